What follows belongs to an exercise in optimizing a design on an open flow for small area and a short achievable clock period; a production flow would make more cautious choices.
Where RTL was checked, it was by simulation tests only, not by an equivalence proof against the original.
Runs are listed by start time; runs that overlapped did not see each other's results, and the first one shown may already differ from the original design.
The series may have gaps, and a smaller design here may also do less where the tests do not look.
Only the layout flow was run in runs 1, 2, 13, 15, 18 to 21, 23, 24 and 28; the RTL was not checked for function there.
Power is estimated from default activity; no workload was simulated.

File: design.v
module cmul(input clk, input [22:0] x, input [4:0] xe, input xs, input [22:0] wm, input [7:0] we, input ws,
            output reg [31:0] p);
  wire one0 = wm[0] ^ 1'b0;
  wire two0 = (wm[1] & ~wm[0] & ~1'b0) | (~wm[1] & wm[0] & 1'b0);
  wire neg0 = wm[1] & ~(wm[0] & 1'b0);
  wire pp0_0 = neg0 ^ ((one0 & x[0]));
  wire pp0_1 = neg0 ^ ((one0 & x[1]) | (two0 & x[0]));
  wire pp0_2 = neg0 ^ ((one0 & x[2]) | (two0 & x[1]));
  wire pp0_3 = neg0 ^ ((one0 & x[3]) | (two0 & x[2]));
  wire pp0_4 = neg0 ^ ((one0 & x[4]) | (two0 & x[3]));
  wire pp0_5 = neg0 ^ ((one0 & x[5]) | (two0 & x[4]));
  wire pp0_6 = neg0 ^ ((one0 & x[6]) | (two0 & x[5]));
  wire pp0_7 = neg0 ^ ((one0 & x[7]) | (two0 & x[6]));
  wire pp0_8 = neg0 ^ ((one0 & x[8]) | (two0 & x[7]));
  wire pp0_9 = neg0 ^ ((one0 & x[9]) | (two0 & x[8]));
  wire pp0_10 = neg0 ^ ((one0 & x[10]) | (two0 & x[9]));
  wire pp0_11 = neg0 ^ ((one0 & x[11]) | (two0 & x[10]));
  wire pp0_12 = neg0 ^ ((one0 & x[12]) | (two0 & x[11]));
  wire pp0_13 = neg0 ^ ((one0 & x[13]) | (two0 & x[12]));
  wire pp0_14 = neg0 ^ ((one0 & x[14]) | (two0 & x[13]));
  wire pp0_15 = neg0 ^ ((one0 & x[15]) | (two0 & x[14]));
  wire pp0_16 = neg0 ^ ((one0 & x[16]) | (two0 & x[15]));
  wire pp0_17 = neg0 ^ ((one0 & x[17]) | (two0 & x[16]));
  wire pp0_18 = neg0 ^ ((one0 & x[18]) | (two0 & x[17]));
  wire pp0_19 = neg0 ^ ((one0 & x[19]) | (two0 & x[18]));
  wire pp0_20 = neg0 ^ ((one0 & x[20]) | (two0 & x[19]));
  wire pp0_21 = neg0 ^ ((one0 & x[21]) | (two0 & x[20]));
  wire pp0_22 = neg0 ^ ((one0 & x[22]) | (two0 & x[21]));
  wire pp0_23 = neg0 ^ ((one0 & 1'b1) | (two0 & x[22]));
  wire pp0_24 = neg0 ^ ((two0 & 1'b1));
  wire one1 = wm[2] ^ wm[1];
  wire two1 = (wm[3] & ~wm[2] & ~wm[1]) | (~wm[3] & wm[2] & wm[1]);
  wire neg1 = wm[3] & ~(wm[2] & wm[1]);
  wire pp1_0 = neg1 ^ ((one1 & x[0]));
  wire pp1_1 = neg1 ^ ((one1 & x[1]) | (two1 & x[0]));
  wire pp1_2 = neg1 ^ ((one1 & x[2]) | (two1 & x[1]));
  wire pp1_3 = neg1 ^ ((one1 & x[3]) | (two1 & x[2]));
  wire pp1_4 = neg1 ^ ((one1 & x[4]) | (two1 & x[3]));
  wire pp1_5 = neg1 ^ ((one1 & x[5]) | (two1 & x[4]));
  wire pp1_6 = neg1 ^ ((one1 & x[6]) | (two1 & x[5]));
  wire pp1_7 = neg1 ^ ((one1 & x[7]) | (two1 & x[6]));
  wire pp1_8 = neg1 ^ ((one1 & x[8]) | (two1 & x[7]));
  wire pp1_9 = neg1 ^ ((one1 & x[9]) | (two1 & x[8]));
  wire pp1_10 = neg1 ^ ((one1 & x[10]) | (two1 & x[9]));
  wire pp1_11 = neg1 ^ ((one1 & x[11]) | (two1 & x[10]));
  wire pp1_12 = neg1 ^ ((one1 & x[12]) | (two1 & x[11]));
  wire pp1_13 = neg1 ^ ((one1 & x[13]) | (two1 & x[12]));
  wire pp1_14 = neg1 ^ ((one1 & x[14]) | (two1 & x[13]));
  wire pp1_15 = neg1 ^ ((one1 & x[15]) | (two1 & x[14]));
  wire pp1_16 = neg1 ^ ((one1 & x[16]) | (two1 & x[15]));
  wire pp1_17 = neg1 ^ ((one1 & x[17]) | (two1 & x[16]));
  wire pp1_18 = neg1 ^ ((one1 & x[18]) | (two1 & x[17]));
  wire pp1_19 = neg1 ^ ((one1 & x[19]) | (two1 & x[18]));
  wire pp1_20 = neg1 ^ ((one1 & x[20]) | (two1 & x[19]));
  wire pp1_21 = neg1 ^ ((one1 & x[21]) | (two1 & x[20]));
  wire pp1_22 = neg1 ^ ((one1 & x[22]) | (two1 & x[21]));
  wire pp1_23 = neg1 ^ ((one1 & 1'b1) | (two1 & x[22]));
  wire pp1_24 = neg1 ^ ((two1 & 1'b1));
  wire one2 = wm[4] ^ wm[3];
  wire two2 = (wm[5] & ~wm[4] & ~wm[3]) | (~wm[5] & wm[4] & wm[3]);
  wire neg2 = wm[5] & ~(wm[4] & wm[3]);
  wire pp2_0 = neg2 ^ ((one2 & x[0]));
  wire pp2_1 = neg2 ^ ((one2 & x[1]) | (two2 & x[0]));
  wire pp2_2 = neg2 ^ ((one2 & x[2]) | (two2 & x[1]));
  wire pp2_3 = neg2 ^ ((one2 & x[3]) | (two2 & x[2]));
  wire pp2_4 = neg2 ^ ((one2 & x[4]) | (two2 & x[3]));
  wire pp2_5 = neg2 ^ ((one2 & x[5]) | (two2 & x[4]));
  wire pp2_6 = neg2 ^ ((one2 & x[6]) | (two2 & x[5]));
  wire pp2_7 = neg2 ^ ((one2 & x[7]) | (two2 & x[6]));
  wire pp2_8 = neg2 ^ ((one2 & x[8]) | (two2 & x[7]));
  wire pp2_9 = neg2 ^ ((one2 & x[9]) | (two2 & x[8]));
  wire pp2_10 = neg2 ^ ((one2 & x[10]) | (two2 & x[9]));
  wire pp2_11 = neg2 ^ ((one2 & x[11]) | (two2 & x[10]));
  wire pp2_12 = neg2 ^ ((one2 & x[12]) | (two2 & x[11]));
  wire pp2_13 = neg2 ^ ((one2 & x[13]) | (two2 & x[12]));
  wire pp2_14 = neg2 ^ ((one2 & x[14]) | (two2 & x[13]));
  wire pp2_15 = neg2 ^ ((one2 & x[15]) | (two2 & x[14]));
  wire pp2_16 = neg2 ^ ((one2 & x[16]) | (two2 & x[15]));
  wire pp2_17 = neg2 ^ ((one2 & x[17]) | (two2 & x[16]));
  wire pp2_18 = neg2 ^ ((one2 & x[18]) | (two2 & x[17]));
  wire pp2_19 = neg2 ^ ((one2 & x[19]) | (two2 & x[18]));
  wire pp2_20 = neg2 ^ ((one2 & x[20]) | (two2 & x[19]));
  wire pp2_21 = neg2 ^ ((one2 & x[21]) | (two2 & x[20]));
  wire pp2_22 = neg2 ^ ((one2 & x[22]) | (two2 & x[21]));
  wire pp2_23 = neg2 ^ ((one2 & 1'b1) | (two2 & x[22]));
  wire pp2_24 = neg2 ^ ((two2 & 1'b1));
  wire one3 = wm[6] ^ wm[5];
  wire two3 = (wm[7] & ~wm[6] & ~wm[5]) | (~wm[7] & wm[6] & wm[5]);
  wire neg3 = wm[7] & ~(wm[6] & wm[5]);
  wire pp3_0 = neg3 ^ ((one3 & x[0]));
  wire pp3_1 = neg3 ^ ((one3 & x[1]) | (two3 & x[0]));
  wire pp3_2 = neg3 ^ ((one3 & x[2]) | (two3 & x[1]));
  wire pp3_3 = neg3 ^ ((one3 & x[3]) | (two3 & x[2]));
  wire pp3_4 = neg3 ^ ((one3 & x[4]) | (two3 & x[3]));
  wire pp3_5 = neg3 ^ ((one3 & x[5]) | (two3 & x[4]));
  wire pp3_6 = neg3 ^ ((one3 & x[6]) | (two3 & x[5]));
  wire pp3_7 = neg3 ^ ((one3 & x[7]) | (two3 & x[6]));
  wire pp3_8 = neg3 ^ ((one3 & x[8]) | (two3 & x[7]));
  wire pp3_9 = neg3 ^ ((one3 & x[9]) | (two3 & x[8]));
  wire pp3_10 = neg3 ^ ((one3 & x[10]) | (two3 & x[9]));
  wire pp3_11 = neg3 ^ ((one3 & x[11]) | (two3 & x[10]));
  wire pp3_12 = neg3 ^ ((one3 & x[12]) | (two3 & x[11]));
  wire pp3_13 = neg3 ^ ((one3 & x[13]) | (two3 & x[12]));
  wire pp3_14 = neg3 ^ ((one3 & x[14]) | (two3 & x[13]));
  wire pp3_15 = neg3 ^ ((one3 & x[15]) | (two3 & x[14]));
  wire pp3_16 = neg3 ^ ((one3 & x[16]) | (two3 & x[15]));
  wire pp3_17 = neg3 ^ ((one3 & x[17]) | (two3 & x[16]));
  wire pp3_18 = neg3 ^ ((one3 & x[18]) | (two3 & x[17]));
  wire pp3_19 = neg3 ^ ((one3 & x[19]) | (two3 & x[18]));
  wire pp3_20 = neg3 ^ ((one3 & x[20]) | (two3 & x[19]));
  wire pp3_21 = neg3 ^ ((one3 & x[21]) | (two3 & x[20]));
  wire pp3_22 = neg3 ^ ((one3 & x[22]) | (two3 & x[21]));
  wire pp3_23 = neg3 ^ ((one3 & 1'b1) | (two3 & x[22]));
  wire pp3_24 = neg3 ^ ((two3 & 1'b1));
  wire one4 = wm[8] ^ wm[7];
  wire two4 = (wm[9] & ~wm[8] & ~wm[7]) | (~wm[9] & wm[8] & wm[7]);
  wire neg4 = wm[9] & ~(wm[8] & wm[7]);
  wire pp4_0 = neg4 ^ ((one4 & x[0]));
  wire pp4_1 = neg4 ^ ((one4 & x[1]) | (two4 & x[0]));
  wire pp4_2 = neg4 ^ ((one4 & x[2]) | (two4 & x[1]));
  wire pp4_3 = neg4 ^ ((one4 & x[3]) | (two4 & x[2]));
  wire pp4_4 = neg4 ^ ((one4 & x[4]) | (two4 & x[3]));
  wire pp4_5 = neg4 ^ ((one4 & x[5]) | (two4 & x[4]));
  wire pp4_6 = neg4 ^ ((one4 & x[6]) | (two4 & x[5]));
  wire pp4_7 = neg4 ^ ((one4 & x[7]) | (two4 & x[6]));
  wire pp4_8 = neg4 ^ ((one4 & x[8]) | (two4 & x[7]));
  wire pp4_9 = neg4 ^ ((one4 & x[9]) | (two4 & x[8]));
  wire pp4_10 = neg4 ^ ((one4 & x[10]) | (two4 & x[9]));
  wire pp4_11 = neg4 ^ ((one4 & x[11]) | (two4 & x[10]));
  wire pp4_12 = neg4 ^ ((one4 & x[12]) | (two4 & x[11]));
  wire pp4_13 = neg4 ^ ((one4 & x[13]) | (two4 & x[12]));
  wire pp4_14 = neg4 ^ ((one4 & x[14]) | (two4 & x[13]));
  wire pp4_15 = neg4 ^ ((one4 & x[15]) | (two4 & x[14]));
  wire pp4_16 = neg4 ^ ((one4 & x[16]) | (two4 & x[15]));
  wire pp4_17 = neg4 ^ ((one4 & x[17]) | (two4 & x[16]));
  wire pp4_18 = neg4 ^ ((one4 & x[18]) | (two4 & x[17]));
  wire pp4_19 = neg4 ^ ((one4 & x[19]) | (two4 & x[18]));
  wire pp4_20 = neg4 ^ ((one4 & x[20]) | (two4 & x[19]));
  wire pp4_21 = neg4 ^ ((one4 & x[21]) | (two4 & x[20]));
  wire pp4_22 = neg4 ^ ((one4 & x[22]) | (two4 & x[21]));
  wire pp4_23 = neg4 ^ ((one4 & 1'b1) | (two4 & x[22]));
  wire pp4_24 = neg4 ^ ((two4 & 1'b1));
  wire one5 = wm[10] ^ wm[9];
  wire two5 = (wm[11] & ~wm[10] & ~wm[9]) | (~wm[11] & wm[10] & wm[9]);
  wire neg5 = wm[11] & ~(wm[10] & wm[9]);
  wire pp5_0 = neg5 ^ ((one5 & x[0]));
  wire pp5_1 = neg5 ^ ((one5 & x[1]) | (two5 & x[0]));
  wire pp5_2 = neg5 ^ ((one5 & x[2]) | (two5 & x[1]));
  wire pp5_3 = neg5 ^ ((one5 & x[3]) | (two5 & x[2]));
  wire pp5_4 = neg5 ^ ((one5 & x[4]) | (two5 & x[3]));
  wire pp5_5 = neg5 ^ ((one5 & x[5]) | (two5 & x[4]));
  wire pp5_6 = neg5 ^ ((one5 & x[6]) | (two5 & x[5]));
  wire pp5_7 = neg5 ^ ((one5 & x[7]) | (two5 & x[6]));
  wire pp5_8 = neg5 ^ ((one5 & x[8]) | (two5 & x[7]));
  wire pp5_9 = neg5 ^ ((one5 & x[9]) | (two5 & x[8]));
  wire pp5_10 = neg5 ^ ((one5 & x[10]) | (two5 & x[9]));
  wire pp5_11 = neg5 ^ ((one5 & x[11]) | (two5 & x[10]));
  wire pp5_12 = neg5 ^ ((one5 & x[12]) | (two5 & x[11]));
  wire pp5_13 = neg5 ^ ((one5 & x[13]) | (two5 & x[12]));
  wire pp5_14 = neg5 ^ ((one5 & x[14]) | (two5 & x[13]));
  wire pp5_15 = neg5 ^ ((one5 & x[15]) | (two5 & x[14]));
  wire pp5_16 = neg5 ^ ((one5 & x[16]) | (two5 & x[15]));
  wire pp5_17 = neg5 ^ ((one5 & x[17]) | (two5 & x[16]));
  wire pp5_18 = neg5 ^ ((one5 & x[18]) | (two5 & x[17]));
  wire pp5_19 = neg5 ^ ((one5 & x[19]) | (two5 & x[18]));
  wire pp5_20 = neg5 ^ ((one5 & x[20]) | (two5 & x[19]));
  wire pp5_21 = neg5 ^ ((one5 & x[21]) | (two5 & x[20]));
  wire pp5_22 = neg5 ^ ((one5 & x[22]) | (two5 & x[21]));
  wire pp5_23 = neg5 ^ ((one5 & 1'b1) | (two5 & x[22]));
  wire pp5_24 = neg5 ^ ((two5 & 1'b1));
  wire one6 = wm[12] ^ wm[11];
  wire two6 = (wm[13] & ~wm[12] & ~wm[11]) | (~wm[13] & wm[12] & wm[11]);
  wire neg6 = wm[13] & ~(wm[12] & wm[11]);
  wire pp6_0 = neg6 ^ ((one6 & x[0]));
  wire pp6_1 = neg6 ^ ((one6 & x[1]) | (two6 & x[0]));
  wire pp6_2 = neg6 ^ ((one6 & x[2]) | (two6 & x[1]));
  wire pp6_3 = neg6 ^ ((one6 & x[3]) | (two6 & x[2]));
  wire pp6_4 = neg6 ^ ((one6 & x[4]) | (two6 & x[3]));
  wire pp6_5 = neg6 ^ ((one6 & x[5]) | (two6 & x[4]));
  wire pp6_6 = neg6 ^ ((one6 & x[6]) | (two6 & x[5]));
  wire pp6_7 = neg6 ^ ((one6 & x[7]) | (two6 & x[6]));
  wire pp6_8 = neg6 ^ ((one6 & x[8]) | (two6 & x[7]));
  wire pp6_9 = neg6 ^ ((one6 & x[9]) | (two6 & x[8]));
  wire pp6_10 = neg6 ^ ((one6 & x[10]) | (two6 & x[9]));
  wire pp6_11 = neg6 ^ ((one6 & x[11]) | (two6 & x[10]));
  wire pp6_12 = neg6 ^ ((one6 & x[12]) | (two6 & x[11]));
  wire pp6_13 = neg6 ^ ((one6 & x[13]) | (two6 & x[12]));
  wire pp6_14 = neg6 ^ ((one6 & x[14]) | (two6 & x[13]));
  wire pp6_15 = neg6 ^ ((one6 & x[15]) | (two6 & x[14]));
  wire pp6_16 = neg6 ^ ((one6 & x[16]) | (two6 & x[15]));
  wire pp6_17 = neg6 ^ ((one6 & x[17]) | (two6 & x[16]));
  wire pp6_18 = neg6 ^ ((one6 & x[18]) | (two6 & x[17]));
  wire pp6_19 = neg6 ^ ((one6 & x[19]) | (two6 & x[18]));
  wire pp6_20 = neg6 ^ ((one6 & x[20]) | (two6 & x[19]));
  wire pp6_21 = neg6 ^ ((one6 & x[21]) | (two6 & x[20]));
  wire pp6_22 = neg6 ^ ((one6 & x[22]) | (two6 & x[21]));
  wire pp6_23 = neg6 ^ ((one6 & 1'b1) | (two6 & x[22]));
  wire pp6_24 = neg6 ^ ((two6 & 1'b1));
  wire one7 = wm[14] ^ wm[13];
  wire two7 = (wm[15] & ~wm[14] & ~wm[13]) | (~wm[15] & wm[14] & wm[13]);
  wire neg7 = wm[15] & ~(wm[14] & wm[13]);
  wire pp7_0 = neg7 ^ ((one7 & x[0]));
  wire pp7_1 = neg7 ^ ((one7 & x[1]) | (two7 & x[0]));
  wire pp7_2 = neg7 ^ ((one7 & x[2]) | (two7 & x[1]));
  wire pp7_3 = neg7 ^ ((one7 & x[3]) | (two7 & x[2]));
  wire pp7_4 = neg7 ^ ((one7 & x[4]) | (two7 & x[3]));
  wire pp7_5 = neg7 ^ ((one7 & x[5]) | (two7 & x[4]));
  wire pp7_6 = neg7 ^ ((one7 & x[6]) | (two7 & x[5]));
  wire pp7_7 = neg7 ^ ((one7 & x[7]) | (two7 & x[6]));
  wire pp7_8 = neg7 ^ ((one7 & x[8]) | (two7 & x[7]));
  wire pp7_9 = neg7 ^ ((one7 & x[9]) | (two7 & x[8]));
  wire pp7_10 = neg7 ^ ((one7 & x[10]) | (two7 & x[9]));
  wire pp7_11 = neg7 ^ ((one7 & x[11]) | (two7 & x[10]));
  wire pp7_12 = neg7 ^ ((one7 & x[12]) | (two7 & x[11]));
  wire pp7_13 = neg7 ^ ((one7 & x[13]) | (two7 & x[12]));
  wire pp7_14 = neg7 ^ ((one7 & x[14]) | (two7 & x[13]));
  wire pp7_15 = neg7 ^ ((one7 & x[15]) | (two7 & x[14]));
  wire pp7_16 = neg7 ^ ((one7 & x[16]) | (two7 & x[15]));
  wire pp7_17 = neg7 ^ ((one7 & x[17]) | (two7 & x[16]));
  wire pp7_18 = neg7 ^ ((one7 & x[18]) | (two7 & x[17]));
  wire pp7_19 = neg7 ^ ((one7 & x[19]) | (two7 & x[18]));
  wire pp7_20 = neg7 ^ ((one7 & x[20]) | (two7 & x[19]));
  wire pp7_21 = neg7 ^ ((one7 & x[21]) | (two7 & x[20]));
  wire pp7_22 = neg7 ^ ((one7 & x[22]) | (two7 & x[21]));
  wire pp7_23 = neg7 ^ ((one7 & 1'b1) | (two7 & x[22]));
  wire pp7_24 = neg7 ^ ((two7 & 1'b1));
  wire one8 = wm[16] ^ wm[15];
  wire two8 = (wm[17] & ~wm[16] & ~wm[15]) | (~wm[17] & wm[16] & wm[15]);
  wire neg8 = wm[17] & ~(wm[16] & wm[15]);
  wire pp8_0 = neg8 ^ ((one8 & x[0]));
  wire pp8_1 = neg8 ^ ((one8 & x[1]) | (two8 & x[0]));
  wire pp8_2 = neg8 ^ ((one8 & x[2]) | (two8 & x[1]));
  wire pp8_3 = neg8 ^ ((one8 & x[3]) | (two8 & x[2]));
  wire pp8_4 = neg8 ^ ((one8 & x[4]) | (two8 & x[3]));
  wire pp8_5 = neg8 ^ ((one8 & x[5]) | (two8 & x[4]));
  wire pp8_6 = neg8 ^ ((one8 & x[6]) | (two8 & x[5]));
  wire pp8_7 = neg8 ^ ((one8 & x[7]) | (two8 & x[6]));
  wire pp8_8 = neg8 ^ ((one8 & x[8]) | (two8 & x[7]));
  wire pp8_9 = neg8 ^ ((one8 & x[9]) | (two8 & x[8]));
  wire pp8_10 = neg8 ^ ((one8 & x[10]) | (two8 & x[9]));
  wire pp8_11 = neg8 ^ ((one8 & x[11]) | (two8 & x[10]));
  wire pp8_12 = neg8 ^ ((one8 & x[12]) | (two8 & x[11]));
  wire pp8_13 = neg8 ^ ((one8 & x[13]) | (two8 & x[12]));
  wire pp8_14 = neg8 ^ ((one8 & x[14]) | (two8 & x[13]));
  wire pp8_15 = neg8 ^ ((one8 & x[15]) | (two8 & x[14]));
  wire pp8_16 = neg8 ^ ((one8 & x[16]) | (two8 & x[15]));
  wire pp8_17 = neg8 ^ ((one8 & x[17]) | (two8 & x[16]));
  wire pp8_18 = neg8 ^ ((one8 & x[18]) | (two8 & x[17]));
  wire pp8_19 = neg8 ^ ((one8 & x[19]) | (two8 & x[18]));
  wire pp8_20 = neg8 ^ ((one8 & x[20]) | (two8 & x[19]));
  wire pp8_21 = neg8 ^ ((one8 & x[21]) | (two8 & x[20]));
  wire pp8_22 = neg8 ^ ((one8 & x[22]) | (two8 & x[21]));
  wire pp8_23 = neg8 ^ ((one8 & 1'b1) | (two8 & x[22]));
  wire pp8_24 = neg8 ^ ((two8 & 1'b1));
  wire one9 = wm[18] ^ wm[17];
  wire two9 = (wm[19] & ~wm[18] & ~wm[17]) | (~wm[19] & wm[18] & wm[17]);
  wire neg9 = wm[19] & ~(wm[18] & wm[17]);
  wire pp9_0 = neg9 ^ ((one9 & x[0]));
  wire pp9_1 = neg9 ^ ((one9 & x[1]) | (two9 & x[0]));
  wire pp9_2 = neg9 ^ ((one9 & x[2]) | (two9 & x[1]));
  wire pp9_3 = neg9 ^ ((one9 & x[3]) | (two9 & x[2]));
  wire pp9_4 = neg9 ^ ((one9 & x[4]) | (two9 & x[3]));
  wire pp9_5 = neg9 ^ ((one9 & x[5]) | (two9 & x[4]));
  wire pp9_6 = neg9 ^ ((one9 & x[6]) | (two9 & x[5]));
  wire pp9_7 = neg9 ^ ((one9 & x[7]) | (two9 & x[6]));
  wire pp9_8 = neg9 ^ ((one9 & x[8]) | (two9 & x[7]));
  wire pp9_9 = neg9 ^ ((one9 & x[9]) | (two9 & x[8]));
  wire pp9_10 = neg9 ^ ((one9 & x[10]) | (two9 & x[9]));
  wire pp9_11 = neg9 ^ ((one9 & x[11]) | (two9 & x[10]));
  wire pp9_12 = neg9 ^ ((one9 & x[12]) | (two9 & x[11]));
  wire pp9_13 = neg9 ^ ((one9 & x[13]) | (two9 & x[12]));
  wire pp9_14 = neg9 ^ ((one9 & x[14]) | (two9 & x[13]));
  wire pp9_15 = neg9 ^ ((one9 & x[15]) | (two9 & x[14]));
  wire pp9_16 = neg9 ^ ((one9 & x[16]) | (two9 & x[15]));
  wire pp9_17 = neg9 ^ ((one9 & x[17]) | (two9 & x[16]));
  wire pp9_18 = neg9 ^ ((one9 & x[18]) | (two9 & x[17]));
  wire pp9_19 = neg9 ^ ((one9 & x[19]) | (two9 & x[18]));
  wire pp9_20 = neg9 ^ ((one9 & x[20]) | (two9 & x[19]));
  wire pp9_21 = neg9 ^ ((one9 & x[21]) | (two9 & x[20]));
  wire pp9_22 = neg9 ^ ((one9 & x[22]) | (two9 & x[21]));
  wire pp9_23 = neg9 ^ ((one9 & 1'b1) | (two9 & x[22]));
  wire pp9_24 = neg9 ^ ((two9 & 1'b1));
  wire one10 = wm[20] ^ wm[19];
  wire two10 = (wm[21] & ~wm[20] & ~wm[19]) | (~wm[21] & wm[20] & wm[19]);
  wire neg10 = wm[21] & ~(wm[20] & wm[19]);
  wire pp10_0 = neg10 ^ ((one10 & x[0]));
  wire pp10_1 = neg10 ^ ((one10 & x[1]) | (two10 & x[0]));
  wire pp10_2 = neg10 ^ ((one10 & x[2]) | (two10 & x[1]));
  wire pp10_3 = neg10 ^ ((one10 & x[3]) | (two10 & x[2]));
  wire pp10_4 = neg10 ^ ((one10 & x[4]) | (two10 & x[3]));
  wire pp10_5 = neg10 ^ ((one10 & x[5]) | (two10 & x[4]));
  wire pp10_6 = neg10 ^ ((one10 & x[6]) | (two10 & x[5]));
  wire pp10_7 = neg10 ^ ((one10 & x[7]) | (two10 & x[6]));
  wire pp10_8 = neg10 ^ ((one10 & x[8]) | (two10 & x[7]));
  wire pp10_9 = neg10 ^ ((one10 & x[9]) | (two10 & x[8]));
  wire pp10_10 = neg10 ^ ((one10 & x[10]) | (two10 & x[9]));
  wire pp10_11 = neg10 ^ ((one10 & x[11]) | (two10 & x[10]));
  wire pp10_12 = neg10 ^ ((one10 & x[12]) | (two10 & x[11]));
  wire pp10_13 = neg10 ^ ((one10 & x[13]) | (two10 & x[12]));
  wire pp10_14 = neg10 ^ ((one10 & x[14]) | (two10 & x[13]));
  wire pp10_15 = neg10 ^ ((one10 & x[15]) | (two10 & x[14]));
  wire pp10_16 = neg10 ^ ((one10 & x[16]) | (two10 & x[15]));
  wire pp10_17 = neg10 ^ ((one10 & x[17]) | (two10 & x[16]));
  wire pp10_18 = neg10 ^ ((one10 & x[18]) | (two10 & x[17]));
  wire pp10_19 = neg10 ^ ((one10 & x[19]) | (two10 & x[18]));
  wire pp10_20 = neg10 ^ ((one10 & x[20]) | (two10 & x[19]));
  wire pp10_21 = neg10 ^ ((one10 & x[21]) | (two10 & x[20]));
  wire pp10_22 = neg10 ^ ((one10 & x[22]) | (two10 & x[21]));
  wire pp10_23 = neg10 ^ ((one10 & 1'b1) | (two10 & x[22]));
  wire pp10_24 = neg10 ^ ((two10 & 1'b1));
  wire one11 = wm[22] ^ wm[21];
  wire two11 = (1'b1 & ~wm[22] & ~wm[21]) | (~1'b1 & wm[22] & wm[21]);
  wire neg11 = 1'b1 & ~(wm[22] & wm[21]);
  wire pp11_0 = neg11 ^ ((one11 & x[0]));
  wire pp11_1 = neg11 ^ ((one11 & x[1]) | (two11 & x[0]));
  wire pp11_2 = neg11 ^ ((one11 & x[2]) | (two11 & x[1]));
  wire pp11_3 = neg11 ^ ((one11 & x[3]) | (two11 & x[2]));
  wire pp11_4 = neg11 ^ ((one11 & x[4]) | (two11 & x[3]));
  wire pp11_5 = neg11 ^ ((one11 & x[5]) | (two11 & x[4]));
  wire pp11_6 = neg11 ^ ((one11 & x[6]) | (two11 & x[5]));
  wire pp11_7 = neg11 ^ ((one11 & x[7]) | (two11 & x[6]));
  wire pp11_8 = neg11 ^ ((one11 & x[8]) | (two11 & x[7]));
  wire pp11_9 = neg11 ^ ((one11 & x[9]) | (two11 & x[8]));
  wire pp11_10 = neg11 ^ ((one11 & x[10]) | (two11 & x[9]));
  wire pp11_11 = neg11 ^ ((one11 & x[11]) | (two11 & x[10]));
  wire pp11_12 = neg11 ^ ((one11 & x[12]) | (two11 & x[11]));
  wire pp11_13 = neg11 ^ ((one11 & x[13]) | (two11 & x[12]));
  wire pp11_14 = neg11 ^ ((one11 & x[14]) | (two11 & x[13]));
  wire pp11_15 = neg11 ^ ((one11 & x[15]) | (two11 & x[14]));
  wire pp11_16 = neg11 ^ ((one11 & x[16]) | (two11 & x[15]));
  wire pp11_17 = neg11 ^ ((one11 & x[17]) | (two11 & x[16]));
  wire pp11_18 = neg11 ^ ((one11 & x[18]) | (two11 & x[17]));
  wire pp11_19 = neg11 ^ ((one11 & x[19]) | (two11 & x[18]));
  wire pp11_20 = neg11 ^ ((one11 & x[20]) | (two11 & x[19]));
  wire pp11_21 = neg11 ^ ((one11 & x[21]) | (two11 & x[20]));
  wire pp11_22 = neg11 ^ ((one11 & x[22]) | (two11 & x[21]));
  wire pp11_23 = neg11 ^ ((one11 & 1'b1) | (two11 & x[22]));
  wire pp11_24 = neg11 ^ ((two11 & 1'b1));
  wire s1 = pp0_16 ^ pp1_14;
  wire c2 = pp0_16 & pp1_14;
  wire s3 = pp0_17 ^ pp1_15;
  wire c4 = pp0_17 & pp1_15;
  wire s5 = pp0_18 ^ pp1_16 ^ pp2_14;
  wire c6 = (pp0_18 & pp1_16) | (pp0_18 & pp2_14) | (pp1_16 & pp2_14);
  wire s7 = pp3_12 ^ pp4_10;
  wire c8 = pp3_12 & pp4_10;
  wire s9 = pp0_19 ^ pp1_17 ^ pp2_15;
  wire c10 = (pp0_19 & pp1_17) | (pp0_19 & pp2_15) | (pp1_17 & pp2_15);
  wire s11 = pp3_13 ^ pp4_11;
  wire c12 = pp3_13 & pp4_11;
  wire s13 = pp0_20 ^ pp1_18 ^ pp2_16;
  wire c14 = (pp0_20 & pp1_18) | (pp0_20 & pp2_16) | (pp1_18 & pp2_16);
  wire s15 = pp3_14 ^ pp4_12 ^ pp5_10;
  wire c16 = (pp3_14 & pp4_12) | (pp3_14 & pp5_10) | (pp4_12 & pp5_10);
  wire s17 = pp6_8 ^ pp7_6;
  wire c18 = pp6_8 & pp7_6;
  wire s19 = pp0_21 ^ pp1_19 ^ pp2_17;
  wire c20 = (pp0_21 & pp1_19) | (pp0_21 & pp2_17) | (pp1_19 & pp2_17);
  wire s21 = pp3_15 ^ pp4_13 ^ pp5_11;
  wire c22 = (pp3_15 & pp4_13) | (pp3_15 & pp5_11) | (pp4_13 & pp5_11);
  wire s23 = pp6_9 ^ pp7_7;
  wire c24 = pp6_9 & pp7_7;
  wire s25 = pp0_22 ^ pp1_20 ^ pp2_18;
  wire c26 = (pp0_22 & pp1_20) | (pp0_22 & pp2_18) | (pp1_20 & pp2_18);
  wire s27 = pp3_16 ^ pp4_14 ^ pp5_12;
  wire c28 = (pp3_16 & pp4_14) | (pp3_16 & pp5_12) | (pp4_14 & pp5_12);
  wire s29 = pp6_10 ^ pp7_8 ^ pp8_6;
  wire c30 = (pp6_10 & pp7_8) | (pp6_10 & pp8_6) | (pp7_8 & pp8_6);
  wire s31 = pp9_4 ^ pp10_2;
  wire c32 = pp9_4 & pp10_2;
  wire s33 = pp0_23 ^ pp1_21 ^ pp2_19;
  wire c34 = (pp0_23 & pp1_21) | (pp0_23 & pp2_19) | (pp1_21 & pp2_19);
  wire s35 = pp3_17 ^ pp4_15 ^ pp5_13;
  wire c36 = (pp3_17 & pp4_15) | (pp3_17 & pp5_13) | (pp4_15 & pp5_13);
  wire s37 = pp6_11 ^ pp7_9 ^ pp8_7;
  wire c38 = (pp6_11 & pp7_9) | (pp6_11 & pp8_7) | (pp7_9 & pp8_7);
  wire s39 = pp9_5 ^ pp10_3;
  wire c40 = pp9_5 & pp10_3;
  wire s41 = pp0_24 ^ pp1_22 ^ pp2_20;
  wire c42 = (pp0_24 & pp1_22) | (pp0_24 & pp2_20) | (pp1_22 & pp2_20);
  wire s43 = pp3_18 ^ pp4_16 ^ pp5_14;
  wire c44 = (pp3_18 & pp4_16) | (pp3_18 & pp5_14) | (pp4_16 & pp5_14);
  wire s45 = pp6_12 ^ pp7_10 ^ pp8_8;
  wire c46 = (pp6_12 & pp7_10) | (pp6_12 & pp8_8) | (pp7_10 & pp8_8);
  wire s47 = pp9_6 ^ pp10_4 ^ pp11_2;
  wire c48 = (pp9_6 & pp10_4) | (pp9_6 & pp11_2) | (pp10_4 & pp11_2);
  wire s49 = pp1_23 ^ pp2_21 ^ pp3_19;
  wire c50 = (pp1_23 & pp2_21) | (pp1_23 & pp3_19) | (pp2_21 & pp3_19);
  wire s51 = pp4_17 ^ pp5_15 ^ pp6_13;
  wire c52 = (pp4_17 & pp5_15) | (pp4_17 & pp6_13) | (pp5_15 & pp6_13);
  wire s53 = pp7_11 ^ pp8_9 ^ pp9_7;
  wire c54 = (pp7_11 & pp8_9) | (pp7_11 & pp9_7) | (pp8_9 & pp9_7);
  wire s55 = pp10_5 ^ pp11_3 ^ neg0;
  wire c56 = (pp10_5 & pp11_3) | (pp10_5 & neg0) | (pp11_3 & neg0);
  wire s57 = pp1_24 ^ pp2_22 ^ pp3_20;
  wire c58 = (pp1_24 & pp2_22) | (pp1_24 & pp3_20) | (pp2_22 & pp3_20);
  wire s59 = pp4_18 ^ pp5_16 ^ pp6_14;
  wire c60 = (pp4_18 & pp5_16) | (pp4_18 & pp6_14) | (pp5_16 & pp6_14);
  wire s61 = pp7_12 ^ pp8_10 ^ pp9_8;
  wire c62 = (pp7_12 & pp8_10) | (pp7_12 & pp9_8) | (pp8_10 & pp9_8);
  wire s63 = pp10_6 ^ pp11_4 ^ neg0;
  wire c64 = (pp10_6 & pp11_4) | (pp10_6 & neg0) | (pp11_4 & neg0);
  wire s65 = pp2_23 ^ pp3_21 ^ pp4_19;
  wire c66 = (pp2_23 & pp3_21) | (pp2_23 & pp4_19) | (pp3_21 & pp4_19);
  wire s67 = pp5_17 ^ pp6_15 ^ pp7_13;
  wire c68 = (pp5_17 & pp6_15) | (pp5_17 & pp7_13) | (pp6_15 & pp7_13);
  wire s69 = pp8_11 ^ pp9_9 ^ pp10_7;
  wire c70 = (pp8_11 & pp9_9) | (pp8_11 & pp10_7) | (pp9_9 & pp10_7);
  wire s71 = pp11_5 ^ ~neg0 ^ ~neg1;
  wire c72 = (pp11_5 & ~neg0) | (pp11_5 & ~neg1) | (~neg0 & ~neg1);
  wire s73 = pp2_24 ^ pp3_22 ^ pp4_20;
  wire c74 = (pp2_24 & pp3_22) | (pp2_24 & pp4_20) | (pp3_22 & pp4_20);
  wire s75 = pp5_18 ^ pp6_16 ^ pp7_14;
  wire c76 = (pp5_18 & pp6_16) | (pp5_18 & pp7_14) | (pp6_16 & pp7_14);
  wire s77 = pp8_12 ^ pp9_10 ^ pp10_8;
  wire c78 = (pp8_12 & pp9_10) | (pp8_12 & pp10_8) | (pp9_10 & pp10_8);
  wire s79 = pp11_6 ^ 1'b1;
  wire c80 = pp11_6 & 1'b1;
  wire s81 = pp3_23 ^ pp4_21 ^ pp5_19;
  wire c82 = (pp3_23 & pp4_21) | (pp3_23 & pp5_19) | (pp4_21 & pp5_19);
  wire s83 = pp6_17 ^ pp7_15 ^ pp8_13;
  wire c84 = (pp6_17 & pp7_15) | (pp6_17 & pp8_13) | (pp7_15 & pp8_13);
  wire s85 = pp9_11 ^ pp10_9 ^ pp11_7;
  wire c86 = (pp9_11 & pp10_9) | (pp9_11 & pp11_7) | (pp10_9 & pp11_7);
  wire s87 = pp3_24 ^ pp4_22 ^ pp5_20;
  wire c88 = (pp3_24 & pp4_22) | (pp3_24 & pp5_20) | (pp4_22 & pp5_20);
  wire s89 = pp6_18 ^ pp7_16 ^ pp8_14;
  wire c90 = (pp6_18 & pp7_16) | (pp6_18 & pp8_14) | (pp7_16 & pp8_14);
  wire s91 = pp9_12 ^ pp10_10;
  wire c92 = pp9_12 & pp10_10;
  wire s93 = pp4_23 ^ pp5_21 ^ pp6_19;
  wire c94 = (pp4_23 & pp5_21) | (pp4_23 & pp6_19) | (pp5_21 & pp6_19);
  wire s95 = pp7_17 ^ pp8_15 ^ pp9_13;
  wire c96 = (pp7_17 & pp8_15) | (pp7_17 & pp9_13) | (pp8_15 & pp9_13);
  wire s97 = pp4_24 ^ pp5_22 ^ pp6_20;
  wire c98 = (pp4_24 & pp5_22) | (pp4_24 & pp6_20) | (pp5_22 & pp6_20);
  wire s99 = pp7_18 ^ pp8_16;
  wire c100 = pp7_18 & pp8_16;
  wire s101 = pp5_23 ^ pp6_21 ^ pp7_19;
  wire c102 = (pp5_23 & pp6_21) | (pp5_23 & pp7_19) | (pp6_21 & pp7_19);
  wire s103 = pp5_24 ^ pp6_22;
  wire c104 = pp5_24 & pp6_22;
  wire s105 = pp0_10 ^ pp1_8;
  wire c106 = pp0_10 & pp1_8;
  wire s107 = pp0_11 ^ pp1_9;
  wire c108 = pp0_11 & pp1_9;
  wire s109 = pp0_12 ^ pp1_10 ^ pp2_8;
  wire c110 = (pp0_12 & pp1_10) | (pp0_12 & pp2_8) | (pp1_10 & pp2_8);
  wire s111 = pp3_6 ^ pp4_4;
  wire c112 = pp3_6 & pp4_4;
  wire s113 = pp0_13 ^ pp1_11 ^ pp2_9;
  wire c114 = (pp0_13 & pp1_11) | (pp0_13 & pp2_9) | (pp1_11 & pp2_9);
  wire s115 = pp3_7 ^ pp4_5;
  wire c116 = pp3_7 & pp4_5;
  wire s117 = pp0_14 ^ pp1_12 ^ pp2_10;
  wire c118 = (pp0_14 & pp1_12) | (pp0_14 & pp2_10) | (pp1_12 & pp2_10);
  wire s119 = pp3_8 ^ pp4_6 ^ pp5_4;
  wire c120 = (pp3_8 & pp4_6) | (pp3_8 & pp5_4) | (pp4_6 & pp5_4);
  wire s121 = pp6_2 ^ pp7_0;
  wire c122 = pp6_2 & pp7_0;
  wire s123 = pp0_15 ^ pp1_13 ^ pp2_11;
  wire c124 = (pp0_15 & pp1_13) | (pp0_15 & pp2_11) | (pp1_13 & pp2_11);
  wire s125 = pp3_9 ^ pp4_7 ^ pp5_5;
  wire c126 = (pp3_9 & pp4_7) | (pp3_9 & pp5_5) | (pp4_7 & pp5_5);
  wire s127 = pp6_3 ^ pp7_1;
  wire c128 = pp6_3 & pp7_1;
  wire s129 = pp2_12 ^ pp3_10 ^ pp4_8;
  wire c130 = (pp2_12 & pp3_10) | (pp2_12 & pp4_8) | (pp3_10 & pp4_8);
  wire s131 = pp5_6 ^ pp6_4 ^ pp7_2;
  wire c132 = (pp5_6 & pp6_4) | (pp5_6 & pp7_2) | (pp6_4 & pp7_2);
  wire s133 = pp8_0 ^ neg8 ^ s1;
  wire c134 = (pp8_0 & neg8) | (pp8_0 & s1) | (neg8 & s1);
  wire s135 = pp2_13 ^ pp3_11 ^ pp4_9;
  wire c136 = (pp2_13 & pp3_11) | (pp2_13 & pp4_9) | (pp3_11 & pp4_9);
  wire s137 = pp5_7 ^ pp6_5 ^ pp7_3;
  wire c138 = (pp5_7 & pp6_5) | (pp5_7 & pp7_3) | (pp6_5 & pp7_3);
  wire s139 = pp8_1 ^ c2 ^ s3;
  wire c140 = (pp8_1 & c2) | (pp8_1 & s3) | (c2 & s3);
  wire s141 = pp5_8 ^ pp6_6 ^ pp7_4;
  wire c142 = (pp5_8 & pp6_6) | (pp5_8 & pp7_4) | (pp6_6 & pp7_4);
  wire s143 = pp8_2 ^ pp9_0 ^ neg9;
  wire c144 = (pp8_2 & pp9_0) | (pp8_2 & neg9) | (pp9_0 & neg9);
  wire s145 = c4 ^ s5 ^ s7;
  wire c146 = (c4 & s5) | (c4 & s7) | (s5 & s7);
  wire s147 = pp5_9 ^ pp6_7 ^ pp7_5;
  wire c148 = (pp5_9 & pp6_7) | (pp5_9 & pp7_5) | (pp6_7 & pp7_5);
  wire s149 = pp8_3 ^ pp9_1 ^ c6;
  wire c150 = (pp8_3 & pp9_1) | (pp8_3 & c6) | (pp9_1 & c6);
  wire s151 = c8 ^ s9 ^ s11;
  wire c152 = (c8 & s9) | (c8 & s11) | (s9 & s11);
  wire s153 = pp8_4 ^ pp9_2 ^ pp10_0;
  wire c154 = (pp8_4 & pp9_2) | (pp8_4 & pp10_0) | (pp9_2 & pp10_0);
  wire s155 = neg10 ^ c10 ^ c12;
  wire c156 = (neg10 & c10) | (neg10 & c12) | (c10 & c12);
  wire s157 = s13 ^ s15 ^ s17;
  wire c158 = (s13 & s15) | (s13 & s17) | (s15 & s17);
  wire s159 = pp8_5 ^ pp9_3 ^ pp10_1;
  wire c160 = (pp8_5 & pp9_3) | (pp8_5 & pp10_1) | (pp9_3 & pp10_1);
  wire s161 = c14 ^ c16 ^ c18;
  wire c162 = (c14 & c16) | (c14 & c18) | (c16 & c18);
  wire s163 = s19 ^ s21 ^ s23;
  wire c164 = (s19 & s21) | (s19 & s23) | (s21 & s23);
  wire s165 = pp11_0 ^ neg11 ^ c20;
  wire c166 = (pp11_0 & neg11) | (pp11_0 & c20) | (neg11 & c20);
  wire s167 = c22 ^ c24 ^ s25;
  wire c168 = (c22 & c24) | (c22 & s25) | (c24 & s25);
  wire s169 = s27 ^ s29 ^ s31;
  wire c170 = (s27 & s29) | (s27 & s31) | (s29 & s31);
  wire s171 = pp11_1 ^ c26 ^ c28;
  wire c172 = (pp11_1 & c26) | (pp11_1 & c28) | (c26 & c28);
  wire s173 = c30 ^ c32 ^ s33;
  wire c174 = (c30 & c32) | (c30 & s33) | (c32 & s33);
  wire s175 = s35 ^ s37 ^ s39;
  wire c176 = (s35 & s37) | (s35 & s39) | (s37 & s39);
  wire s177 = x[0] ^ c34 ^ c36;
  wire c178 = (x[0] & c34) | (x[0] & c36) | (c34 & c36);
  wire s179 = c38 ^ c40 ^ s41;
  wire c180 = (c38 & c40) | (c38 & s41) | (c40 & s41);
  wire s181 = s43 ^ s45 ^ s47;
  wire c182 = (s43 & s45) | (s43 & s47) | (s45 & s47);
  wire s183 = x[1] ^ c42 ^ c44;
  wire c184 = (x[1] & c42) | (x[1] & c44) | (c42 & c44);
  wire s185 = c46 ^ c48 ^ s49;
  wire c186 = (c46 & c48) | (c46 & s49) | (c48 & s49);
  wire s187 = s51 ^ s53 ^ s55;
  wire c188 = (s51 & s53) | (s51 & s55) | (s53 & s55);
  wire s189 = x[2] ^ c50 ^ c52;
  wire c190 = (x[2] & c50) | (x[2] & c52) | (c50 & c52);
  wire s191 = c54 ^ c56 ^ s57;
  wire c192 = (c54 & c56) | (c54 & s57) | (c56 & s57);
  wire s193 = s59 ^ s61 ^ s63;
  wire c194 = (s59 & s61) | (s59 & s63) | (s61 & s63);
  wire s195 = x[3] ^ c58 ^ c60;
  wire c196 = (x[3] & c58) | (x[3] & c60) | (c58 & c60);
  wire s197 = c62 ^ c64 ^ s65;
  wire c198 = (c62 & c64) | (c62 & s65) | (c64 & s65);
  wire s199 = s67 ^ s69 ^ s71;
  wire c200 = (s67 & s69) | (s67 & s71) | (s69 & s71);
  wire s201 = x[4] ^ c66 ^ c68;
  wire c202 = (x[4] & c66) | (x[4] & c68) | (c66 & c68);
  wire s203 = c70 ^ c72 ^ s73;
  wire c204 = (c70 & c72) | (c70 & s73) | (c72 & s73);
  wire s205 = s75 ^ s77 ^ s79;
  wire c206 = (s75 & s77) | (s75 & s79) | (s77 & s79);
  wire s207 = ~neg2 ^ x[5] ^ c74;
  wire c208 = (~neg2 & x[5]) | (~neg2 & c74) | (x[5] & c74);
  wire s209 = c76 ^ c78 ^ c80;
  wire c210 = (c76 & c78) | (c76 & c80) | (c78 & c80);
  wire s211 = s81 ^ s83 ^ s85;
  wire c212 = (s81 & s83) | (s81 & s85) | (s83 & s85);
  wire s213 = pp11_8 ^ 1'b1 ^ x[6];
  wire c214 = (pp11_8 & 1'b1) | (pp11_8 & x[6]) | (1'b1 & x[6]);
  wire s215 = c82 ^ c84 ^ c86;
  wire c216 = (c82 & c84) | (c82 & c86) | (c84 & c86);
  wire s217 = s87 ^ s89 ^ s91;
  wire c218 = (s87 & s89) | (s87 & s91) | (s89 & s91);
  wire s219 = pp10_11 ^ pp11_9 ^ ~neg3;
  wire c220 = (pp10_11 & pp11_9) | (pp10_11 & ~neg3) | (pp11_9 & ~neg3);
  wire s221 = x[7] ^ c88 ^ c90;
  wire c222 = (x[7] & c88) | (x[7] & c90) | (c88 & c90);
  wire s223 = c92 ^ s93 ^ s95;
  wire c224 = (c92 & s93) | (c92 & s95) | (s93 & s95);
  wire s225 = pp9_14 ^ pp10_12 ^ pp11_10;
  wire c226 = (pp9_14 & pp10_12) | (pp9_14 & pp11_10) | (pp10_12 & pp11_10);
  wire s227 = 1'b1 ^ x[8] ^ c94;
  wire c228 = (1'b1 & x[8]) | (1'b1 & c94) | (x[8] & c94);
  wire s229 = c96 ^ s97 ^ s99;
  wire c230 = (c96 & s97) | (c96 & s99) | (s97 & s99);
  wire s231 = pp8_17 ^ pp9_15 ^ pp10_13;
  wire c232 = (pp8_17 & pp9_15) | (pp8_17 & pp10_13) | (pp9_15 & pp10_13);
  wire s233 = pp11_11 ^ ~neg4 ^ x[9];
  wire c234 = (pp11_11 & ~neg4) | (pp11_11 & x[9]) | (~neg4 & x[9]);
  wire s235 = c98 ^ c100 ^ s101;
  wire c236 = (c98 & c100) | (c98 & s101) | (c100 & s101);
  wire s237 = pp7_20 ^ pp8_18 ^ pp9_16;
  wire c238 = (pp7_20 & pp8_18) | (pp7_20 & pp9_16) | (pp8_18 & pp9_16);
  wire s239 = pp10_14 ^ pp11_12 ^ 1'b1;
  wire c240 = (pp10_14 & pp11_12) | (pp10_14 & 1'b1) | (pp11_12 & 1'b1);
  wire s241 = x[10] ^ c102 ^ s103;
  wire c242 = (x[10] & c102) | (x[10] & s103) | (c102 & s103);
  wire s243 = pp6_23 ^ pp7_21 ^ pp8_19;
  wire c244 = (pp6_23 & pp7_21) | (pp6_23 & pp8_19) | (pp7_21 & pp8_19);
  wire s245 = pp9_17 ^ pp10_15 ^ pp11_13;
  wire c246 = (pp9_17 & pp10_15) | (pp9_17 & pp11_13) | (pp10_15 & pp11_13);
  wire s247 = ~neg5 ^ x[11] ^ c104;
  wire c248 = (~neg5 & x[11]) | (~neg5 & c104) | (x[11] & c104);
  wire s249 = pp6_24 ^ pp7_22 ^ pp8_20;
  wire c250 = (pp6_24 & pp7_22) | (pp6_24 & pp8_20) | (pp7_22 & pp8_20);
  wire s251 = pp9_18 ^ pp10_16 ^ pp11_14;
  wire c252 = (pp9_18 & pp10_16) | (pp9_18 & pp11_14) | (pp10_16 & pp11_14);
  wire s253 = 1'b1 ^ x[12];
  wire c254 = 1'b1 & x[12];
  wire s255 = pp7_23 ^ pp8_21 ^ pp9_19;
  wire c256 = (pp7_23 & pp8_21) | (pp7_23 & pp9_19) | (pp8_21 & pp9_19);
  wire s257 = pp10_17 ^ pp11_15 ^ ~neg6;
  wire c258 = (pp10_17 & pp11_15) | (pp10_17 & ~neg6) | (pp11_15 & ~neg6);
  wire s259 = pp7_24 ^ pp8_22 ^ pp9_20;
  wire c260 = (pp7_24 & pp8_22) | (pp7_24 & pp9_20) | (pp8_22 & pp9_20);
  wire s261 = pp10_18 ^ pp11_16;
  wire c262 = pp10_18 & pp11_16;
  wire s263 = pp8_23 ^ pp9_21 ^ pp10_19;
  wire c264 = (pp8_23 & pp9_21) | (pp8_23 & pp10_19) | (pp9_21 & pp10_19);
  wire s265 = pp8_24 ^ pp9_22;
  wire c266 = pp8_24 & pp9_22;
  wire s509 = t1_282 ^ t1_283;
  wire c510 = t1_282 & t1_283;
  wire s511 = t1_287 ^ t1_288;
  wire c512 = t1_287 & t1_288;
  wire s513 = t1_291 ^ t1_292 ^ t1_293;
  wire c514 = (t1_291 & t1_292) | (t1_291 & t1_293) | (t1_292 & t1_293);
  wire s515 = t1_294 ^ t1_295;
  wire c516 = t1_294 & t1_295;
  wire s517 = t1_297 ^ t1_298 ^ t1_299;
  wire c518 = (t1_297 & t1_298) | (t1_297 & t1_299) | (t1_298 & t1_299);
  wire s519 = t1_300 ^ t1_301;
  wire c520 = t1_300 & t1_301;
  wire s521 = t1_302 ^ t1_303 ^ t1_304;
  wire c522 = (t1_302 & t1_303) | (t1_302 & t1_304) | (t1_303 & t1_304);
  wire s523 = t1_305 ^ t1_306 ^ t1_307;
  wire c524 = (t1_305 & t1_306) | (t1_305 & t1_307) | (t1_306 & t1_307);
  wire s525 = t1_308 ^ t1_309 ^ t1_310;
  wire c526 = (t1_308 & t1_309) | (t1_308 & t1_310) | (t1_309 & t1_310);
  wire s527 = t1_311 ^ t1_312 ^ t1_313;
  wire c528 = (t1_311 & t1_312) | (t1_311 & t1_313) | (t1_312 & t1_313);
  wire s529 = t1_314 ^ t1_315 ^ t1_316;
  wire c530 = (t1_314 & t1_315) | (t1_314 & t1_316) | (t1_315 & t1_316);
  wire s531 = t1_317 ^ t1_318 ^ t1_319;
  wire c532 = (t1_317 & t1_318) | (t1_317 & t1_319) | (t1_318 & t1_319);
  wire s533 = t1_320 ^ t1_321 ^ t1_322;
  wire c534 = (t1_320 & t1_321) | (t1_320 & t1_322) | (t1_321 & t1_322);
  wire s535 = t1_323 ^ t1_324 ^ t1_325;
  wire c536 = (t1_323 & t1_324) | (t1_323 & t1_325) | (t1_324 & t1_325);
  wire s537 = t1_326 ^ t1_327 ^ t1_328;
  wire c538 = (t1_326 & t1_327) | (t1_326 & t1_328) | (t1_327 & t1_328);
  wire s539 = t1_329 ^ t1_330 ^ t1_331;
  wire c540 = (t1_329 & t1_330) | (t1_329 & t1_331) | (t1_330 & t1_331);
  wire s541 = t1_332 ^ t1_333 ^ t1_334;
  wire c542 = (t1_332 & t1_333) | (t1_332 & t1_334) | (t1_333 & t1_334);
  wire s543 = t1_335 ^ t1_336 ^ t1_337;
  wire c544 = (t1_335 & t1_336) | (t1_335 & t1_337) | (t1_336 & t1_337);
  wire s545 = t1_338 ^ t1_339 ^ t1_340;
  wire c546 = (t1_338 & t1_339) | (t1_338 & t1_340) | (t1_339 & t1_340);
  wire s547 = t1_341 ^ t1_342 ^ t1_343;
  wire c548 = (t1_341 & t1_342) | (t1_341 & t1_343) | (t1_342 & t1_343);
  wire s549 = t1_344 ^ t1_345 ^ t1_346;
  wire c550 = (t1_344 & t1_345) | (t1_344 & t1_346) | (t1_345 & t1_346);
  wire s551 = t1_347 ^ t1_348 ^ t1_349;
  wire c552 = (t1_347 & t1_348) | (t1_347 & t1_349) | (t1_348 & t1_349);
  wire s553 = t1_350 ^ t1_351 ^ t1_352;
  wire c554 = (t1_350 & t1_351) | (t1_350 & t1_352) | (t1_351 & t1_352);
  wire s555 = t1_353 ^ t1_354 ^ t1_355;
  wire c556 = (t1_353 & t1_354) | (t1_353 & t1_355) | (t1_354 & t1_355);
  wire s557 = t1_356 ^ t1_357 ^ t1_358;
  wire c558 = (t1_356 & t1_357) | (t1_356 & t1_358) | (t1_357 & t1_358);
  wire s559 = t1_359 ^ t1_360 ^ t1_361;
  wire c560 = (t1_359 & t1_360) | (t1_359 & t1_361) | (t1_360 & t1_361);
  wire s561 = t1_362 ^ t1_363 ^ t1_364;
  wire c562 = (t1_362 & t1_363) | (t1_362 & t1_364) | (t1_363 & t1_364);
  wire s563 = t1_365 ^ t1_366 ^ t1_367;
  wire c564 = (t1_365 & t1_366) | (t1_365 & t1_367) | (t1_366 & t1_367);
  wire s565 = t1_368 ^ t1_369 ^ t1_370;
  wire c566 = (t1_368 & t1_369) | (t1_368 & t1_370) | (t1_369 & t1_370);
  wire s567 = t1_371 ^ t1_372 ^ t1_373;
  wire c568 = (t1_371 & t1_372) | (t1_371 & t1_373) | (t1_372 & t1_373);
  wire s569 = t1_374 ^ t1_375 ^ t1_376;
  wire c570 = (t1_374 & t1_375) | (t1_374 & t1_376) | (t1_375 & t1_376);
  wire s571 = t1_377 ^ t1_378 ^ t1_379;
  wire c572 = (t1_377 & t1_378) | (t1_377 & t1_379) | (t1_378 & t1_379);
  wire s573 = t1_380 ^ t1_381 ^ t1_382;
  wire c574 = (t1_380 & t1_381) | (t1_380 & t1_382) | (t1_381 & t1_382);
  wire s575 = t1_383 ^ t1_384 ^ t1_385;
  wire c576 = (t1_383 & t1_384) | (t1_383 & t1_385) | (t1_384 & t1_385);
  wire s577 = t1_386 ^ t1_387 ^ t1_388;
  wire c578 = (t1_386 & t1_387) | (t1_386 & t1_388) | (t1_387 & t1_388);
  wire s579 = t1_389 ^ t1_390 ^ t1_391;
  wire c580 = (t1_389 & t1_390) | (t1_389 & t1_391) | (t1_390 & t1_391);
  wire s581 = t1_392 ^ t1_393 ^ t1_394;
  wire c582 = (t1_392 & t1_393) | (t1_392 & t1_394) | (t1_393 & t1_394);
  wire s583 = t1_395 ^ t1_396 ^ t1_397;
  wire c584 = (t1_395 & t1_396) | (t1_395 & t1_397) | (t1_396 & t1_397);
  wire s585 = t1_398 ^ t1_399 ^ t1_400;
  wire c586 = (t1_398 & t1_399) | (t1_398 & t1_400) | (t1_399 & t1_400);
  wire s587 = t1_401 ^ t1_402 ^ t1_403;
  wire c588 = (t1_401 & t1_402) | (t1_401 & t1_403) | (t1_402 & t1_403);
  wire s589 = t1_404 ^ t1_405 ^ t1_406;
  wire c590 = (t1_404 & t1_405) | (t1_404 & t1_406) | (t1_405 & t1_406);
  wire s591 = t1_407 ^ t1_408 ^ t1_409;
  wire c592 = (t1_407 & t1_408) | (t1_407 & t1_409) | (t1_408 & t1_409);
  wire s593 = t1_410 ^ t1_411 ^ t1_412;
  wire c594 = (t1_410 & t1_411) | (t1_410 & t1_412) | (t1_411 & t1_412);
  wire s595 = t1_413 ^ t1_414 ^ t1_415;
  wire c596 = (t1_413 & t1_414) | (t1_413 & t1_415) | (t1_414 & t1_415);
  wire s597 = t1_416 ^ t1_417 ^ t1_418;
  wire c598 = (t1_416 & t1_417) | (t1_416 & t1_418) | (t1_417 & t1_418);
  wire s599 = t1_419 ^ t1_420 ^ t1_421;
  wire c600 = (t1_419 & t1_420) | (t1_419 & t1_421) | (t1_420 & t1_421);
  wire s601 = t1_422 ^ t1_423 ^ t1_424;
  wire c602 = (t1_422 & t1_423) | (t1_422 & t1_424) | (t1_423 & t1_424);
  wire s603 = t1_425 ^ t1_426 ^ t1_427;
  wire c604 = (t1_425 & t1_426) | (t1_425 & t1_427) | (t1_426 & t1_427);
  wire s605 = t1_428 ^ t1_429 ^ t1_430;
  wire c606 = (t1_428 & t1_429) | (t1_428 & t1_430) | (t1_429 & t1_430);
  wire s607 = t1_431 ^ t1_432 ^ t1_433;
  wire c608 = (t1_431 & t1_432) | (t1_431 & t1_433) | (t1_432 & t1_433);
  wire s609 = t1_434 ^ t1_435 ^ t1_436;
  wire c610 = (t1_434 & t1_435) | (t1_434 & t1_436) | (t1_435 & t1_436);
  wire s611 = t1_437 ^ t1_438 ^ t1_439;
  wire c612 = (t1_437 & t1_438) | (t1_437 & t1_439) | (t1_438 & t1_439);
  wire s613 = t1_440 ^ t1_441 ^ t1_442;
  wire c614 = (t1_440 & t1_441) | (t1_440 & t1_442) | (t1_441 & t1_442);
  wire s615 = t1_443 ^ t1_444 ^ t1_445;
  wire c616 = (t1_443 & t1_444) | (t1_443 & t1_445) | (t1_444 & t1_445);
  wire s617 = t1_446 ^ t1_447 ^ t1_448;
  wire c618 = (t1_446 & t1_447) | (t1_446 & t1_448) | (t1_447 & t1_448);
  wire s619 = t1_449 ^ t1_450 ^ t1_451;
  wire c620 = (t1_449 & t1_450) | (t1_449 & t1_451) | (t1_450 & t1_451);
  wire s621 = t1_452 ^ t1_453 ^ t1_454;
  wire c622 = (t1_452 & t1_453) | (t1_452 & t1_454) | (t1_453 & t1_454);
  wire s623 = t1_455 ^ t1_456 ^ t1_457;
  wire c624 = (t1_455 & t1_456) | (t1_455 & t1_457) | (t1_456 & t1_457);
  wire s625 = t1_458 ^ t1_459 ^ t1_460;
  wire c626 = (t1_458 & t1_459) | (t1_458 & t1_460) | (t1_459 & t1_460);
  wire s627 = t1_461 ^ t1_462 ^ t1_463;
  wire c628 = (t1_461 & t1_462) | (t1_461 & t1_463) | (t1_462 & t1_463);
  wire s629 = t1_464 ^ t1_465 ^ t1_466;
  wire c630 = (t1_464 & t1_465) | (t1_464 & t1_466) | (t1_465 & t1_466);
  wire s631 = t1_467 ^ t1_468 ^ t1_469;
  wire c632 = (t1_467 & t1_468) | (t1_467 & t1_469) | (t1_468 & t1_469);
  wire s633 = 1'b1 ^ t1_470 ^ t1_471;
  wire c634 = (1'b1 & t1_470) | (1'b1 & t1_471) | (t1_470 & t1_471);
  wire s635 = t1_472 ^ t1_473 ^ t1_474;
  wire c636 = (t1_472 & t1_473) | (t1_472 & t1_474) | (t1_473 & t1_474);
  wire s637 = t1_475 ^ t1_476 ^ t1_477;
  wire c638 = (t1_475 & t1_476) | (t1_475 & t1_477) | (t1_476 & t1_477);
  wire s639 = t1_478 ^ t1_479 ^ t1_480;
  wire c640 = (t1_478 & t1_479) | (t1_478 & t1_480) | (t1_479 & t1_480);
  wire s641 = t1_481 ^ t1_482 ^ 1'b1;
  wire c642 = (t1_481 & t1_482) | (t1_481 & 1'b1) | (t1_482 & 1'b1);
  wire s643 = t1_483 ^ t1_484 ^ t1_485;
  wire c644 = (t1_483 & t1_484) | (t1_483 & t1_485) | (t1_484 & t1_485);
  wire s645 = t1_486 ^ t1_487 ^ t1_488;
  wire c646 = (t1_486 & t1_487) | (t1_486 & t1_488) | (t1_487 & t1_488);
  wire s647 = t1_489 ^ t1_490 ^ t1_491;
  wire c648 = (t1_489 & t1_490) | (t1_489 & t1_491) | (t1_490 & t1_491);
  wire s649 = t1_492 ^ t1_493 ^ t1_494;
  wire c650 = (t1_492 & t1_493) | (t1_492 & t1_494) | (t1_493 & t1_494);
  wire s651 = 1'b1 ^ t1_495;
  wire c652 = 1'b1 & t1_495;
  wire s653 = t1_496 ^ t1_497 ^ t1_498;
  wire c654 = (t1_496 & t1_497) | (t1_496 & t1_498) | (t1_497 & t1_498);
  wire s655 = t1_500 ^ t1_501;
  wire c656 = t1_500 & t1_501;
  wire s657 = t1_275 ^ t1_276;
  wire c658 = t1_275 & t1_276;
  wire s659 = t1_279 ^ t1_280;
  wire c660 = t1_279 & t1_280;
  wire s661 = t1_284 ^ t1_285 ^ t1_286;
  wire c662 = (t1_284 & t1_285) | (t1_284 & t1_286) | (t1_285 & t1_286);
  wire s663 = t1_289 ^ t1_290 ^ c510;
  wire c664 = (t1_289 & t1_290) | (t1_289 & c510) | (t1_290 & c510);
  wire s665 = t1_296 ^ c512 ^ s513;
  wire c666 = (t1_296 & c512) | (t1_296 & s513) | (c512 & s513);
  wire s667 = c514 ^ c516 ^ s517;
  wire c668 = (c514 & c516) | (c514 & s517) | (c516 & s517);
  wire s669 = c518 ^ c520 ^ s521;
  wire c670 = (c518 & c520) | (c518 & s521) | (c520 & s521);
  wire s671 = c522 ^ c524 ^ s525;
  wire c672 = (c522 & c524) | (c522 & s525) | (c524 & s525);
  wire s673 = c526 ^ c528 ^ s529;
  wire c674 = (c526 & c528) | (c526 & s529) | (c528 & s529);
  wire s675 = c530 ^ c532 ^ s533;
  wire c676 = (c530 & c532) | (c530 & s533) | (c532 & s533);
  wire s677 = c534 ^ c536 ^ s537;
  wire c678 = (c534 & c536) | (c534 & s537) | (c536 & s537);
  wire s679 = c538 ^ c540 ^ s541;
  wire c680 = (c538 & c540) | (c538 & s541) | (c540 & s541);
  wire s681 = c542 ^ c544 ^ s545;
  wire c682 = (c542 & c544) | (c542 & s545) | (c544 & s545);
  wire s683 = c546 ^ c548 ^ s549;
  wire c684 = (c546 & c548) | (c546 & s549) | (c548 & s549);
  wire s685 = c550 ^ c552 ^ s553;
  wire c686 = (c550 & c552) | (c550 & s553) | (c552 & s553);
  wire s687 = c554 ^ c556 ^ s557;
  wire c688 = (c554 & c556) | (c554 & s557) | (c556 & s557);
  wire s689 = c558 ^ c560 ^ s561;
  wire c690 = (c558 & c560) | (c558 & s561) | (c560 & s561);
  wire s691 = c562 ^ c564 ^ s565;
  wire c692 = (c562 & c564) | (c562 & s565) | (c564 & s565);
  wire s693 = c566 ^ c568 ^ s569;
  wire c694 = (c566 & c568) | (c566 & s569) | (c568 & s569);
  wire s695 = c570 ^ c572 ^ s573;
  wire c696 = (c570 & c572) | (c570 & s573) | (c572 & s573);
  wire s697 = c574 ^ c576 ^ s577;
  wire c698 = (c574 & c576) | (c574 & s577) | (c576 & s577);
  wire s699 = c578 ^ c580 ^ s581;
  wire c700 = (c578 & c580) | (c578 & s581) | (c580 & s581);
  wire s701 = c582 ^ c584 ^ s585;
  wire c702 = (c582 & c584) | (c582 & s585) | (c584 & s585);
  wire s703 = c586 ^ c588 ^ s589;
  wire c704 = (c586 & c588) | (c586 & s589) | (c588 & s589);
  wire s705 = c590 ^ c592 ^ s593;
  wire c706 = (c590 & c592) | (c590 & s593) | (c592 & s593);
  wire s707 = c594 ^ c596 ^ s597;
  wire c708 = (c594 & c596) | (c594 & s597) | (c596 & s597);
  wire s709 = c598 ^ c600 ^ s601;
  wire c710 = (c598 & c600) | (c598 & s601) | (c600 & s601);
  wire s711 = c602 ^ c604 ^ s605;
  wire c712 = (c602 & c604) | (c602 & s605) | (c604 & s605);
  wire s713 = c606 ^ c608 ^ s609;
  wire c714 = (c606 & c608) | (c606 & s609) | (c608 & s609);
  wire s715 = c610 ^ c612 ^ s613;
  wire c716 = (c610 & c612) | (c610 & s613) | (c612 & s613);
  wire s717 = c614 ^ c616 ^ s617;
  wire c718 = (c614 & c616) | (c614 & s617) | (c616 & s617);
  wire s719 = c618 ^ c620 ^ s621;
  wire c720 = (c618 & c620) | (c618 & s621) | (c620 & s621);
  wire s721 = c622 ^ c624 ^ s625;
  wire c722 = (c622 & c624) | (c622 & s625) | (c624 & s625);
  wire s723 = c626 ^ c628 ^ s629;
  wire c724 = (c626 & c628) | (c626 & s629) | (c628 & s629);
  wire s725 = c630 ^ c632 ^ s633;
  wire c726 = (c630 & c632) | (c630 & s633) | (c632 & s633);
  wire s727 = c634 ^ c636 ^ s637;
  wire c728 = (c634 & c636) | (c634 & s637) | (c636 & s637);
  wire s729 = c638 ^ c640 ^ s641;
  wire c730 = (c638 & c640) | (c638 & s641) | (c640 & s641);
  wire s731 = c642 ^ c644 ^ s645;
  wire c732 = (c642 & c644) | (c642 & s645) | (c644 & s645);
  wire s733 = c646 ^ c648 ^ s649;
  wire c734 = (c646 & c648) | (c646 & s649) | (c648 & s649);
  wire s735 = t1_499 ^ c650 ^ c652;
  wire c736 = (t1_499 & c650) | (t1_499 & c652) | (c650 & c652);
  wire s737 = 1'b1 ^ t1_502 ^ c654;
  wire c738 = (1'b1 & t1_502) | (1'b1 & c654) | (t1_502 & c654);
  wire s739 = t1_503 ^ t1_504 ^ t1_505;
  wire c740 = (t1_503 & t1_504) | (t1_503 & t1_505) | (t1_504 & t1_505);
  wire s741 = t1_506 ^ 1'b1;
  wire c742 = t1_506 & 1'b1;
  wire s882 = t2_746 ^ t2_747;
  wire c883 = t2_746 & t2_747;
  wire s884 = t2_749 ^ t2_750;
  wire c885 = t2_749 & t2_750;
  wire s886 = t2_751 ^ t2_752 ^ t2_753;
  wire c887 = (t2_751 & t2_752) | (t2_751 & t2_753) | (t2_752 & t2_753);
  wire s888 = t2_754 ^ t2_755 ^ t2_756;
  wire c889 = (t2_754 & t2_755) | (t2_754 & t2_756) | (t2_755 & t2_756);
  wire s890 = t2_757 ^ t2_758 ^ t2_759;
  wire c891 = (t2_757 & t2_758) | (t2_757 & t2_759) | (t2_758 & t2_759);
  wire s892 = t2_760 ^ t2_761 ^ t2_762;
  wire c893 = (t2_760 & t2_761) | (t2_760 & t2_762) | (t2_761 & t2_762);
  wire s894 = t2_763 ^ t2_764 ^ t2_765;
  wire c895 = (t2_763 & t2_764) | (t2_763 & t2_765) | (t2_764 & t2_765);
  wire s896 = t2_766 ^ t2_767 ^ t2_768;
  wire c897 = (t2_766 & t2_767) | (t2_766 & t2_768) | (t2_767 & t2_768);
  wire s898 = t2_769 ^ t2_770 ^ t2_771;
  wire c899 = (t2_769 & t2_770) | (t2_769 & t2_771) | (t2_770 & t2_771);
  wire s900 = t2_772 ^ t2_773 ^ t2_774;
  wire c901 = (t2_772 & t2_773) | (t2_772 & t2_774) | (t2_773 & t2_774);
  wire s902 = t2_775 ^ t2_776 ^ t2_777;
  wire c903 = (t2_775 & t2_776) | (t2_775 & t2_777) | (t2_776 & t2_777);
  wire s904 = t2_778 ^ t2_779 ^ t2_780;
  wire c905 = (t2_778 & t2_779) | (t2_778 & t2_780) | (t2_779 & t2_780);
  wire s906 = t2_781 ^ t2_782 ^ t2_783;
  wire c907 = (t2_781 & t2_782) | (t2_781 & t2_783) | (t2_782 & t2_783);
  wire s908 = t2_784 ^ t2_785 ^ t2_786;
  wire c909 = (t2_784 & t2_785) | (t2_784 & t2_786) | (t2_785 & t2_786);
  wire s910 = t2_787 ^ t2_788 ^ t2_789;
  wire c911 = (t2_787 & t2_788) | (t2_787 & t2_789) | (t2_788 & t2_789);
  wire s912 = t2_790 ^ t2_791 ^ t2_792;
  wire c913 = (t2_790 & t2_791) | (t2_790 & t2_792) | (t2_791 & t2_792);
  wire s914 = t2_793 ^ t2_794 ^ t2_795;
  wire c915 = (t2_793 & t2_794) | (t2_793 & t2_795) | (t2_794 & t2_795);
  wire s916 = t2_796 ^ t2_797 ^ t2_798;
  wire c917 = (t2_796 & t2_797) | (t2_796 & t2_798) | (t2_797 & t2_798);
  wire s918 = t2_799 ^ t2_800 ^ t2_801;
  wire c919 = (t2_799 & t2_800) | (t2_799 & t2_801) | (t2_800 & t2_801);
  wire s920 = t2_802 ^ t2_803 ^ t2_804;
  wire c921 = (t2_802 & t2_803) | (t2_802 & t2_804) | (t2_803 & t2_804);
  wire s922 = t2_805 ^ t2_806 ^ t2_807;
  wire c923 = (t2_805 & t2_806) | (t2_805 & t2_807) | (t2_806 & t2_807);
  wire s924 = t2_808 ^ t2_809 ^ t2_810;
  wire c925 = (t2_808 & t2_809) | (t2_808 & t2_810) | (t2_809 & t2_810);
  wire s926 = t2_811 ^ t2_812 ^ t2_813;
  wire c927 = (t2_811 & t2_812) | (t2_811 & t2_813) | (t2_812 & t2_813);
  wire s928 = t2_814 ^ t2_815 ^ t2_816;
  wire c929 = (t2_814 & t2_815) | (t2_814 & t2_816) | (t2_815 & t2_816);
  wire s930 = t2_817 ^ t2_818 ^ t2_819;
  wire c931 = (t2_817 & t2_818) | (t2_817 & t2_819) | (t2_818 & t2_819);
  wire s932 = t2_820 ^ t2_821 ^ t2_822;
  wire c933 = (t2_820 & t2_821) | (t2_820 & t2_822) | (t2_821 & t2_822);
  wire s934 = t2_823 ^ t2_824 ^ t2_825;
  wire c935 = (t2_823 & t2_824) | (t2_823 & t2_825) | (t2_824 & t2_825);
  wire s936 = t2_826 ^ t2_827 ^ t2_828;
  wire c937 = (t2_826 & t2_827) | (t2_826 & t2_828) | (t2_827 & t2_828);
  wire s938 = t2_829 ^ t2_830 ^ t2_831;
  wire c939 = (t2_829 & t2_830) | (t2_829 & t2_831) | (t2_830 & t2_831);
  wire s940 = t2_832 ^ t2_833 ^ t2_834;
  wire c941 = (t2_832 & t2_833) | (t2_832 & t2_834) | (t2_833 & t2_834);
  wire s942 = t2_835 ^ t2_836 ^ t2_837;
  wire c943 = (t2_835 & t2_836) | (t2_835 & t2_837) | (t2_836 & t2_837);
  wire s944 = t2_838 ^ t2_839 ^ t2_840;
  wire c945 = (t2_838 & t2_839) | (t2_838 & t2_840) | (t2_839 & t2_840);
  wire s946 = t2_841 ^ t2_842 ^ t2_843;
  wire c947 = (t2_841 & t2_842) | (t2_841 & t2_843) | (t2_842 & t2_843);
  wire s948 = t2_844 ^ t2_845 ^ t2_846;
  wire c949 = (t2_844 & t2_845) | (t2_844 & t2_846) | (t2_845 & t2_846);
  wire s950 = t2_847 ^ t2_848 ^ t2_849;
  wire c951 = (t2_847 & t2_848) | (t2_847 & t2_849) | (t2_848 & t2_849);
  wire s952 = t2_850 ^ t2_851 ^ t2_852;
  wire c953 = (t2_850 & t2_851) | (t2_850 & t2_852) | (t2_851 & t2_852);
  wire s954 = t2_853 ^ t2_854 ^ t2_855;
  wire c955 = (t2_853 & t2_854) | (t2_853 & t2_855) | (t2_854 & t2_855);
  wire s956 = t2_856 ^ t2_857 ^ t2_858;
  wire c957 = (t2_856 & t2_857) | (t2_856 & t2_858) | (t2_857 & t2_858);
  wire s958 = t2_859 ^ t2_860 ^ t2_861;
  wire c959 = (t2_859 & t2_860) | (t2_859 & t2_861) | (t2_860 & t2_861);
  wire s960 = t2_862 ^ t2_863 ^ t2_864;
  wire c961 = (t2_862 & t2_863) | (t2_862 & t2_864) | (t2_863 & t2_864);
  wire s962 = t2_865 ^ t2_866 ^ t2_867;
  wire c963 = (t2_865 & t2_866) | (t2_865 & t2_867) | (t2_866 & t2_867);
  wire s964 = t2_868 ^ t2_869 ^ t2_870;
  wire c965 = (t2_868 & t2_869) | (t2_868 & t2_870) | (t2_869 & t2_870);
  wire s966 = t2_871 ^ t2_872 ^ t2_873;
  wire c967 = (t2_871 & t2_872) | (t2_871 & t2_873) | (t2_872 & t2_873);
  wire s968 = t2_874 ^ t2_875 ^ t2_876;
  wire c969 = (t2_874 & t2_875) | (t2_874 & t2_876) | (t2_875 & t2_876);
  wire s970 = t2_877 ^ t2_878 ^ t2_879;
  wire c971 = (t2_877 & t2_878) | (t2_877 & t2_879) | (t2_878 & t2_879);
  wire s972 = t2_880 ^ 1'b1 ^ t2_881;
  wire c973 = (t2_880 & 1'b1) | (t2_880 & t2_881) | (1'b1 & t2_881);
  reg t1_267;
  reg t1_268;
  reg t1_269;
  reg t1_270;
  reg t1_271;
  reg t1_272;
  reg t1_273;
  reg t1_274;
  reg t1_275;
  reg t1_276;
  reg t1_277;
  reg t1_278;
  reg t1_279;
  reg t1_280;
  reg t1_281;
  reg t1_282;
  reg t1_283;
  reg t1_284;
  reg t1_285;
  reg t1_286;
  reg t1_287;
  reg t1_288;
  reg t1_289;
  reg t1_290;
  reg t1_291;
  reg t1_292;
  reg t1_293;
  reg t1_294;
  reg t1_295;
  reg t1_296;
  reg t1_297;
  reg t1_298;
  reg t1_299;
  reg t1_300;
  reg t1_301;
  reg t1_302;
  reg t1_303;
  reg t1_304;
  reg t1_305;
  reg t1_306;
  reg t1_307;
  reg t1_308;
  reg t1_309;
  reg t1_310;
  reg t1_311;
  reg t1_312;
  reg t1_313;
  reg t1_314;
  reg t1_315;
  reg t1_316;
  reg t1_317;
  reg t1_318;
  reg t1_319;
  reg t1_320;
  reg t1_321;
  reg t1_322;
  reg t1_323;
  reg t1_324;
  reg t1_325;
  reg t1_326;
  reg t1_327;
  reg t1_328;
  reg t1_329;
  reg t1_330;
  reg t1_331;
  reg t1_332;
  reg t1_333;
  reg t1_334;
  reg t1_335;
  reg t1_336;
  reg t1_337;
  reg t1_338;
  reg t1_339;
  reg t1_340;
  reg t1_341;
  reg t1_342;
  reg t1_343;
  reg t1_344;
  reg t1_345;
  reg t1_346;
  reg t1_347;
  reg t1_348;
  reg t1_349;
  reg t1_350;
  reg t1_351;
  reg t1_352;
  reg t1_353;
  reg t1_354;
  reg t1_355;
  reg t1_356;
  reg t1_357;
  reg t1_358;
  reg t1_359;
  reg t1_360;
  reg t1_361;
  reg t1_362;
  reg t1_363;
  reg t1_364;
  reg t1_365;
  reg t1_366;
  reg t1_367;
  reg t1_368;
  reg t1_369;
  reg t1_370;
  reg t1_371;
  reg t1_372;
  reg t1_373;
  reg t1_374;
  reg t1_375;
  reg t1_376;
  reg t1_377;
  reg t1_378;
  reg t1_379;
  reg t1_380;
  reg t1_381;
  reg t1_382;
  reg t1_383;
  reg t1_384;
  reg t1_385;
  reg t1_386;
  reg t1_387;
  reg t1_388;
  reg t1_389;
  reg t1_390;
  reg t1_391;
  reg t1_392;
  reg t1_393;
  reg t1_394;
  reg t1_395;
  reg t1_396;
  reg t1_397;
  reg t1_398;
  reg t1_399;
  reg t1_400;
  reg t1_401;
  reg t1_402;
  reg t1_403;
  reg t1_404;
  reg t1_405;
  reg t1_406;
  reg t1_407;
  reg t1_408;
  reg t1_409;
  reg t1_410;
  reg t1_411;
  reg t1_412;
  reg t1_413;
  reg t1_414;
  reg t1_415;
  reg t1_416;
  reg t1_417;
  reg t1_418;
  reg t1_419;
  reg t1_420;
  reg t1_421;
  reg t1_422;
  reg t1_423;
  reg t1_424;
  reg t1_425;
  reg t1_426;
  reg t1_427;
  reg t1_428;
  reg t1_429;
  reg t1_430;
  reg t1_431;
  reg t1_432;
  reg t1_433;
  reg t1_434;
  reg t1_435;
  reg t1_436;
  reg t1_437;
  reg t1_438;
  reg t1_439;
  reg t1_440;
  reg t1_441;
  reg t1_442;
  reg t1_443;
  reg t1_444;
  reg t1_445;
  reg t1_446;
  reg t1_447;
  reg t1_448;
  reg t1_449;
  reg t1_450;
  reg t1_451;
  reg t1_452;
  reg t1_453;
  reg t1_454;
  reg t1_455;
  reg t1_456;
  reg t1_457;
  reg t1_458;
  reg t1_459;
  reg t1_460;
  reg t1_461;
  reg t1_462;
  reg t1_463;
  reg t1_464;
  reg t1_465;
  reg t1_466;
  reg t1_467;
  reg t1_468;
  reg t1_469;
  reg t1_470;
  reg t1_471;
  reg t1_472;
  reg t1_473;
  reg t1_474;
  reg t1_475;
  reg t1_476;
  reg t1_477;
  reg t1_478;
  reg t1_479;
  reg t1_480;
  reg t1_481;
  reg t1_482;
  reg t1_483;
  reg t1_484;
  reg t1_485;
  reg t1_486;
  reg t1_487;
  reg t1_488;
  reg t1_489;
  reg t1_490;
  reg t1_491;
  reg t1_492;
  reg t1_493;
  reg t1_494;
  reg t1_495;
  reg t1_496;
  reg t1_497;
  reg t1_498;
  reg t1_499;
  reg t1_500;
  reg t1_501;
  reg t1_502;
  reg t1_503;
  reg t1_504;
  reg t1_505;
  reg t1_506;
  reg t1_507;
  reg t1_508;
  reg t2_743;
  reg t2_744;
  reg t2_745;
  reg t2_746;
  reg t2_747;
  reg t2_748;
  reg t2_749;
  reg t2_750;
  reg t2_751;
  reg t2_752;
  reg t2_753;
  reg t2_754;
  reg t2_755;
  reg t2_756;
  reg t2_757;
  reg t2_758;
  reg t2_759;
  reg t2_760;
  reg t2_761;
  reg t2_762;
  reg t2_763;
  reg t2_764;
  reg t2_765;
  reg t2_766;
  reg t2_767;
  reg t2_768;
  reg t2_769;
  reg t2_770;
  reg t2_771;
  reg t2_772;
  reg t2_773;
  reg t2_774;
  reg t2_775;
  reg t2_776;
  reg t2_777;
  reg t2_778;
  reg t2_779;
  reg t2_780;
  reg t2_781;
  reg t2_782;
  reg t2_783;
  reg t2_784;
  reg t2_785;
  reg t2_786;
  reg t2_787;
  reg t2_788;
  reg t2_789;
  reg t2_790;
  reg t2_791;
  reg t2_792;
  reg t2_793;
  reg t2_794;
  reg t2_795;
  reg t2_796;
  reg t2_797;
  reg t2_798;
  reg t2_799;
  reg t2_800;
  reg t2_801;
  reg t2_802;
  reg t2_803;
  reg t2_804;
  reg t2_805;
  reg t2_806;
  reg t2_807;
  reg t2_808;
  reg t2_809;
  reg t2_810;
  reg t2_811;
  reg t2_812;
  reg t2_813;
  reg t2_814;
  reg t2_815;
  reg t2_816;
  reg t2_817;
  reg t2_818;
  reg t2_819;
  reg t2_820;
  reg t2_821;
  reg t2_822;
  reg t2_823;
  reg t2_824;
  reg t2_825;
  reg t2_826;
  reg t2_827;
  reg t2_828;
  reg t2_829;
  reg t2_830;
  reg t2_831;
  reg t2_832;
  reg t2_833;
  reg t2_834;
  reg t2_835;
  reg t2_836;
  reg t2_837;
  reg t2_838;
  reg t2_839;
  reg t2_840;
  reg t2_841;
  reg t2_842;
  reg t2_843;
  reg t2_844;
  reg t2_845;
  reg t2_846;
  reg t2_847;
  reg t2_848;
  reg t2_849;
  reg t2_850;
  reg t2_851;
  reg t2_852;
  reg t2_853;
  reg t2_854;
  reg t2_855;
  reg t2_856;
  reg t2_857;
  reg t2_858;
  reg t2_859;
  reg t2_860;
  reg t2_861;
  reg t2_862;
  reg t2_863;
  reg t2_864;
  reg t2_865;
  reg t2_866;
  reg t2_867;
  reg t2_868;
  reg t2_869;
  reg t2_870;
  reg t2_871;
  reg t2_872;
  reg t2_873;
  reg t2_874;
  reg t2_875;
  reg t2_876;
  reg t2_877;
  reg t2_878;
  reg t2_879;
  reg t2_880;
  reg t2_881;
  wire pz0 = (xe == 5'd0) | (we == 8'd0);
  wire ps0 = xs ^ ws;
  wire [4:0] pe0 = xe;
  reg pz1, ps1; reg [4:0] pe1;
  reg pz2, ps2; reg [4:0] pe2;
  always @(posedge clk) begin
    t1_267 <= pp0_0;
    t1_268 <= neg0;
    t1_269 <= pp0_1;
    t1_270 <= pp0_2;
    t1_271 <= pp1_0;
    t1_272 <= neg1;
    t1_273 <= pp0_3;
    t1_274 <= pp1_1;
    t1_275 <= pp0_4;
    t1_276 <= pp1_2;
    t1_277 <= pp2_0;
    t1_278 <= neg2;
    t1_279 <= pp0_5;
    t1_280 <= pp1_3;
    t1_281 <= pp2_1;
    t1_282 <= pp0_6;
    t1_283 <= pp1_4;
    t1_284 <= pp2_2;
    t1_285 <= pp3_0;
    t1_286 <= neg3;
    t1_287 <= pp0_7;
    t1_288 <= pp1_5;
    t1_289 <= pp2_3;
    t1_290 <= pp3_1;
    t1_291 <= pp0_8;
    t1_292 <= pp1_6;
    t1_293 <= pp2_4;
    t1_294 <= pp3_2;
    t1_295 <= pp4_0;
    t1_296 <= neg4;
    t1_297 <= pp0_9;
    t1_298 <= pp1_7;
    t1_299 <= pp2_5;
    t1_300 <= pp3_3;
    t1_301 <= pp4_1;
    t1_302 <= pp2_6;
    t1_303 <= pp3_4;
    t1_304 <= pp4_2;
    t1_305 <= pp5_0;
    t1_306 <= neg5;
    t1_307 <= s105;
    t1_308 <= pp2_7;
    t1_309 <= pp3_5;
    t1_310 <= pp4_3;
    t1_311 <= pp5_1;
    t1_312 <= c106;
    t1_313 <= s107;
    t1_314 <= pp5_2;
    t1_315 <= pp6_0;
    t1_316 <= neg6;
    t1_317 <= c108;
    t1_318 <= s109;
    t1_319 <= s111;
    t1_320 <= pp5_3;
    t1_321 <= pp6_1;
    t1_322 <= c110;
    t1_323 <= c112;
    t1_324 <= s113;
    t1_325 <= s115;
    t1_326 <= neg7;
    t1_327 <= c114;
    t1_328 <= c116;
    t1_329 <= s117;
    t1_330 <= s119;
    t1_331 <= s121;
    t1_332 <= c118;
    t1_333 <= c120;
    t1_334 <= c122;
    t1_335 <= s123;
    t1_336 <= s125;
    t1_337 <= s127;
    t1_338 <= c124;
    t1_339 <= c126;
    t1_340 <= c128;
    t1_341 <= s129;
    t1_342 <= s131;
    t1_343 <= s133;
    t1_344 <= c130;
    t1_345 <= c132;
    t1_346 <= c134;
    t1_347 <= s135;
    t1_348 <= s137;
    t1_349 <= s139;
    t1_350 <= c136;
    t1_351 <= c138;
    t1_352 <= c140;
    t1_353 <= s141;
    t1_354 <= s143;
    t1_355 <= s145;
    t1_356 <= c142;
    t1_357 <= c144;
    t1_358 <= c146;
    t1_359 <= s147;
    t1_360 <= s149;
    t1_361 <= s151;
    t1_362 <= c148;
    t1_363 <= c150;
    t1_364 <= c152;
    t1_365 <= s153;
    t1_366 <= s155;
    t1_367 <= s157;
    t1_368 <= c154;
    t1_369 <= c156;
    t1_370 <= c158;
    t1_371 <= s159;
    t1_372 <= s161;
    t1_373 <= s163;
    t1_374 <= c160;
    t1_375 <= c162;
    t1_376 <= c164;
    t1_377 <= s165;
    t1_378 <= s167;
    t1_379 <= s169;
    t1_380 <= c166;
    t1_381 <= c168;
    t1_382 <= c170;
    t1_383 <= s171;
    t1_384 <= s173;
    t1_385 <= s175;
    t1_386 <= c172;
    t1_387 <= c174;
    t1_388 <= c176;
    t1_389 <= s177;
    t1_390 <= s179;
    t1_391 <= s181;
    t1_392 <= c178;
    t1_393 <= c180;
    t1_394 <= c182;
    t1_395 <= s183;
    t1_396 <= s185;
    t1_397 <= s187;
    t1_398 <= c184;
    t1_399 <= c186;
    t1_400 <= c188;
    t1_401 <= s189;
    t1_402 <= s191;
    t1_403 <= s193;
    t1_404 <= c190;
    t1_405 <= c192;
    t1_406 <= c194;
    t1_407 <= s195;
    t1_408 <= s197;
    t1_409 <= s199;
    t1_410 <= c196;
    t1_411 <= c198;
    t1_412 <= c200;
    t1_413 <= s201;
    t1_414 <= s203;
    t1_415 <= s205;
    t1_416 <= c202;
    t1_417 <= c204;
    t1_418 <= c206;
    t1_419 <= s207;
    t1_420 <= s209;
    t1_421 <= s211;
    t1_422 <= c208;
    t1_423 <= c210;
    t1_424 <= c212;
    t1_425 <= s213;
    t1_426 <= s215;
    t1_427 <= s217;
    t1_428 <= c214;
    t1_429 <= c216;
    t1_430 <= c218;
    t1_431 <= s219;
    t1_432 <= s221;
    t1_433 <= s223;
    t1_434 <= c220;
    t1_435 <= c222;
    t1_436 <= c224;
    t1_437 <= s225;
    t1_438 <= s227;
    t1_439 <= s229;
    t1_440 <= c226;
    t1_441 <= c228;
    t1_442 <= c230;
    t1_443 <= s231;
    t1_444 <= s233;
    t1_445 <= s235;
    t1_446 <= c232;
    t1_447 <= c234;
    t1_448 <= c236;
    t1_449 <= s237;
    t1_450 <= s239;
    t1_451 <= s241;
    t1_452 <= c238;
    t1_453 <= c240;
    t1_454 <= c242;
    t1_455 <= s243;
    t1_456 <= s245;
    t1_457 <= s247;
    t1_458 <= c244;
    t1_459 <= c246;
    t1_460 <= c248;
    t1_461 <= s249;
    t1_462 <= s251;
    t1_463 <= s253;
    t1_464 <= x[13];
    t1_465 <= c250;
    t1_466 <= c252;
    t1_467 <= c254;
    t1_468 <= s255;
    t1_469 <= s257;
    t1_470 <= x[14];
    t1_471 <= c256;
    t1_472 <= c258;
    t1_473 <= s259;
    t1_474 <= s261;
    t1_475 <= pp11_17;
    t1_476 <= ~neg7;
    t1_477 <= x[15];
    t1_478 <= c260;
    t1_479 <= c262;
    t1_480 <= s263;
    t1_481 <= pp10_20;
    t1_482 <= pp11_18;
    t1_483 <= x[16];
    t1_484 <= c264;
    t1_485 <= s265;
    t1_486 <= pp9_23;
    t1_487 <= pp10_21;
    t1_488 <= pp11_19;
    t1_489 <= ~neg8;
    t1_490 <= x[17];
    t1_491 <= c266;
    t1_492 <= pp9_24;
    t1_493 <= pp10_22;
    t1_494 <= pp11_20;
    t1_495 <= x[18];
    t1_496 <= pp10_23;
    t1_497 <= pp11_21;
    t1_498 <= ~neg9;
    t1_499 <= x[19];
    t1_500 <= pp10_24;
    t1_501 <= pp11_22;
    t1_502 <= x[20];
    t1_503 <= pp11_23;
    t1_504 <= ~neg10;
    t1_505 <= x[21];
    t1_506 <= pp11_24;
    t1_507 <= x[22];
    t1_508 <= ~neg11;
    t2_743 <= t1_267;
    t2_744 <= t1_268;
    t2_745 <= t1_269;
    t2_746 <= t1_270;
    t2_747 <= t1_271;
    t2_748 <= t1_272;
    t2_749 <= t1_273;
    t2_750 <= t1_274;
    t2_751 <= t1_277;
    t2_752 <= t1_278;
    t2_753 <= s657;
    t2_754 <= t1_281;
    t2_755 <= c658;
    t2_756 <= s659;
    t2_757 <= s509;
    t2_758 <= c660;
    t2_759 <= s661;
    t2_760 <= s511;
    t2_761 <= c662;
    t2_762 <= s663;
    t2_763 <= s515;
    t2_764 <= c664;
    t2_765 <= s665;
    t2_766 <= s519;
    t2_767 <= c666;
    t2_768 <= s667;
    t2_769 <= s523;
    t2_770 <= c668;
    t2_771 <= s669;
    t2_772 <= s527;
    t2_773 <= c670;
    t2_774 <= s671;
    t2_775 <= s531;
    t2_776 <= c672;
    t2_777 <= s673;
    t2_778 <= s535;
    t2_779 <= c674;
    t2_780 <= s675;
    t2_781 <= s539;
    t2_782 <= c676;
    t2_783 <= s677;
    t2_784 <= s543;
    t2_785 <= c678;
    t2_786 <= s679;
    t2_787 <= s547;
    t2_788 <= c680;
    t2_789 <= s681;
    t2_790 <= s551;
    t2_791 <= c682;
    t2_792 <= s683;
    t2_793 <= s555;
    t2_794 <= c684;
    t2_795 <= s685;
    t2_796 <= s559;
    t2_797 <= c686;
    t2_798 <= s687;
    t2_799 <= s563;
    t2_800 <= c688;
    t2_801 <= s689;
    t2_802 <= s567;
    t2_803 <= c690;
    t2_804 <= s691;
    t2_805 <= s571;
    t2_806 <= c692;
    t2_807 <= s693;
    t2_808 <= s575;
    t2_809 <= c694;
    t2_810 <= s695;
    t2_811 <= s579;
    t2_812 <= c696;
    t2_813 <= s697;
    t2_814 <= s583;
    t2_815 <= c698;
    t2_816 <= s699;
    t2_817 <= s587;
    t2_818 <= c700;
    t2_819 <= s701;
    t2_820 <= s591;
    t2_821 <= c702;
    t2_822 <= s703;
    t2_823 <= s595;
    t2_824 <= c704;
    t2_825 <= s705;
    t2_826 <= s599;
    t2_827 <= c706;
    t2_828 <= s707;
    t2_829 <= s603;
    t2_830 <= c708;
    t2_831 <= s709;
    t2_832 <= s607;
    t2_833 <= c710;
    t2_834 <= s711;
    t2_835 <= s611;
    t2_836 <= c712;
    t2_837 <= s713;
    t2_838 <= s615;
    t2_839 <= c714;
    t2_840 <= s715;
    t2_841 <= s619;
    t2_842 <= c716;
    t2_843 <= s717;
    t2_844 <= s623;
    t2_845 <= c718;
    t2_846 <= s719;
    t2_847 <= s627;
    t2_848 <= c720;
    t2_849 <= s721;
    t2_850 <= s631;
    t2_851 <= c722;
    t2_852 <= s723;
    t2_853 <= s635;
    t2_854 <= c724;
    t2_855 <= s725;
    t2_856 <= s639;
    t2_857 <= c726;
    t2_858 <= s727;
    t2_859 <= s643;
    t2_860 <= c728;
    t2_861 <= s729;
    t2_862 <= s647;
    t2_863 <= c730;
    t2_864 <= s731;
    t2_865 <= s651;
    t2_866 <= c732;
    t2_867 <= s733;
    t2_868 <= s653;
    t2_869 <= c734;
    t2_870 <= s735;
    t2_871 <= s655;
    t2_872 <= c736;
    t2_873 <= s737;
    t2_874 <= c656;
    t2_875 <= c738;
    t2_876 <= s739;
    t2_877 <= t1_507;
    t2_878 <= c740;
    t2_879 <= s741;
    t2_880 <= t1_508;
    t2_881 <= c742;
    pz1 <= pz0; ps1 <= ps0; pe1 <= pe0;
    pz2 <= pz1; ps2 <= ps1; pe2 <= pe1;
  end
  wire [47:0] ca = {c971, c969, c967, c965, c963, c961, c959, c957, c955, c953, c951, c949, c947, c945, c943, c941, c939, c937, c935, c933, c931, c929, c927, c925, c923, c921, c919, c917, c915, c913, c911, c909, c907, c905, c903, c901, c899, c897, c895, c893, c891, c889, c887, c885, c883, t2_748, t2_745, t2_743};
  wire [47:0] cb = {s972, s970, s968, s966, s964, s962, s960, s958, s956, s954, s952, s950, s948, s946, s944, s942, s940, s938, s936, s934, s932, s930, s928, s926, s924, s922, s920, s918, s916, s914, s912, s910, s908, s906, s904, s902, s900, s898, s896, s894, s892, s890, s888, s886, s884, s882, 1'b0, t2_744};
  wire [47:0] sm = ca + cb;
  wire [7:0] eb = {3'b0, pe2} + we - 8'd16;
  wire [31:0] pn = pz2 ? 32'd0 : sm[47] ? {ps2, eb + 8'd1, sm[46:24]} : {ps2, eb, sm[45:23]};
  always @(posedge clk) p <= pn;
endmodule
module fadd(input clk, input [31:0] a, input [31:0] b, output reg [31:0] y);
  wire [7:0] ea = a[30:23], eb = b[30:23];
  wire agb = a[30:0] >= b[30:0];
  wire [7:0] dab = ea - eb, dba = eb - ea;
  wire [7:0] d0 = agb ? dab : dba;
  wire [30:0] big0 = agb ? a[30:0] : b[30:0];
  wire [22:0] sm0 = agb ? b[22:0] : a[22:0];
  wire [7:0] es0 = agb ? eb : ea;
  wire kill0 = (d0 > 8'd23) | (es0 == 8'd0);
  wire sgn0 = agb ? a[31] : b[31];
  wire sub0 = a[31] ^ b[31];
  wire [22:0] mb1;
  wire [7:0] eb1;
  wire [22:0] ms1;
  wire [4:0] d1;
  wire kill1;
  wire sub1;
  wire sgn1;
  reg [22:0] mb1_q;
  reg [7:0] eb1_q;
  reg [22:0] ms1_q;
  reg [4:0] d1_q;
  reg kill1_q;
  reg sub1_q;
  reg sgn1_q;
  always @(posedge clk) begin
    mb1_q <= big0[22:0];
    eb1_q <= big0[30:23];
    ms1_q <= sm0;
    d1_q <= d0[4:0];
    kill1_q <= kill0;
    sub1_q <= sub0;
    sgn1_q <= sgn0;
  end
  assign mb1 = mb1_q;
  assign eb1 = eb1_q;
  assign ms1 = ms1_q;
  assign d1 = d1_q;
  assign kill1 = kill1_q;
  assign sub1 = sub1_q;
  assign sgn1 = sgn1_q;
  wire [23:0] sh1 = kill1 ? 24'd0 : ({1'b1, ms1} >> d1);
  wire [23:0] mbh1 = {eb1 != 8'd0, mb1};
  wire [23:0] mb2;
  wire [23:0] sh2;
  wire [7:0] eb2;
  wire sub2;
  wire sgn2;
  reg [23:0] mb2_q;
  reg [23:0] sh2_q;
  reg [7:0] eb2_q;
  reg sub2_q;
  reg sgn2_q;
  always @(posedge clk) begin
    mb2_q <= mbh1;
    sh2_q <= sh1;
    eb2_q <= eb1;
    sub2_q <= sub1;
    sgn2_q <= sgn1;
  end
  assign mb2 = mb2_q;
  assign sh2 = sh2_q;
  assign eb2 = eb2_q;
  assign sub2 = sub2_q;
  assign sgn2 = sgn2_q;
  wire [24:0] r2 = {1'b0, mb2} + ({1'b0, sh2} ^ {25{sub2}}) + {24'd0, sub2};
  wire [24:0] r3;
  wire [7:0] eb3;
  wire sgn3;
  reg [24:0] r3_q;
  reg [7:0] eb3_q;
  reg sgn3_q;
  always @(posedge clk) begin
    r3_q <= r2;
    eb3_q <= eb2;
    sgn3_q <= sgn2;
  end
  assign r3 = r3_q;
  assign eb3 = eb3_q;
  assign sgn3 = sgn3_q;
  reg [4:0] lz3; integer i;
  always @* begin lz3 = 5'd0; for (i = 0; i < 24; i = i + 1) if (r3[i]) lz3 = 5'd23 - i[4:0]; end
  wire z3 = (r3 == 25'd0);
  wire [24:0] r4;
  wire [7:0] eb4;
  wire sgn4;
  wire [4:0] lz4;
  wire z4;
  reg [24:0] r4_q;
  reg [7:0] eb4_q;
  reg sgn4_q;
  reg [4:0] lz4_q;
  reg z4_q;
  always @(posedge clk) begin
    r4_q <= r3;
    eb4_q <= eb3;
    sgn4_q <= sgn3;
    lz4_q <= lz3;
    z4_q <= z3;
  end
  assign r4 = r4_q;
  assign eb4 = eb4_q;
  assign sgn4 = sgn4_q;
  assign lz4 = lz4_q;
  assign z4 = z4_q;
  wire [23:0] nl = r4[23:0] << lz4;
  wire [31:0] yn = r4[24] ? {sgn4, eb4 + 8'd1, r4[23:1]} : z4 ? 32'd0 : {sgn4, eb4 - {3'b0, lz4}, nl[22:0]};
  always @(posedge clk) y <= yn;
endmodule
module conv3x3_fp32(
    input         clk,
    input         resetn,
    input         valid_in,
    input  [31:0] data,
    input  [31:0] w1, w2, w3, w4, w5, w6, w7, w8, w9,
    output        valid_out,
    output [31:0] data_out
);
  reg [3:0] col, row;
  always @(posedge clk or negedge resetn) begin
    if (!resetn) begin col <= 4'd0; row <= 4'd0; end
    else if (valid_in) begin
      if (col == 4'd13) begin col <= 4'd0; row <= (row == 4'd13) ? 4'd0 : row + 4'd1; end
      else col <= col + 4'd1;
    end
  end
  wire win = valid_in & (row >= 4'd2) & (col >= 4'd2);
  reg [23:0] vp;
  always @(posedge clk or negedge resetn) begin
    if (!resetn) vp <= 24'd0;
    else vp <= {vp[22:0], win};
  end
  assign valid_out = vp[23];
  wire [4:0] de = (data[30:23] == 8'd0) ? 5'd0 : data[27:23] + 5'd17;
  wire [28:0] din = {data[31], de, data[22:0]};
  reg [28:0] lb [1:31];
  integer k;
  always @(posedge clk) if (valid_in) begin
    lb[1] <= din;
    for (k = 2; k <= 31; k = k + 1) lb[k] <= lb[k-1];
  end
  reg [22:0] wm1; always @(posedge clk) wm1 <= w1[22:0];
  reg [22:0] wm2; always @(posedge clk) wm2 <= w2[22:0];
  reg [22:0] wm3; always @(posedge clk) wm3 <= w3[22:0];
  reg [22:0] wm4; always @(posedge clk) wm4 <= w4[22:0];
  reg [22:0] wm5; always @(posedge clk) wm5 <= w5[22:0];
  reg [22:0] wm6; always @(posedge clk) wm6 <= w6[22:0];
  reg [22:0] wm7; always @(posedge clk) wm7 <= w7[22:0];
  reg [22:0] wm8; always @(posedge clk) wm8 <= w8[22:0];
  reg [22:0] wm9; always @(posedge clk) wm9 <= w9[22:0];
  wire [31:0] P1;
  cmul u_m1(.clk(clk), .x(lb[31][22:0]), .xe(lb[31][27:23]), .xs(lb[31][28]), .wm(wm1), .we(w1[30:23]), .ws(w1[31]), .p(P1));
  wire [31:0] P2;
  cmul u_m2(.clk(clk), .x(lb[30][22:0]), .xe(lb[30][27:23]), .xs(lb[30][28]), .wm(wm2), .we(w2[30:23]), .ws(w2[31]), .p(P2));
  wire [31:0] P3;
  cmul u_m3(.clk(clk), .x(lb[29][22:0]), .xe(lb[29][27:23]), .xs(lb[29][28]), .wm(wm3), .we(w3[30:23]), .ws(w3[31]), .p(P3));
  wire [31:0] P4;
  cmul u_m4(.clk(clk), .x(lb[17][22:0]), .xe(lb[17][27:23]), .xs(lb[17][28]), .wm(wm4), .we(w4[30:23]), .ws(w4[31]), .p(P4));
  wire [31:0] P5;
  cmul u_m5(.clk(clk), .x(lb[16][22:0]), .xe(lb[16][27:23]), .xs(lb[16][28]), .wm(wm5), .we(w5[30:23]), .ws(w5[31]), .p(P5));
  wire [31:0] P6;
  cmul u_m6(.clk(clk), .x(lb[15][22:0]), .xe(lb[15][27:23]), .xs(lb[15][28]), .wm(wm6), .we(w6[30:23]), .ws(w6[31]), .p(P6));
  wire [31:0] P7;
  cmul u_m7(.clk(clk), .x(lb[3][22:0]), .xe(lb[3][27:23]), .xs(lb[3][28]), .wm(wm7), .we(w7[30:23]), .ws(w7[31]), .p(P7));
  wire [31:0] P8;
  cmul u_m8(.clk(clk), .x(lb[2][22:0]), .xe(lb[2][27:23]), .xs(lb[2][28]), .wm(wm8), .we(w8[30:23]), .ws(w8[31]), .p(P8));
  wire [31:0] P9;
  cmul u_m9(.clk(clk), .x(lb[1][22:0]), .xe(lb[1][27:23]), .xs(lb[1][28]), .wm(wm9), .we(w9[30:23]), .ws(w9[31]), .p(P9));
  wire [31:0] s98, s76, s54, s32, s9876, s5432, s8, y;
  fadd a0(.clk(clk), .a(P9), .b(P8), .y(s98));
  fadd a1(.clk(clk), .a(P7), .b(P6), .y(s76));
  fadd a2(.clk(clk), .a(P5), .b(P4), .y(s54));
  fadd a3(.clk(clk), .a(P3), .b(P2), .y(s32));
  fadd a4(.clk(clk), .a(s98), .b(s76), .y(s9876));
  fadd a5(.clk(clk), .a(s54), .b(s32), .y(s5432));
  fadd a6(.clk(clk), .a(s5432), .b(s9876), .y(s8));
  reg [31:0] p1d [1:15];
  always @(posedge clk) begin
    p1d[1] <= P1;
    for (k = 2; k <= 15; k = k + 1) p1d[k] <= p1d[k-1];
  end
  fadd a7(.clk(clk), .a(s8), .b(p1d[15]), .y(y));
  assign data_out = y;
endmodule
File: run.sh
#!/bin/bash
# synth_recipe.tcl (not shown) runs the flow's synth.tcl, then flattens the netlist and writes it again
# the make line also repeats each setting of config.mk as NAME=value (left out here)
make -C /OpenROAD-flow-scripts/flow DESIGN_CONFIG=/design/flow/config.mk WORK_HOME=/design/flow/orfs CLKGATE_MAP_FILE= SYNTH_SCRIPT=/design/flow/synth_recipe.tcl finish
File: config.mk
export PLATFORM = sky130hd
export DESIGN_NAME = conv3x3_fp32
export DESIGN_NICKNAME = conv3x3_fp32
export VERILOG_FILES = /design/flow/design.v
export SDC_FILE = /design/flow/constraint.sdc
export NUM_CORES = 8
export LEC_CHECK = 0
export CAP_MARGIN = 30
export CORE_MARGIN = 2
export CORE_UTILIZATION = 45
export SLEW_MARGIN = 20
File: constraint.sdc
create_clock -name core_clock -period 8.0 [get_ports {clk}]
set_input_delay 1.6000 -clock core_clock [delete_from_list [all_inputs] [get_ports {clk}]]
set_output_delay 1.6000 -clock core_clock [all_outputs]
set_load 0.01 [all_outputs]
==> summary.txt, run 1 <==
Yosys Warn Count=7; final core occ=50.7%; CTS Buffer Depth=4; Die X=873 um; Sw Pwr=72.6 mW; Slowest-stage cell, CP=a311oi_2; Top FF cell, synth=dfxtp_1; H-Tree Depth=6; Peak VDD IR=0.392 mV; mapped cell area=0.340 sq mm; min Tclk post-route=5.47 ns; RSZ-0062 raised after global routing=no; count of unique library cells instantiated by Yosys=95; wire per inst=21.9 um; area share of the largest cell type after synthesis=37.4%; area delta synth->final=12.6%; Slew headroom=27.6%; syn_area_per_cell=10.9 sq um; placed cells=40400; Comb pwr share=47.1%; MaxCap Viol Count=0; post-DP HPWL=617000 um; slowest cell delay on critical path=0.50 ns; CP Cell Sequence=fa_1 > ha_1 > nand3_1 > or3_1 > or3_1 > a311oi_2 > o311ai_1 > a211oi_2 > nor2_1 > o31ai_4 > mux2i_1 > buf_4 > nor2_4 > buf_4 > nand2_1 > xor2_1 > nor2b_1; Setup-failing EPs final=0; Final GP Congestion=0.875; Vias/cell=5.31; cts hold-fix bufs=0; Mapped Nets=35200; setup_tns=0 ns; Buffers & Inverters on Critical Path=2; postcts setup bufs=0; P_leak=167 nW; pre-CTS WS=2.60 ns; antenna viol nets, final=0; Post-CTS Resized=0; CTS buffer count=766; leading cell types by total area after synthesis=dfxtp_1, fa_1, edfxtp_1, xnor2_1, ha_1; area leader, netlist=dfxtp_1; Setup crit end kind=flip-flop; Max Clock Skew=0.0836 ns; Slew @ Worst Pin=1.08 ns; final count of hold timing violations=0; Post-synth EDFFs=899; largest registers=lb (899), p1d (480); pin count of the biggest net entering global routing=154; initial antenna violation count=38; vias in the first global route=231000; Crit path required time=9.00 ns; share of post-route cells with drive strength above 1=8.15%; most common cell after layout, fill and taps aside=dfxtp_1; PwrDens=473 mW/mm^2; Clk network pwr share=20.5%; first-pass GRT wire length=1390000 um; Reg power frac=32.5%; crit share post-route=68.4%; GR Overflow Total=0; overall routing resource usage=23.5%; status=complete, no violations; core area=0.754 sq mm; Post-Syn Instances=31100; NumNets Final=35300; Setup Crit Path Kind=reg2reg; Post-Layout Cell Count=41900; most frequent cells in the layout=dfxtp_1, inv_1, fa_1, xnor2_1, a22oi_1; Int Power=108 mW; DR vias=222000; startpoint types=flip-flop; Clk Latency, worst-skew pair=1.17 ns; f_max=183 MHz; # rows=319; Largest register FFs=899; switch share=40.1%; FF+latch count, synth=7269; Post-Route WL=916000 um; Seq. cell area=0.155 sq mm; Power Total=181 mW; sequential fraction of the synthesis area=45.5%; CP top delay family=simple AND/OR/NAND/NOR gates; first drt pass iteration count=19; Most flops, register=lb; starting density of the core=45.1%; TritonCTS clock tree=yes; Sink Count=7269; worst min-delay path category=reg2reg; I/O pin total=356; Async S/R FF share, synth=0.440%; Port Buffer Count=355; number of DRC markers in iteration 0=17700; pins over their slew limit=0; fill count=66700; Worst EP arrival=6.48 ns; Reg clk slew, reported paths=0.06 ns; Vert. Die Dim=873 um; # DRC=0; worst-path fanout max=36; final worst setup slack=2.53 ns; full die area=0.762 sq mm; Root Driver=clkbuf_16; Multi-input gate area=0.163 sq mm
-- final cells by class --
| type | instances | area share, % |
|---|---|---|
| tap | 9951 | 3.26 |
| multi-input combinational | 17800 | 42.6 |
| clock inverter | 400 | 1.33 |
| clock buffer | 1032 | 5.68 |
| sequential | 7269 | 40.5 |
| antenna | 31 | 0.0203 |
| inverter | 4412 | 4.33 |
| timing repair buffer | 969 | 2.30 |
-- logic make-up after synthesis --
family	after synthesis	synth area share (%)
buffers and inverters	6044	6.69
AOI/OAI and AO/OA	5686	11.2
muxes	950	3.27
adders and majority gates	3809	19.2
xor gates and xnor gates	3352	8.64
DFF	7269	45.5
and+or+nand+nor	3993	5.45
-- stage by stage --
stage | hold WS (ns) | area, sq um
floorplan | 0.310 | 340000
CTS | 0.298 | 382000
finish | 0.298 | 382000
global placement | 0.310 | 355000
detailed placement | 0.312 | 355000
global route | 0.309 | 382000
-- Yosys cell counts, drive strengths merged (290+ instances only) --
library cell	instances
nor2	1115
xnor2	2294
mux2	398
nand2b	290
inv	4405
fa	2327
a21oi	1085
nand2	1338
edfxtp	899
a22oi	2189
xor2	1058
clkbuf	1387
dfxtp	6338
mux2i	465
ha	1482
o21ai	887
a21o	318
-- per-layer routing --
layer | vias to the layer above | part of all wire (%) | GRT usage (%)
met5 | - | 0.0039 | 0
met3 | 2263 | 7.4 | 4.05
met1 | 109000 | 42 | 30.4
met4 | 6 | 4.8 | 10.1
met2 | 8492 | 46 | 38.7
li1 | 103000 | - | -
-- worst paths after layout --
path | from | end | slack (ns) | cells after the start
setup / recovery | u_m4.t2_822$_DFF_P_ | u_m4.p[25]$_SDFF_PP0_ | 2.53 | 17
hold / removal | p1d[2][26]$_DFF_P_ | p1d[3][26]$_DFF_P_ | 0.30 | 0
setup reg to reg | u_m4.t2_822$_DFF_P_ | u_m4.p[25]$_SDFF_PP0_ | 2.53 | 17
hold reg to reg | p1d[2][26]$_DFF_P_ | p1d[3][26]$_DFF_P_ | 0.30 | 0
max in group asynchronous | resetn | row[2]$_DFFE_PN0P_ | 6.85 | 2
min in group asynchronous | resetn | vp[23]$_DFF_PN0_ | 0.82 | 2
-- power groups by stage --
stage	clock network [mW]	logic (mW)	registers (mW)
after floorplan	0	62.1	55.9
after global placement	0	82.8	59.6
after detailed placement	0	84.2	59.7
after CTS	37.8	84.9	59.0
after global routing	39.3	96.2	60.1
final	37.0	85.2	58.8
==> run 2, diff against run 1 <==
--- a/config.mk
+++ b/config.mk
@@ -9,3 +9,4 @@
 export CORE_MARGIN = 2
 export CORE_UTILIZATION = 45
+export SETUP_SLACK_MARGIN = 4.5
 export SLEW_MARGIN = 20
==> run 2 against run 1 <==
Synthesized area stayed put. Highest routed layer unchanged. Still clean. Synthesized cell count stayed put. Maximum frequency is 23% higher. Sequential share of layout area is 1.3 points lower. Register-to-register slack better by 1.0 ns. Clock power is 2% higher.
==> summary.txt, run 2 <==
status=complete, no violations; Post-Route WL=948000 um; CTS Buffer Depth=4; Mapped Nets=35200; setup_tns=0 ns; Clk Latency, worst-skew pair=1.17 ns; synth cell count leaders=dfxtp_1, inv_1, fa_1; first-pass GRT wire length=1430000 um; GR Overflow Total=0; Async S/R FF share, synth=0.440%; NumNets Final=35900; Most flops, register=lb; Post-Syn Instances=31100; initial antenna violation count=47; post-DP HPWL=621000 um; area delta synth->final=16.3%; mapped cell area=0.340 sq mm; number of DRC markers in iteration 0=18500; Top FF cell, synth=dfxtp_1; antenna viol nets, final=0; # rows=319; cts hold-fix bufs=0; syn_area_per_cell=10.9 sq um; DP Area=0.356 sq mm; H-Tree Depth=6; pin count of the biggest net entering global routing=176; I/O pin total=356; largest registers=lb (899), p1d (480); Root Driver=clkbuf_16; Yosys Warn Count=7; wire per inst=22.3 um; Largest register FFs=899; MaxCap Viol Count=0; Port Buffer Count=355; Clk network pwr share=18.7%; Slew @ Worst Pin=1.03 ns; area share of the largest cell type after synthesis=37.4%; startpoint types=flip-flop; CTS buffer count=764; first drt pass iteration count=17; most common cell after layout, fill and taps aside=dfxtp_1; vias in the first global route=235000; count of unique library cells instantiated by Yosys=95; Setup crit end kind=flip-flop; f_max=225 MHz; switch share=40.2%; Reg power frac=29.2%; hold slack=0.291 ns; Reg clk slew, reported paths=0.06 ns; # DRC=0; sequential fraction of the synthesis area=45.5%; most frequent cell after synthesis=dfxtp_1; worst-path fanout max=5; Vert. Die Dim=873 um; Vias/cell=5.34; crit share post-route=55.6%; Crit path required time=9.07 ns; Comb pwr share=52.0%; leading cell types by total area after synthesis=dfxtp_1, fa_1, edfxtp_1, xnor2_1, ha_1; overall routing resource usage=24.1%; min Tclk post-route=4.45 ns; full die area=0.762 sq mm; Sw Pwr=81.0 mW; Final GP Congestion=0.873; core area=0.754 sq mm; Int Power=120 mW; Worst EP arrival=5.51 ns; starting density of the core=45.1%; Setup-failing EPs final=0; DR vias=227000; Max Clock Skew=0.0580 ns; FF+latch count, synth=7269; Die X=873 um; share of post-route cells with drive strength above 1=12.6%; P_leak=172 nW; PwrDens=510 mW/mm^2; Peak VDD IR=0.377 mV; Setup Crit Path Kind=reg2reg; most frequent cells in the layout=dfxtp_1, inv_1, fa_1, xnor2_1, a22oi_1; RSZ-0062 raised after global routing=yes; area leader, netlist=dfxtp_1; Slew headroom=31.3%; TritonCTS clock tree=yes; pins over their slew limit=0; final count of hold timing violations=0; Sink Count=7269; design area=0.395 sq mm; worst min-delay path category=reg2reg; Post-synth EDFFs=899
-- run 2: changes by cell type in the layout (fill, tap and decap cells not counted), moves of 61 or more --
cell | previous run | this run
dfxtp_1 | 6324 | 6211
buf_6 | 0 | 143
buf_4 | 566 | 887
ha_1 | 1480 | 1408
ha_4 | 0 | 61
a21oi_1 | 1082 | 922
dfxtp_2 | 14 | 94
a21oi_2 | 0 | 150
nand2_1 | 1338 | 1260
o21ai_0 | 794 | 702
-- run 2: area by class of cell --
type | instances | area [sq um]
fillers | 65300 | 358000
multi-input cells | 17800 | 169000
flip-flops and latches | 7269 | 155000
clock buffers | 1078 | 22000
inverters | 4412 | 16600
repair buffers | 1548 | 15300
well taps | 9951 | 12500
clock inverters | 357 | 5200
diodes | 25 | 62.6
-- run 2: critical path, cell delays in order, from the launching register on --
cell and delay [ns]:
dfxtp_1 0.33, fa_1 0.53, ha_4 0.31, nand3_4 0.06
or3_4 0.35, or3_4 0.39, a311oi_4 0.39, o311ai_4 0.16
a211oi_2 0.29, nor2_2 0.11, o31ai_4 0.30, mux2i_4 0.34
nor2_4 0.10, buf_12 0.14, buf_16 0.13, a22o_1 0.20
a211oi_1 0.21
-- run 2: kinds of logic after synthesis --
group                      Yosys count  synth area share, %
buffers and inverters             6044                 6.69
adders and majority gates         3809                 19.2
DFF                               7269                 45.5
AOI/OAI and AO/OA                 5686                 11.2
muxes                              950                 3.27
and+or+nand+nor                   3993                 5.45
xor gates and xnor gates          3352                 8.64
-- run 2: worst paths after layout --
path                                startpoint                    to  slack (ns)  cells past startpoint
max                        u_m4.t2_819$_DFF_P_  u_m4.p[5]$_SDFF_PP0_        3.55                     16
min                        a5.mb1_q[1]$_DFF_P_   a5.mb2_q[1]$_DFF_P_        0.29                      0
max reg2reg                u_m4.t2_819$_DFF_P_  u_m4.p[5]$_SDFF_PP0_        3.55                     16
min reg2reg                a5.mb1_q[1]$_DFF_P_   a5.mb2_q[1]$_DFF_P_        0.29                      0
max in group asynchronous               resetn    col[3]$_DFFE_PN0P_        6.85                      2
min in group asynchronous               resetn      vp[20]$_DFF_PN0_        0.85                      2
-- run 2: metal layers --
layer | routed length (um) | share of wire, % | track usage (%)
met4 | 42800 | 4.5 | 9.81
met1 | 396000 | 42 | 31.4
met3 | 70300 | 7.4 | 4.47
met2 | 440000 | 46 | 39.9
met5 | 238 | 0.025 | 0
-- run 2: power groups by stage --
stage,sequential [mW],combinational (mW),clock [mW]
2_1_floorplan,55.9,63.7,0
3_3_place_gp,59.6,84.4,0
3_5_place_dp,59.7,85.9,0
4_1_cts,59.1,97.8,38.5
5_1_grt,60.3,116,39.9
6_report,58.9,105,37.7
-- run 2: timing repair --
action                     CTS  global route
cloned                      59             8
pin swaps                  360           450
resized for setup          833           618
buffers inserted           383           154
setup endpoints to repair  818           428
-- run 2: through the flow --
stage / power [mW] / cells / utilization, % / worst slack [ns]
finish: 201 / 42400 / 52.4 / 3.55
global route: 216 / 42400 / 52.4 / 3.40
CTS: 195 / 42200 / 51.8 / 3.42
detailed placement: 146 / 40400 / 47.2 / 2.68
global placement: 144 / 40300 / 47.1 / 2.68
floorplan: 120 / 31100 / - / 3.82
## Run 3: large edit since run 2, in outline
design.v: 1892 -> 2081 lines; modules unchanged: 0
  cmul: edited, 1708 -> 1581 lines, shown in part
  fadd: edited, 109 -> 425 lines, not shown
  conv3x3_fp32: edited, 75 -> 75 lines, not shown
==> module cmul as of run 3, first 63 of 1581 lines <==
module cmul(input clk, input [22:0] xm, input [4:0] xe, input xs, input [22:0] wm, input [7:0] we, input ws,
            output reg [31:0] p);
  reg t1_213;
  reg t1_214;
  reg t1_215;
  reg t1_216;
  reg t1_217;
  reg t1_218;
  reg t1_219;
  reg t1_220;
  reg t1_221;
  reg t1_222;
  reg t1_223;
  reg t1_224;
  reg t1_225;
  reg t1_226;
  reg t1_227;
  reg t1_228;
  reg t1_229;
  reg t1_230;
  reg t1_231;
  reg t1_232;
  reg t1_233;
  reg t1_234;
  reg t1_235;
  reg t1_236;
  reg t1_237;
  reg t1_238;
  reg t1_239;
  reg t1_240;
  reg t1_241;
  reg t1_242;
  reg t1_243;
  reg t1_244;
  reg t1_245;
  reg t1_246;
  reg t1_247;
  reg t1_248;
  reg t1_249;
  reg t1_250;
  reg t1_251;
  reg t1_252;
  reg t1_253;
  reg t1_254;
  reg t1_255;
  reg t1_256;
  reg t1_257;
  reg t1_258;
  reg t1_259;
  reg t1_260;
  reg t1_261;
  reg t1_262;
  reg t1_263;
  reg t1_264;
  reg t1_265;
  reg t1_266;
  reg t1_267;
  reg t1_268;
  reg t1_269;
  reg t1_270;
  reg t1_271;
  reg t1_272;
  reg t1_273;
--- a/config.mk
+++ b/config.mk
@@ -8,5 +8,5 @@
 export CAP_MARGIN = 30
 export CORE_MARGIN = 2
-export CORE_UTILIZATION = 45
+export CORE_UTILIZATION = 55
 export SETUP_SLACK_MARGIN = 4.5
 export SLEW_MARGIN = 20
==> run 3 against run 2 <==
Synthesized area is 17% lower. Flip-flop and latch count decreased by 2586. Combinational power fell by 7%. Synthesized cell count down 14%. Cell count shrank 19%. Maximum frequency is 0.59% higher. Core utilization rose by 12 points. Die area is 32% lower. Largest cell class unchanged. Largest power group unchanged.
==> summary.txt, run 3 <==
area delta synth->final=16.7%; worst min-delay path category=reg2reg; met2 wire length=384000 um; full die area=0.520 sq mm; worst-path fanout max=6; startpoint types=flip-flop; Vert. Die Dim=721 um; Post-Layout Cell Count=34600; hold path cells=0; Yosys Warn Count=7; setup_tns=0 ns; Clk Latency, worst-skew pair=1.10 ns; area share of the largest cell type after synthesis=26.6%; number of DRC markers in iteration 0=16600; syn_area_per_cell=10.5 sq um; post-DP HPWL=552000 um; area leader, netlist=dfxtp_1; Setup crit start=a0.d1[0]$_DFF_P_; CP Cell Sequence=buf_8 > buf_12 > mux2i_1 > mux2i_1 > nand2_1 > nand2_2 > nor2_1 > o32a_1 > nor2_2 > xor2_1 > ha_1 > nor2b_4 > o31a_1 > o41a_1 > a21o_1 > buf_4 > buf_6 > a21o_1 > a21oi_2 > o21ai_2 > fa_2 > xor2_1; Mapped Nets=31100; Die X=721 um; Peak VDD IR=0.375 mV; slowest cell delay on critical path=0.38 ns; Worst EP arrival=5.36 ns; most frequent cell after synthesis=dfxtp_1; fill count=40900; wl on met1=340000 um; Max Clock Skew=0.0637 ns; PwrDens=494 mW/mm^2; Sink Count=4683; # DRC=0; worst hold start=u_m5.pe1[4]$_DFF_P_; crit share post-route=55.2%; min Tclk post-route=4.42 ns; first drt pass iteration count=6; Crit path required time=8.94 ns; wire per inst=23.8 um; first-pass GRT wire length=1250000 um; R2R setup slack=3.58 ns; hold slack=0.297 ns; # rows=263; Post-Syn Instances=26800; highest metal used=met5; Buffers & Inverters on Critical Path=4; H-Tree Depth=6; pins over their slew limit=0; placed cells=32800; largest registers=lb (899), p1d (261); share of post-route cells with drive strength above 1=15.8%; Post-synth EDFFs=899; wire length on met3=61300 um; Crit path depth=22; most common cell after layout, fill and taps aside=dfxtp_1; leading cell types by total area after synthesis=dfxtp_1, fa_1, edfxtp_1, ha_1, xnor2_1; antenna viol nets, final=0; Slowest-stage cell, CP=dfxtp_4; Most flops, register=lb; Largest register FFs=899; final count of hold timing violations=0; DR vias=201000; Slew headroom=29.5%; most frequent cells in the layout=dfxtp_1, inv_1, fa_1, a22oi_1, xnor2_1; TritonCTS clock tree=yes; Vias/cell=5.82; CP top delay family=compound AO/OA/AOI/OAI gates; core area=0.512 sq mm; CTS buffer count=531; starting density of the core=55.2%; synth cell count leaders=dfxtp_1, inv_1, fa_1; I/O pin total=356; mapped cell area=0.283 sq mm; pin count of the biggest net entering global routing=182; RSZ-0062 raised after global routing=yes; Slew @ Worst Pin=1.06 ns; overall routing resource usage=30.8%; FF+latch count, synth=4683; Port Buffer Count=355; DP Area=0.295 sq mm; vias in the first global route=207000; NumNets Final=31600; count of unique library cells instantiated by Yosys=112; Setup crit end kind=flip-flop; design area=0.330 sq mm; CTS Buffer Depth=4; Reg clk slew, reported paths=0.06 ns; status=complete, no violations; Setup Crit Path Kind=reg2reg; Setup-failing EPs final=0; Post-Route WL=823000 um; sequential fraction of the synthesis area=36.4%; P_leak=139 nW; f_max=226 MHz; final core occ=64.4%; MaxCap Viol Count=0; initial antenna violation count=17; Final GP Congestion=0.905; Top FF cell, synth=dfxtp_1; worst r2r src=a0.d1[0]$_DFF_P_; R2R depth=22; Async S/R FF share, synth=0.512%; GR Overflow Total=0; Root Driver=clkbuf_16
[run 3: cell count changes in the layout (fill, tap and decap cells not counted), sizes merged, moves of 130 or more]
| cell | previous run | this run |
|---|---|---|
| buf | 1171 | 1301 |
| clkbuf | 1088 | 751 |
| a21oi | 1087 | 911 |
| dfxtp | 6338 | 3760 |
| xor2 | 1059 | 1223 |
| inv | 4441 | 2881 |
[run 3: metal layers]
metal	track usage (%)	vias up
met5	0	-
met4	12.9	2
met3	5.20	1855
met2	50.4	7943
met1	40.6	99900
li1	-	91700
[run 3: kinds of logic (layout without fill, tap and decap cells)]
family	Yosys count	count (layout)	synth area share [%]
other	0	7	0
adder cells (fa/ha/maj)	3941	3941	23.8
AND/OR/NAND/NOR	3823	3829	6.25
multiplexers	899	899	3.63
buffers and inverters	4574	5582	6.15
AO/OA/AOI/OAI	5469	5472	13.2
XOR/XNOR	3404	3404	10.6
flip-flops	4683	4683	36.4
[run 3: report_power, final]
part	switching (mW)	internal (mW)	total, mW	leakage (nW)
Clock	10.4	14.9	25.3	8.90
Combinational	53.6	44.3	97.9	89.7
Sequential	6.45	33.2	39.7	40.8
Total	70.5	92.4	163	139
[run 3: path summary, 6_finish.rpt]
| path | endpoint |
|---|---|
| max | a0.r2[17]$_DFF_P_ |
| min | u_m5.pe2[4]$_DFF_P_ |
| max reg2reg | a0.r2[17]$_DFF_P_ |
| min reg2reg | u_m5.pe2[4]$_DFF_P_ |
| max in group asynchronous | vp[3]$_DFF_PN0_ |
| min in group asynchronous | vp[15]$_DFF_PN0_ |
[run 3: repair_timing]
item,4_1_cts,5_1_grt
cloned,68,34
hold buffers,0,0
pin swaps,430,718
setup endpoints to repair,1449,838
resized for setup,1030,1367
setup buffers,397,270
[run 3: area by class of cell]
class / count / area [sq um] / area share, %
Clock buffer: 719 / 14900 / 4.51
Sequential cell: 4683 / 103000 / 31.3
Tap cell: 6757 / 8450 / 2.56
Inverter: 2900 / 11200 / 3.39
Clock inverter: 251 / 3450 / 1.05
Timing Repair inverter: 7 / 61.3 / 0.0186
Timing Repair Buffer: 1705 / 18100 / 5.50
Antenna cell: 7 / 17.5 / 0.00531
Multi-Input combinational cell: 17500 / 170000 / 51.7
[run 3: per-stage QoR]
stage / total power, mW / worst slack [ns]
2_1_floorplan: 98.5 / 3.82
3_3_place_gp: 123 / 2.78
3_5_place_dp: 125 / 2.74
4_1_cts: 157 / 3.55
5_1_grt: 177 / 3.37
6_report: 163 / 3.58
==> run 4, diff against run 3 <==
--- a/config.mk
+++ b/config.mk
@@ -8,5 +8,4 @@
 export CAP_MARGIN = 30
 export CORE_MARGIN = 2
-export CORE_UTILIZATION = 55
-export SETUP_SLACK_MARGIN = 4.5
+export CORE_UTILIZATION = 45
 export SLEW_MARGIN = 20
==> run 4 against run 3 <==
Maximum frequency shrank 25%. Clock power grew 2%. Synthesized area is the same. Still clean. Critical path type unchanged. Highest routed layer unchanged.
==> summary.txt, run 4 <==
postcts setup bufs=0; Port Buffer Count=355; post-synthesis simple-gate area fraction=6.25%; CP Cell Sequence=clkinv_1 > a211oi_1 > a21oi_1 > mux2i_1 > nor2_1 > a21oi_1 > o22a_1 > nor2_1 > mux2i_1 > fa_1 > nand2b_1 > a21oi_1 > o221ai_1 > a21oi_1 > o21ai_0 > a311oi_1 > o21ai_0 > a21oi_1 > o41ai_1 > o21bai_1 > xor2_1; Sink Count=4683; Clk Latency, worst-skew pair=1.14 ns; met1 Usage GRT=32.9%; worst min-delay path category=reg2reg; post-DP HPWL=559000 um; syn_area_per_cell=10.5 sq um; largest registers=lb (899), p1d (261); placed cells=34400; H-Tree Depth=6; most common cell after layout, fill and taps aside=dfxtp_1; Max Clock Skew=0.114 ns; Peak VDD IR=0.319 mV; first-pass GRT wire length=1230000 um; Post-synth EDFFs=899; Power Total=149 mW; PwrDens=475 mW/mm^2; Top FF cell, synth=dfxtp_1; CTS buffer count=539; area leader, netlist=dfxtp_1; pins over their slew limit=0; Post-Syn Instances=26800; Post-CTS Resized=0; f_max=170 MHz; Slew headroom=29.3%; mapped cell area=0.283 sq mm; most frequent cell after synthesis=dfxtp_1; P_leak=133 nW; Setup Crit Path Kind=reg2reg; I/O pin total=356; largest family of logic cells by synthesized area=adder cells; Slowest-stage cell, CP=dfxtp_1; slowest cell delay on critical path=0.91 ns; Die X=796 um; synth cell count leaders=dfxtp_1, inv_1, fa_1; cts hold-fix bufs=0; MaxCap Viol Count=0; Vert. Die Dim=796 um; wire per inst=22.4 um; met2 Usage GRT=40.2%; core area=0.627 sq mm; Vias/cell=5.53; min Tclk post-route=5.87 ns; Most flops, register=lb; startpoint types=flip-flop; Reg clk slew, reported paths=0.06 ns; RSZ-0062 raised after global routing=no; CTS Buffer Depth=4; first drt pass iteration count=8; Crit path required time=8.98 ns; count of unique library cells instantiated by Yosys=112; sequential fraction of the synthesis area=36.4%; TritonCTS clock tree=yes; Yosys Warn Count=7; mux share of post-synthesis cell area=3.63%; Root Driver=clkbuf_16; Post-Route WL=795000 um; Async S/R FF share, synth=0.512%; pin count of the biggest net entering global routing=184; most frequent cells in the layout=dfxtp_1, inv_1, fa_1, a22oi_1, xnor2_1; antenna viol nets, final=0; met3 Usage GRT=3.89%; # DRC=0; Final GP Congestion=0.892; initial antenna violation count=35; Worst EP arrival=6.85 ns; setup_tns=0 ns; share of post-route cells with drive strength above 1=7.75%; leading cell types by total area after synthesis=dfxtp_1, fa_1, edfxtp_1, ha_1, xnor2_1; Post-Synth Adder-Cell Area=23.8%; status=complete, no violations; vias in the first global route=203000; number of DRC markers in iteration 0=16400; most used cell, CP=a21oi_1; Setup crit end kind=flip-flop; Synth Area in XOR/XNOR=10.6%; hold slack=0.266 ns; Post-Layout Cell Count=35500; GR peak layer=met2; worst-path fanout max=27; # rows=291; overall routing resource usage=24.6%; area delta synth->final=11.4%; GR Overflow Total=0; area share of the largest cell type after synthesis=26.6%; final core occ=50.2%; starting density of the core=45.1%; Largest register FFs=899; NumNets Final=30900; final count of hold timing violations=0; Slew @ Worst Pin=1.06 ns; Setup-failing EPs final=0; FF+latch count, synth=4683; Mapped Nets=31100; full die area=0.634 sq mm; DR vias=196000; Synth Area in Compound Gates=13.2%; crit share post-route=73.3%
[run 4: per-stage QoR]
step | area [sq um] | setup slack [ns]
CTS | 314000 | 2.13
detailed placement | 296000 | 2.20
floorplan | 283000 | 3.19
global placement | 295000 | 2.16
global route | 315000 | 1.46
finish | 315000 | 2.13
[run 4: cells by family after synthesis]
| family | Yosys count |
|---|---|
| adder cells (fa/ha/maj) | 3941 |
| buffers and inverters | 4574 |
| AO/OA/AOI/OAI | 5469 |
| flip-flops | 4683 |
| XOR/XNOR | 3404 |
| AND/OR/NAND/NOR | 3823 |
| multiplexers | 899 |
[run 4: power breakdown]
part	internal (mW)	switching, mW
Combinational	36.0	48.3
Sequential	33.2	6.24
Clock	14.9	10.8
Total	84.1	65.3
[run 4: per-layer routing]
metal / routed length [um] / vias up
met2: 367000 / 7170
met1: 342000 / 97100
met5: 114 / -
met4: 31300 / 16
li1: - / 90100
met3: 54500 / 1615
[run 4: worst max-delay path, delay by kind of cell, from the launching register on]
family,cells,cell delay (ns)
compound gates,13,2.82
simple gates,3,0.32
buf+inv,1,0.71
fa+ha+maj,1,0.46
mux,2,0.37
xor+xnor,1,0.15
flops,1,0.91
[run 4: final timing paths]
path                                    startpoint  depth (start not counted)  slack, ns            endpoint
max in group asynchronous                   resetn                          2       6.81  col[3]$_DFFE_PN0P_
worst min-delay path            p1d[6][22]$_DFF_P_                          0       0.27  p1d[7][22]$_DFF_P_
worst max-delay path              a5.d1[1]$_DFF_P_                         21       2.13   a5.r2[24]$_DFF_P_
min in group asynchronous                   resetn                          2       0.90    vp[15]$_DFF_PN0_
worst max register to register    a5.d1[1]$_DFF_P_                         21       2.13   a5.r2[24]$_DFF_P_
worst min register to register  p1d[6][22]$_DFF_P_                          0       0.27  p1d[7][22]$_DFF_P_
[run 4: final cells by class]
type / instances / area (sq um)
diodes: 28 / 70.1
repair buffers: 971 / 8920
well taps: 8350 / 10400
inverters: 2900 / 10900
flip-flops and latches: 4683 / 103000
clock inverters: 261 / 3750
multi-input cells: 17500 / 163000
fillers: 56400 / 312000
clock buffers: 721 / 15000
--- run 5: outline of the changes from run 4 ---
design.v: 2081 -> 2085 lines; modules unchanged: 0
  cmul: edited, 1581 -> 1582 lines, shown in part
  fadd: edited, 425 -> 428 lines, not shown
  conv3x3_fp32: edited, 75 -> 75 lines, not shown
==> module cmul as of run 5, first 63 of 1582 lines <==
module cmul(input clk, input [22:0] xm, input [4:0] xe, input xs, input [22:0] wm, input [7:0] we, input ws,
            output reg [31:0] p);
  reg t1_213;
  reg t1_214;
  reg t1_215;
  reg t1_216;
  reg t1_217;
  reg t1_218;
  reg t1_219;
  reg t1_220;
  reg t1_221;
  reg t1_222;
  reg t1_223;
  reg t1_224;
  reg t1_225;
  reg t1_226;
  reg t1_227;
  reg t1_228;
  reg t1_229;
  reg t1_230;
  reg t1_231;
  reg t1_232;
  reg t1_233;
  reg t1_234;
  reg t1_235;
  reg t1_236;
  reg t1_237;
  reg t1_238;
  reg t1_239;
  reg t1_240;
  reg t1_241;
  reg t1_242;
  reg t1_243;
  reg t1_244;
  reg t1_245;
  reg t1_246;
  reg t1_247;
  reg t1_248;
  reg t1_249;
  reg t1_250;
  reg t1_251;
  reg t1_252;
  reg t1_253;
  reg t1_254;
  reg t1_255;
  reg t1_256;
  reg t1_257;
  reg t1_258;
  reg t1_259;
  reg t1_260;
  reg t1_261;
  reg t1_262;
  reg t1_263;
  reg t1_264;
  reg t1_265;
  reg t1_266;
  reg t1_267;
  reg t1_268;
  reg t1_269;
  reg t1_270;
  reg t1_271;
  reg t1_272;
  reg t1_273;
--- a/config.mk
+++ b/config.mk
@@ -8,4 +8,5 @@
 export CAP_MARGIN = 30
 export CORE_MARGIN = 2
-export CORE_UTILIZATION = 45
+export CORE_UTILIZATION = 55
+export SETUP_SLACK_MARGIN = 4.8
 export SLEW_MARGIN = 20
==> run 5 against run 4 <==
Routed wire length is 9.5% higher. Combinational power is 18% higher. Register-to-register slack better by 1.9 ns. Worst setup slack better by 1.9 ns. Largest power group unchanged. Total power is 19% higher. First-iteration DRC count is 6.7% higher. Synthesized area is 8.3% higher. Highest routed layer unchanged.
==> summary.txt, run 5 <==
count of unique library cells instantiated by Yosys=104; Crit path required time=8.95 ns; first-pass GRT wire length=1320000 um; starting density of the core=55.1%; Yosys Warn Count=7; synth cell count leaders=dfxtp_1, inv_1, fa_1; worst min-delay path category=reg2reg; crit share post-route=49.2%; Sink Count=5769; Worst EP arrival=4.89 ns; # rows=274; R2R depth=16; f_max=254 MHz; startpoint types=flip-flop; Most flops, register=lb; R2R setup slack=4.06 ns; RSZ-0062 raised after global routing=yes; Setup crit end kind=flip-flop; core area=0.556 sq mm; Die X=750 um; wire per inst=23.5 um; Vert. Die Dim=750 um; overall routing resource usage=30.1%; Port Buffer Count=355; P_leak=156 nW; worst r2r src=u_m6.t2_lb[13]$_DFF_P_; status=complete, no violations; Async S/R FF share, synth=0.485%; largest registers=lb (899), p1d (348); CTS Buffer Depth=4; H-Tree Depth=6; NumNets Final=33300; FF-to-FF End=u_m6.p[21]$_SDFF_PP0_; # DRC=0; Vias/cell=5.71; most common cell after layout, fill and taps aside=dfxtp_1; Setup Crit Path Kind=reg2reg; Final GP Congestion=0.899; Peak VDD IR=0.331 mV; pins over their slew limit=0; post-DP HPWL=571000 um; I/O pin total=356; number of DRC markers in iteration 0=17500; Root Driver=clkbuf_16; most frequent cells in the layout=dfxtp_1, inv_1, xnor2_1, a22oi_1, fa_1; vias in the first global route=218000; mapped cell area=0.306 sq mm; Post-Syn Instances=28100; final count of hold timing violations=0; Mapped Nets=32400; Post-synth EDFFs=899; antenna viol nets, final=0; PwrDens=479 mW/mm^2; Clk Latency, worst-skew pair=1.13 ns; worst hold start=u_m8.ps1$_DFF_P_; Hold EP=u_m8.ps2$_DFF_P_; setup_tns=0 ns; area delta synth->final=21.7%; most frequent cell after synthesis=dfxtp_1; hold path cells=0; Largest register FFs=899; Slew @ Worst Pin=1.12 ns; Top FF cell, synth=dfxtp_1; MaxCap Viol Count=0; initial antenna violation count=38; syn_area_per_cell=10.9 sq um; GR Overflow Total=0; pin count of the biggest net entering global routing=198; cts hold-fix bufs=0; Slew headroom=25.5%; Post-Route WL=871000 um; TritonCTS clock tree=yes; area share of the largest cell type after synthesis=31.7%; Power Total=178 mW; sequential fraction of the synthesis area=40.7%; FF+latch count, synth=5769; worst-path fanout max=7; CTS buffer count=622; share of post-route cells with drive strength above 1=24.5%; area leader, netlist=dfxtp_1; leading cell types by total area after synthesis=dfxtp_1, fa_1, edfxtp_1, ha_1, xnor2_1; Setup-failing EPs final=0; first drt pass iteration count=7; full die area=0.563 sq mm; Max Clock Skew=0.0725 ns; Reg clk slew, reported paths=0.06 ns; min Tclk post-route=3.94 ns; DR vias=212000
## run 5: final cells by class
class	instances	area (sq um)
diodes	14	35.0
clock inverters	330	4240
well taps	7452	9320
inverters	3037	11900
flip-flops and latches	5769	125000
repair inverters	15	145
fillers	41800	183000
repair buffers	2143	24300
multi-input cells	17500	180000
clock buffers	822	17600
## run 5: worst max path at each step
stage	from	to	cells past startpoint
6_report	u_m6.t2_lb[13]$_DFF_P_	u_m6.p[21]$_SDFF_PP0_	16
5_1_grt	u_m6.t2_la[9]$_DFF_P_	u_m6.p[21]$_SDFF_PP0_	16
4_1_cts	u_m6.t2_lb[13]$_DFF_P_	u_m6.p[18]$_SDFF_PP0_	15
3_5_place_dp	u_m6.t2_la[13]$_DFF_P_	u_m6.p[21]$_SDFF_PP0_	14
3_3_place_gp	u_m6.t2_la[13]$_DFF_P_	u_m6.p[21]$_SDFF_PP0_	14
2_1_floorplan	u_m3.t2_la[9]$_DFF_P_	u_m3.p[10]$_SDFF_PP0_	14
## run 5: cell families after synthesis
group	count (synthesis)	share of synthesized area, %
XOR/XNOR	3408	9.76
AND/OR/NAND/NOR	3738	5.68
buffers and inverters	4918	6.13
multiplexers	979	3.79
adder cells (fa/ha/maj)	3922	21.8
AO/OA/AOI/OAI	5403	12.1
flip-flops	5769	40.7
## run 5: report_power, final
| part | switching [mW] | internal, mW | total, mW | leakage [nW] |
|---|---|---|---|---|
| logic | 52.9 | 46.5 | 99.4 | 94.9 |
| registers | 7.71 | 40.9 | 48.6 | 50.0 |
| clock network | 12.5 | 17.7 | 30.2 | 10.6 |
## run 5: worst max-delay path, cell delays in order, from the launching register on
cell and delay, ns:
dfxtp_2 0.33, ha_4 0.24, nand4_1 0.24, nor3_2 0.09, a221oi_2 0.26, nand3_2 0.22
o311ai_4 0.40, o211ai_1 0.22, a211oi_2 0.24, buf_4 0.16, a211oi_4 0.07, o211ai_1 0.29
and3_4 0.28, buf_12 0.15, buf_6 0.16, nand2_1 0.10, a21oi_4 0.32
## run 5: routing by layer
| layer | vias up | GRT usage (%) | part of all wire [%] |
|---|---|---|---|
| met1 | 105000 | 40.9 | 42 |
| met3 | 1826 | 4.55 | 7.0 |
| met5 | - | 0 | 0.0030 |
| met4 | 4 | 10.9 | 3.9 |
| li1 | 96400 | - | - |
| met2 | 8211 | 49.0 | 47 |
## run 5: repair_timing
item	in CTS	in global routing
gates cloned	149	19
setup buffers	769	379
resized for setup	3217	1941
endpoints found under the setup margin	1843	1217
pin swaps	1504	1344
## run 5: metrics by stage
step,util [%],cells,setup WS (ns),cell area (sq um),hold slack (ns)
5_1_grt,67.0,37000,4.01,372000,0.304
3_5_place_dp,57.2,34500,3.21,318000,0.312
6_report,67.0,37100,4.06,372000,0.290
3_3_place_gp,57.0,34500,3.26,317000,0.310
2_1_floorplan,-,28100,4.59,309000,0.310
4_1_cts,64.9,36600,4.14,361000,0.302
==> run 6, diff against run 5 <==
--- a/config.mk
+++ b/config.mk
@@ -9,4 +9,4 @@
 export CORE_MARGIN = 2
 export CORE_UTILIZATION = 55
-export SETUP_SLACK_MARGIN = 4.8
+export SETUP_SLACK_MARGIN = 4.0
 export SLEW_MARGIN = 20
==> run 6 against run 5 <==
Still clean on timing, DRC and antenna. Critical path depth fell by 5. Count of clock-buffer cells in the layout rose by 36. Core utilization down 5.5 points. Via count down 4.2%. Largest cell class unchanged. Highest routed layer unchanged.
==> summary.txt, run 6 <==
status=complete, no violations; area share of the largest cell type after synthesis=31.7%; sequential fraction of the synthesis area=40.7%; DR vias=203000; Setup-failing EPs final=0; Root Driver=clkbuf_16; Yosys Warn Count=7; overall routing resource usage=28.2%; post-DP HPWL=569000 um; pins over their slew limit=0; RSZ-0062 raised after global routing=yes; Post-Route WL=808000 um; MaxCap Viol Count=0; Port Buffer Count=355; Largest register FFs=899; hold slack=0.320 ns; CP top delay family=compound AO/OA/AOI/OAI gates; CTS buffer count=622; R2R setup slack=4.11 ns; worst r2r src=u_m1.p[13]$_SDFF_PP0_; Sink Count=5769; Post-synth EDFFs=899; first drt pass iteration count=6; largest registers=lb (899), p1d (348); Top FF cell, synth=dfxtp_1; Peak VDD IR=0.287 mV; hold path cells=0; initial antenna violation count=32; crit share post-route=48.7%; CTS Buffer Depth=4; Worst EP arrival=4.85 ns; f_max=257 MHz; full die area=0.563 sq mm; final count of hold timing violations=0; Max Clock Skew=0.0703 ns; Setup Crit Path Kind=reg2reg; Die X=750 um; Vert. Die Dim=750 um; synth cell count leaders=dfxtp_1, inv_1, fa_1; # rows=274; FF-to-FF End=a7.kill1$_DFF_P_; most frequent cell after synthesis=dfxtp_1; Vias/cell=5.65; leading cell types by total area after synthesis=dfxtp_1, fa_1, edfxtp_1, ha_1, xnor2_1; count of unique library cells instantiated by Yosys=104; TritonCTS clock tree=yes; design area=0.342 sq mm; I/O pin total=356; first-pass GRT wire length=1240000 um; min Tclk post-route=3.89 ns; Slew headroom=22.6%; Crit path depth=11; worst-path fanout max=41; Crit path required time=8.96 ns; Slew @ Worst Pin=1.15 ns; Hold EP=p1d[3][9]$_DFF_P_; starting density of the core=55.1%; most common cell after layout, fill and taps aside=dfxtp_1; mapped cell area=0.306 sq mm; GR Overflow Total=0; PwrDens=458 mW/mm^2; # DRC=0; H-Tree Depth=6; CP Cell Sequence=inv_1 > ha_1 > nand4_1 > nor4_1 > a31o_4 > buf_16 > mux2i_1 > a221o_1 > a21oi_1 > xnor2_1 > a2111o_1; P_leak=146 nW; Clk Latency, worst-skew pair=1.12 ns; area leader, netlist=dfxtp_1; Setup crit start=u_m1.p[13]$_SDFF_PP0_; area delta synth->final=11.7%; DP Area=0.317 sq mm; NumNets Final=32200; core area=0.556 sq mm; Final GP Congestion=0.892; setup_tns=0 ns; FF+latch count, synth=5769; R2R depth=11; pin count of the biggest net entering global routing=199; placed cells=34600; Mapped Nets=32400; Slowest-stage cell, CP=nor4_1; Buffers & Inverters on Critical Path=2; share of post-route cells with drive strength above 1=9.07%; most frequent cells in the layout=dfxtp_1, inv_1, fa_1, a22oi_1, xnor2_1; syn_area_per_cell=10.9 sq um; number of DRC markers in iteration 0=17000; Most flops, register=lb; Post-Layout Cell Count=35900; Post-Syn Instances=28100; worst hold start=p1d[2][9]$_DFF_P_; Power Total=157 mW; Setup crit end kind=flip-flop; slowest cell delay on critical path=1.00 ns; wire per inst=22.5 um; startpoint types=flip-flop; antenna viol nets, final=0; Reg clk slew, reported paths=0.06 ns; Async S/R FF share, synth=0.485%; worst min-delay path category=reg2reg; vias in the first global route=209000
run 6: cell counts after synthesis:
Identical to the previous run, type by type.
run 6: through the flow:
step	util, %	worst slack [ns]
2_1_floorplan	-	4.18
3_3_place_gp	56.8	2.58
3_5_place_dp	57.0	3.00
4_1_cts	61.1	4.00
5_1_grt	61.5	3.79
6_report	61.5	4.11
run 6: cell type report:
class / instances / area (sq um)
antenna: 12 / 30.0
clock buffer: 858 / 17900
clock inverter: 295 / 3690
fill: 45400 / 214000
inverter: 3037 / 11500
multi-input combinational: 17500 / 165000
sequential: 5769 / 125000
tap: 7452 / 9320
timing repair buffer: 1028 / 10200
timing repair inverter: 1 / 5.00
run 6: logic make-up after synthesis:
| logic type | count (synthesis) | share of synthesized area [%] |
|---|---|---|
| AND/OR/NAND/NOR | 3738 | 5.68 |
| XOR/XNOR | 3408 | 9.76 |
| flip-flops | 5769 | 40.7 |
| AO/OA/AOI/OAI | 5403 | 12.1 |
| buffers and inverters | 4918 | 6.13 |
| multiplexers | 979 | 3.79 |
| adder cells (fa/ha/maj) | 3922 | 21.8 |
run 6: what timing repair did:
| action | 4_1_cts | 5_1_grt |
|---|---|---|
| cloned | 9 | 15 |
| endpoints found under the setup margin | 786 | 400 |
| gates resized for setup | 130 | 209 |
| pin swaps | 38 | 74 |
| hold buffers | 0 | 0 |
| setup buffers | 44 | 69 |
run 6: routing by layer:
metal	track usage, %	up-vias	part of all wire (%)
li1	-	94000	-
met1	38.7	100000	43
met2	45.7	7327	46
met3	4.91	1458	7.3
met4	8.87	16	3.1
met5	0	-	0.019
run 6: power by group:
part           internal, mW  leakage, nW  total (mW)  switching (mW)
Sequential             40.7         50.0        48.0            7.31
Combinational          34.4         85.5        78.9            44.4
Clock                  17.5         10.5        29.8            12.3
Total                  92.6          146         157            64.0
run 6: worst max path at each step:
stage                                  endpoint  slack (ns)
after floorplan                a2.y[29]$_DFF_P_        4.18
after global placement    u_m2.p[30]$_SDFF_PP0_        2.58
after detailed placement  u_m3.p[22]$_SDFF_PP0_        3.00
after CTS                 u_m1.p[29]$_SDFF_PP0_        4.00
after global routing           a2.y[30]$_DFF_P_        3.79
final                          a7.kill1$_DFF_P_        4.11
run 6: worst reg2reg max path: cells and delay by family, from the launching register on:
family / cells / cell delay (ns)
fa+ha+maj: 1 / 0.30
mux: 1 / 0.15
buf+inv: 2 / 0.32
simple gates: 2 / 1.13
xor+xnor: 1 / 0.13
flops: 1 / 0.37
compound gates: 4 / 1.38
==> run 7, diff against run 6 <==
--- a/config.mk
+++ b/config.mk
@@ -8,5 +8,5 @@
 export CAP_MARGIN = 30
 export CORE_MARGIN = 2
-export CORE_UTILIZATION = 55
+export CORE_UTILIZATION = 65
 export SETUP_SLACK_MARGIN = 4.0
 export SLEW_MARGIN = 20
==> run 7 against run 6 <==
Routed wire length down 3.3%. Critical endpoint is now u_m2.p[18]$_SDFF_PP0_. Core utilization up 10 points. Clock skew is 0.025 ns lower. Hold slack got worse by 0.012 ns. Sequential share of layout area rose by 0.38 points. Non-clock buffer count is 63 lower. Largest cell class unchanged.
==> summary.txt, run 7 <==
Slew @ Worst Pin=1.22 ns; Reg clk slew, reported paths=0.06 ns; share of post-route cells with drive strength above 1=8.69%; hold slack=0.308 ns; crit share post-route=49.5%; Crit path required time=8.95 ns; Slowest-stage cell, CP=a2111oi_4; most frequent cells in the layout=dfxtp_1, inv_1, fa_1, a22oi_1, xnor2_1; starting density of the core=65.1%; worst-path fanout max=7; TritonCTS clock tree=yes; Sink Count=5769; final worst setup slack=4.04 ns; design area=0.338 sq mm; mapped cell area=0.306 sq mm; pre-CTS WS=3.14 ns; Final GP Congestion=0.914; cts hold-fix bufs=0; area leader, netlist=dfxtp_1; Largest register FFs=899; worst min-delay path category=reg2reg; core area=0.470 sq mm; antenna viol nets, final=0; Root Driver=clkbuf_16; Comb pwr share=50.7%; Port Buffer Count=355; first drt pass iteration count=6; post-DP HPWL=547000 um; synth cell count leaders=dfxtp_1, inv_1, fa_1; PwrDens=460 mW/mm^2; Mapped Nets=32400; CTS buffer count=601; Vias/cell=5.95; Post-Layout Cell Count=34600; Yosys Warn Count=7; count of unique library cells instantiated by Yosys=104; MaxCap Viol Count=0; H-Tree Depth=6; pin count of the biggest net entering global routing=139; Most flops, register=lb; Slew headroom=17.6%; sequential fraction of the synthesis area=40.7%; GR Overflow Total=0; area share of the largest cell type after synthesis=31.7%; Top FF cell, synth=dfxtp_1; highest metal used=met5; Clk Latency, worst-skew pair=1.08 ns; Post-Route WL=781000 um; Vert. Die Dim=690 um; RSZ-0062 raised after global routing=yes; Die X=690 um; placed cells=33300; Post-synth EDFFs=899; Max Clock Skew=0.0456 ns; overall routing resource usage=32.1%; DR vias=206000; Int Power=91.8 mW; syn_area_per_cell=10.9 sq um; final count of hold timing violations=0; Setup crit end kind=flip-flop; most used cell, CP=buf_4; met2 wire length=363000 um; full die area=0.476 sq mm; wire per inst=22.6 um; Reg power frac=30.8%; largest registers=lb (899), p1d (348); area delta synth->final=10.6%; switch share=41.0%; Power Total=156 mW; most frequent cell after synthesis=dfxtp_1; Async S/R FF share, synth=0.485%; slowest cell delay on critical path=0.34 ns; P_leak=145 nW; first-pass GRT wire length=1210000 um; NumNets Final=32100; wl on met1=325000 um; Clk network pwr share=18.5%; Worst EP arrival=4.91 ns; initial antenna violation count=36; FF+latch count, synth=5769; status=complete, no violations; Sw Pwr=63.8 mW; vias in the first global route=211000; startpoint types=flip-flop; DP Area=0.314 sq mm; setup_tns=0 ns; Peak VDD IR=0.294 mV; f_max=253 MHz; # DRC=0; leading cell types by total area after synthesis=dfxtp_1, fa_1, edfxtp_1, ha_1, xnor2_1; I/O pin total=356; min Tclk post-route=3.96 ns; pins over their slew limit=0; # rows=252; Setup-failing EPs final=0; CP Cell Sequence=ha_4 > nand4_1 > a211oi_2 > o21ai_4 > a2111oi_4 > buf_4 > o211ai_1 > buf_4 > a211oi_4 > o211ai_1 > nand2_1 > o21ai_2 > mux2i_2 > buf_6 > or2_4 > buf_4 > clkbuf_16 > o21a_1 > nor4_4; number of DRC markers in iteration 0=19600; most common cell after layout, fill and taps aside=dfxtp_1; Post-Syn Instances=28100; final core occ=72.0%; CTS Buffer Depth=4; Setup Crit Path Kind=reg2reg; wire length on met3=61400 um
==> run 7: cell counts after synthesis <==
Identical to the previous run, type by type.
==> run 7: power by group through the flow <==
| stage | Sequential (mW) | Combinational (mW) | Clock (mW) |
|---|---|---|---|
| CTS | 48.0 | 77.0 | 29.2 |
| global route | 48.9 | 89.1 | 30.3 |
| floorplan | 44.9 | 55.8 | 0 |
| detailed placement | 48.6 | 75.5 | 0 |
| finish | 48.0 | 78.9 | 28.7 |
| global placement | 48.5 | 73.4 | 0 |
==> run 7: area by class of cell <==
class / instances / area [sq um]
clock inverters: 268 / 3350
repair inverters: 2 / 10.0
repair buffers: 965 / 9450
multi-input cells: 17500 / 165000
clock buffers: 837 / 17200
inverters: 3037 / 11500
fillers: 33700 / 132000
diodes: 15 / 37.5
flip-flops and latches: 5769 / 125000
well taps: 6223 / 7790
==> run 7: cells by family after synthesis <==
kind of cell,after synthesis,synth area share [%]
AOI/OAI and AO/OA,5403,12.1
xor gates and xnor gates,3408,9.76
adders and majority gates,3922,21.8
buffers and inverters,4918,6.13
DFF,5769,40.7
muxes,979,3.79
and+or+nand+nor,3738,5.68
==> run 7: final timing paths <==
check,start,endpoint,slack [ns],cells past startpoint
worst max-delay path,u_m2.t2_la[10]$_DFF_P_,u_m2.p[18]$_SDFF_PP0_,4.04,19
worst min-delay path,a2.mb1[22]$_DFF_P_,a2.mhq[22]$_DFF_P_,0.31,0
worst max register to register,u_m2.t2_la[10]$_DFF_P_,u_m2.p[18]$_SDFF_PP0_,4.04,19
worst min register to register,a2.mb1[22]$_DFF_P_,a2.mhq[22]$_DFF_P_,0.31,0
max in group asynchronous,resetn,col[3]$_DFFE_PN0P_,6.89,1
min in group asynchronous,resetn,vp[19]$_DFF_PN0_,0.59,1
==> run 7: timing repair <==
| action | in CTS | in global routing |
|---|---|---|
| endpoints found under the setup margin | 663 | 459 |
| setup buffers | 37 | 74 |
| gates cloned | 9 | 11 |
| pin swaps | 29 | 77 |
| resized for setup | 97 | 251 |
==> run 7: worst max-delay path, delay by kind of cell, from the launching register on <==
kind,cells,cell delay [ns]
flip-flops,1,0.33
buffers and inverters,5,0.83
AND/OR/NAND/NOR,4,0.74
AO/OA/AOI/OAI,8,1.49
multiplexers,1,0.16
adder cells (fa/ha/maj),1,0.26
==> run 7: layer usage <==
metal | vias to the layer above | track usage [%]
li1 | 93800 | -
met1 | 101000 | 43.4
met2 | 8964 | 52.1
met3 | 1921 | 5.23
met4 | 6 | 12.8
met5 | - | 0
==> run 8, diff against run 7 <==
--- a/config.mk
+++ b/config.mk
@@ -8,5 +8,5 @@
 export CAP_MARGIN = 30
 export CORE_MARGIN = 2
-export CORE_UTILIZATION = 65
-export SETUP_SLACK_MARGIN = 4.0
+export CORE_UTILIZATION = 55
+export SETUP_SLACK_MARGIN = 3.6
 export SLEW_MARGIN = 20
==> run 8 against run 7 <==
First-iteration DRC count down 15%. Via count down 1.7%. Clock skew up 0.029 ns. Synthesized area unchanged. Count of clock-buffer cells in the layout up 21. Cell count up 3.6%. Global-route usage down 4.0 points. Combinational power down 2.8%.
==> summary.txt, run 8 <==
share of post-route cells with drive strength above 1=8.32%; synth cell count leaders=dfxtp_1, inv_1, fa_1; design area=0.340 sq mm; Root Driver=clkbuf_16; first-pass GRT wire length=1240000 um; overall routing resource usage=28.2%; Vias/cell=5.65; Sw Pwr=63.1 mW; leading cell types by total area after synthesis=dfxtp_1, fa_1, edfxtp_1, ha_1, xnor2_1; H-Tree Depth=6; starting density of the core=55.1%; post-DP HPWL=569000 um; GR Overflow Total=0; Port Buffer Count=355; Post-Syn Instances=28100; FF+latch count, synth=5769; startpoint types=flip-flop; Largest register FFs=899; wire per inst=22.4 um; PwrDens=454 mW/mm^2; Reg power frac=31.1%; pin count of the biggest net entering global routing=199; core area=0.556 sq mm; min Tclk post-route=4.23 ns; Comb pwr share=49.7%; Top FF cell, synth=dfxtp_1; Crit path required time=8.95 ns; TritonCTS clock tree=yes; Post-Route WL=803000 um; Sink Count=5769; wl on met1=350000 um; Reg clk slew, reported paths=0.06 ns; Slew headroom=22.2%; count of unique library cells instantiated by Yosys=104; Vert. Die Dim=750 um; full die area=0.563 sq mm; Die X=750 um; antenna viol nets, final=0; Max Clock Skew=0.0746 ns; highest metal used=met5; # rows=274; Slowest-stage cell, CP=nand2b_1; RSZ-0062 raised after global routing=no; vias in the first global route=208000; f_max=236 MHz; mapped cell area=0.306 sq mm; first drt pass iteration count=9; Setup-failing EPs final=0; met2 wire length=369000 um; Setup Crit Path Kind=reg2reg; Post-synth EDFFs=899; sequential fraction of the synthesis area=40.7%; most common cell after layout, fill and taps aside=dfxtp_1; worst min-delay path category=reg2reg; most frequent cell after synthesis=dfxtp_1; area delta synth->final=11.1%; hold slack=0.317 ns; Setup crit end kind=flip-flop; Buffers & Inverters on Critical Path=3; DR vias=202000; pins over their slew limit=0; NumNets Final=32100; status=complete, no violations; wire length on met3=57600 um; slowest cell delay on critical path=0.61 ns; most frequent cells in the layout=dfxtp_1, inv_1, fa_1, a22oi_1, xnor2_1; Slew @ Worst Pin=1.16 ns; Worst EP arrival=5.18 ns; CTS buffer count=622; Peak VDD IR=0.286 mV; area share of the largest cell type after synthesis=31.7%; crit share post-route=52.9%; I/O pin total=356; Final GP Congestion=0.892; Mapped Nets=32400; most used cell, CP=fa_1; Most flops, register=lb; initial antenna violation count=30; syn_area_per_cell=10.9 sq um; # DRC=0; number of DRC markers in iteration 0=16700; cts hold-fix bufs=0; CTS Buffer Depth=4; DP Area=0.317 sq mm; setup_tns=0 ns; P_leak=145 nW; CP Cell Sequence=ha_1 > nand2b_1 > inv_2 > xnor2_1 > fa_1 > fa_1 > inv_1 > fa_1 > inv_1 > fa_1; area leader, netlist=dfxtp_1; worst-path fanout max=19; MaxCap Viol Count=0; Clk network pwr share=19.3%; Async S/R FF share, synth=0.485%; Yosys Warn Count=7; Int Power=91.4 mW; CP top delay family=adder cells; final count of hold timing violations=0; Clk Latency, worst-skew pair=1.12 ns; largest registers=lb (899), p1d (348); switch share=40.8%
run 8: cell count changes in the layout (fill, tap and decap cells not counted), sizes merged, moves of 2 or more:
cell	before	now
a221oi	48	46
clkbuf	845	859
clkinv	184	209
buf	604	584
inv	3035	3033
diode	15	13
run 8: logic make-up after synthesis:
logic type | Yosys count | synth area share (%)
multiplexers | 979 | 3.79
AND/OR/NAND/NOR | 3738 | 5.68
AO/OA/AOI/OAI | 5403 | 12.1
adder cells (fa/ha/maj) | 3922 | 21.8
XOR/XNOR | 3408 | 9.76
buffers and inverters | 4918 | 6.13
flip-flops | 5769 | 40.7
run 8: per-stage QoR:
stage / power, mW / setup slack, ns / cells / util [%]
finish: 154 / 3.77 / 35800 / 61.2
global route: 168 / 3.58 / 35800 / 61.2
CTS: 155 / 3.56 / 35700 / 60.9
detailed placement: 124 / 3.00 / 34600 / 57.0
global placement: 123 / 2.58 / 34500 / 56.8
floorplan: 101 / 4.18 / 28100 / -
run 8: timing repair:
| item | CTS | global route |
|---|---|---|
| pin swaps | 11 | 15 |
| endpoints found under the hold margin | 0 | 0 |
| gates resized for setup | 20 | 51 |
| buffers inserted | 11 | 21 |
| cloned | 4 | 3 |
| setup endpoints to repair | 183 | 229 |
run 8: worst paths after layout:
path	from	to	slack, ns	cells past startpoint
max	wm9[17]$_DFF_P_	u_m9.t2_hb[4]$_DFF_P_	3.77	10
min reg2reg	a5.mb1[6]$_DFF_P_	a5.mhq[6]$_DFF_P_	0.32	0
max reg2reg	wm9[17]$_DFF_P_	u_m9.t2_hb[4]$_DFF_P_	3.77	10
min in group asynchronous	resetn	vp[19]$_DFF_PN0_	0.57	1
min	a5.mb1[6]$_DFF_P_	a5.mhq[6]$_DFF_P_	0.32	0
max in group asynchronous	resetn	row[3]$_DFFE_PN0P_	6.91	1
run 8: cell type report:
cell class,count,area [sq um]
Sequential cell,5769,125000
Tap cell,7452,9320
Clock buffer,858,17900
Timing Repair Buffer,938,9260
Fill cell,45600,216000
Antenna cell,13,32.5
Inverter,3037,11400
Clock inverter,295,3690
Multi-Input combinational cell,17500,164000
run 8: power groups by stage:
stage	Combinational (mW)	Clock, mW	Sequential, mW
3_5_place_dp	75.8	0	48.7
5_1_grt	87.7	31.6	49.0
4_1_cts	76.6	30.4	48.1
2_1_floorplan	55.8	0	44.9
6_report	76.7	29.8	48.0
3_3_place_gp	74.6	0	48.7
run 8: routing by layer:
layer,GRT usage [%],vias up
met5,0,-
met4,8.86,20
met3,4.87,1470
met2,45.5,7228
met1,38.7,99800
li1,-,93700
--- run 9: outline of the changes from run 8 ---
design.v: 2085 -> 2039 lines; modules unchanged: 0
  cmul: edited, 1582 -> 1584 lines, not shown
  fadd: edited, 428 -> 380 lines, not shown
  conv3x3_fp32: edited, 75 -> 75 lines, not shown
--- a/config.mk
+++ b/config.mk
@@ -9,4 +9,4 @@
 export CORE_MARGIN = 2
 export CORE_UTILIZATION = 55
-export SETUP_SLACK_MARGIN = 3.6
+export SETUP_SLACK_MARGIN = 4.6
 export SLEW_MARGIN = 20
==> run 9 against run 8 <==
Design area rose by 8.1%. Via count rose by 2.5%. Worst setup slack improved by 0.49 ns. Die area rose by 0.12%. Non-clock buffer count rose by 725. Largest power group unchanged. Routed wire length rose by 9.7%. Synthesized area rose by 0.12%. Global-route usage rose by 2.4 points.
==> summary.txt, run 9 <==
status=complete, no violations; worst min-delay path category=reg2reg; area delta synth->final=19.9%; wire per inst=24.2 um; setup_tns=0 ns; area share of the largest cell type after synthesis=32.3%; Port Buffer Count=355; Vert. Die Dim=750 um; Async S/R FF share, synth=0.493%; H-Tree Depth=6; starting density of the core=55.1%; TritonCTS clock tree=yes; first drt pass iteration count=6; Clk Latency, worst-skew pair=1.10 ns; P_leak=154 nW; area leader, netlist=dfxtp_1; Hold EP=p1d[9][16]$_DFF_P_; Post-Syn Instances=27900; number of DRC markers in iteration 0=16100; Setup-failing EPs final=0; cts hold-fix bufs=0; Yosys Warn Count=7; # DRC=0; RSZ-0062 raised after global routing=yes; first-pass GRT wire length=1330000 um; Max Clock Skew=0.0386 ns; count of unique library cells instantiated by Yosys=97; Setup Crit Path Kind=in2reg; Root Driver=clkbuf_16; startpoint types=input port; core area=0.556 sq mm; Slew headroom=24.4%; initial antenna violation count=41; leading cell types by total area after synthesis=dfxtp_1, fa_1, edfxtp_1, ha_1, xnor2_1; Setup crit start=w5[21]; most used cell, CP=fa_1; worst hold start=p1d[8][16]$_DFF_P_; R2R depth=15; Setup crit end kind=flip-flop; FF+latch count, synth=5878; hold path cells=0; share of post-route cells with drive strength above 1=23.0%; f_max=267 MHz; syn_area_per_cell=11.0 sq um; Vias/cell=5.69; Worst EP arrival=4.70 ns; Slew @ Worst Pin=1.13 ns; mapped cell area=0.306 sq mm; Crit path required time=8.96 ns; synth cell count leaders=dfxtp_1, inv_1, fa_1; sequential fraction of the synthesis area=41.4%; most common cell after layout, fill and taps aside=dfxtp_1; vias in the first global route=215000; post-DP HPWL=587000 um; GR Overflow Total=0; Buffers & Inverters on Critical Path=7; Final GP Congestion=0.889; # rows=274; Peak VDD IR=0.294 mV; I/O pin total=356; R2R setup slack=4.59 ns; MaxCap Viol Count=0; Largest register FFs=899; Power Total=159 mW; worst r2r src=a6.r2[1]$_DFF_P_; most frequent cells in the layout=dfxtp_1, inv_1, xnor2_1, ha_1, a22oi_1; Reg clk slew, reported paths=0.06 ns; PwrDens=432 mW/mm^2; CTS buffer count=633; overall routing resource usage=30.6%; pins over their slew limit=0; Most flops, register=lb; FF-to-FF End=a6.y[21]$_DFF_P_; Sink Count=5878; Post-synth EDFFs=899; Mapped Nets=32200; CP top delay family=adder cells; final count of hold timing violations=0; antenna viol nets, final=0; CTS Buffer Depth=4; Top FF cell, synth=dfxtp_1; Post-Route WL=881000 um; min Tclk post-route=3.74 ns; largest registers=lb (899), p1d (348); Slowest-stage cell, CP=fa_1; CP Cell Sequence=buf_12 > inv_8 > or3_4 > o21ai_4 > buf_12 > buf_16 > a22oi_2 > xnor2_2 > fa_1 > inv_1 > fa_1 > inv_1 > fa_1 > inv_2 > fa_1; NumNets Final=32700; crit share post-route=46.8%; worst-path fanout max=6; most frequent cell after synthesis=dfxtp_1; slowest cell delay on critical path=0.43 ns; pin count of the biggest net entering global routing=197; Die X=750 um; full die area=0.563 sq mm; DR vias=207000
## run 9: changes by cell type in the layout (fill, tap and decap cells not counted), moves of 240 or more
cell,delta
buf_4,+293
xnor2_2,+252
inv_1,-678
fa_1,-1012
fa_2,+964
buf_12,+240
a22oi_2,+812
inv_2,+560
a22oi_1,-814
xnor2_1,-274
## run 9: what timing repair did
item / in CTS / in global routing
buffers inserted: 593 / 259
endpoints found under the setup margin: 1846 / 902
pin swaps: 890 / 974
gates cloned: 113 / 15
resized for setup: 1693 / 1028
## run 9: layout make-up
| type | count | area, sq um |
|---|---|---|
| Antenna cell | 21 | 52.6 |
| Sequential cell | 5878 | 127000 |
| Tap cell | 7452 | 9320 |
| Clock inverter | 308 | 3890 |
| Timing Repair inverter | 16 | 150 |
| Clock buffer | 850 | 17700 |
| Inverter | 2979 | 12000 |
| Timing Repair Buffer | 1663 | 19400 |
| Multi-Input combinational cell | 17300 | 178000 |
| Fill cell | 42300 | 189000 |
## run 9: worst max-delay path by stage
stage	to	slack (ns)	cells after the start
3_3_place_gp	u_m3.t2_hb[15]$_DFF_P_	2.15	11
6_report	u_m5.t2_hb[14]$_DFF_P_	4.26	15
4_1_cts	u_m9.t2_hb[5]$_DFF_P_	4.39	14
2_1_floorplan	u_m5.t2_hb[5]$_DFF_P_	3.51	10
3_5_place_dp	u_m1.t2_hb[17]$_DFF_P_	2.14	11
5_1_grt	u_m5.t2_hb[14]$_DFF_P_	4.29	15
## run 9: through the flow
stage / instances / hold slack [ns] / instance area (sq um) / utilization (%) / setup WS (ns)
floorplan: 27900 / 0.310 / 322000 / - / 3.51
global placement: 34200 / 0.310 / 325000 / 58.4 / 2.15
detailed placement: 34300 / 0.312 / 326000 / 58.7 / 2.14
CTS: 36100 / 0.297 / 361000 / 64.8 / 4.39
global route: 36500 / 0.304 / 367000 / 66.1 / 4.29
finish: 36500 / 0.298 / 367000 / 66.1 / 4.26
## run 9: where the power goes
part / internal [mW] / switching [mW] / total, mW
clock network: 17.4 / 12.6 / 30.0
logic: 35.1 / 43.7 / 78.8
registers: 42.0 / 7.94 / 49.9
total: 94.5 / 64.2 / 159
## run 9: logic make-up (layout without fill, tap and decap cells)
logic type / after synthesis / in the layout / share of synthesized area [%]
flops: 5878 / 5878 / 41.4
compound gates: 5131 / 5187 / 11.4
fa+ha+maj: 3938 / 3938 / 21.8
mux: 1159 / 1159 / 4.26
simple gates: 3547 / 3552 / 5.28
other cells: 0 / 21 / 0
buf+inv: 4823 / 5816 / 6.00
xor+xnor: 3457 / 3457 / 9.88
## run 9: metal layers
metal | routed length (um) | vias to the layer above | global-route usage [%]
li1 | - | 94700 | -
met1 | 364000 | 103000 | 39.7
met2 | 418000 | 7695 | 50.9
met3 | 59700 | 2002 | 5.09
met4 | 39600 | 10 | 12.5
met5 | 61 | - | 0
==> run 10, diff against run 9 <==
--- a/config.mk
+++ b/config.mk
@@ -9,4 +9,5 @@
 export CORE_MARGIN = 2
 export CORE_UTILIZATION = 55
-export SETUP_SLACK_MARGIN = 4.6
+export CTS_BUF_LIST = sky130_fd_sc_hd__clkbuf_8
+export SETUP_SLACK_MARGIN = 4.2
 export SLEW_MARGIN = 20
==> run 10 against run 9 <==
Combinational power is 7.5% lower. Worst setup slack worse by 0.060 ns. Critical endpoint is now u_m6.t2_hb[9]$_DFF_P_. Largest power group unchanged. Via count is 1.5% lower. Global-route usage is 1.4 points lower.
==> summary.txt, run 10 <==
status=complete, no violations; worst r2r src=u_m6.p[27]$_SDFF_PP0_; area delta synth->final=13.6%; pin count of the biggest net entering global routing=181; startpoint types=input port; wire per inst=23.1 um; Worst EP arrival=5.06 ns; Clk Latency, worst-skew pair=1.35 ns; min Tclk post-route=3.80 ns; Setup Crit Path Kind=in2reg; hold path cells=0; I/O pin total=356; share of post-route cells with drive strength above 1=15.5%; largest registers=lb (899), p1d (348); Die X=750 um; # rows=274; Buffers & Inverters on Critical Path=3; GR Overflow Total=0; Yosys Warn Count=7; crit share post-route=47.5%; Setup crit end kind=flip-flop; P_leak=149 nW; setup_tns=0 ns; RSZ-0062 raised after global routing=yes; FF+latch count, synth=5878; mapped cell area=0.306 sq mm; switch share=40.8%; TritonCTS clock tree=yes; Vert. Die Dim=750 um; Max Clock Skew=0.0712 ns; Reg power frac=33.0%; most common cell after layout, fill and taps aside=dfxtp_1; pre-CTS WS=2.04 ns; CP top delay family=adder cells; antenna viol nets, final=0; Clk network pwr share=18.8%; Hold EP=u_m9.pe3[1]$_DFF_P_; Post-Route WL=840000 um; final count of hold timing violations=0; Post-synth EDFFs=899; MaxCap Viol Count=0; area leader, netlist=dfxtp_1; Comb pwr share=48.2%; worst min-delay path category=reg2reg; first-pass GRT wire length=1280000 um; Slew @ Worst Pin=1.14 ns; syn_area_per_cell=11.0 sq um; CTS buffer count=953; Slew headroom=23.5%; overall routing resource usage=29.2%; most frequent cells in the layout=dfxtp_1, inv_1, xnor2_1, a22oi_1, fa_1; Async S/R FF share, synth=0.493%; sequential fraction of the synthesis area=41.4%; core area=0.556 sq mm; PwrDens=435 mW/mm^2; most frequent cell after synthesis=dfxtp_1; Vias/cell=5.61; pins over their slew limit=0; Largest register FFs=899; worst-path fanout max=13; # DRC=0; R2R setup slack=4.31 ns; Top FF cell, synth=dfxtp_1; area share of the largest cell type after synthesis=32.3%; Crit path required time=9.26 ns; first drt pass iteration count=6; R2R depth=12; slowest cell delay on critical path=0.50 ns; CTS Buffer Depth=4; starting density of the core=55.1%; Most flops, register=lb; f_max=263 MHz; full die area=0.563 sq mm; post-DP HPWL=583000 um; worst hold start=u_m9.pe2[1]$_DFF_P_; placed cells=34300; Reg clk slew, reported paths=0.06 ns; final worst setup slack=4.20 ns; FF-to-FF End=a1.mb1[6]$_DFF_P_; Int Power=89.5 mW; Sw Pwr=61.8 mW; Mapped Nets=32200; Peak VDD IR=0.283 mV; Slowest-stage cell, CP=fa_2; vias in the first global route=211000; Post-Syn Instances=27900; Sink Count=5878; Final GP Congestion=0.883; CP Cell Sequence=clkdlybuf4s50_1 > ha_4 > nand2b_2 > xor2_1 > fa_2 > inv_2 > fa_1 > fa_1 > inv_1 > fa_2; Root Driver=clkbuf_8; number of DRC markers in iteration 0=16100; count of unique library cells instantiated by Yosys=97; synth cell count leaders=dfxtp_1, inv_1, fa_1; NumNets Final=32400; Post-Layout Cell Count=36400; initial antenna violation count=50; Setup-failing EPs final=0; H-Tree Depth=6; Port Buffer Count=355; leading cell types by total area after synthesis=dfxtp_1, fa_1, edfxtp_1, ha_1, xnor2_1; DR vias=204000
[run 10: cell counts after synthesis]
Identical to the previous run, type by type.
[run 10: final cells by class]
class	instances	area, sq um
fill	45200	208000
multi-input combinational	17300	168000
sequential	5878	127000
clock buffer	1166	16000
inverter	2979	11600
timing repair buffer	1045	10500
tap	7452	9320
clock inverter	596	5380
antenna	29	72.6
timing repair inverter	4	27.5
[run 10: how the worst max path moves through the flow]
stage	startpoint	endpoint	slack, ns	cells after the start
global placement	w1[15]	u_m1.t2_hb[17]$_DFF_P_	2.09	11
global route	a5.r2[0]$_DFF_P_	a5.y[29]$_DFF_P_	4.15	18
finish	w6[20]	u_m6.t2_hb[9]$_DFF_P_	4.20	10
CTS	w7[18]	u_m7.t2_hb[8]$_DFF_P_	4.19	12
detailed placement	w1[15]	u_m1.t2_hb[13]$_DFF_P_	2.04	11
floorplan	w5[20]	u_m5.t2_hb[15]$_DFF_P_	3.51	11
[run 10: power by group through the flow]
stage / Sequential (mW) / Clock (mW) / Combinational (mW)
CTS: 49.9 / 29.2 / 72.6
finish: 49.9 / 28.5 / 72.9
detailed placement: 50.5 / 0 / 71.8
global route: 51.0 / 30.5 / 83.1
global placement: 50.4 / 0 / 70.2
floorplan: 46.5 / 0 / 52.9
[run 10: repair_timing]
| item | 4_1_cts | 5_1_grt |
|---|---|---|
| pin swaps | 51 | 77 |
| setup buffers | 84 | 147 |
| cloned | 24 | 21 |
| endpoints found under the setup margin | 715 | 598 |
| hold buffers | 0 | 0 |
| resized for setup | 223 | 236 |
| hold endpoints to repair | 0 | 0 |
[run 10: worst register-to-register path: stages (launching register included)]
cell and delay (ns):
dfxtp_1 0.39, inv_1 0.08, ha_1 0.35, inv_1 0.17, nor3_1 0.10, a211oi_1 0.22
o21ai_0 0.20, a21oi_1 0.16, o21ai_0 0.09, a31oi_1 0.60, o21ai_4 0.25, buf_8 0.29
o21ai_0 0.60
[run 10: cells by family (layout without fill, tap and decap cells)]
logic type | count (synthesis) | after routing | share of synthesized area, %
AO/OA/AOI/OAI | 5131 | 5157 | 11.4
XOR/XNOR | 3457 | 3457 | 9.88
adder cells (fa/ha/maj) | 3938 | 3938 | 21.8
buffers and inverters | 4823 | 5790 | 6.00
flip-flops | 5878 | 5878 | 41.4
multiplexers | 1159 | 1159 | 4.26
other | 0 | 29 | 0
AND/OR/NAND/NOR | 3547 | 3553 | 5.28
[run 10: metal layers]
layer	vias to the layer above	routed length, um	global-route usage (%)	share of wire, %
met3	1697	57900	4.93	6.9
li1	94100	-	-	-
met5	-	137	0	0.016
met2	7644	396000	48.0	47
met1	101000	354000	38.7	42
met4	20	30900	10.9	3.7
[run 10: through the flow]
stage          total power, mW  hold WS (ns)  util (%)  instance area [sq um]
6_report                   151         0.287      62.6                 348000
5_1_grt                    165         0.289      62.6                 348000
4_1_cts                    152         0.267      62.0                 345000
3_5_place_dp               122         0.312      57.9                 322000
3_3_place_gp               121         0.309      57.7                 321000
2_1_floorplan             99.4         0.310         -                 315000
==> run 11, diff against run 10 <==
--- a/config.mk
+++ b/config.mk
@@ -9,5 +9,5 @@
 export CORE_MARGIN = 2
 export CORE_UTILIZATION = 55
-export CTS_BUF_LIST = sky130_fd_sc_hd__clkbuf_8
+export CTS_BUF_LIST = sky130_fd_sc_hd__clkbuf_4
 export SETUP_SLACK_MARGIN = 4.2
 export SLEW_MARGIN = 20
==> run 11 against run 10 <==
Hold slack lost 0.045 ns. Routed wire length shrank 1.0%. Synthesized area stayed put. Still clean on timing, DRC and antenna. Sequential share of layout area increased by 0.56 points. Sequential power is essentially flat. Critical endpoint is now u_m5.t2_hb[10]$_DFF_P_. Critical path depth grew 1.
==> summary.txt, run 11 <==
status=complete, no violations; worst-path fanout max=12; count of unique library cells instantiated by Yosys=97; CTS Buffer Depth=5; Largest register FFs=899; crit share post-route=49.8%; GR Overflow Total=0; most frequent cells in the layout=dfxtp_1, inv_1, clkbuf_4, xnor2_1, a22oi_1; Worst EP arrival=5.69 ns; Slew @ Worst Pin=1.13 ns; area share of the largest cell type after synthesis=32.3%; startpoint types=input port; Setup crit end kind=flip-flop; Yosys Warn Count=7; initial antenna violation count=50; Synth Area in Compound Gates=11.4%; syn_area_per_cell=11.0 sq um; FF+latch count, synth=5878; pins over their slew limit=0; antenna viol nets, final=0; pin count of the biggest net entering global routing=181; share of post-route cells with drive strength above 1=17.1%; area delta synth->final=11.9%; largest family of logic cells by synthesized area=adder cells; Root Driver=clkbuf_4; RSZ-0062 raised after global routing=yes; Final GP Congestion=0.883; worst r2r src=u_m6.p[27]$_SDFF_PP0_; I/O pin total=356; area leader, netlist=dfxtp_1; post-synthesis simple-gate area fraction=5.28%; Most flops, register=lb; fill count=46300; Die X=750 um; MaxCap Viol Count=0; setup_tns=0 ns; Post-Synth Adder-Cell Area=21.8%; R2R setup slack=4.25 ns; wire per inst=22.4 um; Crit path required time=9.70 ns; worst min-delay path category=reg2reg; final core occ=61.7%; sequential fraction of the synthesis area=41.4%; P_leak=147 nW; Vert. Die Dim=750 um; Async S/R FF share, synth=0.493%; Synth Area in XOR/XNOR=9.88%; Post-Syn Instances=27900; most frequent cell after synthesis=dfxtp_1; synth cell count leaders=dfxtp_1, inv_1, fa_1; number of DRC markers in iteration 0=15700; Sink Count=5878; H-Tree Depth=7; FF-to-FF End=a1.mb1[5]$_DFF_P_; f_max=251 MHz; CTS buffer count=1572; Post-synth EDFFs=899; full die area=0.563 sq mm; Top FF cell, synth=dfxtp_1; R2R depth=12; Peak VDD IR=0.294 mV; leading cell types by total area after synthesis=dfxtp_1, fa_1, edfxtp_1, ha_1, xnor2_1; hold path cells=0; Reg clk slew, reported paths=0.07 ns; DR vias=207000; Port Buffer Count=355; Setup Crit Path Kind=in2reg; mux share of post-synthesis cell area=4.26%; PwrDens=431 mW/mm^2; worst hold start=u_m9.pe2[0]$_DFF_P_; min Tclk post-route=3.98 ns; # DRC=0; vias in the first global route=216000; Hold EP=u_m9.pe3[0]$_DFF_P_; Vias/cell=5.57; TritonCTS clock tree=yes; Post-Route WL=831000 um; mapped cell area=0.306 sq mm; Slew headroom=23.7%; Clk Latency, worst-skew pair=1.84 ns; largest registers=lb (899), p1d (348); NumNets Final=32800; post-DP HPWL=583000 um; # rows=274; core area=0.556 sq mm; Setup-failing EPs final=0; first-pass GRT wire length=1270000 um; Mapped Nets=32200; first drt pass iteration count=9; starting density of the core=55.1%; final count of hold timing violations=0; overall routing resource usage=29.3%; Max Clock Skew=0.138 ns; most common cell after layout, fill and taps aside=dfxtp_1
==> run 11: cell types whose count changed in the layout (fill, tap and decap cells not counted), sizes merged, moves of 11 or more <==
cell / previous run / this run
dlygate4sd2: 41 / 0
bufinv: 78 / 20
clkinv: 260 / 424
o21ai: 760 / 749
clkinvlp: 44 / 15
buf: 697 / 528
dlymetal6s2s: 25 / 8
inv: 3197 / 2962
clkdlybuf4s50: 250 / 302
diode: 29 / 50
clkbuf: 1188 / 2230
==> run 11: kinds of logic after synthesis <==
logic type | count (synthesis)
AO/OA/AOI/OAI | 5131
flip-flops | 5878
adder cells (fa/ha/maj) | 3938
multiplexers | 1159
XOR/XNOR | 3457
buffers and inverters | 4823
AND/OR/NAND/NOR | 3547
==> run 11: cell type report <==
class                           count  area [sq um]  area share, %
Multi-Input combinational cell  17200        168000           48.9
Sequential cell                  5878        127000           37.0
Clock buffer                     2228         16700           4.88
Inverter                         2979         11500           3.36
Tap cell                         7452          9320           2.72
Timing Repair Buffer              842          8200           2.39
Clock inverter                    440          2270          0.661
Antenna cell                       50           125         0.0365
Timing Repair inverter              2          10.0        0.00292
==> run 11: where the power goes <==
group | switching [mW] | internal [mW]
Combinational | 41.0 | 31.5
Clock | 12.1 | 13.4
Sequential | 7.93 | 41.9
==> run 11: how the worst max path moves through the flow <==
| stage | startpoint | end | cells after the start |
|---|---|---|---|
| 2_1_floorplan | w5[20] | u_m5.t2_hb[15]$_DFF_P_ | 11 |
| 4_1_cts | vp[20]$_DFF_PN0_ | valid_out | 1 |
| 5_1_grt | vp[20]$_DFF_PN0_ | valid_out | 1 |
| 3_5_place_dp | w1[15] | u_m1.t2_hb[13]$_DFF_P_ | 11 |
| 6_report | w5[15] | u_m5.t2_hb[10]$_DFF_P_ | 11 |
| 3_3_place_gp | w1[15] | u_m1.t2_hb[17]$_DFF_P_ | 11 |
==> run 11: repair_timing <==
action | CTS | global route
setup endpoints to repair | 333 | 449
buffers inserted | 7 | 21
gates resized for setup | 227 | 158
cloned | 3 | 18
pin swaps | 7 | 36
hold endpoints to repair | 24 | 0
hold buffers | 2 | 0
==> run 11: critical path: stages <==
cell and delay (ns):
clkdlybuf4s50_1 0.88, nand3b_1 0.44, o21ai_4 0.36, a22oi_1 0.16
xnor2_1 0.18, fa_1 0.42, inv_1 0.08, fa_2 0.44
fa_2 0.54, inv_1 0.05, fa_2 0.50
==> run 11: per-layer routing <==
layer	wire (um)	GRT usage, %
met1	349000	38.0
met2	394000	47.8
met3	56300	5.80
met4	31300	12.5
met5	108	0
==> run 11: through the flow <==
stage	power [mW]	std cells	hold slack [ns]	instance area (sq um)	worst slack, ns
CTS	149	37000	0.00320	341000	3.83
global placement	121	34300	0.309	321000	2.09
detailed placement	122	34300	0.312	322000	2.04
global route	162	37100	0.120	343000	3.93
finish	148	37100	0.242	343000	4.02
floorplan	99.4	27900	0.310	315000	3.51
==> run 12, diff against run 11 <==
--- a/config.mk
+++ b/config.mk
@@ -9,5 +9,4 @@
 export CORE_MARGIN = 2
 export CORE_UTILIZATION = 55
-export CTS_BUF_LIST = sky130_fd_sc_hd__clkbuf_4
 export SETUP_SLACK_MARGIN = 4.2
 export SLEW_MARGIN = 20
==> run 12 against run 11 <==
Sequential share of layout area down 0.73 points. Non-clock buffer count is 277 higher. Sequential power hardly changed. Design area grew 2.0%. Via count down 1.8%. Clock skew shrank 0.081 ns. Critical path type unchanged. Still clean on timing, DRC and antenna. Die area is the same.
==> summary.txt, run 12 <==
most used cell, CP=fa_2; Clk Latency, worst-skew pair=1.09 ns; Peak VDD IR=0.286 mV; NumNets Final=32100; Max Clock Skew=0.0568 ns; RSZ-0062 raised after global routing=yes; Power Total=153 mW; TritonCTS clock tree=yes; initial antenna violation count=51; worst min-delay path category=reg2reg; final count of hold timing violations=0; Async S/R FF share, synth=0.493%; Most flops, register=lb; area delta synth->final=14.1%; share of post-route cells with drive strength above 1=14.5%; full die area=0.563 sq mm; number of DRC markers in iteration 0=16100; final core occ=62.9%; starting density of the core=55.1%; CP top delay family=adder cells; CP Cell Sequence=clkbuf_2 > nand2b_4 > o21ai_4 > clkbuf_16 > clkbuf_8 > a22oi_2 > xnor2_1 > fa_2 > inv_2 > fa_2 > fa_2 > inv_1 > fa_2; area leader, netlist=dfxtp_1; core area=0.556 sq mm; min Tclk post-route=3.78 ns; I/O pin total=356; leading cell types by total area after synthesis=dfxtp_1, fa_1, edfxtp_1, ha_1, xnor2_1; vias in the first global route=210000; Yosys Warn Count=7; f_max=265 MHz; worst-path fanout max=8; MaxCap Viol Count=0; Top FF cell, synth=dfxtp_1; FF+latch count, synth=5878; overall routing resource usage=29.4%; pin count of the biggest net entering global routing=181; Post-Syn Instances=27900; H-Tree Depth=6; Post-Route WL=840000 um; Crit path required time=9.04 ns; setup_tns=0 ns; GR Overflow Total=0; most frequent cell after synthesis=dfxtp_1; most frequent cells in the layout=dfxtp_1, inv_1, xnor2_1, a22oi_1, fa_1; crit share post-route=47.2%; area share of the largest cell type after synthesis=32.3%; Slowest-stage cell, CP=fa_2; count of unique library cells instantiated by Yosys=97; status=complete, no violations; CTS buffer count=629; wire per inst=23.4 um; pins over their slew limit=0; CTS Buffer Depth=4; slowest cell delay on critical path=0.55 ns; antenna viol nets, final=0; most common cell after layout, fill and taps aside=dfxtp_1; sequential fraction of the synthesis area=41.4%; startpoint types=input port; # rows=274; Reg clk slew, reported paths=0.06 ns; Sink Count=5878; mapped cell area=0.306 sq mm; Vert. Die Dim=750 um; P_leak=148 nW; Slew headroom=19.7%; Setup crit end kind=flip-flop; DR vias=203000; Largest register FFs=899; Worst EP arrival=4.82 ns; Buffers & Inverters on Critical Path=5; syn_area_per_cell=11.0 sq um; Post-synth EDFFs=899; Mapped Nets=32200; fill count=44600; cts hold-fix bufs=0; Slew @ Worst Pin=1.19 ns; synth cell count leaders=dfxtp_1, inv_1, fa_1; Die X=750 um; Root Driver=clkbuf_16; Vias/cell=5.65; PwrDens=437 mW/mm^2; Final GP Congestion=0.883; first drt pass iteration count=6; # DRC=0; largest registers=lb (899), p1d (348); Port Buffer Count=355; Setup Crit Path Kind=in2reg; Setup-failing EPs final=0; post-DP HPWL=583000 um; first-pass GRT wire length=1280000 um
-- run 12: changes by cell type in the layout (fill, tap and decap cells not counted), sizes merged, moves of 26 or more --
cell,previous run,this run
buf,528,790
clkinv,424,215
clkbuf,2230,900
clkdlybuf4s50,302,267
bufinv,20,46
inv,2962,2989
-- run 12: final timing paths --
check                           slack [ns]                   from  cells after the start                     end
min in group asynchronous             0.91                 resetn                      2         vp[2]$_DFF_PN0_
worst max-delay path                  4.22                 w6[18]                     13  u_m6.t2_hb[17]$_DFF_P_
max in group asynchronous             6.76                 resetn                      2      row[3]$_DFFE_PN0P_
worst max register to register        4.30  u_m6.t2_lb[2]$_DFF_P_                     12     u_m6.hq[14]$_DFF_P_
worst min-delay path                  0.30        a3.sgnq$_DFF_P_                      0         a3.sgn2$_DFF_P_
worst min register to register        0.30        a3.sgnq$_DFF_P_                      0         a3.sgn2$_DFF_P_
-- run 12: logic make-up after synthesis --
family                   share of synthesized area (%)
flip-flops                                        41.4
AO/OA/AOI/OAI                                     11.4
buffers and inverters                             6.00
adder cells (fa/ha/maj)                           21.8
AND/OR/NAND/NOR                                   5.28
XOR/XNOR                                          9.88
multiplexers                                      4.26
-- run 12: per-layer routing --
metal / GRT usage [%] / vias up / routed length [um]
li1: - / 93400 / -
met1: 39.2 / 100000 / 355000
met2: 48.5 / 7423 / 396000
met3: 4.75 / 1720 / 57700
met4: 10.8 / 14 / 32400
met5: 0.0340 / - / 94
-- run 12: timing repair --
item	in CTS	in global routing
gates cloned	41	11
endpoints found under the setup margin	966	716
setup buffers	208	95
pin swaps	83	92
endpoints found under the hold margin	0	0
resized for setup	372	309
-- run 12: area by class of cell --
cell class | count | area, sq um | share of cell area, %
Clock buffer | 859 | 17900 | 5.13
Timing Repair inverter | 8 | 62.6 | 0.0179
Tap cell | 7452 | 9320 | 2.67
Clock inverter | 303 | 3740 | 1.07
Antenna cell | 29 | 72.6 | 0.0208
Multi-Input combinational cell | 17300 | 168000 | 48.2
Inverter | 2979 | 11700 | 3.34
Timing Repair Buffer | 1119 | 11500 | 3.29
Sequential cell | 5878 | 127000 | 36.3
-- run 12: where the power goes --
| part | total (mW) | internal (mW) | switching [mW] |
|---|---|---|---|
| Clock | 30.0 | 17.4 | 12.6 |
| Combinational | 73.0 | 31.8 | 41.2 |
| Sequential | 49.9 | 41.9 | 7.93 |
-- run 12: stage by stage --
| step | hold slack [ns] | area (sq um) | std cells | setup WS [ns] |
|---|---|---|---|---|
| 2_1_floorplan | 0.310 | 315000 | 27900 | 3.51 |
| 3_3_place_gp | 0.309 | 321000 | 34300 | 2.09 |
| 3_5_place_dp | 0.312 | 322000 | 34300 | 2.04 |
| 4_1_cts | 0.289 | 347000 | 35700 | 4.19 |
| 5_1_grt | 0.310 | 350000 | 35900 | 4.11 |
| 6_report | 0.301 | 350000 | 35900 | 4.22 |
==> run 13, diff against run 12 <==
--- a/design.v
+++ b/design.v
@@ -147,6 +147,5 @@
   reg [24:0] t2_hb;
   reg [22:0] xh;
-  reg pz1, ps1, pz2, ps2; reg [7:0] pe1, pe2;
-  wire [7:0] esum = {3'b0, xe} + we - 8'd16;    
+  reg xs1, xs2; reg [4:0] xe1, xe2;
   wire one0 = wm[0] ^ 1'b0;
   wire two0 = (wm[1] & ~wm[0] & ~1'b0) | (~wm[1] & wm[0] & 1'b0);
@@ -1244,10 +1243,10 @@
     t1_353 <= ~neg7;
     xh <= xm[22:0];
-    pz1 <= (xe == 5'd0) | (we == 8'd0); ps1 <= xs ^ ws; pe1 <= esum;
+    xs1 <= xs; xe1 <= xe;
     t2_la <= la;
     t2_lb <= lb_;
     t2_ha <= ha;
     t2_hb <= hb;
-    pz2 <= pz1; ps2 <= ps1; pe2 <= pe1;
+    xs2 <= xs1; xe2 <= xe1;
   end
   wire lc_g0_0 = t2_la[0] & t2_lb[0];
@@ -1578,7 +1577,9 @@
   wire hs_s24 = hs_p0_24 ^ (hs_g5_23 | (hs_p5_23 & t2_lc));
   wire [24:0] hs = {hs_s24, hs_s23, hs_s22, hs_s21, hs_s20, hs_s19, hs_s18, hs_s17, hs_s16, hs_s15, hs_s14, hs_s13, hs_s12, hs_s11, hs_s10, hs_s9, hs_s8, hs_s7, hs_s6, hs_s5, hs_s4, hs_s3, hs_s2, hs_s1, hs_s0};
-  reg [24:0] hq; reg pz3, ps3; reg [7:0] pe3;
-  always @(posedge clk) begin hq <= hs; pz3 <= pz2; ps3 <= ps2; pe3 <= pe2; end
-  wire [31:0] pn = pz3 ? 32'd0 : hq[24] ? {ps3, pe3 + 8'd1, hq[23:1]} : {ps3, pe3, hq[22:0]};
+  reg [24:0] hq; reg xs3; reg [4:0] xe3;
+  always @(posedge clk) begin hq <= hs; xs3 <= xs2; xe3 <= xe2; end
+  wire pz = (xe3 == 5'd0) | (we == 8'd0), ps = xs3 ^ ws;
+  wire [7:0] pe = {3'b0, xe3} + we - 8'd16;    
+  wire [31:0] pn = pz ? 32'd0 : hq[24] ? {ps, pe + 8'd1, hq[23:1]} : {ps, pe, hq[22:0]};
   always @(posedge clk) p <= pn;
 endmodule
==> run 13 against run 12 <==
Clock skew rose by 0.0026 ns. Critical endpoint is now u_m7.t2_hb[17]$_DFF_P_. Clock power about the same. Still clean on timing, DRC and antenna. Synthesized cell count fell by 0.20%. Synthesized area fell by 0.46%. Design area down 0.49%. Global-route usage up 0.067 points. Count of clock-buffer cells in the layout decreased by 36.
==> summary.txt, run 13 <==
f_max=263 MHz; Setup crit end kind=flip-flop; full die area=0.561 sq mm; share of post-route cells with drive strength above 1=14.4%; pre-CTS WS=2.15 ns; Crit path required time=9.02 ns; leading cell types by total area after synthesis=dfxtp_1, fa_1, edfxtp_1, ha_1, xnor2_1; startpoint types=input port; GR Overflow Total=0; area leader, netlist=dfxtp_1; setup_tns=0 ns; Mapped Nets=32100; Final GP Congestion=0.893; R2R depth=12; # rows=273; Async S/R FF share, synth=0.503%; starting density of the core=55.2%; mapped cell area=0.305 sq mm; worst r2r src=u_m2.p[9]$_SDFF_PP0_; Max Clock Skew=0.0593 ns; Vias/cell=5.70; Reg clk slew, reported paths=0.06 ns; wire per inst=23.6 um; CP Cell Sequence=clkbuf_4 > nand3b_1 > buf_4 > o21ai_4 > buf_12 > a22oi_1 > xnor2_1 > fa_2 > inv_2 > fa_2 > fa_2 > inv_1 > fa_2; Yosys Warn Count=7; antenna viol nets, final=0; count of unique library cells instantiated by Yosys=108; Die X=749 um; fill count=44500; RSZ-0062 raised after global routing=yes; Sink Count=5770; placed cells=34100; most frequent cell after synthesis=dfxtp_1; Port Buffer Count=355; area share of the largest cell type after synthesis=31.8%; vias in the first global route=210000; most used cell, CP=fa_2; I/O pin total=356; number of DRC markers in iteration 0=16600; Root Driver=clkbuf_16; area delta synth->final=14.1%; Hold EP=p1d[8][20]$_DFF_P_; CTS buffer count=620; overall routing resource usage=29.5%; synth cell count leaders=dfxtp_1, inv_1, fa_1; most common cell after layout, fill and taps aside=dfxtp_1; Slew @ Worst Pin=1.21 ns; core area=0.553 sq mm; PwrDens=439 mW/mm^2; Vert. Die Dim=749 um; worst-path fanout max=12; Post-Syn Instances=27900; Synth Area in XOR/XNOR=10.0%; crit share post-route=47.5%; FF+latch count, synth=5770; sequential fraction of the synthesis area=40.9%; Setup-failing EPs final=0; initial antenna violation count=65; Peak VDD IR=0.295 mV; largest registers=lb (899), p1d (348); Worst EP arrival=4.82 ns; final worst setup slack=4.20 ns; Most flops, register=lb; CTS Buffer Depth=4; mux share of post-synthesis cell area=4.17%; hold path cells=0; TritonCTS clock tree=yes; min Tclk post-route=3.80 ns; pins over their slew limit=0; Post-Route WL=843000 um; Post-Layout Cell Count=35700; P_leak=147 nW; post-synthesis simple-gate area fraction=5.23%; Clk Latency, worst-skew pair=1.12 ns; status=complete, no violations; worst min-delay path category=reg2reg; R2R setup slack=4.34 ns; Largest register FFs=899; # DRC=0; Setup Crit Path Kind=in2reg; post-DP HPWL=581000 um; NumNets Final=32100; first-pass GRT wire length=1280000 um; Top FF cell, synth=dfxtp_1; syn_area_per_cell=10.9 sq um; final count of hold timing violations=0; slowest cell delay on critical path=0.55 ns; worst hold start=p1d[7][20]$_DFF_P_; FF-to-FF End=a3.mb1[6]$_DFF_P_; H-Tree Depth=6; Synth Area in Compound Gates=11.7%; Slowest-stage cell, CP=fa_2; largest family of logic cells by synthesized area=adder cells; DR vias=203000; Post-Synth Adder-Cell Area=21.9%; pin count of the biggest net entering global routing=211; most frequent cells in the layout=dfxtp_1, inv_1, xnor2_1, a22oi_1, fa_1; Slew headroom=19.6%; hold slack=0.300 ns; MaxCap Viol Count=0; first drt pass iteration count=9; Post-synth EDFFs=899
[run 13: cell types whose count changed in the layout (fill, tap and decap cells not counted), sizes merged, moves of 25 or more]
| cell | change |
|---|---|
| clkbuf | -37 |
| dfxtp | -108 |
| buf | +47 |
| a21o | +41 |
| and3 | -25 |
| mux2i | -54 |
| a21oi | -37 |
| xnor2 | +52 |
[run 13: cell families (layout without fill, tap and decap cells)]
family	Yosys count	after routing
compound gates	5202	5232
mux	1113	1113
buf+inv	4866	5305
flops	5770	5770
xor+xnor	3492	3492
other cells	0	45
fa+ha+maj	3938	3938
simple gates	3495	3501
[run 13: area by class of cell]
type / count / area (sq um) / area share [%]
Inverter: 2992 / 11700 / 3.37
Clock inverter: 318 / 4290 / 1.23
Antenna cell: 45 / 113 / 0.0324
Sequential cell: 5770 / 125000 / 35.8
Timing Repair inverter: 7 / 65.1 / 0.0187
Multi-Input combinational cell: 17300 / 169000 / 48.6
Timing Repair Buffer: 1165 / 11400 / 3.28
Clock buffer: 823 / 17600 / 5.05
Tap cell: 7287 / 9120 / 2.62
[run 13: power by group]
group	switching (mW)	total [mW]	internal, mW
Sequential	8.01	49.2	41.2
Clock	12.4	30.2	17.8
Combinational	41.5	73.2	31.7
Total	61.9	153	90.7
[run 13: repair_timing]
action,in CTS,in global routing
pin swaps,83,87
buffers inserted,202,121
cloned,41,6
setup endpoints to repair,961,616
gates resized for setup,306,281
hold buffers,0,0
[run 13: how the worst max path moves through the flow]
stage | from | to | slack [ns] | cells past startpoint
floorplan | w8[20] | u_m8.t2_hb[13]$_DFF_P_ | 3.54 | 11
global placement | w8[19] | u_m8.t2_hb[10]$_DFF_P_ | 2.13 | 12
detailed placement | w8[21] | u_m8.t2_hb[4]$_DFF_P_ | 2.15 | 12
CTS | w9[22] | u_m9.t2_hb[10]$_DFF_P_ | 4.13 | 12
global route | w9[19] | u_m9.t2_hb[11]$_DFF_P_ | 4.15 | 12
finish | w7[19] | u_m7.t2_hb[17]$_DFF_P_ | 4.20 | 13
[run 13: through the flow]
| step | total power [mW] | util, % | instance area (sq um) |
|---|---|---|---|
| after global routing | 166 | 62.9 | 348000 |
| after global placement | 121 | 57.8 | 320000 |
| after detailed placement | 122 | 58.0 | 320000 |
| after floorplan | 98.9 | - | 313000 |
| final | 153 | 63.0 | 348000 |
| after CTS | 153 | 62.5 | 346000 |
[run 13: worst max-delay path: cells and delay by family]
family          cells  cell delay, ns
buf+inv             5            0.72
xor+xnor            1            0.14
simple gates        1            0.17
compound gates      2            0.24
fa+ha+maj           4            1.92
[run 13: routing by layer]
metal | share of wire [%] | routed length (um) | track usage [%]
met1 | 42 | 356000 | 39.4
met2 | 47 | 392000 | 48.2
met3 | 7.2 | 60800 | 4.81
met4 | 4.0 | 34100 | 11.2
met5 | 0.014 | 119 | 0
==> run 14, diff against run 13 <==
--- a/design.v
+++ b/design.v
@@ -142,6 +142,7 @@
   reg t1_352;
   reg t1_353;
-  reg [22:0] t2_la;
-  reg [22:0] t2_lb;
+  reg t2_lk;
+  reg [6:0] t2_la;
+  reg [6:0] t2_lb;
   reg [24:0] t2_ha;
   reg [24:0] t2_hb;
@@ -1098,4 +1099,101 @@
   wire [22:0] la = {c701, c699, c697, c695, c693, c691, c689, c687, c685, c683, c681, c679, c677, c675, c673, c671, c669, c667, c665, c663, t1_218, t1_215, t1_213};
   wire [22:0] lb_ = {s702, s700, s698, s696, s694, s692, s690, s688, s686, s684, s682, s680, s678, s676, s674, s672, s670, s668, s666, s664, s662, 1'b0, t1_214};
+  wire lk_g0_0 = la[0] & lb_[0];
+  wire lk_p0_0 = la[0] ^ lb_[0];
+  wire lk_g0_1 = la[1] & lb_[1];
+  wire lk_p0_1 = la[1] ^ lb_[1];
+  wire lk_g0_2 = la[2] & lb_[2];
+  wire lk_p0_2 = la[2] ^ lb_[2];
+  wire lk_g0_3 = la[3] & lb_[3];
+  wire lk_p0_3 = la[3] ^ lb_[3];
+  wire lk_g0_4 = la[4] & lb_[4];
+  wire lk_p0_4 = la[4] ^ lb_[4];
+  wire lk_g0_5 = la[5] & lb_[5];
+  wire lk_p0_5 = la[5] ^ lb_[5];
+  wire lk_g0_6 = la[6] & lb_[6];
+  wire lk_p0_6 = la[6] ^ lb_[6];
+  wire lk_g0_7 = la[7] & lb_[7];
+  wire lk_p0_7 = la[7] ^ lb_[7];
+  wire lk_g0_8 = la[8] & lb_[8];
+  wire lk_p0_8 = la[8] ^ lb_[8];
+  wire lk_g0_9 = la[9] & lb_[9];
+  wire lk_p0_9 = la[9] ^ lb_[9];
+  wire lk_g0_10 = la[10] & lb_[10];
+  wire lk_p0_10 = la[10] ^ lb_[10];
+  wire lk_g0_11 = la[11] & lb_[11];
+  wire lk_p0_11 = la[11] ^ lb_[11];
+  wire lk_g0_12 = la[12] & lb_[12];
+  wire lk_p0_12 = la[12] ^ lb_[12];
+  wire lk_g0_13 = la[13] & lb_[13];
+  wire lk_p0_13 = la[13] ^ lb_[13];
+  wire lk_g0_14 = la[14] & lb_[14];
+  wire lk_p0_14 = la[14] ^ lb_[14];
+  wire lk_g0_15 = la[15] & lb_[15];
+  wire lk_p0_15 = la[15] ^ lb_[15];
+  wire lk_g1_1 = lk_g0_1 | (lk_p0_1 & lk_g0_0);
+  wire lk_p1_1 = lk_p0_1 & lk_p0_0;
+  wire lk_g1_3 = lk_g0_3 | (lk_p0_3 & lk_g0_2);
+  wire lk_p1_3 = lk_p0_3 & lk_p0_2;
+  wire lk_g1_5 = lk_g0_5 | (lk_p0_5 & lk_g0_4);
+  wire lk_p1_5 = lk_p0_5 & lk_p0_4;
+  wire lk_g1_7 = lk_g0_7 | (lk_p0_7 & lk_g0_6);
+  wire lk_p1_7 = lk_p0_7 & lk_p0_6;
+  wire lk_g1_9 = lk_g0_9 | (lk_p0_9 & lk_g0_8);
+  wire lk_p1_9 = lk_p0_9 & lk_p0_8;
+  wire lk_g1_11 = lk_g0_11 | (lk_p0_11 & lk_g0_10);
+  wire lk_p1_11 = lk_p0_11 & lk_p0_10;
+  wire lk_g1_13 = lk_g0_13 | (lk_p0_13 & lk_g0_12);
+  wire lk_p1_13 = lk_p0_13 & lk_p0_12;
+  wire lk_g1_15 = lk_g0_15 | (lk_p0_15 & lk_g0_14);
+  wire lk_p1_15 = lk_p0_15 & lk_p0_14;
+  wire lk_g2_2 = lk_g0_2 | (lk_p0_2 & lk_g1_1);
+  wire lk_p2_2 = lk_p0_2 & lk_p1_1;
+  wire lk_g2_3 = lk_g1_3 | (lk_p1_3 & lk_g1_1);
+  wire lk_p2_3 = lk_p1_3 & lk_p1_1;
+  wire lk_g2_6 = lk_g0_6 | (lk_p0_6 & lk_g1_5);
+  wire lk_p2_6 = lk_p0_6 & lk_p1_5;
+  wire lk_g2_7 = lk_g1_7 | (lk_p1_7 & lk_g1_5);
+  wire lk_p2_7 = lk_p1_7 & lk_p1_5;
+  wire lk_g2_10 = lk_g0_10 | (lk_p0_10 & lk_g1_9);
+  wire lk_p2_10 = lk_p0_10 & lk_p1_9;
+  wire lk_g2_11 = lk_g1_11 | (lk_p1_11 & lk_g1_9);
+  wire lk_p2_11 = lk_p1_11 & lk_p1_9;
+  wire lk_g2_14 = lk_g0_14 | (lk_p0_14 & lk_g1_13);
+  wire lk_p2_14 = lk_p0_14 & lk_p1_13;
+  wire lk_g2_15 = lk_g1_15 | (lk_p1_15 & lk_g1_13);
+  wire lk_p2_15 = lk_p1_15 & lk_p1_13;
+  wire lk_g3_4 = lk_g0_4 | (lk_p0_4 & lk_g2_3);
+  wire lk_p3_4 = lk_p0_4 & lk_p2_3;
+  wire lk_g3_5 = lk_g1_5 | (lk_p1_5 & lk_g2_3);
+  wire lk_p3_5 = lk_p1_5 & lk_p2_3;
+  wire lk_g3_6 = lk_g2_6 | (lk_p2_6 & lk_g2_3);
+  wire lk_p3_6 = lk_p2_6 & lk_p2_3;
+  wire lk_g3_7 = lk_g2_7 | (lk_p2_7 & lk_g2_3);
+  wire lk_p3_7 = lk_p2_7 & lk_p2_3;
+  wire lk_g3_12 = lk_g0_12 | (lk_p0_12 & lk_g2_11);
+  wire lk_p3_12 = lk_p0_12 & lk_p2_11;
+  wire lk_g3_13 = lk_g1_13 | (lk_p1_13 & lk_g2_11);
+  wire lk_p3_13 = lk_p1_13 & lk_p2_11;
+  wire lk_g3_14 = lk_g2_14 | (lk_p2_14 & lk_g2_11);
+  wire lk_p3_14 = lk_p2_14 & lk_p2_11;
+  wire lk_g3_15 = lk_g2_15 | (lk_p2_15 & lk_g2_11);
+  wire lk_p3_15 = lk_p2_15 & lk_p2_11;
+  wire lk_g4_8 = lk_g0_8 | (lk_p0_8 & lk_g3_7);
+  wire lk_p4_8 = lk_p0_8 & lk_p3_7;
+  wire lk_g4_9 = lk_g1_9 | (lk_p1_9 & lk_g3_7);
+  wire lk_p4_9 = lk_p1_9 & lk_p3_7;
+  wire lk_g4_10 = lk_g2_10 | (lk_p2_10 & lk_g3_7);
+  wire lk_p4_10 = lk_p2_10 & lk_p3_7;
+  wire lk_g4_11 = lk_g2_11 | (lk_p2_11 & lk_g3_7);
+  wire lk_p4_11 = lk_p2_11 & lk_p3_7;
+  wire lk_g4_12 = lk_g3_12 | (lk_p3_12 & lk_g3_7);
+  wire lk_p4_12 = lk_p3_12 & lk_p3_7;
+  wire lk_g4_13 = lk_g3_13 | (lk_p3_13 & lk_g3_7);
+  wire lk_p4_13 = lk_p3_13 & lk_p3_7;
+  wire lk_g4_14 = lk_g3_14 | (lk_p3_14 & lk_g3_7);
+  wire lk_p4_14 = lk_p3_14 & lk_p3_7;
+  wire lk_g4_15 = lk_g3_15 | (lk_p3_15 & lk_g3_7);
+  wire lk_p4_15 = lk_p3_15 & lk_p3_7;
+  wire lk = lk_g4_15;
   wire [24:0] ha = {c751, c749, c747, c745, c743, c741, c739, c737, c735, c733, c731, c729, c727, c725, c723, c721, c719, c717, c715, c713, c711, c709, c707, c705, c703};
   wire [24:0] hb = {s752, s750, s748, s746, s744, s742, s740, s738, s736, s734, s732, s730, s728, s726, s724, s722, s720, s718, s716, s714, s712, s710, s708, s706, s704};
@@ -1244,6 +1342,7 @@
     xh <= xm[22:0];
     xs1 <= xs; xe1 <= xe;
-    t2_la <= la;
-    t2_lb <= lb_;
+    t2_lk <= lk;
+    t2_la <= la[22:16];
+    t2_lb <= lb_[22:16];
     t2_ha <= ha;
     t2_hb <= hb;
@@ -1264,37 +1363,6 @@
   wire lc_g0_6 = t2_la[6] & t2_lb[6];
   wire lc_p0_6 = t2_la[6] ^ t2_lb[6];
-  wire lc_g0_7 = t2_la[7] & t2_lb[7];
-  wire lc_p0_7 = t2_la[7] ^ t2_lb[7];
-  wire lc_g0_8 = t2_la[8] & t2_lb[8];
-  wire lc_p0_8 = t2_la[8] ^ t2_lb[8];
-  wire lc_g0_9 = t2_la[9] & t2_lb[9];
-  wire lc_p0_9 = t2_la[9] ^ t2_lb[9];
-  wire lc_g0_10 = t2_la[10] & t2_lb[10];
-  wire lc_p0_10 = t2_la[10] ^ t2_lb[10];
-  wire lc_g0_11 = t2_la[11] & t2_lb[11];
-  wire lc_p0_11 = t2_la[11] ^ t2_lb[11];
-  wire lc_g0_12 = t2_la[12] & t2_lb[12];
-  wire lc_p0_12 = t2_la[12] ^ t2_lb[12];
-  wire lc_g0_13 = t2_la[13] & t2_lb[13];
-  wire lc_p0_13 = t2_la[13] ^ t2_lb[13];
-  wire lc_g0_14 = t2_la[14] & t2_lb[14];
-  wire lc_p0_14 = t2_la[14] ^ t2_lb[14];
-  wire lc_g0_15 = t2_la[15] & t2_lb[15];
-  wire lc_p0_15 = t2_la[15] ^ t2_lb[15];
-  wire lc_g0_16 = t2_la[16] & t2_lb[16];
-  wire lc_p0_16 = t2_la[16] ^ t2_lb[16];
-  wire lc_g0_17 = t2_la[17] & t2_lb[17];
-  wire lc_p0_17 = t2_la[17] ^ t2_lb[17];
-  wire lc_g0_18 = t2_la[18] & t2_lb[18];
-  wire lc_p0_18 = t2_la[18] ^ t2_lb[18];
-  wire lc_g0_19 = t2_la[19] & t2_lb[19];
-  wire lc_p0_19 = t2_la[19] ^ t2_lb[19];
-  wire lc_g0_20 = t2_la[20] & t2_lb[20];
-  wire lc_p0_20 = t2_la[20] ^ t2_lb[20];
-  wire lc_g0_21 = t2_la[21] & t2_lb[21];
-  wire lc_p0_21 = t2_la[21] ^ t2_lb[21];
-  wire lc_g0_22 = t2_la[22] & t2_lb[22];
-  wire lc_p0_22 = t2_la[22] ^ t2_lb[22];
-  wire lc_g1_1 = lc_g0_1 | (lc_p0_1 & lc_g0_0);
+  wire lc_gc = lc_g0_0 | (lc_p0_0 & t2_lk);
+  wire lc_g1_1 = lc_g0_1 | (lc_p0_1 & lc_gc);
   wire lc_p1_1 = lc_p0_1 & lc_p0_0;
   wire lc_g1_3 = lc_g0_3 | (lc_p0_3 & lc_g0_2);
@@ -1302,20 +1370,4 @@
   wire lc_g1_5 = lc_g0_5 | (lc_p0_5 & lc_g0_4);
   wire lc_p1_5 = lc_p0_5 & lc_p0_4;
-  wire lc_g1_7 = lc_g0_7 | (lc_p0_7 & lc_g0_6);
-  wire lc_p1_7 = lc_p0_7 & lc_p0_6;
-  wire lc_g1_9 = lc_g0_9 | (lc_p0_9 & lc_g0_8);
-  wire lc_p1_9 = lc_p0_9 & lc_p0_8;
-  wire lc_g1_11 = lc_g0_11 | (lc_p0_11 & lc_g0_10);
-  wire lc_p1_11 = lc_p0_11 & lc_p0_10;
-  wire lc_g1_13 = lc_g0_13 | (lc_p0_13 & lc_g0_12);
-  wire lc_p1_13 = lc_p0_13 & lc_p0_12;
-  wire lc_g1_15 = lc_g0_15 | (lc_p0_15 & lc_g0_14);
-  wire lc_p1_15 = lc_p0_15 & lc_p0_14;
-  wire lc_g1_17 = lc_g0_17 | (lc_p0_17 & lc_g0_16);
-  wire lc_p1_17 = lc_p0_17 & lc_p0_16;
-  wire lc_g1_19 = lc_g0_19 | (lc_p0_19 & lc_g0_18);
-  wire lc_p1_19 = lc_p0_19 & lc_p0_18;
-  wire lc_g1_21 = lc_g0_21 | (lc_p0_21 & lc_g0_20);
-  wire lc_p1_21 = lc_p0_21 & lc_p0_20;
   wire lc_g2_2 = lc_g0_2 | (lc_p0_2 & lc_g1_1);
   wire lc_p2_2 = lc_p0_2 & lc_p1_1;
@@ -1324,20 +1376,4 @@
   wire lc_g2_6 = lc_g0_6 | (lc_p0_6 & lc_g1_5);
   wire lc_p2_6 = lc_p0_6 & lc_p1_5;
-  wire lc_g2_7 = lc_g1_7 | (lc_p1_7 & lc_g1_5);
-  wire lc_p2_7 = lc_p1_7 & lc_p1_5;
-  wire lc_g2_10 = lc_g0_10 | (lc_p0_10 & lc_g1_9);
-  wire lc_p2_10 = lc_p0_10 & lc_p1_9;
-  wire lc_g2_11 = lc_g1_11 | (lc_p1_11 & lc_g1_9);
-  wire lc_p2_11 = lc_p1_11 & lc_p1_9;
-  wire lc_g2_14 = lc_g0_14 | (lc_p0_14 & lc_g1_13);
-  wire lc_p2_14 = lc_p0_14 & lc_p1_13;
-  wire lc_g2_15 = lc_g1_15 | (lc_p1_15 & lc_g1_13);
-  wire lc_p2_15 = lc_p1_15 & lc_p1_13;
-  wire lc_g2_18 = lc_g0_18 | (lc_p0_18 & lc_g1_17);
-  wire lc_p2_18 = lc_p0_18 & lc_p1_17;
-  wire lc_g2_19 = lc_g1_19 | (lc_p1_19 & lc_g1_17);
-  wire lc_p2_19 = lc_p1_19 & lc_p1_17;
-  wire lc_g2_22 = lc_g0_22 | (lc_p0_22 & lc_g1_21);
-  wire lc_p2_22 = lc_p0_22 & lc_p1_21;
   wire lc_g3_4 = lc_g0_4 | (lc_p0_4 & lc_g2_3);
   wire lc_p3_4 = lc_p0_4 & lc_p2_3;
@@ -1346,51 +1382,5 @@
   wire lc_g3_6 = lc_g2_6 | (lc_p2_6 & lc_g2_3);
   wire lc_p3_6 = lc_p2_6 & lc_p2_3;
-  wire lc_g3_7 = lc_g2_7 | (lc_p2_7 & lc_g2_3);
-  wire lc_p3_7 = lc_p2_7 & lc_p2_3;
-  wire lc_g3_12 = lc_g0_12 | (lc_p0_12 & lc_g2_11);
-  wire lc_p3_12 = lc_p0_12 & lc_p2_11;
-  wire lc_g3_13 = lc_g1_13 | (lc_p1_13 & lc_g2_11);
-  wire lc_p3_13 = lc_p1_13 & lc_p2_11;
-  wire lc_g3_14 = lc_g2_14 | (lc_p2_14 & lc_g2_11);
-  wire lc_p3_14 = lc_p2_14 & lc_p2_11;
-  wire lc_g3_15 = lc_g2_15 | (lc_p2_15 & lc_g2_11);
-  wire lc_p3_15 = lc_p2_15 & lc_p2_11;
-  wire lc_g3_20 = lc_g0_20 | (lc_p0_20 & lc_g2_19);
-  wire lc_p3_20 = lc_p0_20 & lc_p2_19;
-  wire lc_g3_21 = lc_g1_21 | (lc_p1_21 & lc_g2_19);
-  wire lc_p3_21 = lc_p1_21 & lc_p2_19;
-  wire lc_g3_22 = lc_g2_22 | (lc_p2_22 & lc_g2_19);
-  wire lc_p3_22 = lc_p2_22 & lc_p2_19;
-  wire lc_g4_8 = lc_g0_8 | (lc_p0_8 & lc_g3_7);
-  wire lc_p4_8 = lc_p0_8 & lc_p3_7;
-  wire lc_g4_9 = lc_g1_9 | (lc_p1_9 & lc_g3_7);
-  wire lc_p4_9 = lc_p1_9 & lc_p3_7;
-  wire lc_g4_10 = lc_g2_10 | (lc_p2_10 & lc_g3_7);
-  wire lc_p4_10 = lc_p2_10 & lc_p3_7;
-  wire lc_g4_11 = lc_g2_11 | (lc_p2_11 & lc_g3_7);
-  wire lc_p4_11 = lc_p2_11 & lc_p3_7;
-  wire lc_g4_12 = lc_g3_12 | (lc_p3_12 & lc_g3_7);
-  wire lc_p4_12 = lc_p3_12 & lc_p3_7;
-  wire lc_g4_13 = lc_g3_13 | (lc_p3_13 & lc_g3_7);
-  wire lc_p4_13 = lc_p3_13 & lc_p3_7;
-  wire lc_g4_14 = lc_g3_14 | (lc_p3_14 & lc_g3_7);
-  wire lc_p4_14 = lc_p3_14 & lc_p3_7;
-  wire lc_g4_15 = lc_g3_15 | (lc_p3_15 & lc_g3_7);
-  wire lc_p4_15 = lc_p3_15 & lc_p3_7;
-  wire lc_g5_16 = lc_g0_16 | (lc_p0_16 & lc_g4_15);
-  wire lc_p5_16 = lc_p0_16 & lc_p4_15;
-  wire lc_g5_17 = lc_g1_17 | (lc_p1_17 & lc_g4_15);
-  wire lc_p5_17 = lc_p1_17 & lc_p4_15;
-  wire lc_g5_18 = lc_g2_18 | (lc_p2_18 & lc_g4_15);
-  wire lc_p5_18 = lc_p2_18 & lc_p4_15;
-  wire lc_g5_19 = lc_g2_19 | (lc_p2_19 & lc_g4_15);
-  wire lc_p5_19 = lc_p2_19 & lc_p4_15;
-  wire lc_g5_20 = lc_g3_20 | (lc_p3_20 & lc_g4_15);
-  wire lc_p5_20 = lc_p3_20 & lc_p4_15;
-  wire lc_g5_21 = lc_g3_21 | (lc_p3_21 & lc_g4_15);
-  wire lc_p5_21 = lc_p3_21 & lc_p4_15;
-  wire lc_g5_22 = lc_g3_22 | (lc_p3_22 & lc_g4_15);
-  wire lc_p5_22 = lc_p3_22 & lc_p4_15;
-  wire t2_lc = lc_g5_22;
+  wire t2_lc = lc_g3_6;
   wire hs_g0_0 = t2_ha[0] & t2_hb[0];
   wire hs_p0_0 = t2_ha[0] ^ t2_hb[0];
==> run 14 against run 13 <==
Sequential power fell by 5.1%. Worst setup slack better by 0.0040 ns. Total power decreased by 2.2%. Hold slack improved by 0.0098 ns. Synthesized cell count decreased by 0.86%. Critical path type unchanged. Non-clock buffer count fell by 43. Die area down 1.9%. Maximum frequency is 0.10% higher. Still clean on timing, DRC and antenna.
==> summary.txt, run 14 <==
FF+latch count, synth=5500; Post-Syn Instances=27600; Reg clk slew, reported paths=0.06 ns; initial antenna violation count=49; leading cell types by total area after synthesis=dfxtp_1, fa_1, edfxtp_1, ha_1, xnor2_1; Final GP Congestion=0.890; Async S/R FF share, synth=0.527%; number of DRC markers in iteration 0=15600; worst-path fanout max=7; TritonCTS clock tree=yes; Largest register FFs=899; largest registers=lb (899), p1d (348); first drt pass iteration count=8; status=complete, no violations; Vias/cell=5.65; hold slack=0.310 ns; Slew headroom=21.9%; most frequent cells in the layout=dfxtp_1, inv_1, xnor2_1, a22oi_1, fa_1; min Tclk post-route=3.80 ns; P_leak=144 nW; f_max=263 MHz; crit share post-route=47.5%; # rows=270; synth cell count leaders=dfxtp_1, inv_1, fa_1; RSZ-0062 raised after global routing=yes; antenna viol nets, final=0; overall routing resource usage=29.1%; Post-Route WL=812000 um; NumNets Final=31800; MaxCap Viol Count=0; startpoint types=input port; post-DP HPWL=565000 um; setup_tns=0 ns; Mapped Nets=31900; Yosys Warn Count=7; most frequent cell after synthesis=dfxtp_1; Peak VDD IR=0.313 mV; Port Buffer Count=355; I/O pin total=356; syn_area_per_cell=10.8 sq um; mapped cell area=0.299 sq mm; CTS buffer count=593; DR vias=199000; Max Clock Skew=0.0644 ns; R2R setup slack=4.33 ns; Most flops, register=lb; area leader, netlist=dfxtp_1; share of post-route cells with drive strength above 1=14.4%; pins over their slew limit=0; Die X=742 um; # DRC=0; Post-synth EDFFs=899; core area=0.541 sq mm; Slew @ Worst Pin=1.17 ns; worst min-delay path category=reg2reg; Setup Crit Path Kind=in2reg; CTS Buffer Depth=4; GR Overflow Total=0; Vert. Die Dim=742 um; pin count of the biggest net entering global routing=182; Setup-failing EPs final=0; full die area=0.550 sq mm; PwrDens=438 mW/mm^2; Worst EP arrival=4.82 ns; Crit path required time=9.02 ns; H-Tree Depth=6; Root Driver=clkbuf_16; wire per inst=23.0 um; area share of the largest cell type after synthesis=30.6%; most common cell after layout, fill and taps aside=dfxtp_1; area delta synth->final=13.9%; final count of hold timing violations=0; sequential fraction of the synthesis area=39.8%; first-pass GRT wire length=1250000 um; Clk Latency, worst-skew pair=1.12 ns; Setup crit end kind=flip-flop; starting density of the core=55.3%; count of unique library cells instantiated by Yosys=110; cts hold-fix bufs=0; Top FF cell, synth=dfxtp_1; vias in the first global route=206000; Sink Count=5500
==> run 14: cell count changes in the layout (fill, tap and decap cells not counted), sizes merged, moves of 24 or more <==
cell   before   now
buf       837   785
dfxtp    4842  4572
inv      3001  3042
nor2     1082  1140
o21a      123    99
o22ai      73    43
==> run 14: worst max-delay path, cell delays in order <==
cell and delay (ns):
buf_2 0.28, nand3b_1 0.20, buf_4 0.21, o21ai_4 0.07
buf_4 0.15, a22oi_2 0.06, xnor2_1 0.58, fa_2 0.58
fa_2 0.53, inv_1 0.05, fa_2 0.50
==> run 14: area by class of cell <==
type | instances | area (sq um)
timing repair buffer | 1122 | 11400
antenna | 31 | 77.6
timing repair inverter | 9 | 85.1
inverter | 3038 | 11900
multi-input combinational | 17300 | 168000
tap | 7208 | 9020
fill | 43600 | 200000
sequential | 5500 | 119000
clock inverter | 273 | 3920
clock buffer | 815 | 16900
==> run 14: final timing paths <==
check	endpoint	depth (start not counted)	startpoint
max	u_m3.t2_lb[3]$_DFF_P_	11	w3[15]
min	a0.eb2[2]$_DFF_P_	0	a0.ebq[2]$_DFF_P_
max reg2reg	a4.y[30]$_DFF_P_	13	a4.r2[9]$_DFF_P_
min reg2reg	a0.eb2[2]$_DFF_P_	0	a0.ebq[2]$_DFF_P_
max in group asynchronous	vp[2]$_DFF_PN0_	2	resetn
min in group asynchronous	vp[19]$_DFF_PN0_	2	resetn
==> run 14: per-layer routing <==
metal / part of all wire (%) / global-route usage, % / vias up
met1: 42 / 38.7 / 98000
li1: - / - / 92200
met2: 47 / 48.0 / 7123
met3: 6.7 / 4.65 / 1639
met5: 0.0075 / 0 / -
met4: 3.9 / 10.8 / 10
==> run 14: repair_timing <==
item	CTS	global route
pin swaps	86	65
endpoints found under the setup margin	810	503
cloned	43	6
setup buffers	181	97
gates resized for setup	310	234
==> run 14: stage by stage <==
step                      area [sq um]  cells  util [%]  setup WS (ns)  power [mW]
after floorplan                 308000  27600         -           3.51        97.7
after global placement          314000  33700      58.0           2.12         118
after CTS                       339000  35100      62.6           4.09         150
final                           341000  35300      63.0           4.20         149
after global routing            341000  35200      63.0           4.09         162
after detailed placement        315000  33800      58.2           2.08         120
==> run 14: logic make-up (layout without fill, tap and decap cells) <==
logic type,count (synthesis),count (layout),share of synthesized area (%)
DFF,5500,5500,39.8
AOI/OAI and AO/OA,5189,5216,12.0
buffers and inverters,4909,5257,6.27
adders and majority gates,3938,3938,22.3
and+or+nand+nor,3512,3518,5.31
xor gates and xnor gates,3492,3492,10.2
muxes,1097,1097,4.12
other,0,31,0
==> run 14: power by group <==
group | switching (mW) | total (mW) | internal (mW)
clock | 11.8 | 28.9 | 17.1
combinational | 41.5 | 73.6 | 32.1
sequential | 7.50 | 46.7 | 39.2
==> run 15, diff against run 14 <==
==> design.v: back to that of run 13 <==
==> flow/run.sh (new file) <==
#!/bin/bash
set -euo pipefail
export BUFFER_PORTS_ARGS="-buffer_cell sky130_fd_sc_hd__buf_4"
bash standard.sh > standard_flow.log 2>&1
==> standard.sh (new file) <==
#!/bin/bash
# synth_recipe.tcl (not shown) runs the flow's synth.tcl, then flattens the netlist and writes it again
# the make line also repeats each setting of config.mk as NAME=value (left out here)
make -C /OpenROAD-flow-scripts/flow DESIGN_CONFIG=/design/flow/config.mk WORK_HOME=/design/flow/orfs CLKGATE_MAP_FILE= SYNTH_SCRIPT=/design/flow/synth_recipe.tcl "${@:-finish}"
removed: run.sh
==> run 15 against run 14 <==
Worst setup slack got worse by 0.029 ns. Total power is 2.0% higher. Clock power grew 4%. Maximum frequency decreased by 0.75%. Design area rose by 0.76%. Highest routed layer unchanged. Critical endpoint is now u_m8.t2_hb[11]$_DFF_P_. Largest cell class unchanged. Flip-flop and latch count is 270 higher. Combinational power down 0.8%.
==> summary.txt, run 15 <==
met2 wire length=388000 um; Vert. Die Dim=749 um; count of unique library cells instantiated by Yosys=108; TritonCTS clock tree=yes; crit share post-route=47.8%; area leader, netlist=dfxtp_1; Port Buffer Count=355; startpoint types=input port; Int Power=90.5 mW; Setup-failing EPs final=0; synth cell count leaders=dfxtp_1, inv_1, fa_1; design area=0.343 sq mm; Most flops, register=lb; Yosys Warn Count=7; Sw Pwr=61.7 mW; Post-Syn Instances=27900; Final GP Congestion=0.909; number of DRC markers in iteration 0=16200; setup_tns=0 ns; Synth Area in Compound Gates=11.7%; PwrDens=443 mW/mm^2; full die area=0.561 sq mm; H-Tree Depth=6; Synth Area in XOR/XNOR=10.0%; worst min-delay path category=reg2reg; Die X=749 um; largest family of logic cells by synthesized area=adder cells; switch share=40.6%; FF+latch count, synth=5770; starting density of the core=55.2%; Setup crit end kind=flip-flop; # rows=273; cts hold-fix bufs=0; Root Driver=clkbuf_16; Mapped Nets=32100; vias in the first global route=208000; Sink Count=5770; DR vias=201000; mux share of post-synthesis cell area=4.17%; highest metal used=met5; status=complete, no violations; first-pass GRT wire length=1270000 um; NumNets Final=31800; min Tclk post-route=3.83 ns; first drt pass iteration count=7; most common cell after layout, fill and taps aside=dfxtp_1; CTS buffer count=618; MaxCap Viol Count=0; Setup Crit Path Kind=in2reg; Clk Latency, worst-skew pair=1.12 ns; Reg power frac=32.3%; Post-Layout Cell Count=35400; worst-path fanout max=6; most frequent cells in the layout=dfxtp_1, inv_1, xnor2_1, a22oi_1, fa_1; mapped cell area=0.305 sq mm; RSZ-0062 raised after global routing=no; Crit path required time=8.94 ns; pins over their slew limit=0; Largest register FFs=899; final count of hold timing violations=0; pin count of the biggest net entering global routing=184; Worst EP arrival=4.77 ns; antenna viol nets, final=0; Post-synth EDFFs=899; Post-Synth Adder-Cell Area=21.9%; overall routing resource usage=29.2%; CTS Buffer Depth=4; post-DP HPWL=584000 um; P_leak=145 nW; largest registers=lb (899), p1d (348); Max Clock Skew=0.0453 ns; leading cell types by total area after synthesis=dfxtp_1, fa_1, edfxtp_1, ha_1, xnor2_1; initial antenna violation count=53; Power Total=152 mW; wire per inst=23.5 um; Peak VDD IR=0.291 mV; share of post-route cells with drive strength above 1=14.4%; Post-Route WL=832000 um; Slew @ Worst Pin=1.09 ns; Top FF cell, synth=dfxtp_1; Slew headroom=27.5%; post-synthesis simple-gate area fraction=5.23%; Comb pwr share=48.0%; placed cells=34100; area share of the largest cell type after synthesis=31.8%; syn_area_per_cell=10.9 sq um; GR Overflow Total=0; Vias/cell=5.68; most frequent cell after synthesis=dfxtp_1; Clk network pwr share=19.8%; core area=0.553 sq mm; I/O pin total=356; wire length on met3=55000 um; Reg clk slew, reported paths=0.06 ns; sequential fraction of the synthesis area=40.9%; Async S/R FF share, synth=0.503%; wl on met1=356000 um; f_max=261 MHz; DP Area=0.319 sq mm; area delta synth->final=12.6%; # DRC=0
[run 15: power groups by stage]
stage	Sequential (mW)	Clock, mW	Combinational (mW)
6_report	49.1	30.1	73.0
5_1_grt	50.2	31.8	83.0
4_1_cts	49.2	30.7	73.1
3_5_place_dp	49.7	0	72.5
3_3_place_gp	49.7	0	70.7
2_1_floorplan	45.7	0	53.2
[run 15: metrics by stage]
stage / util (%) / worst slack, ns / hold slack [ns]
after CTS: 61.8 / 4.17 / 0.300
after detailed placement: 57.8 / 2.74 / 0.312
after floorplan: - / 3.54 / 0.310
after global placement: 57.7 / 2.77 / 0.310
final: 62.2 / 4.17 / 0.302
after global routing: 62.1 / 4.13 / 0.310
[run 15: layout make-up]
class                           instances  area [sq um]
Inverter                             2992         11600
Timing Repair Buffer                  908          7850
Tap cell                             7287          9120
Fill cell                           44800        209000
Timing Repair inverter                  2          13.8
Clock buffer                          848         18000
Antenna cell                           32          80.1
Clock inverter                        289          3650
Sequential cell                      5770        125000
Multi-Input combinational cell      17300        168000
[run 15: path summary, 6_finish.rpt]
check	from	end	slack, ns	depth (start not counted)
setup / recovery	w8[21]	u_m8.t2_hb[11]$_DFF_P_	4.17	13
hold reg to reg	a1.ebq[2]$_DFF_P_	a1.eb2[2]$_DFF_P_	0.30	0
hold / removal	a1.ebq[2]$_DFF_P_	a1.eb2[2]$_DFF_P_	0.30	0
min in group asynchronous	resetn	vp[17]$_DFF_PN0_	0.45	1
setup reg to reg	u_m1.p[17]$_SDFF_PP0_	a7.kill1$_DFF_P_	4.36	12
max in group asynchronous	resetn	row[0]$_DFFE_PN0P_	7.22	1
[run 15: cells by family after synthesis]
family | Yosys count
flip-flops | 5770
AND/OR/NAND/NOR | 3495
multiplexers | 1113
AO/OA/AOI/OAI | 5202
adder cells (fa/ha/maj) | 3938
buffers and inverters | 4866
XOR/XNOR | 3492
[run 15: layer usage]
| layer | vias to the layer above | global-route usage, % |
|---|---|---|
| met2 | 6990 | 47.8 |
| met3 | 1646 | 4.32 |
| met5 | - | 0 |
| li1 | 92800 | - |
| met4 | 16 | 11.0 |
| met1 | 99500 | 39.4 |
[run 15: critical path, stage by stage]
cell,delay [ns]
buf_12,0.09
clkinvlp_4,0.12
or3_4,0.42
o21ai_4,0.14
clkbuf_16,0.22
a22oi_2,0.05
xor2_1,0.20
fa_2,0.40
inv_2,0.06
fa_1,0.43
fa_1,0.54
inv_2,0.04
fa_1,0.46
[run 15: repair_timing]
item / in CTS / in global routing
setup buffers: 5 / 86
cloned: 19 / 13
setup endpoints to repair: 569 / 449
gates resized for setup: 57 / 135
pin swaps: 24 / 30
==> run 16, diff against run 15 <==
==> design.v: back to that of run 14 <==
--- a/config.mk
+++ b/config.mk
@@ -9,4 +9,4 @@
 export CORE_MARGIN = 2
 export CORE_UTILIZATION = 55
-export SETUP_SLACK_MARGIN = 4.2
+export SETUP_SLACK_MARGIN = 4.6
 export SLEW_MARGIN = 20
==> run 16 against run 15 <==
Clock power shrank 3%. Global-route usage grew 0.60 points. Combinational power up 6.7%. Core utilization up 3.2 points. Still clean on timing, DRC and antenna. Flip-flop and latch count shrank 270. Routed wire length increased by 0.60%. Highest routed layer unchanged. Maximum frequency fell by 1.3%.
==> summary.txt, run 16 <==
post-DP HPWL=569000 um; Final GP Congestion=0.891; PwrDens=436 mW/mm^2; Sink Count=5500; cts hold-fix bufs=0; worst-path fanout max=6; Setup crit end kind=flip-flop; number of DRC markers in iteration 0=15500; Crit path required time=9.03 ns; final count of hold timing violations=0; most frequent cells in the layout=dfxtp_1, inv_1, xnor2_1, a22oi_1, ha_1; Post-Route WL=837000 um; TritonCTS clock tree=yes; CTS Buffer Depth=4; Most flops, register=lb; P_leak=148 nW; area leader, netlist=dfxtp_1; DR vias=203000; GR Overflow Total=0; Vert. Die Dim=742 um; mapped cell area=0.299 sq mm; Post-Syn Instances=27600; worst min-delay path category=reg2reg; pins over their slew limit=0; Worst EP arrival=4.91 ns; largest registers=lb (899), p1d (348); CTS buffer count=599; status=complete, no violations; wire per inst=23.5 um; first-pass GRT wire length=1270000 um; pin count of the biggest net entering global routing=183; Yosys Warn Count=7; initial antenna violation count=30; full die area=0.550 sq mm; f_max=258 MHz; Async S/R FF share, synth=0.527%; Peak VDD IR=0.285 mV; Setup-failing EPs final=0; Max Clock Skew=0.0554 ns; Mapped Nets=31900; area share of the largest cell type after synthesis=30.6%; Slew @ Worst Pin=1.12 ns; MaxCap Viol Count=0; startpoint types=input port; NumNets Final=32100; crit share post-route=48.5%; Largest register FFs=899; Post-synth EDFFs=899; # DRC=0; vias in the first global route=210000; overall routing resource usage=29.8%; sequential fraction of the synthesis area=39.8%; antenna viol nets, final=0; most frequent cell after synthesis=dfxtp_1; min Tclk post-route=3.88 ns; setup_tns=0 ns; H-Tree Depth=6; core area=0.541 sq mm; Reg clk slew, reported paths=0.07 ns; first drt pass iteration count=8; Power Total=154 mW; syn_area_per_cell=10.8 sq um; FF+latch count, synth=5500; # rows=270; share of post-route cells with drive strength above 1=22.3%; Clk Latency, worst-skew pair=1.13 ns; RSZ-0062 raised after global routing=yes; most common cell after layout, fill and taps aside=dfxtp_1; Slew headroom=25.6%; count of unique library cells instantiated by Yosys=110; I/O pin total=356; synth cell count leaders=dfxtp_1, inv_1, fa_1; Root Driver=clkbuf_16; Top FF cell, synth=dfxtp_1; Port Buffer Count=355; Die X=742 um; leading cell types by total area after synthesis=dfxtp_1, fa_1, edfxtp_1, ha_1, xnor2_1; Vias/cell=5.69; Setup Crit Path Kind=in2reg; starting density of the core=55.3%; area delta synth->final=18.1%
-- run 16: cell types whose count changed in the layout (fill, tap and decap cells not counted), moves of 124 or more --
cell,previous run,this run
buf_6,11,151
buf_12,23,185
dfxtp_1,4827,4499
buf_4,810,934
a22oi_1,1877,1482
fa_1,1700,1369
inv_1,2644,2375
xnor2_1,2198,1955
fa_2,619,950
a22oi_2,331,733
inv_2,276,563
xnor2_2,49,261
-- run 16: logic make-up after synthesis --
| logic type | Yosys count | synth area share [%] |
|---|---|---|
| AND/OR/NAND/NOR | 3512 | 5.31 |
| buffers and inverters | 4909 | 6.27 |
| adder cells (fa/ha/maj) | 3938 | 22.3 |
| multiplexers | 1097 | 4.12 |
| XOR/XNOR | 3492 | 10.2 |
| flip-flops | 5500 | 39.8 |
| AO/OA/AOI/OAI | 5189 | 12.0 |
-- run 16: what timing repair did --
action / 4_1_cts / 5_1_grt
setup buffers: 422 / 217
resized for setup: 786 / 798
cloned: 63 / 15
setup endpoints to repair: 1073 / 811
pin swaps: 628 / 756
-- run 16: routing by layer --
metal	up-vias	track usage [%]	part of all wire [%]
met5	-	0	0.0084
met4	12	11.2	4.0
met3	1813	4.69	6.6
met2	7216	49.5	47
met1	101000	39.3	42
li1	92900	-	-
-- run 16: final cells by class --
type,count,area [sq um]
Fill cell,41900,188000
Timing Repair Buffer,1418,15500
Clock buffer,783,16700
Timing Repair inverter,10,95.1
Multi-Input combinational cell,17300,176000
Clock inverter,328,4630
Tap cell,7208,9020
Sequential cell,5500,119000
Antenna cell,20,50.0
Inverter,3038,12200
-- run 16: critical path, cell delays in order --
cell,delay (ns)
buf_12,0.12
nand3b_1,0.20
o21ai_4,0.12
buf_6,0.16
buf_16,0.13
a22oi_1,0.10
xnor2_1,0.49
fa_2,0.32
inv_1,0.06
fa_1,0.50
fa_2,0.55
inv_2,0.04
fa_2,0.51
-- run 16: final timing paths --
kind | from | end | slack [ns] | depth (start not counted)
worst max-delay path | w5[17] | u_m5.t2_hb[9]$_DFF_P_ | 4.12 | 13
worst min-delay path | p1d[3][10]$_DFF_P_ | p1d[4][10]$_DFF_P_ | 0.28 | 0
worst max register to register | u_m6.t2_la[0]$_DFF_P_ | u_m6.hq[19]$_DFF_P_ | 4.54 | 11
worst min register to register | p1d[3][10]$_DFF_P_ | p1d[4][10]$_DFF_P_ | 0.28 | 0
max in group asynchronous | resetn | col[1]$_DFFE_PN0P_ | 7.21 | 1
min in group asynchronous | resetn | vp[20]$_DFF_PN0_ | 0.45 | 1
-- run 16: per-stage QoR --
stage                     utilization, %  hold slack, ns  cells  area [sq um]  setup WS [ns]
after global routing                65.3           0.295  35600        353000           4.11
after floorplan                        -           0.310  27600        315000           3.51
final                               65.3           0.280  35600        354000           4.12
after CTS                           64.3           0.290  35300        348000           4.34
after detailed placement            58.8           0.312  33700        318000           2.74
after global placement              58.6           0.310  33600        317000           2.69
-- run 16: report_power, final --
part / internal [mW] / switching [mW] / total, mW
clock network: 17.2 / 12.1 / 29.3
registers: 39.3 / 7.58 / 46.9
logic: 34.4 / 43.5 / 77.9
total: 90.9 / 63.1 / 154
==> run 17, diff against run 16 <==
--- a/config.mk
+++ b/config.mk
@@ -9,4 +9,4 @@
 export CORE_MARGIN = 2
 export CORE_UTILIZATION = 55
-export SETUP_SLACK_MARGIN = 4.6
+export SETUP_SLACK_MARGIN = 4.2
 export SLEW_MARGIN = 20
==> run 17 against run 16 <==
Cell count is 1.5% lower. Sequential share of layout area is 1.6 points higher. Global-route usage is 0.97 points lower. Synthesized area stayed put. Combinational power is 5.8% lower. Critical endpoint is now u_m5.t2_hb[17]$_DFF_P_. Largest power group unchanged.
==> summary.txt, run 17 <==
status=complete, no violations; Async S/R FF share, synth=0.527%; worst min-delay path category=reg2reg; Root Driver=clkbuf_16; MaxCap Viol Count=0; TritonCTS clock tree=yes; full die area=0.550 sq mm; DP Area=0.314 sq mm; Largest register FFs=899; f_max=262 MHz; min Tclk post-route=3.82 ns; Setup-failing EPs final=0; FF+latch count, synth=5500; Sw Pwr=60.9 mW; overall routing resource usage=28.8%; Reg power frac=31.3%; share of post-route cells with drive strength above 1=14.6%; Final GP Congestion=0.905; Port Buffer Count=355; Mapped Nets=31900; Most flops, register=lb; switch share=40.8%; NumNets Final=31600; H-Tree Depth=6; Slew @ Worst Pin=1.14 ns; Vert. Die Dim=742 um; starting density of the core=55.3%; leading cell types by total area after synthesis=dfxtp_1, fa_1, edfxtp_1, ha_1, xnor2_1; sequential fraction of the synthesis area=39.8%; first-pass GRT wire length=1240000 um; first drt pass iteration count=8; Reg clk slew, reported paths=0.06 ns; PwrDens=443 mW/mm^2; design area=0.337 sq mm; setup_tns=0 ns; final core occ=62.3%; Post-Layout Cell Count=35000; Worst EP arrival=4.81 ns; Vias/cell=5.67; worst-path fanout max=13; I/O pin total=356; most common cell after layout, fill and taps aside=dfxtp_1; CTS Buffer Depth=4; Max Clock Skew=0.0564 ns; crit share post-route=47.7%; Post-synth EDFFs=899; core area=0.541 sq mm; pins over their slew limit=0; Sink Count=5500; area delta synth->final=12.7%; Post-Route WL=807000 um; P_leak=143 nW; DR vias=199000; Clk network pwr share=19.5%; placed cells=33800; RSZ-0062 raised after global routing=yes; Setup Crit Path Kind=in2reg; Peak VDD IR=0.334 mV; largest registers=lb (899), p1d (348); Crit path required time=8.99 ns; syn_area_per_cell=10.8 sq um; Top FF cell, synth=dfxtp_1; number of DRC markers in iteration 0=15500; Slew headroom=23.1%; most frequent cell after synthesis=dfxtp_1; Int Power=88.3 mW; count of unique library cells instantiated by Yosys=110; final count of hold timing violations=0; mapped cell area=0.299 sq mm; initial antenna violation count=49; startpoint types=input port; # DRC=0; pin count of the biggest net entering global routing=202; CTS buffer count=595; post-DP HPWL=568000 um; Setup crit end kind=flip-flop; area leader, netlist=dfxtp_1; # rows=270; most frequent cells in the layout=dfxtp_1, inv_1, xnor2_1, a22oi_1, fa_1; Comb pwr share=49.2%; area share of the largest cell type after synthesis=30.6%; GR Overflow Total=0; Power Total=149 mW; wire per inst=23.0 um; Post-Syn Instances=27600; synth cell count leaders=dfxtp_1, inv_1, fa_1; Yosys Warn Count=7; vias in the first global route=205000; antenna viol nets, final=0; Die X=742 um; Clk Latency, worst-skew pair=1.10 ns
run 17: cell counts after synthesis:
Identical to the previous run, type by type.
run 17: worst max-delay path: stages:
cell	delay, ns
buf_4	0.20
ha_4	0.48
buf_8	0.22
a21oi_4	0.06
xnor2_4	0.17
fa_2	0.53
inv_2	0.04
fa_2	0.37
fa_2	0.52
inv_1	0.05
fa_2	0.51
run 17: path summary, 6_finish.rpt:
kind	start	to	slack, ns	cells past startpoint
min in group asynchronous	resetn	vp[20]$_DFF_PN0_	0.45	1
max in group asynchronous	resetn	vp[4]$_DFF_PN0_	7.20	1
hold reg to reg	a3.sgnq$_DFF_P_	a3.sgn2$_DFF_P_	0.31	0
setup reg to reg	a1.r2[0]$_DFF_P_	a1.y[8]$_DFF_P_	4.32	11
setup / recovery	w5[15]	u_m5.t2_hb[17]$_DFF_P_	4.18	11
hold / removal	a3.sgnq$_DFF_P_	a3.sgn2$_DFF_P_	0.31	0
run 17: kinds of logic (layout without fill, tap and decap cells):
group / count (synthesis) / after routing / synth area share, %
xor+xnor: 3492 / 3492 / 10.2
other cells: 0 / 25 / 0
compound gates: 5189 / 5217 / 12.0
flops: 5500 / 5500 / 39.8
mux: 1097 / 1097 / 4.12
simple gates: 3512 / 3514 / 5.31
buf+inv: 4909 / 5057 / 6.27
fa+ha+maj: 3938 / 3938 / 22.3
run 17: power by group through the flow:
stage | Sequential, mW | Combinational [mW] | Clock [mW]
6_report | 46.7 | 73.4 | 29.1
5_1_grt | 47.8 | 83.7 | 30.8
4_1_cts | 46.8 | 73.7 | 29.7
3_5_place_dp | 47.3 | 73.1 | 0
3_3_place_gp | 47.3 | 71.3 | 0
2_1_floorplan | 43.6 | 54.1 | 0
run 17: final cells by class:
type | count | area, sq um
flip-flops and latches | 5500 | 119000
repair inverters | 1 | 6.26
fillers | 43900 | 204000
diodes | 25 | 62.6
clock inverters | 295 | 4330
clock buffers | 806 | 16700
well taps | 7208 | 9020
inverters | 3038 | 11800
repair buffers | 917 | 8010
multi-input cells | 17300 | 168000
run 17: layer usage:
layer | track usage, % | wire [um] | part of all wire [%]
met1 | 38.2 | 340000 | 42
met2 | 47.7 | 379000 | 47
met3 | 4.51 | 55500 | 6.9
met4 | 11.0 | 32200 | 4.0
met5 | 0 | 107 | 0.013
run 17: repair_timing:
item,in CTS,in global routing
pin swaps,30,27
resized for setup,43,120
endpoints found under the setup margin,467,350
gates cloned,23,10
setup buffers,13,93
hold buffers,0,0
run 17: metrics by stage:
stage                     hold slack, ns  setup WS, ns
after floorplan                    0.310          3.51
after global placement             0.310          2.59
after detailed placement           0.312          2.74
after CTS                          0.284          4.17
after global routing               0.305          4.07
final                              0.313          4.18
## Run 18: large edit since run 17, in outline
design.v: 2030 -> 2030 lines; modules unchanged: 2
  cmul: edited, 1575 -> 1575 lines, not shown
==> run 18 against run 17 <==
Still clean on timing, DRC and antenna. Maximum frequency increased by 3.0%. Clock skew decreased by 0.0034 ns. Register-to-register slack got worse by 0.03 ns. Design area decreased by 2.1%. Sequential share of layout area about the same. Combinational power increased by 3.4%. Total power increased by 0.28%. Synthesized cell count decreased by 1.2%. Cell count decreased by 0.89%. Flip-flop and latch count decreased by 135. Clock power decreased by 5%. Critical path type is now reg2reg. Largest power group unchanged.
==> summary.txt, run 18 <==
Clk network pwr share=18.4%; Peak VDD IR=0.306 mV; Top FF cell, synth=dfxtp_1; Reg clk slew, reported paths=0.06 ns; Slew @ Worst Pin=1.07 ns; Reg power frac=30.9%; worst-path fanout max=25; Int Power=87.4 mW; wire per inst=23.4 um; Port Buffer Count=355; Comb pwr share=50.7%; Most flops, register=lb; area leader, netlist=dfxtp_1; FF+latch count, synth=5365; CP Cell Sequence=inv_1 > ha_1 > buf_4 > a22oi_2 > xnor2_1 > fa_1 > inv_1 > fa_2 > fa_1 > inv_1 > fa_2; cts hold-fix bufs=0; most used cell, CP=inv_1; # rows=269; core area=0.536 sq mm; Setup crit end kind=flip-flop; hold slack=0.289 ns; H-Tree Depth=6; TritonCTS clock tree=yes; starting density of the core=55.1%; Crit path required time=9.00 ns; Slowest-stage cell, CP=fa_1; P_leak=140 nW; Setup crit start=u_m4.xh[22]$_DFF_P_; placed cells=33600; synth cell count leaders=dfxtp_1, inv_1, fa_1; status=complete, no violations; DP Area=0.309 sq mm; Die X=737 um; RSZ-0062 raised after global routing=yes; GR Overflow Total=0; Post-Syn Instances=27300; overall routing resource usage=29.4%; share of post-route cells with drive strength above 1=13.8%; vias in the first global route=202000; post-DP HPWL=574000 um; I/O pin total=356; Max Clock Skew=0.0530 ns; Sink Count=5365; # DRC=0; Yosys Warn Count=7; most frequent cell after synthesis=dfxtp_1; largest registers=lb (899), p1d (348); DR vias=197000; full die area=0.543 sq mm; worst r2r src=u_m4.xh[22]$_DFF_P_; slowest cell delay on critical path=0.57 ns; MaxCap Viol Count=0; Setup-failing EPs final=0; CTS Buffer Depth=4; min Tclk post-route=3.71 ns; setup_tns=0 ns; Vias/cell=5.67; mapped cell area=0.296 sq mm; crit share post-route=46.3%; Mapped Nets=31600; Worst EP arrival=4.71 ns; leading cell types by total area after synthesis=dfxtp_1, fa_1, edfxtp_1, ha_1, xnor2_1; Sw Pwr=62.3 mW; most frequent cells in the layout=dfxtp_1, inv_1, xnor2_1, fa_1, a22oi_1; f_max=270 MHz; final worst setup slack=4.29 ns; pre-CTS WS=3.52 ns; startpoint types=flip-flop; Clk Latency, worst-skew pair=1.10 ns; most common cell after layout, fill and taps aside=dfxtp_1; syn_area_per_cell=10.8 sq um; switch share=41.6%; antenna viol nets, final=0; Vert. Die Dim=737 um; Largest register FFs=899; worst min-delay path category=reg2reg; area share of the largest cell type after synthesis=30.1%; Power Total=150 mW; NumNets Final=31300; pin count of the biggest net entering global routing=160; Final GP Congestion=0.892; Post-Layout Cell Count=34700; worst hold start=p1d[10][26]$_DFF_P_; Post-synth EDFFs=899; design area=0.330 sq mm; pins over their slew limit=0; PwrDens=453 mW/mm^2; Root Driver=clkbuf_16; Async S/R FF share, synth=0.541%; count of unique library cells instantiated by Yosys=104; Slew headroom=26.7%; Buffers & Inverters on Critical Path=4; number of DRC markers in iteration 0=15100; sequential fraction of the synthesis area=39.4%; first drt pass iteration count=28; Setup Crit Path Kind=reg2reg; CTS buffer count=582; final core occ=61.6%; final count of hold timing violations=0; Post-Route WL=811000 um; CP top delay family=adder cells; initial antenna violation count=27; first-pass GRT wire length=1240000 um; area delta synth->final=11.7%
run 18: cell count changes in the layout (fill, tap and decap cells not counted), sizes merged, moves of 31 or more:
cell,change
clkinv,+35
o31ai,-36
xor2,-62
nor3,+54
nor2,+65
o21a,+37
buf,-114
a21oi,+31
o21ai,-33
nand2,-60
clkbuf,-35
dfxtp,-135
run 18: what timing repair did:
item                                    in CTS  in global routing
endpoints found under the setup margin     558                424
gates resized for setup                     59                131
setup buffers                                8                 34
pin swaps                                   13                 31
cloned                                       3                  6
run 18: path summary, 6_finish.rpt:
| kind | endpoint | slack [ns] | cells after the start |
|---|---|---|---|
| setup / recovery | u_m4.t2_hb[15]$_DFF_P_ | 4.29 | 11 |
| hold / removal | p1d[11][26]$_DFF_P_ | 0.29 | 0 |
| min in group asynchronous | vp[17]$_DFF_PN0_ | 0.42 | 1 |
| setup reg to reg | u_m4.t2_hb[15]$_DFF_P_ | 4.29 | 11 |
| max in group asynchronous | col[0]$_DFFE_PN0P_ | 7.26 | 1 |
| hold reg to reg | p1d[11][26]$_DFF_P_ | 0.29 | 0 |
run 18: power groups by stage:
stage	sequential (mW)	combinational, mW	clock (mW)
6_report	46.2	75.9	27.5
5_1_grt	47.2	86.5	29.2
4_1_cts	46.2	76.0	28.1
3_5_place_dp	46.7	75.3	0
3_3_place_gp	46.6	73.9	0
2_1_floorplan	43.0	54.5	0
run 18: layout make-up:
cell class                      instances  area [sq um]
Clock inverter                        300          3670
Antenna cell                           15          37.5
Clock buffer                          770         16100
Timing Repair inverter                  2          10.0
Timing Repair Buffer                  804          6690
Tap cell                             7181          8980
Inverter                             3028         11500
Fill cell                           44100        206000
Sequential cell                      5365        117000
Multi-Input combinational cell      17300        166000
run 18: metal layers:
layer,share of wire [%],GRT usage (%)
met2,47,48.3
met4,4.0,11.2
met5,0.0059,0
met3,6.2,4.15
met1,43,39.7
run 18: worst register-to-register path: cells and delay by family, from the launching register on:
family,cells,cell delay (ns)
adders and majority gates,5,2.21
buffers and inverters,4,0.58
DFF,1,0.51
xor gates and xnor gates,1,0.18
AOI/OAI and AO/OA,1,0.17
run 18: cells by family after synthesis:
kind of cell,count (synthesis),share of synthesized area [%]
DFF,5365,39.4
AOI/OAI and AO/OA,5196,12.1
buffers and inverters,4683,5.98
adders and majority gates,3938,22.6
and+or+nand+nor,3576,5.49
xor gates and xnor gates,3437,10.2
muxes,1119,4.28
==> run 19: too many edits to list; what changed since run 18 <==
design.v: 2030 -> 2028 lines; modules unchanged: 1
  cmul: edited, 1575 -> 1573 lines, not shown
  conv3x3_fp32: edited, 75 -> 75 lines
==> module conv3x3_fp32, changes in run 19 <==
@@ -17,10 +17,10 @@
   end
   wire win = valid_in & (row >= 4'd2) & (col >= 4'd2);
-  reg [20:0] vp;
+  reg [19:0] vp;
   always @(posedge clk or negedge resetn) begin
-    if (!resetn) vp <= 21'd0;
-    else vp <= {vp[19:0], win};
+    if (!resetn) vp <= 20'd0;
+    else vp <= {vp[18:0], win};
   end
-  assign valid_out = vp[20];
+  assign valid_out = vp[19];
   wire [4:0] de = (data[30:23] == 8'd0) ? 5'd0 : data[27:23] + 5'd17;
   wire [28:0] din = {data[31], de, data[22:0]};
==> run 19 against run 18 <==
Combinational power increased by 4.2%. Clock power about the same. Worst setup slack got worse by 0.079 ns. Die area increased by 0.21%. Flip-flop and latch count decreased by 145. Total power increased by 0.93%. Largest cell class unchanged. Clock skew increased by 0.019 ns. Design area increased by 1.1%. Critical path depth increased by 3. Cell count increased by 1.9%. Routed wire length decreased by 0.93%.
==> summary.txt, run 19 <==
status=complete, no violations; count of unique library cells instantiated by Yosys=102; met1 Usage GRT=38.2%; Seq. cell area=0.114 sq mm; mapped cell area=0.296 sq mm; I/O pin total=356; first-pass GRT wire length=1230000 um; Multi-input gate area=0.171 sq mm; syn_area_per_cell=10.6 sq um; GR Overflow Total=0; # DRC=0; CTS Buffer Depth=4; Worst EP arrival=4.80 ns; Port Buffer Count=355; CP top delay family=adder cells; Post-Syn Instances=28100; Mapped Nets=32300; Final GP Congestion=0.894; antenna viol nets, final=0; vias in the first global route=209000; Post-Route WL=804000 um; TritonCTS clock tree=yes; H-Tree Depth=6; final count of hold timing violations=0; most common cell after layout, fill and taps aside=dfxtp_1; full die area=0.544 sq mm; final worst setup slack=4.21 ns; worst min-delay path category=reg2reg; startpoint types=input port; Die X=738 um; Setup crit start=w8[19]; Setup Crit Path Kind=in2reg; area share of the largest cell type after synthesis=29.0%; synth cell count leaders=dfxtp_1, inv_1, fa_1; pre-CTS WS=2.62 ns; setup_tns=0 ns; core area=0.536 sq mm; crit share post-route=47.3%; DR vias=203000; FF+latch count, synth=5220; RSZ-0062 raised after global routing=yes; starting density of the core=55.2%; Post-synth EDFFs=899; worst hold start=p1d[11][18]$_DFF_P_; Yosys Warn Count=7; number of DRC markers in iteration 0=15400; most frequent cells in the layout=dfxtp_1, inv_1, xnor2_1, a22oi_1, fa_1; slowest cell delay on critical path=0.50 ns; Setup crit end kind=flip-flop; Max Clock Skew=0.0721 ns; Setup-failing EPs final=0; MaxCap Viol Count=0; most frequent cell after synthesis=dfxtp_1; GR peak layer=met2; leading cell types by total area after synthesis=dfxtp_1, fa_1, edfxtp_1, ha_1, xnor2_1; share of post-route cells with drive strength above 1=14.7%; Slew headroom=25.5%; area delta synth->final=12.6%; CP Cell Sequence=buf_4 > or3_4 > o21ai_4 > clkbuf_16 > buf_12 > buf_4 > a22oi_2 > xor2_1 > fa_2 > inv_2 > fa_1 > fa_1 > inv_1 > fa_2; Vias/cell=5.72; PwrDens=453 mW/mm^2; first drt pass iteration count=7; Sink Count=5220; wire per inst=22.7 um; pins over their slew limit=0; initial antenna violation count=42; worst r2r src=u_m5.t2_hb[17]$_DFF_P_; Peak VDD IR=0.306 mV; pin count of the biggest net entering global routing=193; Buffers & Inverters on Critical Path=6; P_leak=140 nW; Vert. Die Dim=738 um; Power Total=151 mW; sequential fraction of the synthesis area=38.4%; min Tclk post-route=3.79 ns; CTS buffer count=573; Top FF cell, synth=dfxtp_1; Crit path required time=9.01 ns; Async S/R FF share, synth=0.536%; largest registers=lb (899), p1d (348); worst-path fanout max=6; # rows=269; Reg clk slew, reported paths=0.06 ns; NumNets Final=32000; Root Driver=clkbuf_16; met2 Usage GRT=48.1%; f_max=264 MHz; Clk Latency, worst-skew pair=1.12 ns; overall routing resource usage=29.0%; fill count=44200; post-DP HPWL=562000 um; Largest register FFs=899; Slew @ Worst Pin=1.11 ns; Slowest-stage cell, CP=fa_2; met3 Usage GRT=4.59%; area leader, netlist=dfxtp_1; Most flops, register=lb
-- run 19: cells by family (layout without fill, tap and decap cells) --
family | after synthesis | count (layout) | share of synthesized area (%)
compound gates | 5731 | 5757 | 13.2
flops | 5220 | 5220 | 38.4
buf+inv | 4935 | 5033 | 6.36
simple gates | 4015 | 4017 | 6.28
fa+ha+maj | 3938 | 3938 | 22.5
xor+xnor | 3405 | 3405 | 10.1
mux | 828 | 828 | 3.18
other cells | 0 | 15 | 0
-- run 19: final cells by class --
cell class	instances	area share, %
Antenna cell	15	0.0113
Clock buffer	766	4.85
Clock inverter	287	1.09
Inverter	3010	3.49
Multi-Input combinational cell	17900	51.2
Sequential cell	5220	34.1
Tap cell	7181	2.69
Timing Repair Buffer	968	2.64
Timing Repair inverter	2	0.00450
-- run 19: power breakdown --
| part | switching [mW] | internal (mW) |
|---|---|---|
| sequential | 7.42 | 37.2 |
| combinational | 44.9 | 34.2 |
| clock | 11.3 | 16.0 |
-- run 19: layer usage --
layer / vias up / routed length [um]
li1: 93900 / -
met1: 100000 / 341000
met2: 6873 / 377000
met3: 1692 / 53600
met4: 24 / 32100
met5: - / 166
-- run 19: worst register-to-register path: cells and delay by family (launching register included) --
family	cells	cell delay [ns]
compound gates	7	2.11
fa+ha+maj	1	0.36
simple gates	2	0.31
flops	1	0.31
buf+inv	1	0.25
xor+xnor	1	0.21
-- run 19: final timing paths --
path	cells past startpoint	end	slack, ns
max	14	u_m8.t2_hb[12]$_DFF_P_	4.21
max in group asynchronous	1	vp[2]$_DFF_PN0_	7.28
min	0	p1d[12][18]$_DFF_P_	0.27
max reg2reg	12	u_m5.p[3]$_SDFF_PP0_	4.29
min in group asynchronous	1	vp[18]$_DFF_PN0_	0.44
min reg2reg	0	p1d[12][18]$_DFF_P_	0.27
-- run 19: timing repair --
action	4_1_cts	5_1_grt
setup buffers	26	130
gates resized for setup	124	220
endpoints found under the setup margin	618	592
gates cloned	21	18
pin swaps	34	53
hold buffers	0	0
-- run 19: through the flow --
stage | cell area (sq um) | std cells | util, % | hold WS (ns)
floorplan | 304000 | 28100 | - | 0.310
global placement | 309000 | 34100 | 57.6 | 0.310
detailed placement | 310000 | 34100 | 57.8 | 0.312
CTS | 331000 | 35200 | 61.7 | 0.288
global route | 334000 | 35400 | 62.2 | 0.283
finish | 334000 | 35400 | 62.2 | 0.273
--- run 20: outline of the changes from run 19 ---
design.v: 2028 -> 2028 lines; modules unchanged: 2
  cmul: edited, 1573 -> 1573 lines, not shown
==> run 20 against run 19 <==
Routed wire length grew 0.84%. Synthesized area decreased by 1.4%. Clock power decreased by 2%. Non-clock buffer count down 152. Highest routed layer unchanged. Synthesized cell count decreased by 1.7%. Core utilization is 0.58 points lower. Total power is 0.52% higher. Flip-flop and latch count shrank 135. Largest cell class unchanged. Register-to-register slack barely moved. Still clean on timing, DRC and antenna. Critical path type is now reg2reg. Largest power group unchanged. Global-route usage increased by 0.83 points.
==> summary.txt, run 20 <==
Post-synth EDFFs=899; Int Power=87.2 mW; I/O pin total=356; synth cell count leaders=dfxtp_1, inv_1, fa_1; count of unique library cells instantiated by Yosys=99; H-Tree Depth=6; wire per inst=23.3 um; Slew @ Worst Pin=1.16 ns; crit share post-route=46.4%; Mapped Nets=31900; most frequent cells in the layout=dfxtp_1, inv_1, xnor2_1, fa_1, a22oi_1; Post-Layout Cell Count=34800; TritonCTS clock tree=yes; sequential fraction of the synthesis area=38.0%; CTS Buffer Depth=4; area delta synth->final=11.6%; design area=0.326 sq mm; worst-path fanout max=24; vias in the first global route=207000; Vias/cell=5.76; Sw Pwr=64.6 mW; pins over their slew limit=0; overall routing resource usage=29.8%; setup_tns=0 ns; status=complete, no violations; largest registers=lb (899), p1d (348); Largest register FFs=899; Max Clock Skew=0.0513 ns; GR Overflow Total=0; P_leak=138 nW; CTS buffer count=566; area leader, netlist=dfxtp_1; Setup crit end kind=flip-flop; Setup-failing EPs final=0; leading cell types by total area after synthesis=dfxtp_1, fa_1, edfxtp_1, ha_1, xnor2_1; min Tclk post-route=3.71 ns; MaxCap Viol Count=0; Clk network pwr share=17.7%; startpoint types=flip-flop; full die area=0.537 sq mm; FF+latch count, synth=5085; NumNets Final=31600; post-DP HPWL=567000 um; Port Buffer Count=355; Yosys Warn Count=7; f_max=270 MHz; core area=0.529 sq mm; Clk Latency, worst-skew pair=1.08 ns; Comb pwr share=53.5%; first-pass GRT wire length=1250000 um; worst min-delay path category=reg2reg; switch share=42.6%; Reg clk slew, reported paths=0.06 ns; Worst EP arrival=4.63 ns; initial antenna violation count=35; DR vias=200000; # rows=267; number of DRC markers in iteration 0=16100; Top FF cell, synth=dfxtp_1; antenna viol nets, final=0; Peak VDD IR=0.316 mV; pin count of the biggest net entering global routing=179; # DRC=0; most frequent cell after synthesis=dfxtp_1; first drt pass iteration count=9; syn_area_per_cell=10.6 sq um; Reg power frac=28.8%; Setup Crit Path Kind=reg2reg; Most flops, register=lb; most common cell after layout, fill and taps aside=dfxtp_1; Root Driver=clkbuf_16; Sink Count=5085; Crit path required time=8.92 ns; Post-Route WL=811000 um; DP Area=0.305 sq mm; Async S/R FF share, synth=0.551%; Post-Syn Instances=27600; mapped cell area=0.292 sq mm; Vert. Die Dim=733 um; Final GP Congestion=0.901; PwrDens=466 mW/mm^2; Slew headroom=21.9%; Die X=733 um; final count of hold timing violations=0; placed cells=33700; RSZ-0062 raised after global routing=no; share of post-route cells with drive strength above 1=13.5%; starting density of the core=55.2%; final core occ=61.6%; area share of the largest cell type after synthesis=28.5%
-- run 20: critical path: stages, from the launching register on --
cell	delay [ns]
edfxtp_1	0.57
ha_1	0.28
nand2b_1	0.32
inv_2	0.72
xnor2_2	0.28
o21ai_0	0.16
a21oi_1	0.65
fa_1	0.54
-- run 20: power groups by stage --
| stage | sequential [mW] | clock (mW) | combinational [mW] |
|---|---|---|---|
| after floorplan | 40.7 | 0 | 58.8 |
| after global placement | 44.2 | 0 | 78.2 |
| after detailed placement | 44.3 | 0 | 79.9 |
| after CTS | 43.8 | 27.5 | 81.0 |
| after global routing | 44.8 | 28.5 | 92.4 |
| final | 43.8 | 26.9 | 81.2 |
-- run 20: final timing paths --
kind | from | to | slack (ns) | depth (start not counted)
worst max-delay path | lb[30][3]$_DFFE_PP_ | u_m2.t1_318$_DFF_P_ | 4.29 | 7
worst min-delay path | p1d[3][21]$_DFF_P_ | p1d[4][21]$_DFF_P_ | 0.31 | 0
worst max register to register | lb[30][3]$_DFFE_PP_ | u_m2.t1_318$_DFF_P_ | 4.29 | 7
worst min register to register | p1d[3][21]$_DFF_P_ | p1d[4][21]$_DFF_P_ | 0.31 | 0
max in group asynchronous | resetn | vp[4]$_DFF_PN0_ | 7.29 | 1
min in group asynchronous | resetn | vp[18]$_DFF_PN0_ | 0.45 | 1
-- run 20: layer usage --
layer	GRT usage [%]	up-vias	wire, um	part of all wire (%)
li1	-	92400	-	-
met1	39.6	99200	346000	43
met2	49.3	7013	380000	47
met3	4.95	1638	54400	6.7
met4	10.5	14	30400	3.8
met5	0.0890	-	90	0.011
-- run 20: logic make-up after synthesis --
kind of cell,share of synthesized area (%)
AOI/OAI and AO/OA,13.0
DFF,38.0
buffers and inverters,6.12
and+or+nand+nor,6.34
adders and majority gates,22.8
xor gates and xnor gates,10.3
muxes,3.36
-- run 20: timing repair --
item                       in CTS  in global routing
cloned                          9                  1
hold buffers                    0                  0
pin swaps                      12                 16
gates resized for setup        72                 96
buffers inserted               21                 35
setup endpoints to repair     448                351
-- run 20: metrics by stage --
stage          power, mW  hold slack (ns)  worst slack (ns)
2_1_floorplan       99.5            0.310              3.98
6_report             152            0.306              4.29
5_1_grt              166            0.315              4.19
3_5_place_dp         124            0.312              3.54
3_3_place_gp         122            0.310              3.35
4_1_cts              152            0.305              4.17
-- run 20: area by class of cell --
class / count / area [sq um]
flip-flops and latches: 5085 / 111000
clock buffers: 751 / 15800
fillers: 43700 / 203000
clock inverters: 287 / 3570
diodes: 14 / 35.0
well taps: 6994 / 8750
inverters: 3032 / 11500
repair inverters: 3 / 15.0
repair buffers: 816 / 6770
multi-input cells: 17800 / 168000
## Run 21: large edit since run 20, in outline
design.v: 2028 -> 1892 lines; modules unchanged: 2
  cmul: edited, 1573 -> 1437 lines, shown in part
==> module cmul as of run 21, first 80 of 1437 lines <==
module cmul(input clk, input [22:0] xm, input [4:0] xe, input xs, input [22:0] wm, input [7:0] we, input ws,
            output reg [31:0] p);
  reg t1_253;
  reg t1_254;
  reg t1_255;
  reg t1_256;
  reg t1_257;
  reg t1_258;
  reg t1_259;
  reg t1_260;
  reg t1_261;
  reg t1_262;
  reg t1_263;
  reg t1_264;
  reg t1_265;
  reg t1_266;
  reg t1_267;
  reg t1_268;
  reg t1_269;
  reg t1_270;
  reg t1_271;
  reg t1_272;
  reg t1_273;
  reg t1_274;
  reg t1_275;
  reg t1_276;
  reg t1_277;
  reg t1_278;
  reg t1_279;
  reg t1_280;
  reg t1_281;
  reg t1_282;
  reg t1_283;
  reg t1_284;
  reg t1_285;
  reg t1_286;
  reg t1_287;
  reg t1_288;
  reg t1_289;
  reg t1_290;
  reg t1_291;
  reg t1_292;
  reg t1_293;
  reg t1_294;
  reg t1_295;
  reg t1_296;
  reg t1_297;
  reg t1_298;
  reg t1_299;
  reg t1_300;
  reg t1_301;
  reg t1_302;
  reg t1_303;
  reg t1_304;
  reg t1_305;
  reg t1_306;
  reg t1_307;
  reg t1_308;
  reg t1_309;
  reg t1_310;
  reg t1_311;
  reg t1_312;
  reg t1_313;
  reg t1_314;
  reg t1_315;
  reg t1_316;
  reg t1_317;
  reg t1_318;
  reg t1_319;
  reg t1_320;
  reg t1_321;
  reg t1_322;
  reg t1_323;
  reg t2_lk;
  reg [10:0] t2_la;
  reg [10:0] t2_lb;
  reg [24:0] t2_ha;
  reg [24:0] t2_hb;
  reg [22:11] xh;
  reg xs1, xs2; reg [4:0] xe1, xe2;
==> run 21 against run 20 <==
Via count decreased by 2.0%. Critical endpoint is now u_m5.t2_hb[15]$_DFF_P_. Non-clock buffer count increased by 20. Register-to-register slack got worse by 0.04 ns. Core utilization increased by 0.18 points. Worst setup slack got worse by 0.041 ns. Routed wire length decreased by 5.3%. Global-route usage decreased by 0.70 points. Sequential share of layout area decreased by 2.4 points. Synthesized cell count decreased by 0.76%.
==> summary.txt, run 21 <==
met2 wire length=361000 um; hold slack=0.293 ns; highest metal used=met5; number of DRC markers in iteration 0=14500; post-DP HPWL=554000 um; Post-synth EDFFs=899; hold path cells=0; mapped cell area=0.284 sq mm; syn_area_per_cell=10.4 sq um; Max Clock Skew=0.0663 ns; Post-Route WL=768000 um; Comb pwr share=55.6%; TritonCTS clock tree=yes; Largest register FFs=899; overall routing resource usage=29.1%; Reg power frac=28.1%; full die area=0.521 sq mm; Peak VDD IR=0.312 mV; count of unique library cells instantiated by Yosys=98; Sw Pwr=60.9 mW; CTS Buffer Depth=4; most frequent cell after synthesis=dfxtp_1; GR Overflow Total=0; Clk Latency, worst-skew pair=1.05 ns; area share of the largest cell type after synthesis=25.7%; cts hold-fix bufs=0; vias in the first global route=201000; wire length on met3=46300 um; P_leak=134 nW; antenna viol nets, final=0; I/O pin total=356; Crit path required time=8.94 ns; Post-Syn Instances=27400; Vert. Die Dim=722 um; worst-path fanout max=12; Reg clk slew, reported paths=0.06 ns; largest registers=lb (899), p1d (348); crit share post-route=46.9%; Yosys Warn Count=7; Top FF cell, synth=dfxtp_1; synth cell count leaders=dfxtp_1, inv_1, fa_1; worst min-delay path category=reg2reg; Int Power=80.3 mW; most common cell after layout, fill and taps aside=dfxtp_1; MaxCap Viol Count=0; Root Driver=clkbuf_16; CTS buffer count=476; Slew @ Worst Pin=1.02 ns; Setup Crit Path Kind=reg2reg; Mapped Nets=31700; RSZ-0062 raised after global routing=yes; Setup-failing EPs final=0; Vias/cell=5.73; setup_tns=0 ns; first-pass GRT wire length=1190000 um; startpoint types=flip-flop; NumNets Final=31300; pin count of the biggest net entering global routing=151; R2R depth=10; sequential fraction of the synthesis area=35.4%; leading cell types by total area after synthesis=dfxtp_1, fa_1, edfxtp_1, ha_1, xnor2_1; PwrDens=445 mW/mm^2; H-Tree Depth=5; DR vias=196000; Most flops, register=lb; Async S/R FF share, synth=0.614%; first drt pass iteration count=9; most frequent cells in the layout=dfxtp_1, inv_1, xnor2_1, ha_1, fa_1; Worst EP arrival=4.69 ns; starting density of the core=55.2%; Setup crit end kind=flip-flop; wire per inst=22.4 um; # rows=263; Final GP Congestion=0.915; Port Buffer Count=355; core area=0.513 sq mm; pre-CTS WS=3.25 ns; Die X=722 um; final worst setup slack=4.25 ns; initial antenna violation count=48; share of post-route cells with drive strength above 1=15.5%; f_max=267 MHz; Sink Count=4563; switch share=43.1%; Clk network pwr share=16.3%; area delta synth->final=11.9%; Slew headroom=31.1%; # DRC=0; area leader, netlist=dfxtp_1; final count of hold timing violations=0; status=complete, no violations; wl on met1=329000 um; pins over their slew limit=0; min Tclk post-route=3.75 ns; FF+latch count, synth=4563
run 21: cell count changes after synthesis, sizes merged, moves of 49 or more:
cell    before   now
inv       2977  3387
clkbuf    1381  1433
mux2       345   430
dfxtp     4158  3636
nor2b      164   214
a21oi      945   851
xor2      1181  1054
buf        304   249
nand2     1554  1274
mux2i      490   539
nand3      175   310
run 21: layer usage:
layer / vias up / track usage, %
li1: 91500 / -
met1: 97400 / 38.6
met2: 5899 / 48.4
met3: 1414 / 4.29
met4: 20 / 10.7
met5: - / 0
run 21: critical path, stage by stage (launching register included):
cell,delay (ns)
dfxtp_1,0.46
nand2b_1,0.27
o21ai_4,0.59
a22oi_2,0.10
xor2_1,0.20
fa_2,0.55
inv_1,0.05
fa_2,0.34
fa_2,0.53
inv_1,0.05
fa_2,0.50
run 21: timing repair:
item	4_1_cts	5_1_grt
endpoints found under the setup margin	1056	661
setup buffers	21	69
resized for setup	157	227
pin swaps	16	32
cloned	8	6
run 21: path summary, 6_finish.rpt:
path / startpoint / end / slack [ns]
max in group asynchronous: resetn / vp[16]$_DFF_PN0_ / 7.27
worst min register to register: a4.ebq[7]$_DFF_P_ / a4.eb2[7]$_DFF_P_ / 0.29
worst max register to register: u_m5.xh[21]$_DFF_P_ / u_m5.t2_hb[15]$_DFF_P_ / 4.25
worst min-delay path: a4.ebq[7]$_DFF_P_ / a4.eb2[7]$_DFF_P_ / 0.29
min in group asynchronous: resetn / vp[19]$_DFF_PN0_ / 0.46
worst max-delay path: u_m5.xh[21]$_DFF_P_ / u_m5.t2_hb[15]$_DFF_P_ / 4.25
run 21: final cells by class:
type / count / area [sq um]
multi-input cells: 17800 / 171000
well taps: 6757 / 8450
repair buffers: 836 / 7360
flip-flops and latches: 4563 / 101000
diodes: 15 / 37.5
clock buffers: 632 / 13200
repair inverters: 2 / 13.8
clock inverters: 270 / 3270
inverters: 3401 / 13000
fillers: 42900 / 196000
run 21: power by group through the flow:
stage | sequential [mW] | combinational, mW | clock, mW
6_report | 39.7 | 78.5 | 23.0
5_1_grt | 40.6 | 89.3 | 24.5
4_1_cts | 39.7 | 78.2 | 23.6
3_5_place_dp | 40.1 | 77.4 | 0
3_3_place_gp | 40.1 | 75.7 | 0
2_1_floorplan | 36.8 | 57.1 | 0
run 21: through the flow:
step | power, mW | cell area [sq um] | utilization [%] | std cells
2_1_floorplan | 94.0 | 293000 | - | 27400
3_3_place_gp | 116 | 297000 | 57.9 | 33200
3_5_place_dp | 117 | 298000 | 58.1 | 33200
4_1_cts | 141 | 315000 | 61.5 | 34100
5_1_grt | 154 | 317000 | 61.8 | 34200
6_report | 141 | 317000 | 61.8 | 34200
run 21: logic make-up after synthesis:
logic type / Yosys count / synth area share [%]
AOI/OAI and AO/OA: 5502 / 13.3
buffers and inverters: 5083 / 6.75
DFF: 4563 / 35.4
adders and majority gates: 3965 / 23.6
and+or+nand+nor: 3937 / 6.54
xor gates and xnor gates: 3302 / 10.2
muxes: 1043 / 4.20
--- run 22: outline of the changes from run 21 ---
design.v: 1892 -> 1898 lines; modules unchanged: 2
  cmul: edited, 1437 -> 1443 lines, shown in part
==> module cmul, changes in run 22, first 77 of 1536 lines <==
@@ -1,54 +1,4 @@
 module cmul(input clk, input [22:0] xm, input [4:0] xe, input xs, input [22:0] wm, input [7:0] we, input ws,
             output reg [31:0] p);
-  reg t1_253;
-  reg t1_254;
-  reg t1_255;
-  reg t1_256;
-  reg t1_257;
-  reg t1_258;
-  reg t1_259;
-  reg t1_260;
-  reg t1_261;
-  reg t1_262;
-  reg t1_263;
-  reg t1_264;
-  reg t1_265;
-  reg t1_266;
-  reg t1_267;
-  reg t1_268;
-  reg t1_269;
-  reg t1_270;
-  reg t1_271;
-  reg t1_272;
-  reg t1_273;
-  reg t1_274;
-  reg t1_275;
-  reg t1_276;
-  reg t1_277;
-  reg t1_278;
-  reg t1_279;
-  reg t1_280;
-  reg t1_281;
-  reg t1_282;
-  reg t1_283;
-  reg t1_284;
-  reg t1_285;
-  reg t1_286;
-  reg t1_287;
-  reg t1_288;
-  reg t1_289;
-  reg t1_290;
-  reg t1_291;
-  reg t1_292;
-  reg t1_293;
-  reg t1_294;
-  reg t1_295;
-  reg t1_296;
-  reg t1_297;
-  reg t1_298;
-  reg t1_299;
-  reg t1_300;
-  reg t1_301;
-  reg t1_302;
   reg t1_303;
   reg t1_304;
@@ -72,10 +22,64 @@
   reg t1_322;
   reg t1_323;
+  reg t1_324;
+  reg t1_325;
+  reg t1_326;
+  reg t1_327;
+  reg t1_328;
+  reg t1_329;
+  reg t1_330;
+  reg t1_331;
+  reg t1_332;
+  reg t1_333;
+  reg t1_334;
+  reg t1_335;
+  reg t1_336;
+  reg t1_337;
+  reg t1_338;
+  reg t1_339;
+  reg t1_340;
+  reg t1_341;
+  reg t1_342;
==> run 22 against run 21 <==
Still clean on timing, DRC and antenna. Count of clock-buffer cells in the layout shrank 6. Critical path depth is the same. Sequential share of layout area shrank 0.13 points. First-iteration DRC count shrank 6.0%. Sequential power is essentially flat. Critical path type unchanged. Critical endpoint is now u_m8.t1_353$_DFF_P_. Largest cell class unchanged. Largest power group unchanged.
==> summary.txt, run 22 <==
status=complete, no violations; FF+latch count, synth=4545; Post-Route WL=752000 um; TritonCTS clock tree=yes; P_leak=136 nW; NumNets Final=31400; RSZ-0062 raised after global routing=yes; DR vias=196000; CTS Buffer Depth=4; area share of the largest cell type after synthesis=25.5%; cts hold-fix bufs=0; worst r2r src=lb[2][1]$_DFFE_PP_; Peak VDD IR=0.328 mV; CTS buffer count=473; area delta synth->final=11.7%; pins over their slew limit=0; Post-synth EDFFs=899; most frequent cell after synthesis=dfxtp_1; Largest register FFs=899; Mapped Nets=31800; final count of hold timing violations=0; Vias/cell=5.68; R2R setup slack=4.24 ns; Top FF cell, synth=dfxtp_1; Setup Crit Path Kind=reg2reg; Die X=723 um; fill count=42400; # rows=263; post-DP HPWL=542000 um; Slew headroom=30.6%; mapped cell area=0.284 sq mm; f_max=266 MHz; starting density of the core=55.3%; initial antenna violation count=40; syn_area_per_cell=10.3 sq um; Slew @ Worst Pin=1.03 ns; setup_tns=0 ns; Reg clk slew, reported paths=0.07 ns; full die area=0.522 sq mm; Vert. Die Dim=723 um; startpoint types=flip-flop; Setup crit end kind=flip-flop; synth cell count leaders=dfxtp_1, inv_1, fa_1; leading cell types by total area after synthesis=dfxtp_1, fa_1, edfxtp_1, ha_1, a22oi_1; Hold EP=p1d[7][12]$_DFF_P_; first-pass GRT wire length=1170000 um; pin count of the biggest net entering global routing=170; Most flops, register=lb; Port Buffer Count=355; share of post-route cells with drive strength above 1=14.8%; Clk Latency, worst-skew pair=1.08 ns; PwrDens=448 mW/mm^2; # DRC=0; number of DRC markers in iteration 0=13600; Yosys Warn Count=7; first drt pass iteration count=8; Post-Syn Instances=27500; count of unique library cells instantiated by Yosys=116; wire per inst=21.8 um; Sink Count=4545; hold path cells=0; most common cell after layout, fill and taps aside=dfxtp_1; Async S/R FF share, synth=0.616%; Setup-failing EPs final=0; hold slack=0.245 ns; most frequent cells in the layout=dfxtp_1, inv_1, xor2_1, a22oi_1, ha_1; area leader, netlist=dfxtp_1; R2R depth=10; MaxCap Viol Count=0; H-Tree Depth=5; vias in the first global route=201000; antenna viol nets, final=0; core area=0.514 sq mm; worst-path fanout max=56; min Tclk post-route=3.76 ns; Worst EP arrival=4.66 ns; overall routing resource usage=28.4%; crit share post-route=47.0%; worst min-delay path category=reg2reg; worst hold start=p1d[6][12]$_DFF_P_; largest registers=lb (899), p1d (348); GR Overflow Total=0; FF-to-FF End=u_m8.t1_353$_DFF_P_; Final GP Congestion=0.891; Max Clock Skew=0.0990 ns; Crit path required time=8.90 ns; I/O pin total=356; sequential fraction of the synthesis area=35.3%; Root Driver=clkbuf_16
-- run 22: critical path, stage by stage (launching register included) --
cell       delay (ns)
edfxtp_1         0.41
clkbuf_16        0.25
ha_1             0.36
buf_6            0.27
a22oi_2          0.13
xor2_1           0.18
fa_1             0.45
fa_1             0.47
fa_1             0.49
inv_1            0.05
fa_2             0.52
-- run 22: layout make-up --
type	count	area (sq um)	share of cell area [%]
multi-input combinational	17700	170000	53.6
inverter	3557	13400	4.23
clock buffer	626	13300	4.18
timing repair buffer	869	8000	2.52
antenna	13	32.5	0.0103
tap	6890	8620	2.72
clock inverter	270	3660	1.15
timing repair inverter	5	32.5	0.0103
sequential	4545	100000	31.6
-- run 22: cell families after synthesis --
logic type	Yosys count	synth area share [%]
xor+xnor	3352	10.3
simple gates	3773	6.09
mux	1121	4.44
fa+ha+maj	3938	23.4
compound gates	5494	13.3
buf+inv	5305	7.13
flops	4545	35.3
-- run 22: routing by layer --
layer,GRT usage [%],vias to the layer above,wire length [um]
met3,3.58,1215,42900
met1,38.3,97600,328000
li1,-,91400,-
met4,9.08,6,24300
met5,0,-,35
met2,47.7,5664,357000
-- run 22: how the worst max path moves through the flow --
stage | startpoint | end | slack [ns] | depth (start not counted)
2_1_floorplan | w1[17] | u_m1.t2_hb[11]$_DFF_P_ | 3.82 | 10
3_3_place_gp | w7[24] | u_m7.p[29]$_SDFF_PP0_ | 2.04 | 11
3_5_place_dp | w7[24] | u_m7.p[29]$_SDFF_PP0_ | 3.26 | 12
4_1_cts | u_m3.xh[17]$_DFF_P_ | u_m3.t2_hb[9]$_DFF_P_ | 4.18 | 10
5_1_grt | u_m2.t2_lb[8]$_DFF_P_ | u_m2.p[22]$_SDFF_PP0_ | 4.19 | 10
6_report | lb[2][1]$_DFFE_PP_ | u_m8.t1_353$_DFF_P_ | 4.24 | 10
-- run 22: report_power, final --
part | switching (mW) | internal, mW
Combinational | 45.9 | 33.6
Clock | 9.56 | 13.9
Sequential | 6.13 | 33.2
Total | 61.6 | 80.7
-- run 22: what timing repair did --
| item | CTS | global route |
|---|---|---|
| gates resized for setup | 102 | 142 |
| buffers inserted | 51 | 67 |
| gates cloned | 10 | 10 |
| endpoints found under the setup margin | 715 | 414 |
| pin swaps | 10 | 17 |
-- run 22: per-stage QoR --
step | utilization, % | area [sq um] | power [mW] | worst slack [ns] | std cells
after global routing | 61.8 | 317000 | 156 | 4.19 | 34500
after detailed placement | 58.0 | 298000 | 119 | 3.26 | 33400
final | 61.8 | 317000 | 142 | 4.24 | 34500
after floorplan | - | 294000 | 95.0 | 3.82 | 27500
after CTS | 61.5 | 316000 | 143 | 4.18 | 34400
after global placement | 57.8 | 297000 | 117 | 2.04 | 33300
==> run 23, diff against run 22 <==
--- a/design.v
+++ b/design.v
@@ -1667,9 +1667,10 @@
   wire sgn0 = agb ? a[31] : b[31];
   wire sub0 = a[31] ^ b[31];
-  wire [23:0] msa0 = {1'b1, sm0};
-  reg [22:0] mb1; reg [7:0] eb1; reg [23:0] ms1; reg [4:0] d1; reg kill1, sub1, sgn1;
+  reg [22:0] ma1, mc1; reg agb1; reg [7:0] eb1; reg [4:0] d1; reg kill1, sub1, sgn1;
   always @(posedge clk) begin
-    mb1 <= big0[22:0]; eb1 <= big0[30:23]; ms1 <= msa0; d1 <= d0[4:0]; kill1 <= kill0; sub1 <= sub0; sgn1 <= sgn0;
+    ma1 <= a[22:0]; mc1 <= b[22:0]; agb1 <= agb; eb1 <= big0[30:23]; d1 <= d0[4:0]; kill1 <= kill0; sub1 <= sub0; sgn1 <= sgn0;
   end
+  wire [22:0] mb1 = agb1 ? ma1 : mc1;
+  wire [23:0] ms1 = {1'b1, agb1 ? mc1 : ma1};
   wire [23:0] sh1 = kill1 ? 24'd0 : (ms1 >> d1);
   wire [24:0] bx1 = {1'b0, sh1} ^ {25{sub1}};
@@ -1816,8 +1817,9 @@
   always @(posedge clk) begin r2 <= r1; eb2 <= ebq; sgn2 <= sgnq; end
   reg [4:0] lz2; integer i;
-  always @* begin lz2 = 5'd0; for (i = 0; i < 24; i = i + 1) if (r2[i]) lz2 = 5'd23 - i[4:0]; end
+  always @* begin lz2 = 5'd0; for (i = 0; i < 25; i = i + 1) if (r2[i]) lz2 = 5'd24 - i[4:0]; end
   wire z2 = (r2 == 25'd0);
-  wire [23:0] nl = r2[23:0] << lz2;
-  wire [31:0] yn = r2[24] ? {sgn2, eb2 + 8'd1, r2[23:1]} : z2 ? 32'd0 : {sgn2, eb2 - {3'b0, lz2}, nl[22:0]};
+  wire [24:0] nl = r2 << lz2;
+  wire [7:0] en = eb2 + 8'd1 - {3'b0, lz2};
+  wire [31:0] yn = z2 ? 32'd0 : {sgn2, en, nl[23:1]};
   always @(posedge clk) y <= yn;
 endmodule
==> run 23 against run 22 <==
Die area down 0.34%. Routed wire length shrank 0.67%. First-iteration DRC count up 1.8%. Register-to-register slack barely moved. Via count down 0.48%. Combinational power is 1% higher. Highest routed layer unchanged. Core utilization grew 0.20 points. Design area up 0.13%.
==> summary.txt, run 23 <==
Worst EP arrival=4.67 ns; Post-synth EDFFs=899; largest registers=lb (899), p1d (348); CTS buffer count=475; pin count of the biggest net entering global routing=194; Root Driver=clkbuf_16; area share of the largest cell type after synthesis=25.6%; syn_area_per_cell=10.3 sq um; antenna viol nets, final=0; Setup crit end kind=flip-flop; P_leak=137 nW; Post-Layout Cell Count=34400; most frequent cells in the layout=dfxtp_1, inv_1, xor2_1, ha_1, a22oi_1; first drt pass iteration count=6; Top FF cell, synth=dfxtp_1; leading cell types by total area after synthesis=dfxtp_1, fa_1, edfxtp_1, ha_1, a22oi_1; synth cell count leaders=dfxtp_1, inv_1, fa_1; Crit path required time=8.90 ns; count of unique library cells instantiated by Yosys=99; Port Buffer Count=355; initial antenna violation count=75; placed cells=33200; starting density of the core=55.2%; overall routing resource usage=28.3%; worst-path fanout max=24; wire per inst=21.7 um; TritonCTS clock tree=yes; f_max=265 MHz; crit share post-route=47.1%; Post-Syn Instances=27400; status=complete, no violations; final count of hold timing violations=0; # rows=263; pins over their slew limit=0; sequential fraction of the synthesis area=35.4%; I/O pin total=356; startpoint types=flip-flop; Setup-failing EPs final=0; Max Clock Skew=0.100 ns; full die area=0.520 sq mm; number of DRC markers in iteration 0=13800; Vert. Die Dim=721 um; Vias/cell=5.67; hold path cells=0; min Tclk post-route=3.77 ns; Most flops, register=lb; core area=0.513 sq mm; first-pass GRT wire length=1170000 um; area delta synth->final=12.3%; Peak VDD IR=0.282 mV; RSZ-0062 raised after global routing=yes; most frequent cell after synthesis=dfxtp_1; # DRC=0; setup_tns=0 ns; area leader, netlist=dfxtp_1; MaxCap Viol Count=0; Final GP Congestion=0.898; Reg clk slew, reported paths=0.07 ns; Async S/R FF share, synth=0.615%; Largest register FFs=899; NumNets Final=31500; fill count=42500; Sink Count=4553; Slew @ Worst Pin=1.01 ns; Yosys Warn Count=7; share of post-route cells with drive strength above 1=15.2%; Mapped Nets=31700; FF+latch count, synth=4553; Setup Crit Path Kind=reg2reg; most common cell after layout, fill and taps aside=dfxtp_1; R2R depth=20; vias in the first global route=200000; post-DP HPWL=545000 um; CTS Buffer Depth=4; worst min-delay path category=reg2reg; Die X=721 um; PwrDens=448 mW/mm^2; Clk Latency, worst-skew pair=1.07 ns; GR Overflow Total=0; Slew headroom=32.8%; mapped cell area=0.283 sq mm; Post-Route WL=747000 um; DR vias=195000; H-Tree Depth=5
run 23: area by class of cell:
| class | count | area (sq um) | share of cell area [%] |
|---|---|---|---|
| inverters | 3634 | 13800 | 4.33 |
| flip-flops and latches | 4553 | 100000 | 31.6 |
| multi-input cells | 17600 | 170000 | 53.4 |
| repair inverters | 7 | 37.5 | 0.0118 |
| diodes | 31 | 77.6 | 0.0244 |
| clock inverters | 269 | 3230 | 1.02 |
| repair buffers | 930 | 8670 | 2.73 |
| well taps | 6757 | 8450 | 2.66 |
| clock buffers | 626 | 13400 | 4.21 |
run 23: path summary, 6_finish.rpt:
path | startpoint | to | slack, ns
max in group asynchronous | resetn | col[2]$_DFFE_PN0P_ | 7.30
setup / recovery | a3.r2[2]$_DFF_P_ | a3.y[30]$_SDFF_PP0_ | 4.23
hold / removal | a2.ebq[0]$_DFF_P_ | a2.eb2[0]$_DFF_P_ | 0.27
setup reg to reg | a3.r2[2]$_DFF_P_ | a3.y[30]$_SDFF_PP0_ | 4.23
hold reg to reg | a2.ebq[0]$_DFF_P_ | a2.eb2[0]$_DFF_P_ | 0.27
min in group asynchronous | resetn | vp[19]$_DFF_PN0_ | 0.43
run 23: stage by stage:
stage               setup slack (ns)  utilization [%]  total power, mW  hold WS [ns]  cell area, sq um
floorplan                       3.82                -             94.3         0.310            293000
global placement                3.33             57.8              117         0.310            296000
detailed placement              3.36             58.0              118         0.312            297000
CTS                             4.01             61.5              142         0.259            315000
global route                    4.03             62.0              156         0.280            318000
finish                          4.23             62.0              142         0.268            318000
run 23: power by group:
part | internal (mW) | total, mW | switching (mW)
clock network | 13.2 | 22.9 | 9.70
logic | 34.2 | 80.3 | 46.1
registers | 33.3 | 39.0 | 5.67
total | 80.7 | 142 | 61.5
run 23: critical path, stage by stage (launching register included):
cell and delay, ns:
dfxtp_2 0.38, nor2_1 0.06, o31ai_1 0.22, a211oi_1 0.13, o31ai_1 0.32, a21oi_1 0.12
or3_4 0.35, buf_12 0.18, inv_6 0.12, ha_1 0.24, inv_1 0.06, ha_1 0.16
inv_1 0.07, fa_1 0.43, nor2b_1 0.16, o21ai_0 0.10, nand2b_1 0.12, a21o_1 0.12
a21oi_1 0.07, xnor2_1 0.18, nor2_1 0.08
run 23: kinds of logic after synthesis:
family | count (synthesis) | synth area share, %
XOR/XNOR | 3315 | 10.3
AO/OA/AOI/OAI | 5289 | 12.8
adder cells (fa/ha/maj) | 3972 | 23.7
multiplexers | 1049 | 4.32
flip-flops | 4553 | 35.4
AND/OR/NAND/NOR | 3932 | 6.45
buffers and inverters | 5307 | 7.07
run 23: timing repair:
item | 4_1_cts | 5_1_grt
endpoints found under the setup margin | 657 | 392
gates cloned | 11 | 12
resized for setup | 184 | 215
hold buffers | 0 | 0
setup buffers | 68 | 84
pin swaps | 25 | 33
run 23: metal layers:
metal | share of wire, % | routed length (um) | up-vias | GRT usage (%)
li1 | - | - | 91200 | -
met1 | 44 | 328000 | 96700 | 38.4
met2 | 47 | 352000 | 5759 | 47.1
met3 | 5.7 | 42900 | 1257 | 3.61
met4 | 3.3 | 24300 | 20 | 9.33
met5 | 0.017 | 126 | - | 0
==> run 24, diff against run 23 <==
--- a/design.v
+++ b/design.v
@@ -1676,58 +1676,105 @@
   wire [24:0] bx1 = {1'b0, sh1} ^ {25{sub1}};
   wire [23:0] mh1 = {eb1 != 8'd0, mb1};
-  wire [24:0] gb1 = {1'b0, mh1} & bx1, pb1 = {1'b0, mh1} ^ bx1;
-  reg [24:0] gq, pq; reg [7:0] ebq; reg subq, sgnq;
-  always @(posedge clk) begin gq <= gb1; pq <= pb1; ebq <= eb1; subq <= sub1; sgnq <= sgn1; end
-  wire add_gc = gq[0] | (pq[0] & subq);
-  wire add_g1_1 = gq[1] | (pq[1] & add_gc);
-  wire add_p1_1 = pq[1] & pq[0];
-  wire add_g1_3 = gq[3] | (pq[3] & gq[2]);
-  wire add_p1_3 = pq[3] & pq[2];
-  wire add_g1_5 = gq[5] | (pq[5] & gq[4]);
-  wire add_p1_5 = pq[5] & pq[4];
-  wire add_g1_7 = gq[7] | (pq[7] & gq[6]);
-  wire add_p1_7 = pq[7] & pq[6];
-  wire add_g1_9 = gq[9] | (pq[9] & gq[8]);
-  wire add_p1_9 = pq[9] & pq[8];
-  wire add_g1_11 = gq[11] | (pq[11] & gq[10]);
-  wire add_p1_11 = pq[11] & pq[10];
-  wire add_g1_13 = gq[13] | (pq[13] & gq[12]);
-  wire add_p1_13 = pq[13] & pq[12];
-  wire add_g1_15 = gq[15] | (pq[15] & gq[14]);
-  wire add_p1_15 = pq[15] & pq[14];
-  wire add_g1_17 = gq[17] | (pq[17] & gq[16]);
-  wire add_p1_17 = pq[17] & pq[16];
-  wire add_g1_19 = gq[19] | (pq[19] & gq[18]);
-  wire add_p1_19 = pq[19] & pq[18];
-  wire add_g1_21 = gq[21] | (pq[21] & gq[20]);
-  wire add_p1_21 = pq[21] & pq[20];
-  wire add_g1_23 = gq[23] | (pq[23] & gq[22]);
-  wire add_p1_23 = pq[23] & pq[22];
-  wire add_g2_2 = gq[2] | (pq[2] & add_g1_1);
-  wire add_p2_2 = pq[2] & add_p1_1;
+  wire add_g0_0 = mh1[0] & bx1[0];
+  wire add_p0_0 = mh1[0] ^ bx1[0];
+  wire add_g0_1 = mh1[1] & bx1[1];
+  wire add_p0_1 = mh1[1] ^ bx1[1];
+  wire add_g0_2 = mh1[2] & bx1[2];
+  wire add_p0_2 = mh1[2] ^ bx1[2];
+  wire add_g0_3 = mh1[3] & bx1[3];
+  wire add_p0_3 = mh1[3] ^ bx1[3];
+  wire add_g0_4 = mh1[4] & bx1[4];
+  wire add_p0_4 = mh1[4] ^ bx1[4];
+  wire add_g0_5 = mh1[5] & bx1[5];
+  wire add_p0_5 = mh1[5] ^ bx1[5];
+  wire add_g0_6 = mh1[6] & bx1[6];
+  wire add_p0_6 = mh1[6] ^ bx1[6];
+  wire add_g0_7 = mh1[7] & bx1[7];
+  wire add_p0_7 = mh1[7] ^ bx1[7];
+  wire add_g0_8 = mh1[8] & bx1[8];
+  wire add_p0_8 = mh1[8] ^ bx1[8];
+  wire add_g0_9 = mh1[9] & bx1[9];
+  wire add_p0_9 = mh1[9] ^ bx1[9];
+  wire add_g0_10 = mh1[10] & bx1[10];
+  wire add_p0_10 = mh1[10] ^ bx1[10];
+  wire add_g0_11 = mh1[11] & bx1[11];
+  wire add_p0_11 = mh1[11] ^ bx1[11];
+  wire add_g0_12 = mh1[12] & bx1[12];
+  wire add_p0_12 = mh1[12] ^ bx1[12];
+  wire add_g0_13 = mh1[13] & bx1[13];
+  wire add_p0_13 = mh1[13] ^ bx1[13];
+  wire add_g0_14 = mh1[14] & bx1[14];
+  wire add_p0_14 = mh1[14] ^ bx1[14];
+  wire add_g0_15 = mh1[15] & bx1[15];
+  wire add_p0_15 = mh1[15] ^ bx1[15];
+  wire add_g0_16 = mh1[16] & bx1[16];
+  wire add_p0_16 = mh1[16] ^ bx1[16];
+  wire add_g0_17 = mh1[17] & bx1[17];
+  wire add_p0_17 = mh1[17] ^ bx1[17];
+  wire add_g0_18 = mh1[18] & bx1[18];
+  wire add_p0_18 = mh1[18] ^ bx1[18];
+  wire add_g0_19 = mh1[19] & bx1[19];
+  wire add_p0_19 = mh1[19] ^ bx1[19];
+  wire add_g0_20 = mh1[20] & bx1[20];
+  wire add_p0_20 = mh1[20] ^ bx1[20];
+  wire add_g0_21 = mh1[21] & bx1[21];
+  wire add_p0_21 = mh1[21] ^ bx1[21];
+  wire add_g0_22 = mh1[22] & bx1[22];
+  wire add_p0_22 = mh1[22] ^ bx1[22];
+  wire add_g0_23 = mh1[23] & bx1[23];
+  wire add_p0_23 = mh1[23] ^ bx1[23];
+  wire add_g0_24 = 1'b0 & bx1[24];
+  wire add_p0_24 = 1'b0 ^ bx1[24];
+  wire add_gc = add_g0_0 | (add_p0_0 & sub1);
+  wire add_g1_1 = add_g0_1 | (add_p0_1 & add_gc);
+  wire add_p1_1 = add_p0_1 & add_p0_0;
+  wire add_g1_3 = add_g0_3 | (add_p0_3 & add_g0_2);
+  wire add_p1_3 = add_p0_3 & add_p0_2;
+  wire add_g1_5 = add_g0_5 | (add_p0_5 & add_g0_4);
+  wire add_p1_5 = add_p0_5 & add_p0_4;
+  wire add_g1_7 = add_g0_7 | (add_p0_7 & add_g0_6);
+  wire add_p1_7 = add_p0_7 & add_p0_6;
+  wire add_g1_9 = add_g0_9 | (add_p0_9 & add_g0_8);
+  wire add_p1_9 = add_p0_9 & add_p0_8;
+  wire add_g1_11 = add_g0_11 | (add_p0_11 & add_g0_10);
+  wire add_p1_11 = add_p0_11 & add_p0_10;
+  wire add_g1_13 = add_g0_13 | (add_p0_13 & add_g0_12);
+  wire add_p1_13 = add_p0_13 & add_p0_12;
+  wire add_g1_15 = add_g0_15 | (add_p0_15 & add_g0_14);
+  wire add_p1_15 = add_p0_15 & add_p0_14;
+  wire add_g1_17 = add_g0_17 | (add_p0_17 & add_g0_16);
+  wire add_p1_17 = add_p0_17 & add_p0_16;
+  wire add_g1_19 = add_g0_19 | (add_p0_19 & add_g0_18);
+  wire add_p1_19 = add_p0_19 & add_p0_18;
+  wire add_g1_21 = add_g0_21 | (add_p0_21 & add_g0_20);
+  wire add_p1_21 = add_p0_21 & add_p0_20;
+  wire add_g1_23 = add_g0_23 | (add_p0_23 & add_g0_22);
+  wire add_p1_23 = add_p0_23 & add_p0_22;
+  wire add_g2_2 = add_g0_2 | (add_p0_2 & add_g1_1);
+  wire add_p2_2 = add_p0_2 & add_p1_1;
   wire add_g2_3 = add_g1_3 | (add_p1_3 & add_g1_1);
   wire add_p2_3 = add_p1_3 & add_p1_1;
-  wire add_g2_6 = gq[6] | (pq[6] & add_g1_5);
-  wire add_p2_6 = pq[6] & add_p1_5;
+  wire add_g2_6 = add_g0_6 | (add_p0_6 & add_g1_5);
+  wire add_p2_6 = add_p0_6 & add_p1_5;
   wire add_g2_7 = add_g1_7 | (add_p1_7 & add_g1_5);
   wire add_p2_7 = add_p1_7 & add_p1_5;
-  wire add_g2_10 = gq[10] | (pq[10] & add_g1_9);
-  wire add_p2_10 = pq[10] & add_p1_9;
+  wire add_g2_10 = add_g0_10 | (add_p0_10 & add_g1_9);
+  wire add_p2_10 = add_p0_10 & add_p1_9;
   wire add_g2_11 = add_g1_11 | (add_p1_11 & add_g1_9);
   wire add_p2_11 = add_p1_11 & add_p1_9;
-  wire add_g2_14 = gq[14] | (pq[14] & add_g1_13);
-  wire add_p2_14 = pq[14] & add_p1_13;
+  wire add_g2_14 = add_g0_14 | (add_p0_14 & add_g1_13);
+  wire add_p2_14 = add_p0_14 & add_p1_13;
   wire add_g2_15 = add_g1_15 | (add_p1_15 & add_g1_13);
   wire add_p2_15 = add_p1_15 & add_p1_13;
-  wire add_g2_18 = gq[18] | (pq[18] & add_g1_17);
-  wire add_p2_18 = pq[18] & add_p1_17;
+  wire add_g2_18 = add_g0_18 | (add_p0_18 & add_g1_17);
+  wire add_p2_18 = add_p0_18 & add_p1_17;
   wire add_g2_19 = add_g1_19 | (add_p1_19 & add_g1_17);
   wire add_p2_19 = add_p1_19 & add_p1_17;
-  wire add_g2_22 = gq[22] | (pq[22] & add_g1_21);
-  wire add_p2_22 = pq[22] & add_p1_21;
+  wire add_g2_22 = add_g0_22 | (add_p0_22 & add_g1_21);
+  wire add_p2_22 = add_p0_22 & add_p1_21;
   wire add_g2_23 = add_g1_23 | (add_p1_23 & add_g1_21);
   wire add_p2_23 = add_p1_23 & add_p1_21;
-  wire add_g3_4 = gq[4] | (pq[4] & add_g2_3);
-  wire add_p3_4 = pq[4] & add_p2_3;
+  wire add_g3_4 = add_g0_4 | (add_p0_4 & add_g2_3);
+  wire add_p3_4 = add_p0_4 & add_p2_3;
   wire add_g3_5 = add_g1_5 | (add_p1_5 & add_g2_3);
   wire add_p3_5 = add_p1_5 & add_p2_3;
@@ -1736,6 +1783,6 @@
   wire add_g3_7 = add_g2_7 | (add_p2_7 & add_g2_3);
   wire add_p3_7 = add_p2_7 & add_p2_3;
-  wire add_g3_12 = gq[12] | (pq[12] & add_g2_11);
-  wire add_p3_12 = pq[12] & add_p2_11;
+  wire add_g3_12 = add_g0_12 | (add_p0_12 & add_g2_11);
+  wire add_p3_12 = add_p0_12 & add_p2_11;
   wire add_g3_13 = add_g1_13 | (add_p1_13 & add_g2_11);
   wire add_p3_13 = add_p1_13 & add_p2_11;
@@ -1744,6 +1791,6 @@
   wire add_g3_15 = add_g2_15 | (add_p2_15 & add_g2_11);
   wire add_p3_15 = add_p2_15 & add_p2_11;
-  wire add_g3_20 = gq[20] | (pq[20] & add_g2_19);
-  wire add_p3_20 = pq[20] & add_p2_19;
+  wire add_g3_20 = add_g0_20 | (add_p0_20 & add_g2_19);
+  wire add_p3_20 = add_p0_20 & add_p2_19;
   wire add_g3_21 = add_g1_21 | (add_p1_21 & add_g2_19);
   wire add_p3_21 = add_p1_21 & add_p2_19;
@@ -1752,6 +1799,6 @@
   wire add_g3_23 = add_g2_23 | (add_p2_23 & add_g2_19);
   wire add_p3_23 = add_p2_23 & add_p2_19;
-  wire add_g4_8 = gq[8] | (pq[8] & add_g3_7);
-  wire add_p4_8 = pq[8] & add_p3_7;
+  wire add_g4_8 = add_g0_8 | (add_p0_8 & add_g3_7);
+  wire add_p4_8 = add_p0_8 & add_p3_7;
   wire add_g4_9 = add_g1_9 | (add_p1_9 & add_g3_7);
   wire add_p4_9 = add_p1_9 & add_p3_7;
@@ -1768,8 +1815,8 @@
   wire add_g4_15 = add_g3_15 | (add_p3_15 & add_g3_7);
   wire add_p4_15 = add_p3_15 & add_p3_7;
-  wire add_g4_24 = gq[24] | (pq[24] & add_g3_23);
-  wire add_p4_24 = pq[24] & add_p3_23;
-  wire add_g5_16 = gq[16] | (pq[16] & add_g4_15);
-  wire add_p5_16 = pq[16] & add_p4_15;
+  wire add_g4_24 = add_g0_24 | (add_p0_24 & add_g3_23);
+  wire add_p4_24 = add_p0_24 & add_p3_23;
+  wire add_g5_16 = add_g0_16 | (add_p0_16 & add_g4_15);
+  wire add_p5_16 = add_p0_16 & add_p4_15;
   wire add_g5_17 = add_g1_17 | (add_p1_17 & add_g4_15);
   wire add_p5_17 = add_p1_17 & add_p4_15;
@@ -1788,32 +1835,32 @@
   wire add_g5_24 = add_g4_24 | (add_p4_24 & add_g4_15);
   wire add_p5_24 = add_p4_24 & add_p4_15;
-  wire add_s0 = pq[0] ^ subq;
-  wire add_s1 = pq[1] ^ add_gc;
-  wire add_s2 = pq[2] ^ add_g1_1;
-  wire add_s3 = pq[3] ^ add_g2_2;
-  wire add_s4 = pq[4] ^ add_g2_3;
-  wire add_s5 = pq[5] ^ add_g3_4;
-  wire add_s6 = pq[6] ^ add_g3_5;
-  wire add_s7 = pq[7] ^ add_g3_6;
-  wire add_s8 = pq[8] ^ add_g3_7;
-  wire add_s9 = pq[9] ^ add_g4_8;
-  wire add_s10 = pq[10] ^ add_g4_9;
-  wire add_s11 = pq[11] ^ add_g4_10;
-  wire add_s12 = pq[12] ^ add_g4_11;
-  wire add_s13 = pq[13] ^ add_g4_12;
-  wire add_s14 = pq[14] ^ add_g4_13;
-  wire add_s15 = pq[15] ^ add_g4_14;
-  wire add_s16 = pq[16] ^ add_g4_15;
-  wire add_s17 = pq[17] ^ add_g5_16;
-  wire add_s18 = pq[18] ^ add_g5_17;
-  wire add_s19 = pq[19] ^ add_g5_18;
-  wire add_s20 = pq[20] ^ add_g5_19;
-  wire add_s21 = pq[21] ^ add_g5_20;
-  wire add_s22 = pq[22] ^ add_g5_21;
-  wire add_s23 = pq[23] ^ add_g5_22;
-  wire add_s24 = pq[24] ^ add_g5_23;
+  wire add_s0 = add_p0_0 ^ sub1;
+  wire add_s1 = add_p0_1 ^ add_gc;
+  wire add_s2 = add_p0_2 ^ add_g1_1;
+  wire add_s3 = add_p0_3 ^ add_g2_2;
+  wire add_s4 = add_p0_4 ^ add_g2_3;
+  wire add_s5 = add_p0_5 ^ add_g3_4;
+  wire add_s6 = add_p0_6 ^ add_g3_5;
+  wire add_s7 = add_p0_7 ^ add_g3_6;
+  wire add_s8 = add_p0_8 ^ add_g3_7;
+  wire add_s9 = add_p0_9 ^ add_g4_8;
+  wire add_s10 = add_p0_10 ^ add_g4_9;
+  wire add_s11 = add_p0_11 ^ add_g4_10;
+  wire add_s12 = add_p0_12 ^ add_g4_11;
+  wire add_s13 = add_p0_13 ^ add_g4_12;
+  wire add_s14 = add_p0_14 ^ add_g4_13;
+  wire add_s15 = add_p0_15 ^ add_g4_14;
+  wire add_s16 = add_p0_16 ^ add_g4_15;
+  wire add_s17 = add_p0_17 ^ add_g5_16;
+  wire add_s18 = add_p0_18 ^ add_g5_17;
+  wire add_s19 = add_p0_19 ^ add_g5_18;
+  wire add_s20 = add_p0_20 ^ add_g5_19;
+  wire add_s21 = add_p0_21 ^ add_g5_20;
+  wire add_s22 = add_p0_22 ^ add_g5_21;
+  wire add_s23 = add_p0_23 ^ add_g5_22;
+  wire add_s24 = add_p0_24 ^ add_g5_23;
   wire [24:0] r1 = {add_s24, add_s23, add_s22, add_s21, add_s20, add_s19, add_s18, add_s17, add_s16, add_s15, add_s14, add_s13, add_s12, add_s11, add_s10, add_s9, add_s8, add_s7, add_s6, add_s5, add_s4, add_s3, add_s2, add_s1, add_s0};
   reg [24:0] r2; reg [7:0] eb2; reg sgn2;
-  always @(posedge clk) begin r2 <= r1; eb2 <= ebq; sgn2 <= sgnq; end
+  always @(posedge clk) begin r2 <= r1; eb2 <= eb1; sgn2 <= sgn1; end
   reg [4:0] lz2; integer i;
   always @* begin lz2 = 5'd0; for (i = 0; i < 25; i = i + 1) if (r2[i]) lz2 = 5'd24 - i[4:0]; end
@@ -1842,10 +1889,10 @@
   end
   wire win = valid_in & (row >= 4'd2) & (col >= 4'd2);
-  reg [19:0] vp;
+  reg [15:0] vp;
   always @(posedge clk or negedge resetn) begin
-    if (!resetn) vp <= 20'd0;
-    else vp <= {vp[18:0], win};
+    if (!resetn) vp <= 16'd0;
+    else vp <= {vp[14:0], win};
   end
-  assign valid_out = vp[19];
+  assign valid_out = vp[15];
   wire [4:0] de = (data[30:23] == 8'd0) ? 5'd0 : data[27:23] + 5'd17;
   wire [28:0] din = {data[31], de, data[22:0]};
@@ -1865,11 +1912,11 @@
   wire [22:0] wm8 = w8[22:0];
   wire [22:0] wm9 = w9[22:0];
-  reg [28:0] p1d [1:12];
+  reg [28:0] p1d [1:9];
   always @(posedge clk) begin
     p1d[1] <= lb[31];
-    for (k = 2; k <= 12; k = k + 1) p1d[k] <= p1d[k-1];
+    for (k = 2; k <= 9; k = k + 1) p1d[k] <= p1d[k-1];
   end
   wire [31:0] P1;
-  cmul u_m1(.clk(clk), .xm(p1d[12][22:0]), .xe(p1d[12][27:23]), .xs(p1d[12][28]), .wm(wm1), .we(w1[30:23]), .ws(w1[31]), .p(P1));
+  cmul u_m1(.clk(clk), .xm(p1d[9][22:0]), .xe(p1d[9][27:23]), .xs(p1d[9][28]), .wm(wm1), .we(w1[30:23]), .ws(w1[31]), .p(P1));
   wire [31:0] P2;
   cmul u_m2(.clk(clk), .xm(lb[30][22:0]), .xe(lb[30][27:23]), .xs(lb[30][28]), .wm(wm2), .we(w2[30:23]), .ws(w2[31]), .p(P2));
==> run 24 against run 23 <==
Still clean on timing, DRC and antenna. Routed wire length fell by 2.2%. Total power rose by 1.7%. Non-clock buffer count rose by 285. Sequential share of layout area fell by 2.7 points. Cell count fell by 3.5%. First-iteration DRC count fell by 0.63%. Core utilization rose by 1.0 points. Register-to-register slack got worse by 0.92 ns. Combinational power rose by 12%. Count of clock-buffer cells in the layout fell by 57. Largest power group unchanged.
==> summary.txt, run 24 <==
Clk network pwr share=14.1%; vias in the first global route=196000; Slew headroom=31.9%; Vias/cell=5.71; count of unique library cells instantiated by Yosys=102; H-Tree Depth=5; Int Power=81.5 mW; Crit path required time=8.87 ns; # DRC=0; Sink Count=3998; most common cell after layout, fill and taps aside=inv_1; Final GP Congestion=0.894; placed cells=31900; TritonCTS clock tree=yes; MaxCap Viol Count=0; Slew @ Worst Pin=1.02 ns; mapped cell area=0.271 sq mm; final core occ=63.0%; DR vias=189000; P_leak=132 nW; met2 wire length=342000 um; leading cell types by total area after synthesis=dfxtp_1, fa_1, edfxtp_1, ha_1, a22oi_1; final worst setup slack=3.31 ns; FF+latch count, synth=3998; worst min-delay path category=reg2reg; area leader, netlist=dfxtp_1; wl on met1=318000 um; Worst EP arrival=5.57 ns; startpoint types=flip-flop; pin count of the biggest net entering global routing=164; initial antenna violation count=51; setup_tns=0 ns; Post-Layout Cell Count=33200; Power Total=145 mW; Clk Latency, worst-skew pair=1.02 ns; cts hold-fix bufs=0; Vert. Die Dim=705 um; syn_area_per_cell=10.3 sq um; Reg power frac=24.0%; Setup crit end kind=flip-flop; Post-Syn Instances=26300; min Tclk post-route=4.69 ns; antenna viol nets, final=0; # rows=257; switch share=43.7%; Peak VDD IR=0.292 mV; number of DRC markers in iteration 0=13700; Buffers & Inverters on Critical Path=1; Post-Route WL=730000 um; starting density of the core=55.2%; Sw Pwr=63.2 mW; Port Buffer Count=355; Top FF cell, synth=dfxtp_1; wire length on met3=41000 um; core area=0.490 sq mm; Setup-failing EPs final=0; CTS buffer count=423; PwrDens=469 mW/mm^2; share of post-route cells with drive strength above 1=18.2%; Most flops, register=lb; Post-synth EDFFs=899; worst-path fanout max=5; Comb pwr share=61.9%; CP Cell Sequence=buf_12 > mux4_2 > mux2_4 > nor2_1 > a21oi_1 > a211o_1 > a32oi_1 > nor2_1 > nand2_1 > o21ai_1 > fa_2 > nor2b_2 > o21ai_2 > a21boi_2 > o221ai_4 > a21oi_4 > nor4_4 > nor4_2 > o21a_1 > o21ai_2 > nand2b_1 > fa_2; Slowest-stage cell, CP=mux4_2; most frequent cells in the layout=inv_1, dfxtp_1, xor2_1, a22oi_1, xnor2_1; Largest register FFs=899; sequential fraction of the synthesis area=33.0%; final count of hold timing violations=0; full die area=0.498 sq mm; Die X=705 um; CTS Buffer Depth=4; Yosys Warn Count=7; area share of the largest cell type after synthesis=22.8%; RSZ-0062 raised after global routing=yes; Max Clock Skew=0.0568 ns; pins over their slew limit=0; crit share post-route=58.7%; Mapped Nets=30600; overall routing resource usage=28.9%; first drt pass iteration count=6; post-DP HPWL=525000 um; CP top delay family=compound AO/OA/AOI/OAI gates; synth cell count leaders=inv_1, dfxtp_1, fa_1; wire per inst=22.0 um; largest registers=lb (899), p1d (261); pre-CTS WS=2.63 ns; most frequent cell after synthesis=inv_1; Root Driver=clkbuf_16; highest metal used=met5; Setup Crit Path Kind=reg2reg; f_max=213 MHz; Reg clk slew, reported paths=0.06 ns; first-pass GRT wire length=1140000 um; I/O pin total=356; NumNets Final=30600; status=complete, no violations; area delta synth->final=14.1%; GR Overflow Total=0; Async S/R FF share, synth=0.600%; slowest cell delay on critical path=0.52 ns
run 24: changes by cell type after synthesis, sizes merged, moves of 40 or more:
cell   before   now
nand2    1444  1089
xnor2    1565  1609
ha       1671  1608
o21a       76   126
fa       2301  2341
dfxtp    3626  3075
a21oi     997   932
mux4      102   171
run 24: worst register-to-register path: stages, from the launching register on:
cell and delay [ns]:
dfxtp_4 0.39, buf_12 0.13, mux4_2 0.52, mux2_4 0.29
nor2_1 0.08, a21oi_1 0.06, a211o_1 0.27, a32oi_1 0.21
nor2_1 0.08, nand2_1 0.10, o21ai_1 0.09, fa_2 0.37
nor2b_2 0.14, o21ai_2 0.08, a21boi_2 0.20, o221ai_4 0.13
a21oi_4 0.24, nor4_4 0.06, nor4_2 0.33, o21a_1 0.21
o21ai_2 0.06, nand2b_1 0.09, fa_2 0.42
run 24: cells by family (layout without fill, tap and decap cells):
family / count (synthesis) / in the layout / synth area share (%)
DFF: 3998 / 3998 / 33.0
other: 0 / 23 / 0
AOI/OAI and AO/OA: 5111 / 5123 / 12.9
adders and majority gates: 3949 / 3949 / 24.8
muxes: 1137 / 1137 / 5.15
and+or+nand+nor: 3473 / 3474 / 6.05
xor gates and xnor gates: 3337 / 3337 / 10.8
buffers and inverters: 5286 / 5666 / 7.37
run 24: power by group through the flow:
stage,Combinational [mW],Sequential (mW),Clock (mW)
after global placement,80.7,35.3,0
after detailed placement,82.2,35.3,0
final,89.6,34.7,20.4
after global routing,101,35.4,21.7
after floorplan,61.1,32.3,0
after CTS,86.8,34.6,20.9
run 24: cell type report:
cell class,count,area (sq um)
clock buffers,569,11900
inverters,3654,13800
multi-input cells,17000,171000
flip-flops and latches,3998,89300
repair inverters,8,57.6
diodes,23,57.6
fillers,40300,181000
clock inverters,220,2840
repair buffers,1215,11700
well taps,6475,8100
run 24: path summary, 6_finish.rpt:
kind / start / end / slack [ns] / cells past startpoint
worst min register to register: p1d[3][12]$_DFF_P_ / p1d[4][12]$_DFF_P_ / 0.31 / 0
min in group asynchronous: resetn / vp[14]$_DFF_PN0_ / 0.49 / 1
worst max register to register: a0.agb1$_DFF_P_ / a0.r2[16]$_DFF_P_ / 3.31 / 22
worst max-delay path: a0.agb1$_DFF_P_ / a0.r2[16]$_DFF_P_ / 3.31 / 22
max in group asynchronous: resetn / row[0]$_DFFE_PN0P_ / 7.20 / 1
worst min-delay path: p1d[3][12]$_DFF_P_ / p1d[4][12]$_DFF_P_ / 0.31 / 0
run 24: per-stage QoR:
step | cell area (sq um) | hold slack (ns)
CTS | 305000 | 0.318
finish | 309000 | 0.312
detailed placement | 285000 | 0.312
floorplan | 282000 | 0.310
global placement | 284000 | 0.309
global route | 309000 | 0.322
run 24: metal layers:
metal	vias up	track usage [%]
li1	88100	-
met1	94600	38.9
met2	5343	47.7
met3	1343	3.89
met4	40	10.7
met5	-	0
run 24: timing repair:
item | CTS | global route
gates cloned | 25 | 14
setup buffers | 306 | 149
gates resized for setup | 492 | 478
pin swaps | 250 | 254
setup endpoints to repair | 899 | 529
==> run 25: too many edits to list; what changed since run 24 <==
design.v: 1947 -> 1899 lines; modules unchanged: 1
  fadd: edited, 429 -> 381 lines, not shown
  conv3x3_fp32: edited, 75 -> 75 lines, not shown
==> run 25 against run 24 <==
Non-clock buffer count decreased by 373. Cell count up 4.7%. Flip-flop and latch count grew 555. Sequential power grew 14%. Combinational power decreased by 13%. Worst setup slack gained 0.98 ns. Clock skew rose by 0.028 ns. Hold slack lost 0.036 ns. Clock power is 13% higher. Total power decreased by 2.7%. Synthesized cell count up 5.9%. Die area rose by 4.9%. Critical path type unchanged. Highest routed layer unchanged.
==> summary.txt, run 25 <==
status=complete, no violations; sequential fraction of the synthesis area=35.3%; Power Total=141 mW; Top FF cell, synth=dfxtp_1; DP Area=0.298 sq mm; Worst EP arrival=4.69 ns; met2 wire length=359000 um; most frequent cell after synthesis=dfxtp_1; syn_area_per_cell=10.2 sq um; leading cell types by total area after synthesis=dfxtp_1, fa_1, edfxtp_1, ha_1, a22oi_1; worst min-delay path category=reg2reg; Vert. Die Dim=723 um; area share of the largest cell type after synthesis=25.6%; Int Power=79.5 mW; DR vias=198000; # rows=263; cts hold-fix bufs=0; Peak VDD IR=0.256 mV; Final GP Congestion=0.898; crit share post-route=46.4%; number of DRC markers in iteration 0=15500; vias in the first global route=202000; final count of hold timing violations=0; CTS buffer count=473; antenna viol nets, final=0; Sw Pwr=61.2 mW; CP Cell Sequence=ha_2 > nor2b_1 > buf_4 > inv_2 > xnor2_1 > fa_1 > fa_2 > inv_2 > fa_2; Post-Route WL=765000 um; I/O pin total=356; Setup crit end kind=flip-flop; Vias/cell=5.69; design area=0.317 sq mm; R2R depth=9; Reg power frac=28.1%; Post-Syn Instances=27800; CTS Buffer Depth=4; pins over their slew limit=0; min Tclk post-route=3.71 ns; Post-synth EDFFs=899; Die X=723 um; synth cell count leaders=dfxtp_1, inv_1, fa_1; Largest register FFs=899; TritonCTS clock tree=yes; Setup Crit Path Kind=reg2reg; core area=0.514 sq mm; fill count=43000; Clk network pwr share=16.3%; worst-path fanout max=21; Reg clk slew, reported paths=0.06 ns; first drt pass iteration count=6; Clk Latency, worst-skew pair=1.06 ns; Max Clock Skew=0.0852 ns; f_max=269 MHz; Yosys Warn Count=7; Crit path required time=8.98 ns; PwrDens=444 mW/mm^2; Slew headroom=28.6%; FF+latch count, synth=4553; first-pass GRT wire length=1190000 um; largest registers=lb (899), p1d (348); wire per inst=22.0 um; highest metal used=met5; MaxCap Viol Count=0; Comb pwr share=55.6%; overall routing resource usage=28.9%; GR Overflow Total=0; pin count of the biggest net entering global routing=135; slowest cell delay on critical path=0.77 ns; area leader, netlist=dfxtp_1; Async S/R FF share, synth=0.615%; wl on met1=336000 um; RSZ-0062 raised after global routing=yes; Most flops, register=lb; # DRC=0; NumNets Final=31700; full die area=0.522 sq mm; Mapped Nets=32100; Root Driver=clkbuf_16; starting density of the core=55.3%; P_leak=136 nW; area delta synth->final=11.7%; most common cell after layout, fill and taps aside=dfxtp_1; mapped cell area=0.284 sq mm; Setup-failing EPs final=0; count of unique library cells instantiated by Yosys=102; Port Buffer Count=355; Slew @ Worst Pin=1.07 ns; wire length on met3=46600 um; most frequent cells in the layout=dfxtp_1, inv_1, xor2_1, a22oi_1, xnor2_1; H-Tree Depth=5; startpoint types=flip-flop; share of post-route cells with drive strength above 1=14.7%; setup_tns=0 ns; post-DP HPWL=556000 um; Sink Count=4553; switch share=43.5%; Slowest-stage cell, CP=edfxtp_1; hold path cells=0; initial antenna violation count=59
[run 25: repair_timing]
item / 4_1_cts / 5_1_grt
pin swaps: 15 / 22
setup endpoints to repair: 567 / 394
setup buffers: 41 / 38
resized for setup: 96 / 213
cloned: 14 / 7
[run 25: area by class of cell]
class	instances	area, sq um	share of cell area [%]
diodes	30	75.1	0.0237
well taps	6890	8620	2.72
multi-input cells	17900	170000	53.7
inverters	3597	13600	4.28
clock buffers	590	12900	4.07
flip-flops and latches	4553	100000	31.6
clock inverters	307	3670	1.16
repair inverters	5	27.5	0.00868
repair buffers	842	7740	2.44
[run 25: power by group through the flow]
stage / combinational [mW] / sequential (mW) / clock [mW]
6_report: 78.3 / 39.5 / 23.0
2_1_floorplan: 57.4 / 36.6 / 0
3_5_place_dp: 77.5 / 39.9 / 0
5_1_grt: 89.5 / 40.4 / 24.5
4_1_cts: 78.3 / 39.5 / 23.6
3_3_place_gp: 76.0 / 39.8 / 0
[run 25: metrics by stage]
| step | hold slack, ns | worst slack, ns | utilization [%] | instances |
|---|---|---|---|---|
| 3_3_place_gp | 0.310 | 3.41 | 57.8 | 33600 |
| 4_1_cts | 0.282 | 4.16 | 61.4 | 34600 |
| 6_report | 0.276 | 4.29 | 61.7 | 34700 |
| 5_1_grt | 0.283 | 4.15 | 61.7 | 34700 |
| 2_1_floorplan | 0.310 | 3.82 | - | 27800 |
| 3_5_place_dp | 0.312 | 3.35 | 58.0 | 33700 |
[run 25: cell families (layout without fill, tap and decap cells)]
family | Yosys count | in the layout | synth area share (%)
buffers and inverters | 5374 | 5341 | 7.14
flip-flops | 4553 | 4553 | 35.3
multiplexers | 894 | 894 | 3.77
AO/OA/AOI/OAI | 5553 | 5563 | 13.2
XOR/XNOR | 3377 | 3379 | 10.4
AND/OR/NAND/NOR | 4145 | 4145 | 6.66
other | 0 | 30 | 0
adder cells (fa/ha/maj) | 3938 | 3938 | 23.4
[run 25: critical path, delay by kind of cell, from the launching register on]
kind,cells,cell delay [ns]
XOR/XNOR,1,0.20
adder cells (fa/ha/maj),4,1.86
buffers and inverters,3,0.76
flip-flops,1,0.77
AND/OR/NAND/NOR,1,0.04
[run 25: path summary, 6_finish.rpt]
kind / start / end / slack [ns]
setup / recovery: lb[17][11]$_DFFE_PP_ / u_m4.t1_359$_DFF_P_ / 4.29
max in group asynchronous: resetn / row[1]$_DFFE_PN0P_ / 7.28
min in group asynchronous: resetn / vp[5]$_DFF_PN0_ / 0.47
hold / removal: u_m5.xe1[0]$_DFF_P_ / u_m5.xe2[0]$_DFF_P_ / 0.28
hold reg to reg: u_m5.xe1[0]$_DFF_P_ / u_m5.xe2[0]$_DFF_P_ / 0.28
setup reg to reg: lb[17][11]$_DFFE_PP_ / u_m4.t1_359$_DFF_P_ / 4.29
[run 25: per-layer routing]
metal	track usage [%]	vias up
li1	-	92100
met3	4.25	1251
met1	39.6	98200
met5	0	-
met4	8.54	16
met2	47.7	6038
==> run 26, diff against run 25 <==
--- a/config.mk
+++ b/config.mk
@@ -9,4 +9,5 @@
 export CORE_MARGIN = 2
 export CORE_UTILIZATION = 55
+export PLACE_DENSITY = 0.72
 export SETUP_SLACK_MARGIN = 4.2
 export SLEW_MARGIN = 20
==> run 26 against run 25 <==
Highest routed layer unchanged. Hold slack gained 0.038 ns. Count of clock-buffer cells in the layout up 8. Clock skew decreased by 0.024 ns. Largest power group unchanged. Critical endpoint is now u_m5.t1_333$_DFF_P_. Critical path depth increased by 2. Still clean on timing, DRC and antenna. Design area decreased by 0.18%. Synthesized area unchanged. Sequential share of layout area rose by 0.059 points.
==> summary.txt, run 26 <==
status=complete, no violations; Slew @ Worst Pin=1.00 ns; slowest cell delay on critical path=0.52 ns; post-DP HPWL=527000 um; Reg clk slew, reported paths=0.07 ns; Port Buffer Count=355; vias in the first global route=206000; Crit path required time=8.98 ns; MaxCap Viol Count=0; R2R setup slack=4.28 ns; sequential fraction of the synthesis area=35.3%; final core occ=61.6%; H-Tree Depth=5; crit share post-route=46.5%; most frequent cells in the layout=dfxtp_1, inv_1, xor2_1, a22oi_1, xnor2_1; Slew headroom=33.2%; mapped cell area=0.284 sq mm; area share of the largest cell type after synthesis=25.6%; startpoint types=flip-flop; synth cell count leaders=dfxtp_1, inv_1, fa_1; CTS buffer count=464; Hold EP=a2.eb2[2]$_DFF_P_; RSZ-0062 raised after global routing=yes; Slowest-stage cell, CP=fa_1; wire per inst=21.3 um; starting density of the core=55.3%; first drt pass iteration count=6; initial antenna violation count=50; leading cell types by total area after synthesis=dfxtp_1, fa_1, edfxtp_1, ha_1, a22oi_1; GR Overflow Total=0; P_leak=135 nW; Peak VDD IR=0.247 mV; Setup crit end kind=flip-flop; setup_tns=0 ns; worst r2r src=lb[16][1]$_DFFE_PP_; met2 Usage GRT=45.7%; syn_area_per_cell=10.2 sq um; CTS Buffer Depth=4; FF+latch count, synth=4553; Final GP Congestion=0.925; Post-Syn Instances=27800; DR vias=201000; antenna viol nets, final=0; overall routing resource usage=27.8%; Clk Latency, worst-skew pair=1.04 ns; min Tclk post-route=3.72 ns; Setup-failing EPs final=0; largest registers=lb (899), p1d (348); Largest register FFs=899; Yosys Warn Count=7; CP Cell Sequence=buf_4 > buf_12 > ha_1 > buf_12 > a22oi_2 > xor2_1 > fa_1 > fa_2 > fa_1 > inv_1 > fa_2; met1 Usage GRT=36.5%; f_max=269 MHz; worst hold start=a2.ebq[2]$_DFF_P_; hold slack=0.314 ns; number of DRC markers in iteration 0=17300; first-pass GRT wire length=1160000 um; core area=0.514 sq mm; full die area=0.522 sq mm; FF-to-FF End=u_m5.t1_333$_DFF_P_; Vias/cell=5.78; worst min-delay path category=reg2reg; NumNets Final=31600; I/O pin total=356; most common cell after layout, fill and taps aside=dfxtp_1; Worst EP arrival=4.70 ns; Most flops, register=lb; count of unique library cells instantiated by Yosys=102; Mapped Nets=32100; # DRC=0; R2R depth=11; Root Driver=clkbuf_16; Power Total=141 mW; final count of hold timing violations=0; pins over their slew limit=0; Max Clock Skew=0.0611 ns; worst-path fanout max=27; area delta synth->final=11.5%; Async S/R FF share, synth=0.615%; Top FF cell, synth=dfxtp_1; Sink Count=4553; pin count of the biggest net entering global routing=186; Post-synth EDFFs=899; Post-Route WL=738000 um; Setup Crit Path Kind=reg2reg; TritonCTS clock tree=yes; PwrDens=444 mW/mm^2; met3 Usage GRT=4.72%; area leader, netlist=dfxtp_1; # rows=263; GR peak layer=met2; share of post-route cells with drive strength above 1=14.6%; Die X=723 um; Vert. Die Dim=723 um; most frequent cell after synthesis=dfxtp_1; hold path cells=0
-- run 26: what timing repair did --
action	in CTS	in global routing
buffers inserted	46	38
hold buffers	0	0
cloned	12	7
gates resized for setup	124	208
setup endpoints to repair	578	414
pin swaps	14	25
-- run 26: cells by family (layout without fill, tap and decap cells) --
family / count (synthesis) / after routing / share of synthesized area, %
other: 0 / 23 / 0
AO/OA/AOI/OAI: 5553 / 5560 / 13.2
AND/OR/NAND/NOR: 4145 / 4145 / 6.66
XOR/XNOR: 3377 / 3379 / 10.4
multiplexers: 894 / 894 / 3.77
adder cells (fa/ha/maj): 3938 / 3938 / 23.4
flip-flops: 4553 / 4553 / 35.3
buffers and inverters: 5374 / 5322 / 7.14
-- run 26: through the flow --
stage               cell area (sq um)  std cells  setup WS [ns]
floorplan                      294000      27800           3.82
global placement               297000      33600           3.48
detailed placement             298000      33700           3.43
CTS                            315000      34600           4.19
global route                   317000      34700           4.07
finish                         317000      34700           4.28
-- run 26: worst max-delay path, delay by kind of cell (launching register included) --
kind	cells	cell delay, ns
xor gates and xnor gates	1	0.20
buffers and inverters	4	0.60
DFF	1	0.36
adders and majority gates	5	2.22
AOI/OAI and AO/OA	1	0.21
-- run 26: layer usage --
metal | wire length, um | part of all wire [%]
met5 | 143 | 0.019
met3 | 57600 | 7.8
met2 | 345000 | 47
met1 | 305000 | 41
met4 | 31000 | 4.2
-- run 26: how the worst max path moves through the flow --
stage | start | to | slack [ns]
floorplan | w3[17] | u_m3.t2_hb[11]$_DFF_P_ | 3.82
global placement | w9[19] | u_m9.t1_345$_DFF_P_ | 3.48
detailed placement | w9[19] | u_m9.t1_345$_DFF_P_ | 3.43
CTS | u_m7.t2_lb[0]$_DFF_P_ | u_m7.p[6]$_SDFF_PP0_ | 4.19
global route | a7.r2[1]$_DFF_P_ | a7.y[30]$_DFF_P_ | 4.07
finish | lb[16][1]$_DFFE_PP_ | u_m5.t1_333$_DFF_P_ | 4.28
-- run 26: area by class of cell --
cell class | count | area [sq um]
Clock buffer | 598 | 12800
Multi-Input combinational cell | 17900 | 170000
Clock inverter | 273 | 3100
Sequential cell | 4553 | 100000
Fill cell | 41400 | 197000
Tap cell | 6890 | 8620
Timing Repair Buffer | 849 | 7870
Antenna cell | 23 | 57.6
Inverter | 3597 | 13600
Timing Repair inverter | 5 | 32.5
-- run 26: power by group --
group | switching (mW) | internal (mW) | leakage, nW
clock network | 9.48 | 12.8 | 7.68
registers | 6.10 | 33.2 | 39.7
logic | 45.4 | 33.6 | 88.0
total | 61.0 | 79.6 | 135
==> run 27, diff against run 26 <==
--- a/config.mk
+++ b/config.mk
@@ -6,8 +6,8 @@
 export NUM_CORES = 8
 export LEC_CHECK = 0
+export ABC_AREA = 1
 export CAP_MARGIN = 30
 export CORE_MARGIN = 2
 export CORE_UTILIZATION = 55
-export PLACE_DENSITY = 0.72
 export SETUP_SLACK_MARGIN = 4.2
 export SLEW_MARGIN = 20
==> run 27 against run 26 <==
Critical path type is now in2reg. Worst setup slack lost 0.22 ns. Critical endpoint is now u_m5.t1_339$_DFF_P_. Non-clock buffer count grew 123. Via count grew 4.3%.
==> summary.txt, run 27 <==
status=complete, no violations; MaxCap Viol Count=0; CP Cell Sequence=buf_4 > clkinvlp_2 > o22ai_2 > xor2_1 > fa_1 > fa_2 > fa_1 > inv_1 > fa_2; starting density of the core=55.2%; core area=0.505 sq mm; P_leak=144 nW; Post-Syn Instances=29900; Port Buffer Count=355; syn_area_per_cell=9.33 sq um; design area=0.318 sq mm; Slew headroom=25.6%; CP top delay family=adder cells; Top FF cell, synth=dfxtp_1; most frequent cells in the layout=inv_1, dfxtp_1, nand2_1, xor2_1, o22ai_1; Post-Route WL=830000 um; share of post-route cells with drive strength above 1=14.3%; first-pass GRT wire length=1230000 um; worst-path fanout max=12; NumNets Final=34300; cts hold-fix bufs=0; Setup-failing EPs final=0; worst min-delay path category=reg2reg; area leader, netlist=dfxtp_1; pre-CTS WS=2.98 ns; Slew @ Worst Pin=1.12 ns; final count of hold timing violations=0; Setup crit end kind=flip-flop; PwrDens=441 mW/mm^2; Crit path required time=8.98 ns; Buffers & Inverters on Critical Path=3; Vert. Die Dim=716 um; Final GP Congestion=0.915; DR vias=209000; R2R setup slack=4.24 ns; mapped cell area=0.279 sq mm; Vias/cell=5.63; Worst EP arrival=4.92 ns; pin count of the biggest net entering global routing=171; startpoint types=input port; CTS Buffer Depth=4; area share of the largest cell type after synthesis=26.0%; TritonCTS clock tree=yes; slowest cell delay on critical path=0.64 ns; Sink Count=4553; Clk Latency, worst-skew pair=1.07 ns; Reg clk slew, reported paths=0.06 ns; Peak VDD IR=0.273 mV; area delta synth->final=14.1%; I/O pin total=356; final worst setup slack=4.06 ns; wire per inst=22.3 um; crit share post-route=49.3%; # rows=261; placed cells=35800; first drt pass iteration count=8; # DRC=0; Yosys Warn Count=7; overall routing resource usage=30.7%; DP Area=0.295 sq mm; Die X=716 um; Largest register FFs=899; synth cell count leaders=inv_1, dfxtp_1, nand2_1; f_max=254 MHz; most frequent cell after synthesis=inv_1; largest registers=lb (899), p1d (348); CTS buffer count=478; met1 Usage GRT=41.5%; Mapped Nets=34200; Slowest-stage cell, CP=clkinvlp_2; H-Tree Depth=5; antenna viol nets, final=0; hold slack=0.287 ns; GR Overflow Total=0; vias in the first global route=207000; leading cell types by total area after synthesis=dfxtp_1, fa_1, xor2_1, edfxtp_1, ha_1; Power Total=141 mW; Async S/R FF share, synth=0.615%; final core occ=63.0%; most common cell after layout, fill and taps aside=inv_1; met2 Usage GRT=48.8%; RSZ-0062 raised after global routing=yes; pins over their slew limit=0; sequential fraction of the synthesis area=35.9%; Root Driver=clkbuf_16; initial antenna violation count=64; setup_tns=0 ns; full die area=0.513 sq mm; number of DRC markers in iteration 0=18800; Post-synth EDFFs=899; FF+latch count, synth=4553; met3 Usage GRT=5.80%; GR peak layer=met2; Setup Crit Path Kind=in2reg; min Tclk post-route=3.94 ns; Post-Layout Cell Count=37200; post-DP HPWL=585000 um; Max Clock Skew=0.110 ns; Most flops, register=lb; count of unique library cells instantiated by Yosys=82
-- run 27: changes by cell type in the layout (fill, tap and decap cells not counted), moves of 623 or more --
cell     before   now
nand2_1    1556  3597
a22oi_1    1618     4
o22ai_1      85  1694
xor2_1     1749  3171
xnor2_1    1610   206
inv_1      3464  4356
nand3_1     198  1050
o22ai_2       6   750
o21ai_0     584  1207
-- run 27: where the power goes --
| part | switching (mW) | leakage (nW) | internal (mW) |
|---|---|---|---|
| logic | 48.5 | 95.9 | 29.3 |
| registers | 5.61 | 39.7 | 33.2 |
| clock network | 9.82 | 8.35 | 14.1 |
-- run 27: worst reg2reg max path, cell delays in order, from the launching register on --
cell and delay [ns]:
edfxtp_1 0.60, ha_1 0.32, nor2_2 0.39, clkinv_4 0.28, buf_16 0.24, xor2_1 0.18
fa_1 0.56, fa_1 0.54, inv_1 0.05, fa_2 0.51
-- run 27: final cells by class --
class                   instances  area, sq um
repair inverters              184         1170
fillers                     42500       187000
multi-input cells           19000       163000
diodes                         36         90.1
clock buffers                 616        13200
well taps                    6706         8390
flip-flops and latches       4553       100000
repair buffers                972         9030
clock inverters               286         4040
inverters                    4843        19500
-- run 27: final timing paths --
kind | cells after the start | end | start
min in group asynchronous | 1 | vp[19]$_DFF_PN0_ | resetn
min | 0 | a2.eb2[6]$_DFF_P_ | a2.ebq[6]$_DFF_P_
min reg2reg | 0 | a2.eb2[6]$_DFF_P_ | a2.ebq[6]$_DFF_P_
max | 9 | u_m5.t1_339$_DFF_P_ | w5[15]
max reg2reg | 9 | u_m7.t1_343$_DFF_P_ | lb[3][11]$_DFFE_PP_
max in group asynchronous | 1 | vp[0]$_DFF_PN0_ | resetn
-- run 27: timing repair --
| item | 4_1_cts | 5_1_grt |
|---|---|---|
| endpoints found under the setup margin | 712 | 622 |
| gates resized for setup | 271 | 348 |
| buffers inserted | 89 | 169 |
| pin swaps | 4 | 26 |
| hold endpoints to repair | 0 | 0 |
| cloned | 52 | 152 |
-- run 27: per-layer routing --
layer	vias up	part of all wire, %
li1	97200	-
met1	101000	42
met2	8790	45
met3	1892	8.6
met4	28	4.6
met5	-	0.023
-- run 27: cells by family after synthesis --
logic type	count (synthesis)	synth area share, %
fa+ha+maj	3938	23.9
xor+xnor	3392	10.6
mux	131	0.493
simple gates	6173	9.14
compound gates	5330	11.3
flops	4553	35.9
buf+inv	6380	8.67
==> run 28, diff against run 27 <==
--- a/design.v
+++ b/design.v
@@ -1,4 +1,16 @@
 module cmul(input clk, input [22:0] xm, input [4:0] xe, input xs, input [22:0] wm, input [7:0] we, input ws,
+            input [20:0] xd,    
             output reg [31:0] p);
+  function [35:0] benc(input [22:0] m);
+    reg [24:0] x; integer i;
+    begin
+      x = {1'b1, m, 1'b0};
+      for (i = 0; i < 12; i = i + 1) begin
+        benc[3*i]   = x[2*i+1] ^ x[2*i];
+        benc[3*i+1] = (x[2*i+2] & ~x[2*i+1] & ~x[2*i]) | (~x[2*i+2] & x[2*i+1] & x[2*i]);
+        benc[3*i+2] = x[2*i+2] & ~(x[2*i+1] & x[2*i]);
+      end
+    end
+  endfunction
   reg t1_303;
   reg t1_304;
@@ -82,8 +94,9 @@
   reg [24:0] t2_hb;
   reg [22:13] xh;
+  reg [14:0] xq;    
   reg xs1, xs2; reg [4:0] xe1, xe2;
-  wire one0 = xm[0] ^ 1'b0;
-  wire two0 = (xm[1] & ~xm[0] & ~1'b0) | (~xm[1] & xm[0] & 1'b0);
-  wire neg0 = xm[1] & ~(xm[0] & 1'b0);
+  wire one0 = xd[0];
+  wire two0 = xd[1];
+  wire neg0 = xd[2];
   wire pp0_0 = neg0 ^ ((one0 & wm[0]));
   wire pp0_1 = neg0 ^ ((one0 & wm[1]) | (two0 & wm[0]));
@@ -111,7 +124,7 @@
   wire pp0_23 = neg0 ^ ((one0 & 1'b1) | (two0 & wm[22]));
   wire pp0_24 = neg0 ^ ((two0 & 1'b1));
-  wire one1 = xm[2] ^ xm[1];
-  wire two1 = (xm[3] & ~xm[2] & ~xm[1]) | (~xm[3] & xm[2] & xm[1]);
-  wire neg1 = xm[3] & ~(xm[2] & xm[1]);
+  wire one1 = xd[3];
+  wire two1 = xd[4];
+  wire neg1 = xd[5];
   wire pp1_0 = neg1 ^ ((one1 & wm[0]));
   wire pp1_1 = neg1 ^ ((one1 & wm[1]) | (two1 & wm[0]));
@@ -139,7 +152,7 @@
   wire pp1_23 = neg1 ^ ((one1 & 1'b1) | (two1 & wm[22]));
   wire pp1_24 = neg1 ^ ((two1 & 1'b1));
-  wire one2 = xm[4] ^ xm[3];
-  wire two2 = (xm[5] & ~xm[4] & ~xm[3]) | (~xm[5] & xm[4] & xm[3]);
-  wire neg2 = xm[5] & ~(xm[4] & xm[3]);
+  wire one2 = xd[6];
+  wire two2 = xd[7];
+  wire neg2 = xd[8];
   wire pp2_0 = neg2 ^ ((one2 & wm[0]));
   wire pp2_1 = neg2 ^ ((one2 & wm[1]) | (two2 & wm[0]));
@@ -167,7 +180,7 @@
   wire pp2_23 = neg2 ^ ((one2 & 1'b1) | (two2 & wm[22]));
   wire pp2_24 = neg2 ^ ((two2 & 1'b1));
-  wire one3 = xm[6] ^ xm[5];
-  wire two3 = (xm[7] & ~xm[6] & ~xm[5]) | (~xm[7] & xm[6] & xm[5]);
-  wire neg3 = xm[7] & ~(xm[6] & xm[5]);
+  wire one3 = xd[9];
+  wire two3 = xd[10];
+  wire neg3 = xd[11];
   wire pp3_0 = neg3 ^ ((one3 & wm[0]));
   wire pp3_1 = neg3 ^ ((one3 & wm[1]) | (two3 & wm[0]));
@@ -195,7 +208,7 @@
   wire pp3_23 = neg3 ^ ((one3 & 1'b1) | (two3 & wm[22]));
   wire pp3_24 = neg3 ^ ((two3 & 1'b1));
-  wire one4 = xm[8] ^ xm[7];
-  wire two4 = (xm[9] & ~xm[8] & ~xm[7]) | (~xm[9] & xm[8] & xm[7]);
-  wire neg4 = xm[9] & ~(xm[8] & xm[7]);
+  wire one4 = xd[12];
+  wire two4 = xd[13];
+  wire neg4 = xd[14];
   wire pp4_0 = neg4 ^ ((one4 & wm[0]));
   wire pp4_1 = neg4 ^ ((one4 & wm[1]) | (two4 & wm[0]));
@@ -223,7 +236,7 @@
   wire pp4_23 = neg4 ^ ((one4 & 1'b1) | (two4 & wm[22]));
   wire pp4_24 = neg4 ^ ((two4 & 1'b1));
-  wire one5 = xm[10] ^ xm[9];
-  wire two5 = (xm[11] & ~xm[10] & ~xm[9]) | (~xm[11] & xm[10] & xm[9]);
-  wire neg5 = xm[11] & ~(xm[10] & xm[9]);
+  wire one5 = xd[15];
+  wire two5 = xd[16];
+  wire neg5 = xd[17];
   wire pp5_0 = neg5 ^ ((one5 & wm[0]));
   wire pp5_1 = neg5 ^ ((one5 & wm[1]) | (two5 & wm[0]));
@@ -251,7 +264,7 @@
   wire pp5_23 = neg5 ^ ((one5 & 1'b1) | (two5 & wm[22]));
   wire pp5_24 = neg5 ^ ((two5 & 1'b1));
-  wire one6 = xm[12] ^ xm[11];
-  wire two6 = (xm[13] & ~xm[12] & ~xm[11]) | (~xm[13] & xm[12] & xm[11]);
-  wire neg6 = xm[13] & ~(xm[12] & xm[11]);
+  wire one6 = xd[18];
+  wire two6 = xd[19];
+  wire neg6 = xd[20];
   wire pp6_0 = neg6 ^ ((one6 & wm[0]));
   wire pp6_1 = neg6 ^ ((one6 & wm[1]) | (two6 & wm[0]));
@@ -1199,4 +1212,5 @@
     t1_377 <= c302;
     xh <= xm[22:13];
+    xq <= benc(xm) >> 21;
     xs1 <= xs; xe1 <= xe;
     t2_lk <= lk;
@@ -1869,22 +1883,42 @@
     for (k = 2; k <= 12; k = k + 1) p1d[k] <= p1d[k-1];
   end
+  function [35:0] benc(input [22:0] m);
+    reg [24:0] x; integer i;
+    begin
+      x = {1'b1, m, 1'b0};
+      for (i = 0; i < 12; i = i + 1) begin
+        benc[3*i]   = x[2*i+1] ^ x[2*i];
+        benc[3*i+1] = (x[2*i+2] & ~x[2*i+1] & ~x[2*i]) | (~x[2*i+2] & x[2*i+1] & x[2*i]);
+        benc[3*i+2] = x[2*i+2] & ~(x[2*i+1] & x[2*i]);
+      end
+    end
+  endfunction
+  reg [20:0] ed2; always @(posedge clk) if (valid_in) ed2 <= benc(lb[29][22:0]);
+  reg [20:0] ed3; always @(posedge clk) if (valid_in) ed3 <= benc(lb[28][22:0]);
+  reg [20:0] ed4; always @(posedge clk) if (valid_in) ed4 <= benc(lb[16][22:0]);
+  reg [20:0] ed5; always @(posedge clk) if (valid_in) ed5 <= benc(lb[15][22:0]);
+  reg [20:0] ed6; always @(posedge clk) if (valid_in) ed6 <= benc(lb[14][22:0]);
+  reg [20:0] ed7; always @(posedge clk) if (valid_in) ed7 <= benc(lb[2][22:0]);
+  reg [20:0] ed8; always @(posedge clk) if (valid_in) ed8 <= benc(lb[1][22:0]);
+  reg [20:0] ed9; always @(posedge clk) if (valid_in) ed9 <= benc(din[22:0]);
+  reg [20:0] ed1; always @(posedge clk) ed1 <= benc(p1d[11][22:0]);
   wire [31:0] P1;
-  cmul u_m1(.clk(clk), .xm(p1d[12][22:0]), .xe(p1d[12][27:23]), .xs(p1d[12][28]), .wm(wm1), .we(w1[30:23]), .ws(w1[31]), .p(P1));
+  cmul u_m1(.clk(clk), .xm(p1d[12][22:0]), .xe(p1d[12][27:23]), .xs(p1d[12][28]), .wm(wm1), .we(w1[30:23]), .ws(w1[31]), .xd(ed1), .p(P1));
   wire [31:0] P2;
-  cmul u_m2(.clk(clk), .xm(lb[30][22:0]), .xe(lb[30][27:23]), .xs(lb[30][28]), .wm(wm2), .we(w2[30:23]), .ws(w2[31]), .p(P2));
+  cmul u_m2(.clk(clk), .xm(lb[30][22:0]), .xe(lb[30][27:23]), .xs(lb[30][28]), .wm(wm2), .we(w2[30:23]), .ws(w2[31]), .xd(ed2), .p(P2));
   wire [31:0] P3;
-  cmul u_m3(.clk(clk), .xm(lb[29][22:0]), .xe(lb[29][27:23]), .xs(lb[29][28]), .wm(wm3), .we(w3[30:23]), .ws(w3[31]), .p(P3));
+  cmul u_m3(.clk(clk), .xm(lb[29][22:0]), .xe(lb[29][27:23]), .xs(lb[29][28]), .wm(wm3), .we(w3[30:23]), .ws(w3[31]), .xd(ed3), .p(P3));
   wire [31:0] P4;
-  cmul u_m4(.clk(clk), .xm(lb[17][22:0]), .xe(lb[17][27:23]), .xs(lb[17][28]), .wm(wm4), .we(w4[30:23]), .ws(w4[31]), .p(P4));
+  cmul u_m4(.clk(clk), .xm(lb[17][22:0]), .xe(lb[17][27:23]), .xs(lb[17][28]), .wm(wm4), .we(w4[30:23]), .ws(w4[31]), .xd(ed4), .p(P4));
   wire [31:0] P5;
-  cmul u_m5(.clk(clk), .xm(lb[16][22:0]), .xe(lb[16][27:23]), .xs(lb[16][28]), .wm(wm5), .we(w5[30:23]), .ws(w5[31]), .p(P5));
+  cmul u_m5(.clk(clk), .xm(lb[16][22:0]), .xe(lb[16][27:23]), .xs(lb[16][28]), .wm(wm5), .we(w5[30:23]), .ws(w5[31]), .xd(ed5), .p(P5));
   wire [31:0] P6;
-  cmul u_m6(.clk(clk), .xm(lb[15][22:0]), .xe(lb[15][27:23]), .xs(lb[15][28]), .wm(wm6), .we(w6[30:23]), .ws(w6[31]), .p(P6));
+  cmul u_m6(.clk(clk), .xm(lb[15][22:0]), .xe(lb[15][27:23]), .xs(lb[15][28]), .wm(wm6), .we(w6[30:23]), .ws(w6[31]), .xd(ed6), .p(P6));
   wire [31:0] P7;
-  cmul u_m7(.clk(clk), .xm(lb[3][22:0]), .xe(lb[3][27:23]), .xs(lb[3][28]), .wm(wm7), .we(w7[30:23]), .ws(w7[31]), .p(P7));
+  cmul u_m7(.clk(clk), .xm(lb[3][22:0]), .xe(lb[3][27:23]), .xs(lb[3][28]), .wm(wm7), .we(w7[30:23]), .ws(w7[31]), .xd(ed7), .p(P7));
   wire [31:0] P8;
-  cmul u_m8(.clk(clk), .xm(lb[2][22:0]), .xe(lb[2][27:23]), .xs(lb[2][28]), .wm(wm8), .we(w8[30:23]), .ws(w8[31]), .p(P8));
+  cmul u_m8(.clk(clk), .xm(lb[2][22:0]), .xe(lb[2][27:23]), .xs(lb[2][28]), .wm(wm8), .we(w8[30:23]), .ws(w8[31]), .xd(ed8), .p(P8));
   wire [31:0] P9;
-  cmul u_m9(.clk(clk), .xm(lb[1][22:0]), .xe(lb[1][27:23]), .xs(lb[1][28]), .wm(wm9), .we(w9[30:23]), .ws(w9[31]), .p(P9));
+  cmul u_m9(.clk(clk), .xm(lb[1][22:0]), .xe(lb[1][27:23]), .xs(lb[1][28]), .wm(wm9), .we(w9[30:23]), .ws(w9[31]), .xd(ed9), .p(P9));
   wire [31:0] s98, s76, s54, s32, s9876, s5432, s8, y;
   fadd a0(.clk(clk), .a(P9), .b(P8), .y(s98));
--- a/config.mk
+++ b/config.mk
@@ -6,5 +6,4 @@
 export NUM_CORES = 8
 export LEC_CHECK = 0
-export ABC_AREA = 1
 export CAP_MARGIN = 30
 export CORE_MARGIN = 2
==> run 28 against run 27 <==
Clock power grew 3%. First-iteration DRC count fell by 24%. Cell count is 6.7% lower. Flip-flop and latch count grew 160. Largest power group unchanged. Non-clock buffer count down 86. Total power rose by 3.0%. Synthesized area grew 3.4%. Synthesized cell count is 7.8% lower. Sequential power rose by 5%. Critical path depth is 7 higher. Count of clock-buffer cells in the layout rose by 99.
==> summary.txt, run 28 <==
worst r2r src=u_m6.t2_la[2]$_DFF_P_; design area=0.324 sq mm; # DRC=0; MaxCap Viol Count=0; I/O pin total=356; count of unique library cells instantiated by Yosys=93; most frequent cell after synthesis=dfxtp_1; Setup crit start=u_m6.t2_la[2]$_DFF_P_; DP Area=0.303 sq mm; share of post-route cells with drive strength above 1=15.1%; PwrDens=447 mW/mm^2; mapped cell area=0.288 sq mm; TritonCTS clock tree=yes; pre-CTS WS=3.47 ns; overall routing resource usage=28.4%; synth cell count leaders=dfxtp_1, inv_1, a22oi_1; number of DRC markers in iteration 0=14200; most frequent cells in the layout=dfxtp_1, inv_1, xnor2_1, a22oi_1, ha_1; Reg power frac=28.1%; FF+latch count, synth=4713; Setup-failing EPs final=0; Reg clk slew, reported paths=0.06 ns; Port Buffer Count=355; met2 Usage GRT=48.0%; Crit path required time=8.99 ns; Slew headroom=28.1%; Vias/cell=5.67; Max Clock Skew=0.0574 ns; final worst setup slack=4.24 ns; status=complete, no violations; setup_tns=0 ns; Root Driver=clkbuf_16; Peak VDD IR=0.308 mV; Post-Syn Instances=27600; GR peak layer=met2; Comb pwr share=55.0%; area leader, netlist=dfxtp_1; CP Cell Sequence=ha_4 > a21oi_2 > o21ai_1 > a2111o_1 > nor4b_4 > o2111a_1 > o21a_2 > a2111o_1 > a2111oi_4 > buf_4 > nor3_4 > buf_12 > buf_12 > buf_6 > a31oi_1 > a41o_1; worst min-delay path category=reg2reg; sequential fraction of the synthesis area=36.4%; core area=0.522 sq mm; met1 Usage GRT=37.7%; first drt pass iteration count=8; Final GP Congestion=0.921; Clk network pwr share=16.9%; Most flops, register=lb; Die X=728 um; antenna viol nets, final=0; NumNets Final=31500; Post-Route WL=764000 um; pin count of the biggest net entering global routing=194; Async S/R FF share, synth=0.594%; area delta synth->final=12.4%; Slew @ Worst Pin=1.08 ns; Clk Latency, worst-skew pair=1.10 ns; Int Power=82.7 mW; Sink Count=4713; Setup Crit Path Kind=reg2reg; P_leak=139 nW; GR Overflow Total=0; most common cell after layout, fill and taps aside=dfxtp_1; Top FF cell, synth=dfxtp_1; pins over their slew limit=0; RSZ-0062 raised after global routing=yes; area share of the largest cell type after synthesis=25.2%; worst hold start=a6.ebq[3]$_DFF_P_; vias in the first global route=202000; Post-synth EDFFs=1051; startpoint types=flip-flop; starting density of the core=55.3%; worst-path fanout max=6; largest registers=lb (899), p1d (337); leading cell types by total area after synthesis=dfxtp_1, fa_1, edfxtp_1, ha_1, a22oi_1; Mapped Nets=31800; DR vias=197000; Slowest-stage cell, CP=a2111o_1; cts hold-fix bufs=0; CTS buffer count=521; Vert. Die Dim=728 um; Worst EP arrival=4.75 ns; switch share=42.9%; initial antenna violation count=28; crit share post-route=47.0%; met3 Usage GRT=3.67%; wire per inst=22.0 um; full die area=0.530 sq mm; final count of hold timing violations=0; Setup crit end kind=flip-flop; f_max=266 MHz; # rows=265; syn_area_per_cell=10.5 sq um; Power Total=145 mW; Yosys Warn Count=7; post-DP HPWL=558000 um; H-Tree Depth=6; Sw Pwr=62.1 mW; first-pass GRT wire length=1190000 um; slowest cell delay on critical path=0.48 ns; min Tclk post-route=3.76 ns; Largest register FFs=899; CTS Buffer Depth=4
==> run 28: layer usage <==
metal	routed length, um	share of wire (%)
met1	327000	43
met3	42900	5.6
met2	365000	48
met5	19	0.0025
met4	28700	3.8
==> run 28: worst max-delay path: cells and delay by family, from the launching register on <==
| kind | cells | cell delay (ns) |
|---|---|---|
| AND/OR/NAND/NOR | 2 | 0.22 |
| buffers and inverters | 4 | 0.60 |
| flip-flops | 1 | 0.33 |
| AO/OA/AOI/OAI | 9 | 2.29 |
| adder cells (fa/ha/maj) | 1 | 0.24 |
==> run 28: power by group through the flow <==
stage          clock (mW)  combinational (mW)  sequential (mW)
2_1_floorplan           0                56.7             37.7
3_3_place_gp            0                76.1             41.1
3_5_place_dp            0                77.5             41.1
4_1_cts              25.1                79.0             40.7
5_1_grt              26.0                90.7             41.5
6_report             24.5                79.7             40.6
==> run 28: kinds of logic (layout without fill, tap and decap cells) <==
| kind of cell | count (synthesis) | in the layout | share of synthesized area (%) |
|---|---|---|---|
| buffers and inverters | 5373 | 5516 | 7.01 |
| xor gates and xnor gates | 3390 | 3390 | 10.3 |
| AOI/OAI and AO/OA | 5400 | 5403 | 12.9 |
| other | 0 | 22 | 0 |
| DFF | 4713 | 4713 | 36.4 |
| adders and majority gates | 3938 | 3938 | 23.1 |
| and+or+nand+nor | 3730 | 3730 | 6.03 |
| muxes | 1026 | 1026 | 4.25 |
==> run 28: through the flow <==
stage	util, %	cells	hold WS [ns]
final	62.1	34700	0.306
after global routing	62.1	34700	0.315
after CTS	61.7	34500	0.305
after floorplan	-	27600	0.310
after global placement	57.9	33500	0.310
after detailed placement	58.1	33600	0.312
==> run 28: final timing paths <==
path	endpoint	cells past startpoint	slack, ns
setup / recovery	u_m6.p[29]$_SDFF_PP0_	16	4.24
hold / removal	a6.eb2[3]$_DFF_P_	0	0.31
setup reg to reg	u_m6.p[29]$_SDFF_PP0_	16	4.24
hold reg to reg	a6.eb2[3]$_DFF_P_	0	0.31
max in group asynchronous	vp[6]$_DFF_PN0_	1	7.21
min in group asynchronous	vp[18]$_DFF_PN0_	1	0.45
==> run 28: timing repair <==
| action | 4_1_cts | 5_1_grt |
|---|---|---|
| setup endpoints to repair | 401 | 357 |
| resized for setup | 152 | 209 |
| hold endpoints to repair | 0 | 0 |
| cloned | 10 | 10 |
| setup buffers | 23 | 60 |
| pin swaps | 27 | 78 |
==> run 28: layout make-up <==
class	count	area, sq um
multi-input cells	17500	170000
clock inverters	239	2930
flip-flops and latches	4713	105000
repair buffers	886	8330
clock buffers	715	14800
fillers	42700	197000
diodes	22	55.1
repair inverters	4	20.0
inverters	3672	13800
well taps	6942	8690
==> run 29, diff against run 28 <==
==> design.v: back to that of run 25 <==
--- a/config.mk
+++ b/config.mk
@@ -9,4 +9,4 @@
 export CORE_MARGIN = 2
 export CORE_UTILIZATION = 55
-export SETUP_SLACK_MARGIN = 4.2
+export SETUP_SLACK_MARGIN = 4.8
 export SLEW_MARGIN = 20
==> run 29 against run 28 <==
Still clean. Sequential share of layout area fell by 3.6 points. Sequential power fell by 2%. Synthesized area fell by 1.5%. Total power rose by 7.1%. Clock power fell by 6%. Critical endpoint is now u_m2.t1_359$_DFF_P_. Highest routed layer unchanged.
==> summary.txt, run 29 <==
status=complete, no violations; worst r2r src=lb[30][4]$_DFFE_PP_; post-DP HPWL=556000 um; worst min-delay path category=reg2reg; # DRC=0; f_max=277 MHz; Largest register FFs=899; most frequent cell after synthesis=dfxtp_1; Yosys Warn Count=7; Worst EP arrival=4.53 ns; number of DRC markers in iteration 0=16400; final count of hold timing violations=0; pin count of the biggest net entering global routing=212; Synth Area in XOR/XNOR=10.4%; MaxCap Viol Count=0; H-Tree Depth=5; Setup-failing EPs final=0; Post-Synth Adder-Cell Area=23.4%; most used cell, CP=fa_2; Sw Pwr=67.3 mW; Async S/R FF share, synth=0.615%; worst-path fanout max=12; post-synthesis simple-gate area fraction=6.66%; # rows=263; slowest cell delay on critical path=0.53 ns; Post-Syn Instances=27800; count of unique library cells instantiated by Yosys=102; sequential fraction of the synthesis area=35.3%; FF-to-FF End=u_m2.t1_359$_DFF_P_; vias in the first global route=209000; starting density of the core=55.3%; Port Buffer Count=355; overall routing resource usage=31.2%; Slew headroom=26.3%; R2R setup slack=4.39 ns; mux share of post-synthesis cell area=3.77%; startpoint types=flip-flop; cts hold-fix bufs=0; TritonCTS clock tree=yes; hold slack=0.289 ns; Peak VDD IR=0.269 mV; pins over their slew limit=0; Comb pwr share=59.4%; area delta synth->final=23.1%; CTS Buffer Depth=4; Top FF cell, synth=dfxtp_1; Reg power frac=25.7%; switch share=43.4%; Mapped Nets=32100; Synth Area in Compound Gates=13.2%; fill count=38900; FF+latch count, synth=4553; mapped cell area=0.284 sq mm; Reg clk slew, reported paths=0.06 ns; Vias/cell=5.75; setup_tns=0 ns; synth cell count leaders=dfxtp_1, inv_1, fa_1; DR vias=207000; NumNets Final=32900; Die X=723 um; PwrDens=443 mW/mm^2; largest family of logic cells by synthesized area=adder cells; wire per inst=23.3 um; CP Cell Sequence=buf_6 > ha_4 > buf_12 > buf_4 > a21oi_4 > xor2_4 > fa_2 > fa_2 > fa_2 > inv_1 > fa_2; GR Overflow Total=0; core area=0.514 sq mm; full die area=0.522 sq mm; Setup crit start=lb[30][4]$_DFFE_PP_; crit path to=u_m2.t1_359$_DFF_P_; R2R depth=11; syn_area_per_cell=10.2 sq um; antenna viol nets, final=0; Setup crit end kind=flip-flop; Most flops, register=lb; Post-Route WL=840000 um; Post-synth EDFFs=899; CTS buffer count=475; first-pass GRT wire length=1270000 um; Clk network pwr share=14.9%; Vert. Die Dim=723 um; share of post-route cells with drive strength above 1=27.6%; Root Driver=clkbuf_16; P_leak=147 nW; Final GP Congestion=0.907; RSZ-0062 raised after global routing=yes; min Tclk post-route=3.61 ns; Crit path required time=8.92 ns; Sink Count=4553; most frequent cells in the layout=dfxtp_1, inv_1, xor2_1, nand2_1, xnor2_1; Slowest-stage cell, CP=fa_2; initial antenna violation count=60; first drt pass iteration count=8; Clk Latency, worst-skew pair=1.06 ns; most common cell after layout, fill and taps aside=dfxtp_1; Max Clock Skew=0.0854 ns; Slew @ Worst Pin=1.11 ns; area leader, netlist=dfxtp_1; crit share post-route=45.1%; Int Power=87.7 mW; leading cell types by total area after synthesis=dfxtp_1, fa_1, edfxtp_1, ha_1, a22oi_1; largest registers=lb (899), p1d (348); Setup Crit Path Kind=reg2reg; I/O pin total=356; area share of the largest cell type after synthesis=25.6%
==> run 29: cell count changes after synthesis, moves of 86 or more <==
cell / previous run / this run
xnor2_1: 1810 / 1614
nand2_1: 1292 / 1560
nor2_1: 988 / 1074
a22oi_1: 2403 / 2220
edfxtp_1: 1051 / 899
a21oi_1: 890 / 1167
xor2_1: 1580 / 1755
==> run 29: area by class of cell <==
| type | instances | area (sq um) | area share (%) |
|---|---|---|---|
| Timing Repair inverter | 8 | 56.3 | 0.0161 |
| Timing Repair Buffer | 2085 | 26700 | 7.65 |
| Clock buffer | 628 | 13300 | 3.82 |
| Tap cell | 6890 | 8620 | 2.47 |
| Multi-Input combinational cell | 17900 | 183000 | 52.3 |
| Sequential cell | 4553 | 101000 | 28.9 |
| Antenna cell | 26 | 65.1 | 0.0186 |
| Inverter | 3597 | 13700 | 3.93 |
| Clock inverter | 272 | 3320 | 0.950 |
==> run 29: cells by family (layout without fill, tap and decap cells) <==
family          count (synthesis)  after routing
buf+inv                      5374           6590
flops                        4553           4553
fa+ha+maj                    3938           3938
xor+xnor                     3377           3379
simple gates                 4145           4152
compound gates               5553           5562
mux                           894            894
other cells                     0             26
==> run 29: power groups by stage <==
stage / sequential, mW / combinational, mW / clock, mW
final: 39.8 / 92.0 / 23.1
after global routing: 40.7 / 103 / 24.5
after CTS: 39.7 / 86.3 / 23.6
after detailed placement: 40.0 / 78.3 / 0
after global placement: 39.9 / 76.7 / 0
after floorplan: 36.6 / 58.1 / 0
==> run 29: worst min-delay path by stage <==
stage,from,end,slack [ns],cells after the start
2_1_floorplan,a0.ebq[0]$_DFF_P_,a0.eb2[0]$_DFF_P_,0.31,0
3_3_place_gp,u_m7.xe1[1]$_DFF_P_,u_m7.xe2[1]$_DFF_P_,0.31,0
6_report,p1d[11][8]$_DFF_P_,p1d[12][8]$_DFF_P_,0.29,0
4_1_cts,p1d[10][9]$_DFF_P_,p1d[11][9]$_DFF_P_,0.28,0
5_1_grt,p1d[11][8]$_DFF_P_,p1d[12][8]$_DFF_P_,0.28,0
3_5_place_dp,p1d[10][18]$_DFF_P_,p1d[11][18]$_DFF_P_,0.31,0
==> run 29: routing by layer <==
layer | up-vias | track usage, % | share of wire, %
li1 | 94600 | - | -
met2 | 7409 | 50.9 | 47
met4 | 30 | 11.1 | 4.0
met3 | 1740 | 5.13 | 7.1
met5 | - | 0 | 0.024
met1 | 103000 | 41.9 | 42
==> run 29: stage by stage <==
| step | setup slack [ns] | instance area (sq um) | power [mW] | instances | util [%] |
|---|---|---|---|---|---|
| after floorplan | 3.82 | 298000 | 94.7 | 27800 | - |
| after global placement | 3.46 | 300000 | 117 | 33700 | 58.3 |
| after detailed placement | 3.43 | 300000 | 118 | 33700 | 58.5 |
| after CTS | 4.47 | 339000 | 150 | 35600 | 66.0 |
| after global routing | 4.32 | 349000 | 168 | 36000 | 68.0 |
| final | 4.39 | 349000 | 155 | 36000 | 68.0 |
==> run 29: what timing repair did <==
item | CTS | global route
gates resized for setup | 2445 | 1610
hold endpoints to repair | 0 | 0
pin swaps | 996 | 1125
cloned | 196 | 43
endpoints found under the setup margin | 1368 | 1189
setup buffers | 780 | 336
==> run 29: worst max-delay path, delay by kind of cell (launching register included) <==
family | cells | cell delay (ns)
buffers and inverters | 4 | 0.54
xor gates and xnor gates | 1 | 0.16
adders and majority gates | 5 | 2.13
DFF | 1 | 0.48
AOI/OAI and AO/OA | 1 | 0.16
==> run 30, diff against run 29 <==
--- a/config.mk
+++ b/config.mk
@@ -9,4 +9,4 @@
 export CORE_MARGIN = 2
 export CORE_UTILIZATION = 55
-export SETUP_SLACK_MARGIN = 4.8
+export SETUP_SLACK_MARGIN = 4.6
 export SLEW_MARGIN = 20
==> run 30 against run 29 <==
Still clean on timing, DRC and antenna. Hold slack better by 0.0032 ns. Maximum frequency shrank 1.5%. Via count fell by 1.9%. Core utilization fell by 2.5 points. Register-to-register slack worse by 0.05 ns. Die area did not move. Critical endpoint is now u_m7.t1_333$_DFF_P_. Largest power group unchanged. Flip-flop and latch count unchanged. Global-route usage down 1.1 points.
==> summary.txt, run 30 <==
RSZ-0062 raised after global routing=yes; Power Total=148 mW; antenna viol nets, final=0; Reg power frac=26.8%; area delta synth->final=18.5%; share of post-route cells with drive strength above 1=22.3%; Comb pwr share=57.4%; overall routing resource usage=30.1%; DP Area=0.300 sq mm; Buffers & Inverters on Critical Path=6; Vert. Die Dim=723 um; post-DP HPWL=558000 um; Async S/R FF share, synth=0.615%; leading cell types by total area after synthesis=dfxtp_1, fa_1, edfxtp_1, ha_1, a22oi_1; Setup-failing EPs final=0; Sw Pwr=63.8 mW; Post-Route WL=809000 um; Post-Syn Instances=27800; CTS Buffer Depth=4; Mapped Nets=32100; hold slack=0.292 ns; met1 Usage GRT=40.6%; fill count=40500; wire per inst=22.8 um; number of DRC markers in iteration 0=16600; core area=0.514 sq mm; GR peak layer=met2; most frequent cells in the layout=dfxtp_1, inv_1, xor2_1, xnor2_1, nand2_1; FF+latch count, synth=4553; vias in the first global route=206000; area leader, netlist=dfxtp_1; most frequent cell after synthesis=dfxtp_1; Port Buffer Count=355; NumNets Final=32500; worst min-delay path category=reg2reg; Setup Crit Path Kind=reg2reg; CP top delay family=adder cells; # DRC=0; Post-synth EDFFs=899; met2 Usage GRT=49.3%; design area=0.336 sq mm; area share of the largest cell type after synthesis=25.6%; setup_tns=0 ns; initial antenna violation count=78; Sink Count=4553; Largest register FFs=899; met3 Usage GRT=5.03%; f_max=273 MHz; Worst EP arrival=4.65 ns; status=complete, no violations; Vias/cell=5.71; Clk Latency, worst-skew pair=1.06 ns; slowest cell delay on critical path=0.54 ns; syn_area_per_cell=10.2 sq um; starting density of the core=55.3%; # rows=263; Clk network pwr share=15.7%; largest registers=lb (899), p1d (348); full die area=0.522 sq mm; CP Cell Sequence=buf_6 > buf_12 > ha_4 > buf_12 > buf_4 > buf_6 > a22oi_2 > xor2_1 > fa_1 > fa_2 > fa_2 > inv_2 > fa_2; pin count of the biggest net entering global routing=165; most used cell, CP=fa_2; placed cells=33700; TritonCTS clock tree=yes; Top FF cell, synth=dfxtp_1; pins over their slew limit=0; Post-Layout Cell Count=35500; Max Clock Skew=0.0635 ns; Peak VDD IR=0.298 mV; Multi-input gate area=0.177 sq mm; Slew @ Worst Pin=1.13 ns; Most flops, register=lb; first-pass GRT wire length=1230000 um; count of unique library cells instantiated by Yosys=102; P_leak=142 nW; DR vias=203000; PwrDens=439 mW/mm^2; Slowest-stage cell, CP=fa_2; startpoint types=flip-flop; worst-path fanout max=7; I/O pin total=356; synth cell count leaders=dfxtp_1, inv_1, fa_1; MaxCap Viol Count=0; switch share=43.2%; cts hold-fix bufs=0; Setup crit end kind=flip-flop; most common cell after layout, fill and taps aside=dfxtp_1; mapped cell area=0.284 sq mm; Yosys Warn Count=7; Root Driver=clkbuf_16; Slew headroom=24.9%; Die X=723 um; Reg clk slew, reported paths=0.06 ns; min Tclk post-route=3.66 ns; first drt pass iteration count=9; crit share post-route=45.8%; GR Overflow Total=0; CTS buffer count=474; H-Tree Depth=5; Crit path required time=8.99 ns; final count of hold timing violations=0; sequential fraction of the synthesis area=35.3%; Final GP Congestion=0.906; Int Power=83.8 mW; Seq. cell area=0.101 sq mm
[run 30: cell types whose count changed in the layout (fill, tap and decap cells not counted), moves of 137 or more]
cell and change:
buf_6 -285, a22oi_1 +137, a22oi_2 -137, inv_1 +204, inv_2 -202
[run 30: cell type report]
| type | count | area share [%] |
|---|---|---|
| well taps | 6890 | 2.56 |
| diodes | 34 | 0.0253 |
| clock inverters | 263 | 0.985 |
| flip-flops and latches | 4553 | 29.9 |
| inverters | 3597 | 4.06 |
| multi-input cells | 17900 | 52.7 |
| repair inverters | 7 | 0.0141 |
| clock buffers | 638 | 3.97 |
| repair buffers | 1641 | 5.77 |
[run 30: power groups by stage]
stage          Sequential, mW  Clock, mW  Combinational (mW)
2_1_floorplan            36.6          0                57.9
3_3_place_gp             39.8          0                76.5
3_5_place_dp             40.0          0                78.2
4_1_cts                  39.6       23.7                82.4
5_1_grt                  40.5       24.7                96.0
6_report                 39.6       23.2                84.8
[run 30: worst paths after layout]
path,startpoint,cells past startpoint,to,slack [ns]
max reg2reg,lb[3][1]$_DFFE_PP_,13,u_m7.t1_333$_DFF_P_,4.34
max in group asynchronous,resetn,1,col[2]$_DFFE_PN0P_,7.28
min reg2reg,p1d[12][19]$_DFF_P_,0,u_m1.xh[19]$_DFF_P_,0.29
min in group asynchronous,resetn,1,vp[18]$_DFF_PN0_,0.45
max,lb[3][1]$_DFFE_PP_,13,u_m7.t1_333$_DFF_P_,4.34
min,p1d[12][19]$_DFF_P_,0,u_m1.xh[19]$_DFF_P_,0.29
[run 30: logic make-up (layout without fill, tap and decap cells)]
group,count (synthesis),in the layout,synth area share (%)
flops,4553,4553,35.3
other cells,0,34,0
mux,894,894,3.77
compound gates,5553,5561,13.2
xor+xnor,3377,3379,10.4
fa+ha+maj,3938,3938,23.4
simple gates,4145,4152,6.66
buf+inv,5374,6146,7.14
[run 30: stage by stage]
stage | util, % | worst slack [ns]
global route | 65.5 | 4.27
global placement | 58.2 | 3.46
floorplan | - | 3.82
detailed placement | 58.4 | 3.44
finish | 65.5 | 4.34
CTS | 63.8 | 4.38
[run 30: timing repair]
action / 4_1_cts / 5_1_grt
setup buffers: 446 / 301
endpoints found under the hold margin: 0 / 0
pin swaps: 484 / 601
setup endpoints to repair: 1129 / 773
gates resized for setup: 1121 / 1073
gates cloned: 92 / 65
[run 30: routing by layer]
layer / routed length [um] / up-vias
li1: - / 93700
met1: 346000 / 101000
met2: 377000 / 6838
met3: 56700 / 1565
met4: 29900 / 32
met5: 215 / -
==> run 31, diff against run 30 <==
--- a/config.mk
+++ b/config.mk
@@ -9,4 +9,4 @@
 export CORE_MARGIN = 2
 export CORE_UTILIZATION = 55
-export SETUP_SLACK_MARGIN = 4.6
+export SETUP_SLACK_MARGIN = 4.4
 export SLEW_MARGIN = 20
==> run 31 against run 30 <==
Still clean. Clock power hardly changed. Core utilization is 2.4 points lower. Sequential power hardly changed. Critical path depth is 3 lower. Clock skew is 0.015 ns higher. Global-route usage is 0.92 points lower. Combinational power is 5.5% lower. Hold slack worse by 0.011 ns. Count of clock-buffer cells in the layout is 13 lower. Synthesized cell count stayed put. Design area is 3.7% lower. Flip-flop and latch count stayed put.
==> summary.txt, run 31 <==
status=complete, no violations; pre-CTS WS=3.39 ns; Slew headroom=33.7%; most frequent cell after synthesis=dfxtp_1; core area=0.514 sq mm; count of unique library cells instantiated by Yosys=102; most frequent cells in the layout=dfxtp_1, inv_1, xor2_1, xnor2_1, ha_1; CTS Buffer Depth=4; Sink Count=4553; Hold EP=p1d[6][21]$_DFF_P_; startpoint types=flip-flop; min Tclk post-route=3.59 ns; Die X=723 um; R2R setup slack=4.41 ns; Crit path required time=8.93 ns; pin count of the biggest net entering global routing=130; share of post-route cells with drive strength above 1=17.6%; sequential fraction of the synthesis area=35.3%; Slew @ Worst Pin=0.991 ns; Vias/cell=5.70; f_max=279 MHz; FF+latch count, synth=4553; most common cell after layout, fill and taps aside=dfxtp_1; first-pass GRT wire length=1200000 um; placed cells=33700; fill count=42200; wire per inst=22.2 um; H-Tree Depth=5; NumNets Final=32000; Setup-failing EPs final=0; post-DP HPWL=554000 um; FF-to-FF End=u_m7.t1_359$_DFF_P_; Sw Pwr=61.8 mW; Final GP Congestion=0.895; worst r2r src=lb[3][3]$_DFFE_PP_; PwrDens=441 mW/mm^2; DR vias=200000; cts hold-fix bufs=0; leading cell types by total area after synthesis=dfxtp_1, fa_1, edfxtp_1, ha_1, a22oi_1; final worst setup slack=4.41 ns; hold path cells=0; # rows=263; GR Overflow Total=0; number of DRC markers in iteration 0=15100; Peak VDD IR=0.247 mV; synth cell count leaders=dfxtp_1, inv_1, fa_1; Int Power=81.3 mW; mapped cell area=0.284 sq mm; Worst EP arrival=4.52 ns; Post-Layout Cell Count=35100; overall routing resource usage=29.1%; final count of hold timing violations=0; syn_area_per_cell=10.2 sq um; wire length on met3=47400 um; Clk network pwr share=16.4%; worst min-delay path category=reg2reg; I/O pin total=356; Post-synth EDFFs=899; R2R depth=10; Mapped Nets=32100; initial antenna violation count=76; switch share=43.2%; Root Driver=clkbuf_16; # DRC=0; worst hold start=p1d[5][21]$_DFF_P_; crit share post-route=44.9%; Top FF cell, synth=dfxtp_1; worst-path fanout max=6; wl on met1=339000 um; MaxCap Viol Count=0; Reg power frac=27.6%; Yosys Warn Count=7; CTS buffer count=477; Largest register FFs=899; Comb pwr share=56.0%; setup_tns=0 ns; TritonCTS clock tree=yes; Clk Latency, worst-skew pair=1.05 ns; Post-Route WL=778000 um; Port Buffer Count=355; full die area=0.522 sq mm; largest registers=lb (899), p1d (348); pins over their slew limit=0; Power Total=143 mW; highest metal used=met5; P_leak=138 nW; antenna viol nets, final=0; Reg clk slew, reported paths=0.06 ns; Setup crit end kind=flip-flop; starting density of the core=55.3%; hold slack=0.281 ns; area delta synth->final=14.1%; Max Clock Skew=0.0781 ns; Most flops, register=lb; met2 wire length=364000 um; vias in the first global route=203000; area share of the largest cell type after synthesis=25.6%; Vert. Die Dim=723 um; RSZ-0062 raised after global routing=yes; Async S/R FF share, synth=0.615%; Setup Crit Path Kind=reg2reg; area leader, netlist=dfxtp_1; first drt pass iteration count=7; Post-Syn Instances=27800
## run 31: worst max-delay path, cell delays in order, from the launching register on
cell and delay, ns:
edfxtp_1 0.50, buf_6 0.17, o21ai_4 0.33, clkbuf_16 0.25, a21oi_4 0.06, xor2_2 0.17
fa_2 0.49, fa_2 0.38, fa_2 0.53, inv_2 0.04, fa_2 0.55
## run 31: layer usage
layer,vias up,GRT usage (%)
li1,92700,-
met1,99200,39.7
met2,6264,48.0
met3,1353,3.95
met4,32,9.69
met5,-,0
## run 31: power by group through the flow
stage / logic [mW] / registers, mW / clock network, mW
3_5_place_dp: 77.4 / 39.9 / 0
6_report: 80.1 / 39.5 / 23.4
4_1_cts: 79.1 / 39.5 / 24.0
2_1_floorplan: 57.6 / 36.6 / 0
3_3_place_gp: 75.7 / 39.9 / 0
5_1_grt: 91.4 / 40.4 / 24.9
## run 31: kinds of logic (layout without fill, tap and decap cells)
| family | count (synthesis) | in the layout | synth area share [%] |
|---|---|---|---|
| and+or+nand+nor | 4145 | 4147 | 6.66 |
| xor gates and xnor gates | 3377 | 3378 | 10.4 |
| adders and majority gates | 3938 | 3938 | 23.4 |
| buffers and inverters | 5374 | 5663 | 7.14 |
| muxes | 894 | 894 | 3.77 |
| AOI/OAI and AO/OA | 5553 | 5559 | 13.2 |
| DFF | 4553 | 4553 | 35.3 |
| other | 0 | 28 | 0 |
## run 31: area by class of cell
cell class                 count  area, sq um  share of cell area, %
multi-input combinational  17900       173000                   53.3
sequential                  4553       100000                   31.0
inverter                    3597        13600                   4.20
clock buffer                 625        13300                   4.12
timing repair buffer        1155        11700                   3.61
tap                         6890         8620                   2.66
clock inverter               281         3570                   1.10
antenna                       28         70.1                 0.0216
timing repair inverter         5         30.0                0.00927
## run 31: worst max-delay path by stage
stage	cells past startpoint	to	start
floorplan	10	u_m3.t2_hb[11]$_DFF_P_	w3[17]
global placement	9	u_m9.t1_341$_DFF_P_	w9[17]
detailed placement	9	u_m9.t1_341$_DFF_P_	w9[17]
CTS	15	u_m8.p[28]$_SDFF_PP0_	u_m8.t2_lb[2]$_DFF_P_
global route	16	a5.y[30]$_DFF_P_	a5.r2[0]$_DFF_P_
finish	10	u_m7.t1_359$_DFF_P_	lb[3][3]$_DFFE_PP_
## run 31: what timing repair did
item                       4_1_cts  5_1_grt
pin swaps                       31      153
buffers inserted               124      216
cloned                          27       31
setup endpoints to repair      851      509
resized for setup              351      465
## run 31: stage by stage
step                utilization [%]  cell area, sq um
floorplan                         -            296000
global placement               58.1            298000
detailed placement             58.3            299000
CTS                            62.2            319000
global route                   63.1            324000
finish                         63.1            324000
==> run 32, diff against run 31 <==
--- a/config.mk
+++ b/config.mk
@@ -11,2 +11,3 @@
 export SETUP_SLACK_MARGIN = 4.4
 export SLEW_MARGIN = 20
+export TNS_END_PERCENT = 10
==> run 32 against run 31 <==
Still clean on timing, DRC and antenna. Sequential share of layout area increased by 0.61 points. Die area unchanged. Combinational power decreased by 1%. Flip-flop and latch count unchanged. Hold slack got worse by 0.0042 ns. Count of clock-buffer cells in the layout increased by 2. Core utilization decreased by 1.2 points. Maximum frequency decreased by 4.0%. First-iteration DRC count increased by 7.4%. Total power decreased by 0.58%. Worst setup slack got worse by 0.15 ns. Critical path type unchanged. Critical endpoint is now u_m2.t1_337$_DFF_P_.
==> summary.txt, run 32 <==
P_leak=138 nW; CTS Buffer Depth=4; most frequent cells in the layout=dfxtp_1, inv_1, fa_1, a22oi_1, xor2_1; starting density of the core=55.3%; vias in the first global route=201000; TritonCTS clock tree=yes; first-pass GRT wire length=1190000 um; full die area=0.522 sq mm; area leader, netlist=dfxtp_1; synth cell count leaders=dfxtp_1, inv_1, fa_1; pins over their slew limit=0; Clk Latency, worst-skew pair=1.05 ns; Yosys Warn Count=7; pin count of the biggest net entering global routing=146; core area=0.514 sq mm; # DRC=0; overall routing resource usage=28.9%; count of unique library cells instantiated by Yosys=102; area delta synth->final=11.9%; hold path cells=0; Max Clock Skew=0.0813 ns; Mapped Nets=32100; CTS buffer count=475; R2R setup slack=4.26 ns; Peak VDD IR=0.287 mV; sequential fraction of the synthesis area=35.3%; PwrDens=448 mW/mm^2; number of DRC markers in iteration 0=16200; largest registers=lb (899), p1d (348); wire per inst=22.1 um; min Tclk post-route=3.74 ns; worst min-delay path category=reg2reg; setup_tns=0 ns; FF-to-FF End=u_m2.t1_337$_DFF_P_; DR vias=199000; Async S/R FF share, synth=0.615%; area share of the largest cell type after synthesis=25.6%; R2R depth=12; Worst EP arrival=4.65 ns; mapped cell area=0.284 sq mm; # rows=263; Largest register FFs=899; crit share post-route=46.7%; startpoint types=flip-flop; Sink Count=4553; worst-path fanout max=6; post-DP HPWL=553000 um; design area=0.318 sq mm; f_max=268 MHz; GR Overflow Total=0; worst r2r src=lb[30][3]$_DFFE_PP_; Crit path required time=8.91 ns; Hold EP=p1d[8][19]$_DFF_P_; MaxCap Viol Count=0; Final GP Congestion=0.897; Post-Route WL=773000 um; DP Area=0.294 sq mm; Slew @ Worst Pin=1.06 ns; Die X=723 um; worst hold start=p1d[7][19]$_DFF_P_; Root Driver=clkbuf_16; Reg clk slew, reported paths=0.06 ns; status=complete, no violations; Most flops, register=lb; Top FF cell, synth=dfxtp_1; Vert. Die Dim=723 um; most frequent cell after synthesis=dfxtp_1; Post-synth EDFFs=899; Setup crit end kind=flip-flop; I/O pin total=356; RSZ-0062 raised after global routing=yes; final count of hold timing violations=0; most common cell after layout, fill and taps aside=dfxtp_1; Post-Syn Instances=27800; syn_area_per_cell=10.2 sq um; share of post-route cells with drive strength above 1=12.1%; Vias/cell=5.69; cts hold-fix bufs=0; first drt pass iteration count=6; NumNets Final=31900; leading cell types by total area after synthesis=dfxtp_1, fa_1, edfxtp_1, ha_1, a22oi_1; H-Tree Depth=5; Slew headroom=29.3%; antenna viol nets, final=0; initial antenna violation count=69; Setup-failing EPs final=0; FF+latch count, synth=4553; Port Buffer Count=355; Setup Crit Path Kind=reg2reg
## run 32: cell counts after synthesis
No cell type changed its count.
## run 32: worst max-delay path: stages (launching register included)
cell and delay, ns:
edfxtp_1 0.47, buf_6 0.17, buf_4 0.14, o21ai_4 0.26
buf_4 0.21, buf_16 0.14, a22oi_2 0.05, xor2_1 0.18
fa_2 0.41, fa_1 0.52, fa_1 0.54, inv_1 0.05
fa_1 0.46
## run 32: timing repair
item                                    in CTS  in global routing
endpoints found under the setup margin     958                920
resized for setup                          209                495
cloned                                      19                 24
buffers inserted                            91                170
pin swaps                                   22                171
## run 32: kinds of logic after synthesis
family / after synthesis / synth area share (%)
xor gates and xnor gates: 3377 / 10.4
and+or+nand+nor: 4145 / 6.66
buffers and inverters: 5374 / 7.14
muxes: 894 / 3.77
DFF: 4553 / 35.3
adders and majority gates: 3938 / 23.4
AOI/OAI and AO/OA: 5553 / 13.2
## run 32: layout make-up
cell class | instances | area (sq um)
sequential | 4553 | 100000
clock buffer | 627 | 13600
timing repair inverter | 4 | 25.0
timing repair buffer | 1047 | 10200
fill | 42800 | 196000
multi-input combinational | 17900 | 168000
antenna | 31 | 77.6
clock inverter | 276 | 3500
tap | 6890 | 8620
inverter | 3597 | 13600
## run 32: worst max-delay path by stage
stage	cells after the start	slack (ns)	startpoint	to
2_1_floorplan	10	3.82	w1[17]	u_m1.t2_hb[11]$_DFF_P_
5_1_grt	13	4.18	lb[30][3]$_DFFE_PP_	u_m2.t1_353$_DFF_P_
4_1_cts	10	4.15	lb[29][1]$_DFFE_PP_	u_m3.t1_333$_DFF_P_
3_5_place_dp	9	3.43	w8[17]	u_m8.t1_341$_DFF_P_
6_report	12	4.26	lb[30][3]$_DFFE_PP_	u_m2.t1_337$_DFF_P_
3_3_place_gp	9	3.41	w1[11]	u_m1.t2_hb[7]$_DFF_P_
## run 32: per-layer routing
metal	routed length (um)	share of wire, %	GRT usage, %
met5	192	0.025	0
met4	24700	3.2	9.09
met3	54600	7.1	4.51
met2	352000	46	46.2
met1	341000	44	40.5
## run 32: through the flow
step / power, mW / util [%] / setup slack, ns / hold WS (ns) / instances
floorplan: 92.8 / - / 3.82 / 0.310 / 27800
global placement: 115 / 57.1 / 3.41 / 0.310 / 33600
detailed placement: 116 / 57.3 / 3.43 / 0.312 / 33700
CTS: 141 / 61.0 / 4.15 / 0.266 / 34700
global route: 156 / 61.8 / 4.18 / 0.271 / 34900
finish: 142 / 61.8 / 4.26 / 0.277 / 34900
## run 32: where the power goes
group	internal (mW)	switching (mW)	leakage [nW]
Combinational	33.5	45.6	89.9
Sequential	33.2	6.27	39.7
Clock	13.8	9.72	8.33
Total	80.6	61.6	138
==> run 33, diff against run 32 <==
--- a/config.mk
+++ b/config.mk
@@ -6,8 +6,7 @@
 export NUM_CORES = 8
 export LEC_CHECK = 0
-export CAP_MARGIN = 30
+export CAP_MARGIN = 5
 export CORE_MARGIN = 2
 export CORE_UTILIZATION = 55
 export SETUP_SLACK_MARGIN = 4.4
-export SLEW_MARGIN = 20
-export TNS_END_PERCENT = 10
+export SLEW_MARGIN = 5
==> run 33 against run 32 <==
Now fails the layout checks on max-capacitance violations, max-slew violations. Synthesized cell count is the same. Largest power group unchanged. Total power up 0.32%. Flip-flop and latch count unchanged. First-iteration DRC count shrank 3.3%. Critical path depth rose by 1. Register-to-register slack gained 0.16 ns.
==> summary.txt, run 33 <==
Most flops, register=lb; P_leak=138 nW; design area=0.324 sq mm; switch share=43.3%; area delta synth->final=14.0%; sequential fraction of the synthesis area=35.3%; Max Clock Skew=0.0802 ns; worst min-delay path category=reg2reg; Slew headroom=-7.69%; Die X=723 um; min Tclk post-route=3.57 ns; overall routing resource usage=29.3%; core area=0.514 sq mm; I/O pin total=356; most common cell after layout, fill and taps aside=dfxtp_1; share of post-route cells with drive strength above 1=17.6%; final count of hold timing violations=0; most frequent cells in the layout=dfxtp_1, inv_1, xor2_1, xnor2_1, ha_1; Power Total=143 mW; Setup crit end kind=flip-flop; slowest cell delay on critical path=0.54 ns; Final GP Congestion=0.895; Vert. Die Dim=723 um; Clk Latency, worst-skew pair=1.06 ns; Root Driver=clkbuf_16; synth cell count leaders=dfxtp_1, inv_1, fa_1; Worst EP arrival=4.50 ns; count of unique library cells instantiated by Yosys=102; CP top delay family=adder cells; number of DRC markers in iteration 0=15700; Top FF cell, synth=dfxtp_1; DR vias=200000; crit share post-route=44.7%; Port Buffer Count=355; starting density of the core=55.3%; pin count of the biggest net entering global routing=130; Comb pwr share=56.0%; Reg power frac=27.7%; first drt pass iteration count=7; FF+latch count, synth=4553; startpoint types=flip-flop; largest registers=lb (899), p1d (348); first-pass GRT wire length=1200000 um; H-Tree Depth=5; CTS Buffer Depth=4; Clk network pwr share=16.3%; TritonCTS clock tree=yes; Reg clk slew, reported paths=0.06 ns; hold slack=0.293 ns; Peak VDD IR=0.247 mV; Crit path required time=8.93 ns; final worst setup slack=4.43 ns; mapped cell area=0.284 sq mm; RSZ-0062 raised after global routing=yes; Async S/R FF share, synth=0.615%; final core occ=63.0%; Int Power=80.9 mW; most frequent cell after synthesis=dfxtp_1; full die area=0.522 sq mm; worst-path fanout max=11; wire per inst=22.3 um; f_max=280 MHz; Post-Layout Cell Count=35000; # rows=263; Setup-failing EPs final=0; area leader, netlist=dfxtp_1; Buffers & Inverters on Critical Path=6; setup_tns=0 ns; # DRC=0; antenna viol nets, final=0; post-DP HPWL=550000 um; CTS buffer count=478; Post-synth EDFFs=899; status=complete, but fails checks; Largest register FFs=899; DP Area=0.298 sq mm; pins over their slew limit=7; GR Overflow Total=0; fill count=42300; area share of the largest cell type after synthesis=25.6%; Sink Count=4553; vias in the first global route=203000; pre-CTS WS=3.38 ns; Slew @ Worst Pin=1.61 ns; Yosys Warn Count=7; MaxCap Viol Count=1; Vias/cell=5.70; syn_area_per_cell=10.2 sq um; leading cell types by total area after synthesis=dfxtp_1, fa_1, edfxtp_1, ha_1, a22oi_1; Post-Route WL=781000 um; Mapped Nets=32100; Slowest-stage cell, CP=fa_2; Setup Crit Path Kind=reg2reg; initial antenna violation count=66; Post-Syn Instances=27800; NumNets Final=32000; PwrDens=441 mW/mm^2; Blocking Checks=max-capacitance violations, max-slew violations; CP Cell Sequence=buf_4 > buf_6 > buf_4 > o21ai_4 > buf_12 > buf_4 > a22oi_2 > xor2_2 > fa_2 > fa_2 > fa_1 > inv_1 > fa_2; placed cells=33700; Sw Pwr=61.7 mW
[run 33: cell counts after synthesis]
No cell type changed its count.
[run 33: worst paths after layout]
| check | start | end | slack [ns] | depth (start not counted) |
|---|---|---|---|---|
| worst min-delay path | p1d[8][9]$_DFF_P_ | p1d[9][9]$_DFF_P_ | 0.29 | 0 |
| worst max register to register | lb[3][3]$_DFFE_PP_ | u_m7.t1_333$_DFF_P_ | 4.43 | 13 |
| worst max-delay path | lb[3][3]$_DFFE_PP_ | u_m7.t1_333$_DFF_P_ | 4.43 | 13 |
| min in group asynchronous | resetn | vp[19]$_DFF_PN0_ | 0.46 | 1 |
| worst min register to register | p1d[8][9]$_DFF_P_ | p1d[9][9]$_DFF_P_ | 0.29 | 0 |
| max in group asynchronous | resetn | row[2]$_DFFE_PN0P_ | 7.17 | 1 |
[run 33: repair_timing]
| action | CTS | global route |
|---|---|---|
| hold buffers | 0 | 0 |
| cloned | 50 | 32 |
| setup endpoints to repair | 945 | 565 |
| setup buffers | 155 | 206 |
| pin swaps | 23 | 147 |
| gates resized for setup | 412 | 452 |
[run 33: layout make-up]
class                   count  area, sq um  area share (%)
clock buffers             656        13800            4.27
clock inverters           251         3020           0.933
repair inverters           13         90.1          0.0278
multi-input cells       17900       173000            53.5
flip-flops and latches   4553       100000            31.0
diodes                     29         72.6          0.0224
repair buffers           1119        11000            3.40
inverters                3597        13600            4.21
well taps                6890         8620            2.66
[run 33: kinds of logic (layout without fill, tap and decap cells)]
group,count (synthesis),in the layout,synth area share [%]
flops,4553,4553,35.3
compound gates,5553,5561,13.2
fa+ha+maj,3938,3938,23.4
mux,894,894,3.77
buf+inv,5374,5636,7.14
simple gates,4145,4158,6.66
other cells,0,29,0
xor+xnor,3377,3381,10.4
[run 33: power by group through the flow]
stage | clock, mW | combinational (mW) | sequential (mW)
2_1_floorplan | 0 | 57.6 | 36.6
3_3_place_gp | 0 | 75.7 | 39.9
3_5_place_dp | 0 | 77.3 | 40.0
4_1_cts | 23.8 | 79.0 | 39.5
5_1_grt | 24.7 | 91.0 | 40.5
6_report | 23.2 | 79.9 | 39.6
[run 33: worst reg2reg max path: stages (launching register included)]
cell and delay (ns):
edfxtp_1 0.38, buf_4 0.20, buf_6 0.13, buf_4 0.16, o21ai_4 0.14, buf_12 0.16, buf_4 0.15, a22oi_2 0.07
xor2_2 0.19, fa_2 0.42, fa_2 0.54, fa_1 0.41, inv_1 0.10, fa_2 0.43
[run 33: per-layer routing]
metal / routed length [um] / share of wire (%) / vias to the layer above / track usage, %
met3: 50700 / 6.5 / 1358 / 4.01
met1: 339000 / 43 / 99100 / 40.1
li1: - / - / 92700 / -
met5: 149 / 0.019 / - / 0
met2: 365000 / 47 / 6613 / 48.2
met4: 26200 / 3.4 / 26 / 9.49
==> run 34, diff against run 33 <==
--- a/config.mk
+++ b/config.mk
@@ -6,7 +6,9 @@
 export NUM_CORES = 8
 export LEC_CHECK = 0
-export CAP_MARGIN = 5
+export CAP_MARGIN = 30
 export CORE_MARGIN = 2
 export CORE_UTILIZATION = 55
+export CTS_CLUSTER_DIAMETER = 100
+export CTS_CLUSTER_SIZE = 25
 export SETUP_SLACK_MARGIN = 4.4
-export SLEW_MARGIN = 5
+export SLEW_MARGIN = 20
==> run 34 against run 33 <==
Synthesized area unchanged. Critical path type is now in2reg. Clock power is about 40% lower. Highest routed layer unchanged. The run now finishes clean. Critical endpoint is now u_m6.t1_341$_DFF_P_. First-iteration DRC count is 4.2% lower. Design area fell by 3.0%. Cell count fell by 1.6%. Largest cell class unchanged.
==> summary.txt, run 34 <==
Mapped Nets=32100; DR vias=197000; status=complete, no violations; Slew headroom=30.0%; Worst EP arrival=4.54 ns; final count of hold timing violations=0; crit path to=u_m6.t1_341$_DFF_P_; min Tclk post-route=3.63 ns; area leader, netlist=dfxtp_1; first-pass GRT wire length=1190000 um; Top FF cell, synth=dfxtp_1; R2R depth=11; pre-CTS WS=3.39 ns; PwrDens=424 mW/mm^2; Async S/R FF share, synth=0.615%; Multi-input gate area=0.173 sq mm; leading cell types by total area after synthesis=dfxtp_1, fa_1, edfxtp_1, ha_1, a22oi_1; # rows=263; most frequent cell after synthesis=dfxtp_1; GR Overflow Total=0; Largest register FFs=899; most common cell after layout, fill and taps aside=dfxtp_1; initial antenna violation count=72; pins over their slew limit=0; area share of the largest cell type after synthesis=25.6%; mapped cell area=0.284 sq mm; f_max=276 MHz; first drt pass iteration count=6; synth cell count leaders=dfxtp_1, inv_1, fa_1; Seq. cell area=0.100 sq mm; FF-to-FF End=u_m8.t1_329$_DFF_P_; sequential fraction of the synthesis area=35.3%; worst-path fanout max=25; core area=0.514 sq mm; RSZ-0062 raised after global routing=yes; DP Area=0.299 sq mm; CTS buffer count=231; # DRC=0; count of unique library cells instantiated by Yosys=102; setup_tns=0 ns; worst min-delay path category=reg2reg; final worst setup slack=4.37 ns; hold slack=0.276 ns; full die area=0.522 sq mm; Peak VDD IR=0.264 mV; fill count=43200; wire per inst=22.3 um; I/O pin total=356; H-Tree Depth=4; CTS Buffer Depth=4; share of post-route cells with drive strength above 1=16.0%; NumNets Final=31700; pin count of the biggest net entering global routing=130; syn_area_per_cell=10.2 sq um; Setup crit end kind=flip-flop; P_leak=133 nW; worst r2r src=lb[2][3]$_DFFE_PP_; vias in the first global route=200000; design area=0.314 sq mm; Root Driver=clkbuf_16; cts hold-fix bufs=0; number of DRC markers in iteration 0=15000; antenna viol nets, final=0; crit share post-route=45.4%; Reg clk slew, reported paths=0.10 ns; Setup Crit Path Kind=in2reg; startpoint types=input port; Power Total=133 mW; Post-Route WL=770000 um; Final GP Congestion=0.895; post-DP HPWL=554000 um; Clk Latency, worst-skew pair=1.02 ns; Vias/cell=5.72; Port Buffer Count=355; FF+latch count, synth=4553; largest registers=lb (899), p1d (348); starting density of the core=55.3%; TritonCTS clock tree=yes; Vert. Die Dim=723 um; Most flops, register=lb; R2R setup slack=4.38 ns; Setup-failing EPs final=0; MaxCap Viol Count=0; Crit path required time=8.92 ns; Post-synth EDFFs=899; overall routing resource usage=28.9%; Die X=723 um; Setup crit start=w6[17]; Post-Syn Instances=27800; Slew @ Worst Pin=1.04 ns; Yosys Warn Count=7; Sink Count=4553; most frequent cells in the layout=dfxtp_1, inv_1, xor2_1, xnor2_1, ha_1; area delta synth->final=10.6%; Max Clock Skew=0.0858 ns
run 34: cell types whose count changed in the layout (fill, tap and decap cells not counted), sizes merged:
| cell | before | now |
|---|---|---|
| buf | 1078 | 1072 |
| xnor2 | 1622 | 1619 |
| inv | 3618 | 3621 |
| nor2b | 210 | 201 |
| o21ai | 719 | 717 |
| clkinv | 139 | 30 |
| bufinv | 39 | 9 |
| clkinvlp | 65 | 24 |
| clkbuf | 683 | 341 |
| bufbuf | 14 | 12 |
| diode | 29 | 25 |
run 34: cell type report:
| cell class | count | area share, % |
|---|---|---|
| Multi-Input combinational cell | 17900 | 55.0 |
| Sequential cell | 4553 | 32.0 |
| Inverter | 3597 | 4.33 |
| Timing Repair Buffer | 1121 | 3.60 |
| Tap cell | 6890 | 2.75 |
| Clock buffer | 304 | 1.97 |
| Clock inverter | 82 | 0.386 |
| Antenna cell | 25 | 0.0199 |
| Timing Repair inverter | 5 | 0.0104 |
run 34: timing repair:
action,CTS,global route
setup buffers,122,183
pin swaps,26,177
gates resized for setup,352,459
gates cloned,25,36
setup endpoints to repair,866,485
endpoints found under the hold margin,0,0
run 34: how the worst min path moves through the flow:
stage / slack, ns / end / depth (start not counted) / from
final: 0.28 / u_m2.xs2$_DFF_P_ / 0 / u_m2.xs1$_DFF_P_
after global routing: 0.27 / u_m2.xs2$_DFF_P_ / 0 / u_m2.xs1$_DFF_P_
after CTS: 0.27 / u_m2.xs2$_DFF_P_ / 0 / u_m2.xs1$_DFF_P_
after detailed placement: 0.31 / u_m5.xe2[2]$_DFF_P_ / 0 / u_m5.xe1[2]$_DFF_P_
after global placement: 0.31 / p1d[6][7]$_DFF_P_ / 0 / p1d[5][7]$_DFF_P_
after floorplan: 0.31 / a0.eb2[0]$_DFF_P_ / 0 / a0.ebq[0]$_DFF_P_
run 34: per-stage QoR:
| stage | instances | util, % |
|---|---|---|
| 4_1_cts | 34200 | 60.3 |
| 2_1_floorplan | 27800 | - |
| 5_1_grt | 34500 | 61.1 |
| 3_5_place_dp | 33700 | 58.3 |
| 3_3_place_gp | 33700 | 58.1 |
| 6_report | 34500 | 61.1 |
run 34: where the power goes:
group / internal [mW] / switching, mW
clock network: 5.95 / 7.90
registers: 33.1 / 6.29
logic: 34.2 / 45.6
run 34: logic make-up after synthesis:
kind of cell,Yosys count,synth area share (%)
muxes,894,3.77
AOI/OAI and AO/OA,5553,13.2
adders and majority gates,3938,23.4
and+or+nand+nor,4145,6.66
DFF,4553,35.3
buffers and inverters,5374,7.14
xor gates and xnor gates,3377,10.4
run 34: per-layer routing:
layer / GRT usage [%] / part of all wire, % / vias to the layer above
met5: 0 / 0.019 / -
met4: 8.68 / 3.2 / 24
li1: - / - / 91800
met3: 3.60 / 5.9 / 1084
met1: 39.6 / 44 / 98500
met2: 47.8 / 47 / 5962
run 34: worst max-delay path, stage by stage:
cell,delay (ns)
buf_4,0.35
inv_1,0.14
o21a_1,0.19
a21oi_1,0.33
fa_2,0.51
fa_2,0.35
fa_1,0.49
inv_1,0.05
fa_2,0.50
==> run 35, diff against run 34 <==
--- a/config.mk
+++ b/config.mk
@@ -9,6 +9,6 @@
 export CORE_MARGIN = 2
 export CORE_UTILIZATION = 55
-export CTS_CLUSTER_DIAMETER = 100
-export CTS_CLUSTER_SIZE = 25
+export CTS_CLUSTER_DIAMETER = 80
+export CTS_CLUSTER_SIZE = 30
 export SETUP_SLACK_MARGIN = 4.4
 export SLEW_MARGIN = 20
==> run 35 against run 34 <==
Still clean. Die area did not move. Largest cell class unchanged. Critical path type is now reg2reg. Cell count rose by 0.32%. Total power rose by 2.0%.
==> summary.txt, run 35 <==
# rows=263; Clk network pwr share=12.1%; H-Tree Depth=5; most common cell after layout, fill and taps aside=dfxtp_1; R2R setup slack=4.39 ns; Max Clock Skew=0.0874 ns; final worst setup slack=4.39 ns; area leader, netlist=dfxtp_1; cts hold-fix bufs=0; first-pass GRT wire length=1190000 um; Sink Count=4553; largest registers=lb (899), p1d (348); Buffers & Inverters on Critical Path=5; placed cells=33700; vias in the first global route=200000; sequential fraction of the synthesis area=35.3%; first drt pass iteration count=6; slowest cell delay on critical path=0.55 ns; post-DP HPWL=554000 um; Final GP Congestion=0.895; Most flops, register=lb; CP top delay family=adder cells; share of post-route cells with drive strength above 1=16.6%; Post-Syn Instances=27800; Slowest-stage cell, CP=edfxtp_1; worst-path fanout max=5; Root Driver=clkbuf_16; Post-Layout Cell Count=34600; syn_area_per_cell=10.2 sq um; mapped cell area=0.284 sq mm; count of unique library cells instantiated by Yosys=102; overall routing resource usage=28.9%; DR vias=198000; initial antenna violation count=71; antenna viol nets, final=0; MaxCap Viol Count=0; CTS buffer count=271; Comb pwr share=58.8%; most used cell, CP=fa_2; number of DRC markers in iteration 0=14900; worst min-delay path category=reg2reg; I/O pin total=356; most frequent cell after synthesis=dfxtp_1; Largest register FFs=899; Top FF cell, synth=dfxtp_1; area share of the largest cell type after synthesis=25.6%; pins over their slew limit=0; Setup Crit Path Kind=reg2reg; crit share post-route=45.2%; DP Area=0.299 sq mm; synth cell count leaders=dfxtp_1, inv_1, fa_1; most frequent cells in the layout=dfxtp_1, inv_1, xor2_1, xnor2_1, ha_1; full die area=0.522 sq mm; final core occ=61.7%; NumNets Final=31700; P_leak=135 nW; wire per inst=22.3 um; Multi-input gate area=0.173 sq mm; Setup crit end kind=flip-flop; Clk Latency, worst-skew pair=1.01 ns; Reg clk slew, reported paths=0.10 ns; CTS Buffer Depth=4; CP Cell Sequence=buf_6 > nand2_4 > o21ai_4 > buf_12 > buf_6 > clkbuf_16 > a22oi_2 > xor2_1 > fa_2 > fa_2 > fa_2 > inv_1 > fa_2; Slew headroom=28.2%; final count of hold timing violations=0; Reg power frac=29.1%; Crit path required time=8.91 ns; Seq. cell area=0.100 sq mm; # DRC=0; pre-CTS WS=3.39 ns; Sw Pwr=61.0 mW; startpoint types=flip-flop; area delta synth->final=11.7%; status=complete, no violations; setup_tns=0 ns; Vert. Die Dim=723 um; Int Power=74.7 mW; leading cell types by total area after synthesis=dfxtp_1, fa_1, edfxtp_1, ha_1, a22oi_1; PwrDens=428 mW/mm^2; design area=0.317 sq mm; core area=0.514 sq mm; FF+latch count, synth=4553; Post-Route WL=770000 um; Vias/cell=5.72; Mapped Nets=32100; f_max=277 MHz; Port Buffer Count=355; pin count of the biggest net entering global routing=130; Slew @ Worst Pin=1.07 ns; GR Overflow Total=0; RSZ-0062 raised after global routing=yes; Die X=723 um; Post-synth EDFFs=899; Yosys Warn Count=7; Worst EP arrival=4.52 ns; switch share=44.9%; Setup-failing EPs final=0; Async S/R FF share, synth=0.615%; TritonCTS clock tree=yes; starting density of the core=55.3%; min Tclk post-route=3.61 ns; Peak VDD IR=0.262 mV; fill count=42800
-- run 35: cell counts after synthesis --
Identical to the previous run, type by type.
-- run 35: worst paths after layout --
check                                            to           startpoint  cells after the start
worst min-delay path              a4.eb2[1]$_DFF_P_    a4.ebq[1]$_DFF_P_                      0
max in group asynchronous        row[3]$_DFFE_PN0P_               resetn                      1
worst max-delay path            u_m2.t1_347$_DFF_P_  lb[30][3]$_DFFE_PP_                     13
min in group asynchronous          vp[19]$_DFF_PN0_               resetn                      1
worst min register to register    a4.eb2[1]$_DFF_P_    a4.ebq[1]$_DFF_P_                      0
worst max register to register  u_m2.t1_347$_DFF_P_  lb[30][3]$_DFFE_PP_                     13
-- run 35: area by class of cell --
cell class / count / area share, %
clock buffers: 308 / 2.27
flip-flops and latches: 4553 / 31.7
inverters: 3597 / 4.29
well taps: 6890 / 2.72
multi-input cells: 17900 / 54.5
repair inverters: 5 / 0.00947
repair buffers: 1128 / 3.65
clock inverters: 179 / 0.897
diodes: 29 / 0.0229
-- run 35: layer usage --
| metal | wire length (um) | global-route usage, % | vias to the layer above |
|---|---|---|---|
| met5 | 277 | 0 | - |
| met4 | 26300 | 9.15 | 24 |
| met3 | 47200 | 3.57 | 1197 |
| met2 | 360000 | 47.6 | 6116 |
| met1 | 336000 | 39.7 | 98600 |
| li1 | - | - | 92000 |
-- run 35: logic make-up (layout without fill, tap and decap cells) --
family / Yosys count / count (layout) / share of synthesized area [%]
AO/OA/AOI/OAI: 5553 / 5559 / 13.2
buffers and inverters: 5374 / 5217 / 7.14
flip-flops: 4553 / 4553 / 35.3
AND/OR/NAND/NOR: 4145 / 4148 / 6.66
adder cells (fa/ha/maj): 3938 / 3938 / 23.4
XOR/XNOR: 3377 / 3378 / 10.4
multiplexers: 894 / 894 / 3.77
other: 0 / 29 / 0
-- run 35: worst reg2reg max path, stage by stage (launching register included) --
cell and delay, ns:
edfxtp_1 0.55, buf_6 0.20, nand2_4 0.07, o21ai_4 0.06, buf_12 0.14, buf_6 0.12, clkbuf_16 0.16, a22oi_2 0.14
xor2_1 0.20, fa_2 0.47, fa_2 0.36, fa_2 0.52, inv_1 0.05, fa_2 0.50
-- run 35: power groups by stage --
stage	Combinational, mW	Clock, mW	Sequential (mW)
6_report	79.9	16.4	39.4
2_1_floorplan	57.6	0	36.6
5_1_grt	91.2	17.7	40.3
4_1_cts	79.0	16.9	39.4
3_5_place_dp	77.4	0	39.9
3_3_place_gp	75.7	0	39.9
-- run 35: repair_timing --
action	4_1_cts	5_1_grt
setup buffers	124	187
endpoints found under the hold margin	0	0
pin swaps	36	156
cloned	25	37
endpoints found under the setup margin	883	503
resized for setup	361	513
-- run 35: through the flow --
| stage | hold WS [ns] | power, mW |
|---|---|---|
| 2_1_floorplan | 0.310 | 94.3 |
| 3_5_place_dp | 0.312 | 117 |
| 5_1_grt | 0.297 | 149 |
| 6_report | 0.294 | 136 |
| 3_3_place_gp | 0.310 | 116 |
| 4_1_cts | 0.284 | 135 |
==> run 36, diff against run 35 <==
--- a/config.mk
+++ b/config.mk
@@ -9,5 +9,5 @@
 export CORE_MARGIN = 2
 export CORE_UTILIZATION = 55
-export CTS_CLUSTER_DIAMETER = 80
+export CTS_CLUSTER_DIAMETER = 60
 export CTS_CLUSTER_SIZE = 30
 export SETUP_SLACK_MARGIN = 4.4
==> run 36 against run 35 <==
Highest routed layer unchanged. Clock skew decreased by 0.023 ns. Critical path depth decreased by 4. Register-to-register slack better by 0.03 ns. Sequential share of layout area down 0.42 points. Largest cell class unchanged. Still clean. Flip-flop and latch count unchanged. Routed wire length increased by 0.28%. Worst setup slack gained 0.011 ns. Count of clock-buffer cells in the layout rose by 106. Total power is 3.4% higher. Largest power group unchanged. Sequential power hardly changed. Non-clock buffer count grew 15.
==> summary.txt, run 36 <==
Largest register FFs=899; Clk network pwr share=14.9%; pins over their slew limit=0; Max Clock Skew=0.0647 ns; NumNets Final=31900; Slew headroom=24.4%; H-Tree Depth=5; worst min-delay path category=reg2reg; PwrDens=437 mW/mm^2; Port Buffer Count=355; Mapped Nets=32100; FF+latch count, synth=4553; Seq. cell area=0.100 sq mm; area share of the largest cell type after synthesis=25.6%; worst-path fanout max=25; Slowest-stage cell, CP=fa_2; CP Cell Sequence=buf_4 > inv_1 > o21a_1 > a21oi_1 > fa_2 > fa_2 > fa_1 > inv_1 > fa_2; Vias/cell=5.70; P_leak=137 nW; syn_area_per_cell=10.2 sq um; f_max=277 MHz; antenna viol nets, final=0; Final GP Congestion=0.895; CTS Buffer Depth=4; MaxCap Viol Count=0; # rows=263; met1 Usage GRT=39.6%; Post-Syn Instances=27800; most frequent cells in the layout=dfxtp_1, inv_1, xor2_1, xnor2_1, ha_1; Sw Pwr=62.5 mW; DR vias=199000; status=complete, no violations; most common cell after layout, fill and taps aside=dfxtp_1; core area=0.514 sq mm; first-pass GRT wire length=1190000 um; startpoint types=input port; count of unique library cells instantiated by Yosys=102; Worst EP arrival=4.57 ns; Sink Count=4553; sequential fraction of the synthesis area=35.3%; GR peak layer=met2; met2 Usage GRT=47.9%; Post-synth EDFFs=899; crit share post-route=45.0%; Most flops, register=lb; pre-CTS WS=3.39 ns; vias in the first global route=202000; Crit path required time=8.96 ns; area delta synth->final=13.2%; leading cell types by total area after synthesis=dfxtp_1, fa_1, edfxtp_1, ha_1, a22oi_1; Vert. Die Dim=723 um; Power Total=140 mW; Clk Latency, worst-skew pair=1.04 ns; Root Driver=clkbuf_16; switch share=44.5%; overall routing resource usage=29.0%; final worst setup slack=4.40 ns; Setup crit end kind=flip-flop; Die X=723 um; Setup-failing EPs final=0; RSZ-0062 raised after global routing=yes; # DRC=0; largest registers=lb (899), p1d (348); GR Overflow Total=0; post-DP HPWL=554000 um; setup_tns=0 ns; hold slack=0.275 ns; TritonCTS clock tree=yes; Reg power frac=28.1%; number of DRC markers in iteration 0=14800; Top FF cell, synth=dfxtp_1; wire per inst=22.2 um; cts hold-fix bufs=0; fill count=42400; slowest cell delay on critical path=0.50 ns; share of post-route cells with drive strength above 1=17.3%; Comb pwr share=57.0%; Post-Route WL=773000 um; synth cell count leaders=dfxtp_1, inv_1, fa_1; Yosys Warn Count=7; Async S/R FF share, synth=0.615%; Slew @ Worst Pin=1.12 ns; Peak VDD IR=0.265 mV; I/O pin total=356; full die area=0.522 sq mm; first drt pass iteration count=6; min Tclk post-route=3.60 ns; Setup Crit Path Kind=in2reg; Multi-input gate area=0.173 sq mm; CTS buffer count=385; Reg clk slew, reported paths=0.09 ns; mapped cell area=0.284 sq mm; starting density of the core=55.3%; initial antenna violation count=70; most used cell, CP=fa_2; pin count of the biggest net entering global routing=130; area leader, netlist=dfxtp_1; final count of hold timing violations=0; most frequent cell after synthesis=dfxtp_1; Int Power=77.9 mW; met3 Usage GRT=3.85%
-- run 36: cell counts after synthesis --
Identical to the previous run, type by type.
-- run 36: power groups by stage --
| stage | clock network (mW) | registers, mW | logic [mW] |
|---|---|---|---|
| 6_report | 20.9 | 39.5 | 80.0 |
| 5_1_grt | 22.3 | 40.4 | 91.3 |
| 4_1_cts | 21.4 | 39.5 | 79.0 |
| 3_5_place_dp | 0 | 39.9 | 77.4 |
| 3_3_place_gp | 0 | 39.9 | 75.7 |
| 2_1_floorplan | 0 | 36.6 | 57.6 |
-- run 36: per-stage QoR --
step                cells  area, sq um  utilization (%)
finish              34900       321000             62.6
global route        34800       321000             62.6
CTS                 34600       317000             61.7
detailed placement  33700       299000             58.3
global placement    33700       298000             58.1
floorplan           27800       296000                -
-- run 36: logic make-up after synthesis --
group	after synthesis	share of synthesized area, %
AOI/OAI and AO/OA	5553	13.2
xor gates and xnor gates	3377	10.4
adders and majority gates	3938	23.4
buffers and inverters	5374	7.14
DFF	4553	35.3
muxes	894	3.77
and+or+nand+nor	4145	6.66
-- run 36: final cells by class --
| class | instances | area share [%] |
|---|---|---|
| Antenna cell | 26 | 0.0202 |
| Inverter | 3597 | 4.23 |
| Multi-Input combinational cell | 17900 | 53.7 |
| Timing Repair Buffer | 1143 | 3.58 |
| Clock inverter | 310 | 1.43 |
| Sequential cell | 4553 | 31.2 |
| Tap cell | 6890 | 2.68 |
| Timing Repair inverter | 5 | 0.00934 |
| Clock buffer | 414 | 3.11 |
-- run 36: routing by layer --
layer,part of all wire (%),up-vias,wire (um)
li1,-,92400,-
met1,43,98800,336000
met2,47,6109,363000
met3,6.2,1294,47700
met4,3.4,26,26400
met5,0.020,-,152
-- run 36: worst paths after layout --
| check | from | endpoint | slack, ns | cells after the start |
|---|---|---|---|---|
| min in group asynchronous | resetn | vp[19]$_DFF_PN0_ | 0.50 | 1 |
| setup / recovery | w9[17] | u_m9.t1_341$_DFF_P_ | 4.40 | 9 |
| hold reg to reg | p1d[12][20]$_DFF_P_ | u_m1.xh[20]$_DFF_P_ | 0.28 | 0 |
| setup reg to reg | lb[2][3]$_DFFE_PP_ | u_m8.t1_343$_DFF_P_ | 4.42 | 12 |
| hold / removal | p1d[12][20]$_DFF_P_ | u_m1.xh[20]$_DFF_P_ | 0.28 | 0 |
| max in group asynchronous | resetn | row[3]$_DFFE_PN0P_ | 7.16 | 1 |
-- run 36: critical path, delay by kind of cell --
family	cells	cell delay (ns)
adders and majority gates	4	1.83
buffers and inverters	3	0.63
AOI/OAI and AO/OA	2	0.48
-- run 36: repair_timing --
item | in CTS | in global routing
setup endpoints to repair | 871 | 519
gates resized for setup | 357 | 486
gates cloned | 26 | 30
buffers inserted | 123 | 209
pin swaps | 32 | 126
==> run 37, diff against run 36 <==
--- a/config.mk
+++ b/config.mk
@@ -9,6 +9,6 @@
 export CORE_MARGIN = 2
 export CORE_UTILIZATION = 55
-export CTS_CLUSTER_DIAMETER = 60
-export CTS_CLUSTER_SIZE = 30
+export CTS_CLUSTER_DIAMETER = 80
+export CTS_CLUSTER_SIZE = 35
 export SETUP_SLACK_MARGIN = 4.4
 export SLEW_MARGIN = 20
==> run 37 against run 36 <==
Critical endpoint is now u_m5.t1_335$_DFF_P_. Largest power group unchanged. Cell count shrank 0.65%. Via count down 0.37%. Flip-flop and latch count unchanged. Combinational power about the same. Largest cell class unchanged. Count of clock-buffer cells in the layout decreased by 121.
==> summary.txt, run 37 <==
count of unique library cells instantiated by Yosys=102; vias in the first global route=200000; setup_tns=0 ns; f_max=278 MHz; Port Buffer Count=355; area leader, netlist=dfxtp_1; mapped cell area=0.284 sq mm; Peak VDD IR=0.262 mV; overall routing resource usage=28.9%; most frequent cell after synthesis=dfxtp_1; slowest cell delay on critical path=0.60 ns; Async S/R FF share, synth=0.615%; # DRC=0; TritonCTS clock tree=yes; Setup Crit Path Kind=reg2reg; pins over their slew limit=0; area share of the largest cell type after synthesis=25.6%; Slew @ Worst Pin=1.05 ns; Sw Pwr=61.1 mW; Clk Latency, worst-skew pair=1.01 ns; Post-Route WL=771000 um; placed cells=33700; Final GP Congestion=0.895; initial antenna violation count=68; syn_area_per_cell=10.2 sq um; final count of hold timing violations=0; Root Driver=clkbuf_16; Setup-failing EPs final=0; CTS buffer count=268; Mapped Nets=32100; first drt pass iteration count=6; most used cell, CP=fa_2; GR Overflow Total=0; Int Power=74.6 mW; Slew headroom=29.0%; post-DP HPWL=554000 um; switch share=45.0%; Post-Layout Cell Count=34600; most frequent cells in the layout=dfxtp_1, inv_1, xor2_1, xnor2_1, ha_1; NumNets Final=31800; Comb pwr share=58.7%; share of post-route cells with drive strength above 1=16.7%; Sink Count=4553; Max Clock Skew=0.0737 ns; Vert. Die Dim=723 um; Worst EP arrival=4.51 ns; H-Tree Depth=5; worst-path fanout max=6; most common cell after layout, fill and taps aside=dfxtp_1; largest registers=lb (899), p1d (348); pin count of the biggest net entering global routing=130; PwrDens=427 mW/mm^2; wire per inst=22.3 um; Vias/cell=5.72; Post-synth EDFFs=899; area delta synth->final=11.9%; Power Total=136 mW; # rows=263; Slowest-stage cell, CP=edfxtp_1; status=complete, no violations; P_leak=135 nW; Reg power frac=29.1%; Top FF cell, synth=dfxtp_1; DR vias=198000; starting density of the core=55.3%; Yosys Warn Count=7; Reg clk slew, reported paths=0.12 ns; MaxCap Viol Count=0; Crit path required time=8.91 ns; synth cell count leaders=dfxtp_1, inv_1, fa_1; Largest register FFs=899; Most flops, register=lb; first-pass GRT wire length=1190000 um; startpoint types=flip-flop; Post-Syn Instances=27800; worst min-delay path category=reg2reg; final core occ=61.9%; antenna viol nets, final=0; I/O pin total=356; leading cell types by total area after synthesis=dfxtp_1, fa_1, edfxtp_1, ha_1, a22oi_1; CTS Buffer Depth=4; crit share post-route=45.0%; sequential fraction of the synthesis area=35.3%; core area=0.514 sq mm; FF+latch count, synth=4553; number of DRC markers in iteration 0=14800; cts hold-fix bufs=0; Clk network pwr share=12.2%; full die area=0.522 sq mm; R2R setup slack=4.40 ns; min Tclk post-route=3.60 ns; CP Cell Sequence=nor2_1 > nand2_1 > o21ai_4 > buf_12 > buf_12 > buf_4 > a22oi_2 > xor2_1 > fa_2 > fa_2 > fa_1 > inv_1 > fa_2; Die X=723 um; Setup crit end kind=flip-flop; RSZ-0062 raised after global routing=yes
-- run 37: cell counts after synthesis --
No cell type changed its count.
-- run 37: power by group through the flow --
stage	registers, mW	clock network, mW	logic [mW]
after floorplan	36.6	0	57.6
after detailed placement	39.9	0	77.4
final	39.4	16.6	79.7
after global routing	40.3	17.9	91.0
after global placement	39.9	0	75.7
after CTS	39.4	17.1	79.0
-- run 37: area by class of cell --
cell class	count	area, sq um
Antenna cell	29	72.6
Clock buffer	293	7050
Clock inverter	190	3260
Fill cell	42800	196000
Inverter	3597	13600
Multi-Input combinational cell	17900	173000
Sequential cell	4553	100000
Tap cell	6890	8620
Timing Repair Buffer	1156	11900
Timing Repair inverter	5	32.5
-- run 37: per-stage QoR --
stage,cell area [sq um],hold WS (ns),setup WS [ns]
2_1_floorplan,296000,0.310,3.82
6_report,318000,0.295,4.40
3_5_place_dp,299000,0.312,3.39
4_1_cts,313000,0.284,4.31
3_3_place_gp,298000,0.310,3.40
5_1_grt,318000,0.302,4.26
-- run 37: worst max-delay path: cells and delay by family, from the launching register on --
kind,cells,cell delay [ns]
buffers and inverters,4,0.44
AND/OR/NAND/NOR,2,0.21
XOR/XNOR,1,0.21
flip-flops,1,0.60
adder cells (fa/ha/maj),4,1.83
AO/OA/AOI/OAI,2,0.22
-- run 37: timing repair --
item                       CTS  global route
cloned                      25            38
setup endpoints to repair  893           525
buffers inserted           132           206
pin swaps                   31           168
resized for setup          372           524
-- run 37: cell families (layout without fill, tap and decap cells) --
group,after synthesis,count (layout),share of synthesized area (%)
xor+xnor,3377,3378,10.4
compound gates,5553,5559,13.2
simple gates,4145,4147,6.66
mux,894,894,3.77
fa+ha+maj,3938,3938,23.4
flops,4553,4553,35.3
other cells,0,29,0
buf+inv,5374,5241,7.14
-- run 37: worst paths after layout --
check	end	startpoint	cells past startpoint
setup / recovery	u_m5.t1_335$_DFF_P_	lb[16][2]$_DFFE_PP_	13
hold / removal	a6.eb2[3]$_DFF_P_	a6.ebq[3]$_DFF_P_	0
setup reg to reg	u_m5.t1_335$_DFF_P_	lb[16][2]$_DFFE_PP_	13
hold reg to reg	a6.eb2[3]$_DFF_P_	a6.ebq[3]$_DFF_P_	0
max in group asynchronous	col[3]$_DFFE_PN0P_	resetn	1
min in group asynchronous	vp[19]$_DFF_PN0_	resetn	1
-- run 37: layer usage --
metal | track usage (%) | vias to the layer above | routed length, um | share of wire (%)
li1 | - | 92000 | - | -
met4 | 8.77 | 22 | 24800 | 3.2
met1 | 39.6 | 98500 | 336000 | 44
met3 | 3.62 | 1146 | 47800 | 6.2
met5 | 0 | - | 142 | 0.018
met2 | 47.8 | 6245 | 362000 | 47
==> run 38, diff against run 37 <==
--- a/config.mk
+++ b/config.mk
@@ -10,5 +10,5 @@
 export CORE_UTILIZATION = 55
 export CTS_CLUSTER_DIAMETER = 80
-export CTS_CLUSTER_SIZE = 35
-export SETUP_SLACK_MARGIN = 4.4
+export CTS_CLUSTER_SIZE = 30
+export SETUP_SLACK_MARGIN = 4.2
 export SLEW_MARGIN = 20
==> run 38 against run 37 <==
Count of clock-buffer cells in the layout grew 31. Synthesized cell count is the same. First-iteration DRC count grew 4.7%. Clock power is essentially flat. Register-to-register slack lost 0.14 ns. Flip-flop and latch count is the same. Design area shrank 2.0%. Core utilization shrank 1.3 points. Worst setup slack lost 0.14 ns. Critical path type unchanged. Critical endpoint is now u_m7.t1_351$_DFF_P_.
==> summary.txt, run 38 <==
Post-Syn Instances=27800; Slew headroom=29.9%; PwrDens=432 mW/mm^2; Mapped Nets=32100; FF+latch count, synth=4553; Buffers & Inverters on Critical Path=2; Slowest-stage cell, CP=ha_1; Setup Crit Path Kind=reg2reg; initial antenna violation count=61; antenna viol nets, final=0; startpoint types=flip-flop; NumNets Final=31500; Worst EP arrival=4.63 ns; post-DP HPWL=556000 um; synth cell count leaders=dfxtp_1, inv_1, fa_1; RSZ-0062 raised after global routing=yes; number of DRC markers in iteration 0=15500; pins over their slew limit=0; met2 wire length=357000 um; vias in the first global route=199000; Largest register FFs=899; TritonCTS clock tree=yes; Post-synth EDFFs=899; setup_tns=0 ns; Power Total=134 mW; first drt pass iteration count=6; core area=0.514 sq mm; Crit path required time=8.88 ns; Vert. Die Dim=723 um; Port Buffer Count=355; Post-Route WL=761000 um; mapped cell area=0.284 sq mm; Top FF cell, synth=dfxtp_1; Die X=723 um; Final GP Congestion=0.898; f_max=267 MHz; most common cell after layout, fill and taps aside=dfxtp_1; most used cell, CP=fa_1; highest metal used=met5; first-pass GRT wire length=1180000 um; full die area=0.522 sq mm; Root Driver=clkbuf_16; P_leak=133 nW; Post-Layout Cell Count=34400; fill count=43500; overall routing resource usage=28.7%; CTS buffer count=276; worst-path fanout max=13; leading cell types by total area after synthesis=dfxtp_1, fa_1, edfxtp_1, ha_1, a22oi_1; wire per inst=22.2 um; count of unique library cells instantiated by Yosys=102; DR vias=196000; Clk Latency, worst-skew pair=0.99 ns; CTS Buffer Depth=4; crit share post-route=46.8%; most frequent cell after synthesis=dfxtp_1; worst min-delay path category=reg2reg; # rows=263; Setup crit end kind=flip-flop; slowest cell delay on critical path=0.80 ns; placed cells=33700; Setup-failing EPs final=0; largest registers=lb (899), p1d (348); pin count of the biggest net entering global routing=135; starting density of the core=55.3%; wl on met1=334000 um; Sink Count=4553; syn_area_per_cell=10.2 sq um; MaxCap Viol Count=0; area share of the largest cell type after synthesis=25.6%; sequential fraction of the synthesis area=35.3%; Peak VDD IR=0.267 mV; # DRC=0; GR Overflow Total=0; min Tclk post-route=3.75 ns; status=complete, no violations; CP top delay family=adder cells; Vias/cell=5.71; H-Tree Depth=5; Async S/R FF share, synth=0.615%; I/O pin total=356; Slew @ Worst Pin=1.05 ns; final count of hold timing violations=0; wire length on met3=45600 um; share of post-route cells with drive strength above 1=13.8%; Yosys Warn Count=7; Max Clock Skew=0.0545 ns; area delta synth->final=9.63%; Most flops, register=lb; most frequent cells in the layout=dfxtp_1, inv_1, xor2_1, a22oi_1, xnor2_1; CP Cell Sequence=ha_1 > buf_8 > a22oi_1 > xor2_1 > fa_1 > fa_1 > inv_1 > fa_2; Reg clk slew, reported paths=0.10 ns; area leader, netlist=dfxtp_1
==> run 38: cell counts after synthesis <==
No cell type changed its count.
==> run 38: worst paths after layout <==
kind	startpoint	endpoint	slack, ns	cells past startpoint
worst max register to register	lb[3][10]$_DFFE_PP_	u_m7.t1_351$_DFF_P_	4.25	8
worst min register to register	p1d[2][19]$_DFF_P_	p1d[3][19]$_DFF_P_	0.31	0
worst min-delay path	p1d[2][19]$_DFF_P_	p1d[3][19]$_DFF_P_	0.31	0
worst max-delay path	lb[3][10]$_DFFE_PP_	u_m7.t1_351$_DFF_P_	4.25	8
max in group asynchronous	resetn	vp[12]$_DFF_PN0_	7.23	1
min in group asynchronous	resetn	vp[19]$_DFF_PN0_	0.49	1
==> run 38: logic make-up (layout without fill, tap and decap cells) <==
kind of cell	after synthesis	in the layout	share of synthesized area (%)
AOI/OAI and AO/OA	5553	5563	13.2
xor gates and xnor gates	3377	3379	10.4
adders and majority gates	3938	3938	23.4
buffers and inverters	5374	4984	7.14
DFF	4553	4553	35.3
muxes	894	894	3.77
other	0	26	0
and+or+nand+nor	4145	4145	6.66
==> run 38: what timing repair did <==
action	4_1_cts	5_1_grt
setup buffers	53	66
hold buffers	0	0
gates resized for setup	112	224
setup endpoints to repair	611	409
pin swaps	15	24
gates cloned	14	10
==> run 38: worst register-to-register path: cells and delay by family (launching register included) <==
| kind | cells | cell delay, ns |
|---|---|---|
| compound gates | 1 | 0.11 |
| xor+xnor | 1 | 0.20 |
| fa+ha+maj | 4 | 2.40 |
| buf+inv | 2 | 0.31 |
| flops | 1 | 0.61 |
==> run 38: routing by layer <==
layer	vias up	track usage (%)
li1	91600	-
met1	97700	39.5
met2	5840	47.5
met3	1178	3.72
met4	24	8.61
met5	-	0
==> run 38: layout make-up <==
class	count	area, sq um	share of cell area, %
inverter	3597	13600	4.36
timing repair inverter	5	27.5	0.00884
sequential	4553	100000	32.2
multi-input combinational	17900	170000	54.7
clock buffer	324	7370	2.37
tap	6890	8620	2.77
clock inverter	174	2910	0.934
timing repair buffer	884	8120	2.61
antenna	26	65.1	0.0209
==> run 38: report_power, final <==
part / switching [mW] / internal [mW]
Clock: 9.18 / 7.45
Combinational: 45.3 / 33.1
Sequential: 6.28 / 33.1
Total: 60.7 / 73.7
==> run 38: per-stage QoR <==
step                setup WS (ns)  hold WS (ns)  util (%)  area [sq um]
floorplan                    3.82         0.310         -        294000
global placement             3.41         0.310      57.8        297000
detailed placement           3.35         0.312      58.0        298000
CTS                          4.20         0.304      60.2        309000
global route                 4.17         0.305      60.6        311000
finish                       4.25         0.308      60.6        311000
==> run 39, diff against run 38 <==
--- a/config.mk
+++ b/config.mk
@@ -9,6 +9,6 @@
 export CORE_MARGIN = 2
 export CORE_UTILIZATION = 55
-export CTS_CLUSTER_DIAMETER = 80
-export CTS_CLUSTER_SIZE = 30
-export SETUP_SLACK_MARGIN = 4.2
+export CTS_CLUSTER_DIAMETER = 90
+export CTS_CLUSTER_SIZE = 28
+export SETUP_SLACK_MARGIN = 4.4
 export SLEW_MARGIN = 20
==> run 39 against run 38 <==
Maximum frequency up 2.9%. Largest cell class unchanged. Critical endpoint is now u_m2.t1_355$_DFF_P_. Combinational power up 2%. Critical path type unchanged. Die area unchanged. Count of clock-buffer cells in the layout down 42. Routed wire length up 0.97%. Via count up 0.56%. Cell count up 0.45%. Sequential share of layout area down 0.33 points. Hold slack worse by 0.010 ns. Synthesized area unchanged. Highest routed layer unchanged.
==> summary.txt, run 39 <==
Comb pwr share=60.0%; vias in the first global route=200000; R2R setup slack=4.36 ns; Worst EP arrival=4.57 ns; starting density of the core=55.3%; MaxCap Viol Count=0; f_max=275 MHz; # rows=263; H-Tree Depth=4; post-DP HPWL=554000 um; mapped cell area=0.284 sq mm; sequential fraction of the synthesis area=35.3%; largest registers=lb (899), p1d (348); FF+latch count, synth=4553; Root Driver=clkbuf_16; Top FF cell, synth=dfxtp_1; Most flops, register=lb; Mapped Nets=32100; hold path cells=0; leading cell types by total area after synthesis=dfxtp_1, fa_1, edfxtp_1, ha_1, a22oi_1; initial antenna violation count=71; Setup-failing EPs final=0; Clk Latency, worst-skew pair=1.00 ns; final count of hold timing violations=0; Setup crit end kind=flip-flop; Slowest-stage cell, CP=edfxtp_1; Die X=723 um; pin count of the biggest net entering global routing=130; FF-to-FF End=u_m2.t1_355$_DFF_P_; CP Cell Sequence=ha_4 > nor2b_4 > buf_8 > xnor2_2 > fa_2 > inv_2 > fa_2 > fa_1 > inv_2 > fa_2; Clk network pwr share=10.4%; status=complete, no violations; TritonCTS clock tree=yes; first-pass GRT wire length=1190000 um; CTS buffer count=225; Vert. Die Dim=723 um; Slew @ Worst Pin=1.12 ns; Async S/R FF share, synth=0.615%; startpoint types=flip-flop; Post-synth EDFFs=899; synth cell count leaders=dfxtp_1, inv_1, fa_1; most frequent cells in the layout=dfxtp_1, inv_1, xor2_1, xnor2_1, ha_1; pins over their slew limit=0; most used cell, CP=fa_2; overall routing resource usage=28.8%; GR peak layer=met2; setup_tns=0 ns; CP top delay family=adder cells; Reg clk slew, reported paths=0.11 ns; Final GP Congestion=0.895; Crit path required time=8.93 ns; Int Power=73.2 mW; wire per inst=22.3 um; DR vias=197000; count of unique library cells instantiated by Yosys=102; area share of the largest cell type after synthesis=25.6%; GR Overflow Total=0; worst min-delay path category=reg2reg; slowest cell delay on critical path=0.58 ns; Hold EP=u_m6.xe2[2]$_DFF_P_; RSZ-0062 raised after global routing=yes; P_leak=134 nW; Post-Syn Instances=27800; crit share post-route=45.5%; I/O pin total=356; hold slack=0.298 ns; CTS Buffer Depth=4; first drt pass iteration count=6; met3 Usage GRT=3.53%; Sink Count=4553; # DRC=0; Seq. cell area=0.100 sq mm; R2R depth=10; Multi-input gate area=0.173 sq mm; Sw Pwr=60.1 mW; most common cell after layout, fill and taps aside=dfxtp_1; design area=0.315 sq mm; Port Buffer Count=355; met1 Usage GRT=39.7%; Vias/cell=5.72; worst hold start=u_m6.xe1[2]$_DFF_P_; syn_area_per_cell=10.2 sq um; fill count=43200; number of DRC markers in iteration 0=15300; share of post-route cells with drive strength above 1=16.3%; met2 Usage GRT=47.7%; Slew headroom=25.2%; Largest register FFs=899; antenna viol nets, final=0; area delta synth->final=10.8%; Buffers & Inverters on Critical Path=3; cts hold-fix bufs=0; Yosys Warn Count=7; NumNets Final=31700; Reg power frac=29.6%; Power Total=133 mW; area leader, netlist=dfxtp_1; Setup Crit Path Kind=reg2reg; PwrDens=424 mW/mm^2; switch share=45.1%; most frequent cell after synthesis=dfxtp_1; DP Area=0.299 sq mm; worst-path fanout max=27; worst r2r src=lb[30][2]$_DFFE_PP_; min Tclk post-route=3.64 ns; core area=0.514 sq mm; Max Clock Skew=0.0658 ns; full die area=0.522 sq mm; Peak VDD IR=0.265 mV; Post-Route WL=769000 um
-- run 39: worst register-to-register path: cells and delay by family, from the launching register on --
kind                       cells  cell delay, ns
xor gates and xnor gates       1            0.20
adders and majority gates      5            2.26
buffers and inverters          3            0.41
and+or+nand+nor                1            0.11
DFF                            1            0.58
-- run 39: cells by family after synthesis --
kind of cell             synth area share, %
AO/OA/AOI/OAI                           13.2
buffers and inverters                   7.14
flip-flops                              35.3
AND/OR/NAND/NOR                         6.66
adder cells (fa/ha/maj)                 23.4
XOR/XNOR                                10.4
multiplexers                            3.77
-- run 39: power by group through the flow --
| stage | Clock (mW) | Sequential (mW) | Combinational [mW] |
|---|---|---|---|
| floorplan | 0 | 36.6 | 57.6 |
| global placement | 0 | 39.9 | 75.7 |
| detailed placement | 0 | 39.9 | 77.4 |
| CTS | 14.4 | 39.4 | 78.9 |
| global route | 15.1 | 40.3 | 91.3 |
| finish | 13.9 | 39.4 | 80.0 |
-- run 39: area by class of cell --
| type | instances | area share [%] |
|---|---|---|
| repair buffers | 1142 | 3.69 |
| well taps | 6890 | 2.74 |
| clock inverters | 108 | 0.515 |
| flip-flops and latches | 4553 | 31.9 |
| multi-input cells | 17900 | 54.9 |
| clock buffers | 282 | 1.89 |
| inverters | 3597 | 4.32 |
| repair inverters | 5 | 0.00954 |
| diodes | 31 | 0.0247 |
-- run 39: how the worst max path moves through the flow --
stage,end,slack [ns],startpoint,depth (start not counted)
after global routing,u_m2.t1_343$_DFF_P_,4.27,lb[30][3]$_DFFE_PP_,13
after global placement,u_m9.t1_341$_DFF_P_,3.40,w9[17],9
after detailed placement,u_m9.t1_341$_DFF_P_,3.39,w9[17],9
after floorplan,u_m3.t2_hb[11]$_DFF_P_,3.82,w3[17],10
final,u_m2.t1_355$_DFF_P_,4.36,lb[30][2]$_DFFE_PP_,10
after CTS,a5.y[30]$_DFF_P_,4.31,a5.r2[9]$_DFF_P_,14
-- run 39: metrics by stage --
stage | cells | utilization (%) | setup slack [ns]
3_5_place_dp | 33700 | 58.3 | 3.39
6_report | 34500 | 61.3 | 4.36
5_1_grt | 34500 | 61.3 | 4.27
2_1_floorplan | 27800 | - | 3.82
4_1_cts | 34300 | 60.3 | 4.31
3_3_place_gp | 33700 | 58.1 | 3.40
-- run 39: layer usage --
metal,wire [um],share of wire [%]
met5,164,0.021
met1,337000,44
met2,361000,47
met3,45400,5.9
met4,24400,3.2
-- run 39: repair_timing --
| action | CTS | global route |
|---|---|---|
| gates cloned | 28 | 36 |
| pin swaps | 28 | 173 |
| buffers inserted | 125 | 197 |
| resized for setup | 349 | 507 |
| endpoints found under the setup margin | 865 | 493 |

afterwards: timing with drivers on the ports:
In the flow no input, the clock included, has a driving cell. The finished layouts below were timed again as built, in two steps.
Step 1 (the two cells are an assumption about what drives the block):
set clk [get_ports {clk}]
set_driving_cell -lib_cell sky130_fd_sc_hd__clkbuf_16 $clk
set_driving_cell -lib_cell sky130_fd_sc_hd__buf_2 [delete_from_list [all_inputs] $clk]
Step 2 adds t to the input delays and takes it off the output delays; t is the mean of the earliest and latest rising clock arrival at the registers after step 1. Input paths then give back, and output paths get back, about the clock's delay inside the block.
a / b / c = ideal / step 1 / step 2; a / b = the first two.
| run | t (ns) | setup slack, ns | hold WS [ns] | worst setup path at the end | pins driven straight from the clock port |
|---|---|---|---|---|---|
| run 1 | 1.274 | 2.528 / 2.528 / 2.528 | 0.298 / 0.298 / 0.298 | register to register | 1 |
| run 2 | 1.279 | 3.554 / 3.554 / 3.251 | 0.291 / 0.291 / 0.291 | input to register | 1 |
| run 3 | 1.188 | 3.580 / 3.580 / 3.580 | 0.297 / 0.297 / 0.297 | register to register | 1 |
| run 4 | 1.211 | 2.133 / 2.133 / 2.133 | 0.266 / 0.266 / 0.266 | register to register | 1 |
| run 5 | 1.220 | 4.061 / 4.061 / 3.827 | 0.290 / 0.290 / 0.290 | input to register | 1 |
| run 6 | 1.216 | 4.107 / 4.107 / 3.429 | 0.320 / 0.320 / 0.320 | input to register | 1 |
| run 7 | 1.192 | 4.043 / 4.043 / 3.736 | 0.308 / 0.308 / 0.308 | input to register | 1 |
| run 8 | 1.217 | 3.770 / 3.770 / 3.457 | 0.317 / 0.317 / 0.317 | input to register | 1 |
| run 9 | 1.225 | 4.259 / 4.152 / 2.926 | 0.298 / 0.298 / 0.298 | input to register | 1 |
| run 10 | 1.457 | 4.199 / 4.145 / 2.688 | 0.287 / 0.287 / 0.287 | input to register | 1 |
| run 11 | 1.906 | 4.016 / 3.935 / 2.029 | 0.242 / 0.150 / 0.242 | input to register | 1 |
| run 12 | 1.215 | 4.223 / 4.170 / 2.955 | 0.301 / 0.301 / 0.301 | input to register | 1 |
| run 13 | 1.212 | 4.197 / 4.140 / 2.929 | 0.300 / 0.300 / 0.300 | input to register | 1 |
| run 14 | 1.219 | 4.201 / 4.136 / 2.917 | 0.310 / 0.310 / 0.310 | input to register | 1 |
| run 15 | 1.227 | 4.172 / 4.168 / 2.941 | 0.302 / 0.302 / 0.302 | input to register | 1 |
| run 16 | 1.223 | 4.122 / 4.112 / 2.889 | 0.280 / 0.280 / 0.280 | input to register | 1 |
| run 17 | 1.208 | 4.180 / 4.138 / 2.929 | 0.313 / 0.313 / 0.313 | input to register | 1 |
| run 18 | 1.206 | 4.292 / 4.292 / 3.481 | 0.289 / 0.289 / 0.289 | input to register | 1 |
| run 19 | 1.209 | 4.213 / 4.189 / 2.980 | 0.273 / 0.273 / 0.273 | input to register | 1 |
| run 20 | 1.176 | 4.290 / 4.290 / 3.388 | 0.306 / 0.306 / 0.306 | input to register | 1 |
| run 21 | 1.146 | 4.249 / 4.249 / 3.350 | 0.293 / 0.293 / 0.293 | input to register | 1 |
| run 22 | 1.143 | 4.241 / 4.241 / 3.296 | 0.245 / 0.245 / 0.245 | input to register | 1 |
| run 23 | 1.140 | 4.231 / 4.231 / 3.319 | 0.268 / 0.268 / 0.268 | input to register | 1 |
| run 24 | 1.121 | 3.307 / 3.307 / 3.307 | 0.312 / 0.312 / 0.312 | register to register | 1 |
| run 25 | 1.157 | 4.287 / 4.287 / 3.211 | 0.276 / 0.276 / 0.276 | input to register | 1 |
| run 26 | 1.141 | 4.276 / 4.276 / 3.307 | 0.314 / 0.314 / 0.314 | input to register | 1 |
| run 27 | 1.139 | 4.060 / 4.097 / 2.958 | 0.287 / 0.287 / 0.287 | input to register | 1 |
| run 28 | 1.195 | 4.243 / 4.243 / 3.321 | 0.306 / 0.306 / 0.306 | input to register | 1 |
| run 29 | 1.145 | 4.390 / 4.390 / 3.263 | 0.289 / 0.289 / 0.289 | input to register | 1 |
| run 30 | 1.144 | 4.337 / 4.333 / 3.189 | 0.292 / 0.292 / 0.292 | input to register | 1 |
| run 31 | 1.144 | 4.409 / 4.338 / 3.194 | 0.281 / 0.281 / 0.281 | input to register | 1 |
| run 32 | 1.142 | 4.262 / 4.262 / 3.237 | 0.277 / 0.277 / 0.277 | input to register | 1 |
| run 33 | 1.151 | 4.425 / 4.329 / 3.178 | 0.293 / 0.293 / 0.293 | input to register | 1 |
| run 34 | 1.111 | 4.371 / 4.272 / 3.161 | 0.276 / 0.276 / 0.276 | input to register | 1 |
| run 35 | 1.091 | 4.386 / 4.350 / 3.258 | 0.294 / 0.294 / 0.294 | input to register | 1 |
| run 36 | 1.139 | 4.396 / 4.335 / 3.195 | 0.275 / 0.275 / 0.275 | input to register | 1 |
| run 37 | 1.087 | 4.399 / 4.328 / 3.240 | 0.295 / 0.295 / 0.295 | input to register | 1 |
| run 38 | 1.091 | 4.254 / 4.254 / 3.253 | 0.308 / 0.308 / 0.308 | input to register | 1 |
| run 39 | 1.113 | 4.360 / 4.327 / 3.215 | 0.298 / 0.298 / 0.298 | input to register | 1 |
For run 11, which loses most, drivers alone change the setup slack by -0.081 ns; drivers and shift together by -1.987 ns.
